This is an optimization exercise on Yosys and OpenROAD, whose aim is small area and a short achievable clock period, not a production implementation.
RTL that was checked went through simulation tests only; none was proved equivalent to the original.
The runs stand in the order in which they began. Some may have run side by side, so a run need not build on the results above it, and the first need not be the original design.
The series may have gaps, and a smaller design here may also do less where the tests do not look.
No functional check of the RTL was part of runs 1, 2, 8 to 13 and 15.

## flow/run.sh

```bash
#!/bin/bash
# synth_recipe.tcl (not shown) runs the flow's synth.tcl, then flattens the netlist and writes it again
# the make line also repeats each setting of config.mk as NAME=value (left out here)
make -C /OpenROAD-flow-scripts/flow DESIGN_CONFIG=/design/flow/config.mk WORK_HOME=/design/flow/orfs CLKGATE_MAP_FILE= SYNTH_SCRIPT=/design/flow/synth_recipe.tcl finish
```

## flow/config.mk

```make
export PLATFORM = sky130hd
export DESIGN_NAME = FFT_TOB
export DESIGN_NICKNAME = FFT_TOB
export VERILOG_FILES = /design/flow/design.v
export SDC_FILE = /design/flow/constraint.sdc
export NUM_CORES = 4
export LEC_CHECK = 0
export CAP_MARGIN = 20
export CORE_MARGIN = 2
export CORE_UTILIZATION = 40
export SLEW_MARGIN = 20
```

## flow/constraint.sdc

```tcl
create_clock -name core_clock -period 27.0 [get_ports {clk}]
set_input_delay 5.4000 -clock core_clock [delete_from_list [all_inputs] [get_ports {clk}]]
set_output_delay 5.4000 -clock core_clock [all_outputs]
set_load 0.01 [all_outputs]
```

## flow/design.v

```verilog
module  MUX2x1_ASYNC #  ( parameter  WIDTH = 16 )
  (
  input    wire signed [WIDTH-1:0]           Input_One   ,
  input    wire signed [WIDTH-1:0]           Input_Two   ,
  input    wire                              Selection   ,
  output   wire        [WIDTH-1:0]           Output_Mux 
  );
assign  Output_Mux  = (Selection) ? Input_One:Input_Two;
endmodule
module  Register_File # ( parameter WIDTH = 16            , 
                                    DEPTH = 8             
                                    )
  (
    input     wire    signed    [WIDTH-1:0]   Input_Re    ,
    input     wire    signed    [WIDTH-1:0]   Input_Im    ,
    input     wire                            clk         ,
    input     wire                            rst         ,
    input     wire                            Enable      ,
    output    wire    signed    [WIDTH-1:0]   Output_Re   ,
    output    wire    signed    [WIDTH-1:0]   Output_Im     
  );
  reg signed  [WIDTH-1:0] reg_re [DEPTH-1:0];
  reg signed  [WIDTH-1:0] reg_im [DEPTH-1:0];
integer I;
assign Output_Re = reg_re [DEPTH-1];
assign Output_Im = reg_im [DEPTH-1];
  always @  ( posedge  clk  or  negedge rst )
  begin
    if(~rst)
      begin
        for (  I = 0  ;  I <  DEPTH ; I = I+1 )
        begin
          reg_re[I] <=  'b0 ;
          reg_im[I] <=  'b0 ;
        end
      end
    else
      begin
        if(Enable)
          begin
            reg_re[0] <=  Input_Re ;
            reg_im[0] <=  Input_Im ;
            for(  I = 1 ; I < DEPTH ; I = I+1  )
            begin
             reg_re[I] <=  reg_re[I-1];
             reg_im[I] <=  reg_im[I-1];
            end
          end
        else
          begin
             for (  I = 0  ;  I <  DEPTH ; I = I+1 )
              begin
                reg_re[I] <=  'b0 ;
                reg_im[I] <=  'b0 ;
             end
          end
      end
  end
endmodule
module Swap # ( parameter WIDTH = 16  )
  (
  input   wire    signed  [ WIDTH-1  : 0 ]    Input_Re        ,
  input   wire    signed  [ WIDTH-1  : 0 ]    Input_Im        ,
  input   wire                                Control_signal  ,
  output  wire    signed  [ WIDTH-1  : 0 ]    Output_Re       ,
  output  wire    signed  [ WIDTH-1  : 0 ]    Output_Im       
  );
  wire    signed  [ WIDTH-1  : 0 ]    input_re_complement       ;  
  wire    signed  [ WIDTH-1  : 0 ]    input_im_complement       ;  
assign input_re_complement  =    Input_Im ;
assign input_im_complement  =    (~Input_Re )+1'b1;
MUX2x1_ASYNC #(.WIDTH(WIDTH)) U5_MUX_Re
(
.Input_One  (input_re_complement)               ,
.Input_Two  (Input_Re)    ,
.Selection  (Control_signal)         ,
.Output_Mux (Output_Re)
);
MUX2x1_ASYNC #(.WIDTH(WIDTH)) U6_MUX_Im
(
.Input_One  (input_im_complement)               ,
.Input_Two  (Input_Im)    ,
.Selection  (Control_signal)         ,
.Output_Mux (Output_Im)
);
endmodule
module Butterfly #    ( parameter         WIDTH    = 16 ,
                                          DEPTH    = 8  
                                          )
  (
  input   wire    signed    [WIDTH-1:0]   Input_Re      ,
  input   wire    signed    [WIDTH-1:0]   Input_Im      ,
  input   wire                            clk           ,
  input   wire                            rst           ,
  input   wire                            ctrl_signal   ,
  input   wire                            cordic_valid  ,
  output  wire    signed    [WIDTH-1:-0]  Output_Re     ,
  output  wire    signed    [WIDTH-1:0]   Output_Im
  );
  wire  signed [WIDTH-1:0]    reg_re_out      ;
  wire  signed [WIDTH-1:0]    reg_im_out      ;
  wire  signed [WIDTH-1:0]    mux_out_one     ; 
  wire  signed [WIDTH-1:0]    mux_out_two     ; 
  wire  signed [WIDTH-1:0]    mux_one_in      ; 
  wire  signed [WIDTH-1:0]    mux_two_in      ; 
  wire  signed [WIDTH-1:0]    mux_three_in    ; 
  wire  signed [WIDTH-1:0]    mux_four_in     ; 
  assign mux_two_in   =  reg_re_out - Input_Re  ;
  assign mux_one_in   =  reg_im_out - Input_Im  ;
  assign mux_three_in =  Input_Im + reg_im_out;
  assign mux_four_in  =  Input_Re + reg_re_out;
  Register_File #(.WIDTH(16),.DEPTH(DEPTH)) U1_REGFILE
(
.Input_Re   (mux_out_two)   ,
.Input_Im   (mux_out_one)   , 
.clk        (clk)           ,
.rst        (rst)           ,
.Output_Re  (reg_re_out)    ,
.Enable     (cordic_valid)  ,
.Output_Im  (reg_im_out)   
);
MUX2x1_ASYNC #(.WIDTH(WIDTH)) U1_MUX 
(
.Input_One  (mux_one_in)      ,
.Input_Two  (Input_Im)        ,
.Selection  (ctrl_signal)     ,
.Output_Mux (mux_out_one)
);
MUX2x1_ASYNC #(.WIDTH(WIDTH)) U2_MUX 
(
.Input_One  (mux_two_in)      ,
.Input_Two  (Input_Re)        ,
.Selection  (ctrl_signal)     ,
.Output_Mux (mux_out_two)
);
MUX2x1_ASYNC #(.WIDTH(WIDTH)) U3_MUX 
(
.Input_One  (mux_three_in)    ,
.Input_Two  (reg_im_out)      ,
.Selection  (ctrl_signal)     ,
.Output_Mux (Output_Im)
);
MUX2x1_ASYNC #(.WIDTH(WIDTH)) U4_MUX 
(
.Input_One  (mux_four_in)    ,
.Input_Two  (reg_re_out)     ,
.Selection  (ctrl_signal)    ,
.Output_Mux (Output_Re)
);  
endmodule
module multiplier #(parameter WIDTH       =16        ,
                              FIXED_POINT =11
                              )
(
  input   wire signed   [WIDTH-1:0]     In_One_Re    ,
  input   wire signed   [WIDTH-1:0]     In_One_Im    ,
  input   wire signed   [WIDTH-1:0]     In_Two_Re    ,
  input   wire signed   [WIDTH-1:0]     In_Two_Im    ,
  input   wire                          clk          ,
  input   wire                          rst          ,
  input   wire                          Enable       ,
  output  reg  signed   [WIDTH-1:0]     Out_Re       ,
  output  reg  signed   [WIDTH-1:0]     Out_Im
  );
  wire  signed [WIDTH-1:0]      subtractor_one;  
  wire  signed [WIDTH-1:0]      subtractor_two;  
  wire  signed [WIDTH-1:0]      add_one       ;  
  wire  signed [(2*WIDTH)-1:0]  multi_one     ;  
  wire  signed [(2*WIDTH)-1:0]  multi_two     ;  
  wire  signed [(2*WIDTH)-1:0]  multi_three   ;  
  wire  signed [2*WIDTH:0]      add_re        ;  
  wire  signed [2*WIDTH:0]      add_im        ;  
assign subtractor_one   =   In_One_Re-In_One_Im;
assign subtractor_two   =   In_Two_Re-In_Two_Im;
assign add_one          =   In_One_Re+In_One_Im;
assign multi_one     =   In_Two_Re  * subtractor_one;
assign multi_two     =   In_One_Im  * subtractor_two;
assign multi_three   =   In_Two_Im  * add_one       ;
assign add_re       =    multi_one   + multi_two      ;
assign add_im       =    multi_three + multi_two      ;
always @ (*)
begin
     if(Enable)
       begin
        Out_Re = add_re[WIDTH+FIXED_POINT-1:FIXED_POINT] ;
        Out_Im = add_im[WIDTH+FIXED_POINT-1:FIXED_POINT] ;
       end
     else
      begin
        Out_Re  =  'b0;
        Out_Im  =  'b0;  
      end
end
endmodule
module  exponential # ( parameter   WIDTH=16 )
  (
  input   wire            Multiplier_Enable   ,
  input   wire            clk                 ,
  input   wire            rst                 ,
  output  reg             mux_selection       ,
  output  reg [WIDTH-1:0] br                  ,
  output  reg [WIDTH-1:0] bi                  
  );
  reg [3:0] counter;
  localparam       [WIDTH-1:0]        w2R = 'b0000010110101000 ,
								                      W2I = 'b1111101001011000 ,
								                     	W4R = 'b0000000000000000 ,
								                     	W4I = 'b1111100000000000 ,
								                     	W6R = 'b1111101001011000 ,
								                     	W6I = 'b1111101001011000 ,
								                     	W1R = 'b0000011101100100 ,
								                     	W1I = 'b1111110011110000 ,
								                     	W3R = 'b0000001100010000 ,
								                     	W3I = 'b1111100010011100 ,
								                     	W9R = 'b1111100010011100 ,
								                     	W9I = 'b0000001100010000 ;
always  @ ( posedge clk or  negedge rst)
begin
   if(!rst)
    begin
      counter <=  'b0;
    end
   else
    begin
      if(Multiplier_Enable)
         begin
          counter <= counter +1'b1;
        end
     else
        begin
         counter <=counter;
        end
    end
end
always @(*)
begin
	if(counter =='d5 || counter == 'd10)
	begin
		br = w2R;
		bi = W2I;
		mux_selection = 'b1;
	end
	else if(counter =='d6)
	begin
		br = W4R;
		bi = W4I;
		mux_selection = 'b1;
	end
	else if (counter =='d7 || counter == 'd14)
	begin
		br = W6R;
		bi = W6I;
		mux_selection = 'b1;
	end
	else if (counter =='d9 )
	begin
		br = W1R;
		bi = W1I;
		mux_selection = 'b1;
	end
	else if (counter =='d11 || counter == 'd13)
	begin
		br = W3R;
		bi = W3I;
		mux_selection = 'b1;
	end
	else if (counter =='d15 )
	begin
		br = W9R;
		bi = W9I;
		mux_selection = 'b1;
	end
	else
	begin
		br = 'b1;
		bi = 'b1;
		mux_selection = 'b0;
	end
end
endmodule
module Control_Unit # ( parameter   WIDTH     = 16  ,
                                    STAGES    = 6   
                                    )
  (
  input   wire                clk                 ,   
  input   wire                rst                 ,
  input   wire                Cordic_Valid        ,
  output  reg                 Multiplier_Enable   ,
  output  reg                 FFT_Valid           ,
  output  wire   [STAGES-1:0] Control_Signal_Out
  );
  reg   [4:0] counter ; 
  wire     c1,c2,c3,c4,c5,c6;
  assign Control_Signal_Out = {c6,c5,c4,c3,c2,c1} ;
  always @(posedge clk or negedge rst)
begin
    if(!rst)
    begin
        FFT_Valid <= 'b0;
        Multiplier_Enable <= 'b0;
    end
    else
    begin
        if(counter == 'd14)
          begin
            FFT_Valid <= 'b1;
          end
        else
          begin
            FFT_Valid <=FFT_Valid;  
          end
        if(counter == 'd11)
        begin
            Multiplier_Enable <= 'b1;
        end
    end
end
always  @ ( posedge clk or  negedge rst)
begin
  if(!rst)
   begin
     counter  <=  'b0;
   end  
  else
    begin
      if(Cordic_Valid)
        begin
          counter <= counter  + 'b1;   
        end
      else
        begin
          counter <=  counter ;
        end
    end
end
assign c6 = counter[0]                                    ;
assign c5= counter[0] &(!counter[1])                      ;
assign c4 = counter[1]                                    ;
assign c3 = counter[2]                                    ;
assign c2 = (~counter[3]&counter[2])                        ; 
assign c1 = counter[3]                                    ;      
endmodule
module FFT_TOB  # ( parameter   DEPTH_BUTTER_ONE    = 8    ,
                                DEPTH_BUTTER_TWO    = 4    ,
                                DEPTH_BUTTER_THREE  = 2    ,
                                DEPTH_BTTER_FOUR    = 1    ,  
                                WIDTH               = 16   ,
                                STAGES              = 6    ,
                                FIXED_POINT         = 11   )
( 
input     wire    signed      [WIDTH-1:0]     Input_re          ,
input     wire    signed      [WIDTH-1:0]     Input_Im          ,
input     wire                                cordic_Valid      ,
input     wire                                clk               ,
input     wire                                rst               ,
output    wire    signed      [WIDTH-1:0]     Output_FFT_Re     ,
output    wire    signed      [WIDTH-1:0]     Output_FFT_Im     ,
output    wire                                Data_Valid    
);
wire   [STAGES-1:0]   control_output        ;
wire                  multiplier_enable     ;
wire                  mux_selection         ;
wire     [WIDTH-1:0]  output_re_stage_one   ;
wire     [WIDTH-1:0]  output_im_stage_one   ;
wire     [WIDTH-1:0]  output_re_stage_two   ;
wire     [WIDTH-1:0]  output_im_stage_two   ;
wire     [WIDTH-1:0]  output_re_stage_three ;
wire     [WIDTH-1:0]  output_im_stage_three ;
wire     [WIDTH-1:0]  output_re_swap_one    ;
wire     [WIDTH-1:0]  output_im_swap_one    ;
wire     [WIDTH-1:0]  output_re_swap_two    ;
wire     [WIDTH-1:0]  output_im_swap_two    ;
wire     [WIDTH-1:0]  output_re_twiddle     ;
wire     [WIDTH-1:0]  output_im_twiddle     ;
wire     [WIDTH-1:0]  output_re_multiplier  ;
wire     [WIDTH-1:0]  output_im_multiplier  ;
wire     [WIDTH-1:0]  output_re_mux         ;
wire     [WIDTH-1:0]  output_im_mux         ;
Control_Unit #(.WIDTH(WIDTH),.STAGES(STAGES)) U1_Control
(
.clk                 (clk)                  ,   
.rst                 (rst)                  ,
.Cordic_Valid        (cordic_Valid)         ,
.Multiplier_Enable   (multiplier_enable)    ,
.FFT_Valid           (Data_Valid)           ,
.Control_Signal_Out  (control_output)
);
Butterfly #(.WIDTH(WIDTH),.DEPTH(DEPTH_BUTTER_ONE)) U1_Butterfly
(
.Input_Re      (Input_re)                   ,
.Input_Im      (Input_Im)                   ,
.clk           (clk)                        ,
.rst           (rst)                        ,
.ctrl_signal   (control_output[0])          ,
.cordic_valid  (cordic_Valid)               ,
.Output_Re     (output_re_stage_one)        ,
.Output_Im     (output_im_stage_one)
);
Swap #(.WIDTH(WIDTH)) U1_Swap
(
.Input_Re         (output_re_stage_one)    ,
.Input_Im         (output_im_stage_one)    ,
.Control_signal   (control_output[1])      ,
.Output_Re        (output_re_swap_one)     ,
.Output_Im        (output_im_swap_one)
);
Butterfly #(.WIDTH(WIDTH),.DEPTH(DEPTH_BUTTER_TWO)) U2_Butterfly
(
.Input_Re      (output_re_swap_one)        ,
.Input_Im      (output_im_swap_one)        ,
.clk           (clk)                       ,
.rst           (rst)                       ,
.ctrl_signal   (control_output[2])         ,
.cordic_valid  (cordic_Valid)              ,
.Output_Re     (output_re_stage_two)       , 
.Output_Im     (output_im_stage_two)
);
exponential #(.WIDTH(WIDTH)) U1_Exponential
(
.Multiplier_Enable   (multiplier_enable)                   ,
.clk                 (clk)                ,
.rst                 (rst)                ,
.mux_selection       (mux_selection)      ,
.br                  (output_re_twiddle)  ,
.bi                  (output_im_twiddle) 
);
multiplier #(.WIDTH(WIDTH),.FIXED_POINT(FIXED_POINT)) U1_Multiplier
(
.In_One_Re   (output_re_stage_two)        ,
.In_One_Im   (output_im_stage_two)        ,
.In_Two_Re   (output_re_twiddle)          ,
.In_Two_Im   (output_im_twiddle)          ,
.clk         (clk)                        ,
.rst         (rst)                        ,
.Enable      (multiplier_enable)          ,
.Out_Re      (output_re_multiplier)       ,
.Out_Im      (output_im_multiplier)
);
MUX2x1_ASYNC #(.WIDTH(WIDTH))  U1_Mux_Re_Multiplier
(
.Input_One  (output_re_multiplier)        ,    
.Input_Two  (output_re_stage_two)         ,
.Selection  (mux_selection)               ,
.Output_Mux (output_re_mux)
);
MUX2x1_ASYNC #(.WIDTH(WIDTH))  U1_Mux_Im_Multiplier
(
.Input_One  (output_im_multiplier)        ,
.Input_Two  (output_im_stage_two)         ,
.Selection  (mux_selection)               ,
.Output_Mux (output_im_mux)
);
Butterfly #(.WIDTH(WIDTH),.DEPTH(DEPTH_BUTTER_THREE)) U3_Butterfly
(
.Input_Re      (output_re_mux)            ,
.Input_Im      (output_im_mux)            ,
.clk           (clk)                      ,
.rst           (rst)                      ,
.ctrl_signal   (control_output[3])        ,
.cordic_valid  (cordic_Valid)             ,
.Output_Re     (output_re_stage_three)    ,
.Output_Im     (output_im_stage_three)
 );
Swap #(.WIDTH(WIDTH)) U2_Swap
(
.Input_Re         (output_re_stage_three) ,
.Input_Im         (output_im_stage_three) ,
.Control_signal   (control_output[4])     ,
.Output_Re        (output_re_swap_two)    ,
.Output_Im        (output_im_swap_two)
);
Butterfly #(.WIDTH(WIDTH),.DEPTH(DEPTH_BTTER_FOUR)) U4_Butterfly
(
.Input_Re      (output_re_swap_two)     ,  
.Input_Im      (output_im_swap_two)     ,
.clk           (clk)                    ,
.rst           (rst)                    ,
.ctrl_signal   (control_output[5])      ,
.cordic_valid  (cordic_Valid)           ,
.Output_Re     (Output_FFT_Re)          ,
.Output_Im     (Output_FFT_Im)
);
endmodule
```

==> metrics.md, run 1 <==
| Metric | Value |
|---|---|
| Status | complete, no violations |
| Cell family with most CP delay | adder cells |
| First-pass GRT wire length | between 200 and 250 mm |
| CTS tree | yes |
| Final HPWL DP | between 100 and 150 mm |
| # setup viols final | 0 |
| CP Buf/Inv Count | 21 |
| Root buffer cell | clkbuf_16 |
| Hold path endpoint | U2_Butterfly.U1_REGFILE.reg_re[2][12] |
| Num CTS Buffers | 55 |
| P&R area growth vs syn | 20.48% |
| Maxcap violations | 0 |
| Die width | around 370 µm |
| Tmin final | roughly 26 ns |
| Post-synth EDFFs | 0 |
| Initial core utilization | 40.36% |
| Final-report hold violation count | 0 |
| Cell area after synthesis | 53930 µm² |
| Post-layout util | 48.62% |
| Largest net degree at the start of global routing | approximately 170 |
| Post-Synth XOR/XNOR Area | around 6% |
| Clk sinks | 491 |
| Initial antenna violation count | 2 |
| Total grt overflow | 0 |
| Post-route ant nets | 0 |
| DR vias | around 42000 |
| Worst Hold Launch | U2_Butterfly.U1_REGFILE.reg_re[1][12] |
| Complex-gate fraction of the synthesized area | a little over a tenth |
| Core ar. | ~130000 µm² |
| Critical Path Start Type | primary input |
| Crit Path Class | in -> out |
| CP max stage delay | 0.56 ns |
| DRT Wirelength | between 150 and 200 mm |
| Netlist cell types | around 110 |
| Commonest non-fill, non-tap cells in the layout | inv_1, buf_4, fa_1 |
| Commonest non-fill, non-tap cell in the layout | inv_1 |
| Largest family of logic cells by synthesized area | adder cells |
| Layout cells sized above 1 | 18.32% |
| Worst Path Required | between 20 and 25 ns |
| R2R Path End | U4_Butterfly.U1_REGFILE.reg_re[0][15] |
| DR vias/cell | between 5 and 6 |
| HP Class | reg -> reg |
| Period utilisation layout | 97.93% |
| RSZ-0062 raised after global routing | yes |
| Global placement routability congestion | ~0.97 |
| CTS H-tree lvls | 2 |
| I/O pins | a little under 70 |
| Synth Flop Type | dfrtp_1 |
| Final nets | 7648 |
| Die area | ~140000 µm² |
| PortBufs | between 60 and 70 |
| DRT Pass-1 Iters | 5 |
| Register area share after synthesis | 22.78% |
| Total GRT Usage | 22.88% |
| Seq cells post-synth | roughly 490 |
| Routed len/inst | roughly 19 µm |
| Worst relative slew slack | between 15 and 20% |
| Worst Path Max Fanout | 5 |
| Clk pin slew, worst setup/hold paths | around 0.06 ns |
| Reg2Reg Setup Slack | around 10 ns |
| Clock Skew | roughly 0.066 ns |
| DRC viols | 0 |
| DR iter-0 viols | about 2400 |
| FFs w/ async S/R, synth | 100.0% |
| Die H | approximately 370 µm |
| Clk buf depth | 3 |
| Post-Synth Adder-Cell Area | a little over a third |
| Ys Warns | 15 |
| Critical Path AT | 21.04 ns |
| Mean area per synthesized cell | 9.252 µm² |
| Multiplexer share of the synthesized area | roughly 2.0% |
| CP most frequent cell | fa_1 |
| Hold_buf cts | 0 |
| Rows | 134 |
| Reg-to-Reg Start | U1_Exponential.counter[0] |
| Least-Margin Pin Slew | about 1.2 ns |
| Fmax | 37.82 MHz |
| Post-Synthesis Cells | 5829 |
| Vias in the first global route | around 43000 |
| Slew Limit Fails | 0 |
| Setup crit end kind | output port |
| Hold path cells | 1 |
| Slowest-stage cell, CP | fa_1 |
| Worst-Skew Late Latency | about 0.7 ns |
| Cells on worst reg2reg path | a little over 70 |
| Simple-gate portion of the synthesized area | 14.56% |
## cells in the mapped netlist (10+ instances only)
| library cell | n | area share [%] |
|---|---|---|
| mux2i_1 | 61 | 1.1 |
| nand2b_1 | 66 | 0.77 |
| nand3b_1 | 15 | 0.21 |
| xnor2_1 | 297 | 4.8 |
| o21a_1 | 38 | 0.53 |
| xor2_1 | 68 | 1.1 |
| inv_1 | 978 | 6.8 |
| a21oi_1 | 313 | 2.9 |
| nor2_1 | 590 | 4.1 |
| or2_2 | 24 | 0.28 |
| buf_2 | 13 | 0.12 |
| nor2b_1 | 44 | 0.51 |
| nor3_1 | 45 | 0.42 |
| o21ai_0 | 106 | 0.98 |
| o22ai_1 | 29 | 0.34 |
| nand4_1 | 10 | 0.12 |
| a21o_1 | 40 | 0.56 |
| nand3_1 | 37 | 0.34 |
| mux2_2 | 40 | 0.84 |
| clkbuf_1 | 174 | 1.2 |
| buf_1 | 22 | 0.15 |
| a211oi_1 | 83 | 1.2 |
| and2_1 | 374 | 4.3 |
| or3_1 | 21 | 0.24 |
| o31a_1 | 10 | 0.16 |
| nand2_1 | 347 | 2.4 |
| ha_1 | 543 | 13 |
| fa_1 | 615 | 23 |
| dfrtp_1 | 491 | 23 |
| a21boi_0 | 10 | 0.14 |
| o21bai_1 | 115 | 1.6 |
## metal layers
metal,GRT usage (%),vias up,wire [µm]
met5,0,-,13
met4,6.268,2,4998
met3,2.865,226,7040
met2,39.05,839,75900
met1,30.51,20810,68220
li1,-,19632,-
## registers in the layout, summed over array words and instances, names as in the netlist, 4 cells and up
register	flops
U4_Butterfly.U1_REGFILE.reg_re	16
U3_Butterfly.U1_REGFILE.reg_re	32
U1_Butterfly.U1_REGFILE.reg_im	128
U1_Butterfly.U1_REGFILE.reg_re	128
U1_Exponential.counter	4
U2_Butterfly.U1_REGFILE.reg_re	64
U1_Control.counter	5
U3_Butterfly.U1_REGFILE.reg_im	32
U2_Butterfly.U1_REGFILE.reg_im	64
U4_Butterfly.U1_REGFILE.reg_im	16
## metrics by stage
step | hold WS [ns] | cell area [µm²] | worst slack, ns | TNS (ns) | instances
2_1_floorplan | 0.4337 | 53930 | 0.7748 | 0 | 5829
3_3_place_gp | 0.4347 | 61080 | -1.007 | -6.437 | 8122
3_5_place_dp | 0.4393 | 61080 | -1.155 | -9.014 | 8122
4_1_cts | 0.4087 | 63680 | 0.006240 | 0 | 8241
5_1_grt | 0.4419 | 64970 | -0.1405 | -0.3887 | 8268
6_report | 0.4192 | 64970 | 0.5588 | 0 | 8269
## worst reg2reg max path, delay by kind of cell (launching register included)
kind	cells	cell delay [ns]
AOI/OAI and AO/OA	22	3.93
xor gates and xnor gates	5	1.38
muxes	2	0.40
buffers and inverters	14	2.01
DFF	1	0.50
and+or+nand+nor	12	1.31
adders and majority gates	17	7.20
## final cells by class
cell class                 instances  area [µm²]
antenna                            1       2.502
multi-input combinational       4134       38600
fill                           12581       68650
timing repair buffer             781        6091
clock buffer                      80        1610
clock inverter                    22       421.7
sequential                       491       12300
tap                             1768        2212
inverter                         992        3740
## cells by family after synthesis
family	count (synthesis)
buffers and inverters	1204
AND/OR/NAND/NOR	1626
XOR/XNOR	367
multiplexers	101
flip-flops	491
adder cells (fa/ha/maj)	1158
AO/OA/AOI/OAI	882
## how the worst max path moves through the flow
stage | start | end | slack [ns] | cells past startpoint
2_1_floorplan | Input_re[0] | Output_FFT_Im[15] | 0.77 | 68
3_3_place_gp | Input_re[0] | Output_FFT_Re[15] | -1.01 | 70
4_1_cts | Input_re[0] | Output_FFT_Re[14] | 0.006 | 72
3_5_place_dp | Input_re[0] | Output_FFT_Re[15] | -1.16 | 74
5_1_grt | Input_re[1] | Output_FFT_Im[15] | -0.14 | 78
6_report | Input_re[0] | Output_FFT_Re[14] | 0.56 | 70
## repair_timing
action	in CTS	in global routing
pin swaps	34	172
buffers inserted	17	31
resized for setup	115	243
endpoints found under the hold margin	0	0
setup endpoints to repair	16	16
Power of run 1 is left out: the tool's default activity adds up to more than one toggle a clock period on the data nets, which glitch-free logic cannot reach.
==> run 2, diff against run 1 <==
==> flow/design.v (replaced) <==
module tw_engine (
  input  wire [15:0] ar,
  input  wire [15:0] ai,
  input  wire        w1, w3, w9, w2, w6,
  output wire [15:0] zr,
  output wire [15:0] zi
);
  wire rm = w1 | w3 | w9;             
  wire [16:0] ts = {ar[15], ar} + {ai[15], ai};           
  wire [16:0] g  = {ai[15], ai} + ~{ar[15], ar};          
  wire od_p = g[16] & ~g[15];    
  wire od_n = ~g[16] & g[15];    
  wire os_p = ~ts[16] & ts[15];  
  wire os_n = ts[16] & ~ts[15];  
  wire [26:0] ar_x = {{11{ar[15]}}, ar};
  wire [26:0] ai_x = {{11{ai[15]}}, ai};
  wire [26:0] ts_x = {{10{ts[16]}}, ts};
  wire [26:0] g_x  = {{10{g[16]}}, g};
  wire [26:0] ru = w1 ? ar_x : w3 ? ai_x : ~ar_x;
  wire [26:0] rv = w1 ? ai_x : w3 ? ar_x : ~ai_x;
  wire [26:0] rt = w2 ? ts_x : g_x;
  wire [26:0] rc = (w9 ? 27'd2676 : 27'd0) + (w6 ? 27'd1448 : 27'd0);
  wire [26:0] rbr = w1 ? 27'd1892 : w3 ? 27'd784 : w9 ? -27'd1892 : w2 ? 27'd1448 : -27'd1448;
  wire [26:0] rcor = od_p ? -(rbr << 16) : od_n ? (rbr << 16) : 27'd0;
  wire [26:0] iu = w1 ? ai_x : w3 ? ~ar_x : ~ai_x;
  wire [26:0] iv = w1 ? ~ar_x : w3 ? ai_x : ar_x;
  wire [26:0] it = w2 ? g_x : ~ts_x;
  wire [26:0] ic = (w1 ? 27'd784 : 27'd0) + (w3 ? 27'd1892 : 27'd0) + (w9 ? 27'd1892 : 27'd0) + ((w2|w6) ? 27'd1448 : 27'd0);
  wire [26:0] ibi = w1 ? -27'd784 : w3 ? -27'd1892 : w9 ? 27'd784 : -27'd1448;
  wire [26:0] icor = os_p ? -(ibi << 16) : os_n ? (ibi << 16) : 27'd0;
  wire [26:0] rk, ik;
  tw_rows u_r (.rm(rm), .u(ru), .v(rv), .t(rt), .c(rc + rcor), .k(rk));
  tw_rows u_i (.rm(rm), .u(iu), .v(iv), .t(it), .c(ic + icor), .k(ik));
  assign zr = rk[26:11];
  assign zi = ik[26:11];
endmodule
module tw_rows (
  input  wire        rm,
  input  wire [26:0] u, v, t, c,
  output wire [26:0] k
);
  wire [26:0] a11 = rm ? u : t;
  wire [26:0] a75 = rm ? u : (t << 2);
  wire [26:0] a2  = rm ? u : (t << 1);
  wire [26:0] b98 = rm ? v : 27'd0;
  wire [26:0] b4  = rm ? v : (t << 1);
  assign k = (a11 << 11) - (a75 << 7) - (a75 << 5) + (a2 << 2)
           + (b98 << 9) + (b98 << 8) + (b4 << 4) + c;
endmodule
module FFT_TOB (
  input  wire signed [15:0] Input_re,
  input  wire signed [15:0] Input_Im,
  input  wire               cordic_Valid,
  input  wire               clk,
  input  wire               rst,
  output wire signed [15:0] Output_FFT_Re,
  output wire signed [15:0] Output_FFT_Im,
  output wire               Data_Valid
);
  reg [3:0] p;
  reg       dv;
  always @(posedge clk or negedge rst)
    if (!rst) begin
      p  <= 4'd0;
      dv <= 1'b0;
    end else begin
      if (cordic_Valid) p <= p + 4'd1;
      if (p == 4'd14)   dv <= 1'b1;
    end
  assign Data_Valid = dv;
  wire p3 = p[3], p2 = p[2], p1 = p[1], p0 = p[0];
  reg [127:0] d1r, d1i;    
  reg [63:0]  d2r, d2i;    
  reg [31:0]  d3r, d3i;    
  reg [15:0]  d4r, d4i;    
  reg [15:0]  zr, zi;      
  reg [15:0]  ar, ai;      
  wire [15:0] xr = Input_re, xi = Input_Im;
  wire [15:0] r1r = d1r[127:112], r1i = d1i[127:112];
  wire [15:0] r2r = d2r[63:48],   r2i = d2i[63:48];
  wire [15:0] r3r = d3r[31:16],   r3i = d3i[31:16];
  wire [15:0] r4r = d4r,          r4i = d4i;
  wire [15:0] s1r = p3 ? r1r + xr : r1r;
  wire [15:0] s1i = p3 ? r1i + xi : r1i;
  wire [15:0] w1r = p3 ? r1r - xr : xr;
  wire [15:0] w1i = p3 ? r1i - xi : xi;
  wire c2 = ~p3 & p2;
  wire [15:0] w2r = p2 ? (c2 ? r2r - r1i : r2r - s1r) : s1r;
  wire [15:0] w2i = p2 ? (c2 ? r2i + r1r : r2i - s1i) : s1i;
  wire [15:0] s2r = r2r + s1r;
  wire [15:0] s2i = r2i + s1i;
  wire [3:0]  q   = p + 4'd1;
  wire [15:0] t2r = d2r[47:32], t2i = d2i[47:32];
  wire [15:0] t1r = d1r[111:96], t1i = d1i[111:96];
  wire        qsw = ~q[3] & q[2];
  wire [15:0] yr  = qsw ? t2r + t1i : t2r;
  wire [15:0] yi  = qsw ? t2i - t1r : t2i;
  wire qw1 = (q == 4'd5);
  wire qw3 = (q == 4'd7) | (q == 4'd9);
  wire qw9 = (q == 4'd11);
  wire qw2 = (q == 4'd1) | (q == 4'd6);
  wire qw6 = (q == 4'd3) | (q == 4'd10);
  wire qw4 = (q == 4'd2);
  wire qmul = qw1 | qw3 | qw9 | qw2 | qw6;
  wire [15:0] er, ei;
  tw_engine u_tw (.ar(yr), .ai(yi), .w1(qw1), .w3(qw3), .w9(qw9), .w2(qw2), .w6(qw6),
                  .zr(er), .zi(ei));
  wire        x3  = p3 & p2;                 
  wire [15:0] mr  = x3 ? s2r : zr;
  wire [15:0] mi  = x3 ? s2i : zi;
  wire [15:0] w3r = p1 ? r3r - mr : mr;
  wire [15:0] w3i = p1 ? r3i - mi : mi;
  wire [15:0] s3or = p1 ? r3r + zr : r3r;
  wire [15:0] s3oi = p1 ? r3i + zi : r3i;
  wire [15:0] s3tr = p1 ? r3r + mr : r3r;
  wire [15:0] s3ti = p1 ? r3i + mi : r3i;
  wire c5 = p0 & ~p1;
  wire [15:0] i4or = c5 ? r3i : s3or;
  wire [15:0] i4oi = c5 ? -r3r : s3oi;
  wire [15:0] i4tr = c5 ? r3i : s3tr;
  wire [15:0] i4ti = c5 ? -r3r : s3ti;
  wire [15:0] w4r = p0 ? r4r - i4tr : i4tr;
  wire [15:0] w4i = p0 ? r4i - i4ti : i4ti;
  wire [15:0] o4r = p0 ? r4r + i4or : r4r;
  wire [15:0] o4i = p0 ? r4i + i4oi : r4i;
  wire        first = (p == 4'd0);
  wire [15:0] sumr = (first ? 16'd0 : ar) + xr;
  wire [15:0] sumi = (first ? 16'd0 : ai) + xi;
  wire        last = (p == 4'd15);
  assign Output_FFT_Re = last ? sumr : o4r;
  assign Output_FFT_Im = last ? sumi : o4i;
  always @(posedge clk) begin
    d1r <= {d1r[111:0], w1r};  d1i <= {d1i[111:0], w1i};
    d2r <= {d2r[47:0],  w2r};  d2i <= {d2i[47:0],  w2i};
    d3r <= {d3r[15:0],  w3r};  d3i <= {d3i[15:0],  w3i};
    d4r <= w4r;                d4i <= w4i;
    zr  <= qmul ? er : qw4 ? yi : yr;
    zi  <= qmul ? ei : qw4 ? -yr : yi;
    ar  <= sumr;               ai  <= sumi;
  end
endmodule
==> run 2 against run 1 <==
Synthesized area decreased by 20%. Cell area is 28% lower. Clock skew is 0.042 ns lower. Largest cell class unchanged.
==> metrics.md, run 2 <==
| Metric | Value |
|---|---|
| Hold path cells | 0 (-1) |
| Commonest non-fill, non-tap cells in the layout | inv_1, dfxtp_1, ha_1 |
| Vias in the first global route | 33475 (-23%) |
| Critical path depth in cells | 16 (-77%) |
| Worst relative slew slack | 24.73% (+7.6 points) |
| DRT Pass-1 Iters | 7 (+2) |
| CTS resizes | 0 (-100%) |
| Register area share after synthesis | 25.53% (+2.7 points) |
| RSZ-0062 raised after global routing | no |
| Worst slack at placement | 11.84 ns (+13.00 ns) |
| Crit path cell chain | clkdlybuf4s50_1 > ha_1 > a21o_1 > a21oi_1 > o21ai_0 > a21oi_1 > o21ai_0 > a21oi_1 > o21ai_0 > o41ai_1 > o21ai_0 > o21a_1 > nor2_1 > xnor2_1 > mux2_2 > clkdlybuf4s50_1 |
| Synth Flop Type | dfxtp_1 |
| Period utilisation layout | 56.49% (-41 points) |
| Root buffer cell | clkbuf_16 |
| Synth top area cells | dfxtp_1, ha_1, fa_1, xnor2_1, a21oi_1 |
| Ys Warns | 1 (-14) |
| Post-Synthesis Cells | 5043 (-13%) |
| Critical Path AT | 9.85 ns (-11.19 ns) |
| Cell area after synthesis | 43150 µm² (-20%) |
| HP Class | reg -> reg |
| Clk pin slew, worst setup/hold paths | 0.07 ns (about the same) |
| Clk sinks | 549 (+12%) |
| Crit Path Class | in -> out |
| Final HPWL DP | 107.7 mm (-13%) |
| Rows | 120 (-10%) |
| Setup TNS | 0 ns (unchanged) |
| CTS tree | yes |
| Setup ws final | 11.75 ns (+11.19 ns) |
| CP most frequent cell | o21ai_0 |
| Tmin final | 15.25 ns (-11.19 ns) |
| Initial antenna violation count | 8 (+6) |
| Least-Margin Pin Slew | 1.117 ns (-0.1170 ns) |
| Top-area cell type share of the netlist area | 25.24% (+2.4 points) |
| Die area | 110500 µm² (-20%) |
| Reg2Reg Setup Slack | 15.75 ns (+5.67 ns) |
| DRT Wirelength | 132.4 mm (-15%) |
| Worst Path Max Fanout | 5 (unchanged) |
| Final-report hold violation count | 0 (unchanged) |
| Clk buf depth | 3 (unchanged) |
| Total GRT Usage | 23.62% (+0.75 points) |
| Worst-Skew Late Latency | 0.62 ns (-0.06 ns) |
| First-pass GRT wire length | 201.5 mm (-18%) |
| Post-synth EDFFs | 0 (unchanged) |
| Most frequent cell after synthesis | inv_1 |
| Die width | 332.4 µm (-10%) |
| Worst Path Required | 21.60 ns (about the same) |
| DR iter-0 viols | 2527 (+6.5%) |
| FFs w/ async S/R, synth | 0.9107% (-99 points) |
| CP max stage delay | 0.67 ns (+0.11 ns) |
| Num CTS Buffers | 51 (-7.3%) |
| Setup crit end kind | output port |
| Critical Path Start Type | primary input |
| Initial core utilization | 40.30% (-0.055 points) |
| Mean area per synthesized cell | 8.556 µm² (-7.5%) |
| Commonest cells post-synth | inv_1, dfxtp_1, ha_1 |
| P&R area growth vs syn | 8.850% |
| Cells on worst reg2reg path | 34 (-53%) |
| DR vias/cell | 5.370 (+7.0%) |
| Post-route ant nets | 0 (unchanged) |
| Die H | 332.4 µm (-10%) |
| Fmax | 65.57 MHz (+73%) |
| CTS H-tree lvls | 2 (unchanged) |
| Slowest-stage cell, CP | o41ai_1 |
| Post-CTS setup buffers | 0 (-17) |
| Hold_buf cts | 0 (unchanged) |
| # setup viols final | 0 (unchanged) |
| Seq cells post-synth | 549 (+12%) |
| Layout cells sized above 1 | 5.106% (-13 points) |
| Largest registers | d1i x128, d1r x128 |
| Core ar. | 107100 µm² (-20%) |
| Netlist cell types | 111 (+1.8%) |
| Routed len/inst | 20.43 µm (+8.2%) |
| Slew Limit Fails | 0 (unchanged) |
| Global placement routability congestion | 0.9547 (-1.6%) |
| Maxcap violations | 0 (unchanged) |
| I/O pins | 68 (unchanged) |
| DR vias | 34792 (-16%) |
| Clock Skew | 0.02395 ns (-0.04208 ns) |
| Cell family with most CP delay | compound AO/OA/AOI/OAI gates |
| Leading area contributor after synthesis | dfxtp_1 |
| PortBufs | 67 (unchanged) |
| Post-layout util | 43.87% (-4.8 points) |
| Status | complete, no violations |
| Largest net degree at the start of global routing | 71 (-57%) |
| DRC viols | 0 (unchanged) |
| Commonest non-fill, non-tap cell in the layout | inv_1 |
| Final nets | 5783 (-24%) |
| CP Buf/Inv Count | 2 (-90%) |
| Total grt overflow | 0 (unchanged) |
==> run 2: stage by stage <==
step           std cells  hold slack (ns)  cell area, µm²
4_1_cts             6475           0.3190           46960
2_1_floorplan       5043           0.3096           43150
6_report            6479           0.3139           46970
3_3_place_gp        6380           0.3096           45230
5_1_grt             6475           0.3290           46960
3_5_place_dp        6381           0.3121           45230
==> run 2: logic make-up after synthesis <==
family                   after synthesis  share of synthesized area (%)
AND/OR/NAND/NOR                     1301                          14.17
AO/OA/AOI/OAI                       1248                          18.28
buffers and inverters                740                          6.539
adder cells (fa/ha/maj)              717                          24.85
flip-flops                           549                          25.53
XOR/XNOR                             359                          7.403
multiplexers                         129                          3.236
==> run 2: per-layer routing <==
metal	routed length, µm	vias up	track usage [%]	part of all wire, %
li1	-	17085	-	-
met1	59960	16588	32.43	45
met2	59930	933	38.33	45
met3	8166	186	3.154	6.2
met4	4308	0	7.495	3.3
met5	0	-	0	0
==> run 2: worst paths after layout <==
kind                                     end   startpoint
setup / recovery           Output_FFT_Im[15]  Input_Im[1]
hold / removal                       d2i[16]       d2i[0]
setup reg to reg                      zr[15]         p[0]
hold reg to reg                      d2i[16]       d2i[0]
max in group asynchronous               p[3]          rst
min in group asynchronous               p[1]          rst
==> run 2: cell type report <==
| cell class | instances | area (µm²) |
|---|---|---|
| Multi-Input combinational cell | 3754 | 29360 |
| Clock inverter | 32 | 355.3 |
| Antenna cell | 4 | 10.01 |
| Sequential cell | 549 | 11030 |
| Clock buffer | 62 | 1368 |
| Inverter | 572 | 2147 |
| Tap cell | 1403 | 1755 |
| Fill cell | 10607 | 60090 |
| Timing Repair Buffer | 103 | 938.4 |
Power of run 2 is left out for the same reason.
==> run 3, diff against run 2 <==
==> flow/design.v (replaced) <==
module rca #(parameter W = 16) (
  input  wire [W-1:0] a,
  input  wire [W-1:0] b,
  input  wire         ci,
  output wire [W-1:0] s
);
  wire [W:0] c;
  assign c[0] = ci;
  genvar i;
  generate
    for (i = 0; i < W; i = i + 1) begin : bit_
      assign s[i]   = a[i] ^ b[i] ^ c[i];
      assign c[i+1] = (a[i] & b[i]) | (a[i] & c[i]) | (b[i] & c[i]);
    end
  endgenerate
endmodule
module tw_csa (
  input  wire [16:0] u,
  input  wire [17:0] v,
  input  wire        rm,
  input  wire [26:0] cst,
  output wire [15:0] z
);
  wire n1 = (u[16] & rm) ^ u[15];
  wire n2 = (u[16] & rm) & u[15];
  wire n3 = ~(u[5] & rm) ^ u[4];
  wire n4 = ~(u[5] & rm) & u[4];
  wire n5 = ~(u[6] & rm) ^ u[5] ^ ~(u[3] & rm);
  wire n6 = (~(u[6] & rm) & u[5]) | (~(u[6] & rm) & ~(u[3] & rm)) | (u[5] & ~(u[3] & rm));
  wire n7 = ~u[1] ^ v[4];
  wire n8 = ~u[1] & v[4];
  wire n9 = ~(u[7] & rm) ^ u[6] ^ ~(u[4] & rm);
  wire n10 = (~(u[7] & rm) & u[6]) | (~(u[7] & rm) & ~(u[4] & rm)) | (u[6] & ~(u[4] & rm));
  wire n11 = ~u[2] ^ v[5];
  wire n12 = ~u[2] & v[5];
  wire n13 = ~(u[8] & rm) ^ u[7] ^ ~(u[5] & rm);
  wire n14 = (~(u[8] & rm) & u[7]) | (~(u[8] & rm) & ~(u[5] & rm)) | (u[7] & ~(u[5] & rm));
  wire n15 = ~u[3] ^ v[6] ^ ~v[2];
  wire n16 = (~u[3] & v[6]) | (~u[3] & ~v[2]) | (v[6] & ~v[2]);
  wire n17 = ~(u[9] & rm) ^ u[8] ^ ~(u[6] & rm);
  wire n18 = (~(u[9] & rm) & u[8]) | (~(u[9] & rm) & ~(u[6] & rm)) | (u[8] & ~(u[6] & rm));
  wire n19 = ~u[4] ^ u[0] ^ v[7];
  wire n20 = (~u[4] & u[0]) | (~u[4] & v[7]) | (u[0] & v[7]);
  wire n21 = ~v[3] ^ (v[1] & rm);
  wire n22 = ~v[3] & (v[1] & rm);
  wire n23 = ~(u[10] & rm) ^ u[9] ^ ~(u[7] & rm);
  wire n24 = (~(u[10] & rm) & u[9]) | (~(u[10] & rm) & ~(u[7] & rm)) | (u[9] & ~(u[7] & rm));
  wire n25 = ~u[5] ^ u[1] ^ v[8];
  wire n26 = (~u[5] & u[1]) | (~u[5] & v[8]) | (u[1] & v[8]);
  wire n27 = ~v[4] ^ (v[2] & rm) ^ cst[12];
  wire n28 = (~v[4] & (v[2] & rm)) | (~v[4] & cst[12]) | ((v[2] & rm) & cst[12]);
  wire n29 = ~(u[11] & rm) ^ u[10] ^ ~(u[8] & rm);
  wire n30 = (~(u[11] & rm) & u[10]) | (~(u[11] & rm) & ~(u[8] & rm)) | (u[10] & ~(u[8] & rm));
  wire n31 = ~u[6] ^ u[2] ^ v[9];
  wire n32 = (~u[6] & u[2]) | (~u[6] & v[9]) | (u[2] & v[9]);
  wire n33 = ~v[5] ^ (v[3] & rm) ^ cst[13];
  wire n34 = (~v[5] & (v[3] & rm)) | (~v[5] & cst[13]) | ((v[3] & rm) & cst[13]);
  wire n35 = ~(u[12] & rm) ^ u[11] ^ ~(u[9] & rm);
  wire n36 = (~(u[12] & rm) & u[11]) | (~(u[12] & rm) & ~(u[9] & rm)) | (u[11] & ~(u[9] & rm));
  wire n37 = ~u[7] ^ u[3] ^ v[10];
  wire n38 = (~u[7] & u[3]) | (~u[7] & v[10]) | (u[3] & v[10]);
  wire n39 = ~v[6] ^ (v[4] & rm) ^ cst[14];
  wire n40 = (~v[6] & (v[4] & rm)) | (~v[6] & cst[14]) | ((v[4] & rm) & cst[14]);
  wire n41 = ~(u[13] & rm) ^ u[12] ^ ~(u[10] & rm);
  wire n42 = (~(u[13] & rm) & u[12]) | (~(u[13] & rm) & ~(u[10] & rm)) | (u[12] & ~(u[10] & rm));
  wire n43 = ~u[8] ^ u[4] ^ v[11];
  wire n44 = (~u[8] & u[4]) | (~u[8] & v[11]) | (u[4] & v[11]);
  wire n45 = ~v[7] ^ (v[5] & rm) ^ cst[15];
  wire n46 = (~v[7] & (v[5] & rm)) | (~v[7] & cst[15]) | ((v[5] & rm) & cst[15]);
  wire n47 = ~(u[14] & rm) ^ u[13] ^ ~(u[11] & rm);
  wire n48 = (~(u[14] & rm) & u[13]) | (~(u[14] & rm) & ~(u[11] & rm)) | (u[13] & ~(u[11] & rm));
  wire n49 = ~u[9] ^ u[5] ^ v[12];
  wire n50 = (~u[9] & u[5]) | (~u[9] & v[12]) | (u[5] & v[12]);
  wire n51 = ~v[8] ^ (v[6] & rm) ^ cst[16];
  wire n52 = (~v[8] & (v[6] & rm)) | (~v[8] & cst[16]) | ((v[6] & rm) & cst[16]);
  wire n53 = ~(u[15] & rm) ^ u[14] ^ ~(u[12] & rm);
  wire n54 = (~(u[15] & rm) & u[14]) | (~(u[15] & rm) & ~(u[12] & rm)) | (u[14] & ~(u[12] & rm));
  wire n55 = ~u[10] ^ u[6] ^ v[13];
  wire n56 = (~u[10] & u[6]) | (~u[10] & v[13]) | (u[6] & v[13]);
  wire n57 = ~v[9] ^ (v[7] & rm) ^ cst[17];
  wire n58 = (~v[9] & (v[7] & rm)) | (~v[9] & cst[17]) | ((v[7] & rm) & cst[17]);
  wire n59 = ~(u[13] & rm) ^ ~u[11] ^ u[7];
  wire n60 = (~(u[13] & rm) & ~u[11]) | (~(u[13] & rm) & u[7]) | (~u[11] & u[7]);
  wire n61 = v[14] ^ ~v[10] ^ (v[8] & rm);
  wire n62 = (v[14] & ~v[10]) | (v[14] & (v[8] & rm)) | (~v[10] & (v[8] & rm));
  wire n63 = cst[18] ^ 1'b1 ^ n1;
  wire n64 = (cst[18] & 1'b1) | (cst[18] & n1) | (1'b1 & n1);
  wire n65 = ~u[16] ^ ~(u[14] & rm) ^ ~u[12];
  wire n66 = (~u[16] & ~(u[14] & rm)) | (~u[16] & ~u[12]) | (~(u[14] & rm) & ~u[12]);
  wire n67 = u[8] ^ v[15] ^ ~v[11];
  wire n68 = (u[8] & v[15]) | (u[8] & ~v[11]) | (v[15] & ~v[11]);
  wire n69 = (v[9] & rm) ^ cst[19] ^ n2;
  wire n70 = ((v[9] & rm) & cst[19]) | ((v[9] & rm) & n2) | (cst[19] & n2);
  wire n71 = ~(u[15] & rm) ^ ~u[13] ^ u[9];
  wire n72 = (~(u[15] & rm) & ~u[13]) | (~(u[15] & rm) & u[9]) | (~u[13] & u[9]);
  wire n73 = v[16] ^ ~v[12] ^ (v[10] & rm);
  wire n74 = (v[16] & ~v[12]) | (v[16] & (v[10] & rm)) | (~v[12] & (v[10] & rm));
  wire n75 = cst[20] ^ 1'b1;
  wire n76 = cst[20] & 1'b1;
  wire n77 = (u[16] & rm) ^ ~u[14] ^ u[10];
  wire n78 = ((u[16] & rm) & ~u[14]) | ((u[16] & rm) & u[10]) | (~u[14] & u[10]);
  wire n79 = ~v[17] ^ ~v[13] ^ (v[11] & rm);
  wire n80 = (~v[17] & ~v[13]) | (~v[17] & (v[11] & rm)) | (~v[13] & (v[11] & rm));
  wire n81 = cst[21] ^ 1'b1;
  wire n82 = cst[21] & 1'b1;
  wire n83 = ~u[15] ^ u[11] ^ ~v[14];
  wire n84 = (~u[15] & u[11]) | (~u[15] & ~v[14]) | (u[11] & ~v[14]);
  wire n85 = ~(u[3] & rm) ^ u[2] ^ ~(u[0] & rm);
  wire n86 = (~(u[3] & rm) & u[2]) | (~(u[3] & rm) & ~(u[0] & rm)) | (u[2] & ~(u[0] & rm));
  wire n87 = ~(u[4] & rm) ^ u[3] ^ ~(u[1] & rm);
  wire n88 = (~(u[4] & rm) & u[3]) | (~(u[4] & rm) & ~(u[1] & rm)) | (u[3] & ~(u[1] & rm));
  wire n89 = ~(u[2] & rm) ^ ~u[0] ^ v[3];
  wire n90 = (~(u[2] & rm) & ~u[0]) | (~(u[2] & rm) & v[3]) | (~u[0] & v[3]);
  wire n91 = cst[7] ^ 1'b1;
  wire n92 = cst[7] & 1'b1;
  wire n93 = ~v[0] ^ cst[8] ^ 1'b1;
  wire n94 = (~v[0] & cst[8]) | (~v[0] & 1'b1) | (cst[8] & 1'b1);
  wire n95 = n4 ^ n5 ^ n7;
  wire n96 = (n4 & n5) | (n4 & n7) | (n5 & n7);
  wire n97 = ~v[1] ^ cst[9] ^ n6;
  wire n98 = (~v[1] & cst[9]) | (~v[1] & n6) | (cst[9] & n6);
  wire n99 = n8 ^ n9 ^ n11;
  wire n100 = (n8 & n9) | (n8 & n11) | (n9 & n11);
  wire n101 = (v[0] & rm) ^ cst[10] ^ n10;
  wire n102 = ((v[0] & rm) & cst[10]) | ((v[0] & rm) & n10) | (cst[10] & n10);
  wire n103 = n12 ^ n13 ^ n15;
  wire n104 = (n12 & n13) | (n12 & n15) | (n13 & n15);
  wire n105 = cst[11] ^ n14 ^ n16;
  wire n106 = (cst[11] & n14) | (cst[11] & n16) | (n14 & n16);
  wire n107 = n17 ^ n19 ^ n21;
  wire n108 = (n17 & n19) | (n17 & n21) | (n19 & n21);
  wire n109 = n18 ^ n20 ^ n22;
  wire n110 = (n18 & n20) | (n18 & n22) | (n20 & n22);
  wire n111 = n23 ^ n25 ^ n27;
  wire n112 = (n23 & n25) | (n23 & n27) | (n25 & n27);
  wire n113 = n24 ^ n26 ^ n28;
  wire n114 = (n24 & n26) | (n24 & n28) | (n26 & n28);
  wire n115 = n29 ^ n31 ^ n33;
  wire n116 = (n29 & n31) | (n29 & n33) | (n31 & n33);
  wire n117 = n30 ^ n32 ^ n34;
  wire n118 = (n30 & n32) | (n30 & n34) | (n32 & n34);
  wire n119 = n35 ^ n37 ^ n39;
  wire n120 = (n35 & n37) | (n35 & n39) | (n37 & n39);
  wire n121 = n36 ^ n38 ^ n40;
  wire n122 = (n36 & n38) | (n36 & n40) | (n38 & n40);
  wire n123 = n41 ^ n43 ^ n45;
  wire n124 = (n41 & n43) | (n41 & n45) | (n43 & n45);
  wire n125 = n42 ^ n44 ^ n46;
  wire n126 = (n42 & n44) | (n42 & n46) | (n44 & n46);
  wire n127 = n47 ^ n49 ^ n51;
  wire n128 = (n47 & n49) | (n47 & n51) | (n49 & n51);
  wire n129 = n48 ^ n50 ^ n52;
  wire n130 = (n48 & n50) | (n48 & n52) | (n50 & n52);
  wire n131 = n53 ^ n55 ^ n57;
  wire n132 = (n53 & n55) | (n53 & n57) | (n55 & n57);
  wire n133 = n54 ^ n56 ^ n58;
  wire n134 = (n54 & n56) | (n54 & n58) | (n56 & n58);
  wire n135 = n59 ^ n61 ^ n63;
  wire n136 = (n59 & n61) | (n59 & n63) | (n61 & n63);
  wire n137 = n60 ^ n62 ^ n64;
  wire n138 = (n60 & n62) | (n60 & n64) | (n62 & n64);
  wire n139 = n65 ^ n67 ^ n69;
  wire n140 = (n65 & n67) | (n65 & n69) | (n67 & n69);
  wire n141 = n66 ^ n68 ^ n70;
  wire n142 = (n66 & n68) | (n66 & n70) | (n68 & n70);
  wire n143 = n71 ^ n73 ^ n75;
  wire n144 = (n71 & n73) | (n71 & n75) | (n73 & n75);
  wire n145 = n72 ^ n74 ^ n76;
  wire n146 = (n72 & n74) | (n72 & n76) | (n74 & n76);
  wire n147 = n77 ^ n79 ^ n81;
  wire n148 = (n77 & n79) | (n77 & n81) | (n79 & n81);
  wire n149 = (v[12] & rm) ^ cst[22] ^ n78;
  wire n150 = ((v[12] & rm) & cst[22]) | ((v[12] & rm) & n78) | (cst[22] & n78);
  wire n151 = n80 ^ n82 ^ n83;
  wire n152 = (n80 & n82) | (n80 & n83) | (n82 & n83);
  wire n153 = u[16] ^ u[12] ^ ~v[15];
  wire n154 = (u[16] & u[12]) | (u[16] & ~v[15]) | (u[12] & ~v[15]);
  wire n155 = (v[13] & rm) ^ cst[23] ^ n84;
  wire n156 = ((v[13] & rm) & cst[23]) | ((v[13] & rm) & n84) | (cst[23] & n84);
  wire n157 = u[13] ^ ~v[16] ^ (v[14] & rm);
  wire n158 = (u[13] & ~v[16]) | (u[13] & (v[14] & rm)) | (~v[16] & (v[14] & rm));
  wire n159 = cst[24] ^ 1'b1;
  wire n160 = cst[24] & 1'b1;
  wire n161 = u[14] ^ v[17] ^ (v[15] & rm);
  wire n162 = (u[14] & v[17]) | (u[14] & (v[15] & rm)) | (v[17] & (v[15] & rm));
  wire n163 = u[15] ^ (v[16] & rm);
  wire n164 = u[15] & (v[16] & rm);
  wire n165 = ~(u[2] & rm) ^ u[1];
  wire n166 = ~(u[2] & rm) & u[1];
  wire n167 = v[1] ^ cst[5] ^ 1'b1;
  wire n168 = (v[1] & cst[5]) | (v[1] & 1'b1) | (cst[5] & 1'b1);
  wire n169 = v[2] ^ cst[6] ^ n86;
  wire n170 = (v[2] & cst[6]) | (v[2] & n86) | (cst[6] & n86);
  wire n171 = n3 ^ n88 ^ n89;
  wire n172 = (n3 & n88) | (n3 & n89) | (n88 & n89);
  wire n173 = n90 ^ n92 ^ n93;
  wire n174 = (n90 & n92) | (n90 & n93) | (n92 & n93);
  wire n175 = n94 ^ n96 ^ n97;
  wire n176 = (n94 & n96) | (n94 & n97) | (n96 & n97);
  wire n177 = n98 ^ n100 ^ n101;
  wire n178 = (n98 & n100) | (n98 & n101) | (n100 & n101);
  wire n179 = n102 ^ n104 ^ n105;
  wire n180 = (n102 & n104) | (n102 & n105) | (n104 & n105);
  wire n181 = n106 ^ n108 ^ n109;
  wire n182 = (n106 & n108) | (n106 & n109) | (n108 & n109);
  wire n183 = n110 ^ n112 ^ n113;
  wire n184 = (n110 & n112) | (n110 & n113) | (n112 & n113);
  wire n185 = n114 ^ n116 ^ n117;
  wire n186 = (n114 & n116) | (n114 & n117) | (n116 & n117);
  wire n187 = n118 ^ n120 ^ n121;
  wire n188 = (n118 & n120) | (n118 & n121) | (n120 & n121);
  wire n189 = n122 ^ n124 ^ n125;
  wire n190 = (n122 & n124) | (n122 & n125) | (n124 & n125);
  wire n191 = n126 ^ n128 ^ n129;
  wire n192 = (n126 & n128) | (n126 & n129) | (n128 & n129);
  wire n193 = n130 ^ n132 ^ n133;
  wire n194 = (n130 & n132) | (n130 & n133) | (n132 & n133);
  wire n195 = n134 ^ n136 ^ n137;
  wire n196 = (n134 & n136) | (n134 & n137) | (n136 & n137);
  wire n197 = n138 ^ n140 ^ n141;
  wire n198 = (n138 & n140) | (n138 & n141) | (n140 & n141);
  wire n199 = n142 ^ n144 ^ n145;
  wire n200 = (n142 & n144) | (n142 & n145) | (n144 & n145);
  wire n201 = n146 ^ n148 ^ n149;
  wire n202 = (n146 & n148) | (n146 & n149) | (n148 & n149);
  wire n203 = n150 ^ n152 ^ n153;
  wire n204 = (n150 & n152) | (n150 & n153) | (n152 & n153);
  wire n205 = n154 ^ n156 ^ n157;
  wire n206 = (n154 & n156) | (n154 & n157) | (n156 & n157);
  wire n207 = cst[25] ^ n158 ^ n160;
  wire n208 = (cst[25] & n158) | (cst[25] & n160) | (n158 & n160);
  wire n209 = cst[26] ^ 1'b1 ^ n162;
  wire n210 = (cst[26] & 1'b1) | (cst[26] & n162) | (1'b1 & n162);
  wire n211 = ~(u[0] & rm) ^ cst[2];
  wire n212 = ~(u[0] & rm) & cst[2];
  wire n213 = ~(u[1] & rm) ^ u[0] ^ cst[3];
  wire n214 = (~(u[1] & rm) & u[0]) | (~(u[1] & rm) & cst[3]) | (u[0] & cst[3]);
  wire n215 = v[0] ^ cst[4] ^ n165;
  wire n216 = (v[0] & cst[4]) | (v[0] & n165) | (cst[4] & n165);
  wire n217 = n85 ^ n166 ^ n167;
  wire n218 = (n85 & n166) | (n85 & n167) | (n166 & n167);
  wire n219 = n87 ^ n168 ^ n169;
  wire n220 = (n87 & n168) | (n87 & n169) | (n168 & n169);
  wire n221 = n91 ^ n170 ^ n171;
  wire n222 = (n91 & n170) | (n91 & n171) | (n170 & n171);
  wire n223 = n95 ^ n172 ^ n173;
  wire n224 = (n95 & n172) | (n95 & n173) | (n172 & n173);
  wire n225 = n99 ^ n174 ^ n175;
  wire n226 = (n99 & n174) | (n99 & n175) | (n174 & n175);
  wire n227 = n103 ^ n176 ^ n177;
  wire n228 = (n103 & n176) | (n103 & n177) | (n176 & n177);
  wire n229 = n107 ^ n178 ^ n179;
  wire n230 = (n107 & n178) | (n107 & n179) | (n178 & n179);
  wire n231 = n111 ^ n180 ^ n181;
  wire n232 = (n111 & n180) | (n111 & n181) | (n180 & n181);
  wire n233 = n115 ^ n182 ^ n183;
  wire n234 = (n115 & n182) | (n115 & n183) | (n182 & n183);
  wire n235 = n119 ^ n184 ^ n185;
  wire n236 = (n119 & n184) | (n119 & n185) | (n184 & n185);
  wire n237 = n123 ^ n186 ^ n187;
  wire n238 = (n123 & n186) | (n123 & n187) | (n186 & n187);
  wire n239 = n127 ^ n188 ^ n189;
  wire n240 = (n127 & n188) | (n127 & n189) | (n188 & n189);
  wire n241 = n131 ^ n190 ^ n191;
  wire n242 = (n131 & n190) | (n131 & n191) | (n190 & n191);
  wire n243 = n135 ^ n192 ^ n193;
  wire n244 = (n135 & n192) | (n135 & n193) | (n192 & n193);
  wire n245 = n139 ^ n194 ^ n195;
  wire n246 = (n139 & n194) | (n139 & n195) | (n194 & n195);
  wire n247 = n143 ^ n196 ^ n197;
  wire n248 = (n143 & n196) | (n143 & n197) | (n196 & n197);
  wire n249 = n147 ^ n198 ^ n199;
  wire n250 = (n147 & n198) | (n147 & n199) | (n198 & n199);
  wire n251 = n151 ^ n200 ^ n201;
  wire n252 = (n151 & n200) | (n151 & n201) | (n200 & n201);
  wire n253 = n155 ^ n202 ^ n203;
  wire n254 = (n155 & n202) | (n155 & n203) | (n202 & n203);
  wire n255 = n159 ^ n204 ^ n205;
  wire n256 = (n159 & n204) | (n159 & n205) | (n204 & n205);
  wire n257 = n161 ^ n206 ^ n207;
  wire n258 = (n161 & n206) | (n161 & n207) | (n206 & n207);
  wire n259 = n163 ^ n208 ^ n209;
  wire n260 = (n163 & n208) | (n163 & n209) | (n208 & n209);
  wire n261 = 1'b1 ^ n211;
  wire n262 = 1'b1 & n211;
  wire n263 = n212 ^ n213 ^ n262;
  wire n264 = (n212 & n213) | (n212 & n262) | (n213 & n262);
  wire n265 = n214 ^ n215 ^ n264;
  wire n266 = (n214 & n215) | (n214 & n264) | (n215 & n264);
  wire n267 = n216 ^ n217 ^ n266;
  wire n268 = (n216 & n217) | (n216 & n266) | (n217 & n266);
  wire n269 = n218 ^ n219 ^ n268;
  wire n270 = (n218 & n219) | (n218 & n268) | (n219 & n268);
  wire n271 = n220 ^ n221 ^ n270;
  wire n272 = (n220 & n221) | (n220 & n270) | (n221 & n270);
  wire n273 = n222 ^ n223 ^ n272;
  wire n274 = (n222 & n223) | (n222 & n272) | (n223 & n272);
  wire n275 = n224 ^ n225 ^ n274;
  wire n276 = (n224 & n225) | (n224 & n274) | (n225 & n274);
  wire n277 = n226 ^ n227 ^ n276;
  wire n278 = (n226 & n227) | (n226 & n276) | (n227 & n276);
  wire n279 = n228 ^ n229 ^ n278;
  wire n280 = (n228 & n229) | (n228 & n278) | (n229 & n278);
  wire n281 = n230 ^ n231 ^ n280;
  wire n282 = (n230 & n231) | (n230 & n280) | (n231 & n280);
  wire n283 = n232 ^ n233 ^ n282;
  wire n284 = (n232 & n233) | (n232 & n282) | (n233 & n282);
  wire n285 = n234 ^ n235 ^ n284;
  wire n286 = (n234 & n235) | (n234 & n284) | (n235 & n284);
  wire n287 = n236 ^ n237 ^ n286;
  wire n288 = (n236 & n237) | (n236 & n286) | (n237 & n286);
  wire n289 = n238 ^ n239 ^ n288;
  wire n290 = (n238 & n239) | (n238 & n288) | (n239 & n288);
  wire n291 = n240 ^ n241 ^ n290;
  wire n292 = (n240 & n241) | (n240 & n290) | (n241 & n290);
  wire n293 = n242 ^ n243 ^ n292;
  wire n294 = (n242 & n243) | (n242 & n292) | (n243 & n292);
  wire n295 = n244 ^ n245 ^ n294;
  wire n296 = (n244 & n245) | (n244 & n294) | (n245 & n294);
  wire n297 = n246 ^ n247 ^ n296;
  wire n298 = (n246 & n247) | (n246 & n296) | (n247 & n296);
  wire n299 = n248 ^ n249 ^ n298;
  wire n300 = (n248 & n249) | (n248 & n298) | (n249 & n298);
  wire n301 = n250 ^ n251 ^ n300;
  wire n302 = (n250 & n251) | (n250 & n300) | (n251 & n300);
  wire n303 = n252 ^ n253 ^ n302;
  wire n304 = (n252 & n253) | (n252 & n302) | (n253 & n302);
  wire n305 = n254 ^ n255 ^ n304;
  wire n306 = (n254 & n255) | (n254 & n304) | (n255 & n304);
  wire n307 = n256 ^ n257 ^ n306;
  wire n308 = (n256 & n257) | (n256 & n306) | (n257 & n306);
  wire n309 = n258 ^ n259 ^ n308;
  wire n310 = (n258 & n259) | (n258 & n308) | (n259 & n308);
  assign z = {n309, n307, n305, n303, n301, n299, n297, n295, n293, n291, n289, n287, n285, n283, n281, n279};
endmodule
module tw_prep (
  input  wire [15:0] ar, ai,
  input  wire        w1, w3, w9, w2, w6,
  output wire [16:0] y0, y1,
  output wire        od_p, od_n, os_p, os_n
);
  wire [16:0] xr = {ar[15], ar}, xi = {ai[15], ai};
  wire [16:0] ts, g;
  rca #(17) u_ts (.a(xr), .b(xi), .ci(1'b0), .s(ts));    
  rca #(17) u_g  (.a(xi), .b(~xr), .ci(1'b0), .s(g));    
  assign od_p = g[16] & ~g[15];     
  assign od_n = ~g[16] & g[15];     
  assign os_p = ~ts[16] & ts[15];   
  assign os_n = ts[16] & ~ts[15];   
  assign y0 = w3 ? xi : w9 ? ~xr : w2 ? ts : w6 ? g : xr;
  assign y1 = w3 ? xr : w9 ? ~xi : w2 ? g : w6 ? ~ts : xi;
endmodule
module tw_mul (
  input  wire [16:0] y0, y1,
  input  wire        w1, w3, w9, w2, w6,
  input  wire        od_p, od_n, os_p, os_n,
  output wire [15:0] zr, zi
);
  wire rm = w1 | w3 | w9;
  wire [26:0] kr = w9 ? 27'd2676 : w6 ? 27'd1448 : 27'd0;
  wire [26:0] ki = w1 ? 27'd784 : (w3 | w9) ? 27'd1892 : (w2 | w6) ? 27'd1448 : 27'd0;
  wire [26:0] br = w1 ? 27'd1892 : w3 ? 27'd784 : w9 ? -27'd1892 : w2 ? 27'd1448 : w6 ? -27'd1448 : 27'd0;
  wire [26:0] bi = w1 ? -27'd784 : w3 ? -27'd1892 : w9 ? 27'd784 : (w2 | w6) ? -27'd1448 : 27'd0;
  wire [26:0] cr = kr + (od_p ? -(br << 16) : od_n ? (br << 16) : 27'd0);
  wire [26:0] ci = ki + (os_p ? -(bi << 16) : os_n ? (bi << 16) : 27'd0);
  wire [16:0] ui = y1 ^ {17{w3}};
  wire [16:0] vi = y0 ^ {17{~w3}};
  tw_csa u_re (.u(y0), .v(rm ? {y1[16], y1} : {y0, 1'b0}), .rm(rm), .cst(cr), .z(zr));
  tw_csa u_im (.u(ui), .v(rm ? {vi[16], vi} : {y1, 1'b0}), .rm(rm), .cst(ci), .z(zi));
endmodule
module FFT_TOB (
  input  wire signed [15:0] Input_re,
  input  wire signed [15:0] Input_Im,
  input  wire               cordic_Valid,
  input  wire               clk,
  input  wire               rst,
  output wire signed [15:0] Output_FFT_Re,
  output wire signed [15:0] Output_FFT_Im,
  output wire               Data_Valid
);
  reg [3:0] p;
  reg       dv;
  always @(posedge clk or negedge rst)
    if (!rst) begin
      p  <= 4'd0;
      dv <= 1'b0;
    end else begin
      if (cordic_Valid) p <= p + 4'd1;
      if (p == 4'd14)   dv <= 1'b1;
    end
  assign Data_Valid = dv;
  wire p3 = p[3], p2 = p[2], p1 = p[1], p0 = p[0];
  wire first = (p == 4'd0);
  wire last  = (p == 4'd15);
  reg [127:0] d1r, d1i;    
  reg [63:0]  d2r, d2i;    
  reg [31:0]  d3r, d3i;    
  reg [15:0]  d4r, d4i;    
  reg [15:0]  zr, zi;      
  reg [16:0]  y0, y1;      
  reg         yw1, yw3, yw9, yw2, yw6, yw4, yodp, yodn, yosp, yosn;
  reg [15:0]  ar, ai;      
  reg [15:0]  br, bi;      
  wire [15:0] xr = Input_re, xi = Input_Im;
  wire [15:0] r1r = d1r[127:112], r1i = d1i[127:112];
  wire [15:0] r2r = d2r[63:48],   r2i = d2i[63:48];
  wire [15:0] r3r = d3r[31:16],   r3i = d3i[31:16];
  wire [15:0] r4r = d4r,          r4i = d4i;
  wire [15:0] a1r, a1i, b1r, b1i;
  rca u_a1r (.a(r1r), .b(xr),  .ci(1'b0), .s(a1r));
  rca u_a1i (.a(r1i), .b(xi),  .ci(1'b0), .s(a1i));
  rca u_b1r (.a(r1r), .b(~xr), .ci(1'b1), .s(b1r));
  rca u_b1i (.a(r1i), .b(~xi), .ci(1'b1), .s(b1i));
  wire [15:0] s1r = p3 ? a1r : r1r;
  wire [15:0] s1i = p3 ? a1i : r1i;
  wire [15:0] w1r = p3 ? b1r : xr;
  wire [15:0] w1i = p3 ? b1i : xi;
  wire c2 = ~p3 & p2;
  wire [15:0] b2r, b2i, a2r, a2i;
  rca u_b2r (.a(r2r), .b(~(c2 ? r1i : s1r)),      .ci(1'b1), .s(b2r));
  rca u_b2i (.a(r2i), .b(c2 ? r1r : ~s1i),        .ci(~c2),  .s(b2i));
  wire [15:0] w2r = p2 ? b2r : s1r;
  wire [15:0] w2i = p2 ? b2i : s1i;
  rca u_a2r (.a(r2r), .b(s1r), .ci(1'b0), .s(a2r));
  rca u_a2i (.a(r2i), .b(s1i), .ci(1'b0), .s(a2i));
  wire [3:0]  q   = p + 4'd2;
  wire [15:0] t2r = d2r[31:16], t2i = d2i[31:16];
  wire [15:0] t1r = d1r[95:80], t1i = d1i[95:80];
  wire        qsw = ~q[3] & q[2];
  wire [15:0] yr, yi;
  rca u_yr (.a(t2r), .b(qsw ? t1i : 16'd0),  .ci(1'b0), .s(yr));
  rca u_yi (.a(t2i), .b(qsw ? ~t1r : 16'd0), .ci(qsw), .s(yi));
  wire qw1 = (q == 4'd5);
  wire qw3 = (q == 4'd7) | (q == 4'd9);
  wire qw9 = (q == 4'd11);
  wire qw2 = (q == 4'd1) | (q == 4'd6);
  wire qw6 = (q == 4'd3) | (q == 4'd10);
  wire qw4 = (q == 4'd2);
  wire [16:0] py0, py1;
  wire        podp, podn, posp, posn;
  tw_prep u_prep (.ar(yr), .ai(yi), .w1(qw1), .w3(qw3), .w9(qw9), .w2(qw2), .w6(qw6),
                  .y0(py0), .y1(py1), .od_p(podp), .od_n(podn), .os_p(posp), .os_n(posn));
  wire [15:0] er, ei;
  tw_mul u_mul (.y0(y0), .y1(y1), .w1(yw1), .w3(yw3), .w9(yw9), .w2(yw2), .w6(yw6),
                .od_p(yodp), .od_n(yodn), .os_p(yosp), .os_n(yosn), .zr(er), .zi(ei));
  wire ymul = yw1 | yw3 | yw9 | yw2 | yw6;
  wire [15:0] ny0;
  rca u_ny0 (.a(~y0[15:0]), .b(16'd0), .ci(1'b1), .s(ny0));
  wire        x3  = p3 & p2;
  wire [15:0] mr  = x3 ? a2r : zr;
  wire [15:0] mi  = x3 ? a2i : zi;
  wire [15:0] b3r, b3i;
  rca u_b3r (.a(r3r), .b(~mr), .ci(1'b1), .s(b3r));
  rca u_b3i (.a(r3i), .b(~mi), .ci(1'b1), .s(b3i));
  wire [15:0] w3r = p1 ? b3r : mr;
  wire [15:0] w3i = p1 ? b3i : mi;
  wire c5 = p0 & ~p1;
  wire [15:0] s3or, s3oi, sumr, sumi, a8r, a8i;
  out_add u_or (.acc(first ? 16'd0 : ar), .x(xr), .r4(r4r), .r3(r3r), .r3s(r3i), .z(zr),
                .p1(p1), .p0(p0), .c5(c5), .neg(1'b0), .last(last),
                .sum(sumr), .s3(s3or), .y(Output_FFT_Re));
  out_add u_oi (.acc(first ? 16'd0 : ai), .x(xi), .r4(r4i), .r3(r3i), .r3s(r3r), .z(zi),
                .p1(p1), .p0(p0), .c5(c5), .neg(1'b1), .last(last),
                .sum(sumi), .s3(s3oi), .y(Output_FFT_Im));
  wire [15:0] i4r = c5 ? r3i : s3or;
  wire [15:0] b4r, b4i;
  rca u_b4r (.a(r4r), .b(~i4r), .ci(1'b1), .s(b4r));
  rca u_b4i (.a(r4i), .b(c5 ? r3r : ~s3oi), .ci(~c5), .s(b4i));
  rca u_a8r (.a(first ? 16'd0 : br), .b(xr ^ {16{p0}}), .ci(p0), .s(a8r));
  rca u_a8i (.a(first ? 16'd0 : bi), .b(xi ^ {16{p0}}), .ci(p0), .s(a8i));
  wire [15:0] w4r = last ? a8r : p0 ? b4r : s3or;
  wire [15:0] w4i = last ? a8i : p0 ? b4i : s3oi;
  always @(posedge clk) begin
    d1r <= {d1r[111:0], w1r};  d1i <= {d1i[111:0], w1i};
    d2r <= {d2r[47:0],  w2r};  d2i <= {d2i[47:0],  w2i};
    d3r <= {d3r[15:0],  w3r};  d3i <= {d3i[15:0],  w3i};
    d4r <= w4r;                d4i <= w4i;
    y0  <= py0;                y1  <= py1;
    yw1 <= qw1; yw3 <= qw3; yw9 <= qw9; yw2 <= qw2; yw6 <= qw6; yw4 <= qw4;
    yodp <= podp; yodn <= podn; yosp <= posp; yosn <= posn;
    zr  <= ymul ? er : yw4 ? y1[15:0] : y0[15:0];
    zi  <= ymul ? ei : yw4 ? ny0 : y1[15:0];
    ar  <= sumr;               ai  <= sumi;
    br  <= a8r;                bi  <= a8i;
  end
endmodule
module out_add (
  input  wire [15:0] acc, x, r4, r3, r3s, z,
  input  wire        p1, p0, c5, neg, last,
  output wire [15:0] sum,
  output wire [15:0] s3,
  output wire [15:0] y
);
  assign sum = acc + x;
  assign s3  = p1 ? r3 + z : r3;
  wire [15:0] o4 = ~p0 ? r4 : ~c5 ? r4 + s3 : neg ? r4 - r3s : r4 + r3s;
  assign y = last ? sum : o4;
endmodule
--- a/flow/config.mk
+++ b/flow/config.mk
@@ -11 +11,2 @@
 export SLEW_MARGIN = 20
+export SYNTH_HIERARCHICAL = 1
==> run 3 against run 2 <==
Global-route usage fell by 4.0 points. Highest routed layer unchanged. Critical path type unchanged. Count of clock-buffer cells in the layout rose by 25. Still clean. Synthesized cell count decreased by 21%. Non-clock buffer count unchanged.
==> metrics.md, run 3 <==
| Metric | Value |
|---|---|
| Crit path cell chain | clkdlybuf4s50_1 > ha_1 > a21o_1 > a21o_1 > a2111oi_0 > o31ai_1 > o211a_1 > nand4_1 > nand3b_1 > a21oi_1 > xnor2_1 > a22oi_1 > nand2_1 > clkdlybuf4s50_1 |
| CTS tree | yes |
| Root buffer cell | clkbuf_16 |
| Diode count | 0 (-4) |
| Cell area after synthesis | 41290 µm² (-4.3%) |
| Ys Warns | 7 (+6) |
| Setup ws final | 12.44 ns (+0.6953 ns) |
| Final-report hold violation count | 0 (unchanged) |
| Worst Path Required | 21.60 ns (about the same) |
| Top-area cell type share of the netlist area | 30.06% (+4.8 points) |
| FFs w/ async S/R, synth | 0.8000% (-0.11 points) |
| Die H | 325.3 µm (-2.1%) |
| Worst slack at placement | 12.45 ns (+0.6043 ns) |
| Most frequent cell after synthesis | dfxtp_1 |
| Total GRT Usage | 19.58% (-4.0 points) |
| CTS H-tree lvls | 3 (+1) |
| Critical path depth in cells | 14 (-2) |
| Worst Hold Launch | d1r[102] |
| Routed len/inst | 18.68 µm (-8.5%) |
| Commonest cells post-synth | dfxtp_1, inv_1, fa_1 |
| Post-CTS setup buffers | 0 (unchanged) |
| CP Capture Point | Output_FFT_Im[15] |
| Least-Margin Pin Slew | 0.9591 ns (-0.1582 ns) |
| Period utilisation layout | 53.91% (-2.6 points) |
| Critical Path AT | 9.16 ns (-0.69 ns) |
| Mean area per synthesized cell | 10.34 µm² (+21%) |
| Slew Limit Fails | 0 (unchanged) |
| Fmax | 68.70 MHz (+4.8%) |
| Synth top area cells | dfxtp_1, fa_1, inv_1, ha_1, mux2i_1 |
| Total grt overflow | 0 (unchanged) |
| Commonest non-fill, non-tap cell in the layout | dfxtp_1 |
| P&R area growth vs syn | 10.38% |
| Critical Path Start Type | primary input |
| Layout cells sized above 1 | 9.053% (+3.9 points) |
| Die width | 325.3 µm (-2.1%) |
| Netlist cell types | 91 (-18%) |
| Worst-Skew Late Latency | 0.62 ns (about the same) |
| DR vias | 26900 (-23%) |
| Reg-to-Reg Start | yw3 |
| Post-route ant nets | 0 (unchanged) |
| Largest registers | d1i x128, d1r x128 |
| Cell family with most CP delay | compound AO/OA/AOI/OAI gates |
| RSZ-0062 raised after global routing | no |
| PortBufs | 67 (unchanged) |
| Seq cells post-synth | 625 (+14%) |
| Initial antenna violation count | 5 (-3) |
| Worst Path Max Fanout | 5 (unchanged) |
| Vias in the first global route | 27169 (-19%) |
| Final HPWL DP | 82.38 mm (-23%) |
| Post-synth EDFFs | 0 (unchanged) |
| Rows | 117 (-2.5%) |
| I/O pins | 68 (unchanged) |
| Setup crit start | Input_Im[1] |
| DR vias/cell | 4.941 (-8.0%) |
| Reg2Reg Setup Slack | 15.02 ns (-0.73 ns) |
| Setup TNS | 0 ns (unchanged) |
| Clk buf depth | 3 (unchanged) |
| Largest net degree at the start of global routing | 80 (+13%) |
| Status | complete, no violations |
| Global placement routability congestion | 0.9069 (-5.0%) |
| Initial core utilization | 40.47% (+0.17 points) |
| Final nets | 4731 (-18%) |
| First-pass GRT wire length | 159.8 mm (-21%) |
| CP Buf/Inv Count | 2 (unchanged) |
| CP max stage delay | 0.65 ns (-0.02 ns) |
| DRT Wirelength | 101.7 mm (-23%) |
| HP Class | reg -> reg |
| Leading area contributor after synthesis | dfxtp_1 |
| Worst relative slew slack | 35.53% (+11 points) |
| Tmin final | 14.56 ns (-0.6953 ns) |
| Setup crit end kind | output port |
| # setup viols final | 0 (unchanged) |
| Num CTS Buffers | 68 (+33%) |
| DRT Pass-1 Iters | 5 (-2) |
| Maxcap violations | 0 (unchanged) |
| DR iter-0 viols | 1643 (-35%) |
| Cells on worst reg2reg path | 35 (+2.9%) |
| Die area | 105800 µm² (-4.2%) |
| Register area share after synthesis | 30.36% (+4.8 points) |
| Hold_buf cts | 0 (unchanged) |
| CTS resizes | 0 (unchanged) |
| Crit Path Class | in -> out |
| Core ar. | 102000 µm² (-4.7%) |
| Post-Synthesis Cells | 3992 (-21%) |
| R2R Path End | zr[15] |
| Clk sinks | 625 (+14%) |
| Clk pin slew, worst setup/hold paths | 0.06 ns (about the same) |
| Slowest-stage cell, CP | a2111oi_0 |
| Clock Skew | 0.02718 ns (+0.003230 ns) |
| DRC viols | 0 (unchanged) |
| Synth Flop Type | dfxtp_1 |
| Commonest non-fill, non-tap cells in the layout | dfxtp_1, inv_1, fa_1 |
-- run 3: changes by cell type after synthesis, moves of 52 or more --
cell,change
o21ai_0,-64
nand2_1,-66
a21o_1,-70
fa_1,+316
mux2_2,+76
a21oi_1,-273
nor2_1,-249
xnor2_1,-172
o21bai_1,-52
o21a_1,-52
dfxtp_1,+76
ha_1,-362
-- run 3: per-module statistics from Yosys, one instance, submodules excluded, excerpt --
module,cells,times used,area (µm²),flip-flops and latches
FFT_TOB,1404,1,17820,625
rca,21,17,342.8,0
out_add,492,2,3437,0
tw_csa,378,2,3725,0
tw_prep,233,1,1291,0
tw_mul,214,1,1304,0
-- run 3: layout make-up --
type,count,area (µm²)
multi-input combinational,2656,25860
fill,9635,56450
timing repair buffer,103,940.9
tap,1368,1712
sequential,625,12550
clock inverter,34,484.2
inverter,571,2143
clock buffer,87,1893
-- run 3: per-layer routing --
metal	part of all wire, %	global-route usage (%)	vias up
met3	4.8	3.079	151
met2	46	31.13	572
met4	3.5	6.834	0
met1	46	27.09	13246
met5	0	0	-
li1	-	-	12931
-- run 3: kinds of logic (layout without fill, tap and decap cells) --
family | Yosys count | after routing | synth area share, %
AOI/OAI and AO/OA | 621 | 621 | 9.347
xor gates and xnor gates | 197 | 197 | 4.869
adders and majority gates | 671 | 671 | 30.31
buffers and inverters | 752 | 795 | 7.538
DFF | 625 | 625 | 30.36
muxes | 280 | 280 | 7.490
other | 4 | 45 | 0.03635
and+or+nand+nor | 842 | 842 | 10.05
-- run 3: worst min path at each step --
| stage | end | cells after the start | slack, ns |
|---|---|---|---|
| after global placement | d1i[116] | 0 | 0.31 |
| after CTS | d1r[118] | 0 | 0.31 |
| after floorplan | d1i[112] | 0 | 0.31 |
| final | d1r[118] | 0 | 0.31 |
| after global routing | d1r[118] | 0 | 0.31 |
| after detailed placement | d1r[70] | 0 | 0.31 |
-- run 3: metrics by stage --
| step | area (µm²) | instances | util [%] | hold WS, ns |
|---|---|---|---|---|
| after floorplan | 41450 | 4033 | - | 0.3096 |
| after global placement | 43200 | 5323 | 42.34 | 0.3098 |
| after detailed placement | 43200 | 5323 | 42.34 | 0.3121 |
| after CTS | 45580 | 5444 | 44.67 | 0.3098 |
| after global routing | 45580 | 5444 | 44.67 | 0.3139 |
| final | 45580 | 5444 | 44.67 | 0.3102 |
Power of run 3 is left out for the same reason.
==> run 4, diff against run 3 <==
--- a/flow/config.mk
+++ b/flow/config.mk
@@ -11,2 +11 @@
 export SLEW_MARGIN = 20
-export SYNTH_HIERARCHICAL = 1
==> run 4 against run 3 <==
Still clean on timing, DRC and antenna. First-iteration DRC count up 12%. Worst hold slack worse by 0.017 ns. Critical path depth did not move. Fmax down 0.42%. Count of clock-buffer cells in the layout decreased by 6. Non-clock buffer count is 8 higher. Sequential share of layout area is 1.8 points higher. Register-to-register slack got worse by 0.08 ns. Utilization is 0.43 points higher. Synthesized area is 7.1% lower. Die area is 7.0% lower. Global-route usage increased by 1.7 points. Largest cell class unchanged. Highest routed layer unchanged.
==> metrics.md, run 4 <==
| Metric | Value |
|---|---|
| Initial core utilization | 40.36% (-0.11 points) |
| Leading area contributor after synthesis | dfxtp_1 |
| Register area share after synthesis | 32.69% (+2.3 points) |
| # setup viols final | 0 (unchanged) |
| Commonest non-fill, non-tap cells in the layout | dfxtp_1, inv_1, fa_1 |
| Tmin final | 14.62 ns (+0.06180 ns) |
| Hold path cells | 0 (unchanged) |
| Worst Path Max Fanout | 6 (+1) |
| Die H | 313.6 µm (-3.6%) |
| Clk buf depth | 3 (unchanged) |
| Global placement routability congestion | 0.9047 (-0.24%) |
| DRC viols | 0 (unchanged) |
| Num CTS Buffers | 66 (-2.9%) |
| Vias in the first global route | 26069 (-4.0%) |
| Seq cells post-synth | 625 (unchanged) |
| DR vias | 25732 (-4.3%) |
| I/O pins | 68 (unchanged) |
| Layout cells sized above 1 | 6.789% (-2.3 points) |
| Status | complete, no violations |
| Top-area cell type share of the netlist area | 32.36% (+2.3 points) |
| Hold path endpoint | d2i[18] |
| Die width | 313.6 µm (-3.6%) |
| Total GRT Usage | 21.25% (+1.7 points) |
| Netlist cell types | 89 (-2.2%) |
| First-pass GRT wire length | 157.8 mm (-1.3%) |
| R2R Path End | zi[15] |
| Least-Margin Pin Slew | 1.109 ns (+0.1500 ns) |
| Critical Path AT | 9.22 ns (+0.06 ns) |
| Slowest-stage cell, CP | clkdlybuf4s50_1 |
| Mean area per synthesized cell | 10.23 µm² (-1.1%) |
| FFs w/ async S/R, synth | 0.8000% (unchanged) |
| PortBufs | 67 (unchanged) |
| Worst relative slew slack | 26.06% (-9.5 points) |
| Worst-Skew Late Latency | 0.64 ns (+0.02 ns) |
| Final-report hold violation count | 0 (unchanged) |
| Post-CTS setup buffers | 0 (unchanged) |
| Largest net degree at the start of global routing | 77 (-3.8%) |
| Setup TNS | 0 ns (unchanged) |
| Worst Path Required | 21.60 ns (about the same) |
| Final HPWL DP | 81.50 mm (-1.1%) |
| Synth top area cells | dfxtp_1, fa_1, ha_1, inv_1, mux2i_1 |
| Commonest non-fill, non-tap cell in the layout | dfxtp_1 |
| Most frequent cell after synthesis | dfxtp_1 |
| Die area | 98370 µm² (-7.0%) |
| P&R area growth vs syn | 11.74% |
| CP max stage delay | 0.65 ns (about the same) |
| Cell area after synthesis | 38350 µm² (-7.1%) |
| Reg-to-Reg Start | yw3 |
| Hold_buf cts | 0 (unchanged) |
| Post-route ant nets | 0 (unchanged) |
| Clk sinks | 625 (unchanged) |
| Routed len/inst | 20.10 µm (+7.6%) |
| Largest registers | d1i x128, d1r x128 |
| Reg2Reg Setup Slack | 14.94 ns (-0.08 ns) |
| Fmax | 68.41 MHz (-0.42%) |
| Maxcap violations | 0 (unchanged) |
| Rows | 113 (-3.4%) |
| DR iter-0 viols | 1847 (+12%) |
| Crit path cell chain | clkdlybuf4s50_1 > ha_1 > a21o_1 > a21oi_1 > o21a_1 > o21ai_0 > a41o_1 > o221a_2 > and4_1 > o41ai_1 > a21o_1 > a31oi_1 > nand2_1 > clkdlybuf4s50_1 |
| Initial antenna violation count | 4 (-1) |
| Critical Path Start Type | primary input |
| HP Class | reg -> reg |
| Root buffer cell | clkbuf_16 |
| Worst Hold Launch | d2i[2] |
| Commonest cells post-synth | dfxtp_1, inv_1, fa_1 |
| Clk pin slew, worst setup/hold paths | 0.06 ns (about the same) |
| CTS resizes | 0 (unchanged) |
| DRT Wirelength | 102.5 mm (+0.74%) |
| Post-synth EDFFs | 0 (unchanged) |
| Period utilisation layout | 54.14% (+0.23 points) |
| Final nets | 4475 (-5.4%) |
| Clock Skew | 0.05570 ns (+0.02852 ns) |
| Setup crit end kind | output port |
| Synth Flop Type | dfxtp_1 |
| Total grt overflow | 0 (unchanged) |
| Post-Synthesis Cells | 3748 (-6.1%) |
| Ys Warns | 1 (-6) |
| DR vias/cell | 5.048 (+2.2%) |
| Core ar. | 95010 µm² (-6.9%) |
| CTS H-tree lvls | 3 (unchanged) |
| CTS tree | yes |
| Slew Limit Fails | 0 (unchanged) |
| RSZ-0062 raised after global routing | no |
| DRT Pass-1 Iters | 5 (unchanged) |
| Cells on worst reg2reg path | 39 (+11%) |
| Crit Path Class | in -> out |
run 4: changes by cell type after synthesis, moves of 32 or more:
cell      previous run  this run
ha_1               122       160
clkbuf_1            87       125
nor2b_1             80        13
buf_2               34         2
nand2_1            357       288
o21ai_0            236       196
xnor2_1             85       133
fa_1               549       501
a21oi_1            154       217
inv_1              565       509
nor2_1             144       251
buf_4               43         0
mux2_2             104        55
run 4: per-layer routing:
layer / track usage, % / share of wire, %
met1: 29.86 / 46
met2: 34.62 / 47
met5: 0 / 0
met3: 2.949 / 4.8
met4: 5.318 / 2.3
run 4: area by class of cell:
cell class	count	area (µm²)
diodes	2	5.005
clock buffers	81	1798
clock inverters	38	661.9
fillers	9062	52160
inverters	513	1926
multi-input cells	2462	23330
flip-flops and latches	625	12550
well taps	1265	1583
repair buffers	111	1001
run 4: per-stage QoR:
stage          utilization, %  hold slack, ns  area, µm²  setup WS [ns]  instances
2_1_floorplan               -          0.3096      38350          13.85       3748
3_3_place_gp            42.51          0.3099      40390          12.45       4976
3_5_place_dp            42.51          0.3121      40390          12.42       4976
4_1_cts                 45.10          0.2883      42850          12.39       5095
5_1_grt                 45.10          0.3004      42850          11.97       5095
6_report                45.10          0.2934      42850          12.38       5097
run 4: how the worst max path moves through the flow:
| stage | start | slack, ns | cells after the start | end |
|---|---|---|---|---|
| 6_report | Input_Im[1] | 12.38 | 14 | Output_FFT_Im[15] |
| 5_1_grt | Input_Im[0] | 11.97 | 16 | Output_FFT_Im[14] |
| 4_1_cts | Input_Im[1] | 12.39 | 14 | Output_FFT_Im[15] |
| 3_5_place_dp | Input_Im[1] | 12.42 | 14 | Output_FFT_Im[15] |
| 3_3_place_gp | Input_Im[1] | 12.45 | 14 | Output_FFT_Im[15] |
| 2_1_floorplan | Input_Im[1] | 13.85 | 12 | Output_FFT_Im[15] |
run 4: kinds of logic (layout without fill, tap and decap cells):
group | count (synthesis) | count (layout) | synth area share, %
muxes | 206 | 206 | 5.615
adders and majority gates | 671 | 671 | 31.65
buffers and inverters | 661 | 743 | 6.535
and+or+nand+nor | 737 | 737 | 8.584
AOI/OAI and AO/OA | 649 | 649 | 10.38
DFF | 625 | 625 | 32.69
other | 0 | 2 | 0
xor gates and xnor gates | 199 | 199 | 4.545
run 4: worst max-delay path: cells and delay by family:
kind	cells	cell delay, ns
buffers and inverters	2	1.19
AO/OA/AOI/OAI	9	2.00
adder cells (fa/ha/maj)	1	0.30
AND/OR/NAND/NOR	2	0.33
Power of run 4 is left out for the same reason.
==> run 5, diff against run 4 <==
==> flow/design.v (replaced) <==
module rca #(parameter W = 16) (
  input  wire [W-1:0] a,
  input  wire [W-1:0] b,
  input  wire         ci,
  output wire [W-1:0] s
);
  wire [W:0] c;
  assign c[0] = ci;
  genvar i;
  generate
    for (i = 0; i < W; i = i + 1) begin : bit_
      assign s[i]   = a[i] ^ b[i] ^ c[i];
      assign c[i+1] = (a[i] & b[i]) | (a[i] & c[i]) | (b[i] & c[i]);
    end
  endgenerate
endmodule
module tw_csa (
  input  wire [16:0] u,
  input  wire [17:0] v,
  input  wire        rm,
  input  wire [26:0] cst,
  output wire [15:0] z
);
  wire n1 = (u[16] & rm) ^ u[15];
  wire n2 = (u[16] & rm) & u[15];
  wire n3 = u[4] ^ v[3];
  wire n4 = u[4] & v[3];
  wire n5 = u[5] ^ v[4] ^ cst[8];
  wire n6 = (u[5] & v[4]) | (u[5] & cst[8]) | (v[4] & cst[8]);
  wire n7 = (u[6] & rm) ^ (u[3] & rm);
  wire n8 = ~(u[6] & rm) & ~(u[3] & rm);
  wire n9 = u[6] ^ v[5] ^ cst[9];
  wire n10 = (u[6] & v[5]) | (u[6] & cst[9]) | (v[5] & cst[9]);
  wire n11 = (u[7] & rm) ^ (u[4] & rm);
  wire n12 = ~(u[7] & rm) & ~(u[4] & rm);
  wire n13 = u[7] ^ v[6] ^ (v[0] & rm);
  wire n14 = (u[7] & v[6]) | (u[7] & (v[0] & rm)) | (v[6] & (v[0] & rm));
  wire n15 = ~cst[10] ^ (u[8] & rm) ^ (u[5] & rm);
  wire n16 = (~cst[10] & (u[8] & rm)) | (~cst[10] & (u[5] & rm)) | ((u[8] & rm) & (u[5] & rm));
  wire n17 = u[8] ^ u[0] ^ v[7];
  wire n18 = (u[8] & u[0]) | (u[8] & v[7]) | (u[0] & v[7]);
  wire n19 = (v[1] & rm) ^ cst[11] ^ ~(u[9] & rm);
  wire n20 = ((v[1] & rm) & cst[11]) | ((v[1] & rm) & ~(u[9] & rm)) | (cst[11] & ~(u[9] & rm));
  wire n21 = (u[6] & rm) ^ u[4];
  wire n22 = ~(u[6] & rm) & ~u[4];
  wire n23 = u[9] ^ u[1] ^ v[8];
  wire n24 = (u[9] & u[1]) | (u[9] & v[8]) | (u[1] & v[8]);
  wire n25 = (v[2] & rm) ^ cst[12] ^ ~(u[10] & rm);
  wire n26 = ((v[2] & rm) & cst[12]) | ((v[2] & rm) & ~(u[10] & rm)) | (cst[12] & ~(u[10] & rm));
  wire n27 = (u[7] & rm) ^ u[5] ^ v[4];
  wire n28 = ((u[7] & rm) & u[5]) | ((u[7] & rm) & v[4]) | (u[5] & v[4]);
  wire n29 = u[10] ^ u[2] ^ v[9];
  wire n30 = (u[10] & u[2]) | (u[10] & v[9]) | (u[2] & v[9]);
  wire n31 = (v[3] & rm) ^ cst[13] ^ ~(u[11] & rm);
  wire n32 = ((v[3] & rm) & cst[13]) | ((v[3] & rm) & ~(u[11] & rm)) | (cst[13] & ~(u[11] & rm));
  wire n33 = (u[8] & rm) ^ u[6] ^ v[5];
  wire n34 = ((u[8] & rm) & u[6]) | ((u[8] & rm) & v[5]) | (u[6] & v[5]);
  wire n35 = u[11] ^ u[3] ^ v[10];
  wire n36 = (u[11] & u[3]) | (u[11] & v[10]) | (u[3] & v[10]);
  wire n37 = (v[4] & rm) ^ cst[14] ^ ~(u[12] & rm);
  wire n38 = ((v[4] & rm) & cst[14]) | ((v[4] & rm) & ~(u[12] & rm)) | (cst[14] & ~(u[12] & rm));
  wire n39 = (u[9] & rm) ^ u[7] ^ v[6];
  wire n40 = ((u[9] & rm) & u[7]) | ((u[9] & rm) & v[6]) | (u[7] & v[6]);
  wire n41 = u[12] ^ u[4] ^ v[11];
  wire n42 = (u[12] & u[4]) | (u[12] & v[11]) | (u[4] & v[11]);
  wire n43 = (v[5] & rm) ^ cst[15] ^ ~(u[13] & rm);
  wire n44 = ((v[5] & rm) & cst[15]) | ((v[5] & rm) & ~(u[13] & rm)) | (cst[15] & ~(u[13] & rm));
  wire n45 = (u[10] & rm) ^ u[8] ^ v[7];
  wire n46 = ((u[10] & rm) & u[8]) | ((u[10] & rm) & v[7]) | (u[8] & v[7]);
  wire n47 = u[13] ^ u[5] ^ v[12];
  wire n48 = (u[13] & u[5]) | (u[13] & v[12]) | (u[5] & v[12]);
  wire n49 = (v[6] & rm) ^ cst[16] ^ ~(u[14] & rm);
  wire n50 = ((v[6] & rm) & cst[16]) | ((v[6] & rm) & ~(u[14] & rm)) | (cst[16] & ~(u[14] & rm));
  wire n51 = (u[11] & rm) ^ u[9] ^ v[8];
  wire n52 = ((u[11] & rm) & u[9]) | ((u[11] & rm) & v[8]) | (u[9] & v[8]);
  wire n53 = u[14] ^ u[6] ^ v[13];
  wire n54 = (u[14] & u[6]) | (u[14] & v[13]) | (u[6] & v[13]);
  wire n55 = (v[7] & rm) ^ cst[17] ^ ~(u[15] & rm);
  wire n56 = ((v[7] & rm) & cst[17]) | ((v[7] & rm) & ~(u[15] & rm)) | (cst[17] & ~(u[15] & rm));
  wire n57 = (u[12] & rm) ^ u[10] ^ v[9];
  wire n58 = ((u[12] & rm) & u[10]) | ((u[12] & rm) & v[9]) | (u[10] & v[9]);
  wire n59 = u[7] ^ v[14] ^ (v[8] & rm);
  wire n60 = (u[7] & v[14]) | (u[7] & (v[8] & rm)) | (v[14] & (v[8] & rm));
  wire n61 = cst[18] ^ n1 ^ ~(u[13] & rm);
  wire n62 = (cst[18] & n1) | (cst[18] & ~(u[13] & rm)) | (n1 & ~(u[13] & rm));
  wire n63 = u[11] ^ v[10] ^ ~1'b1;
  wire n64 = (u[11] & v[10]) | (u[11] & ~1'b1) | (v[10] & ~1'b1);
  wire n65 = u[8] ^ v[15] ^ (v[9] & rm);
  wire n66 = (u[8] & v[15]) | (u[8] & (v[9] & rm)) | (v[15] & (v[9] & rm));
  wire n67 = cst[19] ^ n2 ^ ~u[16];
  wire n68 = (cst[19] & n2) | (cst[19] & ~u[16]) | (n2 & ~u[16]);
  wire n69 = (u[14] & rm) ^ u[12] ^ v[11];
  wire n70 = ((u[14] & rm) & u[12]) | ((u[14] & rm) & v[11]) | (u[12] & v[11]);
  wire n71 = u[9] ^ v[16] ^ (v[10] & rm);
  wire n72 = (u[9] & v[16]) | (u[9] & (v[10] & rm)) | (v[16] & (v[10] & rm));
  wire n73 = ~cst[20] ^ (u[15] & rm) ^ u[13];
  wire n74 = (~cst[20] & (u[15] & rm)) | (~cst[20] & u[13]) | ((u[15] & rm) & u[13]);
  wire n75 = v[12] ^ 1'b1;
  wire n76 = ~v[12] & 1'b1;
  wire n77 = (u[16] & rm) ^ u[10] ^ (v[11] & rm);
  wire n78 = ((u[16] & rm) & u[10]) | ((u[16] & rm) & (v[11] & rm)) | (u[10] & (v[11] & rm));
  wire n79 = ~cst[21] ^ u[14] ^ v[17];
  wire n80 = (~cst[21] & u[14]) | (~cst[21] & v[17]) | (u[14] & v[17]);
  wire n81 = v[13] ^ 1'b1;
  wire n82 = ~v[13] & 1'b1;
  wire n83 = u[11] ^ (v[12] & rm) ^ cst[22];
  wire n84 = (u[11] & (v[12] & rm)) | (u[11] & cst[22]) | ((v[12] & rm) & cst[22]);
  wire n85 = u[2] ^ v[1] ^ cst[5];
  wire n86 = (u[2] & v[1]) | (u[2] & cst[5]) | (v[1] & cst[5]);
  wire n87 = u[3] ^ v[2] ^ cst[6];
  wire n88 = (u[3] & v[2]) | (u[3] & cst[6]) | (v[2] & cst[6]);
  wire n89 = cst[7] ^ n3 ^ ~(u[5] & rm);
  wire n90 = (cst[7] & n3) | (cst[7] & ~(u[5] & rm)) | (n3 & ~(u[5] & rm));
  wire n91 = (u[2] & rm) ^ u[0];
  wire n92 = ~(u[2] & rm) & ~u[0];
  wire n93 = n4 ^ n5 ^ n7;
  wire n94 = (n4 & n5) | (n4 & n7) | (n5 & n7);
  wire n95 = u[1] ^ v[0] ^ ~1'b1;
  wire n96 = (u[1] & v[0]) | (u[1] & ~1'b1) | (v[0] & ~1'b1);
  wire n97 = n6 ^ n8 ^ n9;
  wire n98 = (n6 & n8) | (n6 & n9) | (n8 & n9);
  wire n99 = ~n11 ^ u[2] ^ v[1];
  wire n100 = (~n11 & u[2]) | (~n11 & v[1]) | (u[2] & v[1]);
  wire n101 = n10 ^ n12 ^ n13;
  wire n102 = (n10 & n12) | (n10 & n13) | (n12 & n13);
  wire n103 = u[3] ^ v[2] ^ n15;
  wire n104 = (u[3] & v[2]) | (u[3] & n15) | (v[2] & n15);
  wire n105 = n14 ^ n17 ^ n19;
  wire n106 = (n14 & n17) | (n14 & n19) | (n17 & n19);
  wire n107 = ~n21 ^ v[3] ^ n16;
  wire n108 = (~n21 & v[3]) | (~n21 & n16) | (v[3] & n16);
  wire n109 = n18 ^ n20 ^ n22;
  wire n110 = (n18 & n20) | (n18 & n22) | (n20 & n22);
  wire n111 = n23 ^ n25 ^ ~n27;
  wire n112 = (n23 & n25) | (n23 & ~n27) | (n25 & ~n27);
  wire n113 = n24 ^ n26 ^ n29;
  wire n114 = (n24 & n26) | (n24 & n29) | (n26 & n29);
  wire n115 = ~n31 ^ n28 ^ n33;
  wire n116 = (~n31 & n28) | (~n31 & n33) | (n28 & n33);
  wire n117 = n30 ^ n32 ^ n35;
  wire n118 = (n30 & n32) | (n30 & n35) | (n32 & n35);
  wire n119 = ~n37 ^ n34 ^ n39;
  wire n120 = (~n37 & n34) | (~n37 & n39) | (n34 & n39);
  wire n121 = n36 ^ n38 ^ n41;
  wire n122 = (n36 & n38) | (n36 & n41) | (n38 & n41);
  wire n123 = ~n43 ^ n40 ^ n45;
  wire n124 = (~n43 & n40) | (~n43 & n45) | (n40 & n45);
  wire n125 = n42 ^ n44 ^ n47;
  wire n126 = (n42 & n44) | (n42 & n47) | (n44 & n47);
  wire n127 = ~n49 ^ n46 ^ n51;
  wire n128 = (~n49 & n46) | (~n49 & n51) | (n46 & n51);
  wire n129 = n48 ^ n50 ^ n53;
  wire n130 = (n48 & n50) | (n48 & n53) | (n50 & n53);
  wire n131 = ~n55 ^ n52 ^ n57;
  wire n132 = (~n55 & n52) | (~n55 & n57) | (n52 & n57);
  wire n133 = n54 ^ n56 ^ n59;
  wire n134 = (n54 & n56) | (n54 & n59) | (n56 & n59);
  wire n135 = ~n61 ^ n58 ^ n63;
  wire n136 = (~n61 & n58) | (~n61 & n63) | (n58 & n63);
  wire n137 = n60 ^ n62 ^ n65;
  wire n138 = (n60 & n62) | (n60 & n65) | (n62 & n65);
  wire n139 = ~n67 ^ n64 ^ n69;
  wire n140 = (~n67 & n64) | (~n67 & n69) | (n64 & n69);
  wire n141 = n66 ^ n68 ^ n71;
  wire n142 = (n66 & n68) | (n66 & n71) | (n68 & n71);
  wire n143 = n70 ^ n73 ^ n75;
  wire n144 = (n70 & n73) | (n70 & n75) | (n73 & n75);
  wire n145 = n72 ^ n76 ^ n77;
  wire n146 = (n72 & n76) | (n72 & n77) | (n76 & n77);
  wire n147 = n74 ^ n79 ^ n81;
  wire n148 = (n74 & n79) | (n74 & n81) | (n79 & n81);
  wire n149 = n78 ^ n82 ^ n83;
  wire n150 = (n78 & n82) | (n78 & n83) | (n82 & n83);
  wire n151 = u[15] ^ v[14] ^ n80;
  wire n152 = (u[15] & v[14]) | (u[15] & n80) | (v[14] & n80);
  wire n153 = u[16] ^ u[12] ^ (v[13] & rm);
  wire n154 = (u[16] & u[12]) | (u[16] & (v[13] & rm)) | (u[12] & (v[13] & rm));
  wire n155 = cst[23] ^ n84 ^ ~v[15];
  wire n156 = (cst[23] & n84) | (cst[23] & ~v[15]) | (n84 & ~v[15]);
  wire n157 = u[13] ^ (v[14] & rm) ^ cst[24];
  wire n158 = (u[13] & (v[14] & rm)) | (u[13] & cst[24]) | ((v[14] & rm) & cst[24]);
  wire n159 = v[16] ^ 1'b1;
  wire n160 = ~v[16] & 1'b1;
  wire n161 = u[14] ^ v[17] ^ (v[15] & rm);
  wire n162 = (u[14] & v[17]) | (u[14] & (v[15] & rm)) | (v[17] & (v[15] & rm));
  wire n163 = u[15] ^ (v[16] & rm);
  wire n164 = u[15] & (v[16] & rm);
  wire n165 = u[1] ^ v[0];
  wire n166 = u[1] & v[0];
  wire n167 = ~n85 ^ (u[3] & rm) ^ (u[0] & rm);
  wire n168 = (~n85 & (u[3] & rm)) | (~n85 & (u[0] & rm)) | ((u[3] & rm) & (u[0] & rm));
  wire n169 = n86 ^ n87 ^ ~(u[4] & rm);
  wire n170 = (n86 & n87) | (n86 & ~(u[4] & rm)) | (n87 & ~(u[4] & rm));
  wire n171 = n88 ^ n89 ^ n91;
  wire n172 = (n88 & n89) | (n88 & n91) | (n89 & n91);
  wire n173 = n90 ^ n92 ^ n93;
  wire n174 = (n90 & n92) | (n90 & n93) | (n92 & n93);
  wire n175 = n94 ^ n97 ^ ~n96;
  wire n176 = (n94 & n97) | (n94 & ~n96) | (n97 & ~n96);
  wire n177 = n98 ^ n101 ^ ~n100;
  wire n178 = (n98 & n101) | (n98 & ~n100) | (n101 & ~n100);
  wire n179 = n102 ^ n105 ^ ~n104;
  wire n180 = (n102 & n105) | (n102 & ~n104) | (n105 & ~n104);
  wire n181 = n106 ^ n109 ^ n111;
  wire n182 = (n106 & n109) | (n106 & n111) | (n109 & n111);
  wire n183 = n110 ^ n112 ^ n113;
  wire n184 = (n110 & n112) | (n110 & n113) | (n112 & n113);
  wire n185 = n114 ^ n117 ^ ~n116;
  wire n186 = (n114 & n117) | (n114 & ~n116) | (n117 & ~n116);
  wire n187 = n118 ^ n121 ^ ~n120;
  wire n188 = (n118 & n121) | (n118 & ~n120) | (n121 & ~n120);
  wire n189 = n122 ^ n125 ^ ~n124;
  wire n190 = (n122 & n125) | (n122 & ~n124) | (n125 & ~n124);
  wire n191 = n126 ^ n129 ^ ~n128;
  wire n192 = (n126 & n129) | (n126 & ~n128) | (n129 & ~n128);
  wire n193 = n130 ^ n133 ^ ~n132;
  wire n194 = (n130 & n133) | (n130 & ~n132) | (n133 & ~n132);
  wire n195 = n134 ^ n137 ^ ~n136;
  wire n196 = (n134 & n137) | (n134 & ~n136) | (n137 & ~n136);
  wire n197 = n138 ^ n141 ^ ~n140;
  wire n198 = (n138 & n141) | (n138 & ~n140) | (n141 & ~n140);
  wire n199 = n142 ^ n145 ^ ~n144;
  wire n200 = (n142 & n145) | (n142 & ~n144) | (n145 & ~n144);
  wire n201 = n146 ^ n149 ^ ~n148;
  wire n202 = (n146 & n149) | (n146 & ~n148) | (n149 & ~n148);
  wire n203 = n150 ^ n153 ^ n155;
  wire n204 = (n150 & n153) | (n150 & n155) | (n153 & n155);
  wire n205 = n154 ^ n156 ^ n157;
  wire n206 = (n154 & n156) | (n154 & n157) | (n156 & n157);
  wire n207 = cst[25] ^ n158 ^ n160;
  wire n208 = (cst[25] & n158) | (cst[25] & n160) | (n158 & n160);
  wire n209 = cst[26] ^ n162 ^ n163;
  wire n210 = (cst[26] & n162) | (cst[26] & n163) | (n162 & n163);
  wire n211 = cst[2] ^ (u[0] & rm);
  wire n212 = cst[2] & ~(u[0] & rm);
  wire n213 = u[0] ^ cst[3] ^ ~(u[1] & rm);
  wire n214 = (u[0] & cst[3]) | (u[0] & ~(u[1] & rm)) | (cst[3] & ~(u[1] & rm));
  wire n215 = cst[4] ^ n165 ^ ~(u[2] & rm);
  wire n216 = (cst[4] & n165) | (cst[4] & ~(u[2] & rm)) | (n165 & ~(u[2] & rm));
  wire n217 = n166 ^ ~n167 ^ 1'b1;
  wire n218 = (n166 & ~n167) | (n166 & 1'b1) | (~n167 & 1'b1);
  wire n219 = ~n169 ^ (u[1] & rm) ^ n168;
  wire n220 = (~n169 & (u[1] & rm)) | (~n169 & n168) | ((u[1] & rm) & n168);
  wire n221 = n170 ^ n171 ^ 1'b1;
  wire n222 = (n170 & n171) | (n170 & 1'b1) | (n171 & 1'b1);
  wire n223 = n172 ^ n173 ^ ~n95;
  wire n224 = (n172 & n173) | (n172 & ~n95) | (n173 & ~n95);
  wire n225 = n174 ^ n175 ^ ~n99;
  wire n226 = (n174 & n175) | (n174 & ~n99) | (n175 & ~n99);
  wire n227 = n176 ^ n177 ^ ~n103;
  wire n228 = (n176 & n177) | (n176 & ~n103) | (n177 & ~n103);
  wire n229 = n178 ^ n179 ^ ~n107;
  wire n230 = (n178 & n179) | (n178 & ~n107) | (n179 & ~n107);
  wire n231 = n180 ^ n181 ^ ~n108;
  wire n232 = (n180 & n181) | (n180 & ~n108) | (n181 & ~n108);
  wire n233 = n182 ^ n183 ^ ~n115;
  wire n234 = (n182 & n183) | (n182 & ~n115) | (n183 & ~n115);
  wire n235 = n184 ^ n185 ^ ~n119;
  wire n236 = (n184 & n185) | (n184 & ~n119) | (n185 & ~n119);
  wire n237 = n186 ^ n187 ^ ~n123;
  wire n238 = (n186 & n187) | (n186 & ~n123) | (n187 & ~n123);
  wire n239 = n188 ^ n189 ^ ~n127;
  wire n240 = (n188 & n189) | (n188 & ~n127) | (n189 & ~n127);
  wire n241 = n190 ^ n191 ^ ~n131;
  wire n242 = (n190 & n191) | (n190 & ~n131) | (n191 & ~n131);
  wire n243 = n192 ^ n193 ^ ~n135;
  wire n244 = (n192 & n193) | (n192 & ~n135) | (n193 & ~n135);
  wire n245 = n194 ^ n195 ^ ~n139;
  wire n246 = (n194 & n195) | (n194 & ~n139) | (n195 & ~n139);
  wire n247 = n196 ^ n197 ^ ~n143;
  wire n248 = (n196 & n197) | (n196 & ~n143) | (n197 & ~n143);
  wire n249 = n198 ^ n199 ^ ~n147;
  wire n250 = (n198 & n199) | (n198 & ~n147) | (n199 & ~n147);
  wire n251 = n200 ^ n201 ^ ~n151;
  wire n252 = (n200 & n201) | (n200 & ~n151) | (n201 & ~n151);
  wire n253 = n202 ^ n203 ^ ~n152;
  wire n254 = (n202 & n203) | (n202 & ~n152) | (n203 & ~n152);
  wire n255 = n204 ^ n205 ^ ~n159;
  wire n256 = (n204 & n205) | (n204 & ~n159) | (n205 & ~n159);
  wire n257 = n161 ^ n206 ^ n207;
  wire n258 = (n161 & n206) | (n161 & n207) | (n206 & n207);
  wire n259 = n208 ^ n209 ^ 1'b1;
  wire n260 = (n208 & n209) | (n208 & 1'b1) | (n209 & 1'b1);
  wire n261 = 1'b1 ^ n211;
  wire n262 = 1'b1 & ~n211;
  wire n263 = n212 ^ n213 ^ n262;
  wire n264 = (n212 & n213) | (n212 & n262) | (n213 & n262);
  wire n265 = n214 ^ n215 ^ n264;
  wire n266 = (n214 & n215) | (n214 & n264) | (n215 & n264);
  wire n267 = n216 ^ n217 ^ n266;
  wire n268 = (n216 & n217) | (n216 & n266) | (n217 & n266);
  wire n269 = n218 ^ ~n219 ^ n268;
  wire n270 = (n218 & ~n219) | (n218 & n268) | (~n219 & n268);
  wire n271 = ~n220 ^ n221 ^ n270;
  wire n272 = (~n220 & n221) | (~n220 & n270) | (n221 & n270);
  wire n273 = n222 ^ n223 ^ n272;
  wire n274 = (n222 & n223) | (n222 & n272) | (n223 & n272);
  wire n275 = n224 ^ n225 ^ n274;
  wire n276 = (n224 & n225) | (n224 & n274) | (n225 & n274);
  wire n277 = n226 ^ n227 ^ n276;
  wire n278 = (n226 & n227) | (n226 & n276) | (n227 & n276);
  wire n279 = n228 ^ n229 ^ n278;
  wire n280 = (n228 & n229) | (n228 & n278) | (n229 & n278);
  wire n281 = n230 ^ n231 ^ n280;
  wire n282 = (n230 & n231) | (n230 & n280) | (n231 & n280);
  wire n283 = n232 ^ n233 ^ n282;
  wire n284 = (n232 & n233) | (n232 & n282) | (n233 & n282);
  wire n285 = n234 ^ n235 ^ n284;
  wire n286 = (n234 & n235) | (n234 & n284) | (n235 & n284);
  wire n287 = n236 ^ n237 ^ n286;
  wire n288 = (n236 & n237) | (n236 & n286) | (n237 & n286);
  wire n289 = n238 ^ n239 ^ n288;
  wire n290 = (n238 & n239) | (n238 & n288) | (n239 & n288);
  wire n291 = n240 ^ n241 ^ n290;
  wire n292 = (n240 & n241) | (n240 & n290) | (n241 & n290);
  wire n293 = n242 ^ n243 ^ n292;
  wire n294 = (n242 & n243) | (n242 & n292) | (n243 & n292);
  wire n295 = n244 ^ n245 ^ n294;
  wire n296 = (n244 & n245) | (n244 & n294) | (n245 & n294);
  wire n297 = n246 ^ n247 ^ n296;
  wire n298 = (n246 & n247) | (n246 & n296) | (n247 & n296);
  wire n299 = n248 ^ n249 ^ n298;
  wire n300 = (n248 & n249) | (n248 & n298) | (n249 & n298);
  wire n301 = n250 ^ n251 ^ n300;
  wire n302 = (n250 & n251) | (n250 & n300) | (n251 & n300);
  wire n303 = n252 ^ n253 ^ n302;
  wire n304 = (n252 & n253) | (n252 & n302) | (n253 & n302);
  wire n305 = n254 ^ n255 ^ n304;
  wire n306 = (n254 & n255) | (n254 & n304) | (n255 & n304);
  wire n307 = n256 ^ n257 ^ n306;
  wire n308 = (n256 & n257) | (n256 & n306) | (n257 & n306);
  wire n309 = n258 ^ n259 ^ n308;
  wire n310 = (n258 & n259) | (n258 & n308) | (n259 & n308);
  assign z = {n309, n307, n305, n303, n301, n299, n297, n295, n293, n291, n289, n287, n285, n283, n281, n279};
endmodule
module tw_prep (
  input  wire [15:0] ar, ai,
  input  wire        w1, w3, w9, w2, w6,
  output wire [16:0] y0, y1,
  output wire        od_p, od_n, os_p, os_n
);
  wire [16:0] xr = {ar[15], ar}, xi = {ai[15], ai};
  wire [16:0] ts, g;
  rca #(17) u_ts (.a(xr), .b(xi), .ci(1'b0), .s(ts));    
  rca #(17) u_g  (.a(xi), .b(~xr), .ci(1'b0), .s(g));    
  assign od_p = g[16] & ~g[15];     
  assign od_n = ~g[16] & g[15];     
  assign os_p = ~ts[16] & ts[15];   
  assign os_n = ts[16] & ~ts[15];   
  assign y0 = w3 ? xi : w9 ? ~xr : w2 ? ts : w6 ? g : xr;
  assign y1 = w3 ? xr : w9 ? ~xi : w2 ? g : w6 ? ~ts : xi;
endmodule
module tw_mul (
  input  wire [16:0] y0, y1,
  input  wire        w1, w3, w9, w2, w6,
  input  wire        od_p, od_n, os_p, os_n,
  output wire [15:0] zr, zi
);
  wire rm = w1 | w3 | w9;
  wire [26:0] kr = w9 ? 27'd2676 : w6 ? 27'd1448 : 27'd0;
  wire [26:0] ki = w1 ? 27'd784 : (w3 | w9) ? 27'd1892 : (w2 | w6) ? 27'd1448 : 27'd0;
  wire [26:0] br = w1 ? 27'd1892 : w3 ? 27'd784 : w9 ? -27'd1892 : w2 ? 27'd1448 : w6 ? -27'd1448 : 27'd0;
  wire [26:0] bi = w1 ? -27'd784 : w3 ? -27'd1892 : w9 ? 27'd784 : (w2 | w6) ? -27'd1448 : 27'd0;
  wire [26:0] cr = kr + (od_p ? -(br << 16) : od_n ? (br << 16) : 27'd0);
  wire [26:0] ci = ki + (os_p ? -(bi << 16) : os_n ? (bi << 16) : 27'd0);
  wire [16:0] ui = y1 ^ {17{w3}};
  wire [16:0] vi = y0 ^ {17{~w3}};
  tw_csa u_re (.u(y0), .v(rm ? {y1[16], y1} : {y0, 1'b0}), .rm(rm), .cst(cr), .z(zr));
  tw_csa u_im (.u(ui), .v(rm ? {vi[16], vi} : {y1, 1'b0}), .rm(rm), .cst(ci), .z(zi));
endmodule
module FFT_TOB (
  input  wire signed [15:0] Input_re,
  input  wire signed [15:0] Input_Im,
  input  wire               cordic_Valid,
  input  wire               clk,
  input  wire               rst,
  output wire signed [15:0] Output_FFT_Re,
  output wire signed [15:0] Output_FFT_Im,
  output wire               Data_Valid
);
  reg [3:0] p;
  reg       dv;
  always @(posedge clk or negedge rst)
    if (!rst) begin
      p  <= 4'd0;
      dv <= 1'b0;
    end else begin
      if (cordic_Valid) p <= p + 4'd1;
      if (p == 4'd14)   dv <= 1'b1;
    end
  assign Data_Valid = dv;
  wire p3 = p[3], p2 = p[2], p1 = p[1], p0 = p[0];
  wire first = (p == 4'd0);
  wire last  = (p == 4'd15);
  reg [127:0] d1r, d1i;    
  reg [63:0]  d2r, d2i;    
  reg [31:0]  d3r, d3i;    
  reg [15:0]  d4r, d4i;    
  reg [15:0]  zr, zi;      
  reg [16:0]  y0, y1;      
  reg         yw1, yw3, yw9, yw2, yw6, yw4, yodp, yodn, yosp, yosn;
  reg [15:0]  ar, ai;      
  reg [15:0]  br, bi;      
  wire [15:0] xr = Input_re, xi = Input_Im;
  wire [15:0] r1r = d1r[127:112], r1i = d1i[127:112];
  wire [15:0] r2r = d2r[63:48],   r2i = d2i[63:48];
  wire [15:0] r3r = d3r[31:16],   r3i = d3i[31:16];
  wire [15:0] r4r = d4r,          r4i = d4i;
  wire [15:0] a1r, a1i, b1r, b1i;
  rca u_a1r (.a(r1r), .b(xr),  .ci(1'b0), .s(a1r));
  rca u_a1i (.a(r1i), .b(xi),  .ci(1'b0), .s(a1i));
  rca u_b1r (.a(r1r), .b(~xr), .ci(1'b1), .s(b1r));
  rca u_b1i (.a(r1i), .b(~xi), .ci(1'b1), .s(b1i));
  wire [15:0] s1r = p3 ? a1r : r1r;
  wire [15:0] s1i = p3 ? a1i : r1i;
  wire [15:0] w1r = p3 ? b1r : xr;
  wire [15:0] w1i = p3 ? b1i : xi;
  wire c2 = ~p3 & p2;
  wire [15:0] b2r, b2i, a2r, a2i;
  rca u_b2r (.a(r2r), .b(~(c2 ? r1i : s1r)),      .ci(1'b1), .s(b2r));
  rca u_b2i (.a(r2i), .b(c2 ? r1r : ~s1i),        .ci(~c2),  .s(b2i));
  wire [15:0] w2r = p2 ? b2r : s1r;
  wire [15:0] w2i = p2 ? b2i : s1i;
  rca u_a2r (.a(r2r), .b(s1r), .ci(1'b0), .s(a2r));
  rca u_a2i (.a(r2i), .b(s1i), .ci(1'b0), .s(a2i));
  wire [3:0]  q   = p + 4'd2;
  wire [15:0] t2r = d2r[31:16], t2i = d2i[31:16];
  wire [15:0] t1r = d1r[95:80], t1i = d1i[95:80];
  wire        qsw = ~q[3] & q[2];
  wire [15:0] yr, yi;
  rca u_yr (.a(t2r), .b(qsw ? t1i : 16'd0),  .ci(1'b0), .s(yr));
  rca u_yi (.a(t2i), .b(qsw ? ~t1r : 16'd0), .ci(qsw), .s(yi));
  wire qw1 = (q == 4'd5);
  wire qw3 = (q == 4'd7) | (q == 4'd9);
  wire qw9 = (q == 4'd11);
  wire qw2 = (q == 4'd1) | (q == 4'd6);
  wire qw6 = (q == 4'd3) | (q == 4'd10);
  wire qw4 = (q == 4'd2);
  wire [16:0] py0, py1;
  wire        podp, podn, posp, posn;
  tw_prep u_prep (.ar(yr), .ai(yi), .w1(qw1), .w3(qw3), .w9(qw9), .w2(qw2), .w6(qw6),
                  .y0(py0), .y1(py1), .od_p(podp), .od_n(podn), .os_p(posp), .os_n(posn));
  wire [15:0] er, ei;
  tw_mul u_mul (.y0(y0), .y1(y1), .w1(yw1), .w3(yw3), .w9(yw9), .w2(yw2), .w6(yw6),
                .od_p(yodp), .od_n(yodn), .os_p(yosp), .os_n(yosn), .zr(er), .zi(ei));
  wire ymul = yw1 | yw3 | yw9 | yw2 | yw6;
  wire [15:0] ny0;
  rca u_ny0 (.a(~y0[15:0]), .b(16'd0), .ci(1'b1), .s(ny0));
  wire        x3  = p3 & p2;
  wire [15:0] mr  = x3 ? a2r : zr;
  wire [15:0] mi  = x3 ? a2i : zi;
  wire [15:0] b3r, b3i;
  rca u_b3r (.a(r3r), .b(~mr), .ci(1'b1), .s(b3r));
  rca u_b3i (.a(r3i), .b(~mi), .ci(1'b1), .s(b3i));
  wire [15:0] w3r = p1 ? b3r : mr;
  wire [15:0] w3i = p1 ? b3i : mi;
  wire c5 = p0 & ~p1;
  wire [15:0] s3r, s3i, a3r, a3i, o4r, o4i, e4r, e4i, sumr, sumi, a8r, a8i;
  rca u_a3r (.a(r3r), .b(zr), .ci(1'b0), .s(a3r));
  rca u_a3i (.a(r3i), .b(zi), .ci(1'b0), .s(a3i));
  wire [15:0] s3or = p1 ? a3r : r3r;
  wire [15:0] s3oi = p1 ? a3i : r3i;
  rca u_e4r (.a(r4r), .b(c5 ? r3i : s3or),  .ci(1'b0), .s(e4r));
  rca u_e4i (.a(r4i), .b(c5 ? ~r3r : s3oi), .ci(c5),   .s(e4i));
  assign o4r = p0 ? e4r : r4r;
  assign o4i = p0 ? e4i : r4i;
  out_add u_or (.acc(first ? 16'd0 : ar), .x(xr), .o(o4r), .last(last), .sum(sumr), .y(Output_FFT_Re));
  out_add u_oi (.acc(first ? 16'd0 : ai), .x(xi), .o(o4i), .last(last), .sum(sumi), .y(Output_FFT_Im));
  wire [15:0] i4r = c5 ? r3i : s3or;
  wire [15:0] b4r, b4i;
  rca u_b4r (.a(r4r), .b(~i4r), .ci(1'b1), .s(b4r));
  rca u_b4i (.a(r4i), .b(c5 ? r3r : ~s3oi), .ci(~c5), .s(b4i));
  rca u_a8r (.a(first ? 16'd0 : br), .b(xr ^ {16{p0}}), .ci(p0), .s(a8r));
  rca u_a8i (.a(first ? 16'd0 : bi), .b(xi ^ {16{p0}}), .ci(p0), .s(a8i));
  wire [15:0] w4r = last ? a8r : p0 ? b4r : s3or;
  wire [15:0] w4i = last ? a8i : p0 ? b4i : s3oi;
  always @(posedge clk) begin
    d1r <= {d1r[111:0], w1r};  d1i <= {d1i[111:0], w1i};
    d2r <= {d2r[47:0],  w2r};  d2i <= {d2i[47:0],  w2i};
    d3r <= {d3r[15:0],  w3r};  d3i <= {d3i[15:0],  w3i};
    d4r <= w4r;                d4i <= w4i;
    y0  <= py0;                y1  <= py1;
    yw1 <= qw1; yw3 <= qw3; yw9 <= qw9; yw2 <= qw2; yw6 <= qw6; yw4 <= qw4;
    yodp <= podp; yodn <= podn; yosp <= posp; yosn <= posn;
    zr  <= ymul ? er : yw4 ? y1[15:0] : y0[15:0];
    zi  <= ymul ? ei : yw4 ? ny0 : y1[15:0];
    ar  <= sumr;               ai  <= sumi;
    br  <= a8r;                bi  <= a8i;
  end
endmodule
module out_add (
  input  wire [15:0] acc,
  input  wire [15:0] x,
  input  wire [15:0] o,
  input  wire        last,
  output wire [15:0] sum,
  output wire [15:0] y
);
  assign sum = acc + x;
  assign y   = last ? sum : o;
endmodule
--- a/flow/config.mk
+++ b/flow/config.mk
@@ -9,3 +9,3 @@
 export CORE_MARGIN = 2
-export CORE_UTILIZATION = 40
+export CORE_UTILIZATION = 65
 export SLEW_MARGIN = 20
==> run 5 against run 4 <==
Routed wire length fell by 5.8%. Global-route usage rose by 13 points. Synthesized area fell by 3.5%. Utilization rose by 27 points. Register-to-register slack improved by 0.22 ns. Cell area fell by 5.4%. Via count fell by 2.6%. Non-clock buffer count fell by 15. Worst hold slack improved by 0.021 ns. Sequential share of layout area rose by 1.7 points. Critical path depth rose by 8. Largest cell class unchanged. Highest routed layer unchanged.
==> metrics.md, run 5 <==
| Metric | Value |
|---|---|
| I/O pins | 68 (unchanged) |
| Hold path endpoint | d1i[47] |
| Fmax | 66.00 MHz (-3.5%) |
| Least-Margin Pin Slew | 1.157 ns (+0.04837 ns) |
| Register area share after synthesis | 33.89% (+1.2 points) |
| CTS resizes | 0 (unchanged) |
| Post-Synth Adder-Cell Area | 33.38% (+1.7 points) |
| Post-synth EDFFs | 0 (unchanged) |
| Die width | 242.6 µm (-23%) |
| Most frequent cell after synthesis | dfxtp_1 |
| Worst relative slew slack | 22.68% (-3.4 points) |
| P&R area growth vs syn | 9.555% |
| Ys Warns | 1 (unchanged) |
| Final-report hold violation count | 0 (unchanged) |
| Slew Limit Fails | 0 (unchanged) |
| Leading area contributor after synthesis | dfxtp_1 |
| Register area | 12550 µm² (about the same) |
| Final nets | 4266 (-4.7%) |
| Initial core utilization | 65.74% (+25 points) |
| Hold_buf cts | 0 (unchanged) |
| CTS tree | yes |
| Seq cells post-synth | 625 (unchanged) |
| DRT Pass-1 Iters | 5 (unchanged) |
| DRT Wirelength | 96.49 mm (-5.8%) |
| Post-route ant nets | 0 (unchanged) |
| Clk sinks | 625 (unchanged) |
| HP Class | reg -> reg |
| Setup crit end kind | output port |
| Routed len/inst | 22.01 µm (+9.5%) |
| Largest net degree at the start of global routing | 86 (+12%) |
| Commonest non-fill, non-tap cell in the layout | dfxtp_1 |
| Rows | 87 (-23%) |
| Reg2Reg Setup Slack | 15.16 ns (+0.22 ns) |
| Cells on worst reg2reg path | 33 (-15%) |
| Largest family of logic cells by synthesized area | adder cells |
| Period utilisation layout | 56.11% (+2.0 points) |
| CTS H-tree lvls | 2 (-1) |
| Filler instances | 4035 (-55%) |
| Post-CTS setup buffers | 0 (unchanged) |
| Min Hold Slack | 0.3145 ns (+0.02101 ns) |
| Total grt overflow | 0 (unchanged) |
| Synth Flop Type | dfxtp_1 |
| R2R Path End | zi[15] |
| DR vias/cell | 5.717 (+13%) |
| Commonest cells post-synth | dfxtp_1, inv_1, fa_1 |
| RSZ-0062 raised after global routing | no |
| FFs w/ async S/R, synth | 0.8000% (unchanged) |
| Die H | 242.6 µm (-23%) |
| DR vias | 25059 (-2.6%) |
| First-pass GRT wire length | 152.2 mm (-3.6%) |
| Status | complete, no violations |
| Initial antenna violation count | 0 (-4) |
| Root buffer cell | clkbuf_16 |
| Complex-gate fraction of the synthesized area | 10.34% (-0.036 points) |
| Multiplexer share of the synthesized area | 4.275% (-1.3 points) |
| Vias in the first global route | 26692 (+2.4%) |
| Core ar. | 56280 µm² (-41%) |
| Setup TNS | 0 ns (unchanged) |
| Layout cells sized above 1 | 5.073% (-1.7 points) |
| Global placement routability congestion | 0.9571 (+5.8%) |
| Die area | 58840 µm² (-40%) |
| Top-area cell type share of the netlist area | 33.55% (+1.2 points) |
| Tmin final | 15.15 ns (+0.5328 ns) |
| Post-Synth XOR/XNOR Area | 3.169% (-1.4 points) |
| Clk buf depth | 3 (unchanged) |
| Diode count | 0 (-2) |
| # setup viols final | 0 (unchanged) |
| DR iter-0 viols | 2093 (+13%) |
| Maxcap violations | 0 (unchanged) |
| Critical Path Start Type | register |
| Worst Path Max Fanout | 62 (+56) |
| PortBufs | 67 (unchanged) |
| Commonest non-fill, non-tap cells in the layout | dfxtp_1, inv_1, fa_1 |
| Largest registers | d1i x128, d1r x128 |
| Clk pin slew, worst setup/hold paths | 0.08 ns (+0.02 ns) |
| Clock Skew | 0.03689 ns (-0.01881 ns) |
| Num CTS Buffers | 61 (-7.6%) |
| Critical Path AT | 9.75 ns (+0.53 ns) |
| DRC viols | 0 (unchanged) |
| Netlist cell types | 67 (-25%) |
| Crit Path Class | reg -> out |
| Mean area per synthesized cell | 10.36 µm² (+1.2%) |
| Reg-to-Reg Start | yw9 |
| Final HPWL DP | 75.89 mm (-6.9%) |
| Synth top area cells | dfxtp_1, fa_1, inv_1, ha_1, mux2i_1 |
| Simple-gate portion of the synthesized area | 7.360% (-1.2 points) |
| Worst-Skew Late Latency | 0.65 ns (about the same) |
| Multi-input gate area | 21670 µm² (-7.1%) |
| Total GRT Usage | 33.98% (+13 points) |
| Worst Path Required | 21.60 ns (about the same) |
| Worst Hold Launch | d1i[31] |
| Post-Synthesis Cells | 3571 (-4.7%) |
| Hold path cells | 0 (unchanged) |
| Cell area after synthesis | 36990 µm² (-3.5%) |
[run 5: critical path: stages (launching register included)]
cell and delay [ns]:
dfrtp_4 0.89, ha_2 0.51, buf_4 0.61, a21oi_1 0.19, fa_1 0.47, fa_1 0.44
fa_1 0.40, fa_1 0.39, fa_1 0.39, fa_1 0.39, fa_1 0.39, fa_1 0.38
fa_1 0.40, fa_1 0.40, fa_1 0.39, fa_1 0.39, fa_1 0.39, fa_1 0.38
xor2_1 0.16, nand2_1 0.08, xnor2_1 0.27, mux2_2 0.20, clkdlybuf4s50_1 0.53
[run 5: area by class of cell]
cell class | instances | area share [%]
multi-input combinational | 2203 | 53.46
tap | 756 | 2.334
sequential | 625 | 30.96
inverter | 588 | 5.446
clock inverter | 38 | 1.494
timing repair buffer | 96 | 2.223
clock buffer | 77 | 4.087
[run 5: cells by family (layout without fill, tap and decap cells)]
group           count (synthesis)  in the layout
compound gates                632            632
xor+xnor                      133            133
fa+ha+maj                     657            657
buf+inv                       743            799
flops                         625            625
mux                           155            155
simple gates                  626            626
[run 5: per-stage QoR]
step	std cells	utilization [%]	setup WS, ns	cell area (µm²)
6_report	4383	72.02	11.85	40530
5_1_grt	4383	72.02	11.51	40530
4_1_cts	4382	71.98	11.89	40510
3_5_place_dp	4267	67.96	12.59	38250
3_3_place_gp	4267	67.96	12.70	38250
2_1_floorplan	3571	-	12.51	36990
[run 5: worst max-delay path by stage]
stage,startpoint,endpoint,slack (ns),cells after the start
after floorplan,p[1],Output_FFT_Im[15],12.51,30
after global placement,d3i[16],Output_FFT_Im[15],12.70,25
after detailed placement,Input_re[0],Output_FFT_Re[12],12.59,12
after CTS,p[0],Output_FFT_Im[15],11.89,22
after global routing,p[0],Output_FFT_Im[15],11.51,22
final,p[0],Output_FFT_Im[15],11.85,22
[run 5: metal layers]
layer	wire, µm	up-vias	global-route usage [%]
li1	-	11304	-
met1	40590	12628	46.92
met2	45900	926	55.11
met3	6670	201	5.628
met4	3332	0	11.29
met5	0	-	0
Power of run 5 is left out for the same reason.
==> run 6, diff against run 5 <==
--- a/flow/config.mk
+++ b/flow/config.mk
@@ -9,3 +9,3 @@
 export CORE_MARGIN = 2
-export CORE_UTILIZATION = 65
+export CORE_UTILIZATION = 40
 export SLEW_MARGIN = 20
==> run 6 against run 5 <==
Die area rose by 61%. Synthesized area did not move. Clock skew fell by 0.011 ns. Sequential share of layout area fell by 0.45 points. Synthesized cell count did not move. Count of clock-buffer cells in the layout rose by 2. Final cell count rose by 9.9%. First-iteration DRC count fell by 27%. Largest cell class unchanged.
==> metrics.md, run 6 <==
| Metric | Value |
|---|---|
| # setup viols final | 0 (unchanged) |
| Vias in the first global route | 24514 (-8.2%) |
| Mean area per synthesized cell | 10.36 µm² (unchanged) |
| Initial core utilization | 40.36% (-25 points) |
| Cell area after synthesis | 36990 µm² (unchanged) |
| Post-Synthesis Cells | 3571 (unchanged) |
| DRC viols | 0 (unchanged) |
| Crit Path Class | reg -> out |
| Least-Margin Pin Slew | 0.8961 ns (-0.2613 ns) |
| DR iter-0 viols | 1524 (-27%) |
| DR vias | 23814 (-5.0%) |
| Largest net degree at the start of global routing | 73 (-15%) |
| Layout cells sized above 1 | 5.291% (+0.22 points) |
| Hold_buf cts | 0 (unchanged) |
| Reg-to-Reg Start | yw3 |
| Met1 Resource Use GR | 27.59% (-19 points) |
| Num CTS Buffers | 66 (+8.2%) |
| Worst relative slew slack | 39.63% (+17 points) |
| Worst-Skew Late Latency | 0.61 ns (-0.04 ns) |
| CP max stage delay | 0.61 ns (-0.28 ns) |
| R2R Path End | zi[15] |
| Busiest grt layer | met2 |
| Final HPWL DP | 72.45 mm (-4.5%) |
| Commonest non-fill, non-tap cells in the layout | dfxtp_1, inv_1, fa_1 |
| Routed len/inst | 18.80 µm (-15%) |
| Fmax | 65.37 MHz (-0.95%) |
| Top-area cell type share of the netlist area | 33.55% (unchanged) |
| Post-route ant nets | 0 (unchanged) |
| CTS resizes | 0 (unchanged) |
| Most frequent cell after synthesis | dfxtp_1 |
| I/O pins | 68 (unchanged) |
| Worst Path Max Fanout | 63 (+1.6%) |
| Status | complete, no violations |
| CP most frequent cell | fa_1 |
| Synth Flop Type | dfxtp_1 |
| Total GRT Usage | 19.84% (-14 points) |
| Final nets | 4271 (+0.12%) |
| P&R area growth vs syn | 11.21% |
| Critical Path AT | 9.90 ns (+0.15 ns) |
| Leading area contributor after synthesis | dfxtp_1 |
| Clk buf depth | 3 (unchanged) |
| RSZ-0062 raised after global routing | no |
| Commonest cells post-synth | dfxtp_1, inv_1, fa_1 |
| HP Class | reg -> reg |
| Slowest-stage cell, CP | inv_2 |
| Maxcap violations | 0 (unchanged) |
| Setup crit end kind | output port |
| Clk sinks | 625 (unchanged) |
| Slew Limit Fails | 0 (unchanged) |
| Clk pin slew, worst setup/hold paths | 0.06 ns (-0.02 ns) |
| Post-synth EDFFs | 0 (unchanged) |
| Reg2Reg Setup Slack | 14.73 ns (-0.43 ns) |
| Clock Skew | 0.02592 ns (-0.01097 ns) |
| Worst Path Required | 21.60 ns (about the same) |
| Met3 GRT Util | 2.501% (-3.1 points) |
| Seq cells post-synth | 625 (unchanged) |
| Rows | 111 (+28%) |
| Die width | 308.1 µm (+27%) |
| Critical Path Start Type | register |
| Hold path endpoint | d2i[19] |
| Total grt overflow | 0 (unchanged) |
| FFs w/ async S/R, synth | 0.8000% (unchanged) |
| Tmin final | 15.30 ns (+0.1454 ns) |
| DRT Pass-1 Iters | 6 (+1) |
| Post-CTS setup buffers | 0 (unchanged) |
| Core ar. | 91660 µm² (+63%) |
| Setup TNS | 0 ns (unchanged) |
| Ys Warns | 1 (unchanged) |
| Global placement routability congestion | 0.8790 (-8.2%) |
| Die area | 94930 µm² (+61%) |
| Initial antenna violation count | 2 (+2) |
| PortBufs | 67 (unchanged) |
| CTS tree | yes |
| Met2 usage | 32.69% (-22 points) |
| Final-report hold violation count | 0 (unchanged) |
| Commonest non-fill, non-tap cell in the layout | dfxtp_1 |
| Netlist cell types | 67 (unchanged) |
| Cells on worst reg2reg path | 36 (+9.1%) |
| Register area share after synthesis | 33.89% (unchanged) |
| Die H | 308.1 µm (+27%) |
| DRT Wirelength | 90.54 mm (-6.2%) |
| Synth top area cells | dfxtp_1, fa_1, inv_1, ha_1, mux2i_1 |
| DR vias/cell | 4.946 (-13%) |
| Hold path cells | 0 (unchanged) |
| CTS H-tree lvls | 3 (+1) |
| Diode count | 0 (unchanged) |
| Root buffer cell | clkbuf_16 |
| Largest registers | d1i x128, d1r x128 |
| Period utilisation layout | 56.65% (+0.54 points) |
| First-pass GRT wire length | 143.0 mm (-6.0%) |
| Worst Hold Launch | d2i[3] |
## run 6: layer usage
metal  part of all wire, %  wire length (µm)
met5                     0                 0
met4                   2.5              2273
met3                   4.3              3896
met2                    47             42990
met1                    46             41380
## run 6: how the worst max path moves through the flow
stage                             end  start  cells past startpoint
floorplan           Output_FFT_Im[15]   p[1]                     30
finish              Output_FFT_Re[15]   p[1]                     26
global route        Output_FFT_Im[15]   p[1]                     26
detailed placement  Output_FFT_Im[15]   p[1]                     26
global placement    Output_FFT_Im[15]   p[1]                     26
CTS                 Output_FFT_Im[15]   p[1]                     26
## run 6: cell type report
class / count / area [µm²]
Clock buffer: 79 / 1790
Multi-Input combinational cell: 2203 / 21670
Clock inverter: 38 / 554.3
Fill cell: 8651 / 50520
Sequential cell: 625 / 12550
Inverter: 588 / 2207
Tap cell: 1186 / 1484
Timing Repair Buffer: 96 / 888.4
## run 6: cell families (layout without fill, tap and decap cells)
group / count (synthesis) / count (layout) / share of synthesized area [%]
adders and majority gates: 657 / 657 / 33.38
buffers and inverters: 743 / 801 / 7.590
AOI/OAI and AO/OA: 632 / 632 / 10.34
and+or+nand+nor: 626 / 626 / 7.360
DFF: 625 / 625 / 33.89
xor gates and xnor gates: 133 / 133 / 3.169
muxes: 155 / 155 / 4.275
## run 6: metrics by stage
step	hold slack [ns]	utilization [%]	worst slack [ns]	cell area (µm²)	std cells
floorplan	0.3096	-	12.51	36990	3571
global placement	0.3097	42.32	12.30	38790	4698
detailed placement	0.3121	42.32	12.25	38790	4698
CTS	0.3076	44.88	11.60	41140	4815
global route	0.3265	44.88	11.24	41140	4815
finish	0.3134	44.88	11.70	41140	4815
## run 6: worst max-delay path: cells and delay by family (launching register included)
| family | cells | cell delay, ns |
|---|---|---|
| simple gates | 2 | 0.19 |
| buf+inv | 4 | 1.76 |
| mux | 1 | 0.24 |
| flops | 1 | 0.38 |
| compound gates | 1 | 0.22 |
| xor+xnor | 2 | 0.50 |
| fa+ha+maj | 16 | 5.99 |
Power of run 6 is left out for the same reason.
==> run 7, diff against run 6 <==
==> flow/design.v: back to that of run 3 <==
==> flow/flow/run.sh (new file) <==
#!/bin/bash
cp standard.sh standard_sh_copy.log
echo "export SETUP_SLACK_MARGIN = 13.3" >> config.mk
bash standard.sh > standard.log 2>&1
==> flow/standard.sh (new file) <==
#!/bin/bash
# synth_recipe.tcl (not shown) runs the flow's synth.tcl, then flattens the netlist and writes it again
# the make line also repeats each setting of config.mk as NAME=value (left out here)
make -C /OpenROAD-flow-scripts/flow DESIGN_CONFIG=/design/flow/config.mk WORK_HOME=/design/flow/orfs CLKGATE_MAP_FILE= SYNTH_SCRIPT=/design/flow/synth_recipe.tcl "${@:-finish}"
--- a/flow/config.mk
+++ b/flow/config.mk
@@ -11 +11,2 @@
 export SLEW_MARGIN = 20
+export SETUP_SLACK_MARGIN = 13.3
removed: flow/run.sh
==> run 7 against run 6 <==
Critical path depth down 14. Final cell count up 6.1%. Largest cell class unchanged. Critical path type is now in -> out. Clock skew up 0.032 ns. Sequential share of layout area down 1.4 points. Count of clock-buffer cells in the layout up 2. Cell area up 4.7%.
==> metrics.md, run 7 <==
| Metric | Value |
|---|---|
| Vias in the first global route | 26148 (+6.7%) |
| Critical Path Start Type | primary input |
| Hold_buf cts | 0 (unchanged) |
| CTS tree | yes |
| Die width | 313.6 µm (+1.8%) |
| Hold path endpoint | d2i[18] |
| Most frequent cell after synthesis | dfxtp_1 |
| DR iter-0 viols | 1841 (+21%) |
| DR vias/cell | 5.074 (+2.6%) |
| Worst-Skew Late Latency | 0.64 ns (+0.03 ns) |
| Top-area cell type share of the netlist area | 32.36% (-1.2 points) |
| RSZ-0062 raised after global routing | yes |
| Slew Limit Fails | 0 (unchanged) |
| Layout cells sized above 1 | 7.908% (+2.6 points) |
| # setup viols final | 0 (unchanged) |
| Min Hold Slack | 0.2920 ns (-0.02144 ns) |
| Post-synth EDFFs | 0 (unchanged) |
| Core ar. | 95010 µm² (+3.7%) |
| Synth Flop Type | dfxtp_1 |
| Routed len/inst | 20.12 µm (+7.0%) |
| Largest registers | d1i x128, d1r x128 |
| Num CTS Buffers | 66 (unchanged) |
| Worst Path Max Fanout | 5 (-92%) |
| Final HPWL DP | 81.50 mm (+12%) |
| Global placement routability congestion | 0.9047 (+2.9%) |
| Commonest non-fill, non-tap cell in the layout | dfxtp_1 |
| First-pass GRT wire length | 158.3 mm (+11%) |
| Clock Skew | 0.05762 ns (+0.03171 ns) |
| Total grt overflow | 0 (unchanged) |
| Largest net degree at the start of global routing | 77 (+5.5%) |
| Total GRT Usage | 21.30% (+1.5 points) |
| Crit Path Class | in -> out |
| Clk sinks | 625 (unchanged) |
| Root buffer cell | clkbuf_16 |
| Leading area contributor after synthesis | dfxtp_1 |
| Worst Path Required | 21.60 ns (about the same) |
| Register area share after synthesis | 32.69% (-1.2 points) |
| Final-report hold violation count | 0 (unchanged) |
| Tmin final | 13.67 ns (-1.626 ns) |
| Reg-to-Reg Start | yw3 |
| Least-Margin Pin Slew | 1.112 ns (+0.2161 ns) |
| Die area | 98370 µm² (+3.6%) |
| Setup TNS | 0 ns (unchanged) |
| Clk buf depth | 3 (unchanged) |
| Rows | 113 (+1.8%) |
| P&R area growth vs syn | 12.32% |
| DR vias | 25930 (+8.9%) |
| Setup crit end kind | output port |
| Clk pin slew, worst setup/hold paths | 0.06 ns (about the same) |
| Die H | 313.6 µm (+1.8%) |
| Status | complete, no violations |
| Worst Hold Launch | d2i[2] |
| Period utilisation layout | 50.63% (-6.0 points) |
| PortBufs | 67 (unchanged) |
| Worst relative slew slack | 25.85% (-14 points) |
| FFs w/ async S/R, synth | 0.8000% (unchanged) |
| Commonest cells post-synth | dfxtp_1, inv_1, fa_1 |
| Initial antenna violation count | 3 (+1) |
| Final nets | 4489 (+5.1%) |
| Hold path cells | 0 (unchanged) |
| I/O pins | 68 (unchanged) |
| Ys Warns | 1 (unchanged) |
| Reg2Reg Setup Slack | 14.95 ns (+0.22 ns) |
| Mean area per synthesized cell | 10.23 µm² (-1.2%) |
| Post-Synthesis Cells | 3748 (+5.0%) |
| Cells on worst reg2reg path | 39 (+8.3%) |
| DRC viols | 0 (unchanged) |
| Fmax | 73.15 MHz (+12%) |
| Seq cells post-synth | 625 (unchanged) |
| Commonest non-fill, non-tap cells in the layout | dfxtp_1, inv_1, fa_1 |
| Initial core utilization | 40.36% (about the same) |
| HP Class | reg -> reg |
| Synth top area cells | dfxtp_1, fa_1, ha_1, inv_1, mux2i_1 |
| Netlist cell types | 89 (+33%) |
| R2R Path End | zi[15] |
| CTS H-tree lvls | 3 (unchanged) |
| Cell area after synthesis | 38350 µm² (+3.7%) |
| DRT Pass-1 Iters | 6 (unchanged) |
| Critical Path AT | 8.27 ns (-1.63 ns) |
| Maxcap violations | 0 (unchanged) |
| Post-route ant nets | 0 (unchanged) |
| DRT Wirelength | 102.8 mm (+14%) |
==> run 7: cell count changes in the layout (fill, tap and decap cells not counted), moves of 31 or more <==
cell and change:
fa_1 -50, ha_1 +50, xnor2_1 +39, mux2_2 +31, inv_1 -76, nor2_1 +48
==> run 7: how the worst max path moves through the flow <==
stage,slack (ns),to,startpoint,cells past startpoint
after floorplan,13.85,Output_FFT_Im[15],Input_Im[1],12
after global placement,12.45,Output_FFT_Im[15],Input_Im[1],14
after detailed placement,12.42,Output_FFT_Im[15],Input_Im[1],14
after CTS,13.16,Output_FFT_Im[15],Input_Im[1],14
after global routing,13.16,Output_FFT_Im[15],Input_Im[1],14
final,13.33,Output_FFT_Im[15],Input_Im[7],12
==> run 7: metrics by stage <==
| step | util, % | instances | setup WS (ns) | area, µm² |
|---|---|---|---|---|
| 6_report | 45.34 | 5110 | 13.33 | 43070 |
| 5_1_grt | 45.33 | 5109 | 13.16 | 43070 |
| 4_1_cts | 45.22 | 5106 | 13.16 | 42960 |
| 3_5_place_dp | 42.51 | 4976 | 12.42 | 40390 |
| 3_3_place_gp | 42.51 | 4976 | 12.45 | 40390 |
| 2_1_floorplan | - | 3748 | 13.85 | 38350 |
==> run 7: area by class of cell <==
class                      instances  area [µm²]
antenna                            1       2.502
clock buffer                      81        1798
clock inverter                    38       661.9
fill                            9043       51940
inverter                         513        1926
multi-input combinational       2462       23460
sequential                       625       12550
tap                             1265        1583
timing repair buffer             125        1092
==> run 7: kinds of logic after synthesis <==
group / share of synthesized area (%)
AND/OR/NAND/NOR: 8.584
adder cells (fa/ha/maj): 31.65
buffers and inverters: 6.535
AO/OA/AOI/OAI: 10.38
flip-flops: 32.69
multiplexers: 5.615
XOR/XNOR: 4.545
==> run 7: per-layer routing <==
metal	share of wire (%)	routed length [µm]	vias up	track usage (%)
li1	-	-	12215	-
met1	46	47130	12972	30.04
met2	47	48410	625	34.72
met3	4.7	4849	118	2.764
met4	2.4	2427	0	5.318
met5	0	0	-	0
==> run 7: critical path, cell delays in order <==
cell and delay, ns:
clkdlybuf4s50_1 0.67, ha_1 0.36, nand3_1 0.09, nand2_1 0.06, a41o_1 0.23, o221a_2 0.29, and4_1 0.22, o41ai_2 0.25
nand3_1 0.14, a31oi_1 0.19, nand2_1 0.08, dlygate4sd2_1 0.30
==> run 7: what timing repair did <==
action / 4_1_cts / 5_1_grt
setup endpoints to repair: 19 / 13
gates resized for setup: 55 / 31
setup buffers: 11 / 3
pin swaps: 10 / 8
Power of run 7 is left out for the same reason.
==> run 8, diff against run 7 <==
==> flow/design.v (replaced) <==
module rca #(parameter W = 16) (
  input  wire [W-1:0] a,
  input  wire [W-1:0] b,
  input  wire         ci,
  output wire [W-1:0] s
);
  wire [W:0] c;
  assign c[0] = ci;
  genvar i;
  generate
    for (i = 0; i < W; i = i + 1) begin : bit_
      assign s[i]   = a[i] ^ b[i] ^ c[i];
      assign c[i+1] = (a[i] & b[i]) | (a[i] & c[i]) | (b[i] & c[i]);
    end
  endgenerate
endmodule
module tw_csa (
  input  wire [16:0] u,
  input  wire [17:0] v,
  input  wire        rm,
  input  wire [26:0] cst,
  output wire [15:0] z
);
  wire n1 = (u[16] & rm) ^ u[15];
  wire n2 = (u[16] & rm) & u[15];
  wire n3 = u[4] ^ v[3];
  wire n4 = u[4] & v[3];
  wire n5 = u[5] ^ v[4] ^ cst[8];
  wire n6 = (u[5] & v[4]) | (u[5] & cst[8]) | (v[4] & cst[8]);
  wire n7 = (u[6] & rm) ^ (u[3] & rm);
  wire n8 = ~(u[6] & rm) & ~(u[3] & rm);
  wire n9 = u[6] ^ v[5] ^ cst[9];
  wire n10 = (u[6] & v[5]) | (u[6] & cst[9]) | (v[5] & cst[9]);
  wire n11 = (u[7] & rm) ^ (u[4] & rm);
  wire n12 = ~(u[7] & rm) & ~(u[4] & rm);
  wire n13 = u[7] ^ v[6] ^ (v[0] & rm);
  wire n14 = (u[7] & v[6]) | (u[7] & (v[0] & rm)) | (v[6] & (v[0] & rm));
  wire n15 = ~cst[10] ^ (u[8] & rm) ^ (u[5] & rm);
  wire n16 = (~cst[10] & (u[8] & rm)) | (~cst[10] & (u[5] & rm)) | ((u[8] & rm) & (u[5] & rm));
  wire n17 = u[8] ^ u[0] ^ v[7];
  wire n18 = (u[8] & u[0]) | (u[8] & v[7]) | (u[0] & v[7]);
  wire n19 = (v[1] & rm) ^ cst[11] ^ ~(u[9] & rm);
  wire n20 = ((v[1] & rm) & cst[11]) | ((v[1] & rm) & ~(u[9] & rm)) | (cst[11] & ~(u[9] & rm));
  wire n21 = (u[6] & rm) ^ u[4];
  wire n22 = ~(u[6] & rm) & ~u[4];
  wire n23 = u[9] ^ u[1] ^ v[8];
  wire n24 = (u[9] & u[1]) | (u[9] & v[8]) | (u[1] & v[8]);
  wire n25 = (v[2] & rm) ^ cst[12] ^ ~(u[10] & rm);
  wire n26 = ((v[2] & rm) & cst[12]) | ((v[2] & rm) & ~(u[10] & rm)) | (cst[12] & ~(u[10] & rm));
  wire n27 = (u[7] & rm) ^ u[5] ^ v[4];
  wire n28 = ((u[7] & rm) & u[5]) | ((u[7] & rm) & v[4]) | (u[5] & v[4]);
  wire n29 = u[10] ^ u[2] ^ v[9];
  wire n30 = (u[10] & u[2]) | (u[10] & v[9]) | (u[2] & v[9]);
  wire n31 = (v[3] & rm) ^ cst[13] ^ ~(u[11] & rm);
  wire n32 = ((v[3] & rm) & cst[13]) | ((v[3] & rm) & ~(u[11] & rm)) | (cst[13] & ~(u[11] & rm));
  wire n33 = (u[8] & rm) ^ u[6] ^ v[5];
  wire n34 = ((u[8] & rm) & u[6]) | ((u[8] & rm) & v[5]) | (u[6] & v[5]);
  wire n35 = u[11] ^ u[3] ^ v[10];
  wire n36 = (u[11] & u[3]) | (u[11] & v[10]) | (u[3] & v[10]);
  wire n37 = (v[4] & rm) ^ cst[14] ^ ~(u[12] & rm);
  wire n38 = ((v[4] & rm) & cst[14]) | ((v[4] & rm) & ~(u[12] & rm)) | (cst[14] & ~(u[12] & rm));
  wire n39 = (u[9] & rm) ^ u[7] ^ v[6];
  wire n40 = ((u[9] & rm) & u[7]) | ((u[9] & rm) & v[6]) | (u[7] & v[6]);
  wire n41 = u[12] ^ u[4] ^ v[11];
  wire n42 = (u[12] & u[4]) | (u[12] & v[11]) | (u[4] & v[11]);
  wire n43 = (v[5] & rm) ^ cst[15] ^ ~(u[13] & rm);
  wire n44 = ((v[5] & rm) & cst[15]) | ((v[5] & rm) & ~(u[13] & rm)) | (cst[15] & ~(u[13] & rm));
  wire n45 = (u[10] & rm) ^ u[8] ^ v[7];
  wire n46 = ((u[10] & rm) & u[8]) | ((u[10] & rm) & v[7]) | (u[8] & v[7]);
  wire n47 = u[13] ^ u[5] ^ v[12];
  wire n48 = (u[13] & u[5]) | (u[13] & v[12]) | (u[5] & v[12]);
  wire n49 = (v[6] & rm) ^ cst[16] ^ ~(u[14] & rm);
  wire n50 = ((v[6] & rm) & cst[16]) | ((v[6] & rm) & ~(u[14] & rm)) | (cst[16] & ~(u[14] & rm));
  wire n51 = (u[11] & rm) ^ u[9] ^ v[8];
  wire n52 = ((u[11] & rm) & u[9]) | ((u[11] & rm) & v[8]) | (u[9] & v[8]);
  wire n53 = u[14] ^ u[6] ^ v[13];
  wire n54 = (u[14] & u[6]) | (u[14] & v[13]) | (u[6] & v[13]);
  wire n55 = (v[7] & rm) ^ cst[17] ^ ~(u[15] & rm);
  wire n56 = ((v[7] & rm) & cst[17]) | ((v[7] & rm) & ~(u[15] & rm)) | (cst[17] & ~(u[15] & rm));
  wire n57 = (u[12] & rm) ^ u[10] ^ v[9];
  wire n58 = ((u[12] & rm) & u[10]) | ((u[12] & rm) & v[9]) | (u[10] & v[9]);
  wire n59 = u[7] ^ v[14] ^ (v[8] & rm);
  wire n60 = (u[7] & v[14]) | (u[7] & (v[8] & rm)) | (v[14] & (v[8] & rm));
  wire n61 = cst[18] ^ n1 ^ ~(u[13] & rm);
  wire n62 = (cst[18] & n1) | (cst[18] & ~(u[13] & rm)) | (n1 & ~(u[13] & rm));
  wire n63 = u[11] ^ v[10] ^ ~1'b1;
  wire n64 = (u[11] & v[10]) | (u[11] & ~1'b1) | (v[10] & ~1'b1);
  wire n65 = u[8] ^ v[15] ^ (v[9] & rm);
  wire n66 = (u[8] & v[15]) | (u[8] & (v[9] & rm)) | (v[15] & (v[9] & rm));
  wire n67 = cst[19] ^ n2 ^ ~u[16];
  wire n68 = (cst[19] & n2) | (cst[19] & ~u[16]) | (n2 & ~u[16]);
  wire n69 = (u[14] & rm) ^ u[12] ^ v[11];
  wire n70 = ((u[14] & rm) & u[12]) | ((u[14] & rm) & v[11]) | (u[12] & v[11]);
  wire n71 = u[9] ^ v[16] ^ (v[10] & rm);
  wire n72 = (u[9] & v[16]) | (u[9] & (v[10] & rm)) | (v[16] & (v[10] & rm));
  wire n73 = ~cst[20] ^ (u[15] & rm) ^ u[13];
  wire n74 = (~cst[20] & (u[15] & rm)) | (~cst[20] & u[13]) | ((u[15] & rm) & u[13]);
  wire n75 = v[12] ^ 1'b1;
  wire n76 = ~v[12] & 1'b1;
  wire n77 = (u[16] & rm) ^ u[10] ^ (v[11] & rm);
  wire n78 = ((u[16] & rm) & u[10]) | ((u[16] & rm) & (v[11] & rm)) | (u[10] & (v[11] & rm));
  wire n79 = ~cst[21] ^ u[14] ^ v[17];
  wire n80 = (~cst[21] & u[14]) | (~cst[21] & v[17]) | (u[14] & v[17]);
  wire n81 = v[13] ^ 1'b1;
  wire n82 = ~v[13] & 1'b1;
  wire n83 = u[11] ^ (v[12] & rm) ^ cst[22];
  wire n84 = (u[11] & (v[12] & rm)) | (u[11] & cst[22]) | ((v[12] & rm) & cst[22]);
  wire n85 = u[2] ^ v[1] ^ cst[5];
  wire n86 = (u[2] & v[1]) | (u[2] & cst[5]) | (v[1] & cst[5]);
  wire n87 = u[3] ^ v[2] ^ cst[6];
  wire n88 = (u[3] & v[2]) | (u[3] & cst[6]) | (v[2] & cst[6]);
  wire n89 = cst[7] ^ n3 ^ ~(u[5] & rm);
  wire n90 = (cst[7] & n3) | (cst[7] & ~(u[5] & rm)) | (n3 & ~(u[5] & rm));
  wire n91 = (u[2] & rm) ^ u[0];
  wire n92 = ~(u[2] & rm) & ~u[0];
  wire n93 = n4 ^ n5 ^ n7;
  wire n94 = (n4 & n5) | (n4 & n7) | (n5 & n7);
  wire n95 = u[1] ^ v[0] ^ ~1'b1;
  wire n96 = (u[1] & v[0]) | (u[1] & ~1'b1) | (v[0] & ~1'b1);
  wire n97 = n6 ^ n8 ^ n9;
  wire n98 = (n6 & n8) | (n6 & n9) | (n8 & n9);
  wire n99 = ~n11 ^ u[2] ^ v[1];
  wire n100 = (~n11 & u[2]) | (~n11 & v[1]) | (u[2] & v[1]);
  wire n101 = n10 ^ n12 ^ n13;
  wire n102 = (n10 & n12) | (n10 & n13) | (n12 & n13);
  wire n103 = u[3] ^ v[2] ^ n15;
  wire n104 = (u[3] & v[2]) | (u[3] & n15) | (v[2] & n15);
  wire n105 = n14 ^ n17 ^ n19;
  wire n106 = (n14 & n17) | (n14 & n19) | (n17 & n19);
  wire n107 = ~n21 ^ v[3] ^ n16;
  wire n108 = (~n21 & v[3]) | (~n21 & n16) | (v[3] & n16);
  wire n109 = n18 ^ n20 ^ n22;
  wire n110 = (n18 & n20) | (n18 & n22) | (n20 & n22);
  wire n111 = n23 ^ n25 ^ ~n27;
  wire n112 = (n23 & n25) | (n23 & ~n27) | (n25 & ~n27);
  wire n113 = n24 ^ n26 ^ n29;
  wire n114 = (n24 & n26) | (n24 & n29) | (n26 & n29);
  wire n115 = ~n31 ^ n28 ^ n33;
  wire n116 = (~n31 & n28) | (~n31 & n33) | (n28 & n33);
  wire n117 = n30 ^ n32 ^ n35;
  wire n118 = (n30 & n32) | (n30 & n35) | (n32 & n35);
  wire n119 = ~n37 ^ n34 ^ n39;
  wire n120 = (~n37 & n34) | (~n37 & n39) | (n34 & n39);
  wire n121 = n36 ^ n38 ^ n41;
  wire n122 = (n36 & n38) | (n36 & n41) | (n38 & n41);
  wire n123 = ~n43 ^ n40 ^ n45;
  wire n124 = (~n43 & n40) | (~n43 & n45) | (n40 & n45);
  wire n125 = n42 ^ n44 ^ n47;
  wire n126 = (n42 & n44) | (n42 & n47) | (n44 & n47);
  wire n127 = ~n49 ^ n46 ^ n51;
  wire n128 = (~n49 & n46) | (~n49 & n51) | (n46 & n51);
  wire n129 = n48 ^ n50 ^ n53;
  wire n130 = (n48 & n50) | (n48 & n53) | (n50 & n53);
  wire n131 = ~n55 ^ n52 ^ n57;
  wire n132 = (~n55 & n52) | (~n55 & n57) | (n52 & n57);
  wire n133 = n54 ^ n56 ^ n59;
  wire n134 = (n54 & n56) | (n54 & n59) | (n56 & n59);
  wire n135 = ~n61 ^ n58 ^ n63;
  wire n136 = (~n61 & n58) | (~n61 & n63) | (n58 & n63);
  wire n137 = n60 ^ n62 ^ n65;
  wire n138 = (n60 & n62) | (n60 & n65) | (n62 & n65);
  wire n139 = ~n67 ^ n64 ^ n69;
  wire n140 = (~n67 & n64) | (~n67 & n69) | (n64 & n69);
  wire n141 = n66 ^ n68 ^ n71;
  wire n142 = (n66 & n68) | (n66 & n71) | (n68 & n71);
  wire n143 = n70 ^ n73 ^ n75;
  wire n144 = (n70 & n73) | (n70 & n75) | (n73 & n75);
  wire n145 = n72 ^ n76 ^ n77;
  wire n146 = (n72 & n76) | (n72 & n77) | (n76 & n77);
  wire n147 = n74 ^ n79 ^ n81;
  wire n148 = (n74 & n79) | (n74 & n81) | (n79 & n81);
  wire n149 = n78 ^ n82 ^ n83;
  wire n150 = (n78 & n82) | (n78 & n83) | (n82 & n83);
  wire n151 = u[15] ^ v[14] ^ n80;
  wire n152 = (u[15] & v[14]) | (u[15] & n80) | (v[14] & n80);
  wire n153 = u[16] ^ u[12] ^ (v[13] & rm);
  wire n154 = (u[16] & u[12]) | (u[16] & (v[13] & rm)) | (u[12] & (v[13] & rm));
  wire n155 = cst[23] ^ n84 ^ ~v[15];
  wire n156 = (cst[23] & n84) | (cst[23] & ~v[15]) | (n84 & ~v[15]);
  wire n157 = u[13] ^ (v[14] & rm) ^ cst[24];
  wire n158 = (u[13] & (v[14] & rm)) | (u[13] & cst[24]) | ((v[14] & rm) & cst[24]);
  wire n159 = v[16] ^ 1'b1;
  wire n160 = ~v[16] & 1'b1;
  wire n161 = u[14] ^ v[17] ^ (v[15] & rm);
  wire n162 = (u[14] & v[17]) | (u[14] & (v[15] & rm)) | (v[17] & (v[15] & rm));
  wire n163 = u[15] ^ (v[16] & rm);
  wire n164 = u[15] & (v[16] & rm);
  wire n165 = u[1] ^ v[0];
  wire n166 = u[1] & v[0];
  wire n167 = ~n85 ^ (u[3] & rm) ^ (u[0] & rm);
  wire n168 = (~n85 & (u[3] & rm)) | (~n85 & (u[0] & rm)) | ((u[3] & rm) & (u[0] & rm));
  wire n169 = n86 ^ n87 ^ ~(u[4] & rm);
  wire n170 = (n86 & n87) | (n86 & ~(u[4] & rm)) | (n87 & ~(u[4] & rm));
  wire n171 = n88 ^ n89 ^ n91;
  wire n172 = (n88 & n89) | (n88 & n91) | (n89 & n91);
  wire n173 = n90 ^ n92 ^ n93;
  wire n174 = (n90 & n92) | (n90 & n93) | (n92 & n93);
  wire n175 = n94 ^ n97 ^ ~n96;
  wire n176 = (n94 & n97) | (n94 & ~n96) | (n97 & ~n96);
  wire n177 = n98 ^ n101 ^ ~n100;
  wire n178 = (n98 & n101) | (n98 & ~n100) | (n101 & ~n100);
  wire n179 = n102 ^ n105 ^ ~n104;
  wire n180 = (n102 & n105) | (n102 & ~n104) | (n105 & ~n104);
  wire n181 = n106 ^ n109 ^ n111;
  wire n182 = (n106 & n109) | (n106 & n111) | (n109 & n111);
  wire n183 = n110 ^ n112 ^ n113;
  wire n184 = (n110 & n112) | (n110 & n113) | (n112 & n113);
  wire n185 = n114 ^ n117 ^ ~n116;
  wire n186 = (n114 & n117) | (n114 & ~n116) | (n117 & ~n116);
  wire n187 = n118 ^ n121 ^ ~n120;
  wire n188 = (n118 & n121) | (n118 & ~n120) | (n121 & ~n120);
  wire n189 = n122 ^ n125 ^ ~n124;
  wire n190 = (n122 & n125) | (n122 & ~n124) | (n125 & ~n124);
  wire n191 = n126 ^ n129 ^ ~n128;
  wire n192 = (n126 & n129) | (n126 & ~n128) | (n129 & ~n128);
  wire n193 = n130 ^ n133 ^ ~n132;
  wire n194 = (n130 & n133) | (n130 & ~n132) | (n133 & ~n132);
  wire n195 = n134 ^ n137 ^ ~n136;
  wire n196 = (n134 & n137) | (n134 & ~n136) | (n137 & ~n136);
  wire n197 = n138 ^ n141 ^ ~n140;
  wire n198 = (n138 & n141) | (n138 & ~n140) | (n141 & ~n140);
  wire n199 = n142 ^ n145 ^ ~n144;
  wire n200 = (n142 & n145) | (n142 & ~n144) | (n145 & ~n144);
  wire n201 = n146 ^ n149 ^ ~n148;
  wire n202 = (n146 & n149) | (n146 & ~n148) | (n149 & ~n148);
  wire n203 = n150 ^ n153 ^ n155;
  wire n204 = (n150 & n153) | (n150 & n155) | (n153 & n155);
  wire n205 = n154 ^ n156 ^ n157;
  wire n206 = (n154 & n156) | (n154 & n157) | (n156 & n157);
  wire n207 = cst[25] ^ n158 ^ n160;
  wire n208 = (cst[25] & n158) | (cst[25] & n160) | (n158 & n160);
  wire n209 = cst[26] ^ n162 ^ n163;
  wire n210 = (cst[26] & n162) | (cst[26] & n163) | (n162 & n163);
  wire n211 = cst[2] ^ (u[0] & rm);
  wire n212 = cst[2] & ~(u[0] & rm);
  wire n213 = u[0] ^ cst[3] ^ ~(u[1] & rm);
  wire n214 = (u[0] & cst[3]) | (u[0] & ~(u[1] & rm)) | (cst[3] & ~(u[1] & rm));
  wire n215 = cst[4] ^ n165 ^ ~(u[2] & rm);
  wire n216 = (cst[4] & n165) | (cst[4] & ~(u[2] & rm)) | (n165 & ~(u[2] & rm));
  wire n217 = n166 ^ ~n167 ^ 1'b1;
  wire n218 = (n166 & ~n167) | (n166 & 1'b1) | (~n167 & 1'b1);
  wire n219 = ~n169 ^ (u[1] & rm) ^ n168;
  wire n220 = (~n169 & (u[1] & rm)) | (~n169 & n168) | ((u[1] & rm) & n168);
  wire n221 = n170 ^ n171 ^ 1'b1;
  wire n222 = (n170 & n171) | (n170 & 1'b1) | (n171 & 1'b1);
  wire n223 = n172 ^ n173 ^ ~n95;
  wire n224 = (n172 & n173) | (n172 & ~n95) | (n173 & ~n95);
  wire n225 = n174 ^ n175 ^ ~n99;
  wire n226 = (n174 & n175) | (n174 & ~n99) | (n175 & ~n99);
  wire n227 = n176 ^ n177 ^ ~n103;
  wire n228 = (n176 & n177) | (n176 & ~n103) | (n177 & ~n103);
  wire n229 = n178 ^ n179 ^ ~n107;
  wire n230 = (n178 & n179) | (n178 & ~n107) | (n179 & ~n107);
  wire n231 = n180 ^ n181 ^ ~n108;
  wire n232 = (n180 & n181) | (n180 & ~n108) | (n181 & ~n108);
  wire n233 = n182 ^ n183 ^ ~n115;
  wire n234 = (n182 & n183) | (n182 & ~n115) | (n183 & ~n115);
  wire n235 = n184 ^ n185 ^ ~n119;
  wire n236 = (n184 & n185) | (n184 & ~n119) | (n185 & ~n119);
  wire n237 = n186 ^ n187 ^ ~n123;
  wire n238 = (n186 & n187) | (n186 & ~n123) | (n187 & ~n123);
  wire n239 = n188 ^ n189 ^ ~n127;
  wire n240 = (n188 & n189) | (n188 & ~n127) | (n189 & ~n127);
  wire n241 = n190 ^ n191 ^ ~n131;
  wire n242 = (n190 & n191) | (n190 & ~n131) | (n191 & ~n131);
  wire n243 = n192 ^ n193 ^ ~n135;
  wire n244 = (n192 & n193) | (n192 & ~n135) | (n193 & ~n135);
  wire n245 = n194 ^ n195 ^ ~n139;
  wire n246 = (n194 & n195) | (n194 & ~n139) | (n195 & ~n139);
  wire n247 = n196 ^ n197 ^ ~n143;
  wire n248 = (n196 & n197) | (n196 & ~n143) | (n197 & ~n143);
  wire n249 = n198 ^ n199 ^ ~n147;
  wire n250 = (n198 & n199) | (n198 & ~n147) | (n199 & ~n147);
  wire n251 = n200 ^ n201 ^ ~n151;
  wire n252 = (n200 & n201) | (n200 & ~n151) | (n201 & ~n151);
  wire n253 = n202 ^ n203 ^ ~n152;
  wire n254 = (n202 & n203) | (n202 & ~n152) | (n203 & ~n152);
  wire n255 = n204 ^ n205 ^ ~n159;
  wire n256 = (n204 & n205) | (n204 & ~n159) | (n205 & ~n159);
  wire n257 = n161 ^ n206 ^ n207;
  wire n258 = (n161 & n206) | (n161 & n207) | (n206 & n207);
  wire n259 = n208 ^ n209 ^ 1'b1;
  wire n260 = (n208 & n209) | (n208 & 1'b1) | (n209 & 1'b1);
  wire n261 = 1'b1 ^ n211;
  wire n262 = 1'b1 & ~n211;
  wire n263 = n212 ^ n213 ^ n262;
  wire n264 = (n212 & n213) | (n212 & n262) | (n213 & n262);
  wire n265 = n214 ^ n215 ^ n264;
  wire n266 = (n214 & n215) | (n214 & n264) | (n215 & n264);
  wire n267 = n216 ^ n217 ^ n266;
  wire n268 = (n216 & n217) | (n216 & n266) | (n217 & n266);
  wire n269 = n218 ^ ~n219 ^ n268;
  wire n270 = (n218 & ~n219) | (n218 & n268) | (~n219 & n268);
  wire n271 = ~n220 ^ n221 ^ n270;
  wire n272 = (~n220 & n221) | (~n220 & n270) | (n221 & n270);
  wire n273 = n222 ^ n223 ^ n272;
  wire n274 = (n222 & n223) | (n222 & n272) | (n223 & n272);
  wire n275 = n224 ^ n225 ^ n274;
  wire n276 = (n224 & n225) | (n224 & n274) | (n225 & n274);
  wire n277 = n226 ^ n227 ^ n276;
  wire n278 = (n226 & n227) | (n226 & n276) | (n227 & n276);
  wire n279 = n228 ^ n229 ^ n278;
  wire n280 = (n228 & n229) | (n228 & n278) | (n229 & n278);
  wire n281 = n230 ^ n231 ^ n280;
  wire n282 = (n230 & n231) | (n230 & n280) | (n231 & n280);
  wire n283 = n232 ^ n233 ^ n282;
  wire n284 = (n232 & n233) | (n232 & n282) | (n233 & n282);
  wire n285 = n234 ^ n235 ^ n284;
  wire n286 = (n234 & n235) | (n234 & n284) | (n235 & n284);
  wire n287 = n236 ^ n237 ^ n286;
  wire n288 = (n236 & n237) | (n236 & n286) | (n237 & n286);
  wire n289 = n238 ^ n239 ^ n288;
  wire n290 = (n238 & n239) | (n238 & n288) | (n239 & n288);
  wire n291 = n240 ^ n241 ^ n290;
  wire n292 = (n240 & n241) | (n240 & n290) | (n241 & n290);
  wire n293 = n242 ^ n243 ^ n292;
  wire n294 = (n242 & n243) | (n242 & n292) | (n243 & n292);
  wire n295 = n244 ^ n245 ^ n294;
  wire n296 = (n244 & n245) | (n244 & n294) | (n245 & n294);
  wire n297 = n246 ^ n247 ^ n296;
  wire n298 = (n246 & n247) | (n246 & n296) | (n247 & n296);
  wire n299 = n248 ^ n249 ^ n298;
  wire n300 = (n248 & n249) | (n248 & n298) | (n249 & n298);
  wire n301 = n250 ^ n251 ^ n300;
  wire n302 = (n250 & n251) | (n250 & n300) | (n251 & n300);
  wire n303 = n252 ^ n253 ^ n302;
  wire n304 = (n252 & n253) | (n252 & n302) | (n253 & n302);
  wire n305 = n254 ^ n255 ^ n304;
  wire n306 = (n254 & n255) | (n254 & n304) | (n255 & n304);
  wire n307 = n256 ^ n257 ^ n306;
  wire n308 = (n256 & n257) | (n256 & n306) | (n257 & n306);
  wire n309 = n258 ^ n259 ^ n308;
  wire n310 = (n258 & n259) | (n258 & n308) | (n259 & n308);
  assign z = {n309, n307, n305, n303, n301, n299, n297, n295, n293, n291, n289, n287, n285, n283, n281, n279};
endmodule
module tw_prep (
  input  wire [15:0] ar, ai,
  input  wire        w1, w3, w9, w2, w6,
  output wire [16:0] y0, y1,
  output wire        od_p, od_n, os_p, os_n
);
  wire [16:0] xr = {ar[15], ar}, xi = {ai[15], ai};
  wire [16:0] ts, g;
  rca #(17) u_ts (.a(xr), .b(xi), .ci(1'b0), .s(ts));    
  rca #(17) u_g  (.a(xi), .b(~xr), .ci(1'b0), .s(g));    
  assign od_p = g[16] & ~g[15];     
  assign od_n = ~g[16] & g[15];     
  assign os_p = ~ts[16] & ts[15];   
  assign os_n = ts[16] & ~ts[15];   
  assign y0 = w3 ? xi : w9 ? ~xr : w2 ? ts : w6 ? g : xr;
  assign y1 = w3 ? xr : w9 ? ~xi : w2 ? g : w6 ? ~ts : xi;
endmodule
module tw_mul (
  input  wire [16:0] y0, y1,
  input  wire        w1, w3, w9, w2, w6,
  input  wire        od_p, od_n, os_p, os_n,
  output wire [15:0] zr, zi
);
  wire rm = w1 | w3 | w9;
  wire [26:0] kr = w9 ? 27'd2676 : w6 ? 27'd1448 : 27'd0;
  wire [26:0] ki = w1 ? 27'd784 : (w3 | w9) ? 27'd1892 : (w2 | w6) ? 27'd1448 : 27'd0;
  wire [26:0] br = w1 ? 27'd1892 : w3 ? 27'd784 : w9 ? -27'd1892 : w2 ? 27'd1448 : w6 ? -27'd1448 : 27'd0;
  wire [26:0] bi = w1 ? -27'd784 : w3 ? -27'd1892 : w9 ? 27'd784 : (w2 | w6) ? -27'd1448 : 27'd0;
  wire [26:0] cr = kr + (od_p ? -(br << 16) : od_n ? (br << 16) : 27'd0);
  wire [26:0] ci = ki + (os_p ? -(bi << 16) : os_n ? (bi << 16) : 27'd0);
  wire [16:0] ui = y1 ^ {17{w3}};
  wire [16:0] vi = y0 ^ {17{~w3}};
  tw_csa u_re (.u(y0), .v(rm ? {y1[16], y1} : {y0, 1'b0}), .rm(rm), .cst(cr), .z(zr));
  tw_csa u_im (.u(ui), .v(rm ? {vi[16], vi} : {y1, 1'b0}), .rm(rm), .cst(ci), .z(zi));
endmodule
module FFT_TOB (
  input  wire signed [15:0] Input_re,
  input  wire signed [15:0] Input_Im,
  input  wire               cordic_Valid,
  input  wire               clk,
  input  wire               rst,
  output wire signed [15:0] Output_FFT_Re,
  output wire signed [15:0] Output_FFT_Im,
  output wire               Data_Valid
);
  reg [3:0] p;
  reg       dv;
  always @(posedge clk or negedge rst)
    if (!rst) begin
      p  <= 4'd0;
      dv <= 1'b0;
    end else begin
      if (cordic_Valid) p <= p + 4'd1;
      if (p == 4'd14)   dv <= 1'b1;
    end
  assign Data_Valid = dv;
  wire p3 = p[3], p2 = p[2], p1 = p[1], p0 = p[0];
  wire first = (p == 4'd0);
  wire last  = (p == 4'd15);
  reg [127:0] d1r, d1i;    
  reg [63:0]  d2r, d2i;    
  reg [31:0]  d3r, d3i;    
  reg [15:0]  d4r, d4i;    
  reg [15:0]  zr, zi;      
  reg [16:0]  y0, y1;      
  reg         yw1, yw3, yw9, yw2, yw6, yw4, yodp, yodn, yosp, yosn;
  reg [15:0]  ar, ai;      
  reg [15:0]  br, bi;      
  wire [15:0] xr = Input_re, xi = Input_Im;
  wire [15:0] r1r = d1r[127:112], r1i = d1i[127:112];
  wire [15:0] r2r = d2r[63:48],   r2i = d2i[63:48];
  wire [15:0] r3r = d3r[31:16],   r3i = d3i[31:16];
  wire [15:0] r4r = d4r,          r4i = d4i;
  wire [15:0] a1r, a1i, b1r, b1i;
  rca u_a1r (.a(r1r), .b(xr),  .ci(1'b0), .s(a1r));
  rca u_a1i (.a(r1i), .b(xi),  .ci(1'b0), .s(a1i));
  rca u_b1r (.a(r1r), .b(~xr), .ci(1'b1), .s(b1r));
  rca u_b1i (.a(r1i), .b(~xi), .ci(1'b1), .s(b1i));
  wire [15:0] s1r = p3 ? a1r : r1r;
  wire [15:0] s1i = p3 ? a1i : r1i;
  wire [15:0] w1r = p3 ? b1r : xr;
  wire [15:0] w1i = p3 ? b1i : xi;
  wire c2 = ~p3 & p2;
  wire [15:0] b2r, b2i, a2r, a2i;
  rca u_b2r (.a(r2r), .b(~(c2 ? r1i : s1r)),      .ci(1'b1), .s(b2r));
  rca u_b2i (.a(r2i), .b(c2 ? r1r : ~s1i),        .ci(~c2),  .s(b2i));
  wire [15:0] w2r = p2 ? b2r : s1r;
  wire [15:0] w2i = p2 ? b2i : s1i;
  rca u_a2r (.a(r2r), .b(s1r), .ci(1'b0), .s(a2r));
  rca u_a2i (.a(r2i), .b(s1i), .ci(1'b0), .s(a2i));
  wire [3:0]  q   = p + 4'd2;
  wire [15:0] t2r = d2r[31:16], t2i = d2i[31:16];
  wire [15:0] t1r = d1r[95:80], t1i = d1i[95:80];
  wire        qsw = ~q[3] & q[2];
  wire [15:0] yr, yi;
  rca u_yr (.a(t2r), .b(qsw ? t1i : 16'd0),  .ci(1'b0), .s(yr));
  rca u_yi (.a(t2i), .b(qsw ? ~t1r : 16'd0), .ci(qsw), .s(yi));
  wire qw1 = (q == 4'd5);
  wire qw3 = (q == 4'd7) | (q == 4'd9);
  wire qw9 = (q == 4'd11);
  wire qw2 = (q == 4'd1) | (q == 4'd6);
  wire qw6 = (q == 4'd3) | (q == 4'd10);
  wire qw4 = (q == 4'd2);
  wire [16:0] py0, py1;
  wire        podp, podn, posp, posn;
  tw_prep u_prep (.ar(yr), .ai(yi), .w1(qw1), .w3(qw3), .w9(qw9), .w2(qw2), .w6(qw6),
                  .y0(py0), .y1(py1), .od_p(podp), .od_n(podn), .os_p(posp), .os_n(posn));
  wire [15:0] er, ei;
  tw_mul u_mul (.y0(y0), .y1(y1), .w1(yw1), .w3(yw3), .w9(yw9), .w2(yw2), .w6(yw6),
                .od_p(yodp), .od_n(yodn), .os_p(yosp), .os_n(yosn), .zr(er), .zi(ei));
  wire ymul = yw1 | yw3 | yw9 | yw2 | yw6;
  wire [15:0] ny0;
  rca u_ny0 (.a(~y0[15:0]), .b(16'd0), .ci(1'b1), .s(ny0));
  wire        x3  = p3 & p2;
  wire [15:0] mr  = x3 ? a2r : zr;
  wire [15:0] mi  = x3 ? a2i : zi;
  wire [15:0] b3r, b3i;
  rca u_b3r (.a(r3r), .b(~mr), .ci(1'b1), .s(b3r));
  rca u_b3i (.a(r3i), .b(~mi), .ci(1'b1), .s(b3i));
  wire [15:0] w3r = p1 ? b3r : mr;
  wire [15:0] w3i = p1 ? b3i : mi;
  wire c5 = p0 & ~p1;
  wire [15:0] s3r, s3i, a3r, a3i, o4r, o4i, e4r, e4i, sumr, sumi, a8r, a8i;
  rca u_a3r (.a(r3r), .b(zr), .ci(1'b0), .s(a3r));
  rca u_a3i (.a(r3i), .b(zi), .ci(1'b0), .s(a3i));
  wire [15:0] s3or = p1 ? a3r : r3r;
  wire [15:0] s3oi = p1 ? a3i : r3i;
  wire        g3 = p0 & p1;
  wire [15:0] f3r = p0 ? (c5 ? r3i : r3r) : 16'd0;
  wire [15:0] f3i = p0 ? (c5 ? ~r3r : r3i) : 16'd0;
  wire [15:0] fzr = g3 ? zr : 16'd0;
  wire [15:0] fzi = g3 ? zi : 16'd0;
  wire [15:0] hsr = r4r ^ f3r ^ fzr, hsi = r4i ^ f3i ^ fzi;
  wire [15:0] hcr = (r4r & f3r) | (r4r & fzr) | (f3r & fzr);
  wire [15:0] hci = (r4i & f3i) | (r4i & fzi) | (f3i & fzi);
  rca u_e4r (.a(hsr), .b({hcr[14:0], 1'b0}), .ci(1'b0), .s(o4r));
  rca u_e4i (.a(hsi), .b({hci[14:0], c5}),   .ci(1'b0), .s(o4i));
  out_add u_or (.acc(first ? 16'd0 : ar), .x(xr), .o(o4r), .last(last), .sum(sumr), .y(Output_FFT_Re));
  out_add u_oi (.acc(first ? 16'd0 : ai), .x(xi), .o(o4i), .last(last), .sum(sumi), .y(Output_FFT_Im));
  wire [15:0] i4r = c5 ? r3i : s3or;
  wire [15:0] b4r, b4i;
  rca u_b4r (.a(r4r), .b(~i4r), .ci(1'b1), .s(b4r));
  rca u_b4i (.a(r4i), .b(c5 ? r3r : ~s3oi), .ci(~c5), .s(b4i));
  rca u_a8r (.a(first ? 16'd0 : br), .b(xr ^ {16{p0}}), .ci(p0), .s(a8r));
  rca u_a8i (.a(first ? 16'd0 : bi), .b(xi ^ {16{p0}}), .ci(p0), .s(a8i));
  wire [15:0] w4r = last ? a8r : p0 ? b4r : s3or;
  wire [15:0] w4i = last ? a8i : p0 ? b4i : s3oi;
  always @(posedge clk) begin
    d1r <= {d1r[111:0], w1r};  d1i <= {d1i[111:0], w1i};
    d2r <= {d2r[47:0],  w2r};  d2i <= {d2i[47:0],  w2i};
    d3r <= {d3r[15:0],  w3r};  d3i <= {d3i[15:0],  w3i};
    d4r <= w4r;                d4i <= w4i;
    y0  <= py0;                y1  <= py1;
    yw1 <= qw1; yw3 <= qw3; yw9 <= qw9; yw2 <= qw2; yw6 <= qw6; yw4 <= qw4;
    yodp <= podp; yodn <= podn; yosp <= posp; yosn <= posn;
    zr  <= ymul ? er : yw4 ? y1[15:0] : y0[15:0];
    zi  <= ymul ? ei : yw4 ? ny0 : y1[15:0];
    ar  <= sumr;               ai  <= sumi;
    br  <= a8r;                bi  <= a8i;
  end
endmodule
module out_add (
  input  wire [15:0] acc,
  input  wire [15:0] x,
  input  wire [15:0] o,
  input  wire        last,
  output wire [15:0] sum,
  output wire [15:0] y
);
  assign sum = acc + x;
  assign y   = last ? sum : o;
endmodule
==> run 8 against run 7 <==
Via count fell by 3.7%. Synthesized cell count fell by 2.1%. Clock skew fell by 0.025 ns. Worst hold slack improved by 0.014 ns. Routed wire length fell by 5.7%. Final cell count fell by 2.2%. Register-to-register slack improved by 0.43 ns. Sequential share of layout area rose by 0.28 points. Critical path depth rose by 15.
==> metrics.md, run 8 <==
| Metric | Value |
|---|---|
| Filler instances | 8938 (-1.2%) |
| Worst Path Max Fanout | 4 (-1) |
| Initial antenna violation count | 2 (-1) |
| Least-Margin Pin Slew | 0.9973 ns (-0.1150 ns) |
| Die H | 313.3 µm (-0.11%) |
| Vias in the first global route | 26104 (-0.17%) |
| Netlist cell types | 72 (-19%) |
| Final HPWL DP | 76.29 mm (-6.4%) |
| Hold_buf cts | 0 (unchanged) |
| Maxcap violations | 0 (unchanged) |
| Post-route ant nets | 0 (unchanged) |
| First-pass GRT wire length | 153.9 mm (-2.7%) |
| DRC viols | 0 (unchanged) |
| CTS tree | yes |
| Worst slack at placement | 12.52 ns (+0.09740 ns) |
| CP max stage delay | 0.53 ns (-0.14 ns) |
| HP Class | reg -> reg |
| Critical Path Start Type | register |
| Fmax | 73.00 MHz (-0.21%) |
| Worst-Skew Late Latency | 0.64 ns (about the same) |
| Rows | 113 (unchanged) |
| Critical Path AT | 8.30 ns (+0.03 ns) |
| CP most frequent cell | fa_2 |
| DR vias | 24965 (-3.7%) |
| Status | complete, no violations |
| Ys Warns | 1 (unchanged) |
| Num CTS Buffers | 61 (-7.6%) |
| Final-report hold violation count | 0 (unchanged) |
| Worst relative slew slack | 32.20% (+6.4 points) |
| Reg-to-Reg Start | yw3 |
| Clk sinks | 625 (unchanged) |
| DRT Pass-1 Iters | 5 (-1) |
| Largest registers | d1i x128, d1r x128 |
| Hold path endpoint | d1i[114] |
| Synth top area cells | dfxtp_1, fa_1, inv_1, mux2i_1, ha_1 |
| Reg2Reg Setup Slack | 15.38 ns (+0.43 ns) |
| DR iter-0 viols | 1543 (-16%) |
| R2R Path End | zi[15] |
| Hold path cells | 0 (unchanged) |
| DR vias/cell | 4.997 (-1.5%) |
| Post-synth EDFFs | 0 (unchanged) |
| Initial core utilization | 40.34% (about the same) |
| Layout cells sized above 1 | 7.265% (-0.64 points) |
| Die area | 98160 µm² (-0.21%) |
| RSZ-0062 raised after global routing | yes |
| Clock Skew | 0.03312 ns (-0.02451 ns) |
| Period utilisation layout | 50.74% (+0.11 points) |
| P&R area growth vs syn | 11.52% |
| Setup ws final | 13.30 ns (-0.02850 ns) |
| Worst Hold Launch | d1i[98] |
| DRT Wirelength | 96.95 mm (-5.7%) |
| Final nets | 4402 (-1.9%) |
| Register area share after synthesis | 32.76% (+0.069 points) |
| Worst Path Required | 21.60 ns (about the same) |
| Commonest cells post-synth | dfxtp_1, fa_1, inv_1 |
| Global placement routability congestion | 0.8897 (-1.7%) |
| Mean area per synthesized cell | 10.43 µm² (+2.0%) |
| Routed len/inst | 19.41 µm (-3.6%) |
| Die width | 313.3 µm (-0.11%) |
| Largest net degree at the start of global routing | 74 (-3.9%) |
| Total GRT Usage | 20.37% (-0.93 points) |
| Tmin final | 13.70 ns (+0.02850 ns) |
| Post-Synthesis Cells | 3668 (-2.1%) |
| Total grt overflow | 0 (unchanged) |
| Register area | 12550 µm² (about the same) |
| I/O pins | 68 (unchanged) |
| Finished Cell Area | 42680 µm² (-0.92%) |
| Leading area contributor after synthesis | dfxtp_1 |
| Top-area cell type share of the netlist area | 32.43% (+0.069 points) |
| Post-DP Area | 40150 µm² (-0.59%) |
| Clk pin slew, worst setup/hold paths | 0.06 ns (about the same) |
| Commonest non-fill, non-tap cell in the layout | dfxtp_1 |
| Setup crit end kind | output port |
| Most frequent cell after synthesis | dfxtp_1 |
| Seq cells post-synth | 625 (unchanged) |
| Setup TNS | 0 ns (unchanged) |
| Slowest-stage cell, CP | dfrtp_4 |
| # setup viols final | 0 (unchanged) |
| Core ar. | 94870 µm² (-0.15%) |
| PortBufs | 67 (unchanged) |
| Slew Limit Fails | 0 (unchanged) |
| Synth Flop Type | dfxtp_1 |
| Crit Path Class | reg -> out |
| Multi-input gate area | 23160 µm² (-1.3%) |
| CTS H-tree lvls | 2 (-1) |
| Clk buf depth | 3 (unchanged) |
| Commonest non-fill, non-tap cells in the layout | dfxtp_1, fa_1, inv_1 |
| Root buffer cell | clkbuf_16 |
| Cells on worst reg2reg path | 39 (unchanged) |
| Cell area after synthesis | 38270 µm² (-0.21%) |
| FFs w/ async S/R, synth | 0.8000% (unchanged) |
[run 8: changes by cell type after synthesis, moves of 23 or more]
cell | previous run | this run
a2111oi_0 | 26 | 3
inv_1 | 509 | 549
and2_1 | 47 | 83
fa_1 | 501 | 579
a21oi_1 | 217 | 180
xnor2_1 | 133 | 105
o21ai_0 | 196 | 168
ha_1 | 160 | 106
mux2_2 | 55 | 32
[run 8: per-layer routing]
layer,wire (µm),track usage [%],vias up
met4,2877,5.785,2
met2,46030,33.51,566
met5,13,0,-
met3,4395,2.395,146
li1,-,-,11632
met1,43640,28.43,12619
[run 8: worst max-delay path, delay by kind of cell (launching register included)]
family / cells / cell delay (ns)
AO/OA/AOI/OAI: 1 / 0.10
flip-flops: 1 / 0.53
buffers and inverters: 2 / 0.30
AND/OR/NAND/NOR: 2 / 0.17
multiplexers: 1 / 0.14
adder cells (fa/ha/maj): 17 / 5.77
XOR/XNOR: 4 / 0.64
[run 8: cell type report]
cell class | instances | share of cell area [%]
inverter | 554 | 4.919
antenna | 1 | 0.005863
sequential | 625 | 29.41
clock buffer | 84 | 4.134
clock inverter | 27 | 0.9850
tap | 1265 | 3.709
timing repair buffer | 117 | 2.565
multi-input combinational | 2322 | 54.26
timing repair inverter | 1 | 0.01173
[run 8: metrics by stage]
stage | util [%] | hold slack [ns] | instances
after global routing | 44.98 | 0.3168 | 4995
after detailed placement | 42.32 | 0.3121 | 4864
after CTS | 44.91 | 0.3088 | 4990
final | 44.99 | 0.3063 | 4996
after floorplan | - | 0.3096 | 3668
after global placement | 42.32 | 0.3096 | 4864
[run 8: how the worst max path moves through the flow]
stage	slack [ns]	from	cells past startpoint	to
5_1_grt	13.04	p[1]	28	Output_FFT_Im[15]
4_1_cts	13.20	p[1]	28	Output_FFT_Im[15]
2_1_floorplan	13.31	p[1]	31	Output_FFT_Re[15]
3_5_place_dp	12.52	p[0]	26	Output_FFT_Im[15]
6_report	13.30	p[0]	27	Output_FFT_Im[15]
3_3_place_gp	12.45	p[0]	26	Output_FFT_Im[15]
[run 8: cells by family after synthesis]
family          count (synthesis)  share of synthesized area (%)
buf+inv                       721                          7.177
simple gates                  721                          8.239
fa+ha+maj                     687                          33.81
flops                         625                          32.76
compound gates                573                          9.400
mux                           184                          4.940
xor+xnor                      157                          3.678
[run 8: timing repair]
item,CTS,global route
endpoints found under the setup margin,16,10
setup buffers,14,5
cloned,1,0
pin swaps,9,11
gates resized for setup,65,22
Power of run 8 is left out for the same reason.
==> run 9, diff against run 8 <==
==> flow/flow/run.sh (replaced) <==
#!/bin/bash
cp standard.sh standard_sh_copy.log
echo "export SETUP_SLACK_MARGIN = 14.0" >> config.mk
bash standard.sh > standard.log 2>&1
--- a/flow/config.mk
+++ b/flow/config.mk
@@ -11,2 +11,2 @@
 export SLEW_MARGIN = 20
-export SETUP_SLACK_MARGIN = 13.3
+export SETUP_SLACK_MARGIN = 14.0
==> run 9 against run 8 <==
Flip-flop and latch count stayed put. Synthesized area stayed put. Sequential share of layout area is 0.23 points lower. Fmax is 0.83% higher. Via count is 0.67% lower. Count of clock-buffer cells in the layout is 6 lower. Non-clock buffer count is 9 higher. Utilization is 0.34 points higher. Routed wire length is 0.31% higher. Critical path type unchanged.
==> metrics.md, run 9 <==
| Metric | Value |
|---|---|
| Clock Skew | 0.03852 ns (+0.005398 ns) |
| Die H | 313.3 µm (unchanged) |
| Post-route ant nets | 0 (unchanged) |
| Leading area contributor after synthesis | dfxtp_1 |
| Ys Warns | 1 (unchanged) |
| Register area share after synthesis | 32.76% (unchanged) |
| Post-synth EDFFs | 0 (unchanged) |
| Synth Flop Type | dfxtp_1 |
| CP max stage delay | 0.56 ns (+0.03 ns) |
| Worst relative slew slack | 28.90% (-3.3 points) |
| Root buffer cell | clkbuf_16 |
| Die width | 313.3 µm (unchanged) |
| Commonest cells post-synth | dfxtp_1, fa_1, inv_1 |
| DRC viols | 0 (unchanged) |
| CTS H-tree lvls | 2 (unchanged) |
| P&R area growth vs syn | 12.37% |
| Synth top area cells | dfxtp_1, fa_1, inv_1, mux2i_1, ha_1 |
| Cells on worst reg2reg path | 39 (unchanged) |
| CTS tree | yes |
| Slowest-stage cell, CP | dfrtp_4 |
| Routed len/inst | 19.43 µm (+0.11%) |
| Setup crit end kind | output port |
| Initial core utilization | 40.34% (unchanged) |
| Post-Synthesis Cells | 3668 (unchanged) |
| Reg-to-Reg Start | yw3 |
| First-pass GRT wire length | 153.3 mm (-0.40%) |
| Seq cells post-synth | 625 (unchanged) |
| PortBufs | 67 (unchanged) |
| Total grt overflow | 0 (unchanged) |
| Die area | 98160 µm² (unchanged) |
| Diode count | 0 (-1) |
| Layout cells sized above 1 | 9.222% (+2.0 points) |
| Period utilisation layout | 50.32% (-0.42 points) |
| Vias in the first global route | 25466 (-2.4%) |
| Worst Path Required | 21.60 ns (about the same) |
| Core ar. | 94870 µm² (unchanged) |
| RSZ-0062 raised after global routing | yes |
| Rows | 113 (unchanged) |
| Netlist cell types | 72 (unchanged) |
| Maxcap violations | 0 (unchanged) |
| Status | complete, no violations |
| Clk sinks | 625 (unchanged) |
| Slew Limit Fails | 0 (unchanged) |
| Initial antenna violation count | 0 (-2) |
| Setup crit start | p[0] |
| Mean area per synthesized cell | 10.43 µm² (unchanged) |
| Clk pin slew, worst setup/hold paths | 0.07 ns (about the same) |
| Commonest non-fill, non-tap cell in the layout | dfxtp_1 |
| Num CTS Buffers | 61 (unchanged) |
| HP Class | reg -> reg |
| DR vias | 24798 (-0.67%) |
| Critical Path AT | 8.19 ns (-0.11 ns) |
| Final nets | 4410 (+0.18%) |
| Hold_buf cts | 0 (unchanged) |
| Cell family with most CP delay | adder cells |
| DRT Pass-1 Iters | 5 (unchanged) |
| Worst-Skew Late Latency | 0.65 ns (about the same) |
| DR vias/cell | 4.954 (-0.87%) |
| FFs w/ async S/R, synth | 0.8000% (unchanged) |
| Largest registers | d1i x128, d1r x128 |
| Setup TNS | 0 ns (unchanged) |
| I/O pins | 68 (unchanged) |
| Critical Path Start Type | register |
| DR iter-0 viols | 2098 (+36%) |
| Global placement routability congestion | 0.8919 (+0.25%) |
| Tmin final | 13.59 ns (-0.1125 ns) |
| CP Capture Point | Output_FFT_Im[15] |
| Fmax | 73.60 MHz (+0.83%) |
| # setup viols final | 0 (unchanged) |
| Final HPWL DP | 76.28 mm (about the same) |
| Least-Margin Pin Slew | 1.063 ns (+0.06544 ns) |
| Crit Path Class | reg -> out |
| Largest net degree at the start of global routing | 70 (-5.4%) |
| Most frequent cell after synthesis | dfxtp_1 |
| Commonest non-fill, non-tap cells in the layout | dfxtp_1, inv_1, fa_1 |
| Critical path depth in cells | 26 (-3.7%) |
| Worst Path Max Fanout | 6 (+2) |
| DRT Wirelength | 97.25 mm (+0.31%) |
| Clk buf depth | 3 (unchanged) |
| Final-report hold violation count | 0 (unchanged) |
| Top-area cell type share of the netlist area | 32.43% (unchanged) |
| Reg2Reg Setup Slack | 15.40 ns (+0.02 ns) |
| Cell area after synthesis | 38270 µm² (unchanged) |
| Total GRT Usage | 20.34% (-0.022 points) |
| R2R Path End | zi[15] |
| CP most frequent cell | fa_2 |
| CP Buf/Inv Count | 1 (-1) |
-- run 9: stage by stage --
| stage | utilization, % | hold WS, ns | worst slack (ns) | cells | instance area [µm²] |
|---|---|---|---|---|---|
| finish | 45.33 | 0.3166 | 13.41 | 5006 | 43000 |
| CTS | 45.20 | 0.3209 | 13.35 | 5000 | 42880 |
| floorplan | - | 0.3096 | 13.75 | 3668 | 38460 |
| detailed placement | 42.39 | 0.3121 | 12.79 | 4865 | 40220 |
| global route | 45.33 | 0.3242 | 13.18 | 5006 | 43000 |
| global placement | 42.39 | 0.3097 | 12.79 | 4865 | 40220 |
-- run 9: kinds of logic after synthesis --
group,share of synthesized area [%]
buffers and inverters,7.177
and+or+nand+nor,8.239
adders and majority gates,33.81
DFF,32.76
AOI/OAI and AO/OA,9.400
muxes,4.940
xor gates and xnor gates,3.678
-- run 9: cell type report --
cell class	instances	area (µm²)
clock buffer	78	1712
clock inverter	36	513.0
fill	8840	51870
inverter	554	2090
multi-input combinational	2322	23450
sequential	625	12550
tap	1265	1583
timing repair buffer	126	1104
-- run 9: layer usage --
layer  up-vias  wire, µm  share of wire (%)  global-route usage, %
met5         -         0                  0                      0
met4         0      2167                2.2                  4.632
met3       112      4798                4.9                  2.751
met2       574     46330                 48                  33.54
met1     12467     43950                 45                  28.56
li1      11645         -                  -                      -
-- run 9: worst min-delay path by stage --
stage,from,to,depth (start not counted),slack (ns)
after floorplan,d1i[96],d1i[112],0,0.31
after global placement,d1r[41],d1r[57],0,0.31
after detailed placement,d1i[19],d1i[35],0,0.31
after CTS,d1i[19],d1i[35],0,0.32
after global routing,d1r[97],d1r[113],0,0.32
final,d1r[48],d1r[64],0,0.32
-- run 9: repair_timing --
action / CTS / global route
endpoints found under the hold margin: 0 / 0
pin swaps: 23 / 15
resized for setup: 182 / 34
cloned: 1 / 0
setup buffers: 20 / 6
endpoints found under the setup margin: 35 / 20
Power of run 9 is left out for the same reason.
==> run 10, diff against run 9 <==
--- a/flow/design.v
+++ b/flow/design.v
@@ -393,2 +393,3 @@
   wire first = (p == 4'd0);
+  wire p2is  = (p == 4'd2);
   wire last  = (p == 4'd15);
@@ -400,3 +401,9 @@
   reg [16:0]  y0, y1;      
-  reg         yw1, yw3, yw9, yw2, yw6, yw4, yodp, yodn, yosp, yosn;
+  reg         yodp, yodn, yosp, yosn;
+  wire yw1 = (p == 4'd4);
+  wire yw3 = (p == 4'd6) | (p == 4'd8);
+  wire yw9 = (p == 4'd10);
+  wire yw2 = (p == 4'd0) | (p == 4'd5);
+  wire yw6 = (p == 4'd2) | (p == 4'd9);
+  wire yw4 = (p == 4'd1);
   reg [15:0]  ar, ai;      
@@ -409,8 +416,8 @@
   wire [15:0] a1r, a1i, b1r, b1i;
-  rca u_a1r (.a(r1r), .b(xr),  .ci(1'b0), .s(a1r));
-  rca u_a1i (.a(r1i), .b(xi),  .ci(1'b0), .s(a1i));
+  rca u_a1r (.a(r1r), .b(p3 ? xr : 16'd0), .ci(1'b0), .s(a1r));
+  rca u_a1i (.a(r1i), .b(p3 ? xi : 16'd0), .ci(1'b0), .s(a1i));
   rca u_b1r (.a(r1r), .b(~xr), .ci(1'b1), .s(b1r));
   rca u_b1i (.a(r1i), .b(~xi), .ci(1'b1), .s(b1i));
-  wire [15:0] s1r = p3 ? a1r : r1r;
-  wire [15:0] s1i = p3 ? a1i : r1i;
+  wire [15:0] s1r = a1r;
+  wire [15:0] s1i = a1i;
   wire [15:0] w1r = p3 ? b1r : xr;
@@ -446,4 +453,2 @@
   wire ymul = yw1 | yw3 | yw9 | yw2 | yw6;
-  wire [15:0] ny0;
-  rca u_ny0 (.a(~y0[15:0]), .b(16'd0), .ci(1'b1), .s(ny0));
   wire        x3  = p3 & p2;
@@ -453,3 +458,3 @@
   rca u_b3r (.a(r3r), .b(~mr), .ci(1'b1), .s(b3r));
-  rca u_b3i (.a(r3i), .b(~mi), .ci(1'b1), .s(b3i));
+  rca u_b3i (.a(r3i), .b(~mi), .ci(~p2is), .s(b3i));
   wire [15:0] w3r = p1 ? b3r : mr;
@@ -458,16 +463,10 @@
   wire [15:0] s3r, s3i, a3r, a3i, o4r, o4i, e4r, e4i, sumr, sumi, a8r, a8i;
-  rca u_a3r (.a(r3r), .b(zr), .ci(1'b0), .s(a3r));
-  rca u_a3i (.a(r3i), .b(zi), .ci(1'b0), .s(a3i));
-  wire [15:0] s3or = p1 ? a3r : r3r;
-  wire [15:0] s3oi = p1 ? a3i : r3i;
-  wire        g3 = p0 & p1;
-  wire [15:0] f3r = p0 ? (c5 ? r3i : r3r) : 16'd0;
-  wire [15:0] f3i = p0 ? (c5 ? ~r3r : r3i) : 16'd0;
-  wire [15:0] fzr = g3 ? zr : 16'd0;
-  wire [15:0] fzi = g3 ? zi : 16'd0;
-  wire [15:0] hsr = r4r ^ f3r ^ fzr, hsi = r4i ^ f3i ^ fzi;
-  wire [15:0] hcr = (r4r & f3r) | (r4r & fzr) | (f3r & fzr);
-  wire [15:0] hci = (r4i & f3i) | (r4i & fzi) | (f3i & fzi);
-  rca u_e4r (.a(hsr), .b({hcr[14:0], 1'b0}), .ci(1'b0), .s(o4r));
-  rca u_e4i (.a(hsi), .b({hci[14:0], c5}),   .ci(1'b0), .s(o4i));
+  rca u_a3r (.a(r3r), .b(p1 ? zr : 16'd0), .ci(1'b0), .s(a3r));
+  rca u_a3i (.a(r3i), .b(p1 ? zi : 16'd0), .ci(p2is), .s(a3i));
+  wire [15:0] s3or = a3r;
+  wire [15:0] s3oi = a3i;
+  rca u_e4r (.a(r4r), .b(c5 ? r3i : s3or),  .ci(1'b0), .s(e4r));
+  rca u_e4i (.a(r4i), .b(c5 ? ~r3r : s3oi), .ci(c5),   .s(e4i));
+  assign o4r = p0 ? e4r : r4r;
+  assign o4i = p0 ? e4i : r4i;
   out_add u_or (.acc(first ? 16'd0 : ar), .x(xr), .o(o4r), .last(last), .sum(sumr), .y(Output_FFT_Re));
@@ -488,6 +487,5 @@
     y0  <= py0;                y1  <= py1;
-    yw1 <= qw1; yw3 <= qw3; yw9 <= qw9; yw2 <= qw2; yw6 <= qw6; yw4 <= qw4;
     yodp <= podp; yodn <= podn; yosp <= posp; yosn <= posn;
     zr  <= ymul ? er : yw4 ? y1[15:0] : y0[15:0];
-    zi  <= ymul ? ei : yw4 ? ny0 : y1[15:0];
+    zi  <= ymul ? ei : yw4 ? ~y0[15:0] : y1[15:0];
     ar  <= sumr;               ai  <= sumi;
==> flow/flow/run.sh (replaced) <==
#!/bin/bash
cp standard.sh standard_sh_copy.log
echo "export SETUP_SLACK_MARGIN = 13.6" >> config.mk
bash standard.sh > standard.log 2>&1
--- a/flow/config.mk
+++ b/flow/config.mk
@@ -11,2 +11,2 @@
 export SLEW_MARGIN = 20
-export SETUP_SLACK_MARGIN = 14.0
+export SETUP_SLACK_MARGIN = 13.6
==> run 10 against run 9 <==
Cell area shrank 4.3%. Worst hold slack lost 0.0083 ns. Largest cell class unchanged. Final cell count shrank 3.8%. Count of clock-buffer cells in the layout shrank 3. Sequential share of layout area grew 1.0 points. Highest routed layer is now met5. Synthesized area shrank 4.3%. Register-to-register slack lost 0.95 ns. Critical path depth is the same. Synthesized cell count shrank 3.1%. Critical endpoint unchanged.
==> metrics.md, run 10 <==
| Metric | Value |
|---|---|
| Slew Limit Fails | 0 (unchanged) |
| Met1 Resource Use GR | 29.47% (+0.90 points) |
| Met2 usage | 33.40% (-0.14 points) |
| Diode count | 0 (unchanged) |
| Worst Hold Launch | d1r[51] |
| Netlist cell types | 72 (unchanged) |
| Seq cells post-synth | 619 (-0.96%) |
| Setup crit end kind | output port |
| Root buffer cell | clkbuf_16 |
| Worst Path Required | 21.60 ns (about the same) |
| Min Hold Slack | 0.3083 ns (-0.008292 ns) |
| Worst-Skew Late Latency | 0.65 ns (about the same) |
| Die area | 93950 µm² (-4.3%) |
| Routed len/inst | 20.01 µm (+3.0%) |
| Vias in the first global route | 24646 (-3.2%) |
| Critical Path Start Type | register |
| Cell area after synthesis | 36610 µm² (-4.3%) |
| Layout cells sized above 1 | 9.066% (-0.16 points) |
| Period utilisation layout | 53.18% (+2.9 points) |
| Final nets | 4262 (-3.4%) |
| Status | complete, no violations |
| Worst relative slew slack | 28.94% (+0.039 points) |
| Least-Margin Pin Slew | 1.063 ns (+0.0006028 ns) |
| Busiest grt layer | met2 |
| Total GRT Usage | 21.01% (+0.67 points) |
| Num CTS Buffers | 59 (-3.3%) |
| Fmax | 69.65 MHz (-5.4%) |
| Core ar. | 90420 µm² (-4.7%) |
| Commonest cells post-synth | dfxtp_1, fa_1, inv_1 |
| I/O pins | 68 (unchanged) |
| Initial antenna violation count | 3 (+3) |
| Critical Path AT | 8.96 ns (+0.77 ns) |
| Clk buf depth | 3 (unchanged) |
| Post-DP Area | 38530 µm² (-4.2%) |
| Leading area contributor after synthesis | dfxtp_1 |
| Register area share after synthesis | 33.92% (+1.2 points) |
| Die width | 306.5 µm (-2.2%) |
| Filler instances | 8416 (-4.8%) |
| Met3 GRT Util | 3.942% (+1.2 points) |
| HP Class | reg -> reg |
| Clk sinks | 619 (-0.96%) |
| Finished Cell Area | 41170 µm² (-4.3%) |
| Post-Synthesis Cells | 3554 (-3.1%) |
| FFs w/ async S/R, synth | 0.8078% (+0.0078 points) |
| DRT Pass-1 Iters | 5 (unchanged) |
| CTS H-tree lvls | 2 (unchanged) |
| Initial core utilization | 40.48% (+0.15 points) |
| DRT Wirelength | 96.38 mm (-0.90%) |
| Commonest non-fill, non-tap cells in the layout | dfxtp_1, inv_1, fa_1 |
| Maxcap violations | 0 (unchanged) |
| Post-route ant nets | 0 (unchanged) |
| CTS tree | yes |
| Most frequent cell after synthesis | dfxtp_1 |
| Commonest non-fill, non-tap cell in the layout | dfxtp_1 |
| P&R area growth vs syn | 12.48% (about the same) |
| First-pass GRT wire length | 148.6 mm (-3.0%) |
| Clock Skew | 0.04387 ns (+0.005353 ns) |
| DRC viols | 0 (unchanged) |
| Setup TNS | 0 ns (unchanged) |
| DR vias/cell | 4.981 (+0.56%) |
| Largest net degree at the start of global routing | 84 (+20%) |
| Post-synth EDFFs | 0 (unchanged) |
| DR vias | 23990 (-3.3%) |
| Rows | 110 (-2.7%) |
| Mean area per synthesized cell | 10.30 µm² (-1.3%) |
| Top-area cell type share of the netlist area | 33.58% (+1.1 points) |
| Ys Warns | 1 (unchanged) |
| Worst Path Max Fanout | 4 (-2) |
| Largest registers | d1i x128, d1r x128 |
| Synth Flop Type | dfxtp_1 |
| Synth top area cells | dfxtp_1, fa_1, inv_1, nand2_1, xnor2_1 |
| Reg-to-Reg Start | p[1] |
| Hold_buf cts | 0 (unchanged) |
| PortBufs | 67 (unchanged) |
| DR iter-0 viols | 1833 (-13%) |
| Die H | 306.5 µm (-2.2%) |
| Clk pin slew, worst setup/hold paths | 0.07 ns (about the same) |
| Crit Path Class | reg -> out |
| Setup crit start | p[0] |
| RSZ-0062 raised after global routing | yes |
| Final HPWL DP | 75.70 mm (-0.76%) |
| # setup viols final | 0 (unchanged) |
| Tmin final | 14.36 ns (+0.7716 ns) |
| Global placement routability congestion | 0.8946 (+0.30%) |
| Final-report hold violation count | 0 (unchanged) |
| Total grt overflow | 0 (unchanged) |
-- run 10: cell types whose count changed in the layout (fill, tap and decap cells not counted), sizes merged, moves of 17 or more --
cell / change
a21oi: +53
a31oi: -18
and2: -31
fa: -31
ha: -17
mux2: -22
mux2i: -53
nand2: +37
xnor2: +30
xor2: -20
-- run 10: path summary, 6_finish.rpt --
kind | depth (start not counted) | slack (ns) | end
min reg2reg | 0 | 0.31 | d1r[67]
max in group asynchronous | 1 | 21.40 | p[0]
min | 0 | 0.31 | d1r[67]
max | 26 | 12.64 | Output_FFT_Im[15]
max reg2reg | 41 | 14.45 | zi[15]
min in group asynchronous | 1 | 5.14 | dv
-- run 10: per-stage QoR --
| stage | util [%] | setup WS [ns] | cells |
|---|---|---|---|
| floorplan | - | 13.53 | 3554 |
| global placement | 42.61 | 12.58 | 4674 |
| detailed placement | 42.61 | 12.43 | 4674 |
| CTS | 45.29 | 12.59 | 4807 |
| global route | 45.53 | 12.33 | 4816 |
| finish | 45.53 | 12.64 | 4816 |
-- run 10: final cells by class --
type | count | area, µm² | share of cell area (%)
Clock inverter | 36 | 419.2 | 1.018
Clock buffer | 75 | 1607 | 3.902
Sequential cell | 619 | 12430 | 30.18
Inverter | 539 | 2038 | 4.950
Multi-Input combinational cell | 2236 | 21930 | 53.25
Tap cell | 1176 | 1471 | 3.574
Timing Repair Buffer | 135 | 1285 | 3.121
-- run 10: kinds of logic after synthesis --
family | count (synthesis) | share of synthesized area (%)
buffers and inverters | 699 | 7.437
xor gates and xnor gates | 166 | 4.043
adders and majority gates | 642 | 33.15
muxes | 109 | 3.018
AOI/OAI and AO/OA | 609 | 10.23
and+or+nand+nor | 710 | 8.206
DFF | 619 | 33.92
-- run 10: routing by layer --
metal  share of wire, %  vias to the layer above
li1                   -                    11262
met5              0.013                        -
met1                 46                    12024
met3                6.1                      126
met2                 46                      576
met4                2.6                        2
-- run 10: what timing repair did --
action                                  in CTS  in global routing
endpoints found under the setup margin      28                 15
pin swaps                                   20                 17
buffers inserted                            20                  8
resized for setup                          121                 30
gates cloned                                 2                  1
hold endpoints to repair                     0                  0
-- run 10: worst max-delay path, cell delays in order (launching register included) --
cell	delay, ns
dfrtp_4	0.51
inv_8	0.07
ha_4	0.12
and2_4	0.14
inv_2	0.04
fa_2	0.34
fa_2	0.35
fa_2	0.37
fa_2	0.37
fa_2	0.38
fa_2	0.37
fa_2	0.37
fa_2	0.37
fa_2	0.38
fa_2	0.38
fa_2	0.37
fa_2	0.37
fa_2	0.46
mux2i_2	0.21
inv_1	0.11
fa_2	0.41
fa_2	0.38
fa_2	0.44
mux2_2	0.29
o2111ai_1	0.16
a21bo_2	0.27
dlygate4sd2_1	0.29
Power of run 10 is left out for the same reason.
==> run 11, diff against run 10 <==
==> flow/flow/run.sh (replaced) <==
#!/bin/bash
cp standard.sh standard_sh_copy.log
echo "export SETUP_SLACK_MARGIN = 13.8" >> config.mk
bash standard.sh > standard.log 2>&1
--- a/flow/config.mk
+++ b/flow/config.mk
@@ -9,4 +9,4 @@
 export CORE_MARGIN = 2
-export CORE_UTILIZATION = 40
+export CORE_UTILIZATION = 65
 export SLEW_MARGIN = 20
-export SETUP_SLACK_MARGIN = 13.6
+export SETUP_SLACK_MARGIN = 13.8
==> run 11 against run 10 <==
Global-route usage increased by 16 points. Critical path depth unchanged. Synthesized area unchanged. Utilization rose by 29 points. Critical path type unchanged. Cell area down 0.23%. Non-clock buffer count is 30 higher. First-iteration DRC count increased by 9.4%. Highest routed layer unchanged. Routed wire length rose by 7.7%.
==> metrics.md, run 11 <==
| Metric | Value |
|---|---|
| Die H | 241.3 µm (-21%) |
| Die area | 58230 µm² (-38%) |
| Filler instances | 3877 (-54%) |
| Clk buf depth | 3 (unchanged) |
| Worst slack at placement | 12.44 ns (+0.004400 ns) |
| Initial antenna violation count | 4 (+1) |
| PortBufs | 67 (unchanged) |
| Period utilisation layout | 53.31% (+0.14 points) |
| DRT Wirelength | 103.8 mm (+7.7%) |
| Synth top area cells | dfxtp_1, fa_1, inv_1, nand2_1, xnor2_1 |
| Maxcap violations | 0 (unchanged) |
| Post-Synthesis Cells | 3554 (unchanged) |
| Crit Path Class | reg -> out |
| First-pass GRT wire length | 156.7 mm (+5.4%) |
| Fmax | 69.47 MHz (-0.25%) |
| Setup ws final | 12.61 ns (-0.03670 ns) |
| Largest registers | d1i x128, d1r x128 |
| Worst relative slew slack | 12.87% (-16 points) |
| Core ar. | 55420 µm² (-39%) |
| DRT Pass-1 Iters | 6 (+1) |
| Worst-Skew Late Latency | 0.66 ns (about the same) |
| Final-report hold violation count | 0 (unchanged) |
| DR vias/cell | 5.816 (+17%) |
| Commonest non-fill, non-tap cell in the layout | dfxtp_1 |
| RSZ-0062 raised after global routing | yes |
| HP Class | reg -> reg |
| Synth Flop Type | dfxtp_1 |
| Worst Path Max Fanout | 4 (unchanged) |
| Slew Limit Fails | 0 (unchanged) |
| Post-synth EDFFs | 0 (unchanged) |
| DR iter-0 viols | 2005 (+9.4%) |
| Netlist cell types | 72 (unchanged) |
| DRC viols | 0 (unchanged) |
| Root buffer cell | clkbuf_16 |
| Total grt overflow | 0 (unchanged) |
| Final nets | 4294 (+0.75%) |
| Leading area contributor after synthesis | dfxtp_1 |
| I/O pins | 68 (unchanged) |
| Final HPWL DP | 78.10 mm (+3.2%) |
| Layout cells sized above 1 | 10.62% (+1.5 points) |
| Least-Margin Pin Slew | 1.291 ns (+0.2273 ns) |
| Tmin final | 14.40 ns (+0.03670 ns) |
| Setup TNS | 0 ns (unchanged) |
| Commonest cells post-synth | dfxtp_1, fa_1, inv_1 |
| Register area share after synthesis | 33.92% (unchanged) |
| Num CTS Buffers | 61 (+3.4%) |
| Ys Warns | 1 (unchanged) |
| Largest net degree at the start of global routing | 75 (-11%) |
| P&R area growth vs syn | 12.22% |
| Clk pin slew, worst setup/hold paths | 0.07 ns (about the same) |
| Status | complete, no violations |
| Total GRT Usage | 36.82% (+16 points) |
| Mean area per synthesized cell | 10.30 µm² (unchanged) |
| # setup viols final | 0 (unchanged) |
| Non-Filler Instances | 4423 (-8.2%) |
| FFs w/ async S/R, synth | 0.8078% (unchanged) |
| Clock Skew | 0.03607 ns (-0.007802 ns) |
| Cell area after synthesis | 36610 µm² (unchanged) |
| Most frequent cell after synthesis | dfxtp_1 |
| Initial core utilization | 66.06% (+26 points) |
| Critical Path AT | 8.99 ns (+0.03 ns) |
| Hold_buf cts | 0 (unchanged) |
| Die width | 241.3 µm (-21%) |
| Worst Path Required | 21.60 ns (about the same) |
| Top-area cell type share of the netlist area | 33.58% (unchanged) |
| DR vias | 25722 (+7.2%) |
| Commonest non-fill, non-tap cells in the layout | dfxtp_1, inv_1, fa_1 |
| Placed cells | 4247 (-9.1%) |
| Vias in the first global route | 26635 (+8.1%) |
| Routed len/inst | 23.47 µm (+17%) |
| Seq cells post-synth | 619 (unchanged) |
| Setup crit end kind | output port |
| Clk sinks | 619 (unchanged) |
| Rows | 86 (-22%) |
| CTS H-tree lvls | 2 (unchanged) |
| Global placement routability congestion | 0.9669 (+8.1%) |
| Post-route ant nets | 0 (unchanged) |
| CTS tree | yes |
| Critical Path Start Type | register |
## run 11: stage by stage
step	area [µm²]	hold slack [ns]	util [%]
finish	41080	0.2988	74.13
global route	41080	0.3169	74.13
CTS	40820	0.3057	73.66
detailed placement	38010	0.3121	68.58
global placement	38010	0.3095	68.58
floorplan	36790	0.3096	-
## run 11: path summary, 6_finish.rpt
path	from	to	slack [ns]	cells after the start
max	p[0]	Output_FFT_Im[15]	12.61	26
max in group asynchronous	rst	p[2]	21.38	1
min	d3r[9]	d3r[25]	0.30	0
max reg2reg	p[1]	zi[15]	14.33	40
min reg2reg	d3r[9]	d3r[25]	0.30	0
min in group asynchronous	rst	p[0]	5.14	1
## run 11: kinds of logic after synthesis
kind of cell             count (synthesis)  share of synthesized area (%)
AO/OA/AOI/OAI                          609                          10.23
buffers and inverters                  699                          7.437
multiplexers                           109                          3.018
XOR/XNOR                               166                          4.043
flip-flops                             619                          33.92
AND/OR/NAND/NOR                        710                          8.206
adder cells (fa/ha/maj)                642                          33.15
## run 11: routing by layer
| layer | vias to the layer above | part of all wire (%) | track usage, % |
|---|---|---|---|
| met1 | 13029 | 39 | 48.45 |
| met5 | - | 0.013 | 0 |
| met2 | 1077 | 47 | 58.88 |
| li1 | 11317 | - | - |
| met4 | 2 | 5.3 | 16.84 |
| met3 | 297 | 8.6 | 7.999 |
## run 11: layout make-up
cell class | count | area (µm²) | area share, %
clock buffer | 75 | 1650 | 4.017
inverter | 539 | 2042 | 4.971
clock inverter | 40 | 491.7 | 1.197
tap | 748 | 935.9 | 2.278
timing repair buffer | 165 | 1501 | 3.655
multi-input combinational | 2236 | 22030 | 53.63
sequential | 619 | 12430 | 30.25
antenna | 1 | 2.502 | 0.006091
## run 11: critical path: stages, from the launching register on
cell,delay [ns]
dfrtp_4,0.51
inv_8,0.07
ha_4,0.12
and2_4,0.15
inv_2,0.04
fa_2,0.36
fa_2,0.38
fa_2,0.36
fa_2,0.35
fa_2,0.38
fa_2,0.37
fa_2,0.38
fa_2,0.39
fa_2,0.38
fa_2,0.46
mux2i_2,0.20
inv_1,0.10
fa_2,0.40
fa_2,0.38
fa_2,0.38
fa_2,0.38
fa_2,0.38
fa_2,0.41
mux2_2,0.29
o2111ai_1,0.16
a21bo_2,0.25
dlygate4sd2_1,0.28
## run 11: repair_timing
item | CTS | global route
buffers inserted | 40 | 17
resized for setup | 165 | 34
setup endpoints to repair | 36 | 18
cloned | 2 | 0
pin swaps | 26 | 15
Power of run 11 is left out for the same reason.
==> run 12, diff against run 11 <==
--- a/flow/design.v
+++ b/flow/design.v
@@ -393,3 +393,3 @@
   wire first = (p == 4'd0);
-  wire p2is  = (p == 4'd2);
+  reg  p2is;                  
   wire last  = (p == 4'd15);
@@ -487,2 +487,3 @@
     y0  <= py0;                y1  <= py1;
+    p2is <= (p == 4'd1);
     yodp <= podp; yodn <= podn; yosp <= posp; yosn <= posn;
==> flow/flow/run.sh (replaced) <==
#!/bin/bash
cp standard.sh standard_sh_copy.log
echo "export SETUP_SLACK_MARGIN = 13.6" >> config.mk
bash standard.sh > standard.log 2>&1
--- a/flow/config.mk
+++ b/flow/config.mk
@@ -9,4 +9,4 @@
 export CORE_MARGIN = 2
-export CORE_UTILIZATION = 65
+export CORE_UTILIZATION = 40
 export SLEW_MARGIN = 20
-export SETUP_SLACK_MARGIN = 13.8
+export SETUP_SLACK_MARGIN = 13.6
==> run 12 against run 11 <==
Clock skew down 0.013 ns. Via count decreased by 6.4%. Flip-flop and latch count increased by 1. Utilization is 28 points lower. Fmax is 1.7% higher. Register-to-register slack better by 0.27 ns. Largest cell class unchanged. Highest routed layer unchanged.
==> metrics.md, run 12 <==
| Metric | Value |
|---|---|
| Status | complete, no violations |
| Cell family with most CP delay | adder cells |
| CTS H-tree lvls | 3 (+1) |
| Largest registers | d1i x128, d1r x128 |
| Post-Synth Adder-Cell Area | 33.29% (+0.14 points) |
| Placed cells | 4712 (+11%) |
| HP Class | reg -> reg |
| Ys Warns | 1 (unchanged) |
| # setup viols final | 0 (unchanged) |
| Most frequent cell after synthesis | dfxtp_1 |
| Leading area contributor after synthesis | dfxtp_1 |
| Rows | 110 (+28%) |
| Critical Path AT | 8.76 ns (-0.23 ns) |
| Multi-input gate area | 21850 µm² (-0.82%) |
| Synth Flop Type | dfxtp_1 |
| Filler instances | 8348 (+120%) |
| Diode count | 0 (-1) |
| RSZ-0062 raised after global routing | yes |
| Clk sinks | 620 (+0.16%) |
| Post-synth EDFFs | 0 (unchanged) |
| CP Buf/Inv Count | 4 (unchanged) |
| Slowest-stage cell, CP | fa_1 |
| Seq cells post-synth | 620 (+0.16%) |
| Post-DP Area | 38410 µm² (+1.1%) |
| Register area | 12450 µm² (+0.16%) |
| Mean area per synthesized cell | 10.17 µm² (-1.3%) |
| Period utilisation layout | 52.43% (-0.89 points) |
| Non-Filler Instances | 4860 (+9.9%) |
| Clk buf depth | 3 (unchanged) |
| Critical Path Start Type | register |
| Post-Synth XOR/XNOR Area | 4.081% (+0.038 points) |
| Synth top area cells | dfxtp_1, fa_1, inv_1, nand2_1, xnor2_1 |
| Largest family of logic cells by synthesized area | adder cells |
| Complex-gate fraction of the synthesized area | 10.04% (-0.19 points) |
| Die H | 305.9 µm (+27%) |
| CP most frequent cell | fa_2 |
| CTS tree | yes |
| CP max stage delay | 0.45 ns (-0.06 ns) |
| Total grt overflow | 0 (unchanged) |
| Root buffer cell | clkbuf_16 |
| Routed len/inst | 19.48 µm (-17%) |
| PortBufs | 67 (unchanged) |
| Vias in the first global route | 24902 (-6.5%) |
| Final HPWL DP | 74.65 mm (-4.4%) |
| I/O pins | 68 (unchanged) |
| Die area | 93570 µm² (+61%) |
| Num CTS Buffers | 66 (+8.2%) |
| Worst relative slew slack | 39.84% (+27 points) |
| Least-Margin Pin Slew | 0.9024 ns (-0.3882 ns) |
| Crit Path Class | reg -> out |
| Initial core utilization | 40.44% (-26 points) |
| Worst Path Required | 21.60 ns (about the same) |
| Global placement routability congestion | 0.9026 (-6.7%) |
| DR iter-0 viols | 1743 (-13%) |
| First-pass GRT wire length | 147.9 mm (-5.6%) |
| Worst-Skew Late Latency | 0.63 ns (-0.03 ns) |
| Commonest non-fill, non-tap cell in the layout | dfxtp_1 |
| Setup crit end kind | output port |
| Commonest non-fill, non-tap cells in the layout | dfxtp_1, inv_1, fa_1 |
| DRT Pass-1 Iters | 5 (-1) |
| Layout cells sized above 1 | 9.039% (-1.6 points) |
| Multiplexer share of the synthesized area | 2.509% (-0.51 points) |
| P&R area growth vs syn | 13.48% |
| Post-layout util | 45.89% (-28 points) |
| Initial antenna violation count | 3 (-1) |
| Post-route ant nets | 0 (unchanged) |
| Die width | 305.9 µm (+27%) |
| Total GRT Usage | 20.87% (-16 points) |
| Commonest cells post-synth | dfxtp_1, fa_1, inv_1 |
| Clk pin slew, worst setup/hold paths | 0.06 ns (about the same) |
| Register area share after synthesis | 34.12% (+0.20 points) |
| Simple-gate portion of the synthesized area | 8.629% (+0.42 points) |
| FFs w/ async S/R, synth | 0.8065% (-0.0013 points) |
| DRT Wirelength | 94.69 mm (-8.8%) |
| Fmax | 70.64 MHz (+1.7%) |
| Largest net degree at the start of global routing | 75 (unchanged) |
| Worst Path Max Fanout | 3 (-1) |
| Slew Limit Fails | 0 (unchanged) |
| Hold_buf cts | 0 (unchanged) |
| Clock Skew | 0.02296 ns (-0.01311 ns) |
| Netlist cell types | 68 (-5.6%) |
| DRC viols | 0 (unchanged) |
| Final-report hold violation count | 0 (unchanged) |
| Core ar. | 90150 µm² (+63%) |
| DR vias | 24088 (-6.4%) |
| Post-Synthesis Cells | 3584 (+0.84%) |
| Maxcap violations | 0 (unchanged) |
| Tmin final | 14.16 ns (-0.2394 ns) |
| Top-area cell type share of the netlist area | 33.77% (+0.20 points) |
| Setup TNS | 0 ns (unchanged) |
| DR vias/cell | 4.956 (-15%) |
| Cell area after synthesis | 36450 µm² (-0.42%) |
| Finished Cell Area | 41370 µm² (+0.70%) |
| Final nets | 4305 (+0.26%) |
## run 12: cell count changes in the layout (fill, tap and decap cells not counted), sizes merged, moves of 7 or more
cell / change
nand2: +13
clkdlybuf4s50: +11
clkinvlp: -8
nor3: +12
mux2i: -16
xnor2: +7
a21oi: +7
clkbuf: +10
buf: -24
o21ai: +35
o211ai: -12
## run 12: stage by stage
step	setup slack [ns]	hold slack [ns]
6_report	12.84	0.3185
5_1_grt	12.58	0.3198
4_1_cts	12.81	0.3171
3_5_place_dp	12.52	0.3121
3_3_place_gp	12.58	0.3096
2_1_floorplan	13.64	0.3096
## run 12: cells by family after synthesis
kind of cell | count (synthesis)
adder cells (fa/ha/maj) | 642
flip-flops | 620
AO/OA/AOI/OAI | 626
buffers and inverters | 698
AND/OR/NAND/NOR | 739
multiplexers | 90
XOR/XNOR | 169
## run 12: what timing repair did
action	CTS	global route
gates cloned	2	0
pin swaps	11	15
setup endpoints to repair	24	15
endpoints found under the hold margin	0	0
resized for setup	109	63
buffers inserted	14	13
## run 12: metal layers
metal	global-route usage [%]	vias up	routed length, µm
met1	29.07	11984	42960
li1	-	11379	-
met5	0	-	12
met4	5.522	2	2312
met2	33.78	591	44350
met3	3.449	132	5052
## run 12: cell type report
class / instances / share of cell area (%)
Clock buffer: 84 / 4.422
Clock inverter: 35 / 1.092
Inverter: 533 / 4.848
Multi-Input combinational cell: 2266 / 52.81
Sequential cell: 620 / 30.09
Tap cell: 1176 / 3.557
Timing Repair Buffer: 146 / 3.179
## run 12: final timing paths
check                        start           endpoint  slack [ns]  depth (start not counted)
setup / recovery              p[1]  Output_FFT_Im[15]       12.84                         26
hold / removal             d2r[42]            d2r[58]        0.32                          0
setup reg to reg              p[0]             zi[15]       14.60                         41
hold reg to reg            d2r[42]            d2r[58]        0.32                          0
max in group asynchronous      rst               p[3]       21.53                          1
min in group asynchronous      rst                 dv        5.10                          1
## run 12: worst reg2reg max path, delay by kind of cell (launching register included)
family,cells,cell delay (ns)
xor+xnor,4,0.69
compound gates,7,1.21
flops,1,0.65
fa+ha+maj,21,7.94
simple gates,2,0.49
buf+inv,7,1.31
Power of run 12 is left out for the same reason.
==> run 13, diff against run 12 <==
--- a/flow/design.v
+++ b/flow/design.v
@@ -463,4 +463,4 @@
   wire [15:0] s3r, s3i, a3r, a3i, o4r, o4i, e4r, e4i, sumr, sumi, a8r, a8i;
-  rca u_a3r (.a(r3r), .b(p1 ? zr : 16'd0), .ci(1'b0), .s(a3r));
-  rca u_a3i (.a(r3i), .b(p1 ? zi : 16'd0), .ci(p2is), .s(a3i));
+  rca u_a3r (.a(r3r), .b(zr), .ci(1'b0), .s(a3r));
+  rca u_a3i (.a(r3i), .b(zi), .ci(p2is), .s(a3i));
   wire [15:0] s3or = a3r;
@@ -479,4 +479,4 @@
   rca u_a8i (.a(first ? 16'd0 : bi), .b(xi ^ {16{p0}}), .ci(p0), .s(a8i));
-  wire [15:0] w4r = last ? a8r : p0 ? b4r : s3or;
-  wire [15:0] w4i = last ? a8i : p0 ? b4i : s3oi;
+  wire [15:0] w4r = last ? a8r : p0 ? b4r : p1 ? s3or : r3r;
+  wire [15:0] w4i = last ? a8i : p0 ? b4i : p1 ? s3oi : r3i;
   always @(posedge clk) begin
==> run 13 against run 12 <==
Via count is 1.6% higher. Largest cell class unchanged. Critical path depth down 1. Flip-flop and latch count stayed put. Non-clock buffer count is 21 lower. Critical path type unchanged. Synthesized area is 1.4% higher. Utilization is 0.50 points lower.
==> metrics.md, run 13 <==
| Metric | Value |
|---|---|
| Register area share after synthesis | 33.65% (-0.46 points) |
| Cell area after synthesis | 36960 µm² (+1.4%) |
| Total grt overflow | 0 (unchanged) |
| Synth Flop Type | dfxtp_1 |
| Worst relative slew slack | 27.53% (-12 points) |
| Global placement routability congestion | 0.8947 (-0.88%) |
| CTS tree | yes |
| Worst Path Max Fanout | 4 (+1) |
| Total GRT Usage | 21.07% (+0.20 points) |
| Worst-Skew Late Latency | 0.64 ns (about the same) |
| Met3 GRT Util | 2.563% (-0.89 points) |
| Die H | 308.0 µm (+0.68%) |
| DRT Pass-1 Iters | 6 (+1) |
| Met1 Resource Use GR | 29.26% (+0.19 points) |
| Netlist cell types | 70 (+2.9%) |
| Rows | 111 (+0.91%) |
| Cells on worst reg2reg path | 41 (unchanged) |
| Vias in the first global route | 25523 (+2.5%) |
| Ys Warns | 1 (unchanged) |
| Die area | 94840 µm² (+1.4%) |
| Busiest grt layer | met2 |
| Commonest cells post-synth | dfxtp_1, inv_1, fa_1 |
| Largest registers | d1i x128, d1r x128 |
| Clk sinks | 620 (unchanged) |
| Clk buf depth | 3 (unchanged) |
| Hold path cells | 0 (unchanged) |
| Clk pin slew, worst setup/hold paths | 0.07 ns (about the same) |
| Finished Cell Area | 41600 µm² (+0.56%) |
| Largest net degree at the start of global routing | 75 (unchanged) |
| Slew Limit Fails | 0 (unchanged) |
| Multi-input gate area | 22220 µm² (+1.7%) |
| Least-Margin Pin Slew | 1.084 ns (+0.1820 ns) |
| Crit Path Class | reg -> out |
| Initial core utilization | 40.32% (-0.12 points) |
| Post-DP Area | 38820 µm² (+1.1%) |
| Fmax | 73.25 MHz (+3.7%) |
| Met2 usage | 35.27% (+1.5 points) |
| Initial antenna violation count | 2 (-1) |
| Final-report hold violation count | 0 (unchanged) |
| P&R area growth vs syn | 12.57% |
| Synth top area cells | dfxtp_1, fa_1, inv_1, nand2_1, xnor2_1 |
| Period utilisation layout | 50.57% (-1.9 points) |
| RSZ-0062 raised after global routing | yes |
| Post-Synthesis Cells | 3640 (+1.6%) |
| Min Hold Slack | 0.3086 ns (-0.009888 ns) |
| Critical Path Start Type | register |
| Critical Path AT | 8.25 ns (-0.51 ns) |
| Layout cells sized above 1 | 8.966% (-0.073 points) |
| Setup TNS | 0 ns (unchanged) |
| CTS H-tree lvls | 2 (-1) |
| Final HPWL DP | 75.60 mm (+1.3%) |
| HP Class | reg -> reg |
| First-pass GRT wire length | 152.3 mm (+2.9%) |
| Clock Skew | 0.03423 ns (+0.01128 ns) |
| Die width | 308.0 µm (+0.68%) |
| Setup crit end kind | output port |
| Core ar. | 91660 µm² (+1.7%) |
| DR vias | 24465 (+1.6%) |
| DRC viols | 0 (unchanged) |
| Filler instances | 8631 (+3.4%) |
| DR vias/cell | 4.989 (+0.65%) |
| Top-area cell type share of the netlist area | 33.31% (-0.46 points) |
| Routed len/inst | 19.71 µm (+1.1%) |
| Commonest non-fill, non-tap cells in the layout | dfxtp_1, inv_1, fa_1 |
| PortBufs | 67 (unchanged) |
| Root buffer cell | clkbuf_16 |
| Commonest non-fill, non-tap cell in the layout | dfxtp_1 |
| Most frequent cell after synthesis | dfxtp_1 |
| Mean area per synthesized cell | 10.15 µm² (-0.18%) |
| Worst slack at placement | 12.15 ns (-0.3754 ns) |
| Tmin final | 13.65 ns (-0.5030 ns) |
| Status | complete, no violations |
| Worst Path Required | 21.60 ns (about the same) |
| Hold_buf cts | 0 (unchanged) |
| Leading area contributor after synthesis | dfxtp_1 |
| Maxcap violations | 0 (unchanged) |
| Num CTS Buffers | 61 (-7.6%) |
| DR iter-0 viols | 1892 (+8.5%) |
| Post-synth EDFFs | 0 (unchanged) |
| DRT Wirelength | 96.64 mm (+2.1%) |
| Setup ws final | 13.35 ns (+0.5030 ns) |
| I/O pins | 68 (unchanged) |
| # setup viols final | 0 (unchanged) |
| Final nets | 4341 (+0.84%) |
| FFs w/ async S/R, synth | 0.8065% (unchanged) |
| Post-route ant nets | 0 (unchanged) |
| Register area | 12460 µm² (about the same) |
| Seq cells post-synth | 620 (unchanged) |
[run 13: changes by cell type in the layout (fill, tap and decap cells not counted), sizes merged, moves of 18 or more]
cell and delta:
nand3 +19, inv +27, mux2i +24, a21oi -24, nand2 -27, o221ai +18
nor2 +31, buf -21
[run 13: cell families (layout without fill, tap and decap cells)]
| logic type | Yosys count | after routing | share of synthesized area, % |
|---|---|---|---|
| flops | 620 | 620 | 33.65 |
| xor+xnor | 168 | 168 | 4.120 |
| simple gates | 753 | 753 | 8.731 |
| other cells | 0 | 4 | 0 |
| fa+ha+maj | 639 | 639 | 32.75 |
| mux | 120 | 120 | 3.298 |
| buf+inv | 721 | 795 | 7.482 |
| compound gates | 619 | 619 | 9.964 |
[run 13: path summary, 6_finish.rpt]
check                           startpoint           endpoint  slack (ns)
worst max-delay path                  p2is  Output_FFT_Im[15]       13.35
worst min-delay path               d2r[32]            d2r[48]        0.31
worst max register to register        p[0]             zr[15]       14.25
worst min register to register     d2r[32]            d2r[48]        0.31
max in group asynchronous              rst               p[3]       21.56
min in group asynchronous              rst               p[0]        5.08
[run 13: worst max-delay path, stage by stage (launching register included)]
cell and delay, ns:
dfxtp_2 0.33, fa_2 0.37, inv_2 0.06, fa_2 0.46
mux2i_4 0.18, inv_2 0.06, fa_2 0.40, fa_2 0.37
fa_2 0.37, fa_2 0.37, fa_2 0.37, fa_2 0.37
fa_2 0.37, fa_2 0.37, fa_2 0.38, fa_2 0.37
fa_2 0.38, fa_2 0.38, fa_2 0.38, fa_2 0.42
inv_1 0.09, nand3_1 0.09, a211oi_2 0.23, a2111oi_2 0.08
o22ai_1 0.20, buf_2 0.15
[run 13: final cells by class]
cell class	instances	area share, %
clock buffers	71	3.880
diodes	4	0.02406
repair inverters	1	0.01203
flip-flops and latches	620	29.94
well taps	1186	3.567
inverters	561	5.101
repair buffers	125	2.833
multi-input cells	2299	53.42
clock inverters	37	1.224
[run 13: repair_timing]
action,CTS,global route
gates cloned,3,0
endpoints found under the setup margin,25,21
resized for setup,162,33
buffers inserted,15,6
pin swaps,27,20
[run 13: stage by stage]
step / util (%) / instances
final: 45.38 / 4904
after global routing: 45.37 / 4900
after CTS: 45.21 / 4894
after detailed placement: 42.35 / 4768
after global placement: 42.35 / 4768
after floorplan: - / 3640
[run 13: metal layers]
| metal | vias to the layer above | share of wire [%] |
|---|---|---|
| li1 | 11544 | - |
| met1 | 12213 | 45 |
| met2 | 602 | 48 |
| met3 | 106 | 4.8 |
| met4 | 0 | 2.0 |
| met5 | - | 0 |
Power of run 13 is left out for the same reason.
==> run 14, diff against run 13 <==
==> flow/design.v: back to that of run 5 <==
==> flow/flow/run.sh (replaced) <==
#!/bin/bash
cp standard.sh standard_sh_copy.log
echo "export SETUP_SLACK_MARGIN = 13.3" >> config.mk
bash standard.sh > standard.log 2>&1
--- a/flow/config.mk
+++ b/flow/config.mk
@@ -11,2 +11,2 @@
 export SLEW_MARGIN = 20
-export SETUP_SLACK_MARGIN = 13.6
+export SETUP_SLACK_MARGIN = 13.3
==> run 14 against run 13 <==
Final cell count shrank 1.4%. Critical path depth down 16. Register-to-register slack improved by 1.2 ns. Synthesized area is 0.10% higher. Clock skew grew 0.0033 ns.
==> metrics.md, run 14 <==
| Metric | Value |
|---|---|
| Commonest non-fill, non-tap cells in the layout | dfxtp_1, inv_1, fa_1 |
| Initial core utilization | 40.36% (+0.041 points) |
| Register area share after synthesis | 33.89% (+0.24 points) |
| Global placement routability congestion | 0.8774 (-1.9%) |
| Worst Path Required | 21.60 ns (about the same) |
| Fmax | 73.28 MHz (about the same) |
| HP Class | reg -> reg |
| Critical Path AT | 8.25 ns (about the same) |
| Setup crit end kind | output port |
| Core ar. | 91660 µm² (unchanged) |
| Worst relative slew slack | 36.31% (+8.8 points) |
| DRC viols | 0 (unchanged) |
| Final HPWL DP | 71.56 mm (-5.4%) |
| Final-report hold violation count | 0 (unchanged) |
| Mean area per synthesized cell | 10.36 µm² (+2.0%) |
| Vias in the first global route | 24505 (-4.0%) |
| Final nets | 4290 (-1.2%) |
| Hold_buf cts | 0 (unchanged) |
| RSZ-0062 raised after global routing | yes |
| Root buffer cell | clkbuf_16 |
| PortBufs | 67 (unchanged) |
| Die width | 308.1 µm (about the same) |
| Worst Path Max Fanout | 5 (+1) |
| Initial antenna violation count | 5 (+3) |
| Clk sinks | 625 (+0.81%) |
| Post-Synthesis Cells | 3571 (-1.9%) |
| Num CTS Buffers | 66 (+8.2%) |
| Synth top area cells | dfxtp_1, fa_1, inv_1, ha_1, mux2i_1 |
| Tmin final | 13.65 ns (-0.005500 ns) |
| Routed len/inst | 18.68 µm (-5.2%) |
| Status | complete, no violations |
| Crit Path Class | in -> out |
| DR vias/cell | 4.941 (-0.95%) |
| CTS tree | yes |
| Most frequent cell after synthesis | dfxtp_1 |
| Netlist cell types | 67 (-4.3%) |
| Worst-Skew Late Latency | 0.61 ns (-0.03 ns) |
| Rows | 111 (unchanged) |
| Commonest cells post-synth | dfxtp_1, inv_1, fa_1 |
| DR vias | 23886 (-2.4%) |
| Post-synth EDFFs | 0 (unchanged) |
| DR iter-0 viols | 1446 (-24%) |
| Commonest non-fill, non-tap cell in the layout | dfxtp_1 |
| I/O pins | 68 (unchanged) |
| Leading area contributor after synthesis | dfxtp_1 |
| CTS H-tree lvls | 3 (+1) |
| Critical Path Start Type | primary input |
| # setup viols final | 0 (unchanged) |
| Largest registers | d1i x128, d1r x128 |
| Period utilisation layout | 50.54% (about the same) |
| First-pass GRT wire length | 142.6 mm (-6.3%) |
| Top-area cell type share of the netlist area | 33.55% (+0.24 points) |
| Total GRT Usage | 19.68% (-1.4 points) |
| Least-Margin Pin Slew | 0.9553 ns (-0.1291 ns) |
| DRT Wirelength | 90.31 mm (-6.6%) |
| Synth Flop Type | dfxtp_1 |
| FFs w/ async S/R, synth | 0.8000% (-0.0065 points) |
| P&R area growth vs syn | 12.20% |
| Cell area after synthesis | 36990 µm² (+0.10%) |
| Die H | 308.1 µm (about the same) |
| Total grt overflow | 0 (unchanged) |
| Maxcap violations | 0 (unchanged) |
| DRT Pass-1 Iters | 5 (-1) |
| Post-route ant nets | 0 (unchanged) |
| Diode count | 0 (-4) |
| Setup TNS | 0 ns (unchanged) |
| Layout cells sized above 1 | 8.059% (-0.91 points) |
| Largest net degree at the start of global routing | 83 (+11%) |
| Clock Skew | 0.03756 ns (+0.003324 ns) |
| Slew Limit Fails | 0 (unchanged) |
| Seq cells post-synth | 625 (+0.81%) |
| Clk buf depth | 3 (unchanged) |
| Die area | 94930 µm² (+0.10%) |
| Clk pin slew, worst setup/hold paths | 0.06 ns (about the same) |
| Ys Warns | 1 (unchanged) |
==> run 14: timing repair <==
action                                 CTS  global route
gates resized for setup                 98            39
endpoints found under the hold margin    0             0
gates cloned                             0             0
setup endpoints to repair               19            13
pin swaps                               15            23
setup buffers                           12             5
==> run 14: worst max-delay path, cell delays in order <==
cell	delay (ns)
clkdlybuf4s15_2	0.29
ha_1	0.40
a21o_1	0.19
a21o_1	0.19
a221o_1	0.39
o21a_1	0.21
o21a_1	0.18
o31ai_1	0.37
clkdlybuf4s50_1	0.62
==> run 14: final timing paths <==
kind	endpoint	cells past startpoint	slack (ns)	startpoint
max	Output_FFT_Im[11]	9	13.35	Input_Im[7]
min	d2r[26]	0	0.32	d2r[10]
max reg2reg	zi[15]	35	15.43	yw3
min reg2reg	d2r[26]	0	0.32	d2r[10]
max in group asynchronous	p[0]	1	21.65	rst
min in group asynchronous	p[2]	1	5.06	rst
==> run 14: cell families after synthesis <==
family,share of synthesized area [%]
buffers and inverters,7.590
adder cells (fa/ha/maj),33.38
AO/OA/AOI/OAI,10.34
AND/OR/NAND/NOR,7.360
flip-flops,33.89
multiplexers,4.275
XOR/XNOR,3.169
==> run 14: area by class of cell <==
type / count / area (µm²)
sequential: 625 / 12550
tap: 1186 / 1484
fill: 8643 / 50160
inverter: 588 / 2207
timing repair buffer: 115 / 1018
clock buffer: 80 / 1804
clock inverter: 37 / 508.0
multi-input combinational: 2203 / 21930
==> run 14: per-layer routing <==
| metal | vias to the layer above | part of all wire (%) | GRT usage [%] |
|---|---|---|---|
| li1 | 11354 | - | - |
| met1 | 11888 | 45 | 27.26 |
| met2 | 535 | 47 | 32.20 |
| met3 | 107 | 5.2 | 2.989 |
| met4 | 2 | 2.4 | 5.162 |
| met5 | - | 0.014 | 0 |
==> run 14: metrics by stage <==
step	util, %	std cells	setup slack, ns	hold WS, ns	cell area [µm²]
after global placement	42.34	4700	12.58	0.3099	38810
after global routing	45.28	4834	13.15	0.3138	41510
after floorplan	-	3571	13.32	0.3096	37010
after CTS	45.15	4829	13.26	0.3078	41380
final	45.28	4834	13.35	0.3162	41510
after detailed placement	42.34	4700	12.61	0.3121	38810
Power of run 14 is left out for the same reason.
==> run 15, diff against run 14 <==
--- a/flow/design.v
+++ b/flow/design.v
@@ -393,2 +393,3 @@
   wire first = (p == 4'd0);
+  reg  p2is;                  
   wire last  = (p == 4'd15);
@@ -400,3 +401,9 @@
   reg [16:0]  y0, y1;      
-  reg         yw1, yw3, yw9, yw2, yw6, yw4, yodp, yodn, yosp, yosn;
+  reg         yodp, yodn, yosp, yosn;
+  wire yw1 = (p == 4'd4);
+  wire yw3 = (p == 4'd6) | (p == 4'd8);
+  wire yw9 = (p == 4'd10);
+  wire yw2 = (p == 4'd0) | (p == 4'd5);
+  wire yw6 = (p == 4'd2) | (p == 4'd9);
+  wire yw4 = (p == 4'd1);
   reg [15:0]  ar, ai;      
@@ -409,8 +416,8 @@
   wire [15:0] a1r, a1i, b1r, b1i;
-  rca u_a1r (.a(r1r), .b(xr),  .ci(1'b0), .s(a1r));
-  rca u_a1i (.a(r1i), .b(xi),  .ci(1'b0), .s(a1i));
+  rca u_a1r (.a(r1r), .b(p3 ? xr : 16'd0), .ci(1'b0), .s(a1r));
+  rca u_a1i (.a(r1i), .b(p3 ? xi : 16'd0), .ci(1'b0), .s(a1i));
   rca u_b1r (.a(r1r), .b(~xr), .ci(1'b1), .s(b1r));
   rca u_b1i (.a(r1i), .b(~xi), .ci(1'b1), .s(b1i));
-  wire [15:0] s1r = p3 ? a1r : r1r;
-  wire [15:0] s1i = p3 ? a1i : r1i;
+  wire [15:0] s1r = a1r;
+  wire [15:0] s1i = a1i;
   wire [15:0] w1r = p3 ? b1r : xr;
@@ -446,4 +453,2 @@
   wire ymul = yw1 | yw3 | yw9 | yw2 | yw6;
-  wire [15:0] ny0;
-  rca u_ny0 (.a(~y0[15:0]), .b(16'd0), .ci(1'b1), .s(ny0));
   wire        x3  = p3 & p2;
@@ -453,3 +458,3 @@
   rca u_b3r (.a(r3r), .b(~mr), .ci(1'b1), .s(b3r));
-  rca u_b3i (.a(r3i), .b(~mi), .ci(1'b1), .s(b3i));
+  rca u_b3i (.a(r3i), .b(~mi), .ci(~p2is), .s(b3i));
   wire [15:0] w3r = p1 ? b3r : mr;
@@ -458,10 +463,16 @@
   wire [15:0] s3r, s3i, a3r, a3i, o4r, o4i, e4r, e4i, sumr, sumi, a8r, a8i;
-  rca u_a3r (.a(r3r), .b(zr), .ci(1'b0), .s(a3r));
-  rca u_a3i (.a(r3i), .b(zi), .ci(1'b0), .s(a3i));
-  wire [15:0] s3or = p1 ? a3r : r3r;
-  wire [15:0] s3oi = p1 ? a3i : r3i;
-  rca u_e4r (.a(r4r), .b(c5 ? r3i : s3or),  .ci(1'b0), .s(e4r));
-  rca u_e4i (.a(r4i), .b(c5 ? ~r3r : s3oi), .ci(c5),   .s(e4i));
-  assign o4r = p0 ? e4r : r4r;
-  assign o4i = p0 ? e4i : r4i;
+  rca u_a3r (.a(r3r), .b(p1 ? zr : 16'd0), .ci(1'b0), .s(a3r));
+  rca u_a3i (.a(r3i), .b(p1 ? zi : 16'd0), .ci(p2is), .s(a3i));
+  wire [15:0] s3or = a3r;
+  wire [15:0] s3oi = a3i;
+  wire        g3 = p0 & p1;
+  wire [15:0] f3r = p0 ? (c5 ? r3i : r3r) : 16'd0;
+  wire [15:0] f3i = p0 ? (c5 ? ~r3r : r3i) : 16'd0;
+  wire [15:0] fzr = g3 ? zr : 16'd0;
+  wire [15:0] fzi = g3 ? zi : 16'd0;
+  wire [15:0] hsr = r4r ^ f3r ^ fzr, hsi = r4i ^ f3i ^ fzi;
+  wire [15:0] hcr = (r4r & f3r) | (r4r & fzr) | (f3r & fzr);
+  wire [15:0] hci = (r4i & f3i) | (r4i & fzi) | (f3i & fzi);
+  rca u_e4r (.a(hsr), .b({hcr[14:0], 1'b0}), .ci(1'b0), .s(o4r));
+  rca u_e4i (.a(hsi), .b({hci[14:0], c5}),   .ci(1'b0), .s(o4i));
   out_add u_or (.acc(first ? 16'd0 : ar), .x(xr), .o(o4r), .last(last), .sum(sumr), .y(Output_FFT_Re));
@@ -482,6 +493,6 @@
     y0  <= py0;                y1  <= py1;
-    yw1 <= qw1; yw3 <= qw3; yw9 <= qw9; yw2 <= qw2; yw6 <= qw6; yw4 <= qw4;
+    p2is <= (p == 4'd1);
     yodp <= podp; yodn <= podn; yosp <= posp; yosn <= posn;
     zr  <= ymul ? er : yw4 ? y1[15:0] : y0[15:0];
-    zi  <= ymul ? ei : yw4 ? ny0 : y1[15:0];
+    zi  <= ymul ? ei : yw4 ? ~y0[15:0] : y1[15:0];
     ar  <= sumr;               ai  <= sumi;
==> flow/flow/run.sh (replaced) <==
#!/bin/bash
cp standard.sh standard_sh_copy.log
echo "export SETUP_SLACK_MARGIN = 14.0" >> config.mk
bash standard.sh > standard.log 2>&1
--- a/flow/config.mk
+++ b/flow/config.mk
@@ -11,2 +11,2 @@
 export SLEW_MARGIN = 20
-export SETUP_SLACK_MARGIN = 13.3
+export SETUP_SLACK_MARGIN = 14.0
==> run 15 against run 14 <==
Sequential share of layout area decreased by 1.2 points. Critical path depth is 18 higher. First-iteration DRC count increased by 31%. Critical endpoint is now Output_FFT_Im[15]. Routed wire length rose by 16%. Synthesized cell count up 1.8%. Via count is 5.6% higher. Non-clock buffer count rose by 32. Worst setup slack lost 0.19 ns. Clock skew increased by 0.036 ns. Flip-flop and latch count down 5. Register-to-register slack got worse by 0.80 ns.
==> metrics.md, run 15 <==
| Metric | Value |
|---|---|
| Initial core utilization | 40.41% (+0.047 points) |
| Root buffer cell | clkbuf_16 |
| Worst Path Required | 21.60 ns (about the same) |
| Die area | 96750 µm² (+1.9%) |
| Worst Hold Launch | d3r[12] |
| Commonest non-fill, non-tap cells in the layout | dfxtp_1, fa_1, inv_1 |
| Synth Flop Type | dfxtp_1 |
| CP max stage delay | 0.53 ns (-0.09 ns) |
| CP Buf/Inv Count | 2 (unchanged) |
| Finished Cell Area | 42790 µm² (+3.1%) |
| CTS H-tree lvls | 2 (-1) |
| P&R area growth vs syn | 13.47% |
| I/O pins | 68 (unchanged) |
| Synth top area cells | dfxtp_1, fa_1, inv_1, a21oi_1, nand2_1 |
| Num CTS Buffers | 60 (-9.1%) |
| Seq cells post-synth | 620 (-0.80%) |
| DRT Wirelength | 104.9 mm (+16%) |
| Final HPWL DP | 82.28 mm (+15%) |
| First-pass GRT wire length | 159.9 mm (+12%) |
| Total GRT Usage | 21.88% (+2.2 points) |
| R2R Path End | zi[15] |
| Clk sinks | 620 (-0.80%) |
| Critical Path Start Type | register |
| Total grt overflow | 0 (unchanged) |
| Met3 GRT Util | 3.319% (+0.33 points) |
| Fmax | 72.29 MHz (-1.3%) |
| Worst Path Max Fanout | 5 (unchanged) |
| Filler instances | 8712 (+0.80%) |
| Routed len/inst | 21.05 µm (+13%) |
| Post-Synthesis Cells | 3636 (+1.8%) |
| Ys Warns | 1 (unchanged) |
| Hold path cells | 0 (unchanged) |
| Layout cells sized above 1 | 10.41% (+2.3 points) |
| Hold path endpoint | d3r[28] |
| Die width | 311.0 µm (+0.95%) |
| Met1 Resource Use GR | 31.17% (+3.9 points) |
| Status | complete, no violations |
| Largest registers | d1i x128, d1r x128 |
| Post-DP Area | 39670 µm² (+2.2%) |
| Final nets | 4378 (+2.1%) |
| Netlist cell types | 79 (+18%) |
| Reg2Reg Setup Slack | 14.63 ns (-0.80 ns) |
| Slowest-stage cell, CP | dfrtp_4 |
| Vias in the first global route | 25699 (+4.9%) |
| CP most frequent cell | fa_2 |
| Crit Path Class | reg -> out |
| DR vias/cell | 5.063 (+2.5%) |
| Clock Skew | 0.07392 ns (+0.03636 ns) |
| Setup crit end kind | output port |
| Post-synth EDFFs | 0 (unchanged) |
| DR iter-0 viols | 1894 (+31%) |
| Cell area after synthesis | 37710 µm² (+1.9%) |
| CTS tree | yes |
| Register area share after synthesis | 32.98% (-0.91 points) |
| Cells on worst reg2reg path | 48 (+37%) |
| PortBufs | 67 (unchanged) |
| # setup viols final | 0 (unchanged) |
| Critical Path AT | 8.43 ns (+0.18 ns) |
| FFs w/ async S/R, synth | 0.8065% (+0.0065 points) |
| Period utilisation layout | 51.23% (+0.69 points) |
| Commonest non-fill, non-tap cell in the layout | dfxtp_1 |
| DRT Pass-1 Iters | 5 (unchanged) |
| Top-area cell type share of the netlist area | 32.65% (-0.90 points) |
| Most frequent cell after synthesis | dfxtp_1 |
| Clk buf depth | 3 (unchanged) |
| Tmin final | 13.83 ns (+0.1852 ns) |
| Busiest grt layer | met2 |
| Post-route ant nets | 0 (unchanged) |
| Mean area per synthesized cell | 10.37 µm² (+0.12%) |
| Leading area contributor after synthesis | dfxtp_1 |
| HP Class | reg -> reg |
| Rows | 112 (+0.90%) |
| Clk pin slew, worst setup/hold paths | 0.08 ns (+0.02 ns) |
| Commonest cells post-synth | dfxtp_1, fa_1, inv_1 |
| Maxcap violations | 0 (unchanged) |
| Reg-to-Reg Start | p[0] |
| Setup TNS | 0 ns (unchanged) |
| Met2 usage | 35.08% (+2.9 points) |
| DR vias | 25230 (+5.6%) |
| Initial antenna violation count | 1 (-4) |
| Worst-Skew Late Latency | 0.69 ns (+0.08 ns) |
| Final-report hold violation count | 0 (unchanged) |
| DRC viols | 0 (unchanged) |
| Die H | 311.0 µm (+0.95%) |
| Hold_buf cts | 0 (unchanged) |
| Least-Margin Pin Slew | 1.039 ns (+0.08324 ns) |
| Worst relative slew slack | 30.61% (-5.7 points) |
| Largest net degree at the start of global routing | 60 (-28%) |
| Core ar. | 93330 µm² (+1.8%) |
| Global placement routability congestion | 0.9279 (+5.8%) |
| Cell family with most CP delay | adder cells |
| Slew Limit Fails | 0 (unchanged) |
| RSZ-0062 raised after global routing | yes |
## run 15: changes by cell type after synthesis, sizes merged, moves of 23 or more
cell / previous run / this run
o221ai: 4 / 32
fa: 550 / 577
a21oi: 185 / 259
inv: 587 / 518
nand2: 271 / 316
o21ai: 222 / 144
nor2: 202 / 254
nand2b: 39 / 6
o211ai: 34 / 11
o311a: 0 / 27
and2: 44 / 79
xnor2: 95 / 129
buf: 37 / 61
## run 15: final cells by class
class | count | area (µm²) | area share, %
Tap cell | 1254 | 1569 | 3.667
Timing Repair Buffer | 147 | 1395 | 3.260
Clock inverter | 41 | 540.5 | 1.263
Antenna cell | 1 | 2.502 | 0.005848
Sequential cell | 620 | 12450 | 29.09
Multi-Input combinational cell | 2326 | 23260 | 54.35
Timing Repair inverter | 1 | 8.758 | 0.02047
Inverter | 521 | 1973 | 4.611
Clock buffer | 72 | 1597 | 3.731
## run 15: timing repair
action / CTS / global route
pin swaps: 29 / 17
setup endpoints to repair: 35 / 20
setup buffers: 27 / 8
resized for setup: 209 / 52
cloned: 4 / 0
## run 15: worst register-to-register path, delay by kind of cell, from the launching register on
family                   cells  cell delay (ns)
AO/OA/AOI/OAI                6             0.68
XOR/XNOR                     5             0.83
adder cells (fa/ha/maj)     20             7.87
buffers and inverters       12             1.61
flip-flops                   1             0.53
AND/OR/NAND/NOR              5             0.74
## run 15: logic make-up after synthesis
kind of cell	count (synthesis)	share of synthesized area, %
flops	620	32.98
xor+xnor	172	4.210
mux	131	3.530
compound gates	596	9.672
buf+inv	690	7.163
fa+ha+maj	671	33.72
simple gates	756	8.726
## run 15: worst max-delay path by stage
stage | startpoint | endpoint | slack, ns | cells after the start
4_1_cts | p[0] | Output_FFT_Im[15] | 13.10 | 27
5_1_grt | p[0] | Output_FFT_Im[15] | 12.88 | 27
2_1_floorplan | p[1] | Output_FFT_Im[15] | 13.81 | 31
3_5_place_dp | Input_re[0] | Output_FFT_Re[12] | 12.67 | 11
6_report | p[0] | Output_FFT_Im[15] | 13.17 | 27
3_3_place_gp | Input_re[0] | Output_FFT_Re[12] | 12.70 | 11
## run 15: stage by stage
step	cells	utilization [%]	hold slack (ns)	setup WS, ns
2_1_floorplan	3636	-	0.3096	13.81
3_3_place_gp	4830	42.50	0.3100	12.70
3_5_place_dp	4830	42.51	0.3121	12.67
4_1_cts	4974	45.64	0.2899	13.10
5_1_grt	4982	45.85	0.3041	12.88
6_report	4983	45.85	0.2921	13.17
## run 15: per-layer routing
metal,up-vias,routed length (µm)
met5,-,0
met4,0,2439
met3,129,6297
met2,736,48920
met1,12783,47210
li1,11582,-
Power of run 15 is left out for the same reason.
==> run 16, diff against run 15 <==
==> flow/design.v: back to that of run 5 <==
==> flow/flow/run.sh (replaced) <==
#!/bin/bash
cp standard.sh standard_sh_copy.log
echo "export SETUP_SLACK_MARGIN = 13.7" >> config.mk
bash standard.sh > standard.log 2>&1
--- a/flow/config.mk
+++ b/flow/config.mk
@@ -9,4 +9,4 @@
 export CORE_MARGIN = 2
-export CORE_UTILIZATION = 40
+export CORE_UTILIZATION = 65
 export SLEW_MARGIN = 20
-export SETUP_SLACK_MARGIN = 14.0
+export SETUP_SLACK_MARGIN = 13.7
==> run 16 against run 15 <==
Still clean on timing, DRC and antenna. Register-to-register slack improved by 0.78 ns. Cell area decreased by 4.0%. Die area decreased by 39%. Synthesized area decreased by 1.9%. Clock skew decreased by 0.036 ns. Routed wire length decreased by 7.3%. Synthesized cell count decreased by 1.8%. Global-route usage increased by 12 points. Final cell count decreased by 12%. Critical path type unchanged. Highest routed layer unchanged.
==> metrics.md, run 16 <==
| Metric | Value |
|---|---|
| Top-area cell type share of the netlist area | 33.55% (+0.90 points) |
| DRC viols | 0 (unchanged) |
| Filler instances | 3951 (-55%) |
| CP Capture Point | Output_FFT_Im[15] |
| Mean area per synthesized cell | 10.36 µm² (-0.12%) |
| Clock Skew | 0.03765 ns (-0.03627 ns) |
| Initial core utilization | 65.74% (+25 points) |
| Commonest cells post-synth | dfxtp_1, inv_1, fa_1 |
| Hold_buf cts | 0 (unchanged) |
| Largest registers | d1i x128, d1r x128 |
| Clk pin slew, worst setup/hold paths | 0.06 ns (-0.02 ns) |
| HP Class | reg -> reg |
| CTS tree | yes |
| Fmax | 73.55 MHz (+1.7%) |
| Clk sinks | 625 (+0.81%) |
| Leading area contributor after synthesis | dfxtp_1 |
| Setup TNS | 0 ns (unchanged) |
| DR vias | 25173 (-0.23%) |
| Seq cells post-synth | 625 (+0.81%) |
| Critical Path AT | 8.20 ns (-0.23 ns) |
| Cells on worst reg2reg path | 34 (-29%) |
| Reg-to-Reg Start | yw3 |
| RSZ-0062 raised after global routing | yes |
| Most frequent cell after synthesis | dfxtp_1 |
| Post-layout util | 72.96% (+27 points) |
| Commonest non-fill, non-tap cell in the layout | dfxtp_1 |
| Die area | 58840 µm² (-39%) |
| Critical Path Start Type | register |
| Status | complete, no violations |
| Cell area after synthesis | 36990 µm² (-1.9%) |
| First-pass GRT wire length | 153.0 mm (-4.3%) |
| Synth top area cells | dfxtp_1, fa_1, inv_1, ha_1, mux2i_1 |
| Layout cells sized above 1 | 9.533% (-0.87 points) |
| DR iter-0 viols | 1999 (+5.5%) |
| DRT Pass-1 Iters | 5 (unchanged) |
| Setup crit end kind | output port |
| Die H | 242.6 µm (-22%) |
| Min Hold Slack | 0.3158 ns (+0.02365 ns) |
| DRT Wirelength | 97.20 mm (-7.3%) |
| Die width | 242.6 µm (-22%) |
| Total GRT Usage | 34.06% (+12 points) |
| Final HPWL DP | 75.92 mm (-7.7%) |
| Largest net degree at the start of global routing | 78 (+30%) |
| Routed len/inst | 22.10 µm (+5.0%) |
| Clk buf depth | 3 (unchanged) |
| Crit Path Class | reg -> out |
| Vias in the first global route | 26764 (+4.1%) |
| Commonest non-fill, non-tap cells in the layout | dfxtp_1, inv_1, fa_1 |
| R2R Path End | zi[15] |
| Total grt overflow | 0 (unchanged) |
| Setup crit start | d3i[16] |
| FFs w/ async S/R, synth | 0.8000% (-0.0065 points) |
| Maxcap violations | 0 (unchanged) |
| Ys Warns | 1 (unchanged) |
| Worst-Skew Late Latency | 0.64 ns (-0.05 ns) |
| Post-Synthesis Cells | 3571 (-1.8%) |
| Post-route ant nets | 0 (unchanged) |
| Initial antenna violation count | 5 (+4) |
| Reg2Reg Setup Slack | 15.41 ns (+0.78 ns) |
| I/O pins | 68 (unchanged) |
| Num CTS Buffers | 60 (unchanged) |
| Final nets | 4284 (-2.1%) |
| Rows | 87 (-22%) |
| Global placement routability congestion | 0.8927 (-3.8%) |
| Slew Limit Fails | 0 (unchanged) |
| Tmin final | 13.60 ns (-0.2354 ns) |
| Least-Margin Pin Slew | 0.8382 ns (-0.2004 ns) |
| Synth Flop Type | dfxtp_1 |
| # setup viols final | 0 (unchanged) |
| Netlist cell types | 67 (-15%) |
| P&R area growth vs syn | 11.00% |
| Post-synth EDFFs | 0 (unchanged) |
| Root buffer cell | clkbuf_16 |
| Worst Path Max Fanout | 2 (-3) |
| Worst Path Required | 21.60 ns (about the same) |
| PortBufs | 67 (unchanged) |
| Core ar. | 56280 µm² (-40%) |
| Final-report hold violation count | 0 (unchanged) |
| DR vias/cell | 5.722 (+13%) |
| Register area share after synthesis | 33.89% (+0.91 points) |
| Period utilisation layout | 50.36% (-0.87 points) |
| CTS H-tree lvls | 2 (unchanged) |
| Worst relative slew slack | 43.91% (+13 points) |
run 16: changes by cell type after synthesis, sizes merged, moves of 24 or more:
| cell | previous run | this run |
|---|---|---|
| fa | 577 | 550 |
| buf | 61 | 37 |
| nor2 | 254 | 202 |
| o221ai | 32 | 4 |
| inv | 518 | 587 |
| nand2 | 316 | 271 |
| xnor2 | 129 | 95 |
| nand2b | 6 | 39 |
| and2 | 79 | 44 |
| o311a | 27 | 0 |
| a21oi | 259 | 185 |
| o21ai | 144 | 222 |
run 16: layer usage:
layer	global-route usage, %	up-vias	wire length [µm]
met1	47.92	12706	41150
met3	5.927	205	7167
met5	0	-	0
met2	53.76	909	45270
li1	-	11353	-
met4	11.98	0	3614
run 16: worst min-delay path by stage:
stage                         from        to  slack (ns)  cells after the start
after global placement     d2r[46]   d2r[62]        0.31                      0
after floorplan            d1i[96]  d1i[112]        0.31                      0
final                     d1i[100]  d1i[116]        0.32                      0
after global routing       d2r[26]   d2r[42]        0.32                      0
after CTS                   d3i[6]   d3i[22]        0.32                      0
after detailed placement   d1r[30]   d1r[46]        0.31                      0
run 16: cell type report:
type / count / area (µm²) / share of cell area, %
Antenna cell: 3 / 7.507 / 0.01828
Clock buffer: 76 / 1694 / 4.126
Clock inverter: 33 / 361.6 / 0.8806
Inverter: 588 / 2208 / 5.378
Multi-Input combinational cell: 2203 / 22260 / 54.20
Sequential cell: 625 / 12550 / 30.57
Tap cell: 756 / 945.9 / 2.304
Timing Repair Buffer: 115 / 1035 / 2.520
run 16: logic make-up after synthesis:
kind of cell / count (synthesis) / share of synthesized area (%)
muxes: 155 / 4.275
AOI/OAI and AO/OA: 632 / 10.34
DFF: 625 / 33.89
adders and majority gates: 657 / 33.38
buffers and inverters: 743 / 7.590
and+or+nand+nor: 626 / 7.360
xor gates and xnor gates: 133 / 3.169
run 16: timing repair:
item | 4_1_cts | 5_1_grt
pin swaps | 26 | 26
resized for setup | 206 | 41
setup buffers | 15 | 2
endpoints found under the setup margin | 30 | 16
run 16: critical path, stage by stage (launching register included):
cell and delay, ns:
dfxtp_2 0.35, ha_4 0.13, fa_2 0.18, inv_2 0.04
fa_2 0.33, fa_2 0.35, fa_2 0.42, fa_2 0.39
fa_2 0.40, fa_2 0.36, fa_2 0.41, fa_2 0.36
fa_2 0.42, fa_2 0.42, fa_2 0.47, mux2i_1 0.22
o21a_1 0.20, inv_1 0.08, fa_2 0.40, fa_2 0.40
fa_2 0.39, xor2_1 0.17, nand2_1 0.09, xnor2_1 0.19
mux2_4 0.27, buf_6 0.13
run 16: through the flow:
stage | std cells | setup WS [ns] | cell area (µm²)
floorplan | 3571 | 13.71 | 37070
global placement | 4269 | 12.77 | 38270
detailed placement | 4269 | 12.68 | 38270
CTS | 4393 | 13.39 | 40890
global route | 4396 | 13.20 | 41050
finish | 4399 | 13.40 | 41060
Power of run 16 is left out for the same reason.
==> run 17, diff against run 16 <==
==> flow/flow/run.sh (replaced) <==
#!/bin/bash
cp standard.sh standard_sh_copy.log
echo "export SETUP_SLACK_MARGIN = 13.3" >> config.mk
bash standard.sh > standard.log 2>&1
--- a/flow/config.mk
+++ b/flow/config.mk
@@ -9,4 +9,5 @@
 export CORE_MARGIN = 2
-export CORE_UTILIZATION = 65
+export CORE_UTILIZATION = 40
+export CTS_BUF_LIST = sky130_fd_sc_hd__clkbuf_4
 export SLEW_MARGIN = 20
-export SETUP_SLACK_MARGIN = 13.7
+export SETUP_SLACK_MARGIN = 13.3
==> run 17 against run 16 <==
Register-to-register slack gained 0.04 ns. Clock skew up 0.050 ns. Fmax is 0.87% lower. Critical endpoint is now Output_FFT_Re[15]. First-iteration DRC count is 26% lower. Largest cell class unchanged. Sequential share of layout area fell by 0.18 points. Flip-flop and latch count stayed put.
==> metrics.md, run 17 <==
| Metric | Value |
|---|---|
| Status | complete, no violations |
| Setup crit end kind | output port |
| Leading area contributor after synthesis | dfxtp_1 |
| Crit path cell chain | ha_2 > fa_2 > mux2_2 > mux2i_2 > fa_2 > fa_2 > fa_2 > fa_2 > fa_2 > fa_2 > fa_2 > fa_2 > fa_2 > fa_2 > fa_2 > fa_2 > fa_2 > fa_2 > xor2_1 > nand2_1 > xnor2_2 > mux2_4 > clkdlybuf4s15_2 |
| DR vias/cell | 4.892 (-15%) |
| Commonest non-fill, non-tap cells in the layout | dfxtp_1, inv_1, fa_1 |
| First-pass GRT wire length | 144.4 mm (-5.6%) |
| DR vias | 24524 (-2.6%) |
| Netlist cell types | 67 (unchanged) |
| Die width | 308.1 µm (+27%) |
| HP Class | reg -> reg |
| Layout cells sized above 1 | 11.62% (+2.1 points) |
| Routed len/inst | 18.15 µm (-18%) |
| I/O pins | 68 (unchanged) |
| Worst relative slew slack | 37.12% (-6.8 points) |
| Maxcap violations | 0 (unchanged) |
| Die H | 308.1 µm (+27%) |
| Worst Path Max Fanout | 2 (unchanged) |
| Num CTS Buffers | 160 (+170%) |
| # setup viols final | 0 (unchanged) |
| Commonest cells post-synth | dfxtp_1, inv_1, fa_1 |
| Worst-Skew Late Latency | 1.02 ns (+0.38 ns) |
| Least-Margin Pin Slew | 0.9433 ns (+0.1050 ns) |
| PortBufs | 67 (unchanged) |
| Initial core utilization | 40.36% (-25 points) |
| Critical Path Start Type | register |
| P&R area growth vs syn | 11.63% |
| Core ar. | 91660 µm² (+63%) |
| Register area share after synthesis | 33.89% (unchanged) |
| Post-Synthesis Cells | 3571 (unchanged) |
| Clk buf depth | 3 (unchanged) |
| Clk pin slew, worst setup/hold paths | 0.07 ns (about the same) |
| CP most frequent cell | fa_2 |
| Critical path depth in cells | 23 (-8.0%) |
| CTS tree | yes |
| CP Capture Point | Output_FFT_Re[15] |
| Worst Path Required | 21.60 ns (about the same) |
| DR iter-0 viols | 1486 (-26%) |
| Setup crit start | d3r[16] |
| Post-layout util | 45.05% (-28 points) |
| Root buffer cell | clkbuf_4 |
| Cell family with most CP delay | adder cells |
| Synth Flop Type | dfxtp_1 |
| Fmax | 72.91 MHz (-0.87%) |
| Total grt overflow | 0 (unchanged) |
| Die area | 94930 µm² (+61%) |
| Slew Limit Fails | 0 (unchanged) |
| Top-area cell type share of the netlist area | 33.55% (unchanged) |
| Setup TNS | 0 ns (unchanged) |
| Clk sinks | 625 (unchanged) |
| Final-report hold violation count | 0 (unchanged) |
| Crit Path Class | reg -> out |
| Largest net degree at the start of global routing | 83 (+6.4%) |
| Final nets | 4389 (+2.5%) |
| DRC viols | 0 (unchanged) |
| Final HPWL DP | 71.56 mm (-5.8%) |
| Synth top area cells | dfxtp_1, fa_1, inv_1, ha_1, mux2i_1 |
| DRT Pass-1 Iters | 5 (unchanged) |
| Total GRT Usage | 19.99% (-14 points) |
| Ys Warns | 1 (unchanged) |
| Initial antenna violation count | 7 (+2) |
| Most frequent cell after synthesis | dfxtp_1 |
| Clock Skew | 0.08747 ns (+0.04982 ns) |
| CP Buf/Inv Count | 1 (-2) |
| Hold_buf cts | 0 (unchanged) |
| Rows | 111 (+28%) |
| DRT Wirelength | 90.97 mm (-6.4%) |
| Critical Path AT | 8.32 ns (+0.12 ns) |
| Vias in the first global route | 25298 (-5.5%) |
| Post-route ant nets | 0 (unchanged) |
| Global placement routability congestion | 0.8774 (-1.7%) |
| Worst slack at placement | 12.61 ns (-0.07000 ns) |
| Non-Filler Instances | 5013 (+14%) |
| Post-synth EDFFs | 0 (unchanged) |
| CP max stage delay | 0.52 ns (+0.05 ns) |
| FFs w/ async S/R, synth | 0.8000% (unchanged) |
| Reg-to-Reg Start | yw3 |
| RSZ-0062 raised after global routing | yes |
| Largest registers | d1i x128, d1r x128 |
| Period utilisation layout | 50.80% (+0.44 points) |
| Reg2Reg Setup Slack | 15.45 ns (+0.04 ns) |
| Mean area per synthesized cell | 10.36 µm² (unchanged) |
| Placed cells | 4700 (+10%) |
| R2R Path End | zi[15] |
| Cells on worst reg2reg path | 35 (+2.9%) |
| Cell area after synthesis | 36990 µm² (unchanged) |
| Seq cells post-synth | 625 (unchanged) |
| Setup ws final | 13.28 ns (-0.1193 ns) |
| Tmin final | 13.72 ns (+0.1193 ns) |
| Slowest-stage cell, CP | fa_2 |
| CTS H-tree lvls | 4 (+2) |
| Commonest non-fill, non-tap cell in the layout | dfxtp_1 |
[run 17: cell counts after synthesis]
No cell type changed its count.
[run 17: area by class of cell]
| class | instances | area (µm²) |
|---|---|---|
| fill | 8823 | 50370 |
| multi-input combinational | 2203 | 21960 |
| sequential | 625 | 12550 |
| inverter | 588 | 2207 |
| clock buffer | 223 | 1674 |
| tap | 1186 | 1484 |
| timing repair buffer | 120 | 1056 |
| clock inverter | 63 | 345.3 |
| antenna | 5 | 12.51 |
[run 17: routing by layer]
layer	vias up	GRT usage (%)	routed length [µm]
li1	11671	-	-
met4	0	6.251	2020
met3	120	3.697	4634
met2	572	32.40	43500
met5	-	0	0
met1	12161	27.15	40810
[run 17: repair_timing]
item	4_1_cts	5_1_grt
gates resized for setup	128	37
buffers inserted	15	7
cloned	0	0
setup endpoints to repair	19	13
pin swaps	25	17
[run 17: worst min-delay path by stage]
stage	from	to	slack, ns	cells after the start
2_1_floorplan	d1i[96]	d1i[112]	0.31	0
3_3_place_gp	d3r[13]	d3r[29]	0.31	0
3_5_place_dp	d1i[9]	d1i[25]	0.31	0
4_1_cts	d2r[10]	d2r[26]	0.29	0
5_1_grt	d2r[10]	d2r[26]	0.30	0
6_report	d1r[29]	d1r[45]	0.30	0
[run 17: per-stage QoR]
stage | hold WS [ns] | cell area, µm²
floorplan | 0.3096 | 37010
global placement | 0.3099 | 38810
detailed placement | 0.3121 | 38810
CTS | 0.2928 | 41170
global route | 0.2953 | 41290
finish | 0.2954 | 41300
[run 17: cells by family after synthesis]
kind of cell	count (synthesis)	share of synthesized area, %
adder cells (fa/ha/maj)	657	33.38
buffers and inverters	743	7.590
multiplexers	155	4.275
AO/OA/AOI/OAI	632	10.34
flip-flops	625	33.89
XOR/XNOR	133	3.169
AND/OR/NAND/NOR	626	7.360
Power of run 17 is left out for the same reason.
==> run 18, diff against run 17 <==
--- a/flow/config.mk
+++ b/flow/config.mk
@@ -10,3 +10,3 @@
 export CORE_UTILIZATION = 40
-export CTS_BUF_LIST = sky130_fd_sc_hd__clkbuf_4
+export CTS_BUF_LIST = sky130_fd_sc_hd__clkbuf_8
 export SLEW_MARGIN = 20
==> run 18 against run 17 <==
Still clean on timing, DRC and antenna. Cell area grew 0.51%. Via count shrank 1.8%. Register-to-register slack is essentially flat. Global-route usage shrank 0.27 points. Worst setup slack gained 0.070 ns. Die area is the same. Final cell count shrank 2.2%. Routed wire length shrank 0.45%. Critical endpoint is now Output_FFT_Im[11].
==> metrics.md, run 18 <==
| Metric | Value |
|---|---|
| Synth top area cells | dfxtp_1, fa_1, inv_1, ha_1, mux2i_1 |
| Cells on worst reg2reg path | 35 (unchanged) |
| Register area share after synthesis | 33.89% (unchanged) |
| Largest net degree at the start of global routing | 83 (unchanged) |
| Rows | 111 (unchanged) |
| Worst Hold Launch | d3i[3] |
| Worst relative slew slack | 35.19% (-1.9 points) |
| Cell area after synthesis | 36990 µm² (unchanged) |
| Hold_buf cts | 0 (unchanged) |
| Critical Path Start Type | primary input |
| Post-Synthesis Cells | 3571 (unchanged) |
| DR vias/cell | 4.912 (+0.40%) |
| Register area | 12550 µm² (about the same) |
| # setup viols final | 0 (unchanged) |
| Clk buf depth | 3 (unchanged) |
| Status | complete, no violations |
| Fmax | 73.28 MHz (+0.52%) |
| RSZ-0062 raised after global routing | yes |
| Synth Flop Type | dfxtp_1 |
| Worst-Skew Late Latency | 0.72 ns (-0.30 ns) |
| Commonest non-fill, non-tap cells in the layout | dfxtp_1, inv_1, fa_1 |
| I/O pins | 68 (unchanged) |
| Total grt overflow | 0 (unchanged) |
| Routed len/inst | 18.48 µm (+1.8%) |
| Largest registers | d1i x128, d1r x128 |
| Leading area contributor after synthesis | dfxtp_1 |
| Clk pin slew, worst setup/hold paths | 0.06 ns (about the same) |
| Vias in the first global route | 24756 (-2.1%) |
| Slew Limit Fails | 0 (unchanged) |
| Initial antenna violation count | 6 (-1) |
| Least-Margin Pin Slew | 0.9722 ns (+0.02896 ns) |
| Setup crit end kind | output port |
| Hold path endpoint | d3i[19] |
| Core ar. | 91660 µm² (unchanged) |
| DR vias | 24073 (-1.8%) |
| Period utilisation layout | 50.54% (-0.26 points) |
| Hold path cells | 0 (unchanged) |
| P&R area growth vs syn | 12.19% |
| Reg-to-Reg Start | yw3 |
| Post-synth EDFFs | 0 (unchanged) |
| Crit Path Class | in -> out |
| Seq cells post-synth | 625 (unchanged) |
| DRT Wirelength | 90.56 mm (-0.45%) |
| Placed cells | 4700 (unchanged) |
| Critical Path AT | 8.25 ns (-0.07 ns) |
| Commonest cells post-synth | dfxtp_1, inv_1, fa_1 |
| Tmin final | 13.65 ns (-0.07040 ns) |
| Worst Path Required | 21.60 ns (about the same) |
| CTS H-tree lvls | 3 (-1) |
| FFs w/ async S/R, synth | 0.8000% (unchanged) |
| Final HPWL DP | 71.56 mm (unchanged) |
| Multi-input gate area | 21970 µm² (about the same) |
| Mean area per synthesized cell | 10.36 µm² (unchanged) |
| Num CTS Buffers | 100 (-38%) |
| Worst Path Max Fanout | 5 (+3) |
| Final nets | 4322 (-1.5%) |
| DRC viols | 0 (unchanged) |
| Slowest-stage cell, CP | clkdlybuf4s50_1 |
| Clock Skew | 0.05390 ns (-0.03356 ns) |
| Post-route ant nets | 0 (unchanged) |
| DRT Pass-1 Iters | 5 (unchanged) |
| Layout cells sized above 1 | 9.505% (-2.1 points) |
| Filler instances | 8687 (-1.5%) |
| PortBufs | 67 (unchanged) |
| Top-area cell type share of the netlist area | 33.55% (unchanged) |
| Clk sinks | 625 (unchanged) |
| Reg2Reg Setup Slack | 15.44 ns (about the same) |
| Commonest non-fill, non-tap cell in the layout | dfxtp_1 |
| DR iter-0 viols | 1406 (-5.4%) |
| CTS tree | yes |
| Crit path cell chain | clkdlybuf4s15_2 > ha_1 > a21o_1 > a21o_1 > a221o_1 > o21a_1 > o21a_1 > o31ai_1 > clkdlybuf4s50_1 |
| Netlist cell types | 67 (unchanged) |
| Ys Warns | 1 (unchanged) |
| HP Class | reg -> reg |
| Root buffer cell | clkbuf_8 |
| Die width | 308.1 µm (unchanged) |
| CP max stage delay | 0.62 ns (+0.10 ns) |
| Most frequent cell after synthesis | dfxtp_1 |
| R2R Path End | zi[15] |
| Setup TNS | 0 ns (unchanged) |
| Global placement routability congestion | 0.8774 (unchanged) |
| Non-Filler Instances | 4901 (-2.2%) |
| Maxcap violations | 0 (unchanged) |
| Total GRT Usage | 19.72% (-0.27 points) |
| Die H | 308.1 µm (unchanged) |
| Post-layout util | 45.28% (+0.23 points) |
| Final-report hold violation count | 0 (unchanged) |
| Die area | 94930 µm² (unchanged) |
| First-pass GRT wire length | 143.3 mm (-0.80%) |
| Initial core utilization | 40.36% (unchanged) |
==> run 18: metal layers <==
metal,up-vias,wire [µm],track usage (%)
met5,-,0,0
met4,0,2161,5.389
met3,121,4734,3.044
met2,568,43030,32.23
met1,11943,40640,27.24
li1,11441,-,-
==> run 18: critical path, delay by kind of cell <==
kind                     cells  cell delay (ns)
adder cells (fa/ha/maj)      1             0.39
AO/OA/AOI/OAI                6             1.54
buffers and inverters        2             0.91
==> run 18: repair_timing <==
item,4_1_cts,5_1_grt
pin swaps,19,29
endpoints found under the hold margin,0,0
endpoints found under the setup margin,19,13
setup buffers,12,3
gates resized for setup,111,40
==> run 18: cells by family (layout without fill, tap and decap cells) <==
kind of cell | count (synthesis) | count (layout) | share of synthesized area [%]
buf+inv | 743 | 886 | 7.590
fa+ha+maj | 657 | 657 | 33.38
compound gates | 632 | 632 | 10.34
simple gates | 626 | 626 | 7.360
flops | 625 | 625 | 33.89
mux | 155 | 155 | 4.275
xor+xnor | 133 | 133 | 3.169
other cells | 0 | 1 | 0
==> run 18: through the flow <==
stage / area [µm²] / setup WS [ns] / hold slack [ns]
floorplan: 37010 / 13.32 / 0.3096
global placement: 38810 / 12.58 / 0.3099
detailed placement: 38810 / 12.61 / 0.3121
CTS: 41390 / 13.25 / 0.2887
global route: 41500 / 13.17 / 0.2982
finish: 41500 / 13.35 / 0.2958
==> run 18: how the worst max path moves through the flow <==
stage / end / start / slack (ns) / depth (start not counted)
floorplan: Output_FFT_Im[15] / p[1] / 13.32 / 30
global placement: Output_FFT_Im[15] / d3i[16] / 12.58 / 25
detailed placement: Output_FFT_Im[15] / d3i[16] / 12.61 / 25
CTS: Output_FFT_Im[15] / d3i[16] / 13.25 / 27
global route: Output_FFT_Im[15] / d3i[16] / 13.17 / 27
finish: Output_FFT_Im[11] / Input_Im[7] / 13.35 / 9
==> run 18: layout make-up <==
cell class / count / share of cell area (%)
Multi-Input combinational cell: 2203 / 52.92
Clock inverter: 58 / 1.299
Sequential cell: 625 / 30.24
Antenna cell: 1 / 0.006029
Inverter: 588 / 5.318
Tap cell: 1186 / 3.575
Timing Repair Buffer: 113 / 2.427
Clock buffer: 127 / 4.211
Power of run 18 is left out for the same reason.
==> run 19, diff against run 18 <==
--- a/flow/config.mk
+++ b/flow/config.mk
@@ -10,3 +10,5 @@
 export CORE_UTILIZATION = 40
-export CTS_BUF_LIST = sky130_fd_sc_hd__clkbuf_8
+export CTS_BUF_LIST = sky130_fd_sc_hd__clkbuf_8 sky130_fd_sc_hd__clkbuf_16
+export CTS_CLUSTER_DIAMETER = 130
+export CTS_CLUSTER_SIZE = 27
 export SLEW_MARGIN = 20
==> run 19 against run 18 <==
Fmax about the same. Worst hold slack improved by 0.029 ns. Via count decreased by 2.4%. Utilization decreased by 1.8 points. Critical path depth unchanged. Largest cell class unchanged. Final cell count decreased by 3.1%. Global-route usage decreased by 0.49 points. Highest routed layer unchanged. First-iteration DRC count increased by 7.3%.
==> metrics.md, run 19 <==
| Metric | Value |
|---|---|
| Final nets | 4248 (-1.7%) |
| DR WL met3 | 3.804 mm (-20%) |
| Register area share after synthesis | 33.89% (unchanged) |
| Mean area per synthesized cell | 10.36 µm² (unchanged) |
| Slew Limit Fails | 0 (unchanged) |
| CP most frequent cell | o21a_1 |
| DRC viols | 0 (unchanged) |
| Global placement routability congestion | 0.8774 (unchanged) |
| Largest registers | d1i x128, d1r x128 |
| Crit Path Class | in -> out |
| DR vias | 23488 (-2.4%) |
| Total grt overflow | 0 (unchanged) |
| Final HPWL DP | 71.56 mm (unchanged) |
| Die area | 94930 µm² (unchanged) |
| Max layer used | met4 |
| Least-Margin Pin Slew | 0.9371 ns (-0.03511 ns) |
| Ys Warns | 1 (unchanged) |
| Root buffer cell | clkbuf_16 |
| Worst-Skew Late Latency | 0.62 ns (-0.10 ns) |
| Netlist cell types | 67 (unchanged) |
| Worst Path Required | 21.60 ns (about the same) |
| Vias in the first global route | 23891 (-3.5%) |
| PortBufs | 67 (unchanged) |
| FFs w/ async S/R, synth | 0.8000% (unchanged) |
| Post-Synthesis Cells | 3571 (unchanged) |
| CTS tree | yes |
| Layout cells sized above 1 | 5.562% (-3.9 points) |
| Routed len/inst | 18.65 µm (+0.94%) |
| Clock Skew | 0.03294 ns (-0.02096 ns) |
| Worst relative slew slack | 37.53% (+2.3 points) |
| Initial core utilization | 40.36% (unchanged) |
| Maxcap violations | 0 (unchanged) |
| Commonest non-fill, non-tap cell in the layout | dfxtp_1 |
| Leading area contributor after synthesis | dfxtp_1 |
| Met2 wire length | 42.23 mm (-1.8%) |
| First-pass GRT wire length | 140.2 mm (-2.2%) |
| Tmin final | 13.66 ns (+0.01000 ns) |
| I/O pins | 68 (unchanged) |
| Core ar. | 91660 µm² (unchanged) |
| Synth Flop Type | dfxtp_1 |
| Synth top area cells | dfxtp_1, fa_1, inv_1, ha_1, mux2i_1 |
| DR iter-0 viols | 1509 (+7.3%) |
| P&R area growth vs syn | 7.688% |
| Most frequent cell after synthesis | dfxtp_1 |
| DRT Pass-1 Iters | 5 (unchanged) |
| Die H | 308.1 µm (unchanged) |
| Clk sinks | 625 (unchanged) |
| DRT Wirelength | 88.54 mm (-2.2%) |
| Hold_buf cts | 0 (unchanged) |
| Largest net degree at the start of global routing | 83 (unchanged) |
| # setup viols final | 0 (unchanged) |
| RSZ-0062 raised after global routing | yes |
| Clk buf depth | 3 (unchanged) |
| Clk pin slew, worst setup/hold paths | 0.10 ns (+0.04 ns) |
| CTS H-tree lvls | 1 (-2) |
| Period utilisation layout | 50.58% (about the same) |
| Worst Path Max Fanout | 5 (unchanged) |
| Cell area after synthesis | 36990 µm² (unchanged) |
| Die width | 308.1 µm (unchanged) |
| Seq cells post-synth | 625 (unchanged) |
| Setup TNS | 0 ns (unchanged) |
| Post-synth EDFFs | 0 (unchanged) |
| Setup crit end kind | output port |
| Critical Path Start Type | primary input |
| Post-route ant nets | 0 (unchanged) |
| Commonest cells post-synth | dfxtp_1, inv_1, fa_1 |
| HP Class | reg -> reg |
| Top-area cell type share of the netlist area | 33.55% (unchanged) |
| DR vias/cell | 4.948 (+0.74%) |
| CP max stage delay | 0.62 ns (about the same) |
| Fmax | 73.23 MHz (about the same) |
| Post-Route M1 WL | 40.54 mm (-0.24%) |
| Slowest-stage cell, CP | clkdlybuf4s50_1 |
| Status | complete, no violations |
| Commonest non-fill, non-tap cells in the layout | dfxtp_1, inv_1, fa_1 |
| Critical Path AT | 8.26 ns (about the same) |
| Total GRT Usage | 19.23% (-0.49 points) |
| Num CTS Buffers | 27 (-73%) |
| Crit path cell chain | dlygate4sd2_1 > ha_1 > nand4_1 > inv_1 > a221o_1 > o21a_1 > o21a_1 > o31ai_1 > clkdlybuf4s50_1 |
| Final-report hold violation count | 0 (unchanged) |
| Rows | 111 (unchanged) |
| Initial antenna violation count | 5 (-1) |
==> run 19: cell counts after synthesis <==
Identical to the previous run, type by type.
==> run 19: stage by stage <==
stage	cell area [µm²]	hold WS, ns	std cells	worst slack (ns)	util, %
floorplan	37010	0.3096	3571	13.32	-
global placement	38810	0.3099	4700	12.58	42.34
detailed placement	38810	0.3121	4700	12.61	42.34
CTS	39800	0.3261	4744	13.29	43.42
global route	39840	0.3296	4746	13.10	43.46
finish	39840	0.3248	4747	13.34	43.46
==> run 19: per-layer routing <==
metal,track usage [%],vias up
met5,0,-
met3,2.082,92
met4,4.027,0
li1,-,11212
met2,31.76,447
met1,27.33,11737
==> run 19: cell families after synthesis <==
kind of cell	Yosys count	synth area share [%]
compound gates	632	10.34
mux	155	4.275
fa+ha+maj	657	33.38
xor+xnor	133	3.169
flops	625	33.89
simple gates	626	7.360
buf+inv	743	7.590
==> run 19: path summary, 6_finish.rpt <==
path / from / endpoint / slack, ns / depth (start not counted)
setup reg to reg: yw3 / zi[15] / 15.44 / 35
max in group asynchronous: rst / p[0] / 21.69 / 1
min in group asynchronous: rst / dv / 5.02 / 1
setup / recovery: Input_Im[9] / Output_FFT_Im[11] / 13.34 / 9
hold reg to reg: d3r[15] / d3r[31] / 0.32 / 0
hold / removal: d3r[15] / d3r[31] / 0.32 / 0
==> run 19: layout make-up <==
cell class              count  area [µm²]
fillers                  8808       51820
multi-input cells        2203       21880
flip-flops and latches    625       12550
inverters                 588        2207
well taps                1186        1484
repair buffers            112       992.2
clock buffers              27       675.6
clock inverters             5       41.29
diodes                      1       2.502
==> run 19: what timing repair did <==
action / 4_1_cts / 5_1_grt
gates resized for setup: 103 / 22
buffers inserted: 12 / 2
endpoints found under the setup margin: 19 / 13
pin swaps: 16 / 14
==> run 19: worst max-delay path, delay by kind of cell <==
kind | cells | cell delay, ns
buffers and inverters | 3 | 1.16
AOI/OAI and AO/OA | 4 | 1.11
and+or+nand+nor | 1 | 0.19
adders and majority gates | 1 | 0.38
Power of run 19 is left out for the same reason.
==> run 20, diff against run 19 <==
--- a/flow/config.mk
+++ b/flow/config.mk
@@ -10,5 +10,4 @@
 export CORE_UTILIZATION = 40
-export CTS_BUF_LIST = sky130_fd_sc_hd__clkbuf_8 sky130_fd_sc_hd__clkbuf_16
-export CTS_CLUSTER_DIAMETER = 130
-export CTS_CLUSTER_SIZE = 27
+export CTS_CLUSTER_DIAMETER = 110
+export CTS_CLUSTER_SIZE = 22
 export SLEW_MARGIN = 20
==> run 20 against run 19 <==
Sequential share of layout area is 0.21 points lower. Critical path type unchanged. Largest cell class unchanged. Fmax is 0.10% lower. First-iteration DRC count shrank 7.1%. Cell area grew 0.65%.
==> metrics.md, run 20 <==
| Metric | Value |
|---|---|
| Clk sinks | 625 (unchanged) |
| Seq cells post-synth | 625 (unchanged) |
| Least-Margin Pin Slew | 0.9520 ns (+0.01491 ns) |
| Final HPWL DP | 71.56 mm (unchanged) |
| Critical Path Start Type | primary input |
| Worst relative slew slack | 36.53% (-0.99 points) |
| Total grt overflow | 0 (unchanged) |
| First-pass GRT wire length | 140.7 mm (+0.37%) |
| PortBufs | 67 (unchanged) |
| Diode count | 0 (-1) |
| Worst Path Required | 21.60 ns (about the same) |
| Period utilisation layout | 50.63% (+0.052 points) |
| Reg-to-Reg Start | yw3 |
| DRC viols | 0 (unchanged) |
| Reg2Reg Setup Slack | 15.47 ns (+0.03 ns) |
| Status | complete, no violations |
| Cells on worst reg2reg path | 35 (unchanged) |
| Most frequent cell after synthesis | dfxtp_1 |
| Mean area per synthesized cell | 10.36 µm² (unchanged) |
| Worst Path Max Fanout | 5 (unchanged) |
| Met2 usage | 31.55% (-0.21 points) |
| Commonest non-fill, non-tap cell in the layout | dfxtp_1 |
| Num CTS Buffers | 34 (+26%) |
| Final-report hold violation count | 0 (unchanged) |
| Commonest cells post-synth | dfxtp_1, inv_1, fa_1 |
| Synth top area cells | dfxtp_1, fa_1, inv_1, ha_1, mux2i_1 |
| Fmax | 73.15 MHz (-0.10%) |
| Post-synth EDFFs | 0 (unchanged) |
| Worst-Skew Late Latency | 0.59 ns (-0.03 ns) |
| Rows | 111 (unchanged) |
| Commonest non-fill, non-tap cells in the layout | dfxtp_1, inv_1, fa_1 |
| P&R area growth vs syn | 8.384% |
| Met3 GRT Util | 2.384% (+0.30 points) |
| # setup viols final | 0 (unchanged) |
| Final nets | 4258 (+0.24%) |
| Critical Path AT | 8.27 ns (about the same) |
| HP Class | reg -> reg |
| Die H | 308.1 µm (unchanged) |
| FFs w/ async S/R, synth | 0.8000% (unchanged) |
| Ys Warns | 1 (unchanged) |
| Layout cells sized above 1 | 6.215% (+0.65 points) |
| Leading area contributor after synthesis | dfxtp_1 |
| Crit Path Class | in -> out |
| Top-area cell type share of the netlist area | 33.55% (unchanged) |
| Post-layout util | 43.74% (+0.28 points) |
| Met1 Resource Use GR | 27.28% (-0.053 points) |
| Post-route ant nets | 0 (unchanged) |
| Setup TNS | 0 ns (unchanged) |
| Largest net degree at the start of global routing | 83 (unchanged) |
| Global placement routability congestion | 0.8774 (unchanged) |
| Non-Filler Instances | 4758 (+0.23%) |
| I/O pins | 68 (unchanged) |
| Root buffer cell | clkbuf_16 |
| Synth Flop Type | dfxtp_1 |
| Post-Synthesis Cells | 3571 (unchanged) |
| CTS H-tree lvls | 2 (+1) |
| Hold path endpoint | d1r[17] |
| Clk pin slew, worst setup/hold paths | 0.10 ns (about the same) |
| Cell area after synthesis | 36990 µm² (unchanged) |
| DRT Pass-1 Iters | 5 (unchanged) |
| Core ar. | 91660 µm² (unchanged) |
| DR vias/cell | 4.963 (+0.30%) |
| Register area share after synthesis | 33.89% (unchanged) |
| Multiplexer share of the synthesized area | 4.275% (unchanged) |
| Largest registers | d1i x128, d1r x128 |
| Worst slack at placement | 12.61 ns (unchanged) |
| Simple-gate portion of the synthesized area | 7.360% (unchanged) |
| Setup ws final | 13.33 ns (-0.01400 ns) |
| Die width | 308.1 µm (unchanged) |
| Largest family of logic cells by synthesized area | adder cells |
| RSZ-0062 raised after global routing | yes |
| Complex-gate fraction of the synthesized area | 10.34% (unchanged) |
| DRT Wirelength | 89.06 mm (+0.59%) |
| Initial core utilization | 40.36% (unchanged) |
| Initial antenna violation count | 5 (unchanged) |
| Clock Skew | 0.04066 ns (+0.007719 ns) |
| Routed len/inst | 18.72 µm (+0.35%) |
| Post-Synth XOR/XNOR Area | 3.169% (unchanged) |
| DR vias | 23612 (+0.53%) |
| Busiest grt layer | met2 |
| DR iter-0 viols | 1402 (-7.1%) |
| Die area | 94930 µm² (unchanged) |
| Placed cells | 4700 (unchanged) |
| Netlist cell types | 67 (unchanged) |
| Hold_buf cts | 0 (unchanged) |
| Vias in the first global route | 24029 (+0.58%) |
| Setup crit end kind | output port |
| Clk buf depth | 3 (unchanged) |
| R2R Path End | zi[15] |
| Maxcap violations | 0 (unchanged) |
| Slew Limit Fails | 0 (unchanged) |
| Worst Hold Launch | d1r[1] |
| Post-Synth Adder-Cell Area | 33.38% (unchanged) |
| CTS tree | yes |
| Total GRT Usage | 19.37% (+0.14 points) |
| Hold path cells | 0 (unchanged) |
| Tmin final | 13.67 ns (+0.01400 ns) |
[run 20: cell counts after synthesis]
Identical to the previous run, type by type.
[run 20: per-stage QoR]
stage                     hold WS, ns  area [µm²]
after floorplan                0.3096       37010
after global placement         0.3099       38810
after detailed placement       0.3121       38810
after CTS                      0.3132       39980
after global routing           0.3203       40100
final                          0.3121       40100
[run 20: worst max-delay path by stage]
stage	from	slack, ns	endpoint	cells past startpoint
finish	Input_Im[9]	13.33	Output_FFT_Im[11]	9
global route	d3i[16]	13.19	Output_FFT_Im[15]	27
CTS	d3i[16]	13.25	Output_FFT_Im[15]	25
detailed placement	d3i[16]	12.61	Output_FFT_Im[15]	25
global placement	d3i[16]	12.58	Output_FFT_Im[15]	25
floorplan	p[1]	13.32	Output_FFT_Im[15]	30
[run 20: layout make-up]
cell class | instances | area (µm²)
Sequential cell | 625 | 12550
Clock inverter | 4 | 50.05
Multi-Input combinational cell | 2203 | 21930
Clock buffer | 37 | 862.1
Timing Repair Buffer | 115 | 1015
Inverter | 588 | 2207
Tap cell | 1186 | 1484
Fill cell | 8788 | 51570
[run 20: worst max-delay path: stages]
cell             delay (ns)
dlygate4sd2_1          0.48
ha_1                   0.38
nand4_1                0.19
inv_1                  0.06
a221o_1                0.34
o21a_1                 0.21
o21a_1                 0.18
o31ai_1                0.39
clkdlybuf4s50_1        0.62
[run 20: timing repair]
| action | 4_1_cts | 5_1_grt |
|---|---|---|
| setup buffers | 12 | 5 |
| setup endpoints to repair | 19 | 13 |
| pin swaps | 15 | 20 |
| gates resized for setup | 97 | 41 |
| hold endpoints to repair | 0 | 0 |
[run 20: cells by family (layout without fill, tap and decap cells)]
group	Yosys count	after routing
AOI/OAI and AO/OA	632	632
xor gates and xnor gates	133	133
adders and majority gates	657	657
buffers and inverters	743	744
and+or+nand+nor	626	626
DFF	625	625
muxes	155	155
[run 20: per-layer routing]
layer / share of wire, % / wire (µm)
met1: 46 / 40820
met2: 47 / 41900
met3: 4.5 / 3976
met4: 2.7 / 2363
met5: 0 / 0
Power of run 20 is left out for the same reason.
==> run 21, diff against run 20 <==
--- a/flow/config.mk
+++ b/flow/config.mk
@@ -10,4 +10,5 @@
 export CORE_UTILIZATION = 40
-export CTS_CLUSTER_DIAMETER = 110
-export CTS_CLUSTER_SIZE = 22
+export CTS_BUF_LIST = sky130_fd_sc_hd__clkbuf_8 sky130_fd_sc_hd__clkbuf_16
+export CTS_CLUSTER_DIAMETER = 120
+export CTS_CLUSTER_SIZE = 25
 export SLEW_MARGIN = 20
==> run 21 against run 20 <==
Fmax increased by 0.26%. Synthesized cell count unchanged. First-iteration DRC count increased by 9.5%. Clock skew decreased by 0.015 ns. Worst hold slack improved by 0.0028 ns. Sequential share of layout area increased by 0.12 points. Via count decreased by 0.44%. Global-route usage decreased by 0.10 points. Worst setup slack improved by 0.035 ns. Routed wire length decreased by 0.45%. Utilization decreased by 0.15 points. Critical path depth unchanged. Critical path type unchanged. Highest routed layer unchanged.
==> metrics.md, run 21 <==
| Metric | Value |
|---|---|
| Layout cells sized above 1 | 6.064% (-0.15 points) |
| Clk buf depth | 3 (unchanged) |
| DR vias | 23507 (-0.44%) |
| Setup TNS | 0 ns (unchanged) |
| P&R area growth vs syn | 8.002% |
| Post-Synthesis Cells | 3571 (unchanged) |
| Mean area per synthesized cell | 10.36 µm² (unchanged) |
| Worst relative slew slack | 35.40% (-1.1 points) |
| Least-Margin Pin Slew | 0.9691 ns (+0.01704 ns) |
| Rows | 111 (unchanged) |
| Die area | 94930 µm² (unchanged) |
| Status | complete, no violations |
| Slew Limit Fails | 0 (unchanged) |
| Clk pin slew, worst setup/hold paths | 0.11 ns (about the same) |
| # setup viols final | 0 (unchanged) |
| Largest net degree at the start of global routing | 83 (unchanged) |
| Routed len/inst | 18.67 µm (-0.26%) |
| DR vias/cell | 4.950 (-0.26%) |
| Vias in the first global route | 23929 (-0.42%) |
| First-pass GRT wire length | 140.5 mm (-0.14%) |
| RSZ-0062 raised after global routing | yes |
| Crit Path Class | in -> out |
| Commonest cells post-synth | dfxtp_1, inv_1, fa_1 |
| Largest family of logic cells by synthesized area | adder cells |
| Setup ws final | 13.37 ns (+0.03530 ns) |
| Post-route ant nets | 0 (unchanged) |
| Multiplexer share of the synthesized area | 4.275% (unchanged) |
| Period utilisation layout | 50.50% (-0.13 points) |
| Synth top area cells | dfxtp_1, fa_1, inv_1, ha_1, mux2i_1 |
| Worst slack at placement | 12.61 ns (unchanged) |
| I/O pins | 68 (unchanged) |
| Worst Path Required | 21.60 ns (about the same) |
| DR iter-0 viols | 1535 (+9.5%) |
| Final-report hold violation count | 0 (unchanged) |
| Commonest non-fill, non-tap cell in the layout | dfxtp_1 |
| Die H | 308.1 µm (unchanged) |
| Leading area contributor after synthesis | dfxtp_1 |
| Largest registers | d1i x128, d1r x128 |
| CTS tree | yes |
| Global placement routability congestion | 0.8774 (unchanged) |
| Clk sinks | 625 (unchanged) |
| Top-area cell type share of the netlist area | 33.55% (unchanged) |
| Final nets | 4251 (-0.16%) |
| Clock Skew | 0.02521 ns (-0.01545 ns) |
| CTS H-tree lvls | 1 (-1) |
| FFs w/ async S/R, synth | 0.8000% (unchanged) |
| Worst-Skew Late Latency | 0.61 ns (+0.02 ns) |
| Num CTS Buffers | 29 (-15%) |
| Netlist cell types | 67 (unchanged) |
| Setup crit end kind | output port |
| HP Class | reg -> reg |
| Post-Synth Adder-Cell Area | 33.38% (unchanged) |
| Core ar. | 91660 µm² (unchanged) |
| Die width | 308.1 µm (unchanged) |
| Post-synth EDFFs | 0 (unchanged) |
| Fmax | 73.34 MHz (+0.26%) |
| Initial core utilization | 40.36% (unchanged) |
| Cell area after synthesis | 36990 µm² (unchanged) |
| DRT Pass-1 Iters | 5 (unchanged) |
| Most frequent cell after synthesis | dfxtp_1 |
| Critical Path Start Type | primary input |
| Ys Warns | 1 (unchanged) |
| Hold_buf cts | 0 (unchanged) |
| Total grt overflow | 0 (unchanged) |
| Simple-gate portion of the synthesized area | 7.360% (unchanged) |
| Final HPWL DP | 71.56 mm (unchanged) |
| Worst Path Max Fanout | 5 (unchanged) |
| Tmin final | 13.63 ns (-0.03530 ns) |
| Register area share after synthesis | 33.89% (unchanged) |
| Seq cells post-synth | 625 (unchanged) |
| Total GRT Usage | 19.27% (-0.10 points) |
| DRT Wirelength | 88.66 mm (-0.45%) |
| Root buffer cell | clkbuf_16 |
| Critical Path AT | 8.23 ns (-0.04 ns) |
| PortBufs | 67 (unchanged) |
| Filler instances | 8804 (+0.18%) |
| Synth Flop Type | dfxtp_1 |
| Commonest non-fill, non-tap cells in the layout | dfxtp_1, inv_1, fa_1 |
| DRC viols | 0 (unchanged) |
| Maxcap violations | 0 (unchanged) |
| Complex-gate fraction of the synthesized area | 10.34% (unchanged) |
| Post-Synth XOR/XNOR Area | 3.169% (unchanged) |
| Initial antenna violation count | 5 (unchanged) |
-- run 21: path summary, 6_finish.rpt --
kind                             start                end  slack, ns  cells after the start
hold / removal                  d1r[0]            d1r[16]       0.31                      0
max in group asynchronous          rst               p[0]      21.69                      1
setup / recovery           Input_Im[7]  Output_FFT_Im[11]      13.37                      9
setup reg to reg                   yw3             zi[15]      15.46                     35
min in group asynchronous          rst                 dv       5.03                      1
hold reg to reg                 d1r[0]            d1r[16]       0.31                      0
-- run 21: cell type report --
type,count,area (µm²),share of cell area (%)
repair buffers,113,1003,2.512
inverters,588,2207,5.524
clock inverters,4,35.03,0.08768
multi-input cells,2203,21940,54.92
clock buffers,29,725.7,1.816
flip-flops and latches,625,12550,31.42
diodes,1,2.502,0.006263
well taps,1186,1484,3.714
-- run 21: critical path: stages --
cell and delay (ns):
clkdlybuf4s15_2 0.29, ha_1 0.39, a21o_1 0.19, a21o_1 0.18, a221o_1 0.39, o21a_1 0.21, o21a_1 0.18, o31ai_1 0.37
clkdlybuf4s50_1 0.62
-- run 21: kinds of logic after synthesis --
family	Yosys count
buffers and inverters	743
multiplexers	155
AO/OA/AOI/OAI	632
flip-flops	625
adder cells (fa/ha/maj)	657
AND/OR/NAND/NOR	626
XOR/XNOR	133
-- run 21: metal layers --
layer	wire [µm]	global-route usage [%]	vias up
met5	0	0	-
met2	42250	31.92	456
li1	-	-	11219
met1	40520	27.30	11746
met4	1916	3.948	0
met3	3973	2.130	86
-- run 21: repair_timing --
item                                    CTS  global route
gates resized for setup                 103            41
buffers inserted                         11             4
pin swaps                                16            20
endpoints found under the setup margin   19            13
-- run 21: stage by stage --
| step | area (µm²) | hold slack, ns | std cells | utilization, % |
|---|---|---|---|---|
| after global routing | 39950 | 0.3303 | 4748 | 43.59 |
| after detailed placement | 38810 | 0.3121 | 4700 | 42.34 |
| after floorplan | 37010 | 0.3096 | 3571 | - |
| final | 39950 | 0.3149 | 4749 | 43.59 |
| after global placement | 38810 | 0.3099 | 4700 | 42.34 |
| after CTS | 39830 | 0.3207 | 4744 | 43.46 |
Power of run 21 is left out for the same reason.
==> run 22, diff against run 21 <==
--- a/flow/config.mk
+++ b/flow/config.mk
@@ -9,3 +9,3 @@
 export CORE_MARGIN = 2
-export CORE_UTILIZATION = 40
+export CORE_UTILIZATION = 65
 export CTS_BUF_LIST = sky130_fd_sc_hd__clkbuf_8 sky130_fd_sc_hd__clkbuf_16
==> run 22 against run 21 <==
Fmax is 0.16% higher. Non-clock buffer count is 3 higher. Critical endpoint is now Output_FFT_Im[15]. Sequential share of layout area increased by 0.28 points. Cell area shrank 0.86%. Utilization up 27 points. Global-route usage grew 13 points. Synthesized area did not move.
==> metrics.md, run 22 <==
| Metric | Value |
|---|---|
| I/O pins | 68 (unchanged) |
| Crit path cell chain | clkdlybuf4s50_1 > ha_1 > and4_1 > nor4b_1 > o21ba_2 > nor3_2 > mux2_2 > dlygate4sd2_1 |
| Clock Skew | 0.03639 ns (+0.01118 ns) |
| Total GRT Usage | 32.66% (+13 points) |
| Setup ws final | 13.39 ns (+0.02140 ns) |
| CTS H-tree lvls | 1 (unchanged) |
| Most frequent cell after synthesis | dfxtp_1 |
| First-pass GRT wire length | 147.1 mm (+4.7%) |
| DR vias/cell | 5.679 (+15%) |
| Critical Path Start Type | primary input |
| Final nets | 4254 (+0.071%) |
| Seq cells post-synth | 625 (unchanged) |
| Die width | 242.6 µm (-21%) |
| Final-report hold violation count | 0 (unchanged) |
| Leading area contributor after synthesis | dfxtp_1 |
| Die area | 58840 µm² (-38%) |
| FFs w/ async S/R, synth | 0.8000% (unchanged) |
| Clk sinks | 625 (unchanged) |
| Top-area cell type share of the netlist area | 33.55% (unchanged) |
| Commonest non-fill, non-tap cells in the layout | dfxtp_1, inv_1, fa_1 |
| P&R area growth vs syn | 7.072% |
| Worst-Skew Late Latency | 0.64 ns (+0.03 ns) |
| Fmax | 73.46 MHz (+0.16%) |
| Cell family with most CP delay | buffers and inverters |
| Initial antenna violation count | 1 (-4) |
| Clk buf depth | 3 (unchanged) |
| Global placement routability congestion | 0.9275 (+5.7%) |
| HP Class | reg -> reg |
| Synth Flop Type | dfxtp_1 |
| Layout cells sized above 1 | 6.169% (+0.11 points) |
| Post-layout util | 70.38% (+27 points) |
| DR vias | 24549 (+4.4%) |
| Initial core utilization | 65.74% (+25 points) |
| Num CTS Buffers | 29 (unchanged) |
| RSZ-0062 raised after global routing | yes |
| Worst Path Max Fanout | 8 (+3) |
| Netlist cell types | 67 (unchanged) |
| CP Buf/Inv Count | 2 (unchanged) |
| # setup viols final | 0 (unchanged) |
| PortBufs | 67 (unchanged) |
| Slowest-stage cell, CP | clkdlybuf4s50_1 |
| Routed len/inst | 21.72 µm (+16%) |
| Worst relative slew slack | 26.82% (-8.6 points) |
| DRC viols | 0 (unchanged) |
| Register area share after synthesis | 33.89% (unchanged) |
| Hold_buf cts | 0 (unchanged) |
| Post-route ant nets | 0 (unchanged) |
| DRT Pass-1 Iters | 5 (unchanged) |
| Period utilisation layout | 50.42% (-0.079 points) |
| DRT Wirelength | 93.88 mm (+5.9%) |
| Commonest cells post-synth | dfxtp_1, inv_1, fa_1 |
| Core ar. | 56280 µm² (-39%) |
| Status | complete, no violations |
| Total grt overflow | 0 (unchanged) |
| Post-Synthesis Cells | 3571 (unchanged) |
| Tmin final | 13.61 ns (-0.02140 ns) |
| Slew Limit Fails | 0 (unchanged) |
| Mean area per synthesized cell | 10.36 µm² (unchanged) |
| Setup TNS | 0 ns (unchanged) |
| Synth top area cells | dfxtp_1, fa_1, inv_1, ha_1, mux2i_1 |
| CP max stage delay | 0.62 ns (about the same) |
| Maxcap violations | 0 (unchanged) |
| Min Hold Slack | 0.3218 ns (+0.006968 ns) |
| Least-Margin Pin Slew | 1.095 ns (+0.1264 ns) |
| Vias in the first global route | 25839 (+8.0%) |
| Largest registers | d1i x128, d1r x128 |
| Die H | 242.6 µm (-21%) |
| Rows | 87 (-22%) |
| CTS tree | yes |
| Final HPWL DP | 74.86 mm (+4.6%) |
| Largest net degree at the start of global routing | 77 (-7.2%) |
| Worst slack at placement | 12.50 ns (-0.1056 ns) |
| Worst Path Required | 21.60 ns (about the same) |
| Clk pin slew, worst setup/hold paths | 0.10 ns (about the same) |
| Crit Path Class | in -> out |
| Post-synth EDFFs | 0 (unchanged) |
| Critical Path AT | 8.21 ns (-0.02 ns) |
| Commonest non-fill, non-tap cell in the layout | dfxtp_1 |
| Root buffer cell | clkbuf_16 |
| Cell area after synthesis | 36990 µm² (unchanged) |
| Setup crit end kind | output port |
| DR iter-0 viols | 1735 (+13%) |
| Ys Warns | 1 (unchanged) |
run 22: final timing paths:
kind / startpoint / end / slack [ns] / cells past startpoint
worst min-delay path: d1i[23] / d1i[39] / 0.32 / 0
max in group asynchronous: rst / p[3] / 21.71 / 1
worst max register to register: yw3 / zi[15] / 15.03 / 33
min in group asynchronous: rst / p[0] / 5.01 / 1
worst min register to register: d1i[23] / d1i[39] / 0.32 / 0
worst max-delay path: Input_Im[11] / Output_FFT_Im[15] / 13.39 / 8
run 22: routing by layer:
layer | up-vias | global-route usage (%) | share of wire [%]
li1 | 11210 | - | -
met5 | - | 0 | 0
met4 | 0 | 10.20 | 3.7
met2 | 828 | 51.48 | 46
met3 | 159 | 6.447 | 7.3
met1 | 12352 | 45.99 | 43
run 22: stage by stage:
step | area (µm²) | cells
2_1_floorplan | 37010 | 3571
3_3_place_gp | 38260 | 4269
3_5_place_dp | 38260 | 4269
4_1_cts | 39470 | 4316
5_1_grt | 39610 | 4322
6_report | 39610 | 4323
run 22: repair_timing:
| action | CTS | global route |
|---|---|---|
| setup buffers | 10 | 5 |
| setup endpoints to repair | 19 | 13 |
| cloned | 3 | 1 |
| gates resized for setup | 111 | 42 |
| pin swaps | 18 | 24 |
run 22: layout make-up:
class                   instances  area, µm²
multi-input cells            2203      21980
fillers                      4204      16670
flip-flops and latches        625      12560
inverters                     588       2210
repair buffers                116       1134
well taps                     756      945.9
clock buffers                  29      725.7
clock inverters                 5      53.80
diodes                          1      2.502
run 22: kinds of logic (layout without fill, tap and decap cells):
logic type	count (synthesis)	after routing	synth area share, %
buf+inv	743	738	7.590
fa+ha+maj	657	657	33.38
compound gates	632	632	10.34
simple gates	626	626	7.360
flops	625	625	33.89
mux	155	155	4.275
xor+xnor	133	133	3.169
other cells	0	1	0
run 22: worst reg2reg max path, delay by kind of cell (launching register included):
kind	cells	cell delay (ns)
flops	1	0.35
fa+ha+maj	19	7.63
compound gates	3	1.56
xor+xnor	3	0.51
simple gates	2	0.89
buf+inv	6	0.95
Power of run 22 is left out for the same reason.
==> run 23, diff against run 22 <==
==> flow/flow/run.sh (replaced) <==
#!/bin/bash
cp standard.sh standard_sh_copy.log
echo "export SETUP_SLACK_MARGIN = 13.7" >> config.mk
bash standard.sh > standard.log 2>&1
--- a/flow/config.mk
+++ b/flow/config.mk
@@ -9,3 +9,3 @@
 export CORE_MARGIN = 2
-export CORE_UTILIZATION = 65
+export CORE_UTILIZATION = 40
 export CTS_BUF_LIST = sky130_fd_sc_hd__clkbuf_8 sky130_fd_sc_hd__clkbuf_16
@@ -14,2 +14,2 @@
 export SLEW_MARGIN = 20
-export SETUP_SLACK_MARGIN = 13.3
+export SETUP_SLACK_MARGIN = 13.7
==> run 23 against run 22 <==
Cell area is 2.2% higher. Sequential share of layout area is 0.68 points lower. Flip-flop and latch count stayed put. Worst setup slack better by 0.036 ns. Global-route usage is 13 points lower. Die area is 61% higher. Final cell count is 10% higher. Synthesized cell count stayed put. Worst hold slack worse by 0.0089 ns. Highest routed layer unchanged. Fmax is 0.26% higher. Still clean.
==> metrics.md, run 23 <==
| Metric | Value |
|---|---|
| Simple-gate portion of the synthesized area | 7.360% (unchanged) |
| Worst relative slew slack | 34.90% (+8.1 points) |
| Tmin final | 13.58 ns (-0.03560 ns) |
| Routed len/inst | 19.03 µm (-12%) |
| Top-area cell type share of the netlist area | 33.55% (unchanged) |
| Leading area contributor after synthesis | dfxtp_1 |
| Critical Path Start Type | primary input |
| DRT Wirelength | 90.83 mm (-3.2%) |
| Final HPWL DP | 71.99 mm (-3.8%) |
| Setup TNS | 0 ns (unchanged) |
| Worst Path Required | 21.60 ns (about the same) |
| Vias in the first global route | 24411 (-5.5%) |
| Total grt overflow | 0 (unchanged) |
| Worst Path Max Fanout | 7 (-1) |
| Setup ws final | 13.42 ns (+0.03560 ns) |
| Slew Limit Fails | 0 (unchanged) |
| I/O pins | 68 (unchanged) |
| Die width | 308.1 µm (+27%) |
| Slowest-stage cell, CP | clkdlybuf4s50_1 |
| Hold path endpoint | d1i[54] |
| Worst Hold Launch | d1i[38] |
| Crit path cell chain | clkdlybuf4s50_1 > ha_2 > a21oi_1 > o21ai_0 > a21oi_1 > and3b_1 > and3_1 > nor3_1 > mux2_2 > dlygate4sd2_1 |
| Synth top area cells | dfxtp_1, fa_1, inv_1, ha_1, mux2i_1 |
| Complex-gate fraction of the synthesized area | 10.34% (unchanged) |
| Least-Margin Pin Slew | 0.9765 ns (-0.1189 ns) |
| Post-synth EDFFs | 0 (unchanged) |
| Core ar. | 91660 µm² (+63%) |
| Setup crit end kind | output port |
| Post-Route M1 WL | 41.28 mm (+2.6%) |
| DR vias/cell | 4.972 (-12%) |
| Synth Flop Type | dfxtp_1 |
| Post-Synth XOR/XNOR Area | 3.169% (unchanged) |
| Clk pin slew, worst setup/hold paths | 0.11 ns (about the same) |
| Largest registers | d1i x128, d1r x128 |
| Total GRT Usage | 19.73% (-13 points) |
| Commonest cells post-synth | dfxtp_1, inv_1, fa_1 |
| Global placement routability congestion | 0.8652 (-6.7%) |
| Register area share after synthesis | 33.89% (unchanged) |
| Clock Skew | 0.03849 ns (+0.002100 ns) |
| Post-Synth Adder-Cell Area | 33.38% (unchanged) |
| DRC viols | 0 (unchanged) |
| DR iter-0 viols | 1460 (-16%) |
| FFs w/ async S/R, synth | 0.8000% (unchanged) |
| Max layer used | met4 |
| Num CTS Buffers | 29 (unchanged) |
| Largest family of logic cells by synthesized area | adder cells |
| Initial core utilization | 40.36% (-25 points) |
| Crit Path Class | in -> out |
| First-pass GRT wire length | 143.6 mm (-2.4%) |
| PortBufs | 67 (unchanged) |
| Clk sinks | 625 (unchanged) |
| Final-report hold violation count | 0 (unchanged) |
| HP Class | reg -> reg |
| CP max stage delay | 0.82 ns (+0.20 ns) |
| Period utilisation layout | 50.29% (-0.13 points) |
| Largest net degree at the start of global routing | 81 (+5.2%) |
| Post-route ant nets | 0 (unchanged) |
| Post-Synthesis Cells | 3571 (unchanged) |
| Most frequent cell after synthesis | dfxtp_1 |
| DR vias | 23737 (-3.3%) |
| Worst slack at placement | 12.39 ns (-0.1083 ns) |
| P&R area growth vs syn | 9.433% |
| Post-layout util | 44.17% (-26 points) |
| Cells on worst reg2reg path | 35 (+6.1%) |
| Layout cells sized above 1 | 8.280% (+2.1 points) |
| Die H | 308.1 µm (+27%) |
| Commonest non-fill, non-tap cells in the layout | dfxtp_1, inv_1, fa_1 |
| Mean area per synthesized cell | 10.36 µm² (unchanged) |
| Filler instances | 8796 (+110%) |
| Min Hold Slack | 0.3129 ns (-0.008934 ns) |
| DR WL met3 | 3.559 mm (-48%) |
| Final nets | 4274 (+0.47%) |
| Cell area after synthesis | 36990 µm² (unchanged) |
| Maxcap violations | 0 (unchanged) |
| Critical Path AT | 8.18 ns (-0.03 ns) |
| Root buffer cell | clkbuf_16 |
| Die area | 94930 µm² (+61%) |
| # setup viols final | 0 (unchanged) |
| Status | complete, no violations |
| Netlist cell types | 67 (unchanged) |
| Initial antenna violation count | 2 (+1) |
| CTS H-tree lvls | 1 (unchanged) |
| DRT Pass-1 Iters | 6 (+1) |
| Reg-to-Reg Start | yw3 |
| Clk buf depth | 3 (unchanged) |
| Seq cells post-synth | 625 (unchanged) |
| Ys Warns | 1 (unchanged) |
| Rows | 111 (+28%) |
| Hold path cells | 0 (unchanged) |
| Multiplexer share of the synthesized area | 4.275% (unchanged) |
| CTS tree | yes |
| Reg2Reg Setup Slack | 15.47 ns (+0.44 ns) |
| R2R Path End | zi[15] |
| CP most frequent cell | a21oi_1 |
| Commonest non-fill, non-tap cell in the layout | dfxtp_1 |
| Worst-Skew Late Latency | 0.64 ns (about the same) |
| Fmax | 73.65 MHz (+0.26%) |
| RSZ-0062 raised after global routing | yes |
| Met2 wire length | 43.41 mm (+0.21%) |
-- run 23: worst max-delay path, delay by kind of cell --
| family | cells | cell delay, ns |
|---|---|---|
| fa+ha+maj | 1 | 0.38 |
| mux | 1 | 0.20 |
| buf+inv | 2 | 1.09 |
| compound gates | 3 | 0.54 |
| simple gates | 3 | 0.57 |
-- run 23: cells by family after synthesis --
group | count (synthesis)
flops | 625
buf+inv | 743
fa+ha+maj | 657
simple gates | 626
xor+xnor | 133
compound gates | 632
mux | 155
-- run 23: what timing repair did --
| action | in CTS | in global routing |
|---|---|---|
| buffers inserted | 26 | 11 |
| pin swaps | 27 | 19 |
| endpoints found under the setup margin | 31 | 17 |
| resized for setup | 206 | 48 |
| hold buffers | 0 | 0 |
| gates cloned | 2 | 0 |
-- run 23: final cells by class --
class | count | area (µm²) | area share [%]
Timing Repair Buffer | 136 | 1260 | 3.112
Clock buffer | 30 | 739.5 | 1.827
Multi-Input combinational cell | 2203 | 22190 | 54.81
Antenna cell | 1 | 2.502 | 0.006181
Sequential cell | 625 | 12560 | 31.02
Clock inverter | 5 | 43.79 | 0.1082
Inverter | 588 | 2208 | 5.455
Tap cell | 1186 | 1484 | 3.665
-- run 23: how the worst max path moves through the flow --
stage / startpoint / endpoint / slack, ns / depth (start not counted)
final: Input_re[10] / Output_FFT_Re[15] / 13.42 / 10
after global routing: Input_re[10] / Output_FFT_Re[15] / 13.27 / 10
after CTS: zr[0] / Output_FFT_Re[15] / 13.39 / 24
after detailed placement: p[0] / Output_FFT_Re[15] / 12.39 / 25
after global placement: p[0] / Output_FFT_Re[15] / 12.52 / 25
after floorplan: d3i[16] / Output_FFT_Im[15] / 13.71 / 24
-- run 23: metal layers --
metal / up-vias / global-route usage, %
li1: 11268 / -
met1: 11928 / 27.63
met2: 441 / 32.63
met3: 100 / 2.254
met4: 0 / 4.901
met5: - / 0
-- run 23: per-stage QoR --
stage / instances / cell area [µm²]
after floorplan: 3571 / 37070
after global placement: 4698 / 38800
after detailed placement: 4698 / 38800
after CTS: 4761 / 40270
after global routing: 4773 / 40480
final: 4774 / 40480
Power of run 23 is left out for the same reason.
==> run 24, diff against run 23 <==
==> flow/flow/run.sh (replaced) <==
#!/bin/bash
cp standard.sh standard_sh_copy.log
echo "export SETUP_SLACK_MARGIN = 13.5" >> config.mk
bash standard.sh > standard.log 2>&1
--- a/flow/config.mk
+++ b/flow/config.mk
@@ -14,2 +14,2 @@
 export SLEW_MARGIN = 20
-export SETUP_SLACK_MARGIN = 13.7
+export SETUP_SLACK_MARGIN = 13.5
==> run 24 against run 23 <==
Utilization decreased by 0.22 points. Non-clock buffer count down 16. Count of clock-buffer cells in the layout decreased by 1. Critical path depth unchanged. Synthesized area is the same. First-iteration DRC count rose by 11%. Cell area down 0.49%. Routed wire length down 0.81%. Critical path type unchanged. Critical endpoint unchanged. Highest routed layer unchanged.
==> metrics.md, run 24 <==
| Metric | Value |
|---|---|
| Post-route ant nets | 0 (unchanged) |
| Fmax | 73.89 MHz (+0.32%) |
| Worst Path Required | 21.60 ns (about the same) |
| Hold path cells | 0 (unchanged) |
| R2R Path End | zi[15] |
| Layout cells sized above 1 | 7.393% (-0.89 points) |
| Clock Skew | 0.03697 ns (-0.001513 ns) |
| Die H | 308.1 µm (unchanged) |
| Maxcap violations | 0 (unchanged) |
| DRT Pass-1 Iters | 5 (-1) |
| Least-Margin Pin Slew | 1.024 ns (+0.04705 ns) |
| Clk sinks | 625 (unchanged) |
| DRT Wirelength | 90.09 mm (-0.81%) |
| Final-report hold violation count | 0 (unchanged) |
| Mean area per synthesized cell | 10.36 µm² (unchanged) |
| I/O pins | 68 (unchanged) |
| Reg2Reg Setup Slack | 14.80 ns (-0.67 ns) |
| Netlist cell types | 67 (unchanged) |
| DR vias/cell | 4.958 (-0.28%) |
| Setup crit end kind | output port |
| Critical Path AT | 8.13 ns (-0.05 ns) |
| Worst Path Max Fanout | 8 (+1) |
| Crit Path Class | in -> out |
| RSZ-0062 raised after global routing | yes |
| DR vias | 23596 (-0.59%) |
| Cells on worst reg2reg path | 36 (+2.9%) |
| Cell area after synthesis | 36990 µm² (unchanged) |
| Register area share after synthesis | 33.89% (unchanged) |
| Post-Synthesis Cells | 3571 (unchanged) |
| Core ar. | 91660 µm² (unchanged) |
| PortBufs | 67 (unchanged) |
| Synth top area cells | dfxtp_1, fa_1, inv_1, ha_1, mux2i_1 |
| Commonest cells post-synth | dfxtp_1, inv_1, fa_1 |
| P&R area growth vs syn | 8.892% |
| Vias in the first global route | 24316 (-0.39%) |
| Seq cells post-synth | 625 (unchanged) |
| Final HPWL DP | 72.18 mm (+0.27%) |
| Hold path endpoint | d2i[61] |
| Worst-Skew Late Latency | 0.64 ns (about the same) |
| DRC viols | 0 (unchanged) |
| Final nets | 4258 (-0.37%) |
| Worst relative slew slack | 31.27% (-3.6 points) |
| Num CTS Buffers | 29 (unchanged) |
| Commonest non-fill, non-tap cell in the layout | dfxtp_1 |
| First-pass GRT wire length | 142.6 mm (-0.72%) |
| Worst Hold Launch | d2i[45] |
| CTS H-tree lvls | 1 (unchanged) |
| Die area | 94930 µm² (unchanged) |
| Leading area contributor after synthesis | dfxtp_1 |
| Routed len/inst | 18.93 µm (-0.50%) |
| Setup TNS | 0 ns (unchanged) |
| Critical Path Start Type | primary input |
| Ys Warns | 1 (unchanged) |
| Commonest non-fill, non-tap cells in the layout | dfxtp_1, inv_1, fa_1 |
| Post-synth EDFFs | 0 (unchanged) |
| Top-area cell type share of the netlist area | 33.55% (unchanged) |
| Period utilisation layout | 50.13% (-0.16 points) |
| Slew Limit Fails | 0 (unchanged) |
| # setup viols final | 0 (unchanged) |
| Clk pin slew, worst setup/hold paths | 0.10 ns (about the same) |
| Total GRT Usage | 19.59% (-0.14 points) |
| Root buffer cell | clkbuf_16 |
| Clk buf depth | 3 (unchanged) |
| Tmin final | 13.53 ns (-0.04360 ns) |
| Synth Flop Type | dfxtp_1 |
| Initial antenna violation count | 4 (+2) |
| DR iter-0 viols | 1616 (+11%) |
| Total grt overflow | 0 (unchanged) |
| CTS tree | yes |
| Rows | 111 (unchanged) |
| Largest registers | d1i x128, d1r x128 |
| Initial core utilization | 40.36% (unchanged) |
| Most frequent cell after synthesis | dfxtp_1 |
| HP Class | reg -> reg |
| Status | complete, no violations |
| Reg-to-Reg Start | yw3 |
| Largest net degree at the start of global routing | 79 (-2.5%) |
| Global placement routability congestion | 0.8884 (+2.7%) |
| FFs w/ async S/R, synth | 0.8000% (unchanged) |
| Die width | 308.1 µm (unchanged) |
-- run 24: cell count changes in the layout (fill, tap and decap cells not counted), sizes merged --
cell | previous run | this run
buf | 74 | 54
bufbuf | 2 | 0
diode | 1 | 2
dlygate4sd2 | 10 | 7
dlymetal6s2s | 3 | 8
bufinv | 0 | 1
clkdlybuf4s50 | 29 | 32
-- run 24: layout make-up --
class,instances,area (µm²)
sequential,625,12560
fill,8714,51380
clock inverter,6,82.58
antenna,2,5.005
timing repair buffer,120,1087
tap,1186,1484
multi-input combinational,2203,22140
inverter,588,2208
clock buffer,29,725.7
-- run 24: kinds of logic after synthesis --
family	share of synthesized area [%]
compound gates	10.34
xor+xnor	3.169
fa+ha+maj	33.38
buf+inv	7.590
flops	33.89
mux	4.275
simple gates	7.360
-- run 24: metal layers --
layer	share of wire (%)	track usage (%)
met3	4.1	2.144
met2	47	31.90
met4	3.2	5.706
met5	0	0
met1	46	27.57
-- run 24: critical path: stages --
cell and delay [ns]:
clkdlybuf4s50_1 0.67, ha_2 0.55, inv_1 0.07, o21ai_0 0.28
a21oi_1 0.15, and3b_1 0.19, and3_1 0.17, nor3_1 0.23
mux2_4 0.20, clkdlybuf4s15_2 0.22
-- run 24: worst max-delay path by stage --
stage / slack (ns) / start / to / depth (start not counted)
after global routing: 13.30 / Input_Im[10] / Output_FFT_Im[15] / 8
after CTS: 13.40 / d3i[16] / Output_FFT_Im[15] / 27
after floorplan: 13.52 / p[1] / Output_FFT_Im[15] / 30
after global placement: 12.66 / d3i[16] / Output_FFT_Im[15] / 25
final: 13.47 / Input_re[12] / Output_FFT_Re[15] / 10
after detailed placement: 12.65 / d3i[16] / Output_FFT_Im[15] / 25
-- run 24: timing repair --
item	4_1_cts	5_1_grt
setup endpoints to repair	22	17
pin swaps	27	15
hold buffers	0	0
gates resized for setup	173	49
setup buffers	17	5
-- run 24: metrics by stage --
stage               utilization, %  hold WS, ns  instances  setup slack [ns]  instance area [µm²]
finish                       43.95       0.3240       4759             13.47                40280
global route                 43.94       0.3246       4757             13.30                40280
CTS                          43.76       0.3228       4752             13.40                40110
detailed placement           42.34       0.3121       4700             12.65                38810
global placement             42.34       0.3098       4700             12.66                38810
floorplan                        -       0.3096       3571             13.52                37030
Power of run 24 is left out for the same reason.
==> run 25, diff against run 24 <==
==> flow/flow/run.sh (replaced) <==
#!/bin/bash
cp standard.sh standard_sh_copy.log
echo "export SETUP_SLACK_MARGIN = 13.1" >> config.mk
bash standard.sh > standard.log 2>&1
--- a/flow/config.mk
+++ b/flow/config.mk
@@ -14,2 +14,2 @@
 export SLEW_MARGIN = 20
-export SETUP_SLACK_MARGIN = 13.5
+export SETUP_SLACK_MARGIN = 13.1
==> run 25 against run 24 <==
Still clean on timing, DRC and antenna. Sequential share of layout area rose by 0.15 points. Die area unchanged. Via count grew 0.26%. Synthesized cell count unchanged. Worst hold slack got worse by 0.0076 ns. Utilization shrank 0.22 points. Flip-flop and latch count did not move. First-iteration DRC count shrank 6.9%. Critical path type unchanged. Highest routed layer is now met5.
==> metrics.md, run 25 <==
| Metric | Value |
|---|---|
| CP max stage delay | 0.73 ns (+0.06 ns) |
| Clk pin slew, worst setup/hold paths | 0.10 ns (about the same) |
| CP Buf/Inv Count | 2 (-1) |
| Register area share after synthesis | 33.89% (unchanged) |
| Post-Synth XOR/XNOR Area | 3.169% (unchanged) |
| Crit path cell chain | clkdlybuf4s50_1 > ha_1 > o21ai_0 > a21boi_2 > o41ai_4 > o21ai_4 > a2111o_1 > o211ai_1 > clkdlybuf4s50_1 |
| Clk sinks | 625 (unchanged) |
| Die width | 308.1 µm (unchanged) |
| DRT Wirelength | 90.08 mm (about the same) |
| Post-Synthesis Cells | 3571 (unchanged) |
| Clk buf depth | 3 (unchanged) |
| Tmin final | 13.79 ns (+0.2564 ns) |
| Synth top area cells | dfxtp_1, fa_1, inv_1, ha_1, mux2i_1 |
| I/O pins | 68 (unchanged) |
| Most frequent cell after synthesis | dfxtp_1 |
| Worst-Skew Late Latency | 0.63 ns (about the same) |
| # setup viols final | 0 (unchanged) |
| Post-DP Area | 38780 µm² (about the same) |
| Worst Path Max Fanout | 6 (-2) |
| Worst Path Required | 21.60 ns (about the same) |
| Post-synth EDFFs | 0 (unchanged) |
| Vias in the first global route | 24104 (-0.87%) |
| Clock Skew | 0.03877 ns (+0.001794 ns) |
| DRC viols | 0 (unchanged) |
| Cells on worst reg2reg path | 36 (unchanged) |
| Ys Warns | 1 (unchanged) |
| Largest family of logic cells by synthesized area | adder cells |
| Post-route ant nets | 0 (unchanged) |
| DR iter-0 viols | 1505 (-6.9%) |
| DRT Pass-1 Iters | 5 (unchanged) |
| Final HPWL DP | 72.03 mm (-0.21%) |
| Largest net degree at the start of global routing | 79 (unchanged) |
| RSZ-0062 raised after global routing | yes |
| PortBufs | 67 (unchanged) |
| Die H | 308.1 µm (unchanged) |
| Setup crit end kind | output port |
| First-pass GRT wire length | 141.8 mm (-0.51%) |
| Reg2Reg Setup Slack | 14.81 ns (about the same) |
| Worst Hold Launch | d3i[9] |
| Reg-to-Reg Start | yw3 |
| P&R area growth vs syn | 8.347% |
| Root buffer cell | clkbuf_16 |
| DR vias | 23657 (+0.26%) |
| Seq cells post-synth | 625 (unchanged) |
| Mean area per synthesized cell | 10.36 µm² (unchanged) |
| Finished Cell Area | 40080 µm² (-0.50%) |
| Cell family with most CP delay | compound AO/OA/AOI/OAI gates |
| Critical Path Start Type | primary input |
| Critical Path AT | 8.39 ns (+0.26 ns) |
| Diode count | 0 (-2) |
| Synth Flop Type | dfxtp_1 |
| Status | complete, no violations |
| Netlist cell types | 67 (unchanged) |
| Global placement routability congestion | 0.8770 (-1.3%) |
| Hold path cells | 0 (unchanged) |
| Slew Limit Fails | 0 (unchanged) |
| CTS tree | yes |
| Fmax | 72.51 MHz (-1.9%) |
| CTS H-tree lvls | 1 (unchanged) |
| Final nets | 4256 (-0.047%) |
| Commonest non-fill, non-tap cell in the layout | dfxtp_1 |
| Cell area after synthesis | 36990 µm² (unchanged) |
| Num CTS Buffers | 29 (unchanged) |
| Crit Path Class | in -> out |
| Commonest non-fill, non-tap cells in the layout | dfxtp_1, inv_1, fa_1 |
| Hold path endpoint | d3i[25] |
| Hold_buf cts | 0 (unchanged) |
| Top-area cell type share of the netlist area | 33.55% (unchanged) |
| Total grt overflow | 0 (unchanged) |
| HP Class | reg -> reg |
| Worst relative slew slack | 40.08% (+8.8 points) |
| Maxcap violations | 0 (unchanged) |
| Post-Synth Adder-Cell Area | 33.38% (unchanged) |
| Complex-gate fraction of the synthesized area | 10.34% (unchanged) |
| R2R Path End | zi[15] |
| Period utilisation layout | 51.08% (+0.95 points) |
| CP most frequent cell | clkdlybuf4s50_1 |
| Final-report hold violation count | 0 (unchanged) |
| Rows | 111 (unchanged) |
| Simple-gate portion of the synthesized area | 7.360% (unchanged) |
| Initial antenna violation count | 2 (-2) |
| Commonest cells post-synth | dfxtp_1, inv_1, fa_1 |
| Core ar. | 91660 µm² (unchanged) |
| Multiplexer share of the synthesized area | 4.275% (unchanged) |
| Least-Margin Pin Slew | 0.8988 ns (-0.1247 ns) |
| Total GRT Usage | 19.48% (-0.11 points) |
| Routed len/inst | 18.95 µm (+0.12%) |
| Largest registers | d1i x128, d1r x128 |
| Leading area contributor after synthesis | dfxtp_1 |
| FFs w/ async S/R, synth | 0.8000% (unchanged) |
| Post-layout util | 43.73% (-0.22 points) |
| Initial core utilization | 40.36% (unchanged) |
| Die area | 94930 µm² (unchanged) |
| Layout cells sized above 1 | 5.775% (-1.6 points) |
| Setup TNS | 0 ns (unchanged) |
| Filler instances | 8793 (+0.91%) |
| Slowest-stage cell, CP | clkdlybuf4s50_1 |
| DR vias/cell | 4.977 (+0.39%) |
-- run 25: cell counts after synthesis --
Identical to the previous run, type by type.
-- run 25: worst register-to-register path: cells and delay by family (launching register included) --
family / cells / cell delay [ns]
AO/OA/AOI/OAI: 3 / 0.41
XOR/XNOR: 3 / 0.50
adder cells (fa/ha/maj): 19 / 7.82
buffers and inverters: 7 / 2.46
flip-flops: 1 / 0.32
AND/OR/NAND/NOR: 4 / 0.57
-- run 25: kinds of logic after synthesis --
kind of cell	after synthesis
AO/OA/AOI/OAI	632
XOR/XNOR	133
adder cells (fa/ha/maj)	657
buffers and inverters	743
flip-flops	625
multiplexers	155
AND/OR/NAND/NOR	626
-- run 25: through the flow --
step,cells,hold slack [ns],setup WS [ns]
finish,4753,0.3164,13.21
detailed placement,4697,0.3121,12.43
floorplan,3571,0.3096,13.11
CTS,4749,0.3204,13.01
global route,4753,0.3211,12.99
global placement,4697,0.3097,12.45
-- run 25: repair_timing --
| action | in CTS | in global routing |
|---|---|---|
| pin swaps | 8 | 10 |
| resized for setup | 76 | 48 |
| setup buffers | 16 | 3 |
| cloned | 3 | 0 |
| setup endpoints to repair | 12 | 14 |
-- run 25: metal layers --
layer	up-vias	share of wire [%]	GRT usage [%]
li1	11245	-	-
met1	11865	46	27.57
met2	447	48	32.06
met3	98	3.8	2.178
met4	2	2.6	4.481
met5	-	0.013	0
-- run 25: layout make-up --
cell class / count / area [µm²] / share of cell area (%)
inverters: 588 / 2210 / 5.513
clock buffers: 29 / 725.7 / 1.811
flip-flops and latches: 625 / 12550 / 31.32
well taps: 1186 / 1484 / 3.702
clock inverters: 4 / 35.03 / 0.08740
multi-input cells: 2203 / 21940 / 54.73
repair buffers: 118 / 1136 / 2.834
-- run 25: how the worst max path moves through the flow --
stage                            from                end  depth (start not counted)
after CTS                     d3r[16]  Output_FFT_Re[15]                         24
after floorplan                  p[1]  Output_FFT_Im[15]                         30
after global routing          d3r[16]  Output_FFT_Re[15]                         24
after global placement           p[1]  Output_FFT_Re[15]                         24
after detailed placement         p[1]  Output_FFT_Re[15]                         24
final                     Input_re[3]  Output_FFT_Re[12]                          9
Power of run 25 is left out for the same reason.
==> run 26, diff against run 25 <==
--- a/flow/design.v
+++ b/flow/design.v
@@ -462,4 +462,4 @@
   wire [15:0] s3oi = p1 ? a3i : r3i;
-  rca u_e4r (.a(r4r), .b(c5 ? r3i : s3or),  .ci(1'b0), .s(e4r));
-  rca u_e4i (.a(r4i), .b(c5 ? ~r3r : s3oi), .ci(c5),   .s(e4i));
+  rca u_e4r (.a(r4r), .b(c5 ? r3i : a3r),  .ci(1'b0), .s(e4r));
+  rca u_e4i (.a(r4i), .b(c5 ? ~r3r : a3i), .ci(c5),   .s(e4i));
   assign o4r = p0 ? e4r : r4r;
@@ -468,6 +468,6 @@
   out_add u_oi (.acc(first ? 16'd0 : ai), .x(xi), .o(o4i), .last(last), .sum(sumi), .y(Output_FFT_Im));
-  wire [15:0] i4r = c5 ? r3i : s3or;
+  wire [15:0] i4r = c5 ? r3i : a3r;
   wire [15:0] b4r, b4i;
   rca u_b4r (.a(r4r), .b(~i4r), .ci(1'b1), .s(b4r));
-  rca u_b4i (.a(r4i), .b(c5 ? r3r : ~s3oi), .ci(~c5), .s(b4i));
+  rca u_b4i (.a(r4i), .b(c5 ? r3r : ~a3i), .ci(~c5), .s(b4i));
   rca u_a8r (.a(first ? 16'd0 : br), .b(xr ^ {16{p0}}), .ci(p0), .s(a8r));
==> flow/flow/run.sh (replaced) <==
#!/bin/bash
cp standard.sh standard_sh_copy.log
echo "export SETUP_SLACK_MARGIN = 13.3" >> config.mk
bash standard.sh > standard.log 2>&1
--- a/flow/config.mk
+++ b/flow/config.mk
@@ -14,2 +14,2 @@
 export SLEW_MARGIN = 20
-export SETUP_SLACK_MARGIN = 13.1
+export SETUP_SLACK_MARGIN = 13.3
==> run 26 against run 25 <==
Worst hold slack got worse by 0.0031 ns. Utilization about the same. Count of clock-buffer cells in the layout unchanged.
==> metrics.md, run 26 <==
| Metric | Value |
|---|---|
| Total grt overflow | 0 (unchanged) |
| Top-area cell type share of the netlist area | 33.72% (+0.16 points) |
| FFs w/ async S/R, synth | 0.8000% (unchanged) |
| First-pass GRT wire length | 144.2 mm (+1.6%) |
| Core ar. | 91390 µm² (-0.30%) |
| Worst Path Required | 21.60 ns (about the same) |
| Rows | 111 (unchanged) |
| Commonest non-fill, non-tap cells in the layout | dfxtp_1, inv_1, fa_1 |
| DR vias | 23193 (-2.0%) |
| DR iter-0 viols | 1542 (+2.5%) |
| DRT Wirelength | 90.99 mm (+1.0%) |
| # setup viols final | 0 (unchanged) |
| Cell family with most CP delay | buffers and inverters |
| Fmax | 73.48 MHz (+1.3%) |
| Layout cells sized above 1 | 6.135% (+0.36 points) |
| Hold path endpoint | d1r[59] |
| Global placement routability congestion | 0.8882 (+1.3%) |
| Clk buf depth | 3 (unchanged) |
| Status | complete, no violations |
| Worst Hold Launch | d1r[43] |
| R2R Path End | zr[15] |
| CTS H-tree lvls | 1 (unchanged) |
| Total GRT Usage | 19.87% (+0.39 points) |
| Hold_buf cts | 0 (unchanged) |
| Synth Flop Type | dfxtp_1 |
| Reg2Reg Setup Slack | 14.62 ns (-0.19 ns) |
| Critical Path Start Type | primary input |
| Die H | 307.4 µm (-0.24%) |
| I/O pins | 68 (unchanged) |
| Filler instances | 8712 (-0.92%) |
| Ys Warns | 1 (unchanged) |
| CTS tree | yes |
| Slew Limit Fails | 0 (unchanged) |
| Routed len/inst | 19.26 µm (+1.6%) |
| Tmin final | 13.61 ns (-0.1817 ns) |
| Final-report hold violation count | 0 (unchanged) |
| Worst relative slew slack | 35.63% (-4.4 points) |
| Clock Skew | 0.03489 ns (-0.003875 ns) |
| Setup crit end kind | output port |
| Die width | 307.4 µm (-0.24%) |
| Commonest non-fill, non-tap cell in the layout | dfxtp_1 |
| Vias in the first global route | 24278 (+0.72%) |
| Mean area per synthesized cell | 10.40 µm² (+0.41%) |
| P&R area growth vs syn | 8.453% (about the same) |
| DRC viols | 0 (unchanged) |
| Cell area after synthesis | 36810 µm² (-0.49%) |
| Post-Synthesis Cells | 3539 (-0.90%) |
| Die area | 94480 µm² (-0.48%) |
| Most frequent cell after synthesis | dfxtp_1 |
| Netlist cell types | 70 (+4.5%) |
| Cells on worst reg2reg path | 38 (+5.6%) |
| Reg-to-Reg Start | yw3 |
| DRT Pass-1 Iters | 6 (+1) |
| Post-route ant nets | 0 (unchanged) |
| Register area share after synthesis | 34.05% (+0.17 points) |
| Slowest-stage cell, CP | clkdlybuf4s50_1 |
| Post-synth EDFFs | 0 (unchanged) |
| Worst-Skew Late Latency | 0.64 ns (about the same) |
| Leading area contributor after synthesis | dfxtp_1 |
| Crit Path Class | in -> out |
| PortBufs | 67 (unchanged) |
| Final HPWL DP | 72.57 mm (+0.75%) |
| CP Buf/Inv Count | 2 (unchanged) |
| Setup TNS | 0 ns (unchanged) |
| Largest registers | d1i x128, d1r x128 |
| Clk pin slew, worst setup/hold paths | 0.09 ns (about the same) |
| Root buffer cell | clkbuf_16 |
| Critical Path AT | 8.21 ns (-0.18 ns) |
| CP max stage delay | 0.55 ns (-0.18 ns) |
| Clk sinks | 625 (unchanged) |
| Initial core utilization | 40.28% (-0.074 points) |
| Worst Path Max Fanout | 5 (-1) |
| RSZ-0062 raised after global routing | yes |
| Commonest cells post-synth | dfxtp_1, inv_1, fa_1 |
| DR vias/cell | 4.910 (-1.4%) |
| Final nets | 4225 (-0.73%) |
| Least-Margin Pin Slew | 0.9645 ns (+0.06567 ns) |
| Largest net degree at the start of global routing | 76 (-3.8%) |
| Initial antenna violation count | 3 (+1) |
| Synth top area cells | dfxtp_1, fa_1, inv_1, ha_1, mux2i_1 |
| HP Class | reg -> reg |
| Num CTS Buffers | 29 (unchanged) |
| Crit path cell chain | dlygate4sd2_1 > ha_1 > a21o_1 > a21oi_1 > o21ai_1 > a311o_1 > xor2_1 > mux2_2 > clkdlybuf4s50_1 |
| Hold path cells | 0 (unchanged) |
| Maxcap violations | 0 (unchanged) |
| Seq cells post-synth | 625 (unchanged) |
| Period utilisation layout | 50.40% (-0.67 points) |
==> run 26: metrics by stage <==
stage	hold slack (ns)	cells	utilization, %	setup WS (ns)	area (µm²)
6_report	0.3133	4724	43.69	13.39	39930
5_1_grt	0.3133	4723	43.69	13.22	39920
4_1_cts	0.3098	4718	43.53	13.27	39780
3_5_place_dp	0.3121	4671	42.25	12.38	38610
3_3_place_gp	0.3096	4671	42.25	12.36	38610
2_1_floorplan	0.3096	3539	-	13.31	36820
==> run 26: layer usage <==
metal | part of all wire, % | GRT usage [%] | vias up | routed length (µm)
li1 | - | - | 11061 | -
met3 | 3.8 | 1.851 | 95 | 3463
met4 | 2.6 | 4.889 | 0 | 2392
met1 | 46 | 28.42 | 11585 | 42110
met5 | 0 | 0 | - | 0
met2 | 47 | 32.54 | 452 | 43030
==> run 26: cell type report <==
type                    instances  area [µm²]  area share (%)
multi-input cells            2182       21830           54.69
flip-flops and latches        625       12560           31.45
inverters                     587        2203           5.519
well taps                    1186        1484           3.717
repair buffers                109        1064           2.664
clock buffers                  29       725.7           1.818
clock inverters                 5       55.05          0.1379
diodes                          1       2.502        0.006268
==> run 26: kinds of logic after synthesis <==
group	Yosys count	share of synthesized area, %
AOI/OAI and AO/OA	590	9.639
xor gates and xnor gates	151	3.643
adders and majority gates	657	33.54
buffers and inverters	732	7.518
DFF	625	34.05
muxes	154	4.276
and+or+nand+nor	630	7.328
==> run 26: worst max path at each step <==
stage | from | to | slack, ns | cells after the start
3_3_place_gp | p[0] | Output_FFT_Im[15] | 12.36 | 23
2_1_floorplan | p[1] | Output_FFT_Im[15] | 13.31 | 27
5_1_grt | d3i[16] | Output_FFT_Im[15] | 13.22 | 23
3_5_place_dp | p[0] | Output_FFT_Im[15] | 12.38 | 23
4_1_cts | d3i[16] | Output_FFT_Im[15] | 13.27 | 23
6_report | Input_Im[7] | Output_FFT_Im[13] | 13.39 | 9
==> run 26: timing repair <==
item                                    4_1_cts  5_1_grt
pin swaps                                     8        9
buffers inserted                             10        5
endpoints found under the setup margin       19       11
resized for setup                           106       43
gates cloned                                  3        0
Power of run 26 is left out for the same reason.
==> run 27, diff against run 26 <==
==> flow/flow/run.sh (replaced) <==
#!/bin/bash
cp standard.sh standard_sh_copy.log
echo "export BUFFER_PORTS_ARGS = -buffer_cell sky130_fd_sc_hd__buf_2" >> config.mk
echo "export SETUP_SLACK_MARGIN = 13.3" >> config.mk
bash standard.sh > standard.log 2>&1
--- a/flow/config.mk
+++ b/flow/config.mk
@@ -14,2 +14,3 @@
 export SLEW_MARGIN = 20
+export BUFFER_PORTS_ARGS = -buffer_cell sky130_fd_sc_hd__buf_2
 export SETUP_SLACK_MARGIN = 13.3
==> run 27 against run 26 <==
Utilization shrank 0.67 points. Critical endpoint unchanged. Die area is the same. Critical path depth grew 2. Clock skew shrank 0.012 ns. Via count grew 0.12%. Fmax grew 0.12%.
==> metrics.md, run 27 <==
| Metric | Value |
|---|---|
| FFs w/ async S/R, synth | 0.8000% (unchanged) |
| Synth Flop Type | dfxtp_1 |
| Initial core utilization | 40.28% (unchanged) |
| Largest net degree at the start of global routing | 76 (unchanged) |
| DR vias | 23220 (+0.12%) |
| CP most frequent cell | buf_2 |
| Vias in the first global route | 23612 (-2.7%) |
| R2R Path End | zr[15] |
| Reg-to-Reg Start | yw1 |
| DR iter-0 viols | 1641 (+6.4%) |
| Worst-Skew Late Latency | 0.61 ns (-0.03 ns) |
| Largest registers | d1i x128, d1r x128 |
| Die H | 307.4 µm (unchanged) |
| Top-area cell type share of the netlist area | 33.72% (unchanged) |
| DR vias/cell | 4.921 (+0.22%) |
| Total GRT Usage | 19.23% (-0.65 points) |
| Final nets | 4218 (-0.17%) |
| Slew Limit Fails | 0 (unchanged) |
| P&R area growth vs syn | 6.794% |
| Period utilisation layout | 50.34% (-0.058 points) |
| Ys Warns | 1 (unchanged) |
| Root buffer cell | clkbuf_16 |
| Worst relative slew slack | 28.72% (-6.9 points) |
| CP max stage delay | 0.51 ns (-0.04 ns) |
| Core ar. | 91390 µm² (unchanged) |
| Slowest-stage cell, CP | a21oi_1 |
| Layout cells sized above 1 | 6.886% (+0.75 points) |
| Setup TNS | 0 ns (unchanged) |
| Commonest non-fill, non-tap cell in the layout | dfxtp_1 |
| Netlist cell types | 70 (unchanged) |
| First-pass GRT wire length | 139.2 mm (-3.4%) |
| Commonest non-fill, non-tap cells in the layout | dfxtp_1, inv_1, fa_1 |
| Seq cells post-synth | 625 (unchanged) |
| Critical Path Start Type | primary input |
| Cell family with most CP delay | compound AO/OA/AOI/OAI gates |
| CP Buf/Inv Count | 2 (unchanged) |
| Die area | 94480 µm² (unchanged) |
| Critical Path AT | 8.19 ns (-0.02 ns) |
| Crit Path Class | in -> out |
| Die width | 307.4 µm (unchanged) |
| Final-report hold violation count | 0 (unchanged) |
| DRT Wirelength | 88.65 mm (-2.6%) |
| Worst Path Required | 21.60 ns (about the same) |
| Crit path cell chain | buf_2 > ha_1 > a21o_1 > a21oi_2 > o21ai_0 > a21oi_1 > o21ai_1 > a311o_1 > xor2_1 > mux2_2 > buf_2 |
| Worst Path Max Fanout | 6 (+1) |
| Reg2Reg Setup Slack | 14.72 ns (+0.10 ns) |
| Maxcap violations | 0 (unchanged) |
| CTS H-tree lvls | 1 (unchanged) |
| DRC viols | 0 (unchanged) |
| HP Class | reg -> reg |
| Leading area contributor after synthesis | dfxtp_1 |
| Global placement routability congestion | 0.8799 (-0.93%) |
| Clk buf depth | 3 (unchanged) |
| Routed len/inst | 18.79 µm (-2.5%) |
| Clk pin slew, worst setup/hold paths | 0.09 ns (about the same) |
| Post-Synthesis Cells | 3539 (unchanged) |
| DRT Pass-1 Iters | 5 (-1) |
| Num CTS Buffers | 28 (-3.4%) |
| Status | complete, no violations |
| Total grt overflow | 0 (unchanged) |
| Tmin final | 13.59 ns (-0.01570 ns) |
| Clk sinks | 625 (unchanged) |
| Commonest cells post-synth | dfxtp_1, inv_1, fa_1 |
| I/O pins | 68 (unchanged) |
| PortBufs | 67 (unchanged) |
| Initial antenna violation count | 8 (+5) |
| Rows | 111 (unchanged) |
| Post-synth EDFFs | 0 (unchanged) |
| Worst Hold Launch | d1i[78] |
| Clock Skew | 0.02296 ns (-0.01193 ns) |
| Final HPWL DP | 70.87 mm (-2.3%) |
| Least-Margin Pin Slew | 1.065 ns (+0.1009 ns) |
| Mean area per synthesized cell | 10.40 µm² (unchanged) |
| Cell area after synthesis | 36810 µm² (unchanged) |
| # setup viols final | 0 (unchanged) |
| Fmax | 73.57 MHz (+0.12%) |
| Hold path cells | 0 (unchanged) |
| RSZ-0062 raised after global routing | no |
| Most frequent cell after synthesis | dfxtp_1 |
| Register area share after synthesis | 34.05% (unchanged) |
| Post-route ant nets | 0 (unchanged) |
| CTS tree | yes |
| Setup crit end kind | output port |
| Cells on worst reg2reg path | 38 (unchanged) |
| Hold path endpoint | d1i[94] |
| Synth top area cells | dfxtp_1, fa_1, inv_1, ha_1, mux2i_1 |
-- run 27: layer usage --
| layer | up-vias | GRT usage (%) | part of all wire, % |
|---|---|---|---|
| li1 | 11044 | - | - |
| met1 | 11632 | 27.31 | 46 |
| met2 | 445 | 31.30 | 47 |
| met3 | 93 | 2.519 | 4.7 |
| met4 | 6 | 4.447 | 2.5 |
| met5 | - | 0 | 0.046 |
-- run 27: final cells by class --
class                   count  area [µm²]
diodes                      4       10.01
multi-input cells        2182       21690
inverters                 587        2203
fillers                  8824       52070
repair buffers            103       638.1
clock buffers              29       725.7
clock inverters             3       11.26
well taps                1186        1484
flip-flops and latches    625       12550
-- run 27: how the worst max path moves through the flow --
stage | start | to | slack [ns] | depth (start not counted)
after floorplan | p[1] | Output_FFT_Im[15] | 13.31 | 27
after global placement | p[0] | Output_FFT_Im[15] | 12.98 | 21
after detailed placement | p[0] | Output_FFT_Im[15] | 12.96 | 21
after CTS | d3r[16] | Output_FFT_Re[14] | 13.32 | 22
after global routing | d3i[16] | Output_FFT_Im[14] | 13.31 | 23
final | Input_Im[1] | Output_FFT_Im[13] | 13.41 | 11
-- run 27: logic make-up (layout without fill, tap and decap cells) --
group,count (synthesis),in the layout,synth area share [%]
and+or+nand+nor,630,630,7.328
AOI/OAI and AO/OA,590,590,9.639
buffers and inverters,732,722,7.518
muxes,154,154,4.276
other,0,4,0
adders and majority gates,657,657,33.54
DFF,625,625,34.05
xor gates and xnor gates,151,151,3.643
-- run 27: repair_timing --
action,in CTS,in global routing
endpoints found under the hold margin,0,0
buffers inserted,9,3
endpoints found under the setup margin,7,5
pin swaps,5,9
resized for setup,33,26
hold buffers,0,0
-- run 27: through the flow --
| stage | utilization (%) | std cells | hold slack [ns] | area, µm² | setup slack, ns |
|---|---|---|---|---|---|
| final | 43.02 | 4719 | 0.3279 | 39320 | 13.41 |
| after global routing | 43.02 | 4717 | 0.3291 | 39310 | 13.31 |
| after CTS | 42.90 | 4712 | 0.3336 | 39210 | 13.32 |
| after detailed placement | 41.89 | 4671 | 0.3121 | 38280 | 12.96 |
| after global placement | 41.89 | 4671 | 0.3096 | 38280 | 12.98 |
| after floorplan | - | 3539 | 0.3096 | 36820 | 13.31 |
Power of run 27 is left out for the same reason.
==> run 28, diff against run 27 <==
==> flow/flow/run.sh (replaced) <==
#!/bin/bash
cp standard.sh standard_sh_copy.log
echo "export BUFFER_PORTS_ARGS = -buffer_cell sky130_fd_sc_hd__buf_2" >> config.mk
echo "export SETUP_SLACK_MARGIN = 13.6" >> config.mk
bash standard.sh > standard.log 2>&1
--- a/flow/config.mk
+++ b/flow/config.mk
@@ -15,2 +15,2 @@
 export BUFFER_PORTS_ARGS = -buffer_cell sky130_fd_sc_hd__buf_2
-export SETUP_SLACK_MARGIN = 13.3
+export SETUP_SLACK_MARGIN = 13.6
==> run 28 against run 27 <==
Still clean. Non-clock buffer count grew 7. Worst hold slack lost 0.0074 ns. Critical path depth grew 2. Flip-flop and latch count is the same. Register-to-register slack lost 0.29 ns. Highest routed layer unchanged.
==> metrics.md, run 28 <==
| Metric | Value |
|---|---|
| Routed len/inst | 18.70 µm (-0.47%) |
| Die area | 94480 µm² (unchanged) |
| Post-synth EDFFs | 0 (unchanged) |
| Post-Synthesis Cells | 3539 (unchanged) |
| Post-Route M1 WL | 40.41 mm (-0.75%) |
| Least-Margin Pin Slew | 0.9299 ns (-0.1355 ns) |
| Register area share after synthesis | 34.05% (unchanged) |
| DRC viols | 0 (unchanged) |
| Final HPWL DP | 71.06 mm (+0.26%) |
| Final-report hold violation count | 0 (unchanged) |
| Clk pin slew, worst setup/hold paths | 0.09 ns (about the same) |
| Worst relative slew slack | 38.00% (+9.3 points) |
| Slew Limit Fails | 0 (unchanged) |
| Commonest non-fill, non-tap cells in the layout | dfxtp_1, inv_1, fa_1 |
| Synth Flop Type | dfxtp_1 |
| Synth top area cells | dfxtp_1, fa_1, inv_1, ha_1, mux2i_1 |
| Max layer used | met5 |
| Layout cells sized above 1 | 7.692% (+0.81 points) |
| FFs w/ async S/R, synth | 0.8000% (unchanged) |
| Post-route ant nets | 0 (unchanged) |
| Setup crit end kind | output port |
| Largest registers | d1i x128, d1r x128 |
| Final nets | 4225 (+0.17%) |
| Vias in the first global route | 24007 (+1.7%) |
| Rows | 111 (unchanged) |
| Crit Path Class | in -> out |
| Ys Warns | 1 (unchanged) |
| Leading area contributor after synthesis | dfxtp_1 |
| Core ar. | 91390 µm² (unchanged) |
| Tmin final | 13.29 ns (-0.3013 ns) |
| DRT Pass-1 Iters | 5 (unchanged) |
| Period utilisation layout | 49.23% (-1.1 points) |
| Met2 wire length | 41.33 mm (-0.31%) |
| Root buffer cell | clkbuf_16 |
| Die width | 307.4 µm (unchanged) |
| Initial antenna violation count | 6 (-2) |
| CTS tree | yes |
| DR vias/cell | 4.904 (-0.33%) |
| P&R area growth vs syn | 7.355% |
| Maxcap violations | 0 (unchanged) |
| RSZ-0062 raised after global routing | yes |
| Filler instances | 8869 (+0.51%) |
| I/O pins | 68 (unchanged) |
| PortBufs | 67 (unchanged) |
| Initial core utilization | 40.28% (unchanged) |
| Clock Skew | 0.04209 ns (+0.01913 ns) |
| Commonest cells post-synth | dfxtp_1, inv_1, fa_1 |
| First-pass GRT wire length | 140.2 mm (+0.71%) |
| Hold_buf cts | 0 (unchanged) |
| DR vias | 23193 (-0.12%) |
| Total GRT Usage | 19.29% (+0.067 points) |
| Top-area cell type share of the netlist area | 33.72% (unchanged) |
| Die H | 307.4 µm (unchanged) |
| Commonest non-fill, non-tap cell in the layout | dfxtp_1 |
| Status | complete, no violations |
| Total grt overflow | 0 (unchanged) |
| Most frequent cell after synthesis | dfxtp_1 |
| Global placement routability congestion | 0.8907 (+1.2%) |
| Worst Path Required | 21.60 ns (about the same) |
| Cell area after synthesis | 36810 µm² (unchanged) |
| Largest net degree at the start of global routing | 78 (+2.6%) |
| Seq cells post-synth | 625 (unchanged) |
| Critical Path AT | 7.89 ns (-0.30 ns) |
| Fmax | 75.24 MHz (+2.3%) |
| Setup TNS | 0 ns (unchanged) |
| Netlist cell types | 70 (unchanged) |
| Worst-Skew Late Latency | 0.62 ns (about the same) |
| HP Class | reg -> reg |
| # setup viols final | 0 (unchanged) |
| Critical Path Start Type | primary input |
| DR iter-0 viols | 1278 (-22%) |
| CTS H-tree lvls | 1 (unchanged) |
| DRT Wirelength | 88.42 mm (-0.26%) |
| Mean area per synthesized cell | 10.40 µm² (unchanged) |
| Clk sinks | 625 (unchanged) |
| Worst Path Max Fanout | 6 (unchanged) |
| Num CTS Buffers | 28 (unchanged) |
| DR WL met3 | 4.267 mm (+2.2%) |
| Clk buf depth | 3 (unchanged) |
[run 28: layout make-up]
type                       instances  area [µm²]  share of cell area [%]
antenna                            7       17.52                 0.04432
sequential                       625       12550                   31.76
inverter                         587        2203                   5.575
clock buffer                      28       700.7                   1.773
tap                             1186        1484                   3.755
clock inverter                     4       27.53                 0.06965
timing repair buffer             110       745.7                   1.887
multi-input combinational       2182       21790                   55.14
[run 28: kinds of logic (layout without fill, tap and decap cells)]
group	count (synthesis)	in the layout	share of synthesized area [%]
adders and majority gates	657	657	33.54
DFF	625	625	34.05
AOI/OAI and AO/OA	590	590	9.639
xor gates and xnor gates	151	151	3.643
muxes	154	154	4.276
buffers and inverters	732	729	7.518
other	0	7	0
and+or+nand+nor	630	630	7.328
[run 28: timing repair]
item | in CTS | in global routing
pin swaps | 11 | 11
gates resized for setup | 64 | 23
buffers inserted | 11 | 4
endpoints found under the setup margin | 8 | 6
cloned | 2 | 0
[run 28: routing by layer]
layer | up-vias | track usage, %
met5 | - | 0.8269
met4 | 2 | 4.628
met3 | 84 | 3.049
met2 | 437 | 31.29
met1 | 11593 | 27.03
li1 | 11077 | -
[run 28: final timing paths]
| check | start | end | slack, ns | cells after the start |
|---|---|---|---|---|
| max in group asynchronous | rst | p[0] | 22.19 | 1 |
| max reg2reg | yw3 | zr[15] | 14.43 | 38 |
| min reg2reg | d1r[54] | d1r[70] | 0.32 | 0 |
| min in group asynchronous | rst | dv | 4.59 | 1 |
| max | Input_re[0] | Output_FFT_Re[14] | 13.71 | 13 |
| min | d1r[54] | d1r[70] | 0.32 | 0 |
[run 28: metrics by stage]
step / hold slack (ns) / cells / area (µm²) / util (%) / setup slack, ns
after floorplan: 0.3096 / 3539 / 36830 / - / 13.63
after global placement: 0.3096 / 4672 / 38290 / 41.90 / 13.24
after detailed placement: 0.3121 / 4672 / 38290 / 41.90 / 13.21
after CTS: 0.3202 / 4717 / 39370 / 43.08 / 13.58
after global routing: 0.3325 / 4729 / 39520 / 43.25 / 13.51
final: 0.3205 / 4729 / 39520 / 43.25 / 13.71
[run 28: critical path, cell delays in order]
cell and delay (ns):
buf_2 0.15, ha_1 0.21, inv_1 0.08, fa_2 0.24
nor2b_4 0.05, o21ai_2 0.15, a21oi_2 0.11, or4_1 0.46
a41o_2 0.28, a211o_1 0.31, o311ai_2 0.09, a21o_1 0.21
buf_2 0.14
Power of run 28 is left out for the same reason.
==> run 29, diff against run 28 <==
==> flow/flow/run.sh (replaced) <==
#!/bin/bash
cp standard.sh standard_sh_copy.log
echo "export BUFFER_PORTS_ARGS = -buffer_cell sky130_fd_sc_hd__buf_2" >> config.mk
echo "export SETUP_SLACK_MARGIN = 14.2" >> config.mk
bash standard.sh > standard.log 2>&1
--- a/flow/config.mk
+++ b/flow/config.mk
@@ -15,2 +15,2 @@
 export BUFFER_PORTS_ARGS = -buffer_cell sky130_fd_sc_hd__buf_2
-export SETUP_SLACK_MARGIN = 13.6
+export SETUP_SLACK_MARGIN = 14.2
==> run 29 against run 28 <==
Register-to-register slack gained 0.54 ns. Synthesized area is the same. Via count grew 1.0%. First-iteration DRC count grew 24%. Global-route usage grew 0.31 points. Critical endpoint is now Output_FFT_Im[14]. Largest cell class unchanged.
==> metrics.md, run 29 <==
| Metric | Value |
|---|---|
| Crit Path Class | reg -> out |
| Clk pin slew, worst setup/hold paths | 0.10 ns (about the same) |
| Commonest non-fill, non-tap cells in the layout | dfxtp_1, inv_1, fa_1 |
| DRT Wirelength | 90.18 mm (+2.0%) |
| Slew Limit Fails | 0 (unchanged) |
| Post-Synthesis Cells | 3539 (unchanged) |
| Clk buf depth | 3 (unchanged) |
| Global placement routability congestion | 0.8805 (-1.1%) |
| Period utilisation layout | 48.75% (-0.48 points) |
| Met2 usage | 31.89% (+0.59 points) |
| Initial antenna violation count | 2 (-4) |
| Hold path cells | 0 (unchanged) |
| Vias in the first global route | 24011 (+0.017%) |
| Hold path endpoint | d1r[26] |
| DR vias | 23427 (+1.0%) |
| Total grt overflow | 0 (unchanged) |
| R2R Path End | zr[15] |
| Rows | 111 (unchanged) |
| Die H | 307.4 µm (unchanged) |
| First-pass GRT wire length | 141.9 mm (+1.2%) |
| DRT Pass-1 Iters | 7 (+2) |
| Layout cells sized above 1 | 10.49% (+2.8 points) |
| Leading area contributor after synthesis | dfxtp_1 |
| Busiest grt layer | met2 |
| Die area | 94480 µm² (unchanged) |
| Filler instances | 8580 (-3.3%) |
| Status | complete, no violations |
| DR iter-0 viols | 1590 (+24%) |
| Final HPWL DP | 70.72 mm (-0.48%) |
| Cell area after synthesis | 36810 µm² (unchanged) |
| Post-synth EDFFs | 0 (unchanged) |
| Commonest cells post-synth | dfxtp_1, inv_1, fa_1 |
| Routed len/inst | 18.97 µm (+1.5%) |
| P&R area growth vs syn | 9.557% |
| # setup viols final | 0 (unchanged) |
| Core ar. | 91390 µm² (unchanged) |
| Most frequent cell after synthesis | dfxtp_1 |
| Met1 Resource Use GR | 27.59% (+0.56 points) |
| Tmin final | 13.16 ns (-0.1295 ns) |
| Fmax | 75.98 MHz (+0.98%) |
| Clock Skew | 0.05553 ns (+0.01344 ns) |
| Synth top area cells | dfxtp_1, fa_1, inv_1, ha_1, mux2i_1 |
| Worst Path Max Fanout | 2 (-4) |
| Diode count | 0 (-7) |
| Die width | 307.4 µm (unchanged) |
| CTS tree | yes |
| Top-area cell type share of the netlist area | 33.72% (unchanged) |
| Total GRT Usage | 19.60% (+0.31 points) |
| Commonest non-fill, non-tap cell in the layout | dfxtp_1 |
| Final nets | 4254 (+0.69%) |
| Worst Path Required | 21.60 ns (about the same) |
| Post-route ant nets | 0 (unchanged) |
| Setup crit end kind | output port |
| Least-Margin Pin Slew | 0.9954 ns (+0.06547 ns) |
| Critical Path AT | 7.76 ns (-0.13 ns) |
| RSZ-0062 raised after global routing | yes |
| Worst-Skew Late Latency | 0.65 ns (+0.03 ns) |
| Critical Path Start Type | register |
| Largest registers | d1i x128, d1r x128 |
| Initial core utilization | 40.28% (unchanged) |
| Clk sinks | 625 (unchanged) |
| Final-report hold violation count | 0 (unchanged) |
| FFs w/ async S/R, synth | 0.8000% (unchanged) |
| Mean area per synthesized cell | 10.40 µm² (unchanged) |
| Num CTS Buffers | 29 (+3.6%) |
| Netlist cell types | 70 (unchanged) |
| Synth Flop Type | dfxtp_1 |
| Worst relative slew slack | 33.64% (-4.4 points) |
| Cells on worst reg2reg path | 38 (unchanged) |
| DR vias/cell | 4.929 (+0.50%) |
| HP Class | reg -> reg |
| Met3 GRT Util | 2.918% (-0.13 points) |
| I/O pins | 68 (unchanged) |
| Seq cells post-synth | 625 (unchanged) |
| Root buffer cell | clkbuf_16 |
| Register area share after synthesis | 34.05% (unchanged) |
| Maxcap violations | 0 (unchanged) |
| Reg-to-Reg Start | yw3 |
| Setup TNS | 0 ns (unchanged) |
| Worst Hold Launch | d1r[10] |
| Ys Warns | 1 (unchanged) |
| CTS H-tree lvls | 1 (unchanged) |
| PortBufs | 67 (unchanged) |
| DRC viols | 0 (unchanged) |
| Reg2Reg Setup Slack | 14.97 ns (+0.54 ns) |
| Largest net degree at the start of global routing | 84 (+7.7%) |
==> run 29: cell counts after synthesis <==
Identical to the previous run, type by type.
==> run 29: through the flow <==
stage / instances / util (%) / hold slack, ns / setup slack, ns / instance area, µm²
after global routing: 4753 / 44.13 / 0.3070 / 13.51 / 40330
after CTS: 4739 / 43.75 / 0.3018 / 13.70 / 39980
after global placement: 4671 / 41.94 / 0.3095 / 12.90 / 38320
after detailed placement: 4671 / 41.94 / 0.3121 / 12.89 / 38320
after floorplan: 3539 / - / 0.3096 / 14.22 / 36900
final: 4753 / 44.13 / 0.3099 / 13.84 / 40330
==> run 29: cells by family after synthesis <==
| logic type | after synthesis | share of synthesized area [%] |
|---|---|---|
| AOI/OAI and AO/OA | 590 | 9.639 |
| adders and majority gates | 657 | 33.54 |
| DFF | 625 | 34.05 |
| buffers and inverters | 732 | 7.518 |
| muxes | 154 | 4.276 |
| and+or+nand+nor | 630 | 7.328 |
| xor gates and xnor gates | 151 | 3.643 |
==> run 29: repair_timing <==
action                                  in CTS  in global routing
hold buffers                                 0                  0
cloned                                       4                  0
endpoints found under the setup margin      22                 25
pin swaps                                   49                 40
setup buffers                               29                 14
gates resized for setup                    138                 60
==> run 29: worst max path at each step <==
stage | from | cells past startpoint | end
after floorplan | d3i[16] | 22 | Output_FFT_Im[15]
after global placement | p[1] | 24 | Output_FFT_Re[14]
after detailed placement | p[1] | 24 | Output_FFT_Re[14]
after CTS | zi[0] | 23 | Output_FFT_Im[14]
after global routing | zi[0] | 23 | Output_FFT_Im[14]
final | zi[0] | 23 | Output_FFT_Im[14]
==> run 29: critical path: stages (launching register included) <==
cell and delay (ns):
dfxtp_2 0.35, ha_4 0.16, fa_2 0.59, nor2_2 0.05, a21oi_2 0.14, inv_1 0.07
fa_2 0.35, fa_2 0.37, fa_2 0.38, fa_2 0.37, fa_2 0.37, fa_2 0.38
fa_2 0.38, fa_2 0.38, fa_2 0.37, fa_2 0.35, fa_2 0.36, fa_2 0.36
fa_2 0.34, fa_1 0.48, nand2_1 0.05, o211ai_1 0.17, o31ai_1 0.14, buf_2 0.19
==> run 29: layout make-up <==
cell class              instances  area (µm²)  area share (%)
multi-input cells            2182       22170           54.97
clock buffers                  29       725.7           1.799
flip-flops and latches        625       12560           31.14
inverters                     587        2206           5.469
well taps                    1186        1484           3.679
clock inverters                 6       60.06          0.1489
repair buffers                138        1127           2.795
==> run 29: routing by layer <==
layer,up-vias,wire [µm],part of all wire (%)
met5,-,11,0.012
li1,11155,-,-
met4,2,2247,2.5
met2,506,42420,47
met1,11664,41010,45
met3,100,4485,5.0
Power of run 29 is left out for the same reason.
==> run 30, diff against run 29 <==
==> flow/flow/run.sh (replaced) <==
#!/bin/bash
cp standard.sh standard_sh_copy.log
echo "export BUFFER_PORTS_ARGS = -buffer_cell sky130_fd_sc_hd__buf_2" >> config.mk
echo "export SETUP_SLACK_MARGIN = 13.9" >> config.mk
bash standard.sh > standard.log 2>&1
--- a/flow/config.mk
+++ b/flow/config.mk
@@ -15,2 +15,2 @@
 export BUFFER_PORTS_ARGS = -buffer_cell sky130_fd_sc_hd__buf_2
-export SETUP_SLACK_MARGIN = 14.2
+export SETUP_SLACK_MARGIN = 13.9
==> run 30 against run 29 <==
Still clean on timing, DRC and antenna. Synthesized area unchanged. Non-clock buffer count down 20. Via count is 0.54% lower. Worst hold slack better by 0.013 ns. Die area did not move. Critical path type unchanged. Critical endpoint is now Output_FFT_Im[15]. Highest routed layer is now met4.
==> metrics.md, run 30 <==
| Metric | Value |
|---|---|
| Crit path cell chain | ha_4 > fa_2 > nor2_2 > a21oi_2 > inv_2 > fa_2 > fa_2 > fa_2 > fa_2 > fa_2 > fa_2 > fa_2 > fa_2 > fa_2 > fa_2 > fa_2 > fa_2 > fa_2 > fa_1 > xor2_1 > a21oi_2 > a21o_1 > buf_2 |
| Final HPWL DP | 71.17 mm (+0.64%) |
| Total grt overflow | 0 (unchanged) |
| Die H | 307.4 µm (unchanged) |
| Initial antenna violation count | 1 (-1) |
| Worst Hold Launch | d1i[76] |
| Ys Warns | 1 (unchanged) |
| Synth top area cells | dfxtp_1, fa_1, inv_1, ha_1, mux2i_1 |
| Seq cells post-synth | 625 (unchanged) |
| R2R Path End | zr[15] |
| I/O pins | 68 (unchanged) |
| First-pass GRT wire length | 140.1 mm (-1.3%) |
| CP most frequent cell | fa_2 |
| Hold_buf cts | 0 (unchanged) |
| Crit Path Class | reg -> out |
| Setup crit end kind | output port |
| HP Class | reg -> reg |
| Worst Path Required | 21.60 ns (about the same) |
| Core ar. | 91390 µm² (unchanged) |
| Status | complete, no violations |
| Top-area cell type share of the netlist area | 33.72% (unchanged) |
| Cell area after synthesis | 36810 µm² (unchanged) |
| P&R area growth vs syn | 7.963% |
| Critical Path Start Type | register |
| Period utilisation layout | 48.59% (-0.16 points) |
| DRT Wirelength | 88.45 mm (-1.9%) |
| RSZ-0062 raised after global routing | yes |
| Slowest-stage cell, CP | fa_2 |
| CTS H-tree lvls | 1 (unchanged) |
| DR iter-0 viols | 1564 (-1.6%) |
| Worst relative slew slack | 28.18% (-5.5 points) |
| Worst Path Max Fanout | 3 (+1) |
| Clock Skew | 0.04459 ns (-0.01094 ns) |
| CTS tree | yes |
| CP Buf/Inv Count | 2 (unchanged) |
| Global placement routability congestion | 0.8804 (about the same) |
| Die area | 94480 µm² (unchanged) |
| Post-DP Area | 38320 µm² (about the same) |
| Clk pin slew, worst setup/hold paths | 0.10 ns (about the same) |
| Largest registers | d1i x128, d1r x128 |
| Placed cells | 4674 (+0.064%) |
| PortBufs | 67 (unchanged) |
| Critical Path AT | 7.72 ns (-0.04 ns) |
| Cell family with most CP delay | adder cells |
| Final-report hold violation count | 0 (unchanged) |
| FFs w/ async S/R, synth | 0.8000% (unchanged) |
| Final nets | 4233 (-0.49%) |
| DR WL met3 | 3.196 mm (-29%) |
| Reg-to-Reg Start | yw3 |
| Root buffer cell | clkbuf_16 |
| Commonest non-fill, non-tap cell in the layout | dfxtp_1 |
| Clk sinks | 625 (unchanged) |
| Synth Flop Type | dfxtp_1 |
| Least-Margin Pin Slew | 1.074 ns (+0.07813 ns) |
| Commonest cells post-synth | dfxtp_1, inv_1, fa_1 |
| Post-synth EDFFs | 0 (unchanged) |
| Leading area contributor after synthesis | dfxtp_1 |
| DR vias | 23300 (-0.54%) |
| Non-Filler Instances | 4731 (-0.46%) |
| Setup crit start | d3i[16] |
| Setup TNS | 0 ns (unchanged) |
| Layout cells sized above 1 | 8.719% (-1.8 points) |
| Rows | 111 (unchanged) |
| Worst-Skew Late Latency | 0.63 ns (-0.02 ns) |
| Largest net degree at the start of global routing | 76 (-9.5%) |
| Commonest non-fill, non-tap cells in the layout | dfxtp_1, inv_1, fa_1 |
| DRC viols | 0 (unchanged) |
| Vias in the first global route | 23806 (-0.85%) |
| Mean area per synthesized cell | 10.40 µm² (unchanged) |
| Met2 wire length | 42.35 mm (-0.17%) |
| CP max stage delay | 0.58 ns (about the same) |
| Tmin final | 13.12 ns (-0.04320 ns) |
| Cells on worst reg2reg path | 40 (+5.3%) |
| Clk buf depth | 3 (unchanged) |
| Num CTS Buffers | 28 (-3.4%) |
| DRT Pass-1 Iters | 5 (-2) |
| Post-Synthesis Cells | 3539 (unchanged) |
| Routed len/inst | 18.70 µm (-1.5%) |
| Fmax | 76.23 MHz (+0.33%) |
| Max layer used | met4 |
| Post-Route M1 WL | 41.21 mm (+0.48%) |
| Slew Limit Fails | 0 (unchanged) |
| Register area share after synthesis | 34.05% (unchanged) |
| DR vias/cell | 4.925 (about the same) |
| Most frequent cell after synthesis | dfxtp_1 |
| Hold path cells | 0 (unchanged) |
| Min Hold Slack | 0.3233 ns (+0.01346 ns) |
| Post-route ant nets | 0 (unchanged) |
| Reg2Reg Setup Slack | 14.99 ns (+0.02 ns) |
| Netlist cell types | 70 (unchanged) |
| Total GRT Usage | 19.25% (-0.35 points) |
| Finished Cell Area | 39750 µm² (-1.5%) |
| Maxcap violations | 0 (unchanged) |
| Die width | 307.4 µm (unchanged) |
| # setup viols final | 0 (unchanged) |
| Hold path endpoint | d1i[92] |
| Initial core utilization | 40.28% (unchanged) |
[run 30: cell count changes in the layout (fill, tap and decap cells not counted), sizes merged]
| cell | previous run | this run |
|---|---|---|
| inv | 592 | 590 |
| diode | 0 | 1 |
| bufbuf | 4 | 0 |
| buf | 134 | 117 |
[run 30: worst max path at each step]
stage	to	slack (ns)	depth (start not counted)
floorplan	Output_FFT_Im[15]	13.90	22
global placement	Output_FFT_Im[15]	13.36	23
detailed placement	Output_FFT_Im[15]	13.34	23
CTS	Output_FFT_Im[15]	13.83	23
global route	Output_FFT_Im[15]	13.63	24
finish	Output_FFT_Im[15]	13.88	23
[run 30: per-layer routing]
layer	global-route usage, %	vias up
met3	1.672	75
met5	0	-
li1	-	11103
met2	32.06	430
met4	3.381	0
met1	27.70	11692
[run 30: layout make-up]
cell class / instances / area (µm²)
multi-input combinational: 2182 / 21990
tap: 1186 / 1484
fill: 8746 / 51640
timing repair buffer: 118 / 784.5
inverter: 587 / 2203
sequential: 625 / 12550
antenna: 1 / 2.502
clock inverter: 4 / 27.53
clock buffer: 28 / 700.7
[run 30: cell families after synthesis]
kind of cell	Yosys count	share of synthesized area, %
adders and majority gates	657	33.54
and+or+nand+nor	630	7.328
buffers and inverters	732	7.518
AOI/OAI and AO/OA	590	9.639
DFF	625	34.05
muxes	154	4.276
xor gates and xnor gates	151	3.643
[run 30: repair_timing]
item | 4_1_cts | 5_1_grt
setup endpoints to repair | 11 | 11
resized for setup | 103 | 36
setup buffers | 20 | 4
pin swaps | 35 | 40
[run 30: per-stage QoR]
step | utilization, % | worst slack [ns]
4_1_cts | 43.27 | 13.83
3_5_place_dp | 41.93 | 13.34
6_report | 43.49 | 13.88
2_1_floorplan | - | 13.90
5_1_grt | 43.49 | 13.63
3_3_place_gp | 41.93 | 13.36
[run 30: worst register-to-register path, delay by kind of cell (launching register included)]
family,cells,cell delay [ns]
fa+ha+maj,19,7.42
buf+inv,7,1.64
simple gates,5,1.16
xor+xnor,5,0.77
compound gates,4,0.56
flops,1,0.32
Power of run 30 is left out for the same reason.
==> run 31, diff against run 30 <==
==> flow/flow/run.sh (replaced) <==
#!/bin/bash
cp standard.sh standard_sh_copy.log
echo "export BUFFER_PORTS_ARGS = -buffer_cell sky130_fd_sc_hd__buf_4" >> config.mk
echo "export SETUP_SLACK_MARGIN = 13.9" >> config.mk
bash standard.sh > standard.log 2>&1
--- a/flow/config.mk
+++ b/flow/config.mk
@@ -11,6 +11,6 @@
 export CTS_BUF_LIST = sky130_fd_sc_hd__clkbuf_8 sky130_fd_sc_hd__clkbuf_16
-export CTS_CLUSTER_DIAMETER = 120
-export CTS_CLUSTER_SIZE = 25
+export CTS_CLUSTER_DIAMETER = 110
+export CTS_CLUSTER_SIZE = 22
 export SLEW_MARGIN = 20
-export BUFFER_PORTS_ARGS = -buffer_cell sky130_fd_sc_hd__buf_2
+export BUFFER_PORTS_ARGS = -buffer_cell sky130_fd_sc_hd__buf_4
 export SETUP_SLACK_MARGIN = 13.9
==> run 31 against run 30 <==
Still clean on timing, DRC and antenna. Non-clock buffer count decreased by 12. Count of clock-buffer cells in the layout is 6 higher. Worst hold slack worse by 0.013 ns. Utilization rose by 0.17 points. Cell area is 0.39% higher. Critical path type unchanged.
==> metrics.md, run 31 <==
| Metric | Value |
|---|---|
| Worst Path Max Fanout | 2 (-1) |
| # setup viols final | 0 (unchanged) |
| PortBufs | 67 (unchanged) |
| Die width | 307.4 µm (unchanged) |
| I/O pins | 68 (unchanged) |
| Commonest cells post-synth | dfxtp_1, inv_1, fa_1 |
| Commonest non-fill, non-tap cell in the layout | dfxtp_1 |
| Hold_buf cts | 0 (unchanged) |
| Post-route ant nets | 0 (unchanged) |
| Worst-Skew Late Latency | 0.58 ns (-0.05 ns) |
| First-pass GRT wire length | 139.3 mm (-0.54%) |
| Initial core utilization | 40.28% (unchanged) |
| Worst Hold Launch | d3i[9] |
| Leading area contributor after synthesis | dfxtp_1 |
| Routed len/inst | 18.76 µm (+0.36%) |
| Post-Route M1 WL | 40.57 mm (-1.5%) |
| Slew Limit Fails | 0 (unchanged) |
| Rows | 111 (unchanged) |
| Commonest non-fill, non-tap cells in the layout | dfxtp_1, inv_1, fa_1 |
| Tmin final | 13.18 ns (+0.06470 ns) |
| Reg-to-Reg Start | yw3 |
| Maxcap violations | 0 (unchanged) |
| Met2 wire length | 41.73 mm (-1.5%) |
| Hold path endpoint | d3i[25] |
| Post-Synthesis Cells | 3539 (unchanged) |
| DRT Wirelength | 88.70 mm (+0.28%) |
| Synth top area cells | dfxtp_1, fa_1, inv_1, ha_1, mux2i_1 |
| DRT Pass-1 Iters | 5 (unchanged) |
| R2R Path End | zr[15] |
| Crit Path Class | reg -> out |
| DR WL met3 | 4.129 mm (+29%) |
| Hold path cells | 0 (unchanged) |
| Netlist cell types | 70 (unchanged) |
| Largest net degree at the start of global routing | 76 (unchanged) |
| Clk sinks | 625 (unchanged) |
| Core ar. | 91390 µm² (unchanged) |
| Status | complete, no violations |
| Worst slack at placement | 13.35 ns (+0.01580 ns) |
| Most frequent cell after synthesis | dfxtp_1 |
| Die H | 307.4 µm (unchanged) |
| Post-synth EDFFs | 0 (unchanged) |
| Reg2Reg Setup Slack | 14.55 ns (-0.44 ns) |
| RSZ-0062 raised after global routing | yes |
| Final nets | 4227 (-0.14%) |
| Worst relative slew slack | 29.43% (+1.3 points) |
| Clk pin slew, worst setup/hold paths | 0.10 ns (about the same) |
| FFs w/ async S/R, synth | 0.8000% (unchanged) |
| Cell area after synthesis | 36810 µm² (unchanged) |
| Total GRT Usage | 19.29% (+0.042 points) |
| Max layer used | met5 |
| P&R area growth vs syn | 8.385% |
| HP Class | reg -> reg |
| Diode count | 0 (-1) |
| Setup crit end kind | output port |
| Top-area cell type share of the netlist area | 33.72% (unchanged) |
| Setup TNS | 0 ns (unchanged) |
| CTS tree | yes |
| Critical Path Start Type | register |
| Worst Path Required | 21.60 ns (about the same) |
| Post-DP Area | 38470 µm² (+0.40%) |
| Post-layout util | 43.66% (+0.17 points) |
| Die area | 94480 µm² (unchanged) |
| DRC viols | 0 (unchanged) |
| Register area share after synthesis | 34.05% (unchanged) |
| Num CTS Buffers | 34 (+21%) |
| Cells on worst reg2reg path | 38 (-5.0%) |
| Root buffer cell | clkbuf_16 |
| Mean area per synthesized cell | 10.40 µm² (unchanged) |
| CTS H-tree lvls | 2 (+1) |
| Global placement routability congestion | 0.8914 (+1.2%) |
| DR iter-0 viols | 1622 (+3.7%) |
| Period utilisation layout | 48.83% (+0.24 points) |
| Vias in the first global route | 23842 (+0.15%) |
| Ys Warns | 1 (unchanged) |
| Total grt overflow | 0 (unchanged) |
| Clock Skew | 0.03634 ns (-0.008253 ns) |
| Synth Flop Type | dfxtp_1 |
| Largest registers | d1i x128, d1r x128 |
| Setup ws final | 13.82 ns (-0.06470 ns) |
| Final HPWL DP | 71.14 mm (about the same) |
| Least-Margin Pin Slew | 1.055 ns (-0.01877 ns) |
| Seq cells post-synth | 625 (unchanged) |
| Final-report hold violation count | 0 (unchanged) |
| Clk buf depth | 3 (unchanged) |
| Layout cells sized above 1 | 8.500% (-0.22 points) |
| DR vias/cell | 4.883 (-0.84%) |
| Initial antenna violation count | 3 (+2) |
| Fmax | 75.85 MHz (-0.49%) |
| Critical Path AT | 7.78 ns (+0.06 ns) |
| DR vias | 23084 (-0.93%) |
| Finished Cell Area | 39900 µm² (+0.39%) |
==> run 31: cell counts after synthesis <==
No cell type changed its count.
==> run 31: worst max path at each step <==
stage	to	startpoint	slack, ns
after CTS	Output_FFT_Im[15]	zi[0]	13.78
after global routing	Output_FFT_Re[14]	d3r[16]	13.55
after floorplan	Output_FFT_Im[15]	d3i[16]	13.90
final	Output_FFT_Re[15]	d3r[16]	13.82
after detailed placement	Output_FFT_Im[15]	d3i[16]	13.35
after global placement	Output_FFT_Im[15]	d3i[16]	13.37
==> run 31: routing by layer <==
metal  up-vias  global-route usage (%)
met3       103                   3.042
met1     11473                   26.77
met2       443                   31.57
met5         -                       0
met4         4                   4.844
li1      11061                       -
==> run 31: area by class of cell <==
class | instances | area, µm²
multi-input combinational | 2182 | 21930
timing repair buffer | 106 | 823.3
fill | 8668 | 51480
sequential | 625 | 12550
clock buffer | 34 | 850.8
tap | 1186 | 1484
inverter | 587 | 2203
clock inverter | 7 | 57.56
==> run 31: cells by family after synthesis <==
family          after synthesis  share of synthesized area (%)
buf+inv                     732                          7.518
fa+ha+maj                   657                          33.54
simple gates                630                          7.328
flops                       625                          34.05
compound gates              590                          9.639
mux                         154                          4.276
xor+xnor                    151                          3.643
==> run 31: per-stage QoR <==
step | hold WS (ns) | std cells
after floorplan | 0.3096 | 3539
after global placement | 0.3095 | 4672
after detailed placement | 0.3121 | 4672
after CTS | 0.3082 | 4725
after global routing | 0.3194 | 4727
final | 0.3104 | 4727
==> run 31: critical path, stage by stage, from the launching register on <==
cell	delay, ns
dfxtp_2	0.33
ha_2	0.18
fa_2	0.34
inv_2	0.06
fa_2	0.46
nor2_4	0.12
a21oi_4	0.06
fa_2	0.39
fa_2	0.42
fa_2	0.41
fa_2	0.41
fa_2	0.40
fa_2	0.37
fa_2	0.37
fa_2	0.35
fa_2	0.38
fa_2	0.41
fa_2	0.38
fa_2	0.38
fa_2	0.41
xor2_2	0.18
a21oi_2	0.17
a21o_1	0.14
buf_6	0.11
==> run 31: what timing repair did <==
action	in CTS	in global routing
pin swaps	34	28
setup buffers	12	2
gates resized for setup	89	27
endpoints found under the setup margin	9	12
hold endpoints to repair	0	0
Power of run 31 is left out for the same reason.
==> run 32, diff against run 31 <==
==> flow/flow/run.sh (replaced) <==
#!/bin/bash
cp standard.sh standard_sh_copy.log
echo "export BUFFER_PORTS_ARGS = -buffer_cell sky130_fd_sc_hd__buf_2" >> config.mk
echo "export SETUP_SLACK_MARGIN = 13.9" >> config.mk
bash standard.sh > standard.log 2>&1
--- a/flow/config.mk
+++ b/flow/config.mk
@@ -14,3 +14,3 @@
 export SLEW_MARGIN = 20
-export BUFFER_PORTS_ARGS = -buffer_cell sky130_fd_sc_hd__buf_4
+export BUFFER_PORTS_ARGS = -buffer_cell sky130_fd_sc_hd__buf_2
 export SETUP_SLACK_MARGIN = 13.9
==> run 32 against run 31 <==
Flip-flop and latch count unchanged. Routed wire length increased by 0.32%. Cell area is essentially flat. Register-to-register slack improved by 0.40 ns. Still clean on timing, DRC and antenna. Non-clock buffer count up 11. Global-route usage up 0.14 points. Worst setup slack gained 0.069 ns. Utilization about the same. Critical endpoint is now Output_FFT_Im[14]. First-iteration DRC count fell by 0.18%. Die area unchanged.
==> metrics.md, run 32 <==
| Metric | Value |
|---|---|
| Least-Margin Pin Slew | 1.081 ns (+0.02619 ns) |
| Setup ws final | 13.89 ns (+0.06950 ns) |
| Crit Path Class | in -> out |
| Synth Flop Type | dfxtp_1 |
| Commonest cells post-synth | dfxtp_1, inv_1, fa_1 |
| Final nets | 4238 (+0.26%) |
| Largest registers | d1i x128, d1r x128 |
| Final HPWL DP | 71.17 mm (about the same) |
| Critical Path AT | 7.71 ns (-0.07 ns) |
| DR iter-0 viols | 1619 (-0.18%) |
| Worst relative slew slack | 27.68% (-1.8 points) |
| Status | complete, no violations |
| Rows | 111 (unchanged) |
| Met2 wire length | 42.33 mm (+1.4%) |
| Post-layout util | 43.63% (about the same) |
| Total GRT Usage | 19.44% (+0.14 points) |
| Seq cells post-synth | 625 (unchanged) |
| DRT Wirelength | 88.98 mm (+0.32%) |
| Register area share after synthesis | 34.05% (unchanged) |
| PortBufs | 67 (unchanged) |
| Crit path cell chain | buf_4 > ha_2 > inv_2 > fa_2 > nor2b_1 > o21a_1 > o21ai_2 > a21oi_4 > o21ai_1 > a31oi_1 > buf_4 > o21a_1 > o31ai_1 > buf_2 |
| HP Class | reg -> reg |
| DR WL met3 | 3.720 mm (-9.9%) |
| Num CTS Buffers | 34 (unchanged) |
| I/O pins | 68 (unchanged) |
| Clk buf depth | 3 (unchanged) |
| RSZ-0062 raised after global routing | yes |
| Worst-Skew Late Latency | 0.60 ns (+0.02 ns) |
| Post-Route M1 WL | 41.04 mm (+1.1%) |
| Diode count | 0 (unchanged) |
| Worst Path Max Fanout | 6 (+4) |
| Cell area after synthesis | 36810 µm² (unchanged) |
| Slew Limit Fails | 0 (unchanged) |
| Max layer used | met5 |
| Tmin final | 13.11 ns (-0.06950 ns) |
| Synth top area cells | dfxtp_1, fa_1, inv_1, ha_1, mux2i_1 |
| Vias in the first global route | 23925 (+0.35%) |
| Initial core utilization | 40.28% (unchanged) |
| Clk pin slew, worst setup/hold paths | 0.10 ns (about the same) |
| Core ar. | 91390 µm² (unchanged) |
| Clk sinks | 625 (unchanged) |
| FFs w/ async S/R, synth | 0.8000% (unchanged) |
| P&R area growth vs syn | 8.310% (about the same) |
| Die width | 307.4 µm (unchanged) |
| Setup TNS | 0 ns (unchanged) |
| Mean area per synthesized cell | 10.40 µm² (unchanged) |
| Setup crit end kind | output port |
| Die H | 307.4 µm (unchanged) |
| Post-synth EDFFs | 0 (unchanged) |
| Netlist cell types | 70 (unchanged) |
| Most frequent cell after synthesis | dfxtp_1 |
| Total grt overflow | 0 (unchanged) |
| DR vias | 23247 (+0.71%) |
| Initial antenna violation count | 2 (-1) |
| Clock Skew | 0.04239 ns (+0.006046 ns) |
| First-pass GRT wire length | 140.5 mm (+0.88%) |
| Slowest-stage cell, CP | o31ai_1 |
| Ys Warns | 1 (unchanged) |
| Final-report hold violation count | 0 (unchanged) |
| Critical Path Start Type | primary input |
| Layout cells sized above 1 | 8.784% (+0.28 points) |
| Global placement routability congestion | 0.8804 (-1.2%) |
| Commonest non-fill, non-tap cell in the layout | dfxtp_1 |
| Fmax | 76.25 MHz (+0.53%) |
| CTS H-tree lvls | 2 (unchanged) |
| Commonest non-fill, non-tap cells in the layout | dfxtp_1, inv_1, fa_1 |
| CP max stage delay | 0.27 ns (-0.19 ns) |
| DRC viols | 0 (unchanged) |
| Maxcap violations | 0 (unchanged) |
| Die area | 94480 µm² (unchanged) |
| Top-area cell type share of the netlist area | 33.72% (unchanged) |
| Leading area contributor after synthesis | dfxtp_1 |
| Worst slack at placement | 13.34 ns (-0.01580 ns) |
| DRT Pass-1 Iters | 5 (unchanged) |
| Routed len/inst | 18.78 µm (about the same) |
| Post-route ant nets | 0 (unchanged) |
| Largest net degree at the start of global routing | 76 (unchanged) |
| # setup viols final | 0 (unchanged) |
| DR vias/cell | 4.907 (+0.47%) |
| Post-Synthesis Cells | 3539 (unchanged) |
| CTS tree | yes |
| Root buffer cell | clkbuf_16 |
| Worst Path Required | 21.60 ns (about the same) |
| Period utilisation layout | 48.57% (-0.26 points) |
## run 32: cell types whose count changed in the layout (fill, tap and decap cells not counted), moves of 3 or more
cell     previous run  this run
buf_2               0        58
buf_4             101        54
buf_6               4         1
o21ai_0           185       182
## run 32: area by class of cell
class	instances	area (µm²)
clock buffer	34	850.8
clock inverter	7	61.31
fill	8732	51510
inverter	587	2203
multi-input combinational	2182	21940
sequential	625	12550
tap	1186	1484
timing repair buffer	117	774.5
## run 32: through the flow
step / hold slack (ns) / std cells / instance area (µm²)
2_1_floorplan: 0.3096 / 3539 / 36870
3_3_place_gp: 0.3100 / 4674 / 38320
3_5_place_dp: 0.3121 / 4674 / 38320
4_1_cts: 0.3107 / 4733 / 39690
5_1_grt: 0.3121 / 4738 / 39870
6_report: 0.3026 / 4738 / 39870
## run 32: repair_timing
action | 4_1_cts | 5_1_grt
endpoints found under the setup margin | 11 | 11
resized for setup | 97 | 30
hold buffers | 0 | 0
cloned | 0 | 0
setup buffers | 18 | 5
pin swaps | 30 | 34
## run 32: metal layers
metal  up-vias  global-route usage, %
li1      11097                      -
met1     11639                  27.50
met2       426                  31.94
met3        83                  2.340
met4         2                  4.447
met5         -                      0
## run 32: critical path: cells and delay by family
family	cells	cell delay, ns
compound gates	7	1.27
simple gates	1	0.05
fa+ha+maj	2	0.40
buf+inv	4	0.58
## run 32: worst paths after layout
kind / startpoint / to / slack [ns] / depth (start not counted)
setup / recovery: Input_Im[0] / Output_FFT_Im[14] / 13.89 / 14
hold / removal: d3i[8] / d3i[24] / 0.30 / 0
setup reg to reg: yw3 / zr[15] / 14.95 / 40
hold reg to reg: d3i[8] / d3i[24] / 0.30 / 0
max in group asynchronous: rst / p[3] / 22.17 / 1
min in group asynchronous: rst / dv / 4.62 / 1
## run 32: cells by family after synthesis
kind of cell	synth area share, %
buffers and inverters	7.518
adders and majority gates	33.54
and+or+nand+nor	7.328
DFF	34.05
AOI/OAI and AO/OA	9.639
muxes	4.276
xor gates and xnor gates	3.643
Power of run 32 is left out for the same reason.
==> run 33, diff against run 32 <==
--- a/flow/config.mk
+++ b/flow/config.mk
@@ -11,4 +11,5 @@
 export CTS_BUF_LIST = sky130_fd_sc_hd__clkbuf_8 sky130_fd_sc_hd__clkbuf_16
-export CTS_CLUSTER_DIAMETER = 110
-export CTS_CLUSTER_SIZE = 22
+export CTS_CLUSTER_DIAMETER = 120
+export CTS_CLUSTER_SIZE = 25
+export PLACE_DENSITY = 0.75
 export SLEW_MARGIN = 20
==> run 33 against run 32 <==
Still clean on timing, DRC and antenna. Synthesized cell count is the same. Synthesized area stayed put. Worst hold slack improved by 0.013 ns. Global-route usage fell by 0.65 points. First-iteration DRC count rose by 24%. Via count up 3.5%. Die area did not move. Cell area hardly changed. Fmax fell by 0.29%.
==> metrics.md, run 33 <==
| Metric | Value |
|---|---|
| Status | complete, no violations |
| Post-route ant nets | 0 (unchanged) |
| Netlist cell types | 70 (unchanged) |
| Most frequent cell after synthesis | dfxtp_1 |
| DRT Wirelength | 87.66 mm (-1.5%) |
| Worst Path Required | 21.60 ns (about the same) |
| Filler instances | 8398 (-3.8%) |
| Commonest cells post-synth | dfxtp_1, inv_1, fa_1 |
| Die H | 307.4 µm (unchanged) |
| Maxcap violations | 0 (unchanged) |
| Worst relative slew slack | 26.87% (-0.81 points) |
| Rows | 111 (unchanged) |
| Tmin final | 13.15 ns (+0.03870 ns) |
| Post-synth EDFFs | 0 (unchanged) |
| Global placement routability congestion | 0.9032 (+2.6%) |
| P&R area growth vs syn | 8.327% (about the same) |
| Final nets | 4241 (+0.071%) |
| Clock Skew | 0.02531 ns (-0.01708 ns) |
| Mean area per synthesized cell | 10.40 µm² (unchanged) |
| Cell area after synthesis | 36810 µm² (unchanged) |
| I/O pins | 68 (unchanged) |
| PortBufs | 67 (unchanged) |
| # setup viols final | 0 (unchanged) |
| Fmax | 76.03 MHz (-0.29%) |
| Synth Flop Type | dfxtp_1 |
| CTS tree | yes |
| DR iter-0 viols | 2007 (+24%) |
| Layout cells sized above 1 | 8.871% (+0.087 points) |
| Seq cells post-synth | 625 (unchanged) |
| CP max stage delay | 0.59 ns (+0.32 ns) |
| Post-DP Area | 38290 µm² (about the same) |
| Root buffer cell | clkbuf_16 |
| Synth top area cells | dfxtp_1, fa_1, inv_1, ha_1, mux2i_1 |
| DRC viols | 0 (unchanged) |
| Num CTS Buffers | 28 (-18%) |
| Routed len/inst | 18.51 µm (-1.5%) |
| Diode count | 0 (unchanged) |
| Critical Path Start Type | register |
| Initial core utilization | 40.28% (unchanged) |
| Worst-Skew Late Latency | 0.61 ns (about the same) |
| Hold path cells | 0 (unchanged) |
| RSZ-0062 raised after global routing | yes |
| Period utilisation layout | 48.71% (+0.14 points) |
| Leading area contributor after synthesis | dfxtp_1 |
| Clk buf depth | 3 (unchanged) |
| Finished Cell Area | 39880 µm² (about the same) |
| Commonest non-fill, non-tap cell in the layout | dfxtp_1 |
| Setup TNS | 0 ns (unchanged) |
| Setup crit end kind | output port |
| Cells on worst reg2reg path | 37 (-7.5%) |
| Final-report hold violation count | 0 (unchanged) |
| FFs w/ async S/R, synth | 0.8000% (unchanged) |
| Crit path cell chain | ha_4 > fa_2 > nor2_2 > a21oi_2 > inv_1 > fa_2 > fa_2 > fa_2 > fa_2 > fa_2 > fa_2 > fa_2 > fa_2 > fa_2 > fa_2 > fa_2 > fa_2 > fa_2 > fa_1 > nand2_1 > o211ai_1 > o31ai_2 > buf_2 |
| Min Hold Slack | 0.3158 ns (+0.01318 ns) |
| CP most frequent cell | fa_2 |
| Post-Synthesis Cells | 3539 (unchanged) |
| HP Class | reg -> reg |
| CTS H-tree lvls | 1 (-1) |
| Least-Margin Pin Slew | 1.093 ns (+0.01213 ns) |
| Die width | 307.4 µm (unchanged) |
| Top-area cell type share of the netlist area | 33.72% (unchanged) |
| Vias in the first global route | 24657 (+3.1%) |
| Total GRT Usage | 18.79% (-0.65 points) |
| Critical Path AT | 7.75 ns (+0.04 ns) |
| DR vias/cell | 5.081 (+3.6%) |
| Slew Limit Fails | 0 (unchanged) |
| DR vias | 24070 (+3.5%) |
| Crit Path Class | reg -> out |
| Clk pin slew, worst setup/hold paths | 0.11 ns (about the same) |
| Total grt overflow | 0 (unchanged) |
| Clk sinks | 625 (unchanged) |
| Largest registers | d1i x128, d1r x128 |
| Core ar. | 91390 µm² (unchanged) |
| Ys Warns | 1 (unchanged) |
| Initial antenna violation count | 1 (-1) |
| DRT Pass-1 Iters | 5 (unchanged) |
| Commonest non-fill, non-tap cells in the layout | dfxtp_1, inv_1, fa_1 |
| Die area | 94480 µm² (unchanged) |
| Register area share after synthesis | 34.05% (unchanged) |
| Final HPWL DP | 69.51 mm (-2.3%) |
| Worst Path Max Fanout | 2 (-4) |
| Largest net degree at the start of global routing | 78 (+2.6%) |
| Slowest-stage cell, CP | fa_2 |
| First-pass GRT wire length | 139.0 mm (-1.1%) |
[run 33: cell counts after synthesis]
Identical to the previous run, type by type.
[run 33: cell type report]
cell class | count | area (µm²) | area share, %
tap | 1186 | 1484 | 3.721
timing repair buffer | 126 | 914.6 | 2.293
inverter | 587 | 2203 | 5.525
clock buffer | 28 | 700.7 | 1.757
multi-input combinational | 2182 | 22000 | 55.16
sequential | 625 | 12560 | 31.48
clock inverter | 3 | 23.77 | 0.05961
[run 33: critical path, delay by kind of cell, from the launching register on]
kind	cells	cell delay (ns)
adder cells (fa/ha/maj)	16	6.00
AO/OA/AOI/OAI	3	0.41
flip-flops	1	0.35
buffers and inverters	2	0.25
AND/OR/NAND/NOR	2	0.10
[run 33: through the flow]
step	std cells	setup WS (ns)	utilization, %
5_1_grt	4737	13.66	43.64
2_1_floorplan	3539	13.90	-
3_3_place_gp	4670	12.72	41.90
6_report	4737	13.85	43.64
4_1_cts	4725	13.81	43.34
3_5_place_dp	4670	12.69	41.90
[run 33: kinds of logic (layout without fill, tap and decap cells)]
logic type,count (synthesis),count (layout),share of synthesized area (%)
buffers and inverters,732,744,7.518
adder cells (fa/ha/maj),657,657,33.54
AND/OR/NAND/NOR,630,630,7.328
flip-flops,625,625,34.05
AO/OA/AOI/OAI,590,590,9.639
multiplexers,154,154,4.276
XOR/XNOR,151,151,3.643
[run 33: final timing paths]
path / from / to / slack, ns
max in group asynchronous: rst / p[3] / 22.18
min in group asynchronous: rst / dv / 4.61
worst min-delay path: d1i[23] / d1i[39] / 0.32
worst min register to register: d1i[23] / d1i[39] / 0.32
worst max-delay path: d3i[16] / Output_FFT_Im[14] / 13.85
worst max register to register: yw3 / zi[15] / 15.07
[run 33: what timing repair did]
action	CTS	global route
resized for setup	99	32
hold buffers	0	0
cloned	1	0
pin swaps	29	33
endpoints found under the setup margin	15	13
buffers inserted	23	11
[run 33: metal layers]
metal  vias to the layer above  share of wire, %  track usage (%)  wire length, µm
met2                       733                48            31.57            42510
met4                         0               2.4            4.197             2147
li1                      11114                 -                -                -
met1                     12100                43            26.18            37990
met5                         -                 0                0                0
met3                       123               5.7            2.037             5011
Power of run 33 is left out for the same reason.
==> run 34, diff against run 33 <==
--- a/flow/config.mk
+++ b/flow/config.mk
@@ -9,3 +9,3 @@
 export CORE_MARGIN = 2
-export CORE_UTILIZATION = 40
+export CORE_UTILIZATION = 30
 export CTS_BUF_LIST = sky130_fd_sc_hd__clkbuf_8 sky130_fd_sc_hd__clkbuf_16
@@ -13,3 +13,2 @@
 export CTS_CLUSTER_SIZE = 25
-export PLACE_DENSITY = 0.75
 export SLEW_MARGIN = 20
==> run 34 against run 33 <==
Die area rose by 33%. Cell area grew 1.4%. Global-route usage is 4.1 points lower. Non-clock buffer count is the same. Register-to-register slack worse by 0.59 ns. Critical path depth is the same. Final cell count up 9.4%. Synthesized area unchanged. Flip-flop and latch count did not move. Worst hold slack gained 0.0047 ns.
==> metrics.md, run 34 <==
| Metric | Value |
|---|---|
| R2R Path End | zr[15] |
| Post-Route M1 WL | 41.14 mm (+8.3%) |
| Final HPWL DP | 72.11 mm (+3.7%) |
| I/O pins | 68 (unchanged) |
| RSZ-0062 raised after global routing | yes |
| Post-synth EDFFs | 0 (unchanged) |
| DR iter-0 viols | 1507 (-25%) |
| Tmin final | 13.18 ns (+0.02790 ns) |
| Rows | 128 (+15%) |
| Setup crit end kind | output port |
| Worst relative slew slack | 31.95% (+5.1 points) |
| Filler instances | 12445 (+48%) |
| CTS H-tree lvls | 1 (unchanged) |
| Final-report hold violation count | 0 (unchanged) |
| DRC viols | 0 (unchanged) |
| Fmax | 75.87 MHz (-0.21%) |
| Clk pin slew, worst setup/hold paths | 0.11 ns (about the same) |
| CP max stage delay | 0.58 ns (about the same) |
| Synth top area cells | dfxtp_1, fa_1, inv_1, ha_1, mux2i_1 |
| Commonest non-fill, non-tap cells in the layout | dfxtp_1, inv_1, fa_1 |
| Layout cells sized above 1 | 8.996% (+0.13 points) |
| Final nets | 4242 (+0.024%) |
| Least-Margin Pin Slew | 1.020 ns (-0.07341 ns) |
| DR vias/cell | 4.489 (-12%) |
| Clock Skew | 0.02656 ns (+0.001257 ns) |
| Period utilisation layout | 48.82% (+0.10 points) |
| Global placement routability congestion | 0.8807 (-2.5%) |
| Worst-Skew Late Latency | 0.64 ns (+0.03 ns) |
| Reg-to-Reg Start | yw3 |
| First-pass GRT wire length | 142.4 mm (+2.5%) |
| Worst Path Max Fanout | 2 (unchanged) |
| Num CTS Buffers | 29 (+3.6%) |
| Netlist cell types | 70 (unchanged) |
| DRT Wirelength | 90.43 mm (+3.2%) |
| P&R area growth vs syn | 9.812% |
| Setup TNS | 0 ns (unchanged) |
| # setup viols final | 0 (unchanged) |
| Slowest-stage cell, CP | fa_2 |
| Total grt overflow | 0 (unchanged) |
| Total GRT Usage | 14.64% (-4.1 points) |
| FFs w/ async S/R, synth | 0.8000% (unchanged) |
| Root buffer cell | clkbuf_16 |
| Commonest cells post-synth | dfxtp_1, inv_1, fa_1 |
| Leading area contributor after synthesis | dfxtp_1 |
| Initial core utilization | 30.25% (-10 points) |
| Cell family with most CP delay | adder cells |
| Clk sinks | 625 (unchanged) |
| Post-Synthesis Cells | 3539 (unchanged) |
| Status | complete, no violations |
| Hold path endpoint | d3r[30] |
| Cells on worst reg2reg path | 38 (+2.7%) |
| Worst Path Required | 21.60 ns (about the same) |
| HP Class | reg -> reg |
| Register area share after synthesis | 34.05% (unchanged) |
| Vias in the first global route | 24173 (-2.0%) |
| Die width | 354.3 µm (+15%) |
| Register area | 12560 µm² (about the same) |
| Max layer used | met5 |
| Worst Hold Launch | d3r[14] |
| Die area | 125500 µm² (+33%) |
| Top-area cell type share of the netlist area | 33.72% (unchanged) |
| Slew Limit Fails | 0 (unchanged) |
| Clk buf depth | 3 (unchanged) |
| CP most frequent cell | fa_2 |
| Crit path cell chain | ha_4 > fa_2 > nor2_2 > a21oi_2 > inv_1 > fa_2 > fa_2 > fa_2 > fa_2 > fa_2 > fa_2 > fa_2 > fa_2 > fa_2 > fa_2 > fa_2 > fa_2 > fa_2 > fa_1 > xor2_1 > a21oi_2 > a21o_1 > buf_2 |
| DR vias | 23269 (-3.3%) |
| Die H | 354.3 µm (+15%) |
| Hold path cells | 0 (unchanged) |
| DR WL met3 | 4.591 mm (-8.4%) |
| Setup ws final | 13.82 ns (-0.02790 ns) |
| Worst slack at placement | 13.23 ns (+0.5454 ns) |
| Initial antenna violation count | 5 (+4) |
| Routed len/inst | 17.45 µm (-5.7%) |
| Post-route ant nets | 0 (unchanged) |
| Ys Warns | 1 (unchanged) |
| Maxcap violations | 0 (unchanged) |
| Cell area after synthesis | 36810 µm² (unchanged) |
| DRT Pass-1 Iters | 5 (unchanged) |
| Most frequent cell after synthesis | dfxtp_1 |
| PortBufs | 67 (unchanged) |
| Core ar. | 121700 µm² (+33%) |
| Seq cells post-synth | 625 (unchanged) |
| Mean area per synthesized cell | 10.40 µm² (unchanged) |
| Multi-input gate area | 21950 µm² (-0.23%) |
| CP Buf/Inv Count | 2 (unchanged) |
| Met2 wire length | 42.66 mm (+0.35%) |
| Reg2Reg Setup Slack | 14.48 ns (-0.59 ns) |
| Synth Flop Type | dfxtp_1 |
| Hold_buf cts | 0 (unchanged) |
| Largest net degree at the start of global routing | 85 (+9.0%) |
| Commonest non-fill, non-tap cell in the layout | dfxtp_1 |
| CTS tree | yes |
| Critical Path Start Type | register |
| Crit Path Class | reg -> out |
| Critical Path AT | 7.78 ns (+0.03 ns) |
| Largest registers | d1i x128, d1r x128 |
[run 34: cell counts after synthesis]
Identical to the previous run, type by type.
[run 34: cells by family after synthesis]
logic type	after synthesis	share of synthesized area, %
compound gates	590	9.639
xor+xnor	151	3.643
fa+ha+maj	657	33.54
buf+inv	732	7.518
flops	625	34.05
mux	154	4.276
simple gates	630	7.328
[run 34: per-layer routing]
| layer | up-vias | track usage, % |
|---|---|---|
| li1 | 11098 | - |
| met1 | 11615 | 20.16 |
| met3 | 95 | 2.576 |
| met5 | - | 0 |
| met2 | 455 | 24.12 |
| met4 | 6 | 3.000 |
[run 34: worst max path at each step]
stage	startpoint	endpoint	slack, ns	cells after the start
finish	d3i[16]	Output_FFT_Im[15]	13.82	23
CTS	d3i[16]	Output_FFT_Im[15]	13.76	23
global placement	p[0]	Output_FFT_Im[15]	13.32	23
global route	d3i[16]	Output_FFT_Im[15]	13.57	23
floorplan	d3i[16]	Output_FFT_Im[15]	13.90	22
detailed placement	d3i[16]	Output_FFT_Im[15]	13.23	23
[run 34: timing repair]
action	CTS	global route
pin swaps	35	34
resized for setup	104	32
gates cloned	2	0
buffers inserted	26	7
setup endpoints to repair	12	14
[run 34: final cells by class]
type	instances	area share, %
Multi-Input combinational cell	2182	54.29
Sequential cell	625	31.07
Inverter	587	5.450
Tap cell	1625	5.029
Timing Repair Buffer	126	2.232
Clock buffer	29	1.795
Clock inverter	8	0.1300
Antenna cell	1	0.006190
[run 34: stage by stage]
stage | area, µm² | hold WS [ns] | utilization (%) | cells
2_1_floorplan | 36870 | 0.3096 | - | 3539
3_3_place_gp | 38850 | 0.3099 | 31.92 | 5110
3_5_place_dp | 38850 | 0.3121 | 31.92 | 5110
4_1_cts | 40250 | 0.3267 | 33.07 | 5175
5_1_grt | 40420 | 0.3266 | 33.21 | 5182
6_report | 40430 | 0.3206 | 33.21 | 5183
Power of run 34 is left out for the same reason.
==> run 35, diff against run 34 <==
--- a/flow/config.mk
+++ b/flow/config.mk
@@ -9,3 +9,3 @@
 export CORE_MARGIN = 2
-export CORE_UTILIZATION = 30
+export CORE_UTILIZATION = 55
 export CTS_BUF_LIST = sky130_fd_sc_hd__clkbuf_8 sky130_fd_sc_hd__clkbuf_16
==> run 35 against run 34 <==
Utilization up 27 points. Cell area decreased by 2.3%. Clock skew increased by 0.012 ns. Highest routed layer is now met4. Final cell count decreased by 15%. Synthesized area did not move. Die area shrank 45%. Worst setup slack worse by 0.028 ns. Critical endpoint is now Output_FFT_Re[14]. Global-route usage increased by 14 points. Critical path depth shrank 10. Count of clock-buffer cells in the layout stayed put. Non-clock buffer count up 5. Register-to-register slack better by 0.16 ns.
==> metrics.md, run 35 <==
| Metric | Value |
|---|---|
| Reg-to-Reg Start | yw1 |
| Hold path endpoint | d1i[95] |
| CTS tree | yes |
| Critical Path Start Type | primary input |
| DR vias | 23912 (+2.8%) |
| Worst-Skew Late Latency | 0.63 ns (about the same) |
| Worst slack at placement | 13.33 ns (+0.09780 ns) |
| Cells on worst reg2reg path | 38 (unchanged) |
| Post-route ant nets | 0 (unchanged) |
| PortBufs | 67 (unchanged) |
| Slew Limit Fails | 0 (unchanged) |
| Die width | 262.7 µm (-26%) |
| Filler instances | 5626 (-55%) |
| Layout cells sized above 1 | 9.242% (+0.25 points) |
| Post-layout util | 59.87% (+27 points) |
| Clock Skew | 0.03807 ns (+0.01150 ns) |
| CTS H-tree lvls | 1 (unchanged) |
| Total grt overflow | 0 (unchanged) |
| Seq cells post-synth | 625 (unchanged) |
| Worst Hold Launch | d1i[79] |
| Most frequent cell after synthesis | dfxtp_1 |
| Non-Filler Instances | 4425 (-15%) |
| Synth top area cells | dfxtp_1, fa_1, inv_1, ha_1, mux2i_1 |
| Worst Path Required | 21.60 ns (about the same) |
| Largest registers | d1i x128, d1r x128 |
| Clk buf depth | 3 (unchanged) |
| DR iter-0 viols | 1568 (+4.0%) |
| Die area | 69020 µm² (-45%) |
| Num CTS Buffers | 29 (unchanged) |
| Total GRT Usage | 28.55% (+14 points) |
| Final-report hold violation count | 0 (unchanged) |
| Rows | 94 (-27%) |
| Register area | 12560 µm² (about the same) |
| Initial antenna violation count | 2 (-3) |
| DRT Wirelength | 96.14 mm (+6.3%) |
| Initial core utilization | 55.80% (+26 points) |
| Cell area after synthesis | 36810 µm² (unchanged) |
| DRT Pass-1 Iters | 5 (unchanged) |
| HP Class | reg -> reg |
| First-pass GRT wire length | 150.9 mm (+6.0%) |
| Least-Margin Pin Slew | 1.079 ns (+0.05978 ns) |
| Setup ws final | 13.79 ns (-0.02760 ns) |
| Worst relative slew slack | 27.96% (-4.0 points) |
| Multi-input gate area | 22010 µm² (+0.31%) |
| I/O pins | 68 (unchanged) |
| Routed len/inst | 21.73 µm (+25%) |
| Setup TNS | 0 ns (unchanged) |
| Leading area contributor after synthesis | dfxtp_1 |
| Post-synth EDFFs | 0 (unchanged) |
| Clk sinks | 625 (unchanged) |
| Synth Flop Type | dfxtp_1 |
| Setup crit end kind | output port |
| Netlist cell types | 70 (unchanged) |
| Commonest cells post-synth | dfxtp_1, inv_1, fa_1 |
| DR vias/cell | 5.404 (+20%) |
| Core ar. | 65980 µm² (-46%) |
| Final nets | 4247 (+0.12%) |
| Top-area cell type share of the netlist area | 33.72% (unchanged) |
| Mean area per synthesized cell | 10.40 µm² (unchanged) |
| Maxcap violations | 0 (unchanged) |
| Commonest non-fill, non-tap cells in the layout | dfxtp_1, inv_1, fa_1 |
| Root buffer cell | clkbuf_16 |
| FFs w/ async S/R, synth | 0.8000% (unchanged) |
| Tmin final | 13.21 ns (+0.02760 ns) |
| Ys Warns | 1 (unchanged) |
| # setup viols final | 0 (unchanged) |
| Worst Path Max Fanout | 3 (+1) |
| Fmax | 75.71 MHz (-0.21%) |
| Final HPWL DP | 77.64 mm (+7.7%) |
| Status | complete, no violations |
| Clk pin slew, worst setup/hold paths | 0.09 ns (-0.02 ns) |
| DRC viols | 0 (unchanged) |
| Register area share after synthesis | 34.05% (unchanged) |
| Hold path cells | 0 (unchanged) |
| P&R area growth vs syn | 7.300% |
| Post-Synthesis Cells | 3539 (unchanged) |
| Reg2Reg Setup Slack | 14.64 ns (+0.16 ns) |
| Vias in the first global route | 25281 (+4.6%) |
| Crit Path Class | in -> out |
| Critical Path AT | 7.81 ns (+0.03 ns) |
| Largest net degree at the start of global routing | 76 (-11%) |
| Die H | 262.7 µm (-26%) |
| Global placement routability congestion | 0.8908 (+1.1%) |
| R2R Path End | zr[15] |
| Period utilisation layout | 48.92% (+0.10 points) |
| Commonest non-fill, non-tap cell in the layout | dfxtp_1 |
| Placed cells | 4354 (-15%) |
| RSZ-0062 raised after global routing | yes |
run 35: repair_timing:
item	4_1_cts	5_1_grt
hold buffers	0	0
pin swaps	38	21
endpoints found under the setup margin	15	17
setup buffers	25	10
resized for setup	114	27
run 35: area by class of cell:
class | instances | share of cell area, %
diodes | 1 | 0.006335
clock buffers | 29 | 1.837
clock inverters | 6 | 0.1204
inverters | 587 | 5.578
multi-input cells | 2182 | 55.73
flip-flops and latches | 625 | 31.79
well taps | 864 | 2.737
repair buffers | 131 | 2.205
run 35: logic make-up (layout without fill, tap and decap cells):
kind of cell,count (synthesis),after routing,synth area share (%)
XOR/XNOR,151,151,3.643
flip-flops,625,625,34.05
AND/OR/NAND/NOR,630,630,7.328
AO/OA/AOI/OAI,590,590,9.639
other,0,1,0
buffers and inverters,732,753,7.518
multiplexers,154,154,4.276
adder cells (fa/ha/maj),657,657,33.54
run 35: layer usage:
metal | vias up | global-route usage (%) | share of wire (%)
met5 | - | 0 | 0
met2 | 546 | 47.19 | 48
met4 | 0 | 5.902 | 2.0
met3 | 97 | 3.027 | 4.7
li1 | 11102 | - | -
met1 | 12167 | 41.04 | 45
run 35: how the worst max path moves through the flow:
stage	startpoint	endpoint	slack, ns	depth (start not counted)
after floorplan	d3i[16]	Output_FFT_Im[15]	13.90	22
after global placement	d3i[16]	Output_FFT_Im[15]	13.37	23
after detailed placement	d3i[16]	Output_FFT_Im[15]	13.33	23
after CTS	d3i[16]	Output_FFT_Im[14]	13.70	23
after global routing	d3i[16]	Output_FFT_Im[14]	13.59	23
final	Input_re[0]	Output_FFT_Re[14]	13.79	13
run 35: metrics by stage:
step / hold WS [ns] / instance area [µm²]
6_report: 0.3236 / 39500
3_3_place_gp: 0.3095 / 37930
5_1_grt: 0.3296 / 39500
2_1_floorplan: 0.3096 / 36870
4_1_cts: 0.3229 / 39310
3_5_place_dp: 0.3121 / 37930
run 35: critical path: stages:
cell and delay (ns):
buf_12 0.10, ha_4 0.15, inv_2 0.05, fa_2 0.23, nor2b_4 0.05, o21ai_2 0.17, a21oi_2 0.11, or4_4 0.52
a41o_4 0.32, a211o_1 0.27, o311ai_2 0.09, a21o_1 0.19, buf_2 0.14
Power of run 35 is left out for the same reason.
==> run 36, diff against run 35 <==
--- a/flow/config.mk
+++ b/flow/config.mk
@@ -9,3 +9,3 @@
 export CORE_MARGIN = 2
-export CORE_UTILIZATION = 55
+export CORE_UTILIZATION = 40
 export CTS_BUF_LIST = sky130_fd_sc_hd__clkbuf_8 sky130_fd_sc_hd__clkbuf_16
@@ -14,2 +14,3 @@
 export SLEW_MARGIN = 20
+export TNS_END_PERCENT = 0
 export BUFFER_PORTS_ARGS = -buffer_cell sky130_fd_sc_hd__buf_2
==> run 36 against run 35 <==
Routed wire length decreased by 8.3%. Sequential share of layout area increased by 0.074 points. Fmax fell by 0.38%. Synthesized area stayed put. Final cell count up 6.7%. Clock skew is 0.010 ns higher. Count of clock-buffer cells in the layout decreased by 1. Via count shrank 3.1%. Utilization fell by 17 points.
==> metrics.md, run 36 <==
| Metric | Value |
|---|---|
| Initial core utilization | 40.28% (-16 points) |
| Synth Flop Type | dfxtp_1 |
| CP Buf/Inv Count | 2 (-1) |
| Crit Path Class | in -> out |
| Mean area per synthesized cell | 10.40 µm² (unchanged) |
| Least-Margin Pin Slew | 1.045 ns (-0.03436 ns) |
| Post-DP Area | 38320 µm² (+1.0%) |
| Finished Cell Area | 39390 µm² (-0.27%) |
| Slowest-stage cell, CP | a311o_1 |
| CP max stage delay | 0.36 ns (-0.16 ns) |
| Clk sinks | 625 (unchanged) |
| Commonest non-fill, non-tap cell in the layout | dfxtp_1 |
| CTS tree | yes |
| Maxcap violations | 0 (unchanged) |
| Vias in the first global route | 23717 (-6.2%) |
| Hold_buf cts | 0 (unchanged) |
| PortBufs | 67 (unchanged) |
| Die area | 94480 µm² (+37%) |
| Diode count | 0 (-1) |
| Layout cells sized above 1 | 7.553% (-1.7 points) |
| RSZ-0062 raised after global routing | yes |
| Slew Limit Fails | 0 (unchanged) |
| CTS H-tree lvls | 1 (unchanged) |
| Largest net degree at the start of global routing | 76 (unchanged) |
| HP Class | reg -> reg |
| Total GRT Usage | 19.20% (-9.4 points) |
| First-pass GRT wire length | 139.6 mm (-7.5%) |
| Final HPWL DP | 71.17 mm (-8.3%) |
| Setup TNS | 0 ns (unchanged) |
| Cell area after synthesis | 36810 µm² (unchanged) |
| Ys Warns | 1 (unchanged) |
| Total grt overflow | 0 (unchanged) |
| Filler instances | 8781 (+56%) |
| Cell family with most CP delay | compound AO/OA/AOI/OAI gates |
| Clk buf depth | 3 (unchanged) |
| Rows | 111 (+18%) |
| Critical Path AT | 7.86 ns (+0.05 ns) |
| Die H | 307.4 µm (+17%) |
| Tmin final | 13.26 ns (+0.04970 ns) |
| Num CTS Buffers | 28 (-3.4%) |
| Commonest cells post-synth | dfxtp_1, inv_1, fa_1 |
| CP most frequent cell | a21oi_2 |
| Worst Path Max Fanout | 6 (+3) |
| Worst Path Required | 21.60 ns (about the same) |
| Most frequent cell after synthesis | dfxtp_1 |
| Core ar. | 91390 µm² (+39%) |
| DR vias | 23179 (-3.1%) |
| Seq cells post-synth | 625 (unchanged) |
| DRC viols | 0 (unchanged) |
| Status | complete, no violations |
| Post-layout util | 43.11% (-17 points) |
| Clock Skew | 0.04813 ns (+0.01007 ns) |
| Post-route ant nets | 0 (unchanged) |
| Worst-Skew Late Latency | 0.63 ns (about the same) |
| Commonest non-fill, non-tap cells in the layout | dfxtp_1, inv_1, fa_1 |
| DR iter-0 viols | 1571 (+0.19%) |
| Leading area contributor after synthesis | dfxtp_1 |
| Period utilisation layout | 49.10% (+0.18 points) |
| Root buffer cell | clkbuf_16 |
| Post-synth EDFFs | 0 (unchanged) |
| Largest registers | d1i x128, d1r x128 |
| Netlist cell types | 70 (unchanged) |
| Global placement routability congestion | 0.8804 (-1.2%) |
| Die width | 307.4 µm (+17%) |
| Fmax | 75.43 MHz (-0.38%) |
| Worst relative slew slack | 30.08% (+2.1 points) |
| Synth top area cells | dfxtp_1, fa_1, inv_1, ha_1, mux2i_1 |
| Initial antenna violation count | 3 (+1) |
| Final nets | 4224 (-0.54%) |
| I/O pins | 68 (unchanged) |
| Post-Synthesis Cells | 3539 (unchanged) |
| DRT Pass-1 Iters | 5 (unchanged) |
| Critical Path Start Type | primary input |
| Top-area cell type share of the netlist area | 33.72% (unchanged) |
| # setup viols final | 0 (unchanged) |
| FFs w/ async S/R, synth | 0.8000% (unchanged) |
| Routed len/inst | 18.68 µm (-14%) |
| Register area share after synthesis | 34.05% (unchanged) |
| DR vias/cell | 4.910 (-9.1%) |
| Crit path cell chain | buf_4 > ha_1 > a21o_1 > a21oi_2 > o21ai_0 > a21oi_2 > o21ai_1 > a311o_1 > xor2_1 > mux2_2 > buf_2 |
| Final-report hold violation count | 0 (unchanged) |
| DRT Wirelength | 88.17 mm (-8.3%) |
| P&R area growth vs syn | 7.008% |
| Clk pin slew, worst setup/hold paths | 0.10 ns (about the same) |
| Setup crit end kind | output port |
[run 36: cells by family after synthesis]
| family | after synthesis | synth area share, % |
|---|---|---|
| simple gates | 630 | 7.328 |
| buf+inv | 732 | 7.518 |
| compound gates | 590 | 9.639 |
| mux | 154 | 4.276 |
| fa+ha+maj | 657 | 33.54 |
| xor+xnor | 151 | 3.643 |
| flops | 625 | 34.05 |
[run 36: path summary, 6_finish.rpt]
kind                        startpoint           endpoint  slack (ns)  cells after the start
setup / recovery           Input_Im[1]  Output_FFT_Im[13]       13.74                     11
hold reg to reg                d1r[20]            d1r[36]        0.32                      0
hold / removal                 d1r[20]            d1r[36]        0.32                      0
max in group asynchronous          rst               p[3]       22.18                      1
setup reg to reg                   yw3             zr[15]       14.98                     40
min in group asynchronous          rst                 dv        4.59                      1
[run 36: timing repair]
item,CTS,global route
endpoints found under the hold margin,0,0
buffers inserted,14,1
pin swaps,15,5
cloned,0,0
endpoints found under the setup margin,11,14
gates resized for setup,73,1
[run 36: per-stage QoR]
stage                     hold WS [ns]  std cells  worst slack, ns
after floorplan                 0.3096       3539            13.90
after global placement          0.3100       4674            13.36
after detailed placement        0.3121       4674            13.34
after CTS                       0.3258       4720            13.76
after global routing            0.3362       4721            13.56
final                           0.3220       4721            13.74
[run 36: per-layer routing]
metal  vias up  track usage (%)  part of all wire, %  wire (µm)
met3        71            1.727                  3.8       3333
met2       444            31.97                   48      42150
met4         0            3.358                  1.8       1598
met1     11583            27.59                   47      41090
met5         -                0                    0          0
li1      11081                -                    -          -
[run 36: area by class of cell]
class	count	area (µm²)	area share, %
Timing Repair Buffer	109	669.4	1.699
Clock inverter	4	27.53	0.06987
Clock buffer	28	700.7	1.779
Sequential cell	625	12550	31.86
Inverter	587	2203	5.593
Multi-Input combinational cell	2182	21760	55.23
Tap cell	1186	1484	3.767
Power of run 36 is left out for the same reason.
==> run 37, diff against run 36 <==
--- a/flow/config.mk
+++ b/flow/config.mk
@@ -14,3 +14,3 @@
 export SLEW_MARGIN = 20
-export TNS_END_PERCENT = 0
+export TNS_END_PERCENT = 10
 export BUFFER_PORTS_ARGS = -buffer_cell sky130_fd_sc_hd__buf_2
==> run 37 against run 36 <==
Worst hold slack unchanged. Routed wire length unchanged. Register-to-register slack about the same. First-iteration DRC count unchanged. Sequential share of layout area unchanged. Critical path type unchanged.
==> metrics.md, run 37 <==
| Metric | Value |
|---|---|
| Status | complete, no violations |
| Worst-Skew Late Latency | 0.63 ns (about the same) |
| CP Capture Point | Output_FFT_Im[13] |
| Reg-to-Reg Start | yw3 |
| HP Class | reg -> reg |
| Commonest non-fill, non-tap cells in the layout | dfxtp_1, inv_1, fa_1 |
| Slew Limit Fails | 0 (unchanged) |
| Crit Path Class | in -> out |
| CTS tree | yes |
| Clock Skew | 0.04813 ns (unchanged) |
| Root buffer cell | clkbuf_16 |
| Hold_buf cts | 0 (unchanged) |
| DR iter-0 viols | 1571 (unchanged) |
| Initial antenna violation count | 3 (unchanged) |
| Total GRT Usage | 19.20% (unchanged) |
| Commonest cells post-synth | dfxtp_1, inv_1, fa_1 |
| Worst relative slew slack | 30.08% (unchanged) |
| Cells on worst reg2reg path | 40 (unchanged) |
| Vias in the first global route | 23717 (unchanged) |
| Post-Synthesis Cells | 3539 (unchanged) |
| Synth top area cells | dfxtp_1, fa_1, inv_1, ha_1, mux2i_1 |
| Setup crit end kind | output port |
| DR vias/cell | 4.910 (unchanged) |
| # setup viols final | 0 (unchanged) |
| Synth Flop Type | dfxtp_1 |
| Least-Margin Pin Slew | 1.045 ns (unchanged) |
| Period utilisation layout | 49.10% (unchanged) |
| Seq cells post-synth | 625 (unchanged) |
| PortBufs | 67 (unchanged) |
| Fmax | 75.43 MHz (unchanged) |
| I/O pins | 68 (unchanged) |
| Mean area per synthesized cell | 10.40 µm² (unchanged) |
| P&R area growth vs syn | 7.008% (unchanged) |
| Leading area contributor after synthesis | dfxtp_1 |
| Maxcap violations | 0 (unchanged) |
| Die width | 307.4 µm (unchanged) |
| Worst Path Max Fanout | 6 (unchanged) |
| FFs w/ async S/R, synth | 0.8000% (unchanged) |
| Die area | 94480 µm² (unchanged) |
| Filler instances | 8781 (unchanged) |
| RSZ-0062 raised after global routing | yes |
| DRC viols | 0 (unchanged) |
| Critical Path Start Type | primary input |
| Post-route ant nets | 0 (unchanged) |
| Rows | 111 (unchanged) |
| Initial core utilization | 40.28% (unchanged) |
| Register area | 12550 µm² (unchanged) |
| Clk sinks | 625 (unchanged) |
| Netlist cell types | 70 (unchanged) |
| Commonest non-fill, non-tap cell in the layout | dfxtp_1 |
| Largest net degree at the start of global routing | 76 (unchanged) |
| Most frequent cell after synthesis | dfxtp_1 |
| Reg2Reg Setup Slack | 14.98 ns (about the same) |
| Setup crit start | Input_Im[1] |
| Num CTS Buffers | 28 (unchanged) |
| Tmin final | 13.26 ns (unchanged) |
| Multi-input gate area | 21760 µm² (unchanged) |
| Routed len/inst | 18.68 µm (unchanged) |
| Layout cells sized above 1 | 7.553% (unchanged) |
| Largest registers | d1i x128, d1r x128 |
| Clk buf depth | 3 (unchanged) |
| Total grt overflow | 0 (unchanged) |
| Cell area after synthesis | 36810 µm² (unchanged) |
| Critical Path AT | 7.86 ns (about the same) |
| DRT Wirelength | 88.17 mm (unchanged) |
| Final-report hold violation count | 0 (unchanged) |
| Core ar. | 91390 µm² (unchanged) |
| Final HPWL DP | 71.17 mm (unchanged) |
| Worst Path Required | 21.60 ns (about the same) |
| Ys Warns | 1 (unchanged) |
| Post-synth EDFFs | 0 (unchanged) |
| Clk pin slew, worst setup/hold paths | 0.10 ns (about the same) |
| Top-area cell type share of the netlist area | 33.72% (unchanged) |
| DR vias | 23179 (unchanged) |
| Register area share after synthesis | 34.05% (unchanged) |
| Setup TNS | 0 ns (unchanged) |
| First-pass GRT wire length | 139.6 mm (unchanged) |
| DRT Pass-1 Iters | 5 (unchanged) |
| R2R Path End | zr[15] |
| Global placement routability congestion | 0.8804 (unchanged) |
| Final nets | 4224 (unchanged) |
| Die H | 307.4 µm (unchanged) |
| CTS H-tree lvls | 1 (unchanged) |
| Diode count | 0 (unchanged) |
run 37: cell counts after synthesis:
Identical to the previous run, type by type.
run 37: cells by family (layout without fill, tap and decap cells):
family,after synthesis,in the layout,share of synthesized area [%]
fa+ha+maj,657,657,33.54
xor+xnor,151,151,3.643
mux,154,154,4.276
flops,625,625,34.05
buf+inv,732,728,7.518
simple gates,630,630,7.328
compound gates,590,590,9.639
run 37: final cells by class:
class	instances	area share, %
clock buffer	28	1.779
clock inverter	4	0.06987
inverter	587	5.593
multi-input combinational	2182	55.23
sequential	625	31.86
tap	1186	3.767
timing repair buffer	109	1.699
run 37: worst min path at each step:
stage	start	end	slack (ns)	cells past startpoint
2_1_floorplan	d1i[96]	d1i[112]	0.31	0
3_3_place_gp	d3i[3]	d3i[19]	0.31	0
3_5_place_dp	d1i[105]	d1i[121]	0.31	0
4_1_cts	d1r[57]	d1r[73]	0.33	0
6_report	d1r[20]	d1r[36]	0.32	0
5_1_grt	d1r[53]	d1r[69]	0.34	0
run 37: layer usage:
metal	GRT usage (%)	vias to the layer above	part of all wire (%)
li1	-	11081	-
met1	27.59	11583	47
met2	31.97	444	48
met3	1.727	71	3.8
met4	3.358	0	1.8
met5	0	-	0
run 37: per-stage QoR:
step | cells | setup slack (ns) | hold slack, ns | instance area (µm²) | util [%]
floorplan | 3539 | 13.90 | 0.3096 | 36870 | -
global placement | 4674 | 13.36 | 0.3100 | 38320 | 41.93
detailed placement | 4674 | 13.34 | 0.3121 | 38320 | 41.93
global route | 4721 | 13.56 | 0.3362 | 39390 | 43.11
finish | 4721 | 13.74 | 0.3220 | 39390 | 43.11
CTS | 4720 | 13.76 | 0.3258 | 39380 | 43.10
run 37: worst max-delay path, stage by stage:
cell	delay, ns
buf_4	0.16
ha_1	0.28
a21o_1	0.20
a21oi_2	0.22
o21ai_0	0.18
a21oi_2	0.31
o21ai_1	0.17
a311o_1	0.36
xor2_1	0.17
mux2_2	0.26
buf_2	0.14
run 37: repair_timing:
item                                    in CTS  in global routing
gates cloned                                 0                  0
buffers inserted                            14                  1
endpoints found under the setup margin      11                 14
pin swaps                                   15                  5
gates resized for setup                     73                  1
Power of run 37 is left out for the same reason.
==> run 38, diff against run 37 <==
==> flow/flow/run.sh (replaced) <==
#!/bin/bash
cp standard.sh standard_sh_copy.log
echo "export BUFFER_PORTS_ARGS = -buffer_cell sky130_fd_sc_hd__buf_2" >> config.mk
echo "export SETUP_SLACK_MARGIN = 14.2" >> config.mk
bash standard.sh > standard.log 2>&1
--- a/flow/config.mk
+++ b/flow/config.mk
@@ -14,4 +14,4 @@
 export SLEW_MARGIN = 20
-export TNS_END_PERCENT = 10
+export TNS_END_PERCENT = 0
 export BUFFER_PORTS_ARGS = -buffer_cell sky130_fd_sc_hd__buf_2
-export SETUP_SLACK_MARGIN = 13.9
+export SETUP_SLACK_MARGIN = 14.2
==> run 38 against run 37 <==
Critical path depth increased by 2. Sequential share of layout area decreased by 0.087 points. Clock skew grew 0.0079 ns. Via count rose by 0.32%. Fmax fell by 0.72%. Utilization is 0.14 points higher. Count of clock-buffer cells in the layout is 1 higher. Die area is the same. Worst hold slack got worse by 0.013 ns. Non-clock buffer count decreased by 5. Worst setup slack lost 0.096 ns.
==> metrics.md, run 38 <==
| Metric | Value |
|---|---|
| Hold path cells | 0 (unchanged) |
| Filler instances | 8652 (-1.5%) |
| Die area | 94480 µm² (unchanged) |
| Setup crit end kind | output port |
| Post-route ant nets | 0 (unchanged) |
| Post-Synthesis Cells | 3539 (unchanged) |
| HP Class | reg -> reg |
| Critical Path AT | 7.95 ns (+0.09 ns) |
| Clk buf depth | 3 (unchanged) |
| DRC viols | 0 (unchanged) |
| Mean area per synthesized cell | 10.40 µm² (unchanged) |
| Total grt overflow | 0 (unchanged) |
| I/O pins | 68 (unchanged) |
| Post-Synth Adder-Cell Area | 33.54% (unchanged) |
| Complex-gate fraction of the synthesized area | 9.639% (unchanged) |
| Initial antenna violation count | 3 (unchanged) |
| Largest registers | d1i x128, d1r x128 |
| Final-report hold violation count | 0 (unchanged) |
| Maxcap violations | 0 (unchanged) |
| Clock Skew | 0.05600 ns (+0.007869 ns) |
| # setup viols final | 0 (unchanged) |
| FFs w/ async S/R, synth | 0.8000% (unchanged) |
| DR vias/cell | 4.925 (+0.32%) |
| Worst-Skew Late Latency | 0.65 ns (+0.02 ns) |
| Cells on worst reg2reg path | 38 (-5.0%) |
| Root buffer cell | clkbuf_16 |
| Vias in the first global route | 23769 (+0.22%) |
| Post-synth EDFFs | 0 (unchanged) |
| CTS tree | yes |
| Total GRT Usage | 19.45% (+0.25 points) |
| Largest net degree at the start of global routing | 84 (+11%) |
| First-pass GRT wire length | 141.3 mm (+1.2%) |
| DR vias | 23253 (+0.32%) |
| Worst Path Max Fanout | 6 (unchanged) |
| Routed len/inst | 18.88 µm (+1.1%) |
| Final nets | 4220 (-0.095%) |
| Final HPWL DP | 70.72 mm (-0.64%) |
| Fmax | 74.88 MHz (-0.72%) |
| Min Hold Slack | 0.3095 ns (-0.01254 ns) |
| Commonest non-fill, non-tap cell in the layout | dfxtp_1 |
| Layout cells sized above 1 | 7.303% (-0.25 points) |
| Leading area contributor after synthesis | dfxtp_1 |
| Most frequent cell after synthesis | dfxtp_1 |
| Crit Path Class | in -> out |
| Top-area cell type share of the netlist area | 33.72% (unchanged) |
| Seq cells post-synth | 625 (unchanged) |
| Post-DP Area | 38320 µm² (about the same) |
| R2R Path End | zr[15] |
| Core ar. | 91390 µm² (unchanged) |
| P&R area growth vs syn | 7.355% |
| Largest family of logic cells by synthesized area | adder cells |
| DR iter-0 viols | 1557 (-0.89%) |
| Multiplexer share of the synthesized area | 4.276% (unchanged) |
| Synth top area cells | dfxtp_1, fa_1, inv_1, ha_1, mux2i_1 |
| Setup ws final | 13.65 ns (-0.09610 ns) |
| Finished Cell Area | 39520 µm² (+0.32%) |
| Critical Path Start Type | primary input |
| Post-Synth XOR/XNOR Area | 3.643% (unchanged) |
| Num CTS Buffers | 29 (+3.6%) |
| Synth Flop Type | dfxtp_1 |
| Hold path endpoint | d1r[26] |
| Global placement routability congestion | 0.8805 (about the same) |
| Initial core utilization | 40.28% (unchanged) |
| CTS H-tree lvls | 1 (unchanged) |
| Worst Hold Launch | d1r[10] |
| Tmin final | 13.35 ns (+0.09610 ns) |
| Setup TNS | 0 ns (unchanged) |
| RSZ-0062 raised after global routing | yes |
| Met2 wire length | 42.45 mm (+0.73%) |
| DRT Wirelength | 89.13 mm (+1.1%) |
| Worst slack at placement | 12.89 ns (-0.4410 ns) |
| Netlist cell types | 70 (unchanged) |
| Status | complete, no violations |
| Reg2Reg Setup Slack | 14.44 ns (-0.54 ns) |
| Clk pin slew, worst setup/hold paths | 0.09 ns (about the same) |
| Die H | 307.4 µm (unchanged) |
| Slew Limit Fails | 0 (unchanged) |
| Post-Route M1 WL | 41.36 mm (+0.66%) |
| Die width | 307.4 µm (unchanged) |
| Worst Path Required | 21.60 ns (about the same) |
| Reg-to-Reg Start | yw3 |
| Rows | 111 (unchanged) |
| Commonest non-fill, non-tap cells in the layout | dfxtp_1, inv_1, fa_1 |
| Max layer used | met5 |
| Commonest cells post-synth | dfxtp_1, inv_1, fa_1 |
| Period utilisation layout | 49.46% (+0.36 points) |
| Clk sinks | 625 (unchanged) |
| Worst relative slew slack | 34.91% (+4.8 points) |
| Register area share after synthesis | 34.05% (unchanged) |
| PortBufs | 67 (unchanged) |
| Ys Warns | 1 (unchanged) |
| Simple-gate portion of the synthesized area | 7.328% (unchanged) |
| DRT Pass-1 Iters | 5 (unchanged) |
| DR WL met3 | 3.778 mm (+13%) |
| Hold_buf cts | 0 (unchanged) |
| Least-Margin Pin Slew | 0.9763 ns (-0.06877 ns) |
| Cell area after synthesis | 36810 µm² (unchanged) |
[run 38: per-stage QoR]
step / util [%] / std cells
finish: 43.25 / 4721
global route: 43.24 / 4719
floorplan: - / 3539
CTS: 43.21 / 4718
global placement: 41.94 / 4671
detailed placement: 41.94 / 4671
[run 38: routing by layer]
layer / track usage (%) / vias up
met3: 2.292 / 72
met2: 32.00 / 422
met4: 3.324 / 4
met1: 27.97 / 11695
li1: - / 11060
met5: 0 / -
[run 38: cells by family after synthesis]
logic type | after synthesis
compound gates | 590
mux | 154
fa+ha+maj | 657
simple gates | 630
buf+inv | 732
flops | 625
xor+xnor | 151
[run 38: worst max-delay path: stages]
cell and delay, ns:
buf_2 0.15, ha_1 0.21, inv_1 0.08, fa_1 0.26, nor2b_4 0.05, o21ai_2 0.14
a21oi_2 0.10, or4_1 0.46, a41o_2 0.28, a211o_1 0.30, o311ai_1 0.12, a21o_1 0.23
buf_2 0.15
[run 38: worst max path at each step]
stage                            from                 to
after floorplan               d3i[16]  Output_FFT_Im[15]
after global placement           p[1]  Output_FFT_Re[14]
after detailed placement         p[1]  Output_FFT_Re[14]
after CTS                       zi[0]  Output_FFT_Im[14]
after global routing             p[1]  Output_FFT_Im[14]
final                     Input_re[0]  Output_FFT_Re[14]
[run 38: area by class of cell]
type | count | area (µm²) | share of cell area, %
antenna | 2 | 5.005 | 0.01266
timing repair buffer | 104 | 762.0 | 1.928
clock inverter | 6 | 60.06 | 0.1520
sequential | 625 | 12560 | 31.78
tap | 1186 | 1484 | 3.755
multi-input combinational | 2182 | 21720 | 54.96
inverter | 587 | 2206 | 5.581
clock buffer | 29 | 725.7 | 1.836
[run 38: timing repair]
action / 4_1_cts / 5_1_grt
pin swaps: 13 / 4
setup buffers: 8 / 1
setup endpoints to repair: 22 / 26
gates resized for setup: 54 / 5
gates cloned: 4 / 0
Power of run 38 is left out for the same reason.
==> run 39, diff against run 38 <==
==> flow/flow/run.sh (replaced) <==
#!/bin/bash
cp standard.sh standard_sh_copy.log
echo "export BUFFER_PORTS_ARGS = -buffer_cell sky130_fd_sc_hd__buf_2" >> config.mk
echo "export SETUP_SLACK_MARGIN = 14.5" >> config.mk
bash standard.sh > standard.log 2>&1
--- a/flow/config.mk
+++ b/flow/config.mk
@@ -16,2 +16,2 @@
 export BUFFER_PORTS_ARGS = -buffer_cell sky130_fd_sc_hd__buf_2
-export SETUP_SLACK_MARGIN = 14.2
+export SETUP_SLACK_MARGIN = 14.5
==> run 39 against run 38 <==
Routed wire length rose by 0.89%. Critical path depth fell by 2. Synthesized area unchanged. Synthesized cell count unchanged. First-iteration DRC count rose by 11%. Worst setup slack improved by 0.013 ns. Die area unchanged. Utilization shrank 0.14 points. Via count shrank 0.30%. Final cell count barely moved. Sequential share of layout area is 0.10 points higher. Worst hold slack gained 0.0034 ns. Highest routed layer is now met4.
==> metrics.md, run 39 <==
| Metric | Value |
|---|---|
| R2R Path End | zr[15] |
| Critical Path AT | 7.94 ns (about the same) |
| RSZ-0062 raised after global routing | yes |
| Setup crit start | Input_Im[1] |
| Root buffer cell | clkbuf_16 |
| Cell area after synthesis | 36810 µm² (unchanged) |
| Setup TNS | 0 ns (unchanged) |
| Mean area per synthesized cell | 10.40 µm² (unchanged) |
| I/O pins | 68 (unchanged) |
| P&R area growth vs syn | 7.001% |
| Post-DP Area | 38350 µm² (about the same) |
| CP max stage delay | 0.34 ns (-0.12 ns) |
| Clk buf depth | 3 (unchanged) |
| Core ar. | 91390 µm² (unchanged) |
| Most frequent cell after synthesis | dfxtp_1 |
| Worst-Skew Late Latency | 0.63 ns (-0.02 ns) |
| PortBufs | 67 (unchanged) |
| Post-Synth Adder-Cell Area | 33.54% (unchanged) |
| Setup crit end kind | output port |
| CTS tree | yes |
| Multiplexer share of the synthesized area | 4.276% (unchanged) |
| HP Class | reg -> reg |
| Commonest cells post-synth | dfxtp_1, inv_1, fa_1 |
| Reg-to-Reg Start | yw3 |
| Final nets | 4217 (-0.071%) |
| Initial core utilization | 40.28% (unchanged) |
| Finished Cell Area | 39390 µm² (-0.33%) |
| Total GRT Usage | 19.66% (+0.21 points) |
| Seq cells post-synth | 625 (unchanged) |
| Fmax | 74.96 MHz (about the same) |
| First-pass GRT wire length | 142.5 mm (+0.84%) |
| Worst relative slew slack | 28.87% (-6.0 points) |
| Final HPWL DP | 72.60 mm (+2.7%) |
| DRC viols | 0 (unchanged) |
| Clk pin slew, worst setup/hold paths | 0.10 ns (about the same) |
| Synth Flop Type | dfxtp_1 |
| Status | complete, no violations |
| Final-report hold violation count | 0 (unchanged) |
| Total grt overflow | 0 (unchanged) |
| Period utilisation layout | 49.41% (about the same) |
| CP Capture Point | Output_FFT_Im[13] |
| Cells on worst reg2reg path | 38 (unchanged) |
| Clock Skew | 0.02834 ns (-0.02767 ns) |
| Tmin final | 13.34 ns (-0.01330 ns) |
| Commonest non-fill, non-tap cell in the layout | dfxtp_1 |
| Crit Path Class | in -> out |
| DR vias/cell | 4.915 (-0.22%) |
| Vias in the first global route | 23977 (+0.88%) |
| DR iter-0 viols | 1732 (+11%) |
| DRT Wirelength | 89.92 mm (+0.89%) |
| Crit path cell chain | buf_2 > ha_1 > a21o_1 > a21oi_2 > o21ai_0 > a21oi_2 > o21ai_1 > a311o_1 > xor2_1 > mux2_2 > buf_2 |
| Die H | 307.4 µm (unchanged) |
| Post-Synthesis Cells | 3539 (unchanged) |
| Commonest non-fill, non-tap cells in the layout | dfxtp_1, inv_1, fa_1 |
| Slowest-stage cell, CP | a311o_1 |
| Clk sinks | 625 (unchanged) |
| Slew Limit Fails | 0 (unchanged) |
| Hold_buf cts | 0 (unchanged) |
| DRT Pass-1 Iters | 5 (unchanged) |
| Post-route ant nets | 0 (unchanged) |
| Reg2Reg Setup Slack | 15.20 ns (+0.76 ns) |
| # setup viols final | 0 (unchanged) |
| Min Hold Slack | 0.3128 ns (+0.003362 ns) |
| CTS H-tree lvls | 1 (unchanged) |
| Rows | 111 (unchanged) |
| Synth top area cells | dfxtp_1, fa_1, inv_1, ha_1, mux2i_1 |
| DR vias | 23183 (-0.30%) |
| Critical Path Start Type | primary input |
| Register area share after synthesis | 34.05% (unchanged) |
| Die width | 307.4 µm (unchanged) |
| Num CTS Buffers | 29 (unchanged) |
| FFs w/ async S/R, synth | 0.8000% (unchanged) |
| Leading area contributor after synthesis | dfxtp_1 |
| Complex-gate fraction of the synthesized area | 9.639% (unchanged) |
| Largest family of logic cells by synthesized area | adder cells |
| Top-area cell type share of the netlist area | 33.72% (unchanged) |
| Least-Margin Pin Slew | 1.063 ns (+0.08677 ns) |
| Post-synth EDFFs | 0 (unchanged) |
| Routed len/inst | 19.06 µm (+0.98%) |
| Worst Path Max Fanout | 6 (unchanged) |
| Netlist cell types | 70 (unchanged) |
| Initial antenna violation count | 4 (+1) |
| Global placement routability congestion | 0.8896 (+1.0%) |
| Maxcap violations | 0 (unchanged) |
| Simple-gate portion of the synthesized area | 7.328% (unchanged) |
| Worst Path Required | 21.60 ns (about the same) |
| Die area | 94480 µm² (unchanged) |
| Largest net degree at the start of global routing | 76 (-9.5%) |
| Post-Synth XOR/XNOR Area | 3.643% (unchanged) |
| Largest registers | d1i x128, d1r x128 |
| Layout cells sized above 1 | 7.450% (+0.15 points) |
| Ys Warns | 1 (unchanged) |
-- run 39: through the flow --
| step | setup slack, ns | cells | util (%) |
|---|---|---|---|
| global route | 13.51 | 4716 | 43.10 |
| detailed placement | 13.48 | 4671 | 41.97 |
| CTS | 13.73 | 4716 | 43.09 |
| global placement | 13.52 | 4671 | 41.97 |
| floorplan | 14.28 | 3539 | - |
| finish | 13.66 | 4717 | 43.11 |
-- run 39: metal layers --
metal  wire (µm)  GRT usage [%]  share of wire (%)
met3        4008          2.257                4.5
met1       41150          27.97                 46
met4        2494          4.923                2.8
met5           0              0                  0
met2       42270          32.01                 47
-- run 39: cell type report --
cell class	count	area [µm²]
timing repair buffer	101	626.9
inverter	587	2203
multi-input combinational	2182	21740
tap	1186	1484
clock buffer	29	725.7
clock inverter	6	52.55
fill	8802	51990
sequential	625	12560
antenna	1	2.502
-- run 39: cell families after synthesis --
| logic type | count (synthesis) |
|---|---|
| AOI/OAI and AO/OA | 590 |
| xor gates and xnor gates | 151 |
| adders and majority gates | 657 |
| buffers and inverters | 732 |
| DFF | 625 |
| muxes | 154 |
| and+or+nand+nor | 630 |
-- run 39: worst min-delay path by stage --
stage | slack (ns) | depth (start not counted) | end | start
after floorplan | 0.31 | 0 | d1i[112] | d1i[96]
after global placement | 0.31 | 0 | d1i[125] | d1i[109]
after detailed placement | 0.31 | 0 | d1i[17] | d1i[1]
after CTS | 0.31 | 0 | d1r[74] | d1r[58]
after global routing | 0.31 | 0 | d1r[74] | d1r[58]
final | 0.31 | 0 | d1r[74] | d1r[58]
-- run 39: repair_timing --
| item | 4_1_cts | 5_1_grt |
|---|---|---|
| pin swaps | 14 | 4 |
| endpoints found under the setup margin | 30 | 33 |
| gates resized for setup | 49 | 3 |
| setup buffers | 10 | 0 |
-- run 39: critical path: cells and delay by family --
family / cells / cell delay [ns]
adder cells (fa/ha/maj): 1 / 0.30
XOR/XNOR: 1 / 0.27
AO/OA/AOI/OAI: 6 / 1.32
multiplexers: 1 / 0.22
buffers and inverters: 2 / 0.43
Power of run 39 is left out for the same reason.
==> run 40, diff against run 39 <==
==> flow/flow/run.sh (replaced) <==
#!/bin/bash
cp standard.sh standard_sh_copy.log
echo "export BUFFER_PORTS_ARGS = -buffer_cell sky130_fd_sc_hd__buf_2" >> config.mk
echo "export SETUP_SLACK_MARGIN = 13.9" >> config.mk
bash standard.sh > standard.log 2>&1
--- a/flow/config.mk
+++ b/flow/config.mk
@@ -13,5 +13,5 @@
 export CTS_CLUSTER_SIZE = 25
+export GPL_ROUTABILITY_DRIVEN = 0
 export SLEW_MARGIN = 20
-export TNS_END_PERCENT = 0
 export BUFFER_PORTS_ARGS = -buffer_cell sky130_fd_sc_hd__buf_2
-export SETUP_SLACK_MARGIN = 14.5
+export SETUP_SLACK_MARGIN = 13.9
==> run 40 against run 39 <==
Still clean. Register-to-register slack got worse by 0.21 ns. Non-clock buffer count rose by 17. Worst hold slack better by 0.011 ns. Synthesized cell count unchanged. Highest routed layer unchanged.
==> metrics.md, run 40 <==
| Metric | Value |
|---|---|
| Status | complete, no violations |
| Final HPWL DP | 71.17 mm (-2.0%) |
| Clock Skew | 0.04459 ns (+0.01626 ns) |
| Total grt overflow | 0 (unchanged) |
| Synth top area cells | dfxtp_1, fa_1, inv_1, ha_1, mux2i_1 |
| Post-route ant nets | 0 (unchanged) |
| Top-area cell type share of the netlist area | 33.72% (unchanged) |
| Period utilisation layout | 48.59% (-0.82 points) |
| DR vias/cell | 4.925 (+0.21%) |
| Num CTS Buffers | 28 (-3.4%) |
| Maxcap violations | 0 (unchanged) |
| Complex-gate fraction of the synthesized area | 9.639% (unchanged) |
| Slowest-stage cell, CP | fa_2 |
| Setup crit end kind | output port |
| DR vias | 23300 (+0.50%) |
| P&R area growth vs syn | 7.963% |
| Commonest cells post-synth | dfxtp_1, inv_1, fa_1 |
| Crit Path Class | reg -> out |
| Simple-gate portion of the synthesized area | 7.328% (unchanged) |
| Min Hold Slack | 0.3233 ns (+0.01050 ns) |
| Core ar. | 91390 µm² (unchanged) |
| Post-DP Area | 38320 µm² (about the same) |
| Routed len/inst | 18.70 µm (-1.9%) |
| PortBufs | 67 (unchanged) |
| Setup TNS | 0 ns (unchanged) |
| Setup ws final | 13.88 ns (+0.2219 ns) |
| CP max stage delay | 0.58 ns (+0.24 ns) |
| Critical Path Start Type | register |
| Reg-to-Reg Start | yw3 |
| Layout cells sized above 1 | 8.719% (+1.3 points) |
| Post-Synth Adder-Cell Area | 33.54% (unchanged) |
| Cell area after synthesis | 36810 µm² (unchanged) |
| Clk buf depth | 3 (unchanged) |
| DR iter-0 viols | 1564 (-9.7%) |
| Commonest non-fill, non-tap cells in the layout | dfxtp_1, inv_1, fa_1 |
| DRC viols | 0 (unchanged) |
| CP Buf/Inv Count | 2 (unchanged) |
| Clk pin slew, worst setup/hold paths | 0.10 ns (about the same) |
| Register area share after synthesis | 34.05% (unchanged) |
| Ys Warns | 1 (unchanged) |
| DRT Wirelength | 88.45 mm (-1.6%) |
| Largest family of logic cells by synthesized area | adder cells |
| Die H | 307.4 µm (unchanged) |
| Finished Cell Area | 39750 µm² (+0.90%) |
| Cells on worst reg2reg path | 40 (+5.3%) |
| Worst slack at placement | 13.34 ns (-0.1474 ns) |
| Largest registers | d1i x128, d1r x128 |
| Most frequent cell after synthesis | dfxtp_1 |
| Critical Path AT | 7.72 ns (-0.22 ns) |
| Fmax | 76.23 MHz (+1.7%) |
| Reg2Reg Setup Slack | 14.99 ns (-0.21 ns) |
| Post-synth EDFFs | 0 (unchanged) |
| Rows | 111 (unchanged) |
| # setup viols final | 0 (unchanged) |
| Worst Path Max Fanout | 3 (-3) |
| Synth Flop Type | dfxtp_1 |
| Hold path cells | 0 (unchanged) |
| Initial core utilization | 40.28% (unchanged) |
| Filler instances | 8746 (-0.64%) |
| Total GRT Usage | 19.25% (-0.41 points) |
| Worst Path Required | 21.60 ns (about the same) |
| Hold path endpoint | d1i[92] |
| Post-Synth XOR/XNOR Area | 3.643% (unchanged) |
| Least-Margin Pin Slew | 1.074 ns (+0.01043 ns) |
| CTS H-tree lvls | 1 (unchanged) |
| Worst Hold Launch | d1i[76] |
| HP Class | reg -> reg |
| Leading area contributor after synthesis | dfxtp_1 |
| Worst-Skew Late Latency | 0.63 ns (about the same) |
| Initial antenna violation count | 1 (-3) |
| Vias in the first global route | 23806 (-0.71%) |
| CP most frequent cell | fa_2 |
| Final nets | 4233 (+0.38%) |
| Multiplexer share of the synthesized area | 4.276% (unchanged) |
| Final-report hold violation count | 0 (unchanged) |
| Commonest non-fill, non-tap cell in the layout | dfxtp_1 |
| R2R Path End | zr[15] |
| RSZ-0062 raised after global routing | yes |
| Slew Limit Fails | 0 (unchanged) |
| Post-Synthesis Cells | 3539 (unchanged) |
| FFs w/ async S/R, synth | 0.8000% (unchanged) |
| Die width | 307.4 µm (unchanged) |
| Netlist cell types | 70 (unchanged) |
| CTS tree | yes |
| Die area | 94480 µm² (unchanged) |
| DRT Pass-1 Iters | 5 (unchanged) |
| Mean area per synthesized cell | 10.40 µm² (unchanged) |
| Root buffer cell | clkbuf_16 |
| Clk sinks | 625 (unchanged) |
| I/O pins | 68 (unchanged) |
| Cell family with most CP delay | adder cells |
| Largest net degree at the start of global routing | 76 (unchanged) |
| Tmin final | 13.12 ns (-0.2219 ns) |
| Crit path cell chain | ha_4 > fa_2 > nor2_2 > a21oi_2 > inv_2 > fa_2 > fa_2 > fa_2 > fa_2 > fa_2 > fa_2 > fa_2 > fa_2 > fa_2 > fa_2 > fa_2 > fa_2 > fa_2 > fa_1 > xor2_1 > a21oi_2 > a21o_1 > buf_2 |
| Seq cells post-synth | 625 (unchanged) |
| First-pass GRT wire length | 140.1 mm (-1.7%) |
| Worst relative slew slack | 28.18% (-0.70 points) |
run 40: final cells by class:
cell class | count | area [µm²] | share of cell area [%]
Clock buffer | 28 | 700.7 | 1.763
Clock inverter | 4 | 27.53 | 0.06926
Timing Repair Buffer | 118 | 784.5 | 1.974
Multi-Input combinational cell | 2182 | 21990 | 55.32
Sequential cell | 625 | 12550 | 31.59
Antenna cell | 1 | 2.502 | 0.006296
Inverter | 587 | 2203 | 5.544
Tap cell | 1186 | 1484 | 3.734
run 40: cell families after synthesis:
| group | Yosys count |
|---|---|
| DFF | 625 |
| buffers and inverters | 732 |
| xor gates and xnor gates | 151 |
| and+or+nand+nor | 630 |
| adders and majority gates | 657 |
| muxes | 154 |
| AOI/OAI and AO/OA | 590 |
run 40: how the worst max path moves through the flow:
stage	startpoint	end	slack [ns]	cells past startpoint
floorplan	d3i[16]	Output_FFT_Im[15]	13.90	22
global placement	d3i[16]	Output_FFT_Im[15]	13.36	23
global route	zi[0]	Output_FFT_Im[15]	13.63	24
CTS	d3i[16]	Output_FFT_Im[15]	13.83	23
detailed placement	d3i[16]	Output_FFT_Im[15]	13.34	23
finish	d3i[16]	Output_FFT_Im[15]	13.88	23
run 40: metrics by stage:
step                std cells  util [%]
floorplan                3539         -
global placement         4674     41.93
detailed placement       4674     41.93
CTS                      4726     43.27
global route             4730     43.49
finish                   4731     43.49
run 40: repair_timing:
action / 4_1_cts / 5_1_grt
gates resized for setup: 103 / 36
pin swaps: 35 / 40
hold buffers: 0 / 0
buffers inserted: 20 / 4
hold endpoints to repair: 0 / 0
endpoints found under the setup margin: 11 / 11
run 40: metal layers:
metal	GRT usage, %	wire, µm	share of wire (%)	vias up
li1	-	-	-	11103
met1	27.70	41210	47	11692
met2	32.06	42350	48	430
met3	1.672	3196	3.6	75
met4	3.381	1695	1.9	0
met5	0	0	0	-
Power of run 40 is left out for the same reason.
==> run 41, diff against run 40 <==
--- a/flow/config.mk
+++ b/flow/config.mk
@@ -13,3 +13,3 @@
 export CTS_CLUSTER_SIZE = 25
-export GPL_ROUTABILITY_DRIVEN = 0
+export GPL_TIMING_DRIVEN = 0
 export SLEW_MARGIN = 20
==> run 41 against run 40 <==
Sequential share of layout area shrank 0.43 points. Cell area rose by 1.3%. Final cell count is 2.7% higher. Still clean. Die area unchanged. Non-clock buffer count increased by 125.
==> metrics.md, run 41 <==
| Metric | Value |
|---|---|
| Clock Skew | 0.02983 ns (-0.01476 ns) |
| Post-DP Area | 38690 µm² (+0.98%) |
| Setup crit start | p[1] |
| DR vias/cell | 5.071 (+3.0%) |
| Die H | 307.4 µm (unchanged) |
| Maxcap violations | 0 (unchanged) |
| Post-route ant nets | 0 (unchanged) |
| Diode count | 0 (-1) |
| Post-synth EDFFs | 0 (unchanged) |
| Critical Path Start Type | register |
| Crit Path Class | reg -> out |
| Fmax | 74.72 MHz (-2.0%) |
| CP Capture Point | Output_FFT_Im[14] |
| Cells on worst reg2reg path | 39 (-2.5%) |
| FFs w/ async S/R, synth | 0.8000% (unchanged) |
| Synth top area cells | dfxtp_1, fa_1, inv_1, ha_1, mux2i_1 |
| DRT Wirelength | 103.8 mm (+17%) |
| Die width | 307.4 µm (unchanged) |
| Register area share after synthesis | 34.05% (unchanged) |
| Clk sinks | 625 (unchanged) |
| Worst Path Required | 21.60 ns (about the same) |
| PortBufs | 67 (unchanged) |
| Synth Flop Type | dfxtp_1 |
| Finished Cell Area | 40260 µm² (+1.3%) |
| Critical Path AT | 7.98 ns (+0.26 ns) |
| Global placement routability congestion | 0.9442 |
| HP Class | reg -> reg |
| Layout cells sized above 1 | 8.252% (-0.47 points) |
| Post-Synthesis Cells | 3539 (unchanged) |
| Most frequent cell after synthesis | dfxtp_1 |
| CTS tree | yes |
| Cell area after synthesis | 36810 µm² (unchanged) |
| DRC viols | 0 (unchanged) |
| Filler instances | 8807 (+0.70%) |
| Slew Limit Fails | 0 (unchanged) |
| Setup TNS | 0 ns (unchanged) |
| Final HPWL DP | 86.03 mm (+21%) |
| Worst relative slew slack | 38.39% (+10 points) |
| Commonest non-fill, non-tap cells in the layout | dfxtp_1, inv_1, fa_1 |
| First-pass GRT wire length | 156.8 mm (+12%) |
| Clk buf depth | 3 (unchanged) |
| Status | complete, no violations |
| Top-area cell type share of the netlist area | 33.72% (unchanged) |
| Largest registers | d1i x128, d1r x128 |
| Leading area contributor after synthesis | dfxtp_1 |
| Reg-to-Reg Start | yw9 |
| Initial antenna violation count | 4 (+3) |
| CTS H-tree lvls | 1 (unchanged) |
| Num CTS Buffers | 29 (+3.6%) |
| I/O pins | 68 (unchanged) |
| P&R area growth vs syn | 9.363% |
| Clk pin slew, worst setup/hold paths | 0.11 ns (about the same) |
| Total GRT Usage | 22.37% (+3.1 points) |
| Commonest non-fill, non-tap cell in the layout | dfxtp_1 |
| DR vias | 24636 (+5.7%) |
| Seq cells post-synth | 625 (unchanged) |
| Mean area per synthesized cell | 10.40 µm² (unchanged) |
| Netlist cell types | 70 (unchanged) |
| Die area | 94480 µm² (unchanged) |
| Tmin final | 13.38 ns (+0.2637 ns) |
| Total grt overflow | 0 (unchanged) |
| Setup crit end kind | output port |
| Commonest cells post-synth | dfxtp_1, inv_1, fa_1 |
| Routed len/inst | 21.36 µm (+14%) |
| Reg2Reg Setup Slack | 14.60 ns (-0.39 ns) |
| Largest net degree at the start of global routing | 27 (-64%) |
| Final-report hold violation count | 0 (unchanged) |
| Least-Margin Pin Slew | 0.9176 ns (-0.1559 ns) |
| Final nets | 4359 (+3.0%) |
| R2R Path End | zr[15] |
| DRT Pass-1 Iters | 6 (+1) |
| Initial core utilization | 40.28% (unchanged) |
| Ys Warns | 1 (unchanged) |
| Worst-Skew Late Latency | 0.65 ns (+0.02 ns) |
| Root buffer cell | clkbuf_16 |
| Core ar. | 91390 µm² (unchanged) |
| # setup viols final | 0 (unchanged) |
| RSZ-0062 raised after global routing | yes |
| Period utilisation layout | 49.57% (+0.98 points) |
| Hold path cells | 0 (unchanged) |
| Worst Path Max Fanout | 8 (+5) |
| Vias in the first global route | 25615 (+7.6%) |
| Rows | 111 (unchanged) |
| DR iter-0 viols | 1709 (+9.3%) |
run 41: cell counts after synthesis:
Identical to the previous run, type by type.
run 41: per-layer routing:
layer | vias to the layer above | routed length (µm) | track usage [%]
met4 | 2 | 3069 | 6.001
met1 | 12421 | 44230 | 29.62
met3 | 146 | 7177 | 4.618
li1 | 11338 | - | -
met2 | 729 | 49290 | 37.27
met5 | - | 18 | 0
run 41: worst max-delay path, stage by stage, from the launching register on:
cell,delay (ns)
dfrtp_2,0.41
inv_2,0.06
buf_8,0.12
clkbuf_16,0.14
ha_4,0.16
buf_12,0.12
buf_12,0.13
mux2_4,0.21
ha_4,0.13
a21oi_2,0.04
fa_2,0.37
fa_2,0.37
fa_2,0.37
fa_2,0.38
fa_2,0.38
fa_2,0.37
fa_2,0.37
fa_2,0.37
fa_2,0.36
fa_2,0.35
fa_2,0.35
fa_2,0.36
fa_2,0.36
fa_2,0.53
nand2_1,0.05
o211ai_1,0.18
o31ai_1,0.13
buf_2,0.17
run 41: repair_timing:
item,CTS,global route
hold buffers,0,0
setup endpoints to repair,13,18
gates resized for setup,103,44
buffers inserted,25,6
pin swaps,19,15
run 41: cell type report:
class / instances / area (µm²) / share of cell area, %
Buffer: 145 / 655.6 / 1.628
Inverter: 587 / 2207 / 5.482
Sequential cell: 625 / 12550 / 31.16
Tap cell: 1186 / 1484 / 3.686
Timing Repair Buffer: 98 / 613.1 / 1.523
Clock buffer: 29 / 725.7 / 1.802
Multi-Input combinational cell: 2182 / 21970 / 54.57
Clock inverter: 6 / 57.56 / 0.1430
run 41: per-stage QoR:
| stage | hold slack, ns | worst slack (ns) | utilization (%) | cells |
|---|---|---|---|---|
| 2_1_floorplan | 0.3096 | 13.90 | - | 3539 |
| 3_3_place_gp | 0.3099 | 13.03 | 42.34 | 4792 |
| 3_5_place_dp | 0.3121 | 12.89 | 42.34 | 4792 |
| 4_1_cts | 0.3120 | 13.57 | 43.79 | 4852 |
| 5_1_grt | 0.3200 | 13.35 | 44.06 | 4858 |
| 6_report | 0.3128 | 13.62 | 44.06 | 4858 |
run 41: worst min-delay path by stage:
stage	from	endpoint	slack, ns
finish	d2i[2]	d2i[18]	0.31
global route	d1i[7]	d1i[23]	0.32
CTS	d2i[2]	d2i[18]	0.31
detailed placement	d1i[15]	d1i[31]	0.31
global placement	d1r[100]	d1r[116]	0.31
floorplan	d1i[96]	d1i[112]	0.31
run 41: cell families after synthesis:
family,count (synthesis),share of synthesized area (%)
adders and majority gates,657,33.54
xor gates and xnor gates,151,3.643
and+or+nand+nor,630,7.328
muxes,154,4.276
DFF,625,34.05
AOI/OAI and AO/OA,590,9.639
buffers and inverters,732,7.518
Power of run 41 is left out for the same reason.

## afterwards: timing with drivers on the ports
How much do the figures lean on ideal ports? The routed layouts below were timed once more, with nothing changed but the port constraints. Step 1 (the two cells are an assumption about what drives the block):
set clk [get_ports {clk}]
set_driving_cell -lib_cell sky130_fd_sc_hd__clkbuf_16 $clk
set_driving_cell -lib_cell sky130_fd_sc_hd__buf_2 [delete_from_list [all_inputs] $clk]
Step 2 also shifts input and output timing later by t, the mid clock arrival at the registers, as if the neighbouring blocks saw the same clock. a / b / c = ideal ports / drivers / drivers and shift; a / b = the first two.
run	t, ns	setup slack, ns	worst register clock-pin slew, ns	worst data-port slew with drivers (ns)	pins driven straight from the clock port
run 1	0.711	0.559 / 0.531 / 0.531	0.07 / 0.07	0.07	1
run 2	0.667	11.748 / 11.716 / 11.716	0.07 / 0.07	0.06	1
run 3	0.674	12.444 / 12.419 / 12.419	0.07 / 0.07	0.07	1
run 4	0.674	12.382 / 12.339 / 12.339	0.07 / 0.07	0.08	1
run 5	0.698	11.849 / 11.788 / 12.485	0.08 / 0.08	0.17	1
run 6	0.657	11.704 / 11.639 / 12.296	0.07 / 0.07	0.10	1
run 7	0.673	13.329 / 13.308 / 13.304	0.07 / 0.07	0.08	1
run 8	0.689	13.301 / 13.237 / 13.315	0.07 / 0.07	0.10	1
run 9	0.692	13.413 / 13.351 / 13.556	0.07 / 0.07	0.08	1
run 10	0.694	12.642 / 12.579 / 13.273	0.07 / 0.07	0.07	1
run 11	0.701	12.605 / 12.542 / 13.243	0.07 / 0.07	0.07	1
run 12	0.683	12.844 / 12.776 / 13.443	0.07 / 0.07	0.14	1
run 13	0.691	13.347 / 13.282 / 13.564	0.07 / 0.07	0.12	1
run 14	0.660	13.353 / 13.318 / 13.318	0.07 / 0.07	0.12	1
run 15	0.718	13.168 / 13.106 / 13.392	0.08 / 0.08	0.12	1
run 16	0.682	13.403 / 13.338 / 13.501	0.07 / 0.07	0.14	1
run 17	1.034	13.284 / 13.220 / 13.317	0.08 / 0.08	0.10	1
run 18	0.754	13.354 / 13.327 / 13.327	0.08 / 0.08	0.11	1
run 19	0.673	13.344 / 13.306 / 13.318	0.12 / 0.12	0.10	1
run 20	0.639	13.330 / 13.300 / 13.300	0.11 / 0.11	0.10	1
run 21	0.669	13.366 / 13.335 / 13.335	0.11 / 0.11	0.11	1
run 22	0.684	13.387 / 13.358 / 13.328	0.11 / 0.11	0.17	1
run 23	0.693	13.422 / 13.394 / 13.394	0.12 / 0.12	0.08	1
run 24	0.694	13.466 / 13.444 / 13.289	0.12 / 0.12	0.08	1
run 25	0.674	13.210 / 13.116 / 13.116	0.12 / 0.12	0.09	1
run 26	0.691	13.391 / 13.364 / 13.364	0.11 / 0.11	0.07	1
run 27	0.661	13.407 / 13.273 / 13.274	0.12 / 0.12	0.14	1
run 28	0.666	13.708 / 13.569 / 13.569	0.12 / 0.12	0.15	1
run 29	0.688	13.838 / 13.773 / 13.645	0.12 / 0.12	0.13	1
run 30	0.674	13.881 / 13.812 / 13.519	0.12 / 0.12	0.16	1
run 31	0.629	13.816 / 13.753 / 13.574	0.10 / 0.10	0.17	1
run 32	0.647	13.886 / 13.754 / 13.441	0.11 / 0.11	0.14	1
run 33	0.669	13.847 / 13.780 / 13.436	0.11 / 0.11	0.09	1
run 34	0.691	13.819 / 13.754 / 13.526	0.11 / 0.11	0.16	1
run 35	0.679	13.792 / 13.742 / 13.540	0.12 / 0.12	0.13	1
run 36	0.674	13.742 / 13.637 / 13.509	0.12 / 0.12	0.12	1
run 37	0.674	13.742 / 13.637 / 13.509	0.12 / 0.12	0.12	1
run 38	0.689	13.646 / 13.551 / 13.490	0.12 / 0.12	0.11	1
run 39	0.677	13.659 / 13.626 / 13.504	0.12 / 0.12	0.10	1
run 40	0.674	13.881 / 13.812 / 13.519	0.12 / 0.12	0.16	1
run 41	0.692	13.617 / 13.555 / 13.607	0.12 / 0.12	0.07	1
After both steps setup and hold are still met in every run listed. For run 32, which loses most, drivers alone change the setup slack by -0.132 ns; drivers and shift together by -0.445 ns.
